This design comes from an exercise in tuning for small area, a short achievable clock period and few clock cycles on the open sky130 flow, not from production work. Only simulation tests tie the RTL to the original design; equivalence was not proved. Order is by start time. A run may have started before the one above it ended, and the first run may already hold edits. The series may have gaps, and a smaller design here may also do less where the tests do not look.

===== flow/run.sh =====
#!/bin/bash
# synth_recipe.tcl (not shown) runs the flow's synth.tcl, then flattens the netlist and writes it again
# the make line also repeats each setting of config.mk as NAME=value (left out here)
make -C /OpenROAD-flow-scripts/flow DESIGN_CONFIG=/design/flow/config.mk WORK_HOME=/design/flow/orfs CLKGATE_MAP_FILE= SYNTH_SCRIPT=/design/flow/synth_recipe.tcl finish

===== flow/config.mk =====
export PLATFORM = sky130hd
export DESIGN_NAME = associative_memory
export DESIGN_NICKNAME = associative_memory
export VERILOG_FILES = /design/flow/design.v
export SDC_FILE = /design/flow/constraint.sdc
export NUM_CORES = 8
export LEC_CHECK = 0
export CAP_MARGIN = 20
export CORE_MARGIN = 2
export CORE_UTILIZATION = 40
export SLEW_MARGIN = 20
export SYNTH_HIERARCHICAL = 1

===== flow/constraint.sdc =====
create_clock -name core_clock -period 13.5 [get_ports {Clk_CI}]
set_input_delay 2.7000 -clock core_clock [delete_from_list [all_inputs] [get_ports {Clk_CI}]]
set_output_delay 2.7000 -clock core_clock [all_outputs]
set_load 0.01 [all_outputs]

===== flow/design.v =====
module associative_memory
(
	input Clk_CI, Reset_RI,
	input ValidIn_SI, ReadyIn_SI,
	output ReadyOut_SO, ValidOut_SO,
	input [2-1:0] ModeIn_SI,
	input [5-1:0] LabelIn_DI,
	input [0:1000-1] HypervectorIn_DI,
	output [5-1:0] LabelOut_DO,
	output [10-1:0] DistanceOut_DO
);
localparam D = 1000;
localparam NC = 13;
localparam LW = 5;
localparam DW = 10;
localparam KW = DW + 2;          
localparam FD = 6;               
localparam [0:D-1] BIT_SELECT = 1000'b1111101100001010001101000111001110100111111010110010010010010000100111111000111010011100010110101001010100010101001001000100010011000100001011111100010000010011001100010101011010100011010010011010010100001001110101011100111001101111100101000100000100100001000011010000011010000111000011000111101101100010011100111001000111001101001000000100010111000111111010001001011000001101110001001111101010001100010111001111111011111000101100000010000100100001001010111110111001010011000111100101100011010101100110001000001011100110001101101000000111100100111100000001010000110110111011111010001111100101101101110110011010001100011010101001111011011001000011111101011001111001100001101101010100100110100111100111101110101011101101010110100111010110000100000000010010000000000001111011111010000110011110110111011100111100000111000110000100110111000100001111111011110101111100110100110111010111111111010101111001100100101110101111110111110100001000110001110010100010011000000110011110001110101111100111100011011101;
integer j;
genvar i, m;
reg Ready_SP;
reg [2:0] Outst_SP;              
reg [FD-1:0] FifoV_SP;
reg [LW-1:0] FifoL_SP [0:FD-1];
reg [DW-1:0] FifoD_SP [0:FD-1];
wire Accept_S  = ValidIn_SI & Ready_SP;
wire AccPred_S = Accept_S & (ModeIn_SI == 2'b00);
wire Pop_S     = FifoV_SP[0] & ReadyIn_SI;
wire [2:0] OutstN_S = Outst_SP + {2'b0, AccPred_S} - {2'b0, Pop_S};
always @(posedge Clk_CI) begin
	if (Reset_RI) begin
		Outst_SP <= 3'd0;
		Ready_SP <= 1'b1;
	end else begin
		Outst_SP <= OutstN_S;
		Ready_SP <= (OutstN_S < FD);
	end
end
assign ReadyOut_SO = Ready_SP;
reg [0:D-1] Query_DP;
reg [LW-1:0] LabelIn_DP;
reg UpdMode_SP;
reg Shift_SP, Pred_SP;
always @(posedge Clk_CI) begin
	Query_DP   <= HypervectorIn_DI;
	LabelIn_DP <= LabelIn_DI;
	UpdMode_SP <= ModeIn_SI[1];
end
always @(posedge Clk_CI) begin
	if (Reset_RI) begin
		Shift_SP <= 1'b0;
		Pred_SP  <= 1'b0;
	end else begin
		Shift_SP <= Accept_S & ModeIn_SI[0];
		Pred_SP  <= AccPred_S;
	end
end
reg [0:D-1] Mem_DP [0:NC-1];
reg [LW-1:0] Lab_DP [0:NC-1];
reg [NC-1:0] Valid_SP;
reg Rst_SP;
always @(posedge Clk_CI) Rst_SP <= Reset_RI;
wire [0:D-1] Oldest_D = Mem_DP[NC-1];
wire [0:D-1] NewEntry_D = UpdMode_SP ? ((Query_DP & BIT_SELECT) | (Oldest_D & ~BIT_SELECT)) : Query_DP;
wire KeepOld_S = Valid_SP[NC-2] & ~Rst_SP;
always @(posedge Clk_CI) begin
	if (Shift_SP) begin
		Mem_DP[0] <= NewEntry_D;
		for (j = 1; j < NC-1; j = j + 1) Mem_DP[j] <= Mem_DP[j-1];
	end
end
always @(posedge Clk_CI) begin
	if (Shift_SP || Rst_SP)
		Mem_DP[NC-1] <= Mem_DP[NC-2] & {D{KeepOld_S}};
end
always @(posedge Clk_CI) begin
	if (Reset_RI) begin
		for (j = 0; j < NC; j = j + 1) Lab_DP[j] <= {LW{1'b0}};
		Valid_SP <= {NC{1'b0}};
	end else if (Shift_SP) begin
		Lab_DP[0] <= LabelIn_DP;
		for (j = 1; j < NC; j = j + 1) Lab_DP[j] <= Lab_DP[j-1];
		Valid_SP <= {Valid_SP[NC-2:0], 1'b1};
	end
end
localparam UW = 63;
wire [UW-1:0] UPart_D;
reg  [UW-1:0] UPart_DP;
wire [DW-1:0] UCnt_D;
am_pu_a u_ua (.x(NewEntry_D), .m(UPart_D));
am_pu_b u_ub (.m(UPart_DP), .cnt(UCnt_D));
always @(posedge Clk_CI) UPart_DP <= UPart_D;
reg Shift2_SP;
reg Valid12_SP;
reg [DW-1:0] Weight_DP [0:NC-1];
always @(posedge Clk_CI) begin
	Shift2_SP <= Shift_SP & ~Reset_RI;
	Valid12_SP <= Valid_SP[NC-1];
end
always @(posedge Clk_CI) begin
	if (Shift2_SP) begin
		Weight_DP[0] <= UCnt_D;
		for (j = 1; j < NC; j = j + 1) Weight_DP[j] <= Weight_DP[j-1];
	end
end
localparam PW = 63;           
wire [PW-1:0] Part_D [0:NC-1];
reg  [PW-1:0] Part_DP [0:NC-1];
wire [KW-1:0] Key_D [0:NC-1];
generate
	for (i = 0; i < NC; i = i + 1) begin : g_pc
		wire [DW-1:0] w = (i == NC-1) ? (Weight_DP[i] & {DW{Valid12_SP}}) : Weight_DP[i];
		am_pn_a u_a (.e(Mem_DP[i]), .q(Query_DP), .m(Part_D[i]));
		am_pn_b u_b (.m(Part_DP[i]), .pe(w), .cnt(Key_D[i]));
	end
endgenerate
always @(posedge Clk_CI) begin
	for (j = 0; j < NC; j = j + 1) Part_DP[j] <= Part_D[j];
end
reg S1V_SP, S2V_SP;
reg [NC-2:0] S1Valid_SP;
reg [LW-1:0] S1Lab_DP [0:NC-1];
reg [LW-1:0] S2Lab_DP [0:NC-1];
reg [KW-1:0] S2Key_DP [0:NC-1];
reg [DW-1:0] S2Pq_DP;
always @(posedge Clk_CI) begin
	if (Reset_RI) begin
		S1V_SP <= 1'b0;
		S2V_SP <= 1'b0;
	end else begin
		S1V_SP <= Pred_SP;
		S2V_SP <= S1V_SP;
	end
end
always @(posedge Clk_CI) begin
	S1Valid_SP <= Valid_SP[NC-2:0];
	S2Pq_DP <= UCnt_D;
	for (j = 0; j < NC; j = j + 1) begin
		S1Lab_DP[j] <= Lab_DP[j];
		S2Lab_DP[j] <= S1Lab_DP[j];
	end
	for (j = 0; j < NC-1; j = j + 1)
		S2Key_DP[j] <= Key_D[j] | {KW{~S1Valid_SP[j]}};
	S2Key_DP[NC-1] <= Key_D[NC-1];
end
wire [NC-1:0] Win_S;
generate
	for (i = 0; i < NC; i = i + 1) begin : g_win
		wire [NC-1:0] beats;
		for (m = 0; m < NC; m = m + 1) begin : g_b
			if (m == i) assign beats[m] = 1'b1;
			else if (m < i) assign beats[m] = (S2Key_DP[i] <= S2Key_DP[m]);
			else assign beats[m] = (S2Key_DP[i] < S2Key_DP[m]);
		end
		assign Win_S[i] = &beats;
	end
endgenerate
reg [LW-1:0] ResL_D;
reg [KW-1:0] ResK_D;
always @(*) begin
	ResL_D = {LW{1'b0}};
	ResK_D = {KW{1'b0}};
	for (j = 0; j < NC; j = j + 1) begin
		ResL_D = ResL_D | (S2Lab_DP[j] & {LW{Win_S[j]}});
		ResK_D = ResK_D | (S2Key_DP[j] & {KW{Win_S[j]}});
	end
end
localparam [DW-1:0] KOFF = (1 << DW) - ((2 * D) % (1 << DW));
wire [DW-1:0] ResD_D = ResK_D[DW-1:0] + S2Pq_DP + KOFF;
reg [FD-1:0] ShV_S;
reg [FD-1:0] Wr_S;
always @(*) begin
	ShV_S = Pop_S ? {1'b0, FifoV_SP[FD-1:1]} : FifoV_SP;
	for (j = 0; j < FD; j = j + 1)
		Wr_S[j] = S2V_SP & ~ShV_S[j] & ((j == 0) ? 1'b1 : ShV_S[j-1]);
end
always @(posedge Clk_CI) begin
	if (Reset_RI)
		FifoV_SP <= {FD{1'b0}};
	else
		FifoV_SP <= ShV_S | Wr_S;
end
generate
	for (i = 0; i < FD; i = i + 1) begin : g_fifo
		wire [LW-1:0] nl = (i == FD-1) ? {LW{1'b0}} : FifoL_SP[(i == FD-1) ? i : i+1];
		wire [DW-1:0] nd = (i == FD-1) ? {DW{1'b0}} : FifoD_SP[(i == FD-1) ? i : i+1];
		always @(posedge Clk_CI) begin
			if (Wr_S[i]) begin
				FifoL_SP[i] <= ResL_D;
				FifoD_SP[i] <= ResD_D;
			end else if (Pop_S) begin
				FifoL_SP[i] <= nl;
				FifoD_SP[i] <= nd;
			end
		end
	end
endgenerate
assign ValidOut_SO = FifoV_SP[0];
assign LabelOut_DO = FifoL_SP[0];
assign DistanceOut_DO = FifoD_SP[0];
endmodule
module am_pn_a (input [999:0] e, input [999:0] q, output [62:0] m);
  wire [999:0] x = ~(e & q);
  wire s1_1;
  wire c1_1;
  wire s1_2;
  wire c1_2;
  wire s1_3;
  wire c1_3;
  wire s1_4;
  wire c1_4;
  wire s1_5;
  wire c1_5;
  wire s1_6;
  wire c1_6;
  wire s1_7;
  wire c1_7;
  wire s1_8;
  wire c1_8;
  wire s1_9;
  wire c1_9;
  wire s1_10;
  wire c1_10;
  wire s1_11;
  wire c1_11;
  wire s1_12;
  wire c1_12;
  wire s1_13;
  wire c1_13;
  wire s1_14;
  wire c1_14;
  wire s1_15;
  wire c1_15;
  wire s1_16;
  wire c1_16;
  wire s1_17;
  wire c1_17;
  wire s1_18;
  wire c1_18;
  wire s1_19;
  wire c1_19;
  wire s1_20;
  wire c1_20;
  wire s1_21;
  wire c1_21;
  wire s1_22;
  wire c1_22;
  wire s1_23;
  wire c1_23;
  wire s1_24;
  wire c1_24;
  wire s1_25;
  wire c1_25;
  wire s1_26;
  wire c1_26;
  wire s1_27;
  wire c1_27;
  wire s1_28;
  wire c1_28;
  wire s1_29;
  wire c1_29;
  wire s1_30;
  wire c1_30;
  wire s1_31;
  wire c1_31;
  wire s1_32;
  wire c1_32;
  wire s1_33;
  wire c1_33;
  wire s1_34;
  wire c1_34;
  wire s1_35;
  wire c1_35;
  wire s1_36;
  wire c1_36;
  wire s1_37;
  wire c1_37;
  wire s1_38;
  wire c1_38;
  wire s1_39;
  wire c1_39;
  wire s1_40;
  wire c1_40;
  wire s1_41;
  wire c1_41;
  wire s1_42;
  wire c1_42;
  wire s1_43;
  wire c1_43;
  wire s1_44;
  wire c1_44;
  wire s1_45;
  wire c1_45;
  wire s1_46;
  wire c1_46;
  wire s1_47;
  wire c1_47;
  wire s1_48;
  wire c1_48;
  wire s1_49;
  wire c1_49;
  wire s1_50;
  wire c1_50;
  wire s1_51;
  wire c1_51;
  wire s1_52;
  wire c1_52;
  wire s1_53;
  wire c1_53;
  wire s1_54;
  wire c1_54;
  wire s1_55;
  wire c1_55;
  wire s1_56;
  wire c1_56;
  wire s1_57;
  wire c1_57;
  wire s1_58;
  wire c1_58;
  wire s1_59;
  wire c1_59;
  wire s1_60;
  wire c1_60;
  wire s1_61;
  wire c1_61;
  wire s1_62;
  wire c1_62;
  wire s1_63;
  wire c1_63;
  wire s1_64;
  wire c1_64;
  wire s1_65;
  wire c1_65;
  wire s1_66;
  wire c1_66;
  wire s1_67;
  wire c1_67;
  wire s1_68;
  wire c1_68;
  wire s1_69;
  wire c1_69;
  wire s1_70;
  wire c1_70;
  wire s1_71;
  wire c1_71;
  wire s1_72;
  wire c1_72;
  wire s1_73;
  wire c1_73;
  wire s1_74;
  wire c1_74;
  wire s1_75;
  wire c1_75;
  wire s1_76;
  wire c1_76;
  wire s1_77;
  wire c1_77;
  wire s1_78;
  wire c1_78;
  wire s1_79;
  wire c1_79;
  wire s1_80;
  wire c1_80;
  wire s1_81;
  wire c1_81;
  wire s1_82;
  wire c1_82;
  wire s1_83;
  wire c1_83;
  wire s1_84;
  wire c1_84;
  wire s1_85;
  wire c1_85;
  wire s1_86;
  wire c1_86;
  wire s1_87;
  wire c1_87;
  wire s1_88;
  wire c1_88;
  wire s1_89;
  wire c1_89;
  wire s1_90;
  wire c1_90;
  wire s1_91;
  wire c1_91;
  wire s1_92;
  wire c1_92;
  wire s1_93;
  wire c1_93;
  wire s1_94;
  wire c1_94;
  wire s1_95;
  wire c1_95;
  wire s1_96;
  wire c1_96;
  wire s1_97;
  wire c1_97;
  wire s1_98;
  wire c1_98;
  wire s1_99;
  wire c1_99;
  wire s1_100;
  wire c1_100;
  wire s1_101;
  wire c1_101;
  wire s1_102;
  wire c1_102;
  wire s1_103;
  wire c1_103;
  wire s1_104;
  wire c1_104;
  wire s1_105;
  wire c1_105;
  wire s1_106;
  wire c1_106;
  wire s1_107;
  wire c1_107;
  wire s1_108;
  wire c1_108;
  wire s1_109;
  wire c1_109;
  wire s1_110;
  wire c1_110;
  wire s1_111;
  wire c1_111;
  wire s1_112;
  wire c1_112;
  wire s1_113;
  wire c1_113;
  wire s1_114;
  wire c1_114;
  wire s1_115;
  wire c1_115;
  wire s1_116;
  wire c1_116;
  wire s1_117;
  wire c1_117;
  wire s1_118;
  wire c1_118;
  wire s1_119;
  wire c1_119;
  wire s1_120;
  wire c1_120;
  wire s1_121;
  wire c1_121;
  wire s1_122;
  wire c1_122;
  wire s1_123;
  wire c1_123;
  wire s1_124;
  wire c1_124;
  wire s1_125;
  wire c1_125;
  wire s1_126;
  wire c1_126;
  wire s1_127;
  wire c1_127;
  wire s1_128;
  wire c1_128;
  wire s1_129;
  wire c1_129;
  wire s1_130;
  wire c1_130;
  wire s1_131;
  wire c1_131;
  wire s1_132;
  wire c1_132;
  wire s1_133;
  wire c1_133;
  wire s1_134;
  wire c1_134;
  wire s1_135;
  wire c1_135;
  wire s1_136;
  wire c1_136;
  wire s1_137;
  wire c1_137;
  wire s1_138;
  wire c1_138;
  wire s1_139;
  wire c1_139;
  wire s1_140;
  wire c1_140;
  wire s1_141;
  wire c1_141;
  wire s1_142;
  wire c1_142;
  wire s1_143;
  wire c1_143;
  wire s1_144;
  wire c1_144;
  wire s1_145;
  wire c1_145;
  wire s1_146;
  wire c1_146;
  wire s1_147;
  wire c1_147;
  wire s1_148;
  wire c1_148;
  wire s1_149;
  wire c1_149;
  wire s1_150;
  wire c1_150;
  wire s1_151;
  wire c1_151;
  wire s1_152;
  wire c1_152;
  wire s1_153;
  wire c1_153;
  wire s1_154;
  wire c1_154;
  wire s1_155;
  wire c1_155;
  wire s1_156;
  wire c1_156;
  wire s1_157;
  wire c1_157;
  wire s1_158;
  wire c1_158;
  wire s1_159;
  wire c1_159;
  wire s1_160;
  wire c1_160;
  wire s1_161;
  wire c1_161;
  wire s1_162;
  wire c1_162;
  wire s1_163;
  wire c1_163;
  wire s1_164;
  wire c1_164;
  wire s1_165;
  wire c1_165;
  wire s1_166;
  wire c1_166;
  wire s1_167;
  wire c1_167;
  wire s1_168;
  wire c1_168;
  wire s1_169;
  wire c1_169;
  wire s1_170;
  wire c1_170;
  wire s1_171;
  wire c1_171;
  wire s1_172;
  wire c1_172;
  wire s1_173;
  wire c1_173;
  wire s1_174;
  wire c1_174;
  wire s1_175;
  wire c1_175;
  wire s1_176;
  wire c1_176;
  wire s1_177;
  wire c1_177;
  wire s1_178;
  wire c1_178;
  wire s1_179;
  wire c1_179;
  wire s1_180;
  wire c1_180;
  wire s1_181;
  wire c1_181;
  wire s1_182;
  wire c1_182;
  wire s1_183;
  wire c1_183;
  wire s1_184;
  wire c1_184;
  wire s1_185;
  wire c1_185;
  wire s1_186;
  wire c1_186;
  wire s1_187;
  wire c1_187;
  wire s1_188;
  wire c1_188;
  wire s1_189;
  wire c1_189;
  wire s1_190;
  wire c1_190;
  wire s1_191;
  wire c1_191;
  wire s1_192;
  wire c1_192;
  wire s1_193;
  wire c1_193;
  wire s1_194;
  wire c1_194;
  wire s1_195;
  wire c1_195;
  wire s1_196;
  wire c1_196;
  wire s1_197;
  wire c1_197;
  wire s1_198;
  wire c1_198;
  wire s1_199;
  wire c1_199;
  wire s1_200;
  wire c1_200;
  wire s1_201;
  wire c1_201;
  wire s1_202;
  wire c1_202;
  wire s1_203;
  wire c1_203;
  wire s1_204;
  wire c1_204;
  wire s1_205;
  wire c1_205;
  wire s1_206;
  wire c1_206;
  wire s1_207;
  wire c1_207;
  wire s1_208;
  wire c1_208;
  wire s1_209;
  wire c1_209;
  wire s1_210;
  wire c1_210;
  wire s1_211;
  wire c1_211;
  wire s1_212;
  wire c1_212;
  wire s1_213;
  wire c1_213;
  wire s1_214;
  wire c1_214;
  wire s1_215;
  wire c1_215;
  wire s1_216;
  wire c1_216;
  wire s1_217;
  wire c1_217;
  wire s1_218;
  wire c1_218;
  wire s1_219;
  wire c1_219;
  wire s1_220;
  wire c1_220;
  wire s1_221;
  wire c1_221;
  wire s1_222;
  wire c1_222;
  wire s1_223;
  wire c1_223;
  wire s1_224;
  wire c1_224;
  wire s1_225;
  wire c1_225;
  wire s1_226;
  wire c1_226;
  wire s1_227;
  wire c1_227;
  wire s1_228;
  wire c1_228;
  wire s1_229;
  wire c1_229;
  wire s1_230;
  wire c1_230;
  wire s1_231;
  wire c1_231;
  wire s1_232;
  wire c1_232;
  wire s1_233;
  wire c1_233;
  wire s1_234;
  wire c1_234;
  wire s1_235;
  wire c1_235;
  wire s1_236;
  wire c1_236;
  wire s1_237;
  wire c1_237;
  wire s1_238;
  wire c1_238;
  wire s1_239;
  wire c1_239;
  wire s1_240;
  wire c1_240;
  wire s1_241;
  wire c1_241;
  wire s1_242;
  wire c1_242;
  wire s1_243;
  wire c1_243;
  wire s1_244;
  wire c1_244;
  wire s1_245;
  wire c1_245;
  wire s1_246;
  wire c1_246;
  wire s1_247;
  wire c1_247;
  wire s1_248;
  wire c1_248;
  wire s1_249;
  wire c1_249;
  wire s1_250;
  wire c1_250;
  wire s1_251;
  wire c1_251;
  wire s1_252;
  wire c1_252;
  wire s1_253;
  wire c1_253;
  wire s1_254;
  wire c1_254;
  wire s1_255;
  wire c1_255;
  wire s1_256;
  wire c1_256;
  wire s1_257;
  wire c1_257;
  wire s1_258;
  wire c1_258;
  wire s1_259;
  wire c1_259;
  wire s1_260;
  wire c1_260;
  wire s1_261;
  wire c1_261;
  wire s1_262;
  wire c1_262;
  wire s1_263;
  wire c1_263;
  wire s1_264;
  wire c1_264;
  wire s1_265;
  wire c1_265;
  wire s1_266;
  wire c1_266;
  wire s1_267;
  wire c1_267;
  wire s1_268;
  wire c1_268;
  wire s1_269;
  wire c1_269;
  wire s1_270;
  wire c1_270;
  wire s1_271;
  wire c1_271;
  wire s1_272;
  wire c1_272;
  wire s1_273;
  wire c1_273;
  wire s1_274;
  wire c1_274;
  wire s1_275;
  wire c1_275;
  wire s1_276;
  wire c1_276;
  wire s1_277;
  wire c1_277;
  wire s1_278;
  wire c1_278;
  wire s1_279;
  wire c1_279;
  wire s1_280;
  wire c1_280;
  wire s1_281;
  wire c1_281;
  wire s1_282;
  wire c1_282;
  wire s1_283;
  wire c1_283;
  wire s1_284;
  wire c1_284;
  wire s1_285;
  wire c1_285;
  wire s1_286;
  wire c1_286;
  wire s1_287;
  wire c1_287;
  wire s1_288;
  wire c1_288;
  wire s1_289;
  wire c1_289;
  wire s1_290;
  wire c1_290;
  wire s1_291;
  wire c1_291;
  wire s1_292;
  wire c1_292;
  wire s1_293;
  wire c1_293;
  wire s1_294;
  wire c1_294;
  wire s1_295;
  wire c1_295;
  wire s1_296;
  wire c1_296;
  wire s1_297;
  wire c1_297;
  wire s1_298;
  wire c1_298;
  wire s1_299;
  wire c1_299;
  wire s1_300;
  wire c1_300;
  wire s1_301;
  wire c1_301;
  wire s1_302;
  wire c1_302;
  wire s1_303;
  wire c1_303;
  wire s1_304;
  wire c1_304;
  wire s1_305;
  wire c1_305;
  wire s1_306;
  wire c1_306;
  wire s1_307;
  wire c1_307;
  wire s1_308;
  wire c1_308;
  wire s1_309;
  wire c1_309;
  wire s1_310;
  wire c1_310;
  wire s1_311;
  wire c1_311;
  wire s1_312;
  wire c1_312;
  wire s1_313;
  wire c1_313;
  wire s1_314;
  wire c1_314;
  wire s1_315;
  wire c1_315;
  wire s1_316;
  wire c1_316;
  wire s1_317;
  wire c1_317;
  wire s1_318;
  wire c1_318;
  wire s1_319;
  wire c1_319;
  wire s1_320;
  wire c1_320;
  wire s1_321;
  wire c1_321;
  wire s1_322;
  wire c1_322;
  wire s1_323;
  wire c1_323;
  wire s1_324;
  wire c1_324;
  wire s1_325;
  wire c1_325;
  wire s1_326;
  wire c1_326;
  wire s1_327;
  wire c1_327;
  wire s1_328;
  wire c1_328;
  wire s1_329;
  wire c1_329;
  wire s1_330;
  wire c1_330;
  wire s1_331;
  wire c1_331;
  wire s1_332;
  wire c1_332;
  wire s1_333;
  wire c1_333;
  wire s2_334;
  wire c2_334;
  wire s2_335;
  wire c2_335;
  wire s2_336;
  wire c2_336;
  wire s2_337;
  wire c2_337;
  wire s2_338;
  wire c2_338;
  wire s2_339;
  wire c2_339;
  wire s2_340;
  wire c2_340;
  wire s2_341;
  wire c2_341;
  wire s2_342;
  wire c2_342;
  wire s2_343;
  wire c2_343;
  wire s2_344;
  wire c2_344;
  wire s2_345;
  wire c2_345;
  wire s2_346;
  wire c2_346;
  wire s2_347;
  wire c2_347;
  wire s2_348;
  wire c2_348;
  wire s2_349;
  wire c2_349;
  wire s2_350;
  wire c2_350;
  wire s2_351;
  wire c2_351;
  wire s2_352;
  wire c2_352;
  wire s2_353;
  wire c2_353;
  wire s2_354;
  wire c2_354;
  wire s2_355;
  wire c2_355;
  wire s2_356;
  wire c2_356;
  wire s2_357;
  wire c2_357;
  wire s2_358;
  wire c2_358;
  wire s2_359;
  wire c2_359;
  wire s2_360;
  wire c2_360;
  wire s2_361;
  wire c2_361;
  wire s2_362;
  wire c2_362;
  wire s2_363;
  wire c2_363;
  wire s2_364;
  wire c2_364;
  wire s2_365;
  wire c2_365;
  wire s2_366;
  wire c2_366;
  wire s2_367;
  wire c2_367;
  wire s2_368;
  wire c2_368;
  wire s2_369;
  wire c2_369;
  wire s2_370;
  wire c2_370;
  wire s2_371;
  wire c2_371;
  wire s2_372;
  wire c2_372;
  wire s2_373;
  wire c2_373;
  wire s2_374;
  wire c2_374;
  wire s2_375;
  wire c2_375;
  wire s2_376;
  wire c2_376;
  wire s2_377;
  wire c2_377;
  wire s2_378;
  wire c2_378;
  wire s2_379;
  wire c2_379;
  wire s2_380;
  wire c2_380;
  wire s2_381;
  wire c2_381;
  wire s2_382;
  wire c2_382;
  wire s2_383;
  wire c2_383;
  wire s2_384;
  wire c2_384;
  wire s2_385;
  wire c2_385;
  wire s2_386;
  wire c2_386;
  wire s2_387;
  wire c2_387;
  wire s2_388;
  wire c2_388;
  wire s2_389;
  wire c2_389;
  wire s2_390;
  wire c2_390;
  wire s2_391;
  wire c2_391;
  wire s2_392;
  wire c2_392;
  wire s2_393;
  wire c2_393;
  wire s2_394;
  wire c2_394;
  wire s2_395;
  wire c2_395;
  wire s2_396;
  wire c2_396;
  wire s2_397;
  wire c2_397;
  wire s2_398;
  wire c2_398;
  wire s2_399;
  wire c2_399;
  wire s2_400;
  wire c2_400;
  wire s2_401;
  wire c2_401;
  wire s2_402;
  wire c2_402;
  wire s2_403;
  wire c2_403;
  wire s2_404;
  wire c2_404;
  wire s2_405;
  wire c2_405;
  wire s2_406;
  wire c2_406;
  wire s2_407;
  wire c2_407;
  wire s2_408;
  wire c2_408;
  wire s2_409;
  wire c2_409;
  wire s2_410;
  wire c2_410;
  wire s2_411;
  wire c2_411;
  wire s2_412;
  wire c2_412;
  wire s2_413;
  wire c2_413;
  wire s2_414;
  wire c2_414;
  wire s2_415;
  wire c2_415;
  wire s2_416;
  wire c2_416;
  wire s2_417;
  wire c2_417;
  wire s2_418;
  wire c2_418;
  wire s2_419;
  wire c2_419;
  wire s2_420;
  wire c2_420;
  wire s2_421;
  wire c2_421;
  wire s2_422;
  wire c2_422;
  wire s2_423;
  wire c2_423;
  wire s2_424;
  wire c2_424;
  wire s2_425;
  wire c2_425;
  wire s2_426;
  wire c2_426;
  wire s2_427;
  wire c2_427;
  wire s2_428;
  wire c2_428;
  wire s2_429;
  wire c2_429;
  wire s2_430;
  wire c2_430;
  wire s2_431;
  wire c2_431;
  wire s2_432;
  wire c2_432;
  wire s2_433;
  wire c2_433;
  wire s2_434;
  wire c2_434;
  wire s2_435;
  wire c2_435;
  wire s2_436;
  wire c2_436;
  wire s2_437;
  wire c2_437;
  wire s2_438;
  wire c2_438;
  wire s2_439;
  wire c2_439;
  wire s2_440;
  wire c2_440;
  wire s2_441;
  wire c2_441;
  wire s2_442;
  wire c2_442;
  wire s2_443;
  wire c2_443;
  wire s2_444;
  wire c2_444;
  wire s2_445;
  wire c2_445;
  wire s2_446;
  wire c2_446;
  wire s2_447;
  wire c2_447;
  wire s2_448;
  wire c2_448;
  wire s2_449;
  wire c2_449;
  wire s2_450;
  wire c2_450;
  wire s2_451;
  wire c2_451;
  wire s2_452;
  wire c2_452;
  wire s2_453;
  wire c2_453;
  wire s2_454;
  wire c2_454;
  wire s2_455;
  wire c2_455;
  wire s2_456;
  wire c2_456;
  wire s2_457;
  wire c2_457;
  wire s2_458;
  wire c2_458;
  wire s2_459;
  wire c2_459;
  wire s2_460;
  wire c2_460;
  wire s2_461;
  wire c2_461;
  wire s2_462;
  wire c2_462;
  wire s2_463;
  wire c2_463;
  wire s2_464;
  wire c2_464;
  wire s2_465;
  wire c2_465;
  wire s2_466;
  wire c2_466;
  wire s2_467;
  wire c2_467;
  wire s2_468;
  wire c2_468;
  wire s2_469;
  wire c2_469;
  wire s2_470;
  wire c2_470;
  wire s2_471;
  wire c2_471;
  wire s2_472;
  wire c2_472;
  wire s2_473;
  wire c2_473;
  wire s2_474;
  wire c2_474;
  wire s2_475;
  wire c2_475;
  wire s2_476;
  wire c2_476;
  wire s2_477;
  wire c2_477;
  wire s2_478;
  wire c2_478;
  wire s2_479;
  wire c2_479;
  wire s2_480;
  wire c2_480;
  wire s2_481;
  wire c2_481;
  wire s2_482;
  wire c2_482;
  wire s2_483;
  wire c2_483;
  wire s2_484;
  wire c2_484;
  wire s2_485;
  wire c2_485;
  wire s2_486;
  wire c2_486;
  wire s2_487;
  wire c2_487;
  wire s2_488;
  wire c2_488;
  wire s2_489;
  wire c2_489;
  wire s2_490;
  wire c2_490;
  wire s2_491;
  wire c2_491;
  wire s2_492;
  wire c2_492;
  wire s2_493;
  wire c2_493;
  wire s2_494;
  wire c2_494;
  wire s2_495;
  wire c2_495;
  wire s2_496;
  wire c2_496;
  wire s2_497;
  wire c2_497;
  wire s2_498;
  wire c2_498;
  wire s2_499;
  wire c2_499;
  wire s2_500;
  wire c2_500;
  wire s2_501;
  wire c2_501;
  wire s2_502;
  wire c2_502;
  wire s2_503;
  wire c2_503;
  wire s2_504;
  wire c2_504;
  wire s2_505;
  wire c2_505;
  wire s2_506;
  wire c2_506;
  wire s2_507;
  wire c2_507;
  wire s2_508;
  wire c2_508;
  wire s2_509;
  wire c2_509;
  wire s2_510;
  wire c2_510;
  wire s2_511;
  wire c2_511;
  wire s2_512;
  wire c2_512;
  wire s2_513;
  wire c2_513;
  wire s2_514;
  wire c2_514;
  wire s2_515;
  wire c2_515;
  wire s2_516;
  wire c2_516;
  wire s2_517;
  wire c2_517;
  wire s2_518;
  wire c2_518;
  wire s2_519;
  wire c2_519;
  wire s2_520;
  wire c2_520;
  wire s2_521;
  wire c2_521;
  wire s2_522;
  wire c2_522;
  wire s2_523;
  wire c2_523;
  wire s2_524;
  wire c2_524;
  wire s2_525;
  wire c2_525;
  wire s2_526;
  wire c2_526;
  wire s2_527;
  wire c2_527;
  wire s2_528;
  wire c2_528;
  wire s2_529;
  wire c2_529;
  wire s2_530;
  wire c2_530;
  wire s2_531;
  wire c2_531;
  wire s2_532;
  wire c2_532;
  wire s2_533;
  wire c2_533;
  wire s2_534;
  wire c2_534;
  wire s2_535;
  wire c2_535;
  wire s2_536;
  wire c2_536;
  wire s2_537;
  wire c2_537;
  wire s2_538;
  wire c2_538;
  wire s2_539;
  wire c2_539;
  wire s2_540;
  wire c2_540;
  wire s2_541;
  wire c2_541;
  wire s2_542;
  wire c2_542;
  wire s2_543;
  wire c2_543;
  wire s2_544;
  wire c2_544;
  wire s2_545;
  wire c2_545;
  wire s2_546;
  wire c2_546;
  wire s2_547;
  wire c2_547;
  wire s2_548;
  wire c2_548;
  wire s2_549;
  wire c2_549;
  wire s2_550;
  wire c2_550;
  wire s2_551;
  wire c2_551;
  wire s2_552;
  wire c2_552;
  wire s2_553;
  wire c2_553;
  wire s2_554;
  wire c2_554;
  wire s2_555;
  wire c2_555;
  wire s3_556;
  wire c3_556;
  wire s3_557;
  wire c3_557;
  wire s3_558;
  wire c3_558;
  wire s3_559;
  wire c3_559;
  wire s3_560;
  wire c3_560;
  wire s3_561;
  wire c3_561;
  wire s3_562;
  wire c3_562;
  wire s3_563;
  wire c3_563;
  wire s3_564;
  wire c3_564;
  wire s3_565;
  wire c3_565;
  wire s3_566;
  wire c3_566;
  wire s3_567;
  wire c3_567;
  wire s3_568;
  wire c3_568;
  wire s3_569;
  wire c3_569;
  wire s3_570;
  wire c3_570;
  wire s3_571;
  wire c3_571;
  wire s3_572;
  wire c3_572;
  wire s3_573;
  wire c3_573;
  wire s3_574;
  wire c3_574;
  wire s3_575;
  wire c3_575;
  wire s3_576;
  wire c3_576;
  wire s3_577;
  wire c3_577;
  wire s3_578;
  wire c3_578;
  wire s3_579;
  wire c3_579;
  wire s3_580;
  wire c3_580;
  wire s3_581;
  wire c3_581;
  wire s3_582;
  wire c3_582;
  wire s3_583;
  wire c3_583;
  wire s3_584;
  wire c3_584;
  wire s3_585;
  wire c3_585;
  wire s3_586;
  wire c3_586;
  wire s3_587;
  wire c3_587;
  wire s3_588;
  wire c3_588;
  wire s3_589;
  wire c3_589;
  wire s3_590;
  wire c3_590;
  wire s3_591;
  wire c3_591;
  wire s3_592;
  wire c3_592;
  wire s3_593;
  wire c3_593;
  wire s3_594;
  wire c3_594;
  wire s3_595;
  wire c3_595;
  wire s3_596;
  wire c3_596;
  wire s3_597;
  wire c3_597;
  wire s3_598;
  wire c3_598;
  wire s3_599;
  wire c3_599;
  wire s3_600;
  wire c3_600;
  wire s3_601;
  wire c3_601;
  wire s3_602;
  wire c3_602;
  wire s3_603;
  wire c3_603;
  wire s3_604;
  wire c3_604;
  wire s3_605;
  wire c3_605;
  wire s3_606;
  wire c3_606;
  wire s3_607;
  wire c3_607;
  wire s3_608;
  wire c3_608;
  wire s3_609;
  wire c3_609;
  wire s3_610;
  wire c3_610;
  wire s3_611;
  wire c3_611;
  wire s3_612;
  wire c3_612;
  wire s3_613;
  wire c3_613;
  wire s3_614;
  wire c3_614;
  wire s3_615;
  wire c3_615;
  wire s3_616;
  wire c3_616;
  wire s3_617;
  wire c3_617;
  wire s3_618;
  wire c3_618;
  wire s3_619;
  wire c3_619;
  wire s3_620;
  wire c3_620;
  wire s3_621;
  wire c3_621;
  wire s3_622;
  wire c3_622;
  wire s3_623;
  wire c3_623;
  wire s3_624;
  wire c3_624;
  wire s3_625;
  wire c3_625;
  wire s3_626;
  wire c3_626;
  wire s3_627;
  wire c3_627;
  wire s3_628;
  wire c3_628;
  wire s3_629;
  wire c3_629;
  wire s3_630;
  wire c3_630;
  wire s3_631;
  wire c3_631;
  wire s3_632;
  wire c3_632;
  wire s3_633;
  wire c3_633;
  wire s3_634;
  wire c3_634;
  wire s3_635;
  wire c3_635;
  wire s3_636;
  wire c3_636;
  wire s3_637;
  wire c3_637;
  wire s3_638;
  wire c3_638;
  wire s3_639;
  wire c3_639;
  wire s3_640;
  wire c3_640;
  wire s3_641;
  wire c3_641;
  wire s3_642;
  wire c3_642;
  wire s3_643;
  wire c3_643;
  wire s3_644;
  wire c3_644;
  wire s3_645;
  wire c3_645;
  wire s3_646;
  wire c3_646;
  wire s3_647;
  wire c3_647;
  wire s3_648;
  wire c3_648;
  wire s3_649;
  wire c3_649;
  wire s3_650;
  wire c3_650;
  wire s3_651;
  wire c3_651;
  wire s3_652;
  wire c3_652;
  wire s3_653;
  wire c3_653;
  wire s3_654;
  wire c3_654;
  wire s3_655;
  wire c3_655;
  wire s3_656;
  wire c3_656;
  wire s3_657;
  wire c3_657;
  wire s3_658;
  wire c3_658;
  wire s3_659;
  wire c3_659;
  wire s3_660;
  wire c3_660;
  wire s3_661;
  wire c3_661;
  wire s3_662;
  wire c3_662;
  wire s3_663;
  wire c3_663;
  wire s3_664;
  wire c3_664;
  wire s3_665;
  wire c3_665;
  wire s3_666;
  wire c3_666;
  wire s3_667;
  wire c3_667;
  wire s3_668;
  wire c3_668;
  wire s3_669;
  wire c3_669;
  wire s3_670;
  wire c3_670;
  wire s3_671;
  wire c3_671;
  wire s3_672;
  wire c3_672;
  wire s3_673;
  wire c3_673;
  wire s3_674;
  wire c3_674;
  wire s3_675;
  wire c3_675;
  wire s3_676;
  wire c3_676;
  wire s3_677;
  wire c3_677;
  wire s3_678;
  wire c3_678;
  wire s3_679;
  wire c3_679;
  wire s3_680;
  wire c3_680;
  wire s3_681;
  wire c3_681;
  wire s3_682;
  wire c3_682;
  wire s3_683;
  wire c3_683;
  wire s3_684;
  wire c3_684;
  wire s3_685;
  wire c3_685;
  wire s3_686;
  wire c3_686;
  wire s3_687;
  wire c3_687;
  wire s3_688;
  wire c3_688;
  wire s3_689;
  wire c3_689;
  wire s3_690;
  wire c3_690;
  wire s3_691;
  wire c3_691;
  wire s3_692;
  wire c3_692;
  wire s3_693;
  wire c3_693;
  wire s3_694;
  wire c3_694;
  wire s3_695;
  wire c3_695;
  wire s3_696;
  wire c3_696;
  wire s3_697;
  wire c3_697;
  wire s3_698;
  wire c3_698;
  wire s3_699;
  wire c3_699;
  wire s3_700;
  wire c3_700;
  wire s3_701;
  wire c3_701;
  wire s3_702;
  wire c3_702;
  wire s3_703;
  wire c3_703;
  wire s4_704;
  wire c4_704;
  wire s4_705;
  wire c4_705;
  wire s4_706;
  wire c4_706;
  wire s4_707;
  wire c4_707;
  wire s4_708;
  wire c4_708;
  wire s4_709;
  wire c4_709;
  wire s4_710;
  wire c4_710;
  wire s4_711;
  wire c4_711;
  wire s4_712;
  wire c4_712;
  wire s4_713;
  wire c4_713;
  wire s4_714;
  wire c4_714;
  wire s4_715;
  wire c4_715;
  wire s4_716;
  wire c4_716;
  wire s4_717;
  wire c4_717;
  wire s4_718;
  wire c4_718;
  wire s4_719;
  wire c4_719;
  wire s4_720;
  wire c4_720;
  wire s4_721;
  wire c4_721;
  wire s4_722;
  wire c4_722;
  wire s4_723;
  wire c4_723;
  wire s4_724;
  wire c4_724;
  wire s4_725;
  wire c4_725;
  wire s4_726;
  wire c4_726;
  wire s4_727;
  wire c4_727;
  wire s4_728;
  wire c4_728;
  wire s4_729;
  wire c4_729;
  wire s4_730;
  wire c4_730;
  wire s4_731;
  wire c4_731;
  wire s4_732;
  wire c4_732;
  wire s4_733;
  wire c4_733;
  wire s4_734;
  wire c4_734;
  wire s4_735;
  wire c4_735;
  wire s4_736;
  wire c4_736;
  wire s4_737;
  wire c4_737;
  wire s4_738;
  wire c4_738;
  wire s4_739;
  wire c4_739;
  wire s4_740;
  wire c4_740;
  wire s4_741;
  wire c4_741;
  wire s4_742;
  wire c4_742;
  wire s4_743;
  wire c4_743;
  wire s4_744;
  wire c4_744;
  wire s4_745;
  wire c4_745;
  wire s4_746;
  wire c4_746;
  wire s4_747;
  wire c4_747;
  wire s4_748;
  wire c4_748;
  wire s4_749;
  wire c4_749;
  wire s4_750;
  wire c4_750;
  wire s4_751;
  wire c4_751;
  wire s4_752;
  wire c4_752;
  wire s4_753;
  wire c4_753;
  wire s4_754;
  wire c4_754;
  wire s4_755;
  wire c4_755;
  wire s4_756;
  wire c4_756;
  wire s4_757;
  wire c4_757;
  wire s4_758;
  wire c4_758;
  wire s4_759;
  wire c4_759;
  wire s4_760;
  wire c4_760;
  wire s4_761;
  wire c4_761;
  wire s4_762;
  wire c4_762;
  wire s4_763;
  wire c4_763;
  wire s4_764;
  wire c4_764;
  wire s4_765;
  wire c4_765;
  wire s4_766;
  wire c4_766;
  wire s4_767;
  wire c4_767;
  wire s4_768;
  wire c4_768;
  wire s4_769;
  wire c4_769;
  wire s4_770;
  wire c4_770;
  wire s4_771;
  wire c4_771;
  wire s4_772;
  wire c4_772;
  wire s4_773;
  wire c4_773;
  wire s4_774;
  wire c4_774;
  wire s4_775;
  wire c4_775;
  wire s4_776;
  wire c4_776;
  wire s4_777;
  wire c4_777;
  wire s4_778;
  wire c4_778;
  wire s4_779;
  wire c4_779;
  wire s4_780;
  wire c4_780;
  wire s4_781;
  wire c4_781;
  wire s4_782;
  wire c4_782;
  wire s4_783;
  wire c4_783;
  wire s4_784;
  wire c4_784;
  wire s4_785;
  wire c4_785;
  wire s4_786;
  wire c4_786;
  wire s4_787;
  wire c4_787;
  wire s4_788;
  wire c4_788;
  wire s4_789;
  wire c4_789;
  wire s4_790;
  wire c4_790;
  wire s4_791;
  wire c4_791;
  wire s4_792;
  wire c4_792;
  wire s4_793;
  wire c4_793;
  wire s4_794;
  wire c4_794;
  wire s4_795;
  wire c4_795;
  wire s4_796;
  wire c4_796;
  wire s4_797;
  wire c4_797;
  wire s4_798;
  wire c4_798;
  wire s4_799;
  wire c4_799;
  wire s4_800;
  wire c4_800;
  wire s4_801;
  wire c4_801;
  wire s5_802;
  wire c5_802;
  wire s5_803;
  wire c5_803;
  wire s5_804;
  wire c5_804;
  wire s5_805;
  wire c5_805;
  wire s5_806;
  wire c5_806;
  wire s5_807;
  wire c5_807;
  wire s5_808;
  wire c5_808;
  wire s5_809;
  wire c5_809;
  wire s5_810;
  wire c5_810;
  wire s5_811;
  wire c5_811;
  wire s5_812;
  wire c5_812;
  wire s5_813;
  wire c5_813;
  wire s5_814;
  wire c5_814;
  wire s5_815;
  wire c5_815;
  wire s5_816;
  wire c5_816;
  wire s5_817;
  wire c5_817;
  wire s5_818;
  wire c5_818;
  wire s5_819;
  wire c5_819;
  wire s5_820;
  wire c5_820;
  wire s5_821;
  wire c5_821;
  wire s5_822;
  wire c5_822;
  wire s5_823;
  wire c5_823;
  wire s5_824;
  wire c5_824;
  wire s5_825;
  wire c5_825;
  wire s5_826;
  wire c5_826;
  wire s5_827;
  wire c5_827;
  wire s5_828;
  wire c5_828;
  wire s5_829;
  wire c5_829;
  wire s5_830;
  wire c5_830;
  wire s5_831;
  wire c5_831;
  wire s5_832;
  wire c5_832;
  wire s5_833;
  wire c5_833;
  wire s5_834;
  wire c5_834;
  wire s5_835;
  wire c5_835;
  wire s5_836;
  wire c5_836;
  wire s5_837;
  wire c5_837;
  wire s5_838;
  wire c5_838;
  wire s5_839;
  wire c5_839;
  wire s5_840;
  wire c5_840;
  wire s5_841;
  wire c5_841;
  wire s5_842;
  wire c5_842;
  wire s5_843;
  wire c5_843;
  wire s5_844;
  wire c5_844;
  wire s5_845;
  wire c5_845;
  wire s5_846;
  wire c5_846;
  wire s5_847;
  wire c5_847;
  wire s5_848;
  wire c5_848;
  wire s5_849;
  wire c5_849;
  wire s5_850;
  wire c5_850;
  wire s5_851;
  wire c5_851;
  wire s5_852;
  wire c5_852;
  wire s5_853;
  wire c5_853;
  wire s5_854;
  wire c5_854;
  wire s5_855;
  wire c5_855;
  wire s5_856;
  wire c5_856;
  wire s5_857;
  wire c5_857;
  wire s5_858;
  wire c5_858;
  wire s5_859;
  wire c5_859;
  wire s5_860;
  wire c5_860;
  wire s5_861;
  wire c5_861;
  wire s5_862;
  wire c5_862;
  wire s5_863;
  wire c5_863;
  wire s5_864;
  wire c5_864;
  wire c6_866;
  wire c6_867;
  wire s6_868;
  wire c6_868;
  wire s6_869;
  wire c6_869;
  wire s6_870;
  wire c6_870;
  wire s6_871;
  wire c6_871;
  wire s6_872;
  wire c6_872;
  wire s6_873;
  wire c6_873;
  wire s6_874;
  wire c6_874;
  wire s6_875;
  wire c6_875;
  wire s6_876;
  wire c6_876;
  wire s6_877;
  wire c6_877;
  wire s6_878;
  wire c6_878;
  wire s6_879;
  wire c6_879;
  wire s6_880;
  wire c6_880;
  wire s6_881;
  wire c6_881;
  wire s6_882;
  wire c6_882;
  wire s6_883;
  wire c6_883;
  wire s6_884;
  wire c6_884;
  wire s6_885;
  wire c6_885;
  wire s6_886;
  wire c6_886;
  wire s6_887;
  wire c6_887;
  wire s6_888;
  wire c6_888;
  wire s6_889;
  wire c6_889;
  wire s6_890;
  wire c6_890;
  wire s6_891;
  wire c6_891;
  wire s6_892;
  wire c6_892;
  wire s6_893;
  wire c6_893;
  wire s6_894;
  wire c6_894;
  wire s6_895;
  wire c6_895;
  wire s6_896;
  wire c6_896;
  wire s6_897;
  wire c6_897;
  wire s6_898;
  wire c6_898;
  wire s6_899;
  wire c6_899;
  wire s6_900;
  wire c6_900;
  wire s6_901;
  wire c6_901;
  wire c6_902;
  wire s6_903;
  wire c6_903;
  wire s6_904;
  wire c6_904;
  wire s6_905;
  wire c6_905;
  wire s6_906;
  wire c6_906;
  wire s6_907;
  wire c6_907;
  wire s6_908;
  wire c6_908;
  am_fa u1 (.a(x[0]), .b(x[1]), .c(x[2]), .s(s1_1), .co(c1_1));
  am_fa u2 (.a(x[3]), .b(x[4]), .c(x[5]), .s(s1_2), .co(c1_2));
  am_fa u3 (.a(x[6]), .b(x[7]), .c(x[8]), .s(s1_3), .co(c1_3));
  am_fa u4 (.a(x[9]), .b(x[10]), .c(x[11]), .s(s1_4), .co(c1_4));
  am_fa u5 (.a(x[12]), .b(x[13]), .c(x[14]), .s(s1_5), .co(c1_5));
  am_fa u6 (.a(x[15]), .b(x[16]), .c(x[17]), .s(s1_6), .co(c1_6));
  am_fa u7 (.a(x[18]), .b(x[19]), .c(x[20]), .s(s1_7), .co(c1_7));
  am_fa u8 (.a(x[21]), .b(x[22]), .c(x[23]), .s(s1_8), .co(c1_8));
  am_fa u9 (.a(x[24]), .b(x[25]), .c(x[26]), .s(s1_9), .co(c1_9));
  am_fa u10 (.a(x[27]), .b(x[28]), .c(x[29]), .s(s1_10), .co(c1_10));
  am_fa u11 (.a(x[30]), .b(x[31]), .c(x[32]), .s(s1_11), .co(c1_11));
  am_fa u12 (.a(x[33]), .b(x[34]), .c(x[35]), .s(s1_12), .co(c1_12));
  am_fa u13 (.a(x[36]), .b(x[37]), .c(x[38]), .s(s1_13), .co(c1_13));
  am_fa u14 (.a(x[39]), .b(x[40]), .c(x[41]), .s(s1_14), .co(c1_14));
  am_fa u15 (.a(x[42]), .b(x[43]), .c(x[44]), .s(s1_15), .co(c1_15));
  am_fa u16 (.a(x[45]), .b(x[46]), .c(x[47]), .s(s1_16), .co(c1_16));
  am_fa u17 (.a(x[48]), .b(x[49]), .c(x[50]), .s(s1_17), .co(c1_17));
  am_fa u18 (.a(x[51]), .b(x[52]), .c(x[53]), .s(s1_18), .co(c1_18));
  am_fa u19 (.a(x[54]), .b(x[55]), .c(x[56]), .s(s1_19), .co(c1_19));
  am_fa u20 (.a(x[57]), .b(x[58]), .c(x[59]), .s(s1_20), .co(c1_20));
  am_fa u21 (.a(x[60]), .b(x[61]), .c(x[62]), .s(s1_21), .co(c1_21));
  am_fa u22 (.a(x[63]), .b(x[64]), .c(x[65]), .s(s1_22), .co(c1_22));
  am_fa u23 (.a(x[66]), .b(x[67]), .c(x[68]), .s(s1_23), .co(c1_23));
  am_fa u24 (.a(x[69]), .b(x[70]), .c(x[71]), .s(s1_24), .co(c1_24));
  am_fa u25 (.a(x[72]), .b(x[73]), .c(x[74]), .s(s1_25), .co(c1_25));
  am_fa u26 (.a(x[75]), .b(x[76]), .c(x[77]), .s(s1_26), .co(c1_26));
  am_fa u27 (.a(x[78]), .b(x[79]), .c(x[80]), .s(s1_27), .co(c1_27));
  am_fa u28 (.a(x[81]), .b(x[82]), .c(x[83]), .s(s1_28), .co(c1_28));
  am_fa u29 (.a(x[84]), .b(x[85]), .c(x[86]), .s(s1_29), .co(c1_29));
  am_fa u30 (.a(x[87]), .b(x[88]), .c(x[89]), .s(s1_30), .co(c1_30));
  am_fa u31 (.a(x[90]), .b(x[91]), .c(x[92]), .s(s1_31), .co(c1_31));
  am_fa u32 (.a(x[93]), .b(x[94]), .c(x[95]), .s(s1_32), .co(c1_32));
  am_fa u33 (.a(x[96]), .b(x[97]), .c(x[98]), .s(s1_33), .co(c1_33));
  am_fa u34 (.a(x[99]), .b(x[100]), .c(x[101]), .s(s1_34), .co(c1_34));
  am_fa u35 (.a(x[102]), .b(x[103]), .c(x[104]), .s(s1_35), .co(c1_35));
  am_fa u36 (.a(x[105]), .b(x[106]), .c(x[107]), .s(s1_36), .co(c1_36));
  am_fa u37 (.a(x[108]), .b(x[109]), .c(x[110]), .s(s1_37), .co(c1_37));
  am_fa u38 (.a(x[111]), .b(x[112]), .c(x[113]), .s(s1_38), .co(c1_38));
  am_fa u39 (.a(x[114]), .b(x[115]), .c(x[116]), .s(s1_39), .co(c1_39));
  am_fa u40 (.a(x[117]), .b(x[118]), .c(x[119]), .s(s1_40), .co(c1_40));
  am_fa u41 (.a(x[120]), .b(x[121]), .c(x[122]), .s(s1_41), .co(c1_41));
  am_fa u42 (.a(x[123]), .b(x[124]), .c(x[125]), .s(s1_42), .co(c1_42));
  am_fa u43 (.a(x[126]), .b(x[127]), .c(x[128]), .s(s1_43), .co(c1_43));
  am_fa u44 (.a(x[129]), .b(x[130]), .c(x[131]), .s(s1_44), .co(c1_44));
  am_fa u45 (.a(x[132]), .b(x[133]), .c(x[134]), .s(s1_45), .co(c1_45));
  am_fa u46 (.a(x[135]), .b(x[136]), .c(x[137]), .s(s1_46), .co(c1_46));
  am_fa u47 (.a(x[138]), .b(x[139]), .c(x[140]), .s(s1_47), .co(c1_47));
  am_fa u48 (.a(x[141]), .b(x[142]), .c(x[143]), .s(s1_48), .co(c1_48));
  am_fa u49 (.a(x[144]), .b(x[145]), .c(x[146]), .s(s1_49), .co(c1_49));
  am_fa u50 (.a(x[147]), .b(x[148]), .c(x[149]), .s(s1_50), .co(c1_50));
  am_fa u51 (.a(x[150]), .b(x[151]), .c(x[152]), .s(s1_51), .co(c1_51));
  am_fa u52 (.a(x[153]), .b(x[154]), .c(x[155]), .s(s1_52), .co(c1_52));
  am_fa u53 (.a(x[156]), .b(x[157]), .c(x[158]), .s(s1_53), .co(c1_53));
  am_fa u54 (.a(x[159]), .b(x[160]), .c(x[161]), .s(s1_54), .co(c1_54));
  am_fa u55 (.a(x[162]), .b(x[163]), .c(x[164]), .s(s1_55), .co(c1_55));
  am_fa u56 (.a(x[165]), .b(x[166]), .c(x[167]), .s(s1_56), .co(c1_56));
  am_fa u57 (.a(x[168]), .b(x[169]), .c(x[170]), .s(s1_57), .co(c1_57));
  am_fa u58 (.a(x[171]), .b(x[172]), .c(x[173]), .s(s1_58), .co(c1_58));
  am_fa u59 (.a(x[174]), .b(x[175]), .c(x[176]), .s(s1_59), .co(c1_59));
  am_fa u60 (.a(x[177]), .b(x[178]), .c(x[179]), .s(s1_60), .co(c1_60));
  am_fa u61 (.a(x[180]), .b(x[181]), .c(x[182]), .s(s1_61), .co(c1_61));
  am_fa u62 (.a(x[183]), .b(x[184]), .c(x[185]), .s(s1_62), .co(c1_62));
  am_fa u63 (.a(x[186]), .b(x[187]), .c(x[188]), .s(s1_63), .co(c1_63));
  am_fa u64 (.a(x[189]), .b(x[190]), .c(x[191]), .s(s1_64), .co(c1_64));
  am_fa u65 (.a(x[192]), .b(x[193]), .c(x[194]), .s(s1_65), .co(c1_65));
  am_fa u66 (.a(x[195]), .b(x[196]), .c(x[197]), .s(s1_66), .co(c1_66));
  am_fa u67 (.a(x[198]), .b(x[199]), .c(x[200]), .s(s1_67), .co(c1_67));
  am_fa u68 (.a(x[201]), .b(x[202]), .c(x[203]), .s(s1_68), .co(c1_68));
  am_fa u69 (.a(x[204]), .b(x[205]), .c(x[206]), .s(s1_69), .co(c1_69));
  am_fa u70 (.a(x[207]), .b(x[208]), .c(x[209]), .s(s1_70), .co(c1_70));
  am_fa u71 (.a(x[210]), .b(x[211]), .c(x[212]), .s(s1_71), .co(c1_71));
  am_fa u72 (.a(x[213]), .b(x[214]), .c(x[215]), .s(s1_72), .co(c1_72));
  am_fa u73 (.a(x[216]), .b(x[217]), .c(x[218]), .s(s1_73), .co(c1_73));
  am_fa u74 (.a(x[219]), .b(x[220]), .c(x[221]), .s(s1_74), .co(c1_74));
  am_fa u75 (.a(x[222]), .b(x[223]), .c(x[224]), .s(s1_75), .co(c1_75));
  am_fa u76 (.a(x[225]), .b(x[226]), .c(x[227]), .s(s1_76), .co(c1_76));
  am_fa u77 (.a(x[228]), .b(x[229]), .c(x[230]), .s(s1_77), .co(c1_77));
  am_fa u78 (.a(x[231]), .b(x[232]), .c(x[233]), .s(s1_78), .co(c1_78));
  am_fa u79 (.a(x[234]), .b(x[235]), .c(x[236]), .s(s1_79), .co(c1_79));
  am_fa u80 (.a(x[237]), .b(x[238]), .c(x[239]), .s(s1_80), .co(c1_80));
  am_fa u81 (.a(x[240]), .b(x[241]), .c(x[242]), .s(s1_81), .co(c1_81));
  am_fa u82 (.a(x[243]), .b(x[244]), .c(x[245]), .s(s1_82), .co(c1_82));
  am_fa u83 (.a(x[246]), .b(x[247]), .c(x[248]), .s(s1_83), .co(c1_83));
  am_fa u84 (.a(x[249]), .b(x[250]), .c(x[251]), .s(s1_84), .co(c1_84));
  am_fa u85 (.a(x[252]), .b(x[253]), .c(x[254]), .s(s1_85), .co(c1_85));
  am_fa u86 (.a(x[255]), .b(x[256]), .c(x[257]), .s(s1_86), .co(c1_86));
  am_fa u87 (.a(x[258]), .b(x[259]), .c(x[260]), .s(s1_87), .co(c1_87));
  am_fa u88 (.a(x[261]), .b(x[262]), .c(x[263]), .s(s1_88), .co(c1_88));
  am_fa u89 (.a(x[264]), .b(x[265]), .c(x[266]), .s(s1_89), .co(c1_89));
  am_fa u90 (.a(x[267]), .b(x[268]), .c(x[269]), .s(s1_90), .co(c1_90));
  am_fa u91 (.a(x[270]), .b(x[271]), .c(x[272]), .s(s1_91), .co(c1_91));
  am_fa u92 (.a(x[273]), .b(x[274]), .c(x[275]), .s(s1_92), .co(c1_92));
  am_fa u93 (.a(x[276]), .b(x[277]), .c(x[278]), .s(s1_93), .co(c1_93));
  am_fa u94 (.a(x[279]), .b(x[280]), .c(x[281]), .s(s1_94), .co(c1_94));
  am_fa u95 (.a(x[282]), .b(x[283]), .c(x[284]), .s(s1_95), .co(c1_95));
  am_fa u96 (.a(x[285]), .b(x[286]), .c(x[287]), .s(s1_96), .co(c1_96));
  am_fa u97 (.a(x[288]), .b(x[289]), .c(x[290]), .s(s1_97), .co(c1_97));
  am_fa u98 (.a(x[291]), .b(x[292]), .c(x[293]), .s(s1_98), .co(c1_98));
  am_fa u99 (.a(x[294]), .b(x[295]), .c(x[296]), .s(s1_99), .co(c1_99));
  am_fa u100 (.a(x[297]), .b(x[298]), .c(x[299]), .s(s1_100), .co(c1_100));
  am_fa u101 (.a(x[300]), .b(x[301]), .c(x[302]), .s(s1_101), .co(c1_101));
  am_fa u102 (.a(x[303]), .b(x[304]), .c(x[305]), .s(s1_102), .co(c1_102));
  am_fa u103 (.a(x[306]), .b(x[307]), .c(x[308]), .s(s1_103), .co(c1_103));
  am_fa u104 (.a(x[309]), .b(x[310]), .c(x[311]), .s(s1_104), .co(c1_104));
  am_fa u105 (.a(x[312]), .b(x[313]), .c(x[314]), .s(s1_105), .co(c1_105));
  am_fa u106 (.a(x[315]), .b(x[316]), .c(x[317]), .s(s1_106), .co(c1_106));
  am_fa u107 (.a(x[318]), .b(x[319]), .c(x[320]), .s(s1_107), .co(c1_107));
  am_fa u108 (.a(x[321]), .b(x[322]), .c(x[323]), .s(s1_108), .co(c1_108));
  am_fa u109 (.a(x[324]), .b(x[325]), .c(x[326]), .s(s1_109), .co(c1_109));
  am_fa u110 (.a(x[327]), .b(x[328]), .c(x[329]), .s(s1_110), .co(c1_110));
  am_fa u111 (.a(x[330]), .b(x[331]), .c(x[332]), .s(s1_111), .co(c1_111));
  am_fa u112 (.a(x[333]), .b(x[334]), .c(x[335]), .s(s1_112), .co(c1_112));
  am_fa u113 (.a(x[336]), .b(x[337]), .c(x[338]), .s(s1_113), .co(c1_113));
  am_fa u114 (.a(x[339]), .b(x[340]), .c(x[341]), .s(s1_114), .co(c1_114));
  am_fa u115 (.a(x[342]), .b(x[343]), .c(x[344]), .s(s1_115), .co(c1_115));
  am_fa u116 (.a(x[345]), .b(x[346]), .c(x[347]), .s(s1_116), .co(c1_116));
  am_fa u117 (.a(x[348]), .b(x[349]), .c(x[350]), .s(s1_117), .co(c1_117));
  am_fa u118 (.a(x[351]), .b(x[352]), .c(x[353]), .s(s1_118), .co(c1_118));
  am_fa u119 (.a(x[354]), .b(x[355]), .c(x[356]), .s(s1_119), .co(c1_119));
  am_fa u120 (.a(x[357]), .b(x[358]), .c(x[359]), .s(s1_120), .co(c1_120));
  am_fa u121 (.a(x[360]), .b(x[361]), .c(x[362]), .s(s1_121), .co(c1_121));
  am_fa u122 (.a(x[363]), .b(x[364]), .c(x[365]), .s(s1_122), .co(c1_122));
  am_fa u123 (.a(x[366]), .b(x[367]), .c(x[368]), .s(s1_123), .co(c1_123));
  am_fa u124 (.a(x[369]), .b(x[370]), .c(x[371]), .s(s1_124), .co(c1_124));
  am_fa u125 (.a(x[372]), .b(x[373]), .c(x[374]), .s(s1_125), .co(c1_125));
  am_fa u126 (.a(x[375]), .b(x[376]), .c(x[377]), .s(s1_126), .co(c1_126));
  am_fa u127 (.a(x[378]), .b(x[379]), .c(x[380]), .s(s1_127), .co(c1_127));
  am_fa u128 (.a(x[381]), .b(x[382]), .c(x[383]), .s(s1_128), .co(c1_128));
  am_fa u129 (.a(x[384]), .b(x[385]), .c(x[386]), .s(s1_129), .co(c1_129));
  am_fa u130 (.a(x[387]), .b(x[388]), .c(x[389]), .s(s1_130), .co(c1_130));
  am_fa u131 (.a(x[390]), .b(x[391]), .c(x[392]), .s(s1_131), .co(c1_131));
  am_fa u132 (.a(x[393]), .b(x[394]), .c(x[395]), .s(s1_132), .co(c1_132));
  am_fa u133 (.a(x[396]), .b(x[397]), .c(x[398]), .s(s1_133), .co(c1_133));
  am_fa u134 (.a(x[399]), .b(x[400]), .c(x[401]), .s(s1_134), .co(c1_134));
  am_fa u135 (.a(x[402]), .b(x[403]), .c(x[404]), .s(s1_135), .co(c1_135));
  am_fa u136 (.a(x[405]), .b(x[406]), .c(x[407]), .s(s1_136), .co(c1_136));
  am_fa u137 (.a(x[408]), .b(x[409]), .c(x[410]), .s(s1_137), .co(c1_137));
  am_fa u138 (.a(x[411]), .b(x[412]), .c(x[413]), .s(s1_138), .co(c1_138));
  am_fa u139 (.a(x[414]), .b(x[415]), .c(x[416]), .s(s1_139), .co(c1_139));
  am_fa u140 (.a(x[417]), .b(x[418]), .c(x[419]), .s(s1_140), .co(c1_140));
  am_fa u141 (.a(x[420]), .b(x[421]), .c(x[422]), .s(s1_141), .co(c1_141));
  am_fa u142 (.a(x[423]), .b(x[424]), .c(x[425]), .s(s1_142), .co(c1_142));
  am_fa u143 (.a(x[426]), .b(x[427]), .c(x[428]), .s(s1_143), .co(c1_143));
  am_fa u144 (.a(x[429]), .b(x[430]), .c(x[431]), .s(s1_144), .co(c1_144));
  am_fa u145 (.a(x[432]), .b(x[433]), .c(x[434]), .s(s1_145), .co(c1_145));
  am_fa u146 (.a(x[435]), .b(x[436]), .c(x[437]), .s(s1_146), .co(c1_146));
  am_fa u147 (.a(x[438]), .b(x[439]), .c(x[440]), .s(s1_147), .co(c1_147));
  am_fa u148 (.a(x[441]), .b(x[442]), .c(x[443]), .s(s1_148), .co(c1_148));
  am_fa u149 (.a(x[444]), .b(x[445]), .c(x[446]), .s(s1_149), .co(c1_149));
  am_fa u150 (.a(x[447]), .b(x[448]), .c(x[449]), .s(s1_150), .co(c1_150));
  am_fa u151 (.a(x[450]), .b(x[451]), .c(x[452]), .s(s1_151), .co(c1_151));
  am_fa u152 (.a(x[453]), .b(x[454]), .c(x[455]), .s(s1_152), .co(c1_152));
  am_fa u153 (.a(x[456]), .b(x[457]), .c(x[458]), .s(s1_153), .co(c1_153));
  am_fa u154 (.a(x[459]), .b(x[460]), .c(x[461]), .s(s1_154), .co(c1_154));
  am_fa u155 (.a(x[462]), .b(x[463]), .c(x[464]), .s(s1_155), .co(c1_155));
  am_fa u156 (.a(x[465]), .b(x[466]), .c(x[467]), .s(s1_156), .co(c1_156));
  am_fa u157 (.a(x[468]), .b(x[469]), .c(x[470]), .s(s1_157), .co(c1_157));
  am_fa u158 (.a(x[471]), .b(x[472]), .c(x[473]), .s(s1_158), .co(c1_158));
  am_fa u159 (.a(x[474]), .b(x[475]), .c(x[476]), .s(s1_159), .co(c1_159));
  am_fa u160 (.a(x[477]), .b(x[478]), .c(x[479]), .s(s1_160), .co(c1_160));
  am_fa u161 (.a(x[480]), .b(x[481]), .c(x[482]), .s(s1_161), .co(c1_161));
  am_fa u162 (.a(x[483]), .b(x[484]), .c(x[485]), .s(s1_162), .co(c1_162));
  am_fa u163 (.a(x[486]), .b(x[487]), .c(x[488]), .s(s1_163), .co(c1_163));
  am_fa u164 (.a(x[489]), .b(x[490]), .c(x[491]), .s(s1_164), .co(c1_164));
  am_fa u165 (.a(x[492]), .b(x[493]), .c(x[494]), .s(s1_165), .co(c1_165));
  am_fa u166 (.a(x[495]), .b(x[496]), .c(x[497]), .s(s1_166), .co(c1_166));
  am_fa u167 (.a(x[498]), .b(x[499]), .c(x[500]), .s(s1_167), .co(c1_167));
  am_fa u168 (.a(x[501]), .b(x[502]), .c(x[503]), .s(s1_168), .co(c1_168));
  am_fa u169 (.a(x[504]), .b(x[505]), .c(x[506]), .s(s1_169), .co(c1_169));
  am_fa u170 (.a(x[507]), .b(x[508]), .c(x[509]), .s(s1_170), .co(c1_170));
  am_fa u171 (.a(x[510]), .b(x[511]), .c(x[512]), .s(s1_171), .co(c1_171));
  am_fa u172 (.a(x[513]), .b(x[514]), .c(x[515]), .s(s1_172), .co(c1_172));
  am_fa u173 (.a(x[516]), .b(x[517]), .c(x[518]), .s(s1_173), .co(c1_173));
  am_fa u174 (.a(x[519]), .b(x[520]), .c(x[521]), .s(s1_174), .co(c1_174));
  am_fa u175 (.a(x[522]), .b(x[523]), .c(x[524]), .s(s1_175), .co(c1_175));
  am_fa u176 (.a(x[525]), .b(x[526]), .c(x[527]), .s(s1_176), .co(c1_176));
  am_fa u177 (.a(x[528]), .b(x[529]), .c(x[530]), .s(s1_177), .co(c1_177));
  am_fa u178 (.a(x[531]), .b(x[532]), .c(x[533]), .s(s1_178), .co(c1_178));
  am_fa u179 (.a(x[534]), .b(x[535]), .c(x[536]), .s(s1_179), .co(c1_179));
  am_fa u180 (.a(x[537]), .b(x[538]), .c(x[539]), .s(s1_180), .co(c1_180));
  am_fa u181 (.a(x[540]), .b(x[541]), .c(x[542]), .s(s1_181), .co(c1_181));
  am_fa u182 (.a(x[543]), .b(x[544]), .c(x[545]), .s(s1_182), .co(c1_182));
  am_fa u183 (.a(x[546]), .b(x[547]), .c(x[548]), .s(s1_183), .co(c1_183));
  am_fa u184 (.a(x[549]), .b(x[550]), .c(x[551]), .s(s1_184), .co(c1_184));
  am_fa u185 (.a(x[552]), .b(x[553]), .c(x[554]), .s(s1_185), .co(c1_185));
  am_fa u186 (.a(x[555]), .b(x[556]), .c(x[557]), .s(s1_186), .co(c1_186));
  am_fa u187 (.a(x[558]), .b(x[559]), .c(x[560]), .s(s1_187), .co(c1_187));
  am_fa u188 (.a(x[561]), .b(x[562]), .c(x[563]), .s(s1_188), .co(c1_188));
  am_fa u189 (.a(x[564]), .b(x[565]), .c(x[566]), .s(s1_189), .co(c1_189));
  am_fa u190 (.a(x[567]), .b(x[568]), .c(x[569]), .s(s1_190), .co(c1_190));
  am_fa u191 (.a(x[570]), .b(x[571]), .c(x[572]), .s(s1_191), .co(c1_191));
  am_fa u192 (.a(x[573]), .b(x[574]), .c(x[575]), .s(s1_192), .co(c1_192));
  am_fa u193 (.a(x[576]), .b(x[577]), .c(x[578]), .s(s1_193), .co(c1_193));
  am_fa u194 (.a(x[579]), .b(x[580]), .c(x[581]), .s(s1_194), .co(c1_194));
  am_fa u195 (.a(x[582]), .b(x[583]), .c(x[584]), .s(s1_195), .co(c1_195));
  am_fa u196 (.a(x[585]), .b(x[586]), .c(x[587]), .s(s1_196), .co(c1_196));
  am_fa u197 (.a(x[588]), .b(x[589]), .c(x[590]), .s(s1_197), .co(c1_197));
  am_fa u198 (.a(x[591]), .b(x[592]), .c(x[593]), .s(s1_198), .co(c1_198));
  am_fa u199 (.a(x[594]), .b(x[595]), .c(x[596]), .s(s1_199), .co(c1_199));
  am_fa u200 (.a(x[597]), .b(x[598]), .c(x[599]), .s(s1_200), .co(c1_200));
  am_fa u201 (.a(x[600]), .b(x[601]), .c(x[602]), .s(s1_201), .co(c1_201));
  am_fa u202 (.a(x[603]), .b(x[604]), .c(x[605]), .s(s1_202), .co(c1_202));
  am_fa u203 (.a(x[606]), .b(x[607]), .c(x[608]), .s(s1_203), .co(c1_203));
  am_fa u204 (.a(x[609]), .b(x[610]), .c(x[611]), .s(s1_204), .co(c1_204));
  am_fa u205 (.a(x[612]), .b(x[613]), .c(x[614]), .s(s1_205), .co(c1_205));
  am_fa u206 (.a(x[615]), .b(x[616]), .c(x[617]), .s(s1_206), .co(c1_206));
  am_fa u207 (.a(x[618]), .b(x[619]), .c(x[620]), .s(s1_207), .co(c1_207));
  am_fa u208 (.a(x[621]), .b(x[622]), .c(x[623]), .s(s1_208), .co(c1_208));
  am_fa u209 (.a(x[624]), .b(x[625]), .c(x[626]), .s(s1_209), .co(c1_209));
  am_fa u210 (.a(x[627]), .b(x[628]), .c(x[629]), .s(s1_210), .co(c1_210));
  am_fa u211 (.a(x[630]), .b(x[631]), .c(x[632]), .s(s1_211), .co(c1_211));
  am_fa u212 (.a(x[633]), .b(x[634]), .c(x[635]), .s(s1_212), .co(c1_212));
  am_fa u213 (.a(x[636]), .b(x[637]), .c(x[638]), .s(s1_213), .co(c1_213));
  am_fa u214 (.a(x[639]), .b(x[640]), .c(x[641]), .s(s1_214), .co(c1_214));
  am_fa u215 (.a(x[642]), .b(x[643]), .c(x[644]), .s(s1_215), .co(c1_215));
  am_fa u216 (.a(x[645]), .b(x[646]), .c(x[647]), .s(s1_216), .co(c1_216));
  am_fa u217 (.a(x[648]), .b(x[649]), .c(x[650]), .s(s1_217), .co(c1_217));
  am_fa u218 (.a(x[651]), .b(x[652]), .c(x[653]), .s(s1_218), .co(c1_218));
  am_fa u219 (.a(x[654]), .b(x[655]), .c(x[656]), .s(s1_219), .co(c1_219));
  am_fa u220 (.a(x[657]), .b(x[658]), .c(x[659]), .s(s1_220), .co(c1_220));
  am_fa u221 (.a(x[660]), .b(x[661]), .c(x[662]), .s(s1_221), .co(c1_221));
  am_fa u222 (.a(x[663]), .b(x[664]), .c(x[665]), .s(s1_222), .co(c1_222));
  am_fa u223 (.a(x[666]), .b(x[667]), .c(x[668]), .s(s1_223), .co(c1_223));
  am_fa u224 (.a(x[669]), .b(x[670]), .c(x[671]), .s(s1_224), .co(c1_224));
  am_fa u225 (.a(x[672]), .b(x[673]), .c(x[674]), .s(s1_225), .co(c1_225));
  am_fa u226 (.a(x[675]), .b(x[676]), .c(x[677]), .s(s1_226), .co(c1_226));
  am_fa u227 (.a(x[678]), .b(x[679]), .c(x[680]), .s(s1_227), .co(c1_227));
  am_fa u228 (.a(x[681]), .b(x[682]), .c(x[683]), .s(s1_228), .co(c1_228));
  am_fa u229 (.a(x[684]), .b(x[685]), .c(x[686]), .s(s1_229), .co(c1_229));
  am_fa u230 (.a(x[687]), .b(x[688]), .c(x[689]), .s(s1_230), .co(c1_230));
  am_fa u231 (.a(x[690]), .b(x[691]), .c(x[692]), .s(s1_231), .co(c1_231));
  am_fa u232 (.a(x[693]), .b(x[694]), .c(x[695]), .s(s1_232), .co(c1_232));
  am_fa u233 (.a(x[696]), .b(x[697]), .c(x[698]), .s(s1_233), .co(c1_233));
  am_fa u234 (.a(x[699]), .b(x[700]), .c(x[701]), .s(s1_234), .co(c1_234));
  am_fa u235 (.a(x[702]), .b(x[703]), .c(x[704]), .s(s1_235), .co(c1_235));
  am_fa u236 (.a(x[705]), .b(x[706]), .c(x[707]), .s(s1_236), .co(c1_236));
  am_fa u237 (.a(x[708]), .b(x[709]), .c(x[710]), .s(s1_237), .co(c1_237));
  am_fa u238 (.a(x[711]), .b(x[712]), .c(x[713]), .s(s1_238), .co(c1_238));
  am_fa u239 (.a(x[714]), .b(x[715]), .c(x[716]), .s(s1_239), .co(c1_239));
  am_fa u240 (.a(x[717]), .b(x[718]), .c(x[719]), .s(s1_240), .co(c1_240));
  am_fa u241 (.a(x[720]), .b(x[721]), .c(x[722]), .s(s1_241), .co(c1_241));
  am_fa u242 (.a(x[723]), .b(x[724]), .c(x[725]), .s(s1_242), .co(c1_242));
  am_fa u243 (.a(x[726]), .b(x[727]), .c(x[728]), .s(s1_243), .co(c1_243));
  am_fa u244 (.a(x[729]), .b(x[730]), .c(x[731]), .s(s1_244), .co(c1_244));
  am_fa u245 (.a(x[732]), .b(x[733]), .c(x[734]), .s(s1_245), .co(c1_245));
  am_fa u246 (.a(x[735]), .b(x[736]), .c(x[737]), .s(s1_246), .co(c1_246));
  am_fa u247 (.a(x[738]), .b(x[739]), .c(x[740]), .s(s1_247), .co(c1_247));
  am_fa u248 (.a(x[741]), .b(x[742]), .c(x[743]), .s(s1_248), .co(c1_248));
  am_fa u249 (.a(x[744]), .b(x[745]), .c(x[746]), .s(s1_249), .co(c1_249));
  am_fa u250 (.a(x[747]), .b(x[748]), .c(x[749]), .s(s1_250), .co(c1_250));
  am_fa u251 (.a(x[750]), .b(x[751]), .c(x[752]), .s(s1_251), .co(c1_251));
  am_fa u252 (.a(x[753]), .b(x[754]), .c(x[755]), .s(s1_252), .co(c1_252));
  am_fa u253 (.a(x[756]), .b(x[757]), .c(x[758]), .s(s1_253), .co(c1_253));
  am_fa u254 (.a(x[759]), .b(x[760]), .c(x[761]), .s(s1_254), .co(c1_254));
  am_fa u255 (.a(x[762]), .b(x[763]), .c(x[764]), .s(s1_255), .co(c1_255));
  am_fa u256 (.a(x[765]), .b(x[766]), .c(x[767]), .s(s1_256), .co(c1_256));
  am_fa u257 (.a(x[768]), .b(x[769]), .c(x[770]), .s(s1_257), .co(c1_257));
  am_fa u258 (.a(x[771]), .b(x[772]), .c(x[773]), .s(s1_258), .co(c1_258));
  am_fa u259 (.a(x[774]), .b(x[775]), .c(x[776]), .s(s1_259), .co(c1_259));
  am_fa u260 (.a(x[777]), .b(x[778]), .c(x[779]), .s(s1_260), .co(c1_260));
  am_fa u261 (.a(x[780]), .b(x[781]), .c(x[782]), .s(s1_261), .co(c1_261));
  am_fa u262 (.a(x[783]), .b(x[784]), .c(x[785]), .s(s1_262), .co(c1_262));
  am_fa u263 (.a(x[786]), .b(x[787]), .c(x[788]), .s(s1_263), .co(c1_263));
  am_fa u264 (.a(x[789]), .b(x[790]), .c(x[791]), .s(s1_264), .co(c1_264));
  am_fa u265 (.a(x[792]), .b(x[793]), .c(x[794]), .s(s1_265), .co(c1_265));
  am_fa u266 (.a(x[795]), .b(x[796]), .c(x[797]), .s(s1_266), .co(c1_266));
  am_fa u267 (.a(x[798]), .b(x[799]), .c(x[800]), .s(s1_267), .co(c1_267));
  am_fa u268 (.a(x[801]), .b(x[802]), .c(x[803]), .s(s1_268), .co(c1_268));
  am_fa u269 (.a(x[804]), .b(x[805]), .c(x[806]), .s(s1_269), .co(c1_269));
  am_fa u270 (.a(x[807]), .b(x[808]), .c(x[809]), .s(s1_270), .co(c1_270));
  am_fa u271 (.a(x[810]), .b(x[811]), .c(x[812]), .s(s1_271), .co(c1_271));
  am_fa u272 (.a(x[813]), .b(x[814]), .c(x[815]), .s(s1_272), .co(c1_272));
  am_fa u273 (.a(x[816]), .b(x[817]), .c(x[818]), .s(s1_273), .co(c1_273));
  am_fa u274 (.a(x[819]), .b(x[820]), .c(x[821]), .s(s1_274), .co(c1_274));
  am_fa u275 (.a(x[822]), .b(x[823]), .c(x[824]), .s(s1_275), .co(c1_275));
  am_fa u276 (.a(x[825]), .b(x[826]), .c(x[827]), .s(s1_276), .co(c1_276));
  am_fa u277 (.a(x[828]), .b(x[829]), .c(x[830]), .s(s1_277), .co(c1_277));
  am_fa u278 (.a(x[831]), .b(x[832]), .c(x[833]), .s(s1_278), .co(c1_278));
  am_fa u279 (.a(x[834]), .b(x[835]), .c(x[836]), .s(s1_279), .co(c1_279));
  am_fa u280 (.a(x[837]), .b(x[838]), .c(x[839]), .s(s1_280), .co(c1_280));
  am_fa u281 (.a(x[840]), .b(x[841]), .c(x[842]), .s(s1_281), .co(c1_281));
  am_fa u282 (.a(x[843]), .b(x[844]), .c(x[845]), .s(s1_282), .co(c1_282));
  am_fa u283 (.a(x[846]), .b(x[847]), .c(x[848]), .s(s1_283), .co(c1_283));
  am_fa u284 (.a(x[849]), .b(x[850]), .c(x[851]), .s(s1_284), .co(c1_284));
  am_fa u285 (.a(x[852]), .b(x[853]), .c(x[854]), .s(s1_285), .co(c1_285));
  am_fa u286 (.a(x[855]), .b(x[856]), .c(x[857]), .s(s1_286), .co(c1_286));
  am_fa u287 (.a(x[858]), .b(x[859]), .c(x[860]), .s(s1_287), .co(c1_287));
  am_fa u288 (.a(x[861]), .b(x[862]), .c(x[863]), .s(s1_288), .co(c1_288));
  am_fa u289 (.a(x[864]), .b(x[865]), .c(x[866]), .s(s1_289), .co(c1_289));
  am_fa u290 (.a(x[867]), .b(x[868]), .c(x[869]), .s(s1_290), .co(c1_290));
  am_fa u291 (.a(x[870]), .b(x[871]), .c(x[872]), .s(s1_291), .co(c1_291));
  am_fa u292 (.a(x[873]), .b(x[874]), .c(x[875]), .s(s1_292), .co(c1_292));
  am_fa u293 (.a(x[876]), .b(x[877]), .c(x[878]), .s(s1_293), .co(c1_293));
  am_fa u294 (.a(x[879]), .b(x[880]), .c(x[881]), .s(s1_294), .co(c1_294));
  am_fa u295 (.a(x[882]), .b(x[883]), .c(x[884]), .s(s1_295), .co(c1_295));
  am_fa u296 (.a(x[885]), .b(x[886]), .c(x[887]), .s(s1_296), .co(c1_296));
  am_fa u297 (.a(x[888]), .b(x[889]), .c(x[890]), .s(s1_297), .co(c1_297));
  am_fa u298 (.a(x[891]), .b(x[892]), .c(x[893]), .s(s1_298), .co(c1_298));
  am_fa u299 (.a(x[894]), .b(x[895]), .c(x[896]), .s(s1_299), .co(c1_299));
  am_fa u300 (.a(x[897]), .b(x[898]), .c(x[899]), .s(s1_300), .co(c1_300));
  am_fa u301 (.a(x[900]), .b(x[901]), .c(x[902]), .s(s1_301), .co(c1_301));
  am_fa u302 (.a(x[903]), .b(x[904]), .c(x[905]), .s(s1_302), .co(c1_302));
  am_fa u303 (.a(x[906]), .b(x[907]), .c(x[908]), .s(s1_303), .co(c1_303));
  am_fa u304 (.a(x[909]), .b(x[910]), .c(x[911]), .s(s1_304), .co(c1_304));
  am_fa u305 (.a(x[912]), .b(x[913]), .c(x[914]), .s(s1_305), .co(c1_305));
  am_fa u306 (.a(x[915]), .b(x[916]), .c(x[917]), .s(s1_306), .co(c1_306));
  am_fa u307 (.a(x[918]), .b(x[919]), .c(x[920]), .s(s1_307), .co(c1_307));
  am_fa u308 (.a(x[921]), .b(x[922]), .c(x[923]), .s(s1_308), .co(c1_308));
  am_fa u309 (.a(x[924]), .b(x[925]), .c(x[926]), .s(s1_309), .co(c1_309));
  am_fa u310 (.a(x[927]), .b(x[928]), .c(x[929]), .s(s1_310), .co(c1_310));
  am_fa u311 (.a(x[930]), .b(x[931]), .c(x[932]), .s(s1_311), .co(c1_311));
  am_fa u312 (.a(x[933]), .b(x[934]), .c(x[935]), .s(s1_312), .co(c1_312));
  am_fa u313 (.a(x[936]), .b(x[937]), .c(x[938]), .s(s1_313), .co(c1_313));
  am_fa u314 (.a(x[939]), .b(x[940]), .c(x[941]), .s(s1_314), .co(c1_314));
  am_fa u315 (.a(x[942]), .b(x[943]), .c(x[944]), .s(s1_315), .co(c1_315));
  am_fa u316 (.a(x[945]), .b(x[946]), .c(x[947]), .s(s1_316), .co(c1_316));
  am_fa u317 (.a(x[948]), .b(x[949]), .c(x[950]), .s(s1_317), .co(c1_317));
  am_fa u318 (.a(x[951]), .b(x[952]), .c(x[953]), .s(s1_318), .co(c1_318));
  am_fa u319 (.a(x[954]), .b(x[955]), .c(x[956]), .s(s1_319), .co(c1_319));
  am_fa u320 (.a(x[957]), .b(x[958]), .c(x[959]), .s(s1_320), .co(c1_320));
  am_fa u321 (.a(x[960]), .b(x[961]), .c(x[962]), .s(s1_321), .co(c1_321));
  am_fa u322 (.a(x[963]), .b(x[964]), .c(x[965]), .s(s1_322), .co(c1_322));
  am_fa u323 (.a(x[966]), .b(x[967]), .c(x[968]), .s(s1_323), .co(c1_323));
  am_fa u324 (.a(x[969]), .b(x[970]), .c(x[971]), .s(s1_324), .co(c1_324));
  am_fa u325 (.a(x[972]), .b(x[973]), .c(x[974]), .s(s1_325), .co(c1_325));
  am_fa u326 (.a(x[975]), .b(x[976]), .c(x[977]), .s(s1_326), .co(c1_326));
  am_fa u327 (.a(x[978]), .b(x[979]), .c(x[980]), .s(s1_327), .co(c1_327));
  am_fa u328 (.a(x[981]), .b(x[982]), .c(x[983]), .s(s1_328), .co(c1_328));
  am_fa u329 (.a(x[984]), .b(x[985]), .c(x[986]), .s(s1_329), .co(c1_329));
  am_fa u330 (.a(x[987]), .b(x[988]), .c(x[989]), .s(s1_330), .co(c1_330));
  am_fa u331 (.a(x[990]), .b(x[991]), .c(x[992]), .s(s1_331), .co(c1_331));
  am_fa u332 (.a(x[993]), .b(x[994]), .c(x[995]), .s(s1_332), .co(c1_332));
  am_fa u333 (.a(x[996]), .b(x[997]), .c(x[998]), .s(s1_333), .co(c1_333));
  am_fa u334 (.a(s1_1), .b(s1_2), .c(s1_3), .s(s2_334), .co(c2_334));
  am_fa u335 (.a(s1_4), .b(s1_5), .c(s1_6), .s(s2_335), .co(c2_335));
  am_fa u336 (.a(s1_7), .b(s1_8), .c(s1_9), .s(s2_336), .co(c2_336));
  am_fa u337 (.a(s1_10), .b(s1_11), .c(s1_12), .s(s2_337), .co(c2_337));
  am_fa u338 (.a(s1_13), .b(s1_14), .c(s1_15), .s(s2_338), .co(c2_338));
  am_fa u339 (.a(s1_16), .b(s1_17), .c(s1_18), .s(s2_339), .co(c2_339));
  am_fa u340 (.a(s1_19), .b(s1_20), .c(s1_21), .s(s2_340), .co(c2_340));
  am_fa u341 (.a(s1_22), .b(s1_23), .c(s1_24), .s(s2_341), .co(c2_341));
  am_fa u342 (.a(s1_25), .b(s1_26), .c(s1_27), .s(s2_342), .co(c2_342));
  am_fa u343 (.a(s1_28), .b(s1_29), .c(s1_30), .s(s2_343), .co(c2_343));
  am_fa u344 (.a(s1_31), .b(s1_32), .c(s1_33), .s(s2_344), .co(c2_344));
  am_fa u345 (.a(s1_34), .b(s1_35), .c(s1_36), .s(s2_345), .co(c2_345));
  am_fa u346 (.a(s1_37), .b(s1_38), .c(s1_39), .s(s2_346), .co(c2_346));
  am_fa u347 (.a(s1_40), .b(s1_41), .c(s1_42), .s(s2_347), .co(c2_347));
  am_fa u348 (.a(s1_43), .b(s1_44), .c(s1_45), .s(s2_348), .co(c2_348));
  am_fa u349 (.a(s1_46), .b(s1_47), .c(s1_48), .s(s2_349), .co(c2_349));
  am_fa u350 (.a(s1_49), .b(s1_50), .c(s1_51), .s(s2_350), .co(c2_350));
  am_fa u351 (.a(s1_52), .b(s1_53), .c(s1_54), .s(s2_351), .co(c2_351));
  am_fa u352 (.a(s1_55), .b(s1_56), .c(s1_57), .s(s2_352), .co(c2_352));
  am_fa u353 (.a(s1_58), .b(s1_59), .c(s1_60), .s(s2_353), .co(c2_353));
  am_fa u354 (.a(s1_61), .b(s1_62), .c(s1_63), .s(s2_354), .co(c2_354));
  am_fa u355 (.a(s1_64), .b(s1_65), .c(s1_66), .s(s2_355), .co(c2_355));
  am_fa u356 (.a(s1_67), .b(s1_68), .c(s1_69), .s(s2_356), .co(c2_356));
  am_fa u357 (.a(s1_70), .b(s1_71), .c(s1_72), .s(s2_357), .co(c2_357));
  am_fa u358 (.a(s1_73), .b(s1_74), .c(s1_75), .s(s2_358), .co(c2_358));
  am_fa u359 (.a(s1_76), .b(s1_77), .c(s1_78), .s(s2_359), .co(c2_359));
  am_fa u360 (.a(s1_79), .b(s1_80), .c(s1_81), .s(s2_360), .co(c2_360));
  am_fa u361 (.a(s1_82), .b(s1_83), .c(s1_84), .s(s2_361), .co(c2_361));
  am_fa u362 (.a(s1_85), .b(s1_86), .c(s1_87), .s(s2_362), .co(c2_362));
  am_fa u363 (.a(s1_88), .b(s1_89), .c(s1_90), .s(s2_363), .co(c2_363));
  am_fa u364 (.a(s1_91), .b(s1_92), .c(s1_93), .s(s2_364), .co(c2_364));
  am_fa u365 (.a(s1_94), .b(s1_95), .c(s1_96), .s(s2_365), .co(c2_365));
  am_fa u366 (.a(s1_97), .b(s1_98), .c(s1_99), .s(s2_366), .co(c2_366));
  am_fa u367 (.a(s1_100), .b(s1_101), .c(s1_102), .s(s2_367), .co(c2_367));
  am_fa u368 (.a(s1_103), .b(s1_104), .c(s1_105), .s(s2_368), .co(c2_368));
  am_fa u369 (.a(s1_106), .b(s1_107), .c(s1_108), .s(s2_369), .co(c2_369));
  am_fa u370 (.a(s1_109), .b(s1_110), .c(s1_111), .s(s2_370), .co(c2_370));
  am_fa u371 (.a(s1_112), .b(s1_113), .c(s1_114), .s(s2_371), .co(c2_371));
  am_fa u372 (.a(s1_115), .b(s1_116), .c(s1_117), .s(s2_372), .co(c2_372));
  am_fa u373 (.a(s1_118), .b(s1_119), .c(s1_120), .s(s2_373), .co(c2_373));
  am_fa u374 (.a(s1_121), .b(s1_122), .c(s1_123), .s(s2_374), .co(c2_374));
  am_fa u375 (.a(s1_124), .b(s1_125), .c(s1_126), .s(s2_375), .co(c2_375));
  am_fa u376 (.a(s1_127), .b(s1_128), .c(s1_129), .s(s2_376), .co(c2_376));
  am_fa u377 (.a(s1_130), .b(s1_131), .c(s1_132), .s(s2_377), .co(c2_377));
  am_fa u378 (.a(s1_133), .b(s1_134), .c(s1_135), .s(s2_378), .co(c2_378));
  am_fa u379 (.a(s1_136), .b(s1_137), .c(s1_138), .s(s2_379), .co(c2_379));
  am_fa u380 (.a(s1_139), .b(s1_140), .c(s1_141), .s(s2_380), .co(c2_380));
  am_fa u381 (.a(s1_142), .b(s1_143), .c(s1_144), .s(s2_381), .co(c2_381));
  am_fa u382 (.a(s1_145), .b(s1_146), .c(s1_147), .s(s2_382), .co(c2_382));
  am_fa u383 (.a(s1_148), .b(s1_149), .c(s1_150), .s(s2_383), .co(c2_383));
  am_fa u384 (.a(s1_151), .b(s1_152), .c(s1_153), .s(s2_384), .co(c2_384));
  am_fa u385 (.a(s1_154), .b(s1_155), .c(s1_156), .s(s2_385), .co(c2_385));
  am_fa u386 (.a(s1_157), .b(s1_158), .c(s1_159), .s(s2_386), .co(c2_386));
  am_fa u387 (.a(s1_160), .b(s1_161), .c(s1_162), .s(s2_387), .co(c2_387));
  am_fa u388 (.a(s1_163), .b(s1_164), .c(s1_165), .s(s2_388), .co(c2_388));
  am_fa u389 (.a(s1_166), .b(s1_167), .c(s1_168), .s(s2_389), .co(c2_389));
  am_fa u390 (.a(s1_169), .b(s1_170), .c(s1_171), .s(s2_390), .co(c2_390));
  am_fa u391 (.a(s1_172), .b(s1_173), .c(s1_174), .s(s2_391), .co(c2_391));
  am_fa u392 (.a(s1_175), .b(s1_176), .c(s1_177), .s(s2_392), .co(c2_392));
  am_fa u393 (.a(s1_178), .b(s1_179), .c(s1_180), .s(s2_393), .co(c2_393));
  am_fa u394 (.a(s1_181), .b(s1_182), .c(s1_183), .s(s2_394), .co(c2_394));
  am_fa u395 (.a(s1_184), .b(s1_185), .c(s1_186), .s(s2_395), .co(c2_395));
  am_fa u396 (.a(s1_187), .b(s1_188), .c(s1_189), .s(s2_396), .co(c2_396));
  am_fa u397 (.a(s1_190), .b(s1_191), .c(s1_192), .s(s2_397), .co(c2_397));
  am_fa u398 (.a(s1_193), .b(s1_194), .c(s1_195), .s(s2_398), .co(c2_398));
  am_fa u399 (.a(s1_196), .b(s1_197), .c(s1_198), .s(s2_399), .co(c2_399));
  am_fa u400 (.a(s1_199), .b(s1_200), .c(s1_201), .s(s2_400), .co(c2_400));
  am_fa u401 (.a(s1_202), .b(s1_203), .c(s1_204), .s(s2_401), .co(c2_401));
  am_fa u402 (.a(s1_205), .b(s1_206), .c(s1_207), .s(s2_402), .co(c2_402));
  am_fa u403 (.a(s1_208), .b(s1_209), .c(s1_210), .s(s2_403), .co(c2_403));
  am_fa u404 (.a(s1_211), .b(s1_212), .c(s1_213), .s(s2_404), .co(c2_404));
  am_fa u405 (.a(s1_214), .b(s1_215), .c(s1_216), .s(s2_405), .co(c2_405));
  am_fa u406 (.a(s1_217), .b(s1_218), .c(s1_219), .s(s2_406), .co(c2_406));
  am_fa u407 (.a(s1_220), .b(s1_221), .c(s1_222), .s(s2_407), .co(c2_407));
  am_fa u408 (.a(s1_223), .b(s1_224), .c(s1_225), .s(s2_408), .co(c2_408));
  am_fa u409 (.a(s1_226), .b(s1_227), .c(s1_228), .s(s2_409), .co(c2_409));
  am_fa u410 (.a(s1_229), .b(s1_230), .c(s1_231), .s(s2_410), .co(c2_410));
  am_fa u411 (.a(s1_232), .b(s1_233), .c(s1_234), .s(s2_411), .co(c2_411));
  am_fa u412 (.a(s1_235), .b(s1_236), .c(s1_237), .s(s2_412), .co(c2_412));
  am_fa u413 (.a(s1_238), .b(s1_239), .c(s1_240), .s(s2_413), .co(c2_413));
  am_fa u414 (.a(s1_241), .b(s1_242), .c(s1_243), .s(s2_414), .co(c2_414));
  am_fa u415 (.a(s1_244), .b(s1_245), .c(s1_246), .s(s2_415), .co(c2_415));
  am_fa u416 (.a(s1_247), .b(s1_248), .c(s1_249), .s(s2_416), .co(c2_416));
  am_fa u417 (.a(s1_250), .b(s1_251), .c(s1_252), .s(s2_417), .co(c2_417));
  am_fa u418 (.a(s1_253), .b(s1_254), .c(s1_255), .s(s2_418), .co(c2_418));
  am_fa u419 (.a(s1_256), .b(s1_257), .c(s1_258), .s(s2_419), .co(c2_419));
  am_fa u420 (.a(s1_259), .b(s1_260), .c(s1_261), .s(s2_420), .co(c2_420));
  am_fa u421 (.a(s1_262), .b(s1_263), .c(s1_264), .s(s2_421), .co(c2_421));
  am_fa u422 (.a(s1_265), .b(s1_266), .c(s1_267), .s(s2_422), .co(c2_422));
  am_fa u423 (.a(s1_268), .b(s1_269), .c(s1_270), .s(s2_423), .co(c2_423));
  am_fa u424 (.a(s1_271), .b(s1_272), .c(s1_273), .s(s2_424), .co(c2_424));
  am_fa u425 (.a(s1_274), .b(s1_275), .c(s1_276), .s(s2_425), .co(c2_425));
  am_fa u426 (.a(s1_277), .b(s1_278), .c(s1_279), .s(s2_426), .co(c2_426));
  am_fa u427 (.a(s1_280), .b(s1_281), .c(s1_282), .s(s2_427), .co(c2_427));
  am_fa u428 (.a(s1_283), .b(s1_284), .c(s1_285), .s(s2_428), .co(c2_428));
  am_fa u429 (.a(s1_286), .b(s1_287), .c(s1_288), .s(s2_429), .co(c2_429));
  am_fa u430 (.a(s1_289), .b(s1_290), .c(s1_291), .s(s2_430), .co(c2_430));
  am_fa u431 (.a(s1_292), .b(s1_293), .c(s1_294), .s(s2_431), .co(c2_431));
  am_fa u432 (.a(s1_295), .b(s1_296), .c(s1_297), .s(s2_432), .co(c2_432));
  am_fa u433 (.a(s1_298), .b(s1_299), .c(s1_300), .s(s2_433), .co(c2_433));
  am_fa u434 (.a(s1_301), .b(s1_302), .c(s1_303), .s(s2_434), .co(c2_434));
  am_fa u435 (.a(s1_304), .b(s1_305), .c(s1_306), .s(s2_435), .co(c2_435));
  am_fa u436 (.a(s1_307), .b(s1_308), .c(s1_309), .s(s2_436), .co(c2_436));
  am_fa u437 (.a(s1_310), .b(s1_311), .c(s1_312), .s(s2_437), .co(c2_437));
  am_fa u438 (.a(s1_313), .b(s1_314), .c(s1_315), .s(s2_438), .co(c2_438));
  am_fa u439 (.a(s1_316), .b(s1_317), .c(s1_318), .s(s2_439), .co(c2_439));
  am_fa u440 (.a(s1_319), .b(s1_320), .c(s1_321), .s(s2_440), .co(c2_440));
  am_fa u441 (.a(s1_322), .b(s1_323), .c(s1_324), .s(s2_441), .co(c2_441));
  am_fa u442 (.a(s1_325), .b(s1_326), .c(s1_327), .s(s2_442), .co(c2_442));
  am_fa u443 (.a(s1_328), .b(s1_329), .c(s1_330), .s(s2_443), .co(c2_443));
  am_fa u444 (.a(s1_331), .b(s1_332), .c(s1_333), .s(s2_444), .co(c2_444));
  am_fa u445 (.a(c1_1), .b(c1_2), .c(c1_3), .s(s2_445), .co(c2_445));
  am_fa u446 (.a(c1_4), .b(c1_5), .c(c1_6), .s(s2_446), .co(c2_446));
  am_fa u447 (.a(c1_7), .b(c1_8), .c(c1_9), .s(s2_447), .co(c2_447));
  am_fa u448 (.a(c1_10), .b(c1_11), .c(c1_12), .s(s2_448), .co(c2_448));
  am_fa u449 (.a(c1_13), .b(c1_14), .c(c1_15), .s(s2_449), .co(c2_449));
  am_fa u450 (.a(c1_16), .b(c1_17), .c(c1_18), .s(s2_450), .co(c2_450));
  am_fa u451 (.a(c1_19), .b(c1_20), .c(c1_21), .s(s2_451), .co(c2_451));
  am_fa u452 (.a(c1_22), .b(c1_23), .c(c1_24), .s(s2_452), .co(c2_452));
  am_fa u453 (.a(c1_25), .b(c1_26), .c(c1_27), .s(s2_453), .co(c2_453));
  am_fa u454 (.a(c1_28), .b(c1_29), .c(c1_30), .s(s2_454), .co(c2_454));
  am_fa u455 (.a(c1_31), .b(c1_32), .c(c1_33), .s(s2_455), .co(c2_455));
  am_fa u456 (.a(c1_34), .b(c1_35), .c(c1_36), .s(s2_456), .co(c2_456));
  am_fa u457 (.a(c1_37), .b(c1_38), .c(c1_39), .s(s2_457), .co(c2_457));
  am_fa u458 (.a(c1_40), .b(c1_41), .c(c1_42), .s(s2_458), .co(c2_458));
  am_fa u459 (.a(c1_43), .b(c1_44), .c(c1_45), .s(s2_459), .co(c2_459));
  am_fa u460 (.a(c1_46), .b(c1_47), .c(c1_48), .s(s2_460), .co(c2_460));
  am_fa u461 (.a(c1_49), .b(c1_50), .c(c1_51), .s(s2_461), .co(c2_461));
  am_fa u462 (.a(c1_52), .b(c1_53), .c(c1_54), .s(s2_462), .co(c2_462));
  am_fa u463 (.a(c1_55), .b(c1_56), .c(c1_57), .s(s2_463), .co(c2_463));
  am_fa u464 (.a(c1_58), .b(c1_59), .c(c1_60), .s(s2_464), .co(c2_464));
  am_fa u465 (.a(c1_61), .b(c1_62), .c(c1_63), .s(s2_465), .co(c2_465));
  am_fa u466 (.a(c1_64), .b(c1_65), .c(c1_66), .s(s2_466), .co(c2_466));
  am_fa u467 (.a(c1_67), .b(c1_68), .c(c1_69), .s(s2_467), .co(c2_467));
  am_fa u468 (.a(c1_70), .b(c1_71), .c(c1_72), .s(s2_468), .co(c2_468));
  am_fa u469 (.a(c1_73), .b(c1_74), .c(c1_75), .s(s2_469), .co(c2_469));
  am_fa u470 (.a(c1_76), .b(c1_77), .c(c1_78), .s(s2_470), .co(c2_470));
  am_fa u471 (.a(c1_79), .b(c1_80), .c(c1_81), .s(s2_471), .co(c2_471));
  am_fa u472 (.a(c1_82), .b(c1_83), .c(c1_84), .s(s2_472), .co(c2_472));
  am_fa u473 (.a(c1_85), .b(c1_86), .c(c1_87), .s(s2_473), .co(c2_473));
  am_fa u474 (.a(c1_88), .b(c1_89), .c(c1_90), .s(s2_474), .co(c2_474));
  am_fa u475 (.a(c1_91), .b(c1_92), .c(c1_93), .s(s2_475), .co(c2_475));
  am_fa u476 (.a(c1_94), .b(c1_95), .c(c1_96), .s(s2_476), .co(c2_476));
  am_fa u477 (.a(c1_97), .b(c1_98), .c(c1_99), .s(s2_477), .co(c2_477));
  am_fa u478 (.a(c1_100), .b(c1_101), .c(c1_102), .s(s2_478), .co(c2_478));
  am_fa u479 (.a(c1_103), .b(c1_104), .c(c1_105), .s(s2_479), .co(c2_479));
  am_fa u480 (.a(c1_106), .b(c1_107), .c(c1_108), .s(s2_480), .co(c2_480));
  am_fa u481 (.a(c1_109), .b(c1_110), .c(c1_111), .s(s2_481), .co(c2_481));
  am_fa u482 (.a(c1_112), .b(c1_113), .c(c1_114), .s(s2_482), .co(c2_482));
  am_fa u483 (.a(c1_115), .b(c1_116), .c(c1_117), .s(s2_483), .co(c2_483));
  am_fa u484 (.a(c1_118), .b(c1_119), .c(c1_120), .s(s2_484), .co(c2_484));
  am_fa u485 (.a(c1_121), .b(c1_122), .c(c1_123), .s(s2_485), .co(c2_485));
  am_fa u486 (.a(c1_124), .b(c1_125), .c(c1_126), .s(s2_486), .co(c2_486));
  am_fa u487 (.a(c1_127), .b(c1_128), .c(c1_129), .s(s2_487), .co(c2_487));
  am_fa u488 (.a(c1_130), .b(c1_131), .c(c1_132), .s(s2_488), .co(c2_488));
  am_fa u489 (.a(c1_133), .b(c1_134), .c(c1_135), .s(s2_489), .co(c2_489));
  am_fa u490 (.a(c1_136), .b(c1_137), .c(c1_138), .s(s2_490), .co(c2_490));
  am_fa u491 (.a(c1_139), .b(c1_140), .c(c1_141), .s(s2_491), .co(c2_491));
  am_fa u492 (.a(c1_142), .b(c1_143), .c(c1_144), .s(s2_492), .co(c2_492));
  am_fa u493 (.a(c1_145), .b(c1_146), .c(c1_147), .s(s2_493), .co(c2_493));
  am_fa u494 (.a(c1_148), .b(c1_149), .c(c1_150), .s(s2_494), .co(c2_494));
  am_fa u495 (.a(c1_151), .b(c1_152), .c(c1_153), .s(s2_495), .co(c2_495));
  am_fa u496 (.a(c1_154), .b(c1_155), .c(c1_156), .s(s2_496), .co(c2_496));
  am_fa u497 (.a(c1_157), .b(c1_158), .c(c1_159), .s(s2_497), .co(c2_497));
  am_fa u498 (.a(c1_160), .b(c1_161), .c(c1_162), .s(s2_498), .co(c2_498));
  am_fa u499 (.a(c1_163), .b(c1_164), .c(c1_165), .s(s2_499), .co(c2_499));
  am_fa u500 (.a(c1_166), .b(c1_167), .c(c1_168), .s(s2_500), .co(c2_500));
  am_fa u501 (.a(c1_169), .b(c1_170), .c(c1_171), .s(s2_501), .co(c2_501));
  am_fa u502 (.a(c1_172), .b(c1_173), .c(c1_174), .s(s2_502), .co(c2_502));
  am_fa u503 (.a(c1_175), .b(c1_176), .c(c1_177), .s(s2_503), .co(c2_503));
  am_fa u504 (.a(c1_178), .b(c1_179), .c(c1_180), .s(s2_504), .co(c2_504));
  am_fa u505 (.a(c1_181), .b(c1_182), .c(c1_183), .s(s2_505), .co(c2_505));
  am_fa u506 (.a(c1_184), .b(c1_185), .c(c1_186), .s(s2_506), .co(c2_506));
  am_fa u507 (.a(c1_187), .b(c1_188), .c(c1_189), .s(s2_507), .co(c2_507));
  am_fa u508 (.a(c1_190), .b(c1_191), .c(c1_192), .s(s2_508), .co(c2_508));
  am_fa u509 (.a(c1_193), .b(c1_194), .c(c1_195), .s(s2_509), .co(c2_509));
  am_fa u510 (.a(c1_196), .b(c1_197), .c(c1_198), .s(s2_510), .co(c2_510));
  am_fa u511 (.a(c1_199), .b(c1_200), .c(c1_201), .s(s2_511), .co(c2_511));
  am_fa u512 (.a(c1_202), .b(c1_203), .c(c1_204), .s(s2_512), .co(c2_512));
  am_fa u513 (.a(c1_205), .b(c1_206), .c(c1_207), .s(s2_513), .co(c2_513));
  am_fa u514 (.a(c1_208), .b(c1_209), .c(c1_210), .s(s2_514), .co(c2_514));
  am_fa u515 (.a(c1_211), .b(c1_212), .c(c1_213), .s(s2_515), .co(c2_515));
  am_fa u516 (.a(c1_214), .b(c1_215), .c(c1_216), .s(s2_516), .co(c2_516));
  am_fa u517 (.a(c1_217), .b(c1_218), .c(c1_219), .s(s2_517), .co(c2_517));
  am_fa u518 (.a(c1_220), .b(c1_221), .c(c1_222), .s(s2_518), .co(c2_518));
  am_fa u519 (.a(c1_223), .b(c1_224), .c(c1_225), .s(s2_519), .co(c2_519));
  am_fa u520 (.a(c1_226), .b(c1_227), .c(c1_228), .s(s2_520), .co(c2_520));
  am_fa u521 (.a(c1_229), .b(c1_230), .c(c1_231), .s(s2_521), .co(c2_521));
  am_fa u522 (.a(c1_232), .b(c1_233), .c(c1_234), .s(s2_522), .co(c2_522));
  am_fa u523 (.a(c1_235), .b(c1_236), .c(c1_237), .s(s2_523), .co(c2_523));
  am_fa u524 (.a(c1_238), .b(c1_239), .c(c1_240), .s(s2_524), .co(c2_524));
  am_fa u525 (.a(c1_241), .b(c1_242), .c(c1_243), .s(s2_525), .co(c2_525));
  am_fa u526 (.a(c1_244), .b(c1_245), .c(c1_246), .s(s2_526), .co(c2_526));
  am_fa u527 (.a(c1_247), .b(c1_248), .c(c1_249), .s(s2_527), .co(c2_527));
  am_fa u528 (.a(c1_250), .b(c1_251), .c(c1_252), .s(s2_528), .co(c2_528));
  am_fa u529 (.a(c1_253), .b(c1_254), .c(c1_255), .s(s2_529), .co(c2_529));
  am_fa u530 (.a(c1_256), .b(c1_257), .c(c1_258), .s(s2_530), .co(c2_530));
  am_fa u531 (.a(c1_259), .b(c1_260), .c(c1_261), .s(s2_531), .co(c2_531));
  am_fa u532 (.a(c1_262), .b(c1_263), .c(c1_264), .s(s2_532), .co(c2_532));
  am_fa u533 (.a(c1_265), .b(c1_266), .c(c1_267), .s(s2_533), .co(c2_533));
  am_fa u534 (.a(c1_268), .b(c1_269), .c(c1_270), .s(s2_534), .co(c2_534));
  am_fa u535 (.a(c1_271), .b(c1_272), .c(c1_273), .s(s2_535), .co(c2_535));
  am_fa u536 (.a(c1_274), .b(c1_275), .c(c1_276), .s(s2_536), .co(c2_536));
  am_fa u537 (.a(c1_277), .b(c1_278), .c(c1_279), .s(s2_537), .co(c2_537));
  am_fa u538 (.a(c1_280), .b(c1_281), .c(c1_282), .s(s2_538), .co(c2_538));
  am_fa u539 (.a(c1_283), .b(c1_284), .c(c1_285), .s(s2_539), .co(c2_539));
  am_fa u540 (.a(c1_286), .b(c1_287), .c(c1_288), .s(s2_540), .co(c2_540));
  am_fa u541 (.a(c1_289), .b(c1_290), .c(c1_291), .s(s2_541), .co(c2_541));
  am_fa u542 (.a(c1_292), .b(c1_293), .c(c1_294), .s(s2_542), .co(c2_542));
  am_fa u543 (.a(c1_295), .b(c1_296), .c(c1_297), .s(s2_543), .co(c2_543));
  am_fa u544 (.a(c1_298), .b(c1_299), .c(c1_300), .s(s2_544), .co(c2_544));
  am_fa u545 (.a(c1_301), .b(c1_302), .c(c1_303), .s(s2_545), .co(c2_545));
  am_fa u546 (.a(c1_304), .b(c1_305), .c(c1_306), .s(s2_546), .co(c2_546));
  am_fa u547 (.a(c1_307), .b(c1_308), .c(c1_309), .s(s2_547), .co(c2_547));
  am_fa u548 (.a(c1_310), .b(c1_311), .c(c1_312), .s(s2_548), .co(c2_548));
  am_fa u549 (.a(c1_313), .b(c1_314), .c(c1_315), .s(s2_549), .co(c2_549));
  am_fa u550 (.a(c1_316), .b(c1_317), .c(c1_318), .s(s2_550), .co(c2_550));
  am_fa u551 (.a(c1_319), .b(c1_320), .c(c1_321), .s(s2_551), .co(c2_551));
  am_fa u552 (.a(c1_322), .b(c1_323), .c(c1_324), .s(s2_552), .co(c2_552));
  am_fa u553 (.a(c1_325), .b(c1_326), .c(c1_327), .s(s2_553), .co(c2_553));
  am_fa u554 (.a(c1_328), .b(c1_329), .c(c1_330), .s(s2_554), .co(c2_554));
  am_fa u555 (.a(c1_331), .b(c1_332), .c(c1_333), .s(s2_555), .co(c2_555));
  am_fa u556 (.a(s2_334), .b(s2_335), .c(s2_336), .s(s3_556), .co(c3_556));
  am_fa u557 (.a(s2_337), .b(s2_338), .c(s2_339), .s(s3_557), .co(c3_557));
  am_fa u558 (.a(s2_340), .b(s2_341), .c(s2_342), .s(s3_558), .co(c3_558));
  am_fa u559 (.a(s2_343), .b(s2_344), .c(s2_345), .s(s3_559), .co(c3_559));
  am_fa u560 (.a(s2_346), .b(s2_347), .c(s2_348), .s(s3_560), .co(c3_560));
  am_fa u561 (.a(s2_349), .b(s2_350), .c(s2_351), .s(s3_561), .co(c3_561));
  am_fa u562 (.a(s2_352), .b(s2_353), .c(s2_354), .s(s3_562), .co(c3_562));
  am_fa u563 (.a(s2_355), .b(s2_356), .c(s2_357), .s(s3_563), .co(c3_563));
  am_fa u564 (.a(s2_358), .b(s2_359), .c(s2_360), .s(s3_564), .co(c3_564));
  am_fa u565 (.a(s2_361), .b(s2_362), .c(s2_363), .s(s3_565), .co(c3_565));
  am_fa u566 (.a(s2_364), .b(s2_365), .c(s2_366), .s(s3_566), .co(c3_566));
  am_fa u567 (.a(s2_367), .b(s2_368), .c(s2_369), .s(s3_567), .co(c3_567));
  am_fa u568 (.a(s2_370), .b(s2_371), .c(s2_372), .s(s3_568), .co(c3_568));
  am_fa u569 (.a(s2_373), .b(s2_374), .c(s2_375), .s(s3_569), .co(c3_569));
  am_fa u570 (.a(s2_376), .b(s2_377), .c(s2_378), .s(s3_570), .co(c3_570));
  am_fa u571 (.a(s2_379), .b(s2_380), .c(s2_381), .s(s3_571), .co(c3_571));
  am_fa u572 (.a(s2_382), .b(s2_383), .c(s2_384), .s(s3_572), .co(c3_572));
  am_fa u573 (.a(s2_385), .b(s2_386), .c(s2_387), .s(s3_573), .co(c3_573));
  am_fa u574 (.a(s2_388), .b(s2_389), .c(s2_390), .s(s3_574), .co(c3_574));
  am_fa u575 (.a(s2_391), .b(s2_392), .c(s2_393), .s(s3_575), .co(c3_575));
  am_fa u576 (.a(s2_394), .b(s2_395), .c(s2_396), .s(s3_576), .co(c3_576));
  am_fa u577 (.a(s2_397), .b(s2_398), .c(s2_399), .s(s3_577), .co(c3_577));
  am_fa u578 (.a(s2_400), .b(s2_401), .c(s2_402), .s(s3_578), .co(c3_578));
  am_fa u579 (.a(s2_403), .b(s2_404), .c(s2_405), .s(s3_579), .co(c3_579));
  am_fa u580 (.a(s2_406), .b(s2_407), .c(s2_408), .s(s3_580), .co(c3_580));
  am_fa u581 (.a(s2_409), .b(s2_410), .c(s2_411), .s(s3_581), .co(c3_581));
  am_fa u582 (.a(s2_412), .b(s2_413), .c(s2_414), .s(s3_582), .co(c3_582));
  am_fa u583 (.a(s2_415), .b(s2_416), .c(s2_417), .s(s3_583), .co(c3_583));
  am_fa u584 (.a(s2_418), .b(s2_419), .c(s2_420), .s(s3_584), .co(c3_584));
  am_fa u585 (.a(s2_421), .b(s2_422), .c(s2_423), .s(s3_585), .co(c3_585));
  am_fa u586 (.a(s2_424), .b(s2_425), .c(s2_426), .s(s3_586), .co(c3_586));
  am_fa u587 (.a(s2_427), .b(s2_428), .c(s2_429), .s(s3_587), .co(c3_587));
  am_fa u588 (.a(s2_430), .b(s2_431), .c(s2_432), .s(s3_588), .co(c3_588));
  am_fa u589 (.a(s2_433), .b(s2_434), .c(s2_435), .s(s3_589), .co(c3_589));
  am_fa u590 (.a(s2_436), .b(s2_437), .c(s2_438), .s(s3_590), .co(c3_590));
  am_fa u591 (.a(s2_439), .b(s2_440), .c(s2_441), .s(s3_591), .co(c3_591));
  am_fa u592 (.a(s2_442), .b(s2_443), .c(s2_444), .s(s3_592), .co(c3_592));
  am_fa u593 (.a(c2_334), .b(c2_335), .c(c2_336), .s(s3_593), .co(c3_593));
  am_fa u594 (.a(c2_337), .b(c2_338), .c(c2_339), .s(s3_594), .co(c3_594));
  am_fa u595 (.a(c2_340), .b(c2_341), .c(c2_342), .s(s3_595), .co(c3_595));
  am_fa u596 (.a(c2_343), .b(c2_344), .c(c2_345), .s(s3_596), .co(c3_596));
  am_fa u597 (.a(c2_346), .b(c2_347), .c(c2_348), .s(s3_597), .co(c3_597));
  am_fa u598 (.a(c2_349), .b(c2_350), .c(c2_351), .s(s3_598), .co(c3_598));
  am_fa u599 (.a(c2_352), .b(c2_353), .c(c2_354), .s(s3_599), .co(c3_599));
  am_fa u600 (.a(c2_355), .b(c2_356), .c(c2_357), .s(s3_600), .co(c3_600));
  am_fa u601 (.a(c2_358), .b(c2_359), .c(c2_360), .s(s3_601), .co(c3_601));
  am_fa u602 (.a(c2_361), .b(c2_362), .c(c2_363), .s(s3_602), .co(c3_602));
  am_fa u603 (.a(c2_364), .b(c2_365), .c(c2_366), .s(s3_603), .co(c3_603));
  am_fa u604 (.a(c2_367), .b(c2_368), .c(c2_369), .s(s3_604), .co(c3_604));
  am_fa u605 (.a(c2_370), .b(c2_371), .c(c2_372), .s(s3_605), .co(c3_605));
  am_fa u606 (.a(c2_373), .b(c2_374), .c(c2_375), .s(s3_606), .co(c3_606));
  am_fa u607 (.a(c2_376), .b(c2_377), .c(c2_378), .s(s3_607), .co(c3_607));
  am_fa u608 (.a(c2_379), .b(c2_380), .c(c2_381), .s(s3_608), .co(c3_608));
  am_fa u609 (.a(c2_382), .b(c2_383), .c(c2_384), .s(s3_609), .co(c3_609));
  am_fa u610 (.a(c2_385), .b(c2_386), .c(c2_387), .s(s3_610), .co(c3_610));
  am_fa u611 (.a(c2_388), .b(c2_389), .c(c2_390), .s(s3_611), .co(c3_611));
  am_fa u612 (.a(c2_391), .b(c2_392), .c(c2_393), .s(s3_612), .co(c3_612));
  am_fa u613 (.a(c2_394), .b(c2_395), .c(c2_396), .s(s3_613), .co(c3_613));
  am_fa u614 (.a(c2_397), .b(c2_398), .c(c2_399), .s(s3_614), .co(c3_614));
  am_fa u615 (.a(c2_400), .b(c2_401), .c(c2_402), .s(s3_615), .co(c3_615));
  am_fa u616 (.a(c2_403), .b(c2_404), .c(c2_405), .s(s3_616), .co(c3_616));
  am_fa u617 (.a(c2_406), .b(c2_407), .c(c2_408), .s(s3_617), .co(c3_617));
  am_fa u618 (.a(c2_409), .b(c2_410), .c(c2_411), .s(s3_618), .co(c3_618));
  am_fa u619 (.a(c2_412), .b(c2_413), .c(c2_414), .s(s3_619), .co(c3_619));
  am_fa u620 (.a(c2_415), .b(c2_416), .c(c2_417), .s(s3_620), .co(c3_620));
  am_fa u621 (.a(c2_418), .b(c2_419), .c(c2_420), .s(s3_621), .co(c3_621));
  am_fa u622 (.a(c2_421), .b(c2_422), .c(c2_423), .s(s3_622), .co(c3_622));
  am_fa u623 (.a(c2_424), .b(c2_425), .c(c2_426), .s(s3_623), .co(c3_623));
  am_fa u624 (.a(c2_427), .b(c2_428), .c(c2_429), .s(s3_624), .co(c3_624));
  am_fa u625 (.a(c2_430), .b(c2_431), .c(c2_432), .s(s3_625), .co(c3_625));
  am_fa u626 (.a(c2_433), .b(c2_434), .c(c2_435), .s(s3_626), .co(c3_626));
  am_fa u627 (.a(c2_436), .b(c2_437), .c(c2_438), .s(s3_627), .co(c3_627));
  am_fa u628 (.a(c2_439), .b(c2_440), .c(c2_441), .s(s3_628), .co(c3_628));
  am_fa u629 (.a(c2_442), .b(c2_443), .c(c2_444), .s(s3_629), .co(c3_629));
  am_fa u630 (.a(s2_445), .b(s2_446), .c(s2_447), .s(s3_630), .co(c3_630));
  am_fa u631 (.a(s2_448), .b(s2_449), .c(s2_450), .s(s3_631), .co(c3_631));
  am_fa u632 (.a(s2_451), .b(s2_452), .c(s2_453), .s(s3_632), .co(c3_632));
  am_fa u633 (.a(s2_454), .b(s2_455), .c(s2_456), .s(s3_633), .co(c3_633));
  am_fa u634 (.a(s2_457), .b(s2_458), .c(s2_459), .s(s3_634), .co(c3_634));
  am_fa u635 (.a(s2_460), .b(s2_461), .c(s2_462), .s(s3_635), .co(c3_635));
  am_fa u636 (.a(s2_463), .b(s2_464), .c(s2_465), .s(s3_636), .co(c3_636));
  am_fa u637 (.a(s2_466), .b(s2_467), .c(s2_468), .s(s3_637), .co(c3_637));
  am_fa u638 (.a(s2_469), .b(s2_470), .c(s2_471), .s(s3_638), .co(c3_638));
  am_fa u639 (.a(s2_472), .b(s2_473), .c(s2_474), .s(s3_639), .co(c3_639));
  am_fa u640 (.a(s2_475), .b(s2_476), .c(s2_477), .s(s3_640), .co(c3_640));
  am_fa u641 (.a(s2_478), .b(s2_479), .c(s2_480), .s(s3_641), .co(c3_641));
  am_fa u642 (.a(s2_481), .b(s2_482), .c(s2_483), .s(s3_642), .co(c3_642));
  am_fa u643 (.a(s2_484), .b(s2_485), .c(s2_486), .s(s3_643), .co(c3_643));
  am_fa u644 (.a(s2_487), .b(s2_488), .c(s2_489), .s(s3_644), .co(c3_644));
  am_fa u645 (.a(s2_490), .b(s2_491), .c(s2_492), .s(s3_645), .co(c3_645));
  am_fa u646 (.a(s2_493), .b(s2_494), .c(s2_495), .s(s3_646), .co(c3_646));
  am_fa u647 (.a(s2_496), .b(s2_497), .c(s2_498), .s(s3_647), .co(c3_647));
  am_fa u648 (.a(s2_499), .b(s2_500), .c(s2_501), .s(s3_648), .co(c3_648));
  am_fa u649 (.a(s2_502), .b(s2_503), .c(s2_504), .s(s3_649), .co(c3_649));
  am_fa u650 (.a(s2_505), .b(s2_506), .c(s2_507), .s(s3_650), .co(c3_650));
  am_fa u651 (.a(s2_508), .b(s2_509), .c(s2_510), .s(s3_651), .co(c3_651));
  am_fa u652 (.a(s2_511), .b(s2_512), .c(s2_513), .s(s3_652), .co(c3_652));
  am_fa u653 (.a(s2_514), .b(s2_515), .c(s2_516), .s(s3_653), .co(c3_653));
  am_fa u654 (.a(s2_517), .b(s2_518), .c(s2_519), .s(s3_654), .co(c3_654));
  am_fa u655 (.a(s2_520), .b(s2_521), .c(s2_522), .s(s3_655), .co(c3_655));
  am_fa u656 (.a(s2_523), .b(s2_524), .c(s2_525), .s(s3_656), .co(c3_656));
  am_fa u657 (.a(s2_526), .b(s2_527), .c(s2_528), .s(s3_657), .co(c3_657));
  am_fa u658 (.a(s2_529), .b(s2_530), .c(s2_531), .s(s3_658), .co(c3_658));
  am_fa u659 (.a(s2_532), .b(s2_533), .c(s2_534), .s(s3_659), .co(c3_659));
  am_fa u660 (.a(s2_535), .b(s2_536), .c(s2_537), .s(s3_660), .co(c3_660));
  am_fa u661 (.a(s2_538), .b(s2_539), .c(s2_540), .s(s3_661), .co(c3_661));
  am_fa u662 (.a(s2_541), .b(s2_542), .c(s2_543), .s(s3_662), .co(c3_662));
  am_fa u663 (.a(s2_544), .b(s2_545), .c(s2_546), .s(s3_663), .co(c3_663));
  am_fa u664 (.a(s2_547), .b(s2_548), .c(s2_549), .s(s3_664), .co(c3_664));
  am_fa u665 (.a(s2_550), .b(s2_551), .c(s2_552), .s(s3_665), .co(c3_665));
  am_fa u666 (.a(s2_553), .b(s2_554), .c(s2_555), .s(s3_666), .co(c3_666));
  am_fa u667 (.a(c2_445), .b(c2_446), .c(c2_447), .s(s3_667), .co(c3_667));
  am_fa u668 (.a(c2_448), .b(c2_449), .c(c2_450), .s(s3_668), .co(c3_668));
  am_fa u669 (.a(c2_451), .b(c2_452), .c(c2_453), .s(s3_669), .co(c3_669));
  am_fa u670 (.a(c2_454), .b(c2_455), .c(c2_456), .s(s3_670), .co(c3_670));
  am_fa u671 (.a(c2_457), .b(c2_458), .c(c2_459), .s(s3_671), .co(c3_671));
  am_fa u672 (.a(c2_460), .b(c2_461), .c(c2_462), .s(s3_672), .co(c3_672));
  am_fa u673 (.a(c2_463), .b(c2_464), .c(c2_465), .s(s3_673), .co(c3_673));
  am_fa u674 (.a(c2_466), .b(c2_467), .c(c2_468), .s(s3_674), .co(c3_674));
  am_fa u675 (.a(c2_469), .b(c2_470), .c(c2_471), .s(s3_675), .co(c3_675));
  am_fa u676 (.a(c2_472), .b(c2_473), .c(c2_474), .s(s3_676), .co(c3_676));
  am_fa u677 (.a(c2_475), .b(c2_476), .c(c2_477), .s(s3_677), .co(c3_677));
  am_fa u678 (.a(c2_478), .b(c2_479), .c(c2_480), .s(s3_678), .co(c3_678));
  am_fa u679 (.a(c2_481), .b(c2_482), .c(c2_483), .s(s3_679), .co(c3_679));
  am_fa u680 (.a(c2_484), .b(c2_485), .c(c2_486), .s(s3_680), .co(c3_680));
  am_fa u681 (.a(c2_487), .b(c2_488), .c(c2_489), .s(s3_681), .co(c3_681));
  am_fa u682 (.a(c2_490), .b(c2_491), .c(c2_492), .s(s3_682), .co(c3_682));
  am_fa u683 (.a(c2_493), .b(c2_494), .c(c2_495), .s(s3_683), .co(c3_683));
  am_fa u684 (.a(c2_496), .b(c2_497), .c(c2_498), .s(s3_684), .co(c3_684));
  am_fa u685 (.a(c2_499), .b(c2_500), .c(c2_501), .s(s3_685), .co(c3_685));
  am_fa u686 (.a(c2_502), .b(c2_503), .c(c2_504), .s(s3_686), .co(c3_686));
  am_fa u687 (.a(c2_505), .b(c2_506), .c(c2_507), .s(s3_687), .co(c3_687));
  am_fa u688 (.a(c2_508), .b(c2_509), .c(c2_510), .s(s3_688), .co(c3_688));
  am_fa u689 (.a(c2_511), .b(c2_512), .c(c2_513), .s(s3_689), .co(c3_689));
  am_fa u690 (.a(c2_514), .b(c2_515), .c(c2_516), .s(s3_690), .co(c3_690));
  am_fa u691 (.a(c2_517), .b(c2_518), .c(c2_519), .s(s3_691), .co(c3_691));
  am_fa u692 (.a(c2_520), .b(c2_521), .c(c2_522), .s(s3_692), .co(c3_692));
  am_fa u693 (.a(c2_523), .b(c2_524), .c(c2_525), .s(s3_693), .co(c3_693));
  am_fa u694 (.a(c2_526), .b(c2_527), .c(c2_528), .s(s3_694), .co(c3_694));
  am_fa u695 (.a(c2_529), .b(c2_530), .c(c2_531), .s(s3_695), .co(c3_695));
  am_fa u696 (.a(c2_532), .b(c2_533), .c(c2_534), .s(s3_696), .co(c3_696));
  am_fa u697 (.a(c2_535), .b(c2_536), .c(c2_537), .s(s3_697), .co(c3_697));
  am_fa u698 (.a(c2_538), .b(c2_539), .c(c2_540), .s(s3_698), .co(c3_698));
  am_fa u699 (.a(c2_541), .b(c2_542), .c(c2_543), .s(s3_699), .co(c3_699));
  am_fa u700 (.a(c2_544), .b(c2_545), .c(c2_546), .s(s3_700), .co(c3_700));
  am_fa u701 (.a(c2_547), .b(c2_548), .c(c2_549), .s(s3_701), .co(c3_701));
  am_fa u702 (.a(c2_550), .b(c2_551), .c(c2_552), .s(s3_702), .co(c3_702));
  am_fa u703 (.a(c2_553), .b(c2_554), .c(c2_555), .s(s3_703), .co(c3_703));
  am_fa u704 (.a(s3_556), .b(s3_557), .c(s3_558), .s(s4_704), .co(c4_704));
  am_fa u705 (.a(s3_559), .b(s3_560), .c(s3_561), .s(s4_705), .co(c4_705));
  am_fa u706 (.a(s3_562), .b(s3_563), .c(s3_564), .s(s4_706), .co(c4_706));
  am_fa u707 (.a(s3_565), .b(s3_566), .c(s3_567), .s(s4_707), .co(c4_707));
  am_fa u708 (.a(s3_568), .b(s3_569), .c(s3_570), .s(s4_708), .co(c4_708));
  am_fa u709 (.a(s3_571), .b(s3_572), .c(s3_573), .s(s4_709), .co(c4_709));
  am_fa u710 (.a(s3_574), .b(s3_575), .c(s3_576), .s(s4_710), .co(c4_710));
  am_fa u711 (.a(s3_577), .b(s3_578), .c(s3_579), .s(s4_711), .co(c4_711));
  am_fa u712 (.a(s3_580), .b(s3_581), .c(s3_582), .s(s4_712), .co(c4_712));
  am_fa u713 (.a(s3_583), .b(s3_584), .c(s3_585), .s(s4_713), .co(c4_713));
  am_fa u714 (.a(s3_586), .b(s3_587), .c(s3_588), .s(s4_714), .co(c4_714));
  am_fa u715 (.a(s3_589), .b(s3_590), .c(s3_591), .s(s4_715), .co(c4_715));
  am_fa u716 (.a(c3_556), .b(c3_557), .c(c3_558), .s(s4_716), .co(c4_716));
  am_fa u717 (.a(c3_559), .b(c3_560), .c(c3_561), .s(s4_717), .co(c4_717));
  am_fa u718 (.a(c3_562), .b(c3_563), .c(c3_564), .s(s4_718), .co(c4_718));
  am_fa u719 (.a(c3_565), .b(c3_566), .c(c3_567), .s(s4_719), .co(c4_719));
  am_fa u720 (.a(c3_568), .b(c3_569), .c(c3_570), .s(s4_720), .co(c4_720));
  am_fa u721 (.a(c3_571), .b(c3_572), .c(c3_573), .s(s4_721), .co(c4_721));
  am_fa u722 (.a(c3_574), .b(c3_575), .c(c3_576), .s(s4_722), .co(c4_722));
  am_fa u723 (.a(c3_577), .b(c3_578), .c(c3_579), .s(s4_723), .co(c4_723));
  am_fa u724 (.a(c3_580), .b(c3_581), .c(c3_582), .s(s4_724), .co(c4_724));
  am_fa u725 (.a(c3_583), .b(c3_584), .c(c3_585), .s(s4_725), .co(c4_725));
  am_fa u726 (.a(c3_586), .b(c3_587), .c(c3_588), .s(s4_726), .co(c4_726));
  am_fa u727 (.a(c3_589), .b(c3_590), .c(c3_591), .s(s4_727), .co(c4_727));
  am_fa u728 (.a(c3_592), .b(s3_593), .c(s3_594), .s(s4_728), .co(c4_728));
  am_fa u729 (.a(s3_595), .b(s3_596), .c(s3_597), .s(s4_729), .co(c4_729));
  am_fa u730 (.a(s3_598), .b(s3_599), .c(s3_600), .s(s4_730), .co(c4_730));
  am_fa u731 (.a(s3_601), .b(s3_602), .c(s3_603), .s(s4_731), .co(c4_731));
  am_fa u732 (.a(s3_604), .b(s3_605), .c(s3_606), .s(s4_732), .co(c4_732));
  am_fa u733 (.a(s3_607), .b(s3_608), .c(s3_609), .s(s4_733), .co(c4_733));
  am_fa u734 (.a(s3_610), .b(s3_611), .c(s3_612), .s(s4_734), .co(c4_734));
  am_fa u735 (.a(s3_613), .b(s3_614), .c(s3_615), .s(s4_735), .co(c4_735));
  am_fa u736 (.a(s3_616), .b(s3_617), .c(s3_618), .s(s4_736), .co(c4_736));
  am_fa u737 (.a(s3_619), .b(s3_620), .c(s3_621), .s(s4_737), .co(c4_737));
  am_fa u738 (.a(s3_622), .b(s3_623), .c(s3_624), .s(s4_738), .co(c4_738));
  am_fa u739 (.a(s3_625), .b(s3_626), .c(s3_627), .s(s4_739), .co(c4_739));
  am_fa u740 (.a(s3_628), .b(s3_629), .c(s3_630), .s(s4_740), .co(c4_740));
  am_fa u741 (.a(s3_631), .b(s3_632), .c(s3_633), .s(s4_741), .co(c4_741));
  am_fa u742 (.a(s3_634), .b(s3_635), .c(s3_636), .s(s4_742), .co(c4_742));
  am_fa u743 (.a(s3_637), .b(s3_638), .c(s3_639), .s(s4_743), .co(c4_743));
  am_fa u744 (.a(s3_640), .b(s3_641), .c(s3_642), .s(s4_744), .co(c4_744));
  am_fa u745 (.a(s3_643), .b(s3_644), .c(s3_645), .s(s4_745), .co(c4_745));
  am_fa u746 (.a(s3_646), .b(s3_647), .c(s3_648), .s(s4_746), .co(c4_746));
  am_fa u747 (.a(s3_649), .b(s3_650), .c(s3_651), .s(s4_747), .co(c4_747));
  am_fa u748 (.a(s3_652), .b(s3_653), .c(s3_654), .s(s4_748), .co(c4_748));
  am_fa u749 (.a(s3_655), .b(s3_656), .c(s3_657), .s(s4_749), .co(c4_749));
  am_fa u750 (.a(s3_658), .b(s3_659), .c(s3_660), .s(s4_750), .co(c4_750));
  am_fa u751 (.a(s3_661), .b(s3_662), .c(s3_663), .s(s4_751), .co(c4_751));
  am_fa u752 (.a(s3_664), .b(s3_665), .c(s3_666), .s(s4_752), .co(c4_752));
  am_fa u753 (.a(c3_593), .b(c3_594), .c(c3_595), .s(s4_753), .co(c4_753));
  am_fa u754 (.a(c3_596), .b(c3_597), .c(c3_598), .s(s4_754), .co(c4_754));
  am_fa u755 (.a(c3_599), .b(c3_600), .c(c3_601), .s(s4_755), .co(c4_755));
  am_fa u756 (.a(c3_602), .b(c3_603), .c(c3_604), .s(s4_756), .co(c4_756));
  am_fa u757 (.a(c3_605), .b(c3_606), .c(c3_607), .s(s4_757), .co(c4_757));
  am_fa u758 (.a(c3_608), .b(c3_609), .c(c3_610), .s(s4_758), .co(c4_758));
  am_fa u759 (.a(c3_611), .b(c3_612), .c(c3_613), .s(s4_759), .co(c4_759));
  am_fa u760 (.a(c3_614), .b(c3_615), .c(c3_616), .s(s4_760), .co(c4_760));
  am_fa u761 (.a(c3_617), .b(c3_618), .c(c3_619), .s(s4_761), .co(c4_761));
  am_fa u762 (.a(c3_620), .b(c3_621), .c(c3_622), .s(s4_762), .co(c4_762));
  am_fa u763 (.a(c3_623), .b(c3_624), .c(c3_625), .s(s4_763), .co(c4_763));
  am_fa u764 (.a(c3_626), .b(c3_627), .c(c3_628), .s(s4_764), .co(c4_764));
  am_fa u765 (.a(c3_629), .b(c3_630), .c(c3_631), .s(s4_765), .co(c4_765));
  am_fa u766 (.a(c3_632), .b(c3_633), .c(c3_634), .s(s4_766), .co(c4_766));
  am_fa u767 (.a(c3_635), .b(c3_636), .c(c3_637), .s(s4_767), .co(c4_767));
  am_fa u768 (.a(c3_638), .b(c3_639), .c(c3_640), .s(s4_768), .co(c4_768));
  am_fa u769 (.a(c3_641), .b(c3_642), .c(c3_643), .s(s4_769), .co(c4_769));
  am_fa u770 (.a(c3_644), .b(c3_645), .c(c3_646), .s(s4_770), .co(c4_770));
  am_fa u771 (.a(c3_647), .b(c3_648), .c(c3_649), .s(s4_771), .co(c4_771));
  am_fa u772 (.a(c3_650), .b(c3_651), .c(c3_652), .s(s4_772), .co(c4_772));
  am_fa u773 (.a(c3_653), .b(c3_654), .c(c3_655), .s(s4_773), .co(c4_773));
  am_fa u774 (.a(c3_656), .b(c3_657), .c(c3_658), .s(s4_774), .co(c4_774));
  am_fa u775 (.a(c3_659), .b(c3_660), .c(c3_661), .s(s4_775), .co(c4_775));
  am_fa u776 (.a(c3_662), .b(c3_663), .c(c3_664), .s(s4_776), .co(c4_776));
  am_fa u777 (.a(c3_665), .b(c3_666), .c(s3_667), .s(s4_777), .co(c4_777));
  am_fa u778 (.a(s3_668), .b(s3_669), .c(s3_670), .s(s4_778), .co(c4_778));
  am_fa u779 (.a(s3_671), .b(s3_672), .c(s3_673), .s(s4_779), .co(c4_779));
  am_fa u780 (.a(s3_674), .b(s3_675), .c(s3_676), .s(s4_780), .co(c4_780));
  am_fa u781 (.a(s3_677), .b(s3_678), .c(s3_679), .s(s4_781), .co(c4_781));
  am_fa u782 (.a(s3_680), .b(s3_681), .c(s3_682), .s(s4_782), .co(c4_782));
  am_fa u783 (.a(s3_683), .b(s3_684), .c(s3_685), .s(s4_783), .co(c4_783));
  am_fa u784 (.a(s3_686), .b(s3_687), .c(s3_688), .s(s4_784), .co(c4_784));
  am_fa u785 (.a(s3_689), .b(s3_690), .c(s3_691), .s(s4_785), .co(c4_785));
  am_fa u786 (.a(s3_692), .b(s3_693), .c(s3_694), .s(s4_786), .co(c4_786));
  am_fa u787 (.a(s3_695), .b(s3_696), .c(s3_697), .s(s4_787), .co(c4_787));
  am_fa u788 (.a(s3_698), .b(s3_699), .c(s3_700), .s(s4_788), .co(c4_788));
  am_fa u789 (.a(s3_701), .b(s3_702), .c(s3_703), .s(s4_789), .co(c4_789));
  am_fa u790 (.a(c3_667), .b(c3_668), .c(c3_669), .s(s4_790), .co(c4_790));
  am_fa u791 (.a(c3_670), .b(c3_671), .c(c3_672), .s(s4_791), .co(c4_791));
  am_fa u792 (.a(c3_673), .b(c3_674), .c(c3_675), .s(s4_792), .co(c4_792));
  am_fa u793 (.a(c3_676), .b(c3_677), .c(c3_678), .s(s4_793), .co(c4_793));
  am_fa u794 (.a(c3_679), .b(c3_680), .c(c3_681), .s(s4_794), .co(c4_794));
  am_fa u795 (.a(c3_682), .b(c3_683), .c(c3_684), .s(s4_795), .co(c4_795));
  am_fa u796 (.a(c3_685), .b(c3_686), .c(c3_687), .s(s4_796), .co(c4_796));
  am_fa u797 (.a(c3_688), .b(c3_689), .c(c3_690), .s(s4_797), .co(c4_797));
  am_fa u798 (.a(c3_691), .b(c3_692), .c(c3_693), .s(s4_798), .co(c4_798));
  am_fa u799 (.a(c3_694), .b(c3_695), .c(c3_696), .s(s4_799), .co(c4_799));
  am_fa u800 (.a(c3_697), .b(c3_698), .c(c3_699), .s(s4_800), .co(c4_800));
  am_fa u801 (.a(c3_700), .b(c3_701), .c(c3_702), .s(s4_801), .co(c4_801));
  am_fa u802 (.a(s4_704), .b(s4_705), .c(s4_706), .s(s5_802), .co(c5_802));
  am_fa u803 (.a(s4_707), .b(s4_708), .c(s4_709), .s(s5_803), .co(c5_803));
  am_fa u804 (.a(s4_710), .b(s4_711), .c(s4_712), .s(s5_804), .co(c5_804));
  am_fa u805 (.a(s4_713), .b(s4_714), .c(s4_715), .s(s5_805), .co(c5_805));
  am_fa u806 (.a(c4_704), .b(c4_705), .c(c4_706), .s(s5_806), .co(c5_806));
  am_fa u807 (.a(c4_707), .b(c4_708), .c(c4_709), .s(s5_807), .co(c5_807));
  am_fa u808 (.a(c4_710), .b(c4_711), .c(c4_712), .s(s5_808), .co(c5_808));
  am_fa u809 (.a(c4_713), .b(c4_714), .c(c4_715), .s(s5_809), .co(c5_809));
  am_fa u810 (.a(s4_716), .b(s4_717), .c(s4_718), .s(s5_810), .co(c5_810));
  am_fa u811 (.a(s4_719), .b(s4_720), .c(s4_721), .s(s5_811), .co(c5_811));
  am_fa u812 (.a(s4_722), .b(s4_723), .c(s4_724), .s(s5_812), .co(c5_812));
  am_fa u813 (.a(s4_725), .b(s4_726), .c(s4_727), .s(s5_813), .co(c5_813));
  am_fa u814 (.a(s4_728), .b(s4_729), .c(s4_730), .s(s5_814), .co(c5_814));
  am_fa u815 (.a(s4_731), .b(s4_732), .c(s4_733), .s(s5_815), .co(c5_815));
  am_fa u816 (.a(s4_734), .b(s4_735), .c(s4_736), .s(s5_816), .co(c5_816));
  am_fa u817 (.a(s4_737), .b(s4_738), .c(s4_739), .s(s5_817), .co(c5_817));
  am_fa u818 (.a(s4_740), .b(s4_741), .c(s4_742), .s(s5_818), .co(c5_818));
  am_fa u819 (.a(s4_743), .b(s4_744), .c(s4_745), .s(s5_819), .co(c5_819));
  am_fa u820 (.a(s4_746), .b(s4_747), .c(s4_748), .s(s5_820), .co(c5_820));
  am_fa u821 (.a(s4_749), .b(s4_750), .c(s4_751), .s(s5_821), .co(c5_821));
  am_fa u822 (.a(c4_716), .b(c4_717), .c(c4_718), .s(s5_822), .co(c5_822));
  am_fa u823 (.a(c4_719), .b(c4_720), .c(c4_721), .s(s5_823), .co(c5_823));
  am_fa u824 (.a(c4_722), .b(c4_723), .c(c4_724), .s(s5_824), .co(c5_824));
  am_fa u825 (.a(c4_725), .b(c4_726), .c(c4_727), .s(s5_825), .co(c5_825));
  am_fa u826 (.a(c4_728), .b(c4_729), .c(c4_730), .s(s5_826), .co(c5_826));
  am_fa u827 (.a(c4_731), .b(c4_732), .c(c4_733), .s(s5_827), .co(c5_827));
  am_fa u828 (.a(c4_734), .b(c4_735), .c(c4_736), .s(s5_828), .co(c5_828));
  am_fa u829 (.a(c4_737), .b(c4_738), .c(c4_739), .s(s5_829), .co(c5_829));
  am_fa u830 (.a(c4_740), .b(c4_741), .c(c4_742), .s(s5_830), .co(c5_830));
  am_fa u831 (.a(c4_743), .b(c4_744), .c(c4_745), .s(s5_831), .co(c5_831));
  am_fa u832 (.a(c4_746), .b(c4_747), .c(c4_748), .s(s5_832), .co(c5_832));
  am_fa u833 (.a(c4_749), .b(c4_750), .c(c4_751), .s(s5_833), .co(c5_833));
  am_fa u834 (.a(c4_752), .b(s4_753), .c(s4_754), .s(s5_834), .co(c5_834));
  am_fa u835 (.a(s4_755), .b(s4_756), .c(s4_757), .s(s5_835), .co(c5_835));
  am_fa u836 (.a(s4_758), .b(s4_759), .c(s4_760), .s(s5_836), .co(c5_836));
  am_fa u837 (.a(s4_761), .b(s4_762), .c(s4_763), .s(s5_837), .co(c5_837));
  am_fa u838 (.a(s4_764), .b(s4_765), .c(s4_766), .s(s5_838), .co(c5_838));
  am_fa u839 (.a(s4_767), .b(s4_768), .c(s4_769), .s(s5_839), .co(c5_839));
  am_fa u840 (.a(s4_770), .b(s4_771), .c(s4_772), .s(s5_840), .co(c5_840));
  am_fa u841 (.a(s4_773), .b(s4_774), .c(s4_775), .s(s5_841), .co(c5_841));
  am_fa u842 (.a(s4_776), .b(s4_777), .c(s4_778), .s(s5_842), .co(c5_842));
  am_fa u843 (.a(s4_779), .b(s4_780), .c(s4_781), .s(s5_843), .co(c5_843));
  am_fa u844 (.a(s4_782), .b(s4_783), .c(s4_784), .s(s5_844), .co(c5_844));
  am_fa u845 (.a(s4_785), .b(s4_786), .c(s4_787), .s(s5_845), .co(c5_845));
  am_fa u846 (.a(c4_753), .b(c4_754), .c(c4_755), .s(s5_846), .co(c5_846));
  am_fa u847 (.a(c4_756), .b(c4_757), .c(c4_758), .s(s5_847), .co(c5_847));
  am_fa u848 (.a(c4_759), .b(c4_760), .c(c4_761), .s(s5_848), .co(c5_848));
  am_fa u849 (.a(c4_762), .b(c4_763), .c(c4_764), .s(s5_849), .co(c5_849));
  am_fa u850 (.a(c4_765), .b(c4_766), .c(c4_767), .s(s5_850), .co(c5_850));
  am_fa u851 (.a(c4_768), .b(c4_769), .c(c4_770), .s(s5_851), .co(c5_851));
  am_fa u852 (.a(c4_771), .b(c4_772), .c(c4_773), .s(s5_852), .co(c5_852));
  am_fa u853 (.a(c4_774), .b(c4_775), .c(c4_776), .s(s5_853), .co(c5_853));
  am_fa u854 (.a(c4_777), .b(c4_778), .c(c4_779), .s(s5_854), .co(c5_854));
  am_fa u855 (.a(c4_780), .b(c4_781), .c(c4_782), .s(s5_855), .co(c5_855));
  am_fa u856 (.a(c4_783), .b(c4_784), .c(c4_785), .s(s5_856), .co(c5_856));
  am_fa u857 (.a(c4_786), .b(c4_787), .c(c4_788), .s(s5_857), .co(c5_857));
  am_fa u858 (.a(c4_789), .b(s4_790), .c(s4_791), .s(s5_858), .co(c5_858));
  am_fa u859 (.a(s4_792), .b(s4_793), .c(s4_794), .s(s5_859), .co(c5_859));
  am_fa u860 (.a(s4_795), .b(s4_796), .c(s4_797), .s(s5_860), .co(c5_860));
  am_fa u861 (.a(s4_798), .b(s4_799), .c(s4_800), .s(s5_861), .co(c5_861));
  am_fa u862 (.a(c4_790), .b(c4_791), .c(c4_792), .s(s5_862), .co(c5_862));
  am_fa u863 (.a(c4_793), .b(c4_794), .c(c4_795), .s(s5_863), .co(c5_863));
  am_fa u864 (.a(c4_796), .b(c4_797), .c(c4_798), .s(s5_864), .co(c5_864));
  am_fa u865 (.a(c4_799), .b(c4_800), .c(c4_801), .s(m[48]), .co(m[59]));
  am_fa u866 (.a(s5_802), .b(s5_803), .c(s5_804), .s(m[0]), .co(c6_866));
  am_fa u867 (.a(s5_805), .b(s3_592), .c(x[999]), .s(m[1]), .co(c6_867));
  am_fa u868 (.a(c5_802), .b(c5_803), .c(c5_804), .s(s6_868), .co(c6_868));
  am_fa u869 (.a(c5_805), .b(s5_806), .c(s5_807), .s(s6_869), .co(c6_869));
  am_fa u870 (.a(s5_808), .b(s5_809), .c(s5_810), .s(s6_870), .co(c6_870));
  am_fa u871 (.a(s5_811), .b(s5_812), .c(s5_813), .s(s6_871), .co(c6_871));
  am_fa u872 (.a(s5_814), .b(s5_815), .c(s5_816), .s(s6_872), .co(c6_872));
  am_fa u873 (.a(s5_817), .b(s5_818), .c(s5_819), .s(s6_873), .co(c6_873));
  am_fa u874 (.a(s5_820), .b(s5_821), .c(s4_752), .s(s6_874), .co(c6_874));
  am_fa u875 (.a(c5_806), .b(c5_807), .c(c5_808), .s(s6_875), .co(c6_875));
  am_fa u876 (.a(c5_809), .b(c5_810), .c(c5_811), .s(s6_876), .co(c6_876));
  am_fa u877 (.a(c5_812), .b(c5_813), .c(c5_814), .s(s6_877), .co(c6_877));
  am_fa u878 (.a(c5_815), .b(c5_816), .c(c5_817), .s(s6_878), .co(c6_878));
  am_fa u879 (.a(c5_818), .b(c5_819), .c(c5_820), .s(s6_879), .co(c6_879));
  am_fa u880 (.a(c5_821), .b(s5_822), .c(s5_823), .s(s6_880), .co(c6_880));
  am_fa u881 (.a(s5_824), .b(s5_825), .c(s5_826), .s(s6_881), .co(c6_881));
  am_fa u882 (.a(s5_827), .b(s5_828), .c(s5_829), .s(s6_882), .co(c6_882));
  am_fa u883 (.a(s5_830), .b(s5_831), .c(s5_832), .s(s6_883), .co(c6_883));
  am_fa u884 (.a(s5_833), .b(s5_834), .c(s5_835), .s(s6_884), .co(c6_884));
  am_fa u885 (.a(s5_836), .b(s5_837), .c(s5_838), .s(s6_885), .co(c6_885));
  am_fa u886 (.a(s5_839), .b(s5_840), .c(s5_841), .s(s6_886), .co(c6_886));
  am_fa u887 (.a(s5_842), .b(s5_843), .c(s5_844), .s(s6_887), .co(c6_887));
  am_fa u888 (.a(s5_845), .b(s4_788), .c(s4_789), .s(s6_888), .co(c6_888));
  am_fa u889 (.a(c5_822), .b(c5_823), .c(c5_824), .s(s6_889), .co(c6_889));
  am_fa u890 (.a(c5_825), .b(c5_826), .c(c5_827), .s(s6_890), .co(c6_890));
  am_fa u891 (.a(c5_828), .b(c5_829), .c(c5_830), .s(s6_891), .co(c6_891));
  am_fa u892 (.a(c5_831), .b(c5_832), .c(c5_833), .s(s6_892), .co(c6_892));
  am_fa u893 (.a(c5_834), .b(c5_835), .c(c5_836), .s(s6_893), .co(c6_893));
  am_fa u894 (.a(c5_837), .b(c5_838), .c(c5_839), .s(s6_894), .co(c6_894));
  am_fa u895 (.a(c5_840), .b(c5_841), .c(c5_842), .s(s6_895), .co(c6_895));
  am_fa u896 (.a(c5_843), .b(c5_844), .c(c5_845), .s(s6_896), .co(c6_896));
  am_fa u897 (.a(s5_846), .b(s5_847), .c(s5_848), .s(s6_897), .co(c6_897));
  am_fa u898 (.a(s5_849), .b(s5_850), .c(s5_851), .s(s6_898), .co(c6_898));
  am_fa u899 (.a(s5_852), .b(s5_853), .c(s5_854), .s(s6_899), .co(c6_899));
  am_fa u900 (.a(s5_855), .b(s5_856), .c(s5_857), .s(s6_900), .co(c6_900));
  am_fa u901 (.a(s5_858), .b(s5_859), .c(s5_860), .s(s6_901), .co(c6_901));
  am_fa u902 (.a(s5_861), .b(s4_801), .c(c3_703), .s(m[31]), .co(c6_902));
  am_fa u903 (.a(c5_846), .b(c5_847), .c(c5_848), .s(s6_903), .co(c6_903));
  am_fa u904 (.a(c5_849), .b(c5_850), .c(c5_851), .s(s6_904), .co(c6_904));
  am_fa u905 (.a(c5_852), .b(c5_853), .c(c5_854), .s(s6_905), .co(c6_905));
  am_fa u906 (.a(c5_855), .b(c5_856), .c(c5_857), .s(s6_906), .co(c6_906));
  am_fa u907 (.a(c5_858), .b(c5_859), .c(c5_860), .s(s6_907), .co(c6_907));
  am_fa u908 (.a(c5_861), .b(s5_862), .c(s5_863), .s(s6_908), .co(c6_908));
  am_fa u909 (.a(c5_862), .b(c5_863), .c(c5_864), .s(m[58]), .co(m[62]));
  am_fa u910 (.a(c6_866), .b(c6_867), .c(s6_868), .s(m[2]), .co(m[5]));
  am_fa u911 (.a(s6_869), .b(s6_870), .c(s6_871), .s(m[3]), .co(m[6]));
  am_fa u912 (.a(s6_872), .b(s6_873), .c(s6_874), .s(m[4]), .co(m[7]));
  am_fa u913 (.a(c6_868), .b(c6_869), .c(c6_870), .s(m[8]), .co(m[15]));
  am_fa u914 (.a(c6_871), .b(c6_872), .c(c6_873), .s(m[9]), .co(m[16]));
  am_fa u915 (.a(c6_874), .b(s6_875), .c(s6_876), .s(m[10]), .co(m[17]));
  am_fa u916 (.a(s6_877), .b(s6_878), .c(s6_879), .s(m[11]), .co(m[18]));
  am_fa u917 (.a(s6_880), .b(s6_881), .c(s6_882), .s(m[12]), .co(m[19]));
  am_fa u918 (.a(s6_883), .b(s6_884), .c(s6_885), .s(m[13]), .co(m[20]));
  am_fa u919 (.a(s6_886), .b(s6_887), .c(s6_888), .s(m[14]), .co(m[21]));
  am_fa u920 (.a(c6_875), .b(c6_876), .c(c6_877), .s(m[22]), .co(m[32]));
  am_fa u921 (.a(c6_878), .b(c6_879), .c(c6_880), .s(m[23]), .co(m[33]));
  am_fa u922 (.a(c6_881), .b(c6_882), .c(c6_883), .s(m[24]), .co(m[34]));
  am_fa u923 (.a(c6_884), .b(c6_885), .c(c6_886), .s(m[25]), .co(m[35]));
  am_fa u924 (.a(c6_887), .b(c6_888), .c(s6_889), .s(m[26]), .co(m[36]));
  am_fa u925 (.a(s6_890), .b(s6_891), .c(s6_892), .s(m[27]), .co(m[37]));
  am_fa u926 (.a(s6_893), .b(s6_894), .c(s6_895), .s(m[28]), .co(m[38]));
  am_fa u927 (.a(s6_896), .b(s6_897), .c(s6_898), .s(m[29]), .co(m[39]));
  am_fa u928 (.a(s6_899), .b(s6_900), .c(s6_901), .s(m[30]), .co(m[40]));
  am_fa u929 (.a(c6_889), .b(c6_890), .c(c6_891), .s(m[41]), .co(m[49]));
  am_fa u930 (.a(c6_892), .b(c6_893), .c(c6_894), .s(m[42]), .co(m[50]));
  am_fa u931 (.a(c6_895), .b(c6_896), .c(c6_897), .s(m[43]), .co(m[51]));
  am_fa u932 (.a(c6_898), .b(c6_899), .c(c6_900), .s(m[44]), .co(m[52]));
  am_fa u933 (.a(c6_901), .b(c6_902), .c(s6_903), .s(m[45]), .co(m[53]));
  am_fa u934 (.a(s6_904), .b(s6_905), .c(s6_906), .s(m[46]), .co(m[54]));
  am_fa u935 (.a(s6_907), .b(s6_908), .c(s5_864), .s(m[47]), .co(m[55]));
  am_fa u936 (.a(c6_903), .b(c6_904), .c(c6_905), .s(m[56]), .co(m[60]));
  am_fa u937 (.a(c6_906), .b(c6_907), .c(c6_908), .s(m[57]), .co(m[61]));
endmodule
module am_pn_b (input [62:0] m, input [9:0] pe, output [11:0] cnt);
  wire s8_938;
  wire c8_938;
  wire s8_939;
  wire c8_939;
  wire s8_940;
  wire c8_940;
  wire s8_941;
  wire c8_941;
  wire s8_942;
  wire c8_942;
  wire s8_943;
  wire c8_943;
  wire s8_944;
  wire c8_944;
  wire s8_945;
  wire c8_945;
  wire s8_946;
  wire c8_946;
  wire s8_947;
  wire c8_947;
  wire s8_948;
  wire c8_948;
  wire s8_949;
  wire c8_949;
  wire s8_950;
  wire c8_950;
  wire s8_951;
  wire c8_951;
  wire s8_952;
  wire c8_952;
  wire s8_953;
  wire c8_953;
  wire s8_954;
  wire c8_954;
  wire s8_955;
  wire c8_955;
  wire s8_956;
  wire c8_956;
  wire s8_957;
  wire c8_957;
  wire s8_958;
  wire c8_958;
  wire s8_959;
  wire c8_959;
  wire s9_960;
  wire c9_960;
  wire s9_961;
  wire c9_961;
  wire s9_962;
  wire c9_962;
  wire s9_963;
  wire c9_963;
  wire s9_964;
  wire c9_964;
  wire s9_965;
  wire c9_965;
  wire s9_966;
  wire c9_966;
  wire s9_967;
  wire c9_967;
  wire s9_968;
  wire c9_968;
  wire s9_969;
  wire c9_969;
  wire s9_970;
  wire c9_970;
  wire s9_971;
  wire c9_971;
  wire s9_972;
  wire c9_972;
  wire s9_973;
  wire c9_973;
  wire s9_974;
  wire c9_974;
  wire s10_975;
  wire c10_975;
  wire s10_976;
  wire c10_976;
  wire s10_977;
  wire c10_977;
  wire s10_978;
  wire c10_978;
  wire s10_979;
  wire c10_979;
  wire s10_980;
  wire c10_980;
  wire s10_981;
  wire c10_981;
  wire s10_982;
  wire c10_982;
  wire s11_983;
  wire c11_983;
  wire s11_984;
  wire c11_984;
  wire s11_985;
  wire c11_985;
  wire s11_986;
  wire c11_986;
  wire s11_987;
  wire c11_987;
  wire s11_988;
  wire c11_988;
  wire s12_989;
  wire c12_989;
  wire s12_990;
  wire c12_990;
  wire s12_991;
  wire c12_991;
  wire s12_992;
  wire c12_992;
  wire s13_993;
  wire c13_993;
  wire s13_994;
  wire c13_994;
  am_fa u938 (.a(m[0]), .b(m[1]), .c(pe[1]), .s(s8_938), .co(c8_938));
  am_fa u939 (.a(m[2]), .b(m[3]), .c(m[4]), .s(s8_939), .co(c8_939));
  am_fa u940 (.a(m[5]), .b(m[6]), .c(m[7]), .s(s8_940), .co(c8_940));
  am_fa u941 (.a(m[8]), .b(m[9]), .c(m[10]), .s(s8_941), .co(c8_941));
  am_fa u942 (.a(m[11]), .b(m[12]), .c(m[13]), .s(s8_942), .co(c8_942));
  am_fa u943 (.a(m[15]), .b(m[16]), .c(m[17]), .s(s8_943), .co(c8_943));
  am_fa u944 (.a(m[18]), .b(m[19]), .c(m[20]), .s(s8_944), .co(c8_944));
  am_fa u945 (.a(m[21]), .b(m[22]), .c(m[23]), .s(s8_945), .co(c8_945));
  am_fa u946 (.a(m[24]), .b(m[25]), .c(m[26]), .s(s8_946), .co(c8_946));
  am_fa u947 (.a(m[27]), .b(m[28]), .c(m[29]), .s(s8_947), .co(c8_947));
  am_fa u948 (.a(m[30]), .b(m[31]), .c(pe[4]), .s(s8_948), .co(c8_948));
  am_fa u949 (.a(m[32]), .b(m[33]), .c(m[34]), .s(s8_949), .co(c8_949));
  am_fa u950 (.a(m[35]), .b(m[36]), .c(m[37]), .s(s8_950), .co(c8_950));
  am_fa u951 (.a(m[38]), .b(m[39]), .c(m[40]), .s(s8_951), .co(c8_951));
  am_fa u952 (.a(m[41]), .b(m[42]), .c(m[43]), .s(s8_952), .co(c8_952));
  am_fa u953 (.a(m[44]), .b(m[45]), .c(m[46]), .s(s8_953), .co(c8_953));
  am_fa u954 (.a(m[47]), .b(m[48]), .c(pe[5]), .s(s8_954), .co(c8_954));
  am_fa u955 (.a(m[49]), .b(m[50]), .c(m[51]), .s(s8_955), .co(c8_955));
  am_fa u956 (.a(m[52]), .b(m[53]), .c(m[54]), .s(s8_956), .co(c8_956));
  am_fa u957 (.a(m[55]), .b(m[56]), .c(m[57]), .s(s8_957), .co(c8_957));
  am_fa u958 (.a(m[58]), .b(m[59]), .c(pe[6]), .s(s8_958), .co(c8_958));
  am_fa u959 (.a(m[60]), .b(m[61]), .c(m[62]), .s(s8_959), .co(c8_959));
  am_fa u960 (.a(c8_938), .b(s8_939), .c(pe[2]), .s(s9_960), .co(c9_960));
  am_fa u961 (.a(c8_939), .b(s8_940), .c(s8_941), .s(s9_961), .co(c9_961));
  am_fa u962 (.a(s8_942), .b(m[14]), .c(pe[3]), .s(s9_962), .co(c9_962));
  am_fa u963 (.a(c8_940), .b(c8_941), .c(c8_942), .s(s9_963), .co(c9_963));
  am_fa u964 (.a(s8_943), .b(s8_944), .c(s8_945), .s(s9_964), .co(c9_964));
  am_fa u965 (.a(s8_946), .b(s8_947), .c(s8_948), .s(s9_965), .co(c9_965));
  am_fa u966 (.a(c8_943), .b(c8_944), .c(c8_945), .s(s9_966), .co(c9_966));
  am_fa u967 (.a(c8_946), .b(c8_947), .c(c8_948), .s(s9_967), .co(c9_967));
  am_fa u968 (.a(s8_949), .b(s8_950), .c(s8_951), .s(s9_968), .co(c9_968));
  am_fa u969 (.a(s8_952), .b(s8_953), .c(s8_954), .s(s9_969), .co(c9_969));
  am_fa u970 (.a(c8_949), .b(c8_950), .c(c8_951), .s(s9_970), .co(c9_970));
  am_fa u971 (.a(c8_952), .b(c8_953), .c(c8_954), .s(s9_971), .co(c9_971));
  am_fa u972 (.a(s8_955), .b(s8_956), .c(s8_957), .s(s9_972), .co(c9_972));
  am_fa u973 (.a(c8_955), .b(c8_956), .c(c8_957), .s(s9_973), .co(c9_973));
  am_fa u974 (.a(c8_958), .b(s8_959), .c(pe[7]), .s(s9_974), .co(c9_974));
  am_fa u975 (.a(c9_960), .b(s9_961), .c(s9_962), .s(s10_975), .co(c10_975));
  am_fa u976 (.a(c9_961), .b(c9_962), .c(s9_963), .s(s10_976), .co(c10_976));
  am_fa u977 (.a(c9_963), .b(c9_964), .c(c9_965), .s(s10_977), .co(c10_977));
  am_fa u978 (.a(s9_966), .b(s9_967), .c(s9_968), .s(s10_978), .co(c10_978));
  am_fa u979 (.a(c9_966), .b(c9_967), .c(c9_968), .s(s10_979), .co(c10_979));
  am_fa u980 (.a(c9_969), .b(s9_970), .c(s9_971), .s(s10_980), .co(c10_980));
  am_fa u981 (.a(c9_970), .b(c9_971), .c(c9_972), .s(s10_981), .co(c10_981));
  am_fa u982 (.a(c9_973), .b(c9_974), .c(c8_959), .s(s10_982), .co(c10_982));
  am_fa u983 (.a(c10_975), .b(s10_976), .c(s9_964), .s(s11_983), .co(c11_983));
  am_fa u984 (.a(c10_976), .b(s10_977), .c(s10_978), .s(s11_984), .co(c11_984));
  am_fa u985 (.a(c10_977), .b(c10_978), .c(s10_979), .s(s11_985), .co(c11_985));
  am_fa u986 (.a(s10_980), .b(s9_972), .c(s8_958), .s(s11_986), .co(c11_986));
  am_fa u987 (.a(c10_979), .b(c10_980), .c(s10_981), .s(s11_987), .co(c11_987));
  am_fa u988 (.a(c10_981), .b(s10_982), .c(pe[8]), .s(s11_988), .co(c11_988));
  am_fa u989 (.a(c11_983), .b(s11_984), .c(s9_969), .s(s12_989), .co(c12_989));
  am_fa u990 (.a(c11_984), .b(s11_985), .c(s11_986), .s(s12_990), .co(c12_990));
  am_fa u991 (.a(c11_985), .b(c11_986), .c(s11_987), .s(s12_991), .co(c12_991));
  am_fa u992 (.a(c11_988), .b(c10_982), .c(pe[9]), .s(s12_992), .co(c12_992));
  am_fa u993 (.a(c12_990), .b(s12_991), .c(s9_973), .s(s13_993), .co(c13_993));
  am_fa u994 (.a(c12_991), .b(c11_987), .c(s11_988), .s(s13_994), .co(c13_994));
  wire [10:0] ra = {c12_992, c13_994, c13_993, s13_993, c12_989, s12_989, s11_983, s10_975, s9_960, s8_938, pe[0]};
  wire [10:0] rb = {1'b0, s12_992, s13_994, s9_974, s12_990, 1'b0, s9_965, 1'b0, 1'b0, 1'b0, 1'b0};
  wire [11:0] sum = ra + rb;
  assign cnt = sum[11:0];
endmodule
module am_pu_a (input [999:0] x, output [62:0] m);
  wire s1_1;
  wire c1_1;
  wire s1_2;
  wire c1_2;
  wire s1_3;
  wire c1_3;
  wire s1_4;
  wire c1_4;
  wire s1_5;
  wire c1_5;
  wire s1_6;
  wire c1_6;
  wire s1_7;
  wire c1_7;
  wire s1_8;
  wire c1_8;
  wire s1_9;
  wire c1_9;
  wire s1_10;
  wire c1_10;
  wire s1_11;
  wire c1_11;
  wire s1_12;
  wire c1_12;
  wire s1_13;
  wire c1_13;
  wire s1_14;
  wire c1_14;
  wire s1_15;
  wire c1_15;
  wire s1_16;
  wire c1_16;
  wire s1_17;
  wire c1_17;
  wire s1_18;
  wire c1_18;
  wire s1_19;
  wire c1_19;
  wire s1_20;
  wire c1_20;
  wire s1_21;
  wire c1_21;
  wire s1_22;
  wire c1_22;
  wire s1_23;
  wire c1_23;
  wire s1_24;
  wire c1_24;
  wire s1_25;
  wire c1_25;
  wire s1_26;
  wire c1_26;
  wire s1_27;
  wire c1_27;
  wire s1_28;
  wire c1_28;
  wire s1_29;
  wire c1_29;
  wire s1_30;
  wire c1_30;
  wire s1_31;
  wire c1_31;
  wire s1_32;
  wire c1_32;
  wire s1_33;
  wire c1_33;
  wire s1_34;
  wire c1_34;
  wire s1_35;
  wire c1_35;
  wire s1_36;
  wire c1_36;
  wire s1_37;
  wire c1_37;
  wire s1_38;
  wire c1_38;
  wire s1_39;
  wire c1_39;
  wire s1_40;
  wire c1_40;
  wire s1_41;
  wire c1_41;
  wire s1_42;
  wire c1_42;
  wire s1_43;
  wire c1_43;
  wire s1_44;
  wire c1_44;
  wire s1_45;
  wire c1_45;
  wire s1_46;
  wire c1_46;
  wire s1_47;
  wire c1_47;
  wire s1_48;
  wire c1_48;
  wire s1_49;
  wire c1_49;
  wire s1_50;
  wire c1_50;
  wire s1_51;
  wire c1_51;
  wire s1_52;
  wire c1_52;
  wire s1_53;
  wire c1_53;
  wire s1_54;
  wire c1_54;
  wire s1_55;
  wire c1_55;
  wire s1_56;
  wire c1_56;
  wire s1_57;
  wire c1_57;
  wire s1_58;
  wire c1_58;
  wire s1_59;
  wire c1_59;
  wire s1_60;
  wire c1_60;
  wire s1_61;
  wire c1_61;
  wire s1_62;
  wire c1_62;
  wire s1_63;
  wire c1_63;
  wire s1_64;
  wire c1_64;
  wire s1_65;
  wire c1_65;
  wire s1_66;
  wire c1_66;
  wire s1_67;
  wire c1_67;
  wire s1_68;
  wire c1_68;
  wire s1_69;
  wire c1_69;
  wire s1_70;
  wire c1_70;
  wire s1_71;
  wire c1_71;
  wire s1_72;
  wire c1_72;
  wire s1_73;
  wire c1_73;
  wire s1_74;
  wire c1_74;
  wire s1_75;
  wire c1_75;
  wire s1_76;
  wire c1_76;
  wire s1_77;
  wire c1_77;
  wire s1_78;
  wire c1_78;
  wire s1_79;
  wire c1_79;
  wire s1_80;
  wire c1_80;
  wire s1_81;
  wire c1_81;
  wire s1_82;
  wire c1_82;
  wire s1_83;
  wire c1_83;
  wire s1_84;
  wire c1_84;
  wire s1_85;
  wire c1_85;
  wire s1_86;
  wire c1_86;
  wire s1_87;
  wire c1_87;
  wire s1_88;
  wire c1_88;
  wire s1_89;
  wire c1_89;
  wire s1_90;
  wire c1_90;
  wire s1_91;
  wire c1_91;
  wire s1_92;
  wire c1_92;
  wire s1_93;
  wire c1_93;
  wire s1_94;
  wire c1_94;
  wire s1_95;
  wire c1_95;
  wire s1_96;
  wire c1_96;
  wire s1_97;
  wire c1_97;
  wire s1_98;
  wire c1_98;
  wire s1_99;
  wire c1_99;
  wire s1_100;
  wire c1_100;
  wire s1_101;
  wire c1_101;
  wire s1_102;
  wire c1_102;
  wire s1_103;
  wire c1_103;
  wire s1_104;
  wire c1_104;
  wire s1_105;
  wire c1_105;
  wire s1_106;
  wire c1_106;
  wire s1_107;
  wire c1_107;
  wire s1_108;
  wire c1_108;
  wire s1_109;
  wire c1_109;
  wire s1_110;
  wire c1_110;
  wire s1_111;
  wire c1_111;
  wire s1_112;
  wire c1_112;
  wire s1_113;
  wire c1_113;
  wire s1_114;
  wire c1_114;
  wire s1_115;
  wire c1_115;
  wire s1_116;
  wire c1_116;
  wire s1_117;
  wire c1_117;
  wire s1_118;
  wire c1_118;
  wire s1_119;
  wire c1_119;
  wire s1_120;
  wire c1_120;
  wire s1_121;
  wire c1_121;
  wire s1_122;
  wire c1_122;
  wire s1_123;
  wire c1_123;
  wire s1_124;
  wire c1_124;
  wire s1_125;
  wire c1_125;
  wire s1_126;
  wire c1_126;
  wire s1_127;
  wire c1_127;
  wire s1_128;
  wire c1_128;
  wire s1_129;
  wire c1_129;
  wire s1_130;
  wire c1_130;
  wire s1_131;
  wire c1_131;
  wire s1_132;
  wire c1_132;
  wire s1_133;
  wire c1_133;
  wire s1_134;
  wire c1_134;
  wire s1_135;
  wire c1_135;
  wire s1_136;
  wire c1_136;
  wire s1_137;
  wire c1_137;
  wire s1_138;
  wire c1_138;
  wire s1_139;
  wire c1_139;
  wire s1_140;
  wire c1_140;
  wire s1_141;
  wire c1_141;
  wire s1_142;
  wire c1_142;
  wire s1_143;
  wire c1_143;
  wire s1_144;
  wire c1_144;
  wire s1_145;
  wire c1_145;
  wire s1_146;
  wire c1_146;
  wire s1_147;
  wire c1_147;
  wire s1_148;
  wire c1_148;
  wire s1_149;
  wire c1_149;
  wire s1_150;
  wire c1_150;
  wire s1_151;
  wire c1_151;
  wire s1_152;
  wire c1_152;
  wire s1_153;
  wire c1_153;
  wire s1_154;
  wire c1_154;
  wire s1_155;
  wire c1_155;
  wire s1_156;
  wire c1_156;
  wire s1_157;
  wire c1_157;
  wire s1_158;
  wire c1_158;
  wire s1_159;
  wire c1_159;
  wire s1_160;
  wire c1_160;
  wire s1_161;
  wire c1_161;
  wire s1_162;
  wire c1_162;
  wire s1_163;
  wire c1_163;
  wire s1_164;
  wire c1_164;
  wire s1_165;
  wire c1_165;
  wire s1_166;
  wire c1_166;
  wire s1_167;
  wire c1_167;
  wire s1_168;
  wire c1_168;
  wire s1_169;
  wire c1_169;
  wire s1_170;
  wire c1_170;
  wire s1_171;
  wire c1_171;
  wire s1_172;
  wire c1_172;
  wire s1_173;
  wire c1_173;
  wire s1_174;
  wire c1_174;
  wire s1_175;
  wire c1_175;
  wire s1_176;
  wire c1_176;
  wire s1_177;
  wire c1_177;
  wire s1_178;
  wire c1_178;
  wire s1_179;
  wire c1_179;
  wire s1_180;
  wire c1_180;
  wire s1_181;
  wire c1_181;
  wire s1_182;
  wire c1_182;
  wire s1_183;
  wire c1_183;
  wire s1_184;
  wire c1_184;
  wire s1_185;
  wire c1_185;
  wire s1_186;
  wire c1_186;
  wire s1_187;
  wire c1_187;
  wire s1_188;
  wire c1_188;
  wire s1_189;
  wire c1_189;
  wire s1_190;
  wire c1_190;
  wire s1_191;
  wire c1_191;
  wire s1_192;
  wire c1_192;
  wire s1_193;
  wire c1_193;
  wire s1_194;
  wire c1_194;
  wire s1_195;
  wire c1_195;
  wire s1_196;
  wire c1_196;
  wire s1_197;
  wire c1_197;
  wire s1_198;
  wire c1_198;
  wire s1_199;
  wire c1_199;
  wire s1_200;
  wire c1_200;
  wire s1_201;
  wire c1_201;
  wire s1_202;
  wire c1_202;
  wire s1_203;
  wire c1_203;
  wire s1_204;
  wire c1_204;
  wire s1_205;
  wire c1_205;
  wire s1_206;
  wire c1_206;
  wire s1_207;
  wire c1_207;
  wire s1_208;
  wire c1_208;
  wire s1_209;
  wire c1_209;
  wire s1_210;
  wire c1_210;
  wire s1_211;
  wire c1_211;
  wire s1_212;
  wire c1_212;
  wire s1_213;
  wire c1_213;
  wire s1_214;
  wire c1_214;
  wire s1_215;
  wire c1_215;
  wire s1_216;
  wire c1_216;
  wire s1_217;
  wire c1_217;
  wire s1_218;
  wire c1_218;
  wire s1_219;
  wire c1_219;
  wire s1_220;
  wire c1_220;
  wire s1_221;
  wire c1_221;
  wire s1_222;
  wire c1_222;
  wire s1_223;
  wire c1_223;
  wire s1_224;
  wire c1_224;
  wire s1_225;
  wire c1_225;
  wire s1_226;
  wire c1_226;
  wire s1_227;
  wire c1_227;
  wire s1_228;
  wire c1_228;
  wire s1_229;
  wire c1_229;
  wire s1_230;
  wire c1_230;
  wire s1_231;
  wire c1_231;
  wire s1_232;
  wire c1_232;
  wire s1_233;
  wire c1_233;
  wire s1_234;
  wire c1_234;
  wire s1_235;
  wire c1_235;
  wire s1_236;
  wire c1_236;
  wire s1_237;
  wire c1_237;
  wire s1_238;
  wire c1_238;
  wire s1_239;
  wire c1_239;
  wire s1_240;
  wire c1_240;
  wire s1_241;
  wire c1_241;
  wire s1_242;
  wire c1_242;
  wire s1_243;
  wire c1_243;
  wire s1_244;
  wire c1_244;
  wire s1_245;
  wire c1_245;
  wire s1_246;
  wire c1_246;
  wire s1_247;
  wire c1_247;
  wire s1_248;
  wire c1_248;
  wire s1_249;
  wire c1_249;
  wire s1_250;
  wire c1_250;
  wire s1_251;
  wire c1_251;
  wire s1_252;
  wire c1_252;
  wire s1_253;
  wire c1_253;
  wire s1_254;
  wire c1_254;
  wire s1_255;
  wire c1_255;
  wire s1_256;
  wire c1_256;
  wire s1_257;
  wire c1_257;
  wire s1_258;
  wire c1_258;
  wire s1_259;
  wire c1_259;
  wire s1_260;
  wire c1_260;
  wire s1_261;
  wire c1_261;
  wire s1_262;
  wire c1_262;
  wire s1_263;
  wire c1_263;
  wire s1_264;
  wire c1_264;
  wire s1_265;
  wire c1_265;
  wire s1_266;
  wire c1_266;
  wire s1_267;
  wire c1_267;
  wire s1_268;
  wire c1_268;
  wire s1_269;
  wire c1_269;
  wire s1_270;
  wire c1_270;
  wire s1_271;
  wire c1_271;
  wire s1_272;
  wire c1_272;
  wire s1_273;
  wire c1_273;
  wire s1_274;
  wire c1_274;
  wire s1_275;
  wire c1_275;
  wire s1_276;
  wire c1_276;
  wire s1_277;
  wire c1_277;
  wire s1_278;
  wire c1_278;
  wire s1_279;
  wire c1_279;
  wire s1_280;
  wire c1_280;
  wire s1_281;
  wire c1_281;
  wire s1_282;
  wire c1_282;
  wire s1_283;
  wire c1_283;
  wire s1_284;
  wire c1_284;
  wire s1_285;
  wire c1_285;
  wire s1_286;
  wire c1_286;
  wire s1_287;
  wire c1_287;
  wire s1_288;
  wire c1_288;
  wire s1_289;
  wire c1_289;
  wire s1_290;
  wire c1_290;
  wire s1_291;
  wire c1_291;
  wire s1_292;
  wire c1_292;
  wire s1_293;
  wire c1_293;
  wire s1_294;
  wire c1_294;
  wire s1_295;
  wire c1_295;
  wire s1_296;
  wire c1_296;
  wire s1_297;
  wire c1_297;
  wire s1_298;
  wire c1_298;
  wire s1_299;
  wire c1_299;
  wire s1_300;
  wire c1_300;
  wire s1_301;
  wire c1_301;
  wire s1_302;
  wire c1_302;
  wire s1_303;
  wire c1_303;
  wire s1_304;
  wire c1_304;
  wire s1_305;
  wire c1_305;
  wire s1_306;
  wire c1_306;
  wire s1_307;
  wire c1_307;
  wire s1_308;
  wire c1_308;
  wire s1_309;
  wire c1_309;
  wire s1_310;
  wire c1_310;
  wire s1_311;
  wire c1_311;
  wire s1_312;
  wire c1_312;
  wire s1_313;
  wire c1_313;
  wire s1_314;
  wire c1_314;
  wire s1_315;
  wire c1_315;
  wire s1_316;
  wire c1_316;
  wire s1_317;
  wire c1_317;
  wire s1_318;
  wire c1_318;
  wire s1_319;
  wire c1_319;
  wire s1_320;
  wire c1_320;
  wire s1_321;
  wire c1_321;
  wire s1_322;
  wire c1_322;
  wire s1_323;
  wire c1_323;
  wire s1_324;
  wire c1_324;
  wire s1_325;
  wire c1_325;
  wire s1_326;
  wire c1_326;
  wire s1_327;
  wire c1_327;
  wire s1_328;
  wire c1_328;
  wire s1_329;
  wire c1_329;
  wire s1_330;
  wire c1_330;
  wire s1_331;
  wire c1_331;
  wire s1_332;
  wire c1_332;
  wire s1_333;
  wire c1_333;
  wire s2_334;
  wire c2_334;
  wire s2_335;
  wire c2_335;
  wire s2_336;
  wire c2_336;
  wire s2_337;
  wire c2_337;
  wire s2_338;
  wire c2_338;
  wire s2_339;
  wire c2_339;
  wire s2_340;
  wire c2_340;
  wire s2_341;
  wire c2_341;
  wire s2_342;
  wire c2_342;
  wire s2_343;
  wire c2_343;
  wire s2_344;
  wire c2_344;
  wire s2_345;
  wire c2_345;
  wire s2_346;
  wire c2_346;
  wire s2_347;
  wire c2_347;
  wire s2_348;
  wire c2_348;
  wire s2_349;
  wire c2_349;
  wire s2_350;
  wire c2_350;
  wire s2_351;
  wire c2_351;
  wire s2_352;
  wire c2_352;
  wire s2_353;
  wire c2_353;
  wire s2_354;
  wire c2_354;
  wire s2_355;
  wire c2_355;
  wire s2_356;
  wire c2_356;
  wire s2_357;
  wire c2_357;
  wire s2_358;
  wire c2_358;
  wire s2_359;
  wire c2_359;
  wire s2_360;
  wire c2_360;
  wire s2_361;
  wire c2_361;
  wire s2_362;
  wire c2_362;
  wire s2_363;
  wire c2_363;
  wire s2_364;
  wire c2_364;
  wire s2_365;
  wire c2_365;
  wire s2_366;
  wire c2_366;
  wire s2_367;
  wire c2_367;
  wire s2_368;
  wire c2_368;
  wire s2_369;
  wire c2_369;
  wire s2_370;
  wire c2_370;
  wire s2_371;
  wire c2_371;
  wire s2_372;
  wire c2_372;
  wire s2_373;
  wire c2_373;
  wire s2_374;
  wire c2_374;
  wire s2_375;
  wire c2_375;
  wire s2_376;
  wire c2_376;
  wire s2_377;
  wire c2_377;
  wire s2_378;
  wire c2_378;
  wire s2_379;
  wire c2_379;
  wire s2_380;
  wire c2_380;
  wire s2_381;
  wire c2_381;
  wire s2_382;
  wire c2_382;
  wire s2_383;
  wire c2_383;
  wire s2_384;
  wire c2_384;
  wire s2_385;
  wire c2_385;
  wire s2_386;
  wire c2_386;
  wire s2_387;
  wire c2_387;
  wire s2_388;
  wire c2_388;
  wire s2_389;
  wire c2_389;
  wire s2_390;
  wire c2_390;
  wire s2_391;
  wire c2_391;
  wire s2_392;
  wire c2_392;
  wire s2_393;
  wire c2_393;
  wire s2_394;
  wire c2_394;
  wire s2_395;
  wire c2_395;
  wire s2_396;
  wire c2_396;
  wire s2_397;
  wire c2_397;
  wire s2_398;
  wire c2_398;
  wire s2_399;
  wire c2_399;
  wire s2_400;
  wire c2_400;
  wire s2_401;
  wire c2_401;
  wire s2_402;
  wire c2_402;
  wire s2_403;
  wire c2_403;
  wire s2_404;
  wire c2_404;
  wire s2_405;
  wire c2_405;
  wire s2_406;
  wire c2_406;
  wire s2_407;
  wire c2_407;
  wire s2_408;
  wire c2_408;
  wire s2_409;
  wire c2_409;
  wire s2_410;
  wire c2_410;
  wire s2_411;
  wire c2_411;
  wire s2_412;
  wire c2_412;
  wire s2_413;
  wire c2_413;
  wire s2_414;
  wire c2_414;
  wire s2_415;
  wire c2_415;
  wire s2_416;
  wire c2_416;
  wire s2_417;
  wire c2_417;
  wire s2_418;
  wire c2_418;
  wire s2_419;
  wire c2_419;
  wire s2_420;
  wire c2_420;
  wire s2_421;
  wire c2_421;
  wire s2_422;
  wire c2_422;
  wire s2_423;
  wire c2_423;
  wire s2_424;
  wire c2_424;
  wire s2_425;
  wire c2_425;
  wire s2_426;
  wire c2_426;
  wire s2_427;
  wire c2_427;
  wire s2_428;
  wire c2_428;
  wire s2_429;
  wire c2_429;
  wire s2_430;
  wire c2_430;
  wire s2_431;
  wire c2_431;
  wire s2_432;
  wire c2_432;
  wire s2_433;
  wire c2_433;
  wire s2_434;
  wire c2_434;
  wire s2_435;
  wire c2_435;
  wire s2_436;
  wire c2_436;
  wire s2_437;
  wire c2_437;
  wire s2_438;
  wire c2_438;
  wire s2_439;
  wire c2_439;
  wire s2_440;
  wire c2_440;
  wire s2_441;
  wire c2_441;
  wire s2_442;
  wire c2_442;
  wire s2_443;
  wire c2_443;
  wire s2_444;
  wire c2_444;
  wire s2_445;
  wire c2_445;
  wire s2_446;
  wire c2_446;
  wire s2_447;
  wire c2_447;
  wire s2_448;
  wire c2_448;
  wire s2_449;
  wire c2_449;
  wire s2_450;
  wire c2_450;
  wire s2_451;
  wire c2_451;
  wire s2_452;
  wire c2_452;
  wire s2_453;
  wire c2_453;
  wire s2_454;
  wire c2_454;
  wire s2_455;
  wire c2_455;
  wire s2_456;
  wire c2_456;
  wire s2_457;
  wire c2_457;
  wire s2_458;
  wire c2_458;
  wire s2_459;
  wire c2_459;
  wire s2_460;
  wire c2_460;
  wire s2_461;
  wire c2_461;
  wire s2_462;
  wire c2_462;
  wire s2_463;
  wire c2_463;
  wire s2_464;
  wire c2_464;
  wire s2_465;
  wire c2_465;
  wire s2_466;
  wire c2_466;
  wire s2_467;
  wire c2_467;
  wire s2_468;
  wire c2_468;
  wire s2_469;
  wire c2_469;
  wire s2_470;
  wire c2_470;
  wire s2_471;
  wire c2_471;
  wire s2_472;
  wire c2_472;
  wire s2_473;
  wire c2_473;
  wire s2_474;
  wire c2_474;
  wire s2_475;
  wire c2_475;
  wire s2_476;
  wire c2_476;
  wire s2_477;
  wire c2_477;
  wire s2_478;
  wire c2_478;
  wire s2_479;
  wire c2_479;
  wire s2_480;
  wire c2_480;
  wire s2_481;
  wire c2_481;
  wire s2_482;
  wire c2_482;
  wire s2_483;
  wire c2_483;
  wire s2_484;
  wire c2_484;
  wire s2_485;
  wire c2_485;
  wire s2_486;
  wire c2_486;
  wire s2_487;
  wire c2_487;
  wire s2_488;
  wire c2_488;
  wire s2_489;
  wire c2_489;
  wire s2_490;
  wire c2_490;
  wire s2_491;
  wire c2_491;
  wire s2_492;
  wire c2_492;
  wire s2_493;
  wire c2_493;
  wire s2_494;
  wire c2_494;
  wire s2_495;
  wire c2_495;
  wire s2_496;
  wire c2_496;
  wire s2_497;
  wire c2_497;
  wire s2_498;
  wire c2_498;
  wire s2_499;
  wire c2_499;
  wire s2_500;
  wire c2_500;
  wire s2_501;
  wire c2_501;
  wire s2_502;
  wire c2_502;
  wire s2_503;
  wire c2_503;
  wire s2_504;
  wire c2_504;
  wire s2_505;
  wire c2_505;
  wire s2_506;
  wire c2_506;
  wire s2_507;
  wire c2_507;
  wire s2_508;
  wire c2_508;
  wire s2_509;
  wire c2_509;
  wire s2_510;
  wire c2_510;
  wire s2_511;
  wire c2_511;
  wire s2_512;
  wire c2_512;
  wire s2_513;
  wire c2_513;
  wire s2_514;
  wire c2_514;
  wire s2_515;
  wire c2_515;
  wire s2_516;
  wire c2_516;
  wire s2_517;
  wire c2_517;
  wire s2_518;
  wire c2_518;
  wire s2_519;
  wire c2_519;
  wire s2_520;
  wire c2_520;
  wire s2_521;
  wire c2_521;
  wire s2_522;
  wire c2_522;
  wire s2_523;
  wire c2_523;
  wire s2_524;
  wire c2_524;
  wire s2_525;
  wire c2_525;
  wire s2_526;
  wire c2_526;
  wire s2_527;
  wire c2_527;
  wire s2_528;
  wire c2_528;
  wire s2_529;
  wire c2_529;
  wire s2_530;
  wire c2_530;
  wire s2_531;
  wire c2_531;
  wire s2_532;
  wire c2_532;
  wire s2_533;
  wire c2_533;
  wire s2_534;
  wire c2_534;
  wire s2_535;
  wire c2_535;
  wire s2_536;
  wire c2_536;
  wire s2_537;
  wire c2_537;
  wire s2_538;
  wire c2_538;
  wire s2_539;
  wire c2_539;
  wire s2_540;
  wire c2_540;
  wire s2_541;
  wire c2_541;
  wire s2_542;
  wire c2_542;
  wire s2_543;
  wire c2_543;
  wire s2_544;
  wire c2_544;
  wire s2_545;
  wire c2_545;
  wire s2_546;
  wire c2_546;
  wire s2_547;
  wire c2_547;
  wire s2_548;
  wire c2_548;
  wire s2_549;
  wire c2_549;
  wire s2_550;
  wire c2_550;
  wire s2_551;
  wire c2_551;
  wire s2_552;
  wire c2_552;
  wire s2_553;
  wire c2_553;
  wire s2_554;
  wire c2_554;
  wire s2_555;
  wire c2_555;
  wire s3_556;
  wire c3_556;
  wire s3_557;
  wire c3_557;
  wire s3_558;
  wire c3_558;
  wire s3_559;
  wire c3_559;
  wire s3_560;
  wire c3_560;
  wire s3_561;
  wire c3_561;
  wire s3_562;
  wire c3_562;
  wire s3_563;
  wire c3_563;
  wire s3_564;
  wire c3_564;
  wire s3_565;
  wire c3_565;
  wire s3_566;
  wire c3_566;
  wire s3_567;
  wire c3_567;
  wire s3_568;
  wire c3_568;
  wire s3_569;
  wire c3_569;
  wire s3_570;
  wire c3_570;
  wire s3_571;
  wire c3_571;
  wire s3_572;
  wire c3_572;
  wire s3_573;
  wire c3_573;
  wire s3_574;
  wire c3_574;
  wire s3_575;
  wire c3_575;
  wire s3_576;
  wire c3_576;
  wire s3_577;
  wire c3_577;
  wire s3_578;
  wire c3_578;
  wire s3_579;
  wire c3_579;
  wire s3_580;
  wire c3_580;
  wire s3_581;
  wire c3_581;
  wire s3_582;
  wire c3_582;
  wire s3_583;
  wire c3_583;
  wire s3_584;
  wire c3_584;
  wire s3_585;
  wire c3_585;
  wire s3_586;
  wire c3_586;
  wire s3_587;
  wire c3_587;
  wire s3_588;
  wire c3_588;
  wire s3_589;
  wire c3_589;
  wire s3_590;
  wire c3_590;
  wire s3_591;
  wire c3_591;
  wire s3_592;
  wire c3_592;
  wire s3_593;
  wire c3_593;
  wire s3_594;
  wire c3_594;
  wire s3_595;
  wire c3_595;
  wire s3_596;
  wire c3_596;
  wire s3_597;
  wire c3_597;
  wire s3_598;
  wire c3_598;
  wire s3_599;
  wire c3_599;
  wire s3_600;
  wire c3_600;
  wire s3_601;
  wire c3_601;
  wire s3_602;
  wire c3_602;
  wire s3_603;
  wire c3_603;
  wire s3_604;
  wire c3_604;
  wire s3_605;
  wire c3_605;
  wire s3_606;
  wire c3_606;
  wire s3_607;
  wire c3_607;
  wire s3_608;
  wire c3_608;
  wire s3_609;
  wire c3_609;
  wire s3_610;
  wire c3_610;
  wire s3_611;
  wire c3_611;
  wire s3_612;
  wire c3_612;
  wire s3_613;
  wire c3_613;
  wire s3_614;
  wire c3_614;
  wire s3_615;
  wire c3_615;
  wire s3_616;
  wire c3_616;
  wire s3_617;
  wire c3_617;
  wire s3_618;
  wire c3_618;
  wire s3_619;
  wire c3_619;
  wire s3_620;
  wire c3_620;
  wire s3_621;
  wire c3_621;
  wire s3_622;
  wire c3_622;
  wire s3_623;
  wire c3_623;
  wire s3_624;
  wire c3_624;
  wire s3_625;
  wire c3_625;
  wire s3_626;
  wire c3_626;
  wire s3_627;
  wire c3_627;
  wire s3_628;
  wire c3_628;
  wire s3_629;
  wire c3_629;
  wire s3_630;
  wire c3_630;
  wire s3_631;
  wire c3_631;
  wire s3_632;
  wire c3_632;
  wire s3_633;
  wire c3_633;
  wire s3_634;
  wire c3_634;
  wire s3_635;
  wire c3_635;
  wire s3_636;
  wire c3_636;
  wire s3_637;
  wire c3_637;
  wire s3_638;
  wire c3_638;
  wire s3_639;
  wire c3_639;
  wire s3_640;
  wire c3_640;
  wire s3_641;
  wire c3_641;
  wire s3_642;
  wire c3_642;
  wire s3_643;
  wire c3_643;
  wire s3_644;
  wire c3_644;
  wire s3_645;
  wire c3_645;
  wire s3_646;
  wire c3_646;
  wire s3_647;
  wire c3_647;
  wire s3_648;
  wire c3_648;
  wire s3_649;
  wire c3_649;
  wire s3_650;
  wire c3_650;
  wire s3_651;
  wire c3_651;
  wire s3_652;
  wire c3_652;
  wire s3_653;
  wire c3_653;
  wire s3_654;
  wire c3_654;
  wire s3_655;
  wire c3_655;
  wire s3_656;
  wire c3_656;
  wire s3_657;
  wire c3_657;
  wire s3_658;
  wire c3_658;
  wire s3_659;
  wire c3_659;
  wire s3_660;
  wire c3_660;
  wire s3_661;
  wire c3_661;
  wire s3_662;
  wire c3_662;
  wire s3_663;
  wire c3_663;
  wire s3_664;
  wire c3_664;
  wire s3_665;
  wire c3_665;
  wire s3_666;
  wire c3_666;
  wire s3_667;
  wire c3_667;
  wire s3_668;
  wire c3_668;
  wire s3_669;
  wire c3_669;
  wire s3_670;
  wire c3_670;
  wire s3_671;
  wire c3_671;
  wire s3_672;
  wire c3_672;
  wire s3_673;
  wire c3_673;
  wire s3_674;
  wire c3_674;
  wire s3_675;
  wire c3_675;
  wire s3_676;
  wire c3_676;
  wire s3_677;
  wire c3_677;
  wire s3_678;
  wire c3_678;
  wire s3_679;
  wire c3_679;
  wire s3_680;
  wire c3_680;
  wire s3_681;
  wire c3_681;
  wire s3_682;
  wire c3_682;
  wire s3_683;
  wire c3_683;
  wire s3_684;
  wire c3_684;
  wire s3_685;
  wire c3_685;
  wire s3_686;
  wire c3_686;
  wire s3_687;
  wire c3_687;
  wire s3_688;
  wire c3_688;
  wire s3_689;
  wire c3_689;
  wire s3_690;
  wire c3_690;
  wire s3_691;
  wire c3_691;
  wire s3_692;
  wire c3_692;
  wire s3_693;
  wire c3_693;
  wire s3_694;
  wire c3_694;
  wire s3_695;
  wire c3_695;
  wire s3_696;
  wire c3_696;
  wire s3_697;
  wire c3_697;
  wire s3_698;
  wire c3_698;
  wire s3_699;
  wire c3_699;
  wire s3_700;
  wire c3_700;
  wire s3_701;
  wire c3_701;
  wire s3_702;
  wire c3_702;
  wire s3_703;
  wire c3_703;
  wire s4_704;
  wire c4_704;
  wire s4_705;
  wire c4_705;
  wire s4_706;
  wire c4_706;
  wire s4_707;
  wire c4_707;
  wire s4_708;
  wire c4_708;
  wire s4_709;
  wire c4_709;
  wire s4_710;
  wire c4_710;
  wire s4_711;
  wire c4_711;
  wire s4_712;
  wire c4_712;
  wire s4_713;
  wire c4_713;
  wire s4_714;
  wire c4_714;
  wire s4_715;
  wire c4_715;
  wire s4_716;
  wire c4_716;
  wire s4_717;
  wire c4_717;
  wire s4_718;
  wire c4_718;
  wire s4_719;
  wire c4_719;
  wire s4_720;
  wire c4_720;
  wire s4_721;
  wire c4_721;
  wire s4_722;
  wire c4_722;
  wire s4_723;
  wire c4_723;
  wire s4_724;
  wire c4_724;
  wire s4_725;
  wire c4_725;
  wire s4_726;
  wire c4_726;
  wire s4_727;
  wire c4_727;
  wire s4_728;
  wire c4_728;
  wire s4_729;
  wire c4_729;
  wire s4_730;
  wire c4_730;
  wire s4_731;
  wire c4_731;
  wire s4_732;
  wire c4_732;
  wire s4_733;
  wire c4_733;
  wire s4_734;
  wire c4_734;
  wire s4_735;
  wire c4_735;
  wire s4_736;
  wire c4_736;
  wire s4_737;
  wire c4_737;
  wire s4_738;
  wire c4_738;
  wire s4_739;
  wire c4_739;
  wire s4_740;
  wire c4_740;
  wire s4_741;
  wire c4_741;
  wire s4_742;
  wire c4_742;
  wire s4_743;
  wire c4_743;
  wire s4_744;
  wire c4_744;
  wire s4_745;
  wire c4_745;
  wire s4_746;
  wire c4_746;
  wire s4_747;
  wire c4_747;
  wire s4_748;
  wire c4_748;
  wire s4_749;
  wire c4_749;
  wire s4_750;
  wire c4_750;
  wire s4_751;
  wire c4_751;
  wire s4_752;
  wire c4_752;
  wire s4_753;
  wire c4_753;
  wire s4_754;
  wire c4_754;
  wire s4_755;
  wire c4_755;
  wire s4_756;
  wire c4_756;
  wire s4_757;
  wire c4_757;
  wire s4_758;
  wire c4_758;
  wire s4_759;
  wire c4_759;
  wire s4_760;
  wire c4_760;
  wire s4_761;
  wire c4_761;
  wire s4_762;
  wire c4_762;
  wire s4_763;
  wire c4_763;
  wire s4_764;
  wire c4_764;
  wire s4_765;
  wire c4_765;
  wire s4_766;
  wire c4_766;
  wire s4_767;
  wire c4_767;
  wire s4_768;
  wire c4_768;
  wire s4_769;
  wire c4_769;
  wire s4_770;
  wire c4_770;
  wire s4_771;
  wire c4_771;
  wire s4_772;
  wire c4_772;
  wire s4_773;
  wire c4_773;
  wire s4_774;
  wire c4_774;
  wire s4_775;
  wire c4_775;
  wire s4_776;
  wire c4_776;
  wire s4_777;
  wire c4_777;
  wire s4_778;
  wire c4_778;
  wire s4_779;
  wire c4_779;
  wire s4_780;
  wire c4_780;
  wire s4_781;
  wire c4_781;
  wire s4_782;
  wire c4_782;
  wire s4_783;
  wire c4_783;
  wire s4_784;
  wire c4_784;
  wire s4_785;
  wire c4_785;
  wire s4_786;
  wire c4_786;
  wire s4_787;
  wire c4_787;
  wire s4_788;
  wire c4_788;
  wire s4_789;
  wire c4_789;
  wire s4_790;
  wire c4_790;
  wire s4_791;
  wire c4_791;
  wire s4_792;
  wire c4_792;
  wire s4_793;
  wire c4_793;
  wire s4_794;
  wire c4_794;
  wire s4_795;
  wire c4_795;
  wire s4_796;
  wire c4_796;
  wire s4_797;
  wire c4_797;
  wire s4_798;
  wire c4_798;
  wire s4_799;
  wire c4_799;
  wire s4_800;
  wire c4_800;
  wire s4_801;
  wire c4_801;
  wire s5_802;
  wire c5_802;
  wire s5_803;
  wire c5_803;
  wire s5_804;
  wire c5_804;
  wire s5_805;
  wire c5_805;
  wire s5_806;
  wire c5_806;
  wire s5_807;
  wire c5_807;
  wire s5_808;
  wire c5_808;
  wire s5_809;
  wire c5_809;
  wire s5_810;
  wire c5_810;
  wire s5_811;
  wire c5_811;
  wire s5_812;
  wire c5_812;
  wire s5_813;
  wire c5_813;
  wire s5_814;
  wire c5_814;
  wire s5_815;
  wire c5_815;
  wire s5_816;
  wire c5_816;
  wire s5_817;
  wire c5_817;
  wire s5_818;
  wire c5_818;
  wire s5_819;
  wire c5_819;
  wire s5_820;
  wire c5_820;
  wire s5_821;
  wire c5_821;
  wire s5_822;
  wire c5_822;
  wire s5_823;
  wire c5_823;
  wire s5_824;
  wire c5_824;
  wire s5_825;
  wire c5_825;
  wire s5_826;
  wire c5_826;
  wire s5_827;
  wire c5_827;
  wire s5_828;
  wire c5_828;
  wire s5_829;
  wire c5_829;
  wire s5_830;
  wire c5_830;
  wire s5_831;
  wire c5_831;
  wire s5_832;
  wire c5_832;
  wire s5_833;
  wire c5_833;
  wire s5_834;
  wire c5_834;
  wire s5_835;
  wire c5_835;
  wire s5_836;
  wire c5_836;
  wire s5_837;
  wire c5_837;
  wire s5_838;
  wire c5_838;
  wire s5_839;
  wire c5_839;
  wire s5_840;
  wire c5_840;
  wire s5_841;
  wire c5_841;
  wire s5_842;
  wire c5_842;
  wire s5_843;
  wire c5_843;
  wire s5_844;
  wire c5_844;
  wire s5_845;
  wire c5_845;
  wire s5_846;
  wire c5_846;
  wire s5_847;
  wire c5_847;
  wire s5_848;
  wire c5_848;
  wire s5_849;
  wire c5_849;
  wire s5_850;
  wire c5_850;
  wire s5_851;
  wire c5_851;
  wire s5_852;
  wire c5_852;
  wire s5_853;
  wire c5_853;
  wire s5_854;
  wire c5_854;
  wire s5_855;
  wire c5_855;
  wire s5_856;
  wire c5_856;
  wire s5_857;
  wire c5_857;
  wire s5_858;
  wire c5_858;
  wire s5_859;
  wire c5_859;
  wire s5_860;
  wire c5_860;
  wire s5_861;
  wire c5_861;
  wire s5_862;
  wire c5_862;
  wire s5_863;
  wire c5_863;
  wire s5_864;
  wire c5_864;
  wire c6_866;
  wire c6_867;
  wire s6_868;
  wire c6_868;
  wire s6_869;
  wire c6_869;
  wire s6_870;
  wire c6_870;
  wire s6_871;
  wire c6_871;
  wire s6_872;
  wire c6_872;
  wire s6_873;
  wire c6_873;
  wire s6_874;
  wire c6_874;
  wire s6_875;
  wire c6_875;
  wire s6_876;
  wire c6_876;
  wire s6_877;
  wire c6_877;
  wire s6_878;
  wire c6_878;
  wire s6_879;
  wire c6_879;
  wire s6_880;
  wire c6_880;
  wire s6_881;
  wire c6_881;
  wire s6_882;
  wire c6_882;
  wire s6_883;
  wire c6_883;
  wire s6_884;
  wire c6_884;
  wire s6_885;
  wire c6_885;
  wire s6_886;
  wire c6_886;
  wire s6_887;
  wire c6_887;
  wire s6_888;
  wire c6_888;
  wire s6_889;
  wire c6_889;
  wire s6_890;
  wire c6_890;
  wire s6_891;
  wire c6_891;
  wire s6_892;
  wire c6_892;
  wire s6_893;
  wire c6_893;
  wire s6_894;
  wire c6_894;
  wire s6_895;
  wire c6_895;
  wire s6_896;
  wire c6_896;
  wire s6_897;
  wire c6_897;
  wire s6_898;
  wire c6_898;
  wire s6_899;
  wire c6_899;
  wire s6_900;
  wire c6_900;
  wire s6_901;
  wire c6_901;
  wire c6_902;
  wire s6_903;
  wire c6_903;
  wire s6_904;
  wire c6_904;
  wire s6_905;
  wire c6_905;
  wire s6_906;
  wire c6_906;
  wire s6_907;
  wire c6_907;
  wire s6_908;
  wire c6_908;
  am_fa u1 (.a(x[0]), .b(x[1]), .c(x[2]), .s(s1_1), .co(c1_1));
  am_fa u2 (.a(x[3]), .b(x[4]), .c(x[5]), .s(s1_2), .co(c1_2));
  am_fa u3 (.a(x[6]), .b(x[7]), .c(x[8]), .s(s1_3), .co(c1_3));
  am_fa u4 (.a(x[9]), .b(x[10]), .c(x[11]), .s(s1_4), .co(c1_4));
  am_fa u5 (.a(x[12]), .b(x[13]), .c(x[14]), .s(s1_5), .co(c1_5));
  am_fa u6 (.a(x[15]), .b(x[16]), .c(x[17]), .s(s1_6), .co(c1_6));
  am_fa u7 (.a(x[18]), .b(x[19]), .c(x[20]), .s(s1_7), .co(c1_7));
  am_fa u8 (.a(x[21]), .b(x[22]), .c(x[23]), .s(s1_8), .co(c1_8));
  am_fa u9 (.a(x[24]), .b(x[25]), .c(x[26]), .s(s1_9), .co(c1_9));
  am_fa u10 (.a(x[27]), .b(x[28]), .c(x[29]), .s(s1_10), .co(c1_10));
  am_fa u11 (.a(x[30]), .b(x[31]), .c(x[32]), .s(s1_11), .co(c1_11));
  am_fa u12 (.a(x[33]), .b(x[34]), .c(x[35]), .s(s1_12), .co(c1_12));
  am_fa u13 (.a(x[36]), .b(x[37]), .c(x[38]), .s(s1_13), .co(c1_13));
  am_fa u14 (.a(x[39]), .b(x[40]), .c(x[41]), .s(s1_14), .co(c1_14));
  am_fa u15 (.a(x[42]), .b(x[43]), .c(x[44]), .s(s1_15), .co(c1_15));
  am_fa u16 (.a(x[45]), .b(x[46]), .c(x[47]), .s(s1_16), .co(c1_16));
  am_fa u17 (.a(x[48]), .b(x[49]), .c(x[50]), .s(s1_17), .co(c1_17));
  am_fa u18 (.a(x[51]), .b(x[52]), .c(x[53]), .s(s1_18), .co(c1_18));
  am_fa u19 (.a(x[54]), .b(x[55]), .c(x[56]), .s(s1_19), .co(c1_19));
  am_fa u20 (.a(x[57]), .b(x[58]), .c(x[59]), .s(s1_20), .co(c1_20));
  am_fa u21 (.a(x[60]), .b(x[61]), .c(x[62]), .s(s1_21), .co(c1_21));
  am_fa u22 (.a(x[63]), .b(x[64]), .c(x[65]), .s(s1_22), .co(c1_22));
  am_fa u23 (.a(x[66]), .b(x[67]), .c(x[68]), .s(s1_23), .co(c1_23));
  am_fa u24 (.a(x[69]), .b(x[70]), .c(x[71]), .s(s1_24), .co(c1_24));
  am_fa u25 (.a(x[72]), .b(x[73]), .c(x[74]), .s(s1_25), .co(c1_25));
  am_fa u26 (.a(x[75]), .b(x[76]), .c(x[77]), .s(s1_26), .co(c1_26));
  am_fa u27 (.a(x[78]), .b(x[79]), .c(x[80]), .s(s1_27), .co(c1_27));
  am_fa u28 (.a(x[81]), .b(x[82]), .c(x[83]), .s(s1_28), .co(c1_28));
  am_fa u29 (.a(x[84]), .b(x[85]), .c(x[86]), .s(s1_29), .co(c1_29));
  am_fa u30 (.a(x[87]), .b(x[88]), .c(x[89]), .s(s1_30), .co(c1_30));
  am_fa u31 (.a(x[90]), .b(x[91]), .c(x[92]), .s(s1_31), .co(c1_31));
  am_fa u32 (.a(x[93]), .b(x[94]), .c(x[95]), .s(s1_32), .co(c1_32));
  am_fa u33 (.a(x[96]), .b(x[97]), .c(x[98]), .s(s1_33), .co(c1_33));
  am_fa u34 (.a(x[99]), .b(x[100]), .c(x[101]), .s(s1_34), .co(c1_34));
  am_fa u35 (.a(x[102]), .b(x[103]), .c(x[104]), .s(s1_35), .co(c1_35));
  am_fa u36 (.a(x[105]), .b(x[106]), .c(x[107]), .s(s1_36), .co(c1_36));
  am_fa u37 (.a(x[108]), .b(x[109]), .c(x[110]), .s(s1_37), .co(c1_37));
  am_fa u38 (.a(x[111]), .b(x[112]), .c(x[113]), .s(s1_38), .co(c1_38));
  am_fa u39 (.a(x[114]), .b(x[115]), .c(x[116]), .s(s1_39), .co(c1_39));
  am_fa u40 (.a(x[117]), .b(x[118]), .c(x[119]), .s(s1_40), .co(c1_40));
  am_fa u41 (.a(x[120]), .b(x[121]), .c(x[122]), .s(s1_41), .co(c1_41));
  am_fa u42 (.a(x[123]), .b(x[124]), .c(x[125]), .s(s1_42), .co(c1_42));
  am_fa u43 (.a(x[126]), .b(x[127]), .c(x[128]), .s(s1_43), .co(c1_43));
  am_fa u44 (.a(x[129]), .b(x[130]), .c(x[131]), .s(s1_44), .co(c1_44));
  am_fa u45 (.a(x[132]), .b(x[133]), .c(x[134]), .s(s1_45), .co(c1_45));
  am_fa u46 (.a(x[135]), .b(x[136]), .c(x[137]), .s(s1_46), .co(c1_46));
  am_fa u47 (.a(x[138]), .b(x[139]), .c(x[140]), .s(s1_47), .co(c1_47));
  am_fa u48 (.a(x[141]), .b(x[142]), .c(x[143]), .s(s1_48), .co(c1_48));
  am_fa u49 (.a(x[144]), .b(x[145]), .c(x[146]), .s(s1_49), .co(c1_49));
  am_fa u50 (.a(x[147]), .b(x[148]), .c(x[149]), .s(s1_50), .co(c1_50));
  am_fa u51 (.a(x[150]), .b(x[151]), .c(x[152]), .s(s1_51), .co(c1_51));
  am_fa u52 (.a(x[153]), .b(x[154]), .c(x[155]), .s(s1_52), .co(c1_52));
  am_fa u53 (.a(x[156]), .b(x[157]), .c(x[158]), .s(s1_53), .co(c1_53));
  am_fa u54 (.a(x[159]), .b(x[160]), .c(x[161]), .s(s1_54), .co(c1_54));
  am_fa u55 (.a(x[162]), .b(x[163]), .c(x[164]), .s(s1_55), .co(c1_55));
  am_fa u56 (.a(x[165]), .b(x[166]), .c(x[167]), .s(s1_56), .co(c1_56));
  am_fa u57 (.a(x[168]), .b(x[169]), .c(x[170]), .s(s1_57), .co(c1_57));
  am_fa u58 (.a(x[171]), .b(x[172]), .c(x[173]), .s(s1_58), .co(c1_58));
  am_fa u59 (.a(x[174]), .b(x[175]), .c(x[176]), .s(s1_59), .co(c1_59));
  am_fa u60 (.a(x[177]), .b(x[178]), .c(x[179]), .s(s1_60), .co(c1_60));
  am_fa u61 (.a(x[180]), .b(x[181]), .c(x[182]), .s(s1_61), .co(c1_61));
  am_fa u62 (.a(x[183]), .b(x[184]), .c(x[185]), .s(s1_62), .co(c1_62));
  am_fa u63 (.a(x[186]), .b(x[187]), .c(x[188]), .s(s1_63), .co(c1_63));
  am_fa u64 (.a(x[189]), .b(x[190]), .c(x[191]), .s(s1_64), .co(c1_64));
  am_fa u65 (.a(x[192]), .b(x[193]), .c(x[194]), .s(s1_65), .co(c1_65));
  am_fa u66 (.a(x[195]), .b(x[196]), .c(x[197]), .s(s1_66), .co(c1_66));
  am_fa u67 (.a(x[198]), .b(x[199]), .c(x[200]), .s(s1_67), .co(c1_67));
  am_fa u68 (.a(x[201]), .b(x[202]), .c(x[203]), .s(s1_68), .co(c1_68));
  am_fa u69 (.a(x[204]), .b(x[205]), .c(x[206]), .s(s1_69), .co(c1_69));
  am_fa u70 (.a(x[207]), .b(x[208]), .c(x[209]), .s(s1_70), .co(c1_70));
  am_fa u71 (.a(x[210]), .b(x[211]), .c(x[212]), .s(s1_71), .co(c1_71));
  am_fa u72 (.a(x[213]), .b(x[214]), .c(x[215]), .s(s1_72), .co(c1_72));
  am_fa u73 (.a(x[216]), .b(x[217]), .c(x[218]), .s(s1_73), .co(c1_73));
  am_fa u74 (.a(x[219]), .b(x[220]), .c(x[221]), .s(s1_74), .co(c1_74));
  am_fa u75 (.a(x[222]), .b(x[223]), .c(x[224]), .s(s1_75), .co(c1_75));
  am_fa u76 (.a(x[225]), .b(x[226]), .c(x[227]), .s(s1_76), .co(c1_76));
  am_fa u77 (.a(x[228]), .b(x[229]), .c(x[230]), .s(s1_77), .co(c1_77));
  am_fa u78 (.a(x[231]), .b(x[232]), .c(x[233]), .s(s1_78), .co(c1_78));
  am_fa u79 (.a(x[234]), .b(x[235]), .c(x[236]), .s(s1_79), .co(c1_79));
  am_fa u80 (.a(x[237]), .b(x[238]), .c(x[239]), .s(s1_80), .co(c1_80));
  am_fa u81 (.a(x[240]), .b(x[241]), .c(x[242]), .s(s1_81), .co(c1_81));
  am_fa u82 (.a(x[243]), .b(x[244]), .c(x[245]), .s(s1_82), .co(c1_82));
  am_fa u83 (.a(x[246]), .b(x[247]), .c(x[248]), .s(s1_83), .co(c1_83));
  am_fa u84 (.a(x[249]), .b(x[250]), .c(x[251]), .s(s1_84), .co(c1_84));
  am_fa u85 (.a(x[252]), .b(x[253]), .c(x[254]), .s(s1_85), .co(c1_85));
  am_fa u86 (.a(x[255]), .b(x[256]), .c(x[257]), .s(s1_86), .co(c1_86));
  am_fa u87 (.a(x[258]), .b(x[259]), .c(x[260]), .s(s1_87), .co(c1_87));
  am_fa u88 (.a(x[261]), .b(x[262]), .c(x[263]), .s(s1_88), .co(c1_88));
  am_fa u89 (.a(x[264]), .b(x[265]), .c(x[266]), .s(s1_89), .co(c1_89));
  am_fa u90 (.a(x[267]), .b(x[268]), .c(x[269]), .s(s1_90), .co(c1_90));
  am_fa u91 (.a(x[270]), .b(x[271]), .c(x[272]), .s(s1_91), .co(c1_91));
  am_fa u92 (.a(x[273]), .b(x[274]), .c(x[275]), .s(s1_92), .co(c1_92));
  am_fa u93 (.a(x[276]), .b(x[277]), .c(x[278]), .s(s1_93), .co(c1_93));
  am_fa u94 (.a(x[279]), .b(x[280]), .c(x[281]), .s(s1_94), .co(c1_94));
  am_fa u95 (.a(x[282]), .b(x[283]), .c(x[284]), .s(s1_95), .co(c1_95));
  am_fa u96 (.a(x[285]), .b(x[286]), .c(x[287]), .s(s1_96), .co(c1_96));
  am_fa u97 (.a(x[288]), .b(x[289]), .c(x[290]), .s(s1_97), .co(c1_97));
  am_fa u98 (.a(x[291]), .b(x[292]), .c(x[293]), .s(s1_98), .co(c1_98));
  am_fa u99 (.a(x[294]), .b(x[295]), .c(x[296]), .s(s1_99), .co(c1_99));
  am_fa u100 (.a(x[297]), .b(x[298]), .c(x[299]), .s(s1_100), .co(c1_100));
  am_fa u101 (.a(x[300]), .b(x[301]), .c(x[302]), .s(s1_101), .co(c1_101));
  am_fa u102 (.a(x[303]), .b(x[304]), .c(x[305]), .s(s1_102), .co(c1_102));
  am_fa u103 (.a(x[306]), .b(x[307]), .c(x[308]), .s(s1_103), .co(c1_103));
  am_fa u104 (.a(x[309]), .b(x[310]), .c(x[311]), .s(s1_104), .co(c1_104));
  am_fa u105 (.a(x[312]), .b(x[313]), .c(x[314]), .s(s1_105), .co(c1_105));
  am_fa u106 (.a(x[315]), .b(x[316]), .c(x[317]), .s(s1_106), .co(c1_106));
  am_fa u107 (.a(x[318]), .b(x[319]), .c(x[320]), .s(s1_107), .co(c1_107));
  am_fa u108 (.a(x[321]), .b(x[322]), .c(x[323]), .s(s1_108), .co(c1_108));
  am_fa u109 (.a(x[324]), .b(x[325]), .c(x[326]), .s(s1_109), .co(c1_109));
  am_fa u110 (.a(x[327]), .b(x[328]), .c(x[329]), .s(s1_110), .co(c1_110));
  am_fa u111 (.a(x[330]), .b(x[331]), .c(x[332]), .s(s1_111), .co(c1_111));
  am_fa u112 (.a(x[333]), .b(x[334]), .c(x[335]), .s(s1_112), .co(c1_112));
  am_fa u113 (.a(x[336]), .b(x[337]), .c(x[338]), .s(s1_113), .co(c1_113));
  am_fa u114 (.a(x[339]), .b(x[340]), .c(x[341]), .s(s1_114), .co(c1_114));
  am_fa u115 (.a(x[342]), .b(x[343]), .c(x[344]), .s(s1_115), .co(c1_115));
  am_fa u116 (.a(x[345]), .b(x[346]), .c(x[347]), .s(s1_116), .co(c1_116));
  am_fa u117 (.a(x[348]), .b(x[349]), .c(x[350]), .s(s1_117), .co(c1_117));
  am_fa u118 (.a(x[351]), .b(x[352]), .c(x[353]), .s(s1_118), .co(c1_118));
  am_fa u119 (.a(x[354]), .b(x[355]), .c(x[356]), .s(s1_119), .co(c1_119));
  am_fa u120 (.a(x[357]), .b(x[358]), .c(x[359]), .s(s1_120), .co(c1_120));
  am_fa u121 (.a(x[360]), .b(x[361]), .c(x[362]), .s(s1_121), .co(c1_121));
  am_fa u122 (.a(x[363]), .b(x[364]), .c(x[365]), .s(s1_122), .co(c1_122));
  am_fa u123 (.a(x[366]), .b(x[367]), .c(x[368]), .s(s1_123), .co(c1_123));
  am_fa u124 (.a(x[369]), .b(x[370]), .c(x[371]), .s(s1_124), .co(c1_124));
  am_fa u125 (.a(x[372]), .b(x[373]), .c(x[374]), .s(s1_125), .co(c1_125));
  am_fa u126 (.a(x[375]), .b(x[376]), .c(x[377]), .s(s1_126), .co(c1_126));
  am_fa u127 (.a(x[378]), .b(x[379]), .c(x[380]), .s(s1_127), .co(c1_127));
  am_fa u128 (.a(x[381]), .b(x[382]), .c(x[383]), .s(s1_128), .co(c1_128));
  am_fa u129 (.a(x[384]), .b(x[385]), .c(x[386]), .s(s1_129), .co(c1_129));
  am_fa u130 (.a(x[387]), .b(x[388]), .c(x[389]), .s(s1_130), .co(c1_130));
  am_fa u131 (.a(x[390]), .b(x[391]), .c(x[392]), .s(s1_131), .co(c1_131));
  am_fa u132 (.a(x[393]), .b(x[394]), .c(x[395]), .s(s1_132), .co(c1_132));
  am_fa u133 (.a(x[396]), .b(x[397]), .c(x[398]), .s(s1_133), .co(c1_133));
  am_fa u134 (.a(x[399]), .b(x[400]), .c(x[401]), .s(s1_134), .co(c1_134));
  am_fa u135 (.a(x[402]), .b(x[403]), .c(x[404]), .s(s1_135), .co(c1_135));
  am_fa u136 (.a(x[405]), .b(x[406]), .c(x[407]), .s(s1_136), .co(c1_136));
  am_fa u137 (.a(x[408]), .b(x[409]), .c(x[410]), .s(s1_137), .co(c1_137));
  am_fa u138 (.a(x[411]), .b(x[412]), .c(x[413]), .s(s1_138), .co(c1_138));
  am_fa u139 (.a(x[414]), .b(x[415]), .c(x[416]), .s(s1_139), .co(c1_139));
  am_fa u140 (.a(x[417]), .b(x[418]), .c(x[419]), .s(s1_140), .co(c1_140));
  am_fa u141 (.a(x[420]), .b(x[421]), .c(x[422]), .s(s1_141), .co(c1_141));
  am_fa u142 (.a(x[423]), .b(x[424]), .c(x[425]), .s(s1_142), .co(c1_142));
  am_fa u143 (.a(x[426]), .b(x[427]), .c(x[428]), .s(s1_143), .co(c1_143));
  am_fa u144 (.a(x[429]), .b(x[430]), .c(x[431]), .s(s1_144), .co(c1_144));
  am_fa u145 (.a(x[432]), .b(x[433]), .c(x[434]), .s(s1_145), .co(c1_145));
  am_fa u146 (.a(x[435]), .b(x[436]), .c(x[437]), .s(s1_146), .co(c1_146));
  am_fa u147 (.a(x[438]), .b(x[439]), .c(x[440]), .s(s1_147), .co(c1_147));
  am_fa u148 (.a(x[441]), .b(x[442]), .c(x[443]), .s(s1_148), .co(c1_148));
  am_fa u149 (.a(x[444]), .b(x[445]), .c(x[446]), .s(s1_149), .co(c1_149));
  am_fa u150 (.a(x[447]), .b(x[448]), .c(x[449]), .s(s1_150), .co(c1_150));
  am_fa u151 (.a(x[450]), .b(x[451]), .c(x[452]), .s(s1_151), .co(c1_151));
  am_fa u152 (.a(x[453]), .b(x[454]), .c(x[455]), .s(s1_152), .co(c1_152));
  am_fa u153 (.a(x[456]), .b(x[457]), .c(x[458]), .s(s1_153), .co(c1_153));
  am_fa u154 (.a(x[459]), .b(x[460]), .c(x[461]), .s(s1_154), .co(c1_154));
  am_fa u155 (.a(x[462]), .b(x[463]), .c(x[464]), .s(s1_155), .co(c1_155));
  am_fa u156 (.a(x[465]), .b(x[466]), .c(x[467]), .s(s1_156), .co(c1_156));
  am_fa u157 (.a(x[468]), .b(x[469]), .c(x[470]), .s(s1_157), .co(c1_157));
  am_fa u158 (.a(x[471]), .b(x[472]), .c(x[473]), .s(s1_158), .co(c1_158));
  am_fa u159 (.a(x[474]), .b(x[475]), .c(x[476]), .s(s1_159), .co(c1_159));
  am_fa u160 (.a(x[477]), .b(x[478]), .c(x[479]), .s(s1_160), .co(c1_160));
  am_fa u161 (.a(x[480]), .b(x[481]), .c(x[482]), .s(s1_161), .co(c1_161));
  am_fa u162 (.a(x[483]), .b(x[484]), .c(x[485]), .s(s1_162), .co(c1_162));
  am_fa u163 (.a(x[486]), .b(x[487]), .c(x[488]), .s(s1_163), .co(c1_163));
  am_fa u164 (.a(x[489]), .b(x[490]), .c(x[491]), .s(s1_164), .co(c1_164));
  am_fa u165 (.a(x[492]), .b(x[493]), .c(x[494]), .s(s1_165), .co(c1_165));
  am_fa u166 (.a(x[495]), .b(x[496]), .c(x[497]), .s(s1_166), .co(c1_166));
  am_fa u167 (.a(x[498]), .b(x[499]), .c(x[500]), .s(s1_167), .co(c1_167));
  am_fa u168 (.a(x[501]), .b(x[502]), .c(x[503]), .s(s1_168), .co(c1_168));
  am_fa u169 (.a(x[504]), .b(x[505]), .c(x[506]), .s(s1_169), .co(c1_169));
  am_fa u170 (.a(x[507]), .b(x[508]), .c(x[509]), .s(s1_170), .co(c1_170));
  am_fa u171 (.a(x[510]), .b(x[511]), .c(x[512]), .s(s1_171), .co(c1_171));
  am_fa u172 (.a(x[513]), .b(x[514]), .c(x[515]), .s(s1_172), .co(c1_172));
  am_fa u173 (.a(x[516]), .b(x[517]), .c(x[518]), .s(s1_173), .co(c1_173));
  am_fa u174 (.a(x[519]), .b(x[520]), .c(x[521]), .s(s1_174), .co(c1_174));
  am_fa u175 (.a(x[522]), .b(x[523]), .c(x[524]), .s(s1_175), .co(c1_175));
  am_fa u176 (.a(x[525]), .b(x[526]), .c(x[527]), .s(s1_176), .co(c1_176));
  am_fa u177 (.a(x[528]), .b(x[529]), .c(x[530]), .s(s1_177), .co(c1_177));
  am_fa u178 (.a(x[531]), .b(x[532]), .c(x[533]), .s(s1_178), .co(c1_178));
  am_fa u179 (.a(x[534]), .b(x[535]), .c(x[536]), .s(s1_179), .co(c1_179));
  am_fa u180 (.a(x[537]), .b(x[538]), .c(x[539]), .s(s1_180), .co(c1_180));
  am_fa u181 (.a(x[540]), .b(x[541]), .c(x[542]), .s(s1_181), .co(c1_181));
  am_fa u182 (.a(x[543]), .b(x[544]), .c(x[545]), .s(s1_182), .co(c1_182));
  am_fa u183 (.a(x[546]), .b(x[547]), .c(x[548]), .s(s1_183), .co(c1_183));
  am_fa u184 (.a(x[549]), .b(x[550]), .c(x[551]), .s(s1_184), .co(c1_184));
  am_fa u185 (.a(x[552]), .b(x[553]), .c(x[554]), .s(s1_185), .co(c1_185));
  am_fa u186 (.a(x[555]), .b(x[556]), .c(x[557]), .s(s1_186), .co(c1_186));
  am_fa u187 (.a(x[558]), .b(x[559]), .c(x[560]), .s(s1_187), .co(c1_187));
  am_fa u188 (.a(x[561]), .b(x[562]), .c(x[563]), .s(s1_188), .co(c1_188));
  am_fa u189 (.a(x[564]), .b(x[565]), .c(x[566]), .s(s1_189), .co(c1_189));
  am_fa u190 (.a(x[567]), .b(x[568]), .c(x[569]), .s(s1_190), .co(c1_190));
  am_fa u191 (.a(x[570]), .b(x[571]), .c(x[572]), .s(s1_191), .co(c1_191));
  am_fa u192 (.a(x[573]), .b(x[574]), .c(x[575]), .s(s1_192), .co(c1_192));
  am_fa u193 (.a(x[576]), .b(x[577]), .c(x[578]), .s(s1_193), .co(c1_193));
  am_fa u194 (.a(x[579]), .b(x[580]), .c(x[581]), .s(s1_194), .co(c1_194));
  am_fa u195 (.a(x[582]), .b(x[583]), .c(x[584]), .s(s1_195), .co(c1_195));
  am_fa u196 (.a(x[585]), .b(x[586]), .c(x[587]), .s(s1_196), .co(c1_196));
  am_fa u197 (.a(x[588]), .b(x[589]), .c(x[590]), .s(s1_197), .co(c1_197));
  am_fa u198 (.a(x[591]), .b(x[592]), .c(x[593]), .s(s1_198), .co(c1_198));
  am_fa u199 (.a(x[594]), .b(x[595]), .c(x[596]), .s(s1_199), .co(c1_199));
  am_fa u200 (.a(x[597]), .b(x[598]), .c(x[599]), .s(s1_200), .co(c1_200));
  am_fa u201 (.a(x[600]), .b(x[601]), .c(x[602]), .s(s1_201), .co(c1_201));
  am_fa u202 (.a(x[603]), .b(x[604]), .c(x[605]), .s(s1_202), .co(c1_202));
  am_fa u203 (.a(x[606]), .b(x[607]), .c(x[608]), .s(s1_203), .co(c1_203));
  am_fa u204 (.a(x[609]), .b(x[610]), .c(x[611]), .s(s1_204), .co(c1_204));
  am_fa u205 (.a(x[612]), .b(x[613]), .c(x[614]), .s(s1_205), .co(c1_205));
  am_fa u206 (.a(x[615]), .b(x[616]), .c(x[617]), .s(s1_206), .co(c1_206));
  am_fa u207 (.a(x[618]), .b(x[619]), .c(x[620]), .s(s1_207), .co(c1_207));
  am_fa u208 (.a(x[621]), .b(x[622]), .c(x[623]), .s(s1_208), .co(c1_208));
  am_fa u209 (.a(x[624]), .b(x[625]), .c(x[626]), .s(s1_209), .co(c1_209));
  am_fa u210 (.a(x[627]), .b(x[628]), .c(x[629]), .s(s1_210), .co(c1_210));
  am_fa u211 (.a(x[630]), .b(x[631]), .c(x[632]), .s(s1_211), .co(c1_211));
  am_fa u212 (.a(x[633]), .b(x[634]), .c(x[635]), .s(s1_212), .co(c1_212));
  am_fa u213 (.a(x[636]), .b(x[637]), .c(x[638]), .s(s1_213), .co(c1_213));
  am_fa u214 (.a(x[639]), .b(x[640]), .c(x[641]), .s(s1_214), .co(c1_214));
  am_fa u215 (.a(x[642]), .b(x[643]), .c(x[644]), .s(s1_215), .co(c1_215));
  am_fa u216 (.a(x[645]), .b(x[646]), .c(x[647]), .s(s1_216), .co(c1_216));
  am_fa u217 (.a(x[648]), .b(x[649]), .c(x[650]), .s(s1_217), .co(c1_217));
  am_fa u218 (.a(x[651]), .b(x[652]), .c(x[653]), .s(s1_218), .co(c1_218));
  am_fa u219 (.a(x[654]), .b(x[655]), .c(x[656]), .s(s1_219), .co(c1_219));
  am_fa u220 (.a(x[657]), .b(x[658]), .c(x[659]), .s(s1_220), .co(c1_220));
  am_fa u221 (.a(x[660]), .b(x[661]), .c(x[662]), .s(s1_221), .co(c1_221));
  am_fa u222 (.a(x[663]), .b(x[664]), .c(x[665]), .s(s1_222), .co(c1_222));
  am_fa u223 (.a(x[666]), .b(x[667]), .c(x[668]), .s(s1_223), .co(c1_223));
  am_fa u224 (.a(x[669]), .b(x[670]), .c(x[671]), .s(s1_224), .co(c1_224));
  am_fa u225 (.a(x[672]), .b(x[673]), .c(x[674]), .s(s1_225), .co(c1_225));
  am_fa u226 (.a(x[675]), .b(x[676]), .c(x[677]), .s(s1_226), .co(c1_226));
  am_fa u227 (.a(x[678]), .b(x[679]), .c(x[680]), .s(s1_227), .co(c1_227));
  am_fa u228 (.a(x[681]), .b(x[682]), .c(x[683]), .s(s1_228), .co(c1_228));
  am_fa u229 (.a(x[684]), .b(x[685]), .c(x[686]), .s(s1_229), .co(c1_229));
  am_fa u230 (.a(x[687]), .b(x[688]), .c(x[689]), .s(s1_230), .co(c1_230));
  am_fa u231 (.a(x[690]), .b(x[691]), .c(x[692]), .s(s1_231), .co(c1_231));
  am_fa u232 (.a(x[693]), .b(x[694]), .c(x[695]), .s(s1_232), .co(c1_232));
  am_fa u233 (.a(x[696]), .b(x[697]), .c(x[698]), .s(s1_233), .co(c1_233));
  am_fa u234 (.a(x[699]), .b(x[700]), .c(x[701]), .s(s1_234), .co(c1_234));
  am_fa u235 (.a(x[702]), .b(x[703]), .c(x[704]), .s(s1_235), .co(c1_235));
  am_fa u236 (.a(x[705]), .b(x[706]), .c(x[707]), .s(s1_236), .co(c1_236));
  am_fa u237 (.a(x[708]), .b(x[709]), .c(x[710]), .s(s1_237), .co(c1_237));
  am_fa u238 (.a(x[711]), .b(x[712]), .c(x[713]), .s(s1_238), .co(c1_238));
  am_fa u239 (.a(x[714]), .b(x[715]), .c(x[716]), .s(s1_239), .co(c1_239));
  am_fa u240 (.a(x[717]), .b(x[718]), .c(x[719]), .s(s1_240), .co(c1_240));
  am_fa u241 (.a(x[720]), .b(x[721]), .c(x[722]), .s(s1_241), .co(c1_241));
  am_fa u242 (.a(x[723]), .b(x[724]), .c(x[725]), .s(s1_242), .co(c1_242));
  am_fa u243 (.a(x[726]), .b(x[727]), .c(x[728]), .s(s1_243), .co(c1_243));
  am_fa u244 (.a(x[729]), .b(x[730]), .c(x[731]), .s(s1_244), .co(c1_244));
  am_fa u245 (.a(x[732]), .b(x[733]), .c(x[734]), .s(s1_245), .co(c1_245));
  am_fa u246 (.a(x[735]), .b(x[736]), .c(x[737]), .s(s1_246), .co(c1_246));
  am_fa u247 (.a(x[738]), .b(x[739]), .c(x[740]), .s(s1_247), .co(c1_247));
  am_fa u248 (.a(x[741]), .b(x[742]), .c(x[743]), .s(s1_248), .co(c1_248));
  am_fa u249 (.a(x[744]), .b(x[745]), .c(x[746]), .s(s1_249), .co(c1_249));
  am_fa u250 (.a(x[747]), .b(x[748]), .c(x[749]), .s(s1_250), .co(c1_250));
  am_fa u251 (.a(x[750]), .b(x[751]), .c(x[752]), .s(s1_251), .co(c1_251));
  am_fa u252 (.a(x[753]), .b(x[754]), .c(x[755]), .s(s1_252), .co(c1_252));
  am_fa u253 (.a(x[756]), .b(x[757]), .c(x[758]), .s(s1_253), .co(c1_253));
  am_fa u254 (.a(x[759]), .b(x[760]), .c(x[761]), .s(s1_254), .co(c1_254));
  am_fa u255 (.a(x[762]), .b(x[763]), .c(x[764]), .s(s1_255), .co(c1_255));
  am_fa u256 (.a(x[765]), .b(x[766]), .c(x[767]), .s(s1_256), .co(c1_256));
  am_fa u257 (.a(x[768]), .b(x[769]), .c(x[770]), .s(s1_257), .co(c1_257));
  am_fa u258 (.a(x[771]), .b(x[772]), .c(x[773]), .s(s1_258), .co(c1_258));
  am_fa u259 (.a(x[774]), .b(x[775]), .c(x[776]), .s(s1_259), .co(c1_259));
  am_fa u260 (.a(x[777]), .b(x[778]), .c(x[779]), .s(s1_260), .co(c1_260));
  am_fa u261 (.a(x[780]), .b(x[781]), .c(x[782]), .s(s1_261), .co(c1_261));
  am_fa u262 (.a(x[783]), .b(x[784]), .c(x[785]), .s(s1_262), .co(c1_262));
  am_fa u263 (.a(x[786]), .b(x[787]), .c(x[788]), .s(s1_263), .co(c1_263));
  am_fa u264 (.a(x[789]), .b(x[790]), .c(x[791]), .s(s1_264), .co(c1_264));
  am_fa u265 (.a(x[792]), .b(x[793]), .c(x[794]), .s(s1_265), .co(c1_265));
  am_fa u266 (.a(x[795]), .b(x[796]), .c(x[797]), .s(s1_266), .co(c1_266));
  am_fa u267 (.a(x[798]), .b(x[799]), .c(x[800]), .s(s1_267), .co(c1_267));
  am_fa u268 (.a(x[801]), .b(x[802]), .c(x[803]), .s(s1_268), .co(c1_268));
  am_fa u269 (.a(x[804]), .b(x[805]), .c(x[806]), .s(s1_269), .co(c1_269));
  am_fa u270 (.a(x[807]), .b(x[808]), .c(x[809]), .s(s1_270), .co(c1_270));
  am_fa u271 (.a(x[810]), .b(x[811]), .c(x[812]), .s(s1_271), .co(c1_271));
  am_fa u272 (.a(x[813]), .b(x[814]), .c(x[815]), .s(s1_272), .co(c1_272));
  am_fa u273 (.a(x[816]), .b(x[817]), .c(x[818]), .s(s1_273), .co(c1_273));
  am_fa u274 (.a(x[819]), .b(x[820]), .c(x[821]), .s(s1_274), .co(c1_274));
  am_fa u275 (.a(x[822]), .b(x[823]), .c(x[824]), .s(s1_275), .co(c1_275));
  am_fa u276 (.a(x[825]), .b(x[826]), .c(x[827]), .s(s1_276), .co(c1_276));
  am_fa u277 (.a(x[828]), .b(x[829]), .c(x[830]), .s(s1_277), .co(c1_277));
  am_fa u278 (.a(x[831]), .b(x[832]), .c(x[833]), .s(s1_278), .co(c1_278));
  am_fa u279 (.a(x[834]), .b(x[835]), .c(x[836]), .s(s1_279), .co(c1_279));
  am_fa u280 (.a(x[837]), .b(x[838]), .c(x[839]), .s(s1_280), .co(c1_280));
  am_fa u281 (.a(x[840]), .b(x[841]), .c(x[842]), .s(s1_281), .co(c1_281));
  am_fa u282 (.a(x[843]), .b(x[844]), .c(x[845]), .s(s1_282), .co(c1_282));
  am_fa u283 (.a(x[846]), .b(x[847]), .c(x[848]), .s(s1_283), .co(c1_283));
  am_fa u284 (.a(x[849]), .b(x[850]), .c(x[851]), .s(s1_284), .co(c1_284));
  am_fa u285 (.a(x[852]), .b(x[853]), .c(x[854]), .s(s1_285), .co(c1_285));
  am_fa u286 (.a(x[855]), .b(x[856]), .c(x[857]), .s(s1_286), .co(c1_286));
  am_fa u287 (.a(x[858]), .b(x[859]), .c(x[860]), .s(s1_287), .co(c1_287));
  am_fa u288 (.a(x[861]), .b(x[862]), .c(x[863]), .s(s1_288), .co(c1_288));
  am_fa u289 (.a(x[864]), .b(x[865]), .c(x[866]), .s(s1_289), .co(c1_289));
  am_fa u290 (.a(x[867]), .b(x[868]), .c(x[869]), .s(s1_290), .co(c1_290));
  am_fa u291 (.a(x[870]), .b(x[871]), .c(x[872]), .s(s1_291), .co(c1_291));
  am_fa u292 (.a(x[873]), .b(x[874]), .c(x[875]), .s(s1_292), .co(c1_292));
  am_fa u293 (.a(x[876]), .b(x[877]), .c(x[878]), .s(s1_293), .co(c1_293));
  am_fa u294 (.a(x[879]), .b(x[880]), .c(x[881]), .s(s1_294), .co(c1_294));
  am_fa u295 (.a(x[882]), .b(x[883]), .c(x[884]), .s(s1_295), .co(c1_295));
  am_fa u296 (.a(x[885]), .b(x[886]), .c(x[887]), .s(s1_296), .co(c1_296));
  am_fa u297 (.a(x[888]), .b(x[889]), .c(x[890]), .s(s1_297), .co(c1_297));
  am_fa u298 (.a(x[891]), .b(x[892]), .c(x[893]), .s(s1_298), .co(c1_298));
  am_fa u299 (.a(x[894]), .b(x[895]), .c(x[896]), .s(s1_299), .co(c1_299));
  am_fa u300 (.a(x[897]), .b(x[898]), .c(x[899]), .s(s1_300), .co(c1_300));
  am_fa u301 (.a(x[900]), .b(x[901]), .c(x[902]), .s(s1_301), .co(c1_301));
  am_fa u302 (.a(x[903]), .b(x[904]), .c(x[905]), .s(s1_302), .co(c1_302));
  am_fa u303 (.a(x[906]), .b(x[907]), .c(x[908]), .s(s1_303), .co(c1_303));
  am_fa u304 (.a(x[909]), .b(x[910]), .c(x[911]), .s(s1_304), .co(c1_304));
  am_fa u305 (.a(x[912]), .b(x[913]), .c(x[914]), .s(s1_305), .co(c1_305));
  am_fa u306 (.a(x[915]), .b(x[916]), .c(x[917]), .s(s1_306), .co(c1_306));
  am_fa u307 (.a(x[918]), .b(x[919]), .c(x[920]), .s(s1_307), .co(c1_307));
  am_fa u308 (.a(x[921]), .b(x[922]), .c(x[923]), .s(s1_308), .co(c1_308));
  am_fa u309 (.a(x[924]), .b(x[925]), .c(x[926]), .s(s1_309), .co(c1_309));
  am_fa u310 (.a(x[927]), .b(x[928]), .c(x[929]), .s(s1_310), .co(c1_310));
  am_fa u311 (.a(x[930]), .b(x[931]), .c(x[932]), .s(s1_311), .co(c1_311));
  am_fa u312 (.a(x[933]), .b(x[934]), .c(x[935]), .s(s1_312), .co(c1_312));
  am_fa u313 (.a(x[936]), .b(x[937]), .c(x[938]), .s(s1_313), .co(c1_313));
  am_fa u314 (.a(x[939]), .b(x[940]), .c(x[941]), .s(s1_314), .co(c1_314));
  am_fa u315 (.a(x[942]), .b(x[943]), .c(x[944]), .s(s1_315), .co(c1_315));
  am_fa u316 (.a(x[945]), .b(x[946]), .c(x[947]), .s(s1_316), .co(c1_316));
  am_fa u317 (.a(x[948]), .b(x[949]), .c(x[950]), .s(s1_317), .co(c1_317));
  am_fa u318 (.a(x[951]), .b(x[952]), .c(x[953]), .s(s1_318), .co(c1_318));
  am_fa u319 (.a(x[954]), .b(x[955]), .c(x[956]), .s(s1_319), .co(c1_319));
  am_fa u320 (.a(x[957]), .b(x[958]), .c(x[959]), .s(s1_320), .co(c1_320));
  am_fa u321 (.a(x[960]), .b(x[961]), .c(x[962]), .s(s1_321), .co(c1_321));
  am_fa u322 (.a(x[963]), .b(x[964]), .c(x[965]), .s(s1_322), .co(c1_322));
  am_fa u323 (.a(x[966]), .b(x[967]), .c(x[968]), .s(s1_323), .co(c1_323));
  am_fa u324 (.a(x[969]), .b(x[970]), .c(x[971]), .s(s1_324), .co(c1_324));
  am_fa u325 (.a(x[972]), .b(x[973]), .c(x[974]), .s(s1_325), .co(c1_325));
  am_fa u326 (.a(x[975]), .b(x[976]), .c(x[977]), .s(s1_326), .co(c1_326));
  am_fa u327 (.a(x[978]), .b(x[979]), .c(x[980]), .s(s1_327), .co(c1_327));
  am_fa u328 (.a(x[981]), .b(x[982]), .c(x[983]), .s(s1_328), .co(c1_328));
  am_fa u329 (.a(x[984]), .b(x[985]), .c(x[986]), .s(s1_329), .co(c1_329));
  am_fa u330 (.a(x[987]), .b(x[988]), .c(x[989]), .s(s1_330), .co(c1_330));
  am_fa u331 (.a(x[990]), .b(x[991]), .c(x[992]), .s(s1_331), .co(c1_331));
  am_fa u332 (.a(x[993]), .b(x[994]), .c(x[995]), .s(s1_332), .co(c1_332));
  am_fa u333 (.a(x[996]), .b(x[997]), .c(x[998]), .s(s1_333), .co(c1_333));
  am_fa u334 (.a(s1_1), .b(s1_2), .c(s1_3), .s(s2_334), .co(c2_334));
  am_fa u335 (.a(s1_4), .b(s1_5), .c(s1_6), .s(s2_335), .co(c2_335));
  am_fa u336 (.a(s1_7), .b(s1_8), .c(s1_9), .s(s2_336), .co(c2_336));
  am_fa u337 (.a(s1_10), .b(s1_11), .c(s1_12), .s(s2_337), .co(c2_337));
  am_fa u338 (.a(s1_13), .b(s1_14), .c(s1_15), .s(s2_338), .co(c2_338));
  am_fa u339 (.a(s1_16), .b(s1_17), .c(s1_18), .s(s2_339), .co(c2_339));
  am_fa u340 (.a(s1_19), .b(s1_20), .c(s1_21), .s(s2_340), .co(c2_340));
  am_fa u341 (.a(s1_22), .b(s1_23), .c(s1_24), .s(s2_341), .co(c2_341));
  am_fa u342 (.a(s1_25), .b(s1_26), .c(s1_27), .s(s2_342), .co(c2_342));
  am_fa u343 (.a(s1_28), .b(s1_29), .c(s1_30), .s(s2_343), .co(c2_343));
  am_fa u344 (.a(s1_31), .b(s1_32), .c(s1_33), .s(s2_344), .co(c2_344));
  am_fa u345 (.a(s1_34), .b(s1_35), .c(s1_36), .s(s2_345), .co(c2_345));
  am_fa u346 (.a(s1_37), .b(s1_38), .c(s1_39), .s(s2_346), .co(c2_346));
  am_fa u347 (.a(s1_40), .b(s1_41), .c(s1_42), .s(s2_347), .co(c2_347));
  am_fa u348 (.a(s1_43), .b(s1_44), .c(s1_45), .s(s2_348), .co(c2_348));
  am_fa u349 (.a(s1_46), .b(s1_47), .c(s1_48), .s(s2_349), .co(c2_349));
  am_fa u350 (.a(s1_49), .b(s1_50), .c(s1_51), .s(s2_350), .co(c2_350));
  am_fa u351 (.a(s1_52), .b(s1_53), .c(s1_54), .s(s2_351), .co(c2_351));
  am_fa u352 (.a(s1_55), .b(s1_56), .c(s1_57), .s(s2_352), .co(c2_352));
  am_fa u353 (.a(s1_58), .b(s1_59), .c(s1_60), .s(s2_353), .co(c2_353));
  am_fa u354 (.a(s1_61), .b(s1_62), .c(s1_63), .s(s2_354), .co(c2_354));
  am_fa u355 (.a(s1_64), .b(s1_65), .c(s1_66), .s(s2_355), .co(c2_355));
  am_fa u356 (.a(s1_67), .b(s1_68), .c(s1_69), .s(s2_356), .co(c2_356));
  am_fa u357 (.a(s1_70), .b(s1_71), .c(s1_72), .s(s2_357), .co(c2_357));
  am_fa u358 (.a(s1_73), .b(s1_74), .c(s1_75), .s(s2_358), .co(c2_358));
  am_fa u359 (.a(s1_76), .b(s1_77), .c(s1_78), .s(s2_359), .co(c2_359));
  am_fa u360 (.a(s1_79), .b(s1_80), .c(s1_81), .s(s2_360), .co(c2_360));
  am_fa u361 (.a(s1_82), .b(s1_83), .c(s1_84), .s(s2_361), .co(c2_361));
  am_fa u362 (.a(s1_85), .b(s1_86), .c(s1_87), .s(s2_362), .co(c2_362));
  am_fa u363 (.a(s1_88), .b(s1_89), .c(s1_90), .s(s2_363), .co(c2_363));
  am_fa u364 (.a(s1_91), .b(s1_92), .c(s1_93), .s(s2_364), .co(c2_364));
  am_fa u365 (.a(s1_94), .b(s1_95), .c(s1_96), .s(s2_365), .co(c2_365));
  am_fa u366 (.a(s1_97), .b(s1_98), .c(s1_99), .s(s2_366), .co(c2_366));
  am_fa u367 (.a(s1_100), .b(s1_101), .c(s1_102), .s(s2_367), .co(c2_367));
  am_fa u368 (.a(s1_103), .b(s1_104), .c(s1_105), .s(s2_368), .co(c2_368));
  am_fa u369 (.a(s1_106), .b(s1_107), .c(s1_108), .s(s2_369), .co(c2_369));
  am_fa u370 (.a(s1_109), .b(s1_110), .c(s1_111), .s(s2_370), .co(c2_370));
  am_fa u371 (.a(s1_112), .b(s1_113), .c(s1_114), .s(s2_371), .co(c2_371));
  am_fa u372 (.a(s1_115), .b(s1_116), .c(s1_117), .s(s2_372), .co(c2_372));
  am_fa u373 (.a(s1_118), .b(s1_119), .c(s1_120), .s(s2_373), .co(c2_373));
  am_fa u374 (.a(s1_121), .b(s1_122), .c(s1_123), .s(s2_374), .co(c2_374));
  am_fa u375 (.a(s1_124), .b(s1_125), .c(s1_126), .s(s2_375), .co(c2_375));
  am_fa u376 (.a(s1_127), .b(s1_128), .c(s1_129), .s(s2_376), .co(c2_376));
  am_fa u377 (.a(s1_130), .b(s1_131), .c(s1_132), .s(s2_377), .co(c2_377));
  am_fa u378 (.a(s1_133), .b(s1_134), .c(s1_135), .s(s2_378), .co(c2_378));
  am_fa u379 (.a(s1_136), .b(s1_137), .c(s1_138), .s(s2_379), .co(c2_379));
  am_fa u380 (.a(s1_139), .b(s1_140), .c(s1_141), .s(s2_380), .co(c2_380));
  am_fa u381 (.a(s1_142), .b(s1_143), .c(s1_144), .s(s2_381), .co(c2_381));
  am_fa u382 (.a(s1_145), .b(s1_146), .c(s1_147), .s(s2_382), .co(c2_382));
  am_fa u383 (.a(s1_148), .b(s1_149), .c(s1_150), .s(s2_383), .co(c2_383));
  am_fa u384 (.a(s1_151), .b(s1_152), .c(s1_153), .s(s2_384), .co(c2_384));
  am_fa u385 (.a(s1_154), .b(s1_155), .c(s1_156), .s(s2_385), .co(c2_385));
  am_fa u386 (.a(s1_157), .b(s1_158), .c(s1_159), .s(s2_386), .co(c2_386));
  am_fa u387 (.a(s1_160), .b(s1_161), .c(s1_162), .s(s2_387), .co(c2_387));
  am_fa u388 (.a(s1_163), .b(s1_164), .c(s1_165), .s(s2_388), .co(c2_388));
  am_fa u389 (.a(s1_166), .b(s1_167), .c(s1_168), .s(s2_389), .co(c2_389));
  am_fa u390 (.a(s1_169), .b(s1_170), .c(s1_171), .s(s2_390), .co(c2_390));
  am_fa u391 (.a(s1_172), .b(s1_173), .c(s1_174), .s(s2_391), .co(c2_391));
  am_fa u392 (.a(s1_175), .b(s1_176), .c(s1_177), .s(s2_392), .co(c2_392));
  am_fa u393 (.a(s1_178), .b(s1_179), .c(s1_180), .s(s2_393), .co(c2_393));
  am_fa u394 (.a(s1_181), .b(s1_182), .c(s1_183), .s(s2_394), .co(c2_394));
  am_fa u395 (.a(s1_184), .b(s1_185), .c(s1_186), .s(s2_395), .co(c2_395));
  am_fa u396 (.a(s1_187), .b(s1_188), .c(s1_189), .s(s2_396), .co(c2_396));
  am_fa u397 (.a(s1_190), .b(s1_191), .c(s1_192), .s(s2_397), .co(c2_397));
  am_fa u398 (.a(s1_193), .b(s1_194), .c(s1_195), .s(s2_398), .co(c2_398));
  am_fa u399 (.a(s1_196), .b(s1_197), .c(s1_198), .s(s2_399), .co(c2_399));
  am_fa u400 (.a(s1_199), .b(s1_200), .c(s1_201), .s(s2_400), .co(c2_400));
  am_fa u401 (.a(s1_202), .b(s1_203), .c(s1_204), .s(s2_401), .co(c2_401));
  am_fa u402 (.a(s1_205), .b(s1_206), .c(s1_207), .s(s2_402), .co(c2_402));
  am_fa u403 (.a(s1_208), .b(s1_209), .c(s1_210), .s(s2_403), .co(c2_403));
  am_fa u404 (.a(s1_211), .b(s1_212), .c(s1_213), .s(s2_404), .co(c2_404));
  am_fa u405 (.a(s1_214), .b(s1_215), .c(s1_216), .s(s2_405), .co(c2_405));
  am_fa u406 (.a(s1_217), .b(s1_218), .c(s1_219), .s(s2_406), .co(c2_406));
  am_fa u407 (.a(s1_220), .b(s1_221), .c(s1_222), .s(s2_407), .co(c2_407));
  am_fa u408 (.a(s1_223), .b(s1_224), .c(s1_225), .s(s2_408), .co(c2_408));
  am_fa u409 (.a(s1_226), .b(s1_227), .c(s1_228), .s(s2_409), .co(c2_409));
  am_fa u410 (.a(s1_229), .b(s1_230), .c(s1_231), .s(s2_410), .co(c2_410));
  am_fa u411 (.a(s1_232), .b(s1_233), .c(s1_234), .s(s2_411), .co(c2_411));
  am_fa u412 (.a(s1_235), .b(s1_236), .c(s1_237), .s(s2_412), .co(c2_412));
  am_fa u413 (.a(s1_238), .b(s1_239), .c(s1_240), .s(s2_413), .co(c2_413));
  am_fa u414 (.a(s1_241), .b(s1_242), .c(s1_243), .s(s2_414), .co(c2_414));
  am_fa u415 (.a(s1_244), .b(s1_245), .c(s1_246), .s(s2_415), .co(c2_415));
  am_fa u416 (.a(s1_247), .b(s1_248), .c(s1_249), .s(s2_416), .co(c2_416));
  am_fa u417 (.a(s1_250), .b(s1_251), .c(s1_252), .s(s2_417), .co(c2_417));
  am_fa u418 (.a(s1_253), .b(s1_254), .c(s1_255), .s(s2_418), .co(c2_418));
  am_fa u419 (.a(s1_256), .b(s1_257), .c(s1_258), .s(s2_419), .co(c2_419));
  am_fa u420 (.a(s1_259), .b(s1_260), .c(s1_261), .s(s2_420), .co(c2_420));
  am_fa u421 (.a(s1_262), .b(s1_263), .c(s1_264), .s(s2_421), .co(c2_421));
  am_fa u422 (.a(s1_265), .b(s1_266), .c(s1_267), .s(s2_422), .co(c2_422));
  am_fa u423 (.a(s1_268), .b(s1_269), .c(s1_270), .s(s2_423), .co(c2_423));
  am_fa u424 (.a(s1_271), .b(s1_272), .c(s1_273), .s(s2_424), .co(c2_424));
  am_fa u425 (.a(s1_274), .b(s1_275), .c(s1_276), .s(s2_425), .co(c2_425));
  am_fa u426 (.a(s1_277), .b(s1_278), .c(s1_279), .s(s2_426), .co(c2_426));
  am_fa u427 (.a(s1_280), .b(s1_281), .c(s1_282), .s(s2_427), .co(c2_427));
  am_fa u428 (.a(s1_283), .b(s1_284), .c(s1_285), .s(s2_428), .co(c2_428));
  am_fa u429 (.a(s1_286), .b(s1_287), .c(s1_288), .s(s2_429), .co(c2_429));
  am_fa u430 (.a(s1_289), .b(s1_290), .c(s1_291), .s(s2_430), .co(c2_430));
  am_fa u431 (.a(s1_292), .b(s1_293), .c(s1_294), .s(s2_431), .co(c2_431));
  am_fa u432 (.a(s1_295), .b(s1_296), .c(s1_297), .s(s2_432), .co(c2_432));
  am_fa u433 (.a(s1_298), .b(s1_299), .c(s1_300), .s(s2_433), .co(c2_433));
  am_fa u434 (.a(s1_301), .b(s1_302), .c(s1_303), .s(s2_434), .co(c2_434));
  am_fa u435 (.a(s1_304), .b(s1_305), .c(s1_306), .s(s2_435), .co(c2_435));
  am_fa u436 (.a(s1_307), .b(s1_308), .c(s1_309), .s(s2_436), .co(c2_436));
  am_fa u437 (.a(s1_310), .b(s1_311), .c(s1_312), .s(s2_437), .co(c2_437));
  am_fa u438 (.a(s1_313), .b(s1_314), .c(s1_315), .s(s2_438), .co(c2_438));
  am_fa u439 (.a(s1_316), .b(s1_317), .c(s1_318), .s(s2_439), .co(c2_439));
  am_fa u440 (.a(s1_319), .b(s1_320), .c(s1_321), .s(s2_440), .co(c2_440));
  am_fa u441 (.a(s1_322), .b(s1_323), .c(s1_324), .s(s2_441), .co(c2_441));
  am_fa u442 (.a(s1_325), .b(s1_326), .c(s1_327), .s(s2_442), .co(c2_442));
  am_fa u443 (.a(s1_328), .b(s1_329), .c(s1_330), .s(s2_443), .co(c2_443));
  am_fa u444 (.a(s1_331), .b(s1_332), .c(s1_333), .s(s2_444), .co(c2_444));
  am_fa u445 (.a(c1_1), .b(c1_2), .c(c1_3), .s(s2_445), .co(c2_445));
  am_fa u446 (.a(c1_4), .b(c1_5), .c(c1_6), .s(s2_446), .co(c2_446));
  am_fa u447 (.a(c1_7), .b(c1_8), .c(c1_9), .s(s2_447), .co(c2_447));
  am_fa u448 (.a(c1_10), .b(c1_11), .c(c1_12), .s(s2_448), .co(c2_448));
  am_fa u449 (.a(c1_13), .b(c1_14), .c(c1_15), .s(s2_449), .co(c2_449));
  am_fa u450 (.a(c1_16), .b(c1_17), .c(c1_18), .s(s2_450), .co(c2_450));
  am_fa u451 (.a(c1_19), .b(c1_20), .c(c1_21), .s(s2_451), .co(c2_451));
  am_fa u452 (.a(c1_22), .b(c1_23), .c(c1_24), .s(s2_452), .co(c2_452));
  am_fa u453 (.a(c1_25), .b(c1_26), .c(c1_27), .s(s2_453), .co(c2_453));
  am_fa u454 (.a(c1_28), .b(c1_29), .c(c1_30), .s(s2_454), .co(c2_454));
  am_fa u455 (.a(c1_31), .b(c1_32), .c(c1_33), .s(s2_455), .co(c2_455));
  am_fa u456 (.a(c1_34), .b(c1_35), .c(c1_36), .s(s2_456), .co(c2_456));
  am_fa u457 (.a(c1_37), .b(c1_38), .c(c1_39), .s(s2_457), .co(c2_457));
  am_fa u458 (.a(c1_40), .b(c1_41), .c(c1_42), .s(s2_458), .co(c2_458));
  am_fa u459 (.a(c1_43), .b(c1_44), .c(c1_45), .s(s2_459), .co(c2_459));
  am_fa u460 (.a(c1_46), .b(c1_47), .c(c1_48), .s(s2_460), .co(c2_460));
  am_fa u461 (.a(c1_49), .b(c1_50), .c(c1_51), .s(s2_461), .co(c2_461));
  am_fa u462 (.a(c1_52), .b(c1_53), .c(c1_54), .s(s2_462), .co(c2_462));
  am_fa u463 (.a(c1_55), .b(c1_56), .c(c1_57), .s(s2_463), .co(c2_463));
  am_fa u464 (.a(c1_58), .b(c1_59), .c(c1_60), .s(s2_464), .co(c2_464));
  am_fa u465 (.a(c1_61), .b(c1_62), .c(c1_63), .s(s2_465), .co(c2_465));
  am_fa u466 (.a(c1_64), .b(c1_65), .c(c1_66), .s(s2_466), .co(c2_466));
  am_fa u467 (.a(c1_67), .b(c1_68), .c(c1_69), .s(s2_467), .co(c2_467));
  am_fa u468 (.a(c1_70), .b(c1_71), .c(c1_72), .s(s2_468), .co(c2_468));
  am_fa u469 (.a(c1_73), .b(c1_74), .c(c1_75), .s(s2_469), .co(c2_469));
  am_fa u470 (.a(c1_76), .b(c1_77), .c(c1_78), .s(s2_470), .co(c2_470));
  am_fa u471 (.a(c1_79), .b(c1_80), .c(c1_81), .s(s2_471), .co(c2_471));
  am_fa u472 (.a(c1_82), .b(c1_83), .c(c1_84), .s(s2_472), .co(c2_472));
  am_fa u473 (.a(c1_85), .b(c1_86), .c(c1_87), .s(s2_473), .co(c2_473));
  am_fa u474 (.a(c1_88), .b(c1_89), .c(c1_90), .s(s2_474), .co(c2_474));
  am_fa u475 (.a(c1_91), .b(c1_92), .c(c1_93), .s(s2_475), .co(c2_475));
  am_fa u476 (.a(c1_94), .b(c1_95), .c(c1_96), .s(s2_476), .co(c2_476));
  am_fa u477 (.a(c1_97), .b(c1_98), .c(c1_99), .s(s2_477), .co(c2_477));
  am_fa u478 (.a(c1_100), .b(c1_101), .c(c1_102), .s(s2_478), .co(c2_478));
  am_fa u479 (.a(c1_103), .b(c1_104), .c(c1_105), .s(s2_479), .co(c2_479));
  am_fa u480 (.a(c1_106), .b(c1_107), .c(c1_108), .s(s2_480), .co(c2_480));
  am_fa u481 (.a(c1_109), .b(c1_110), .c(c1_111), .s(s2_481), .co(c2_481));
  am_fa u482 (.a(c1_112), .b(c1_113), .c(c1_114), .s(s2_482), .co(c2_482));
  am_fa u483 (.a(c1_115), .b(c1_116), .c(c1_117), .s(s2_483), .co(c2_483));
  am_fa u484 (.a(c1_118), .b(c1_119), .c(c1_120), .s(s2_484), .co(c2_484));
  am_fa u485 (.a(c1_121), .b(c1_122), .c(c1_123), .s(s2_485), .co(c2_485));
  am_fa u486 (.a(c1_124), .b(c1_125), .c(c1_126), .s(s2_486), .co(c2_486));
  am_fa u487 (.a(c1_127), .b(c1_128), .c(c1_129), .s(s2_487), .co(c2_487));
  am_fa u488 (.a(c1_130), .b(c1_131), .c(c1_132), .s(s2_488), .co(c2_488));
  am_fa u489 (.a(c1_133), .b(c1_134), .c(c1_135), .s(s2_489), .co(c2_489));
  am_fa u490 (.a(c1_136), .b(c1_137), .c(c1_138), .s(s2_490), .co(c2_490));
  am_fa u491 (.a(c1_139), .b(c1_140), .c(c1_141), .s(s2_491), .co(c2_491));
  am_fa u492 (.a(c1_142), .b(c1_143), .c(c1_144), .s(s2_492), .co(c2_492));
  am_fa u493 (.a(c1_145), .b(c1_146), .c(c1_147), .s(s2_493), .co(c2_493));
  am_fa u494 (.a(c1_148), .b(c1_149), .c(c1_150), .s(s2_494), .co(c2_494));
  am_fa u495 (.a(c1_151), .b(c1_152), .c(c1_153), .s(s2_495), .co(c2_495));
  am_fa u496 (.a(c1_154), .b(c1_155), .c(c1_156), .s(s2_496), .co(c2_496));
  am_fa u497 (.a(c1_157), .b(c1_158), .c(c1_159), .s(s2_497), .co(c2_497));
  am_fa u498 (.a(c1_160), .b(c1_161), .c(c1_162), .s(s2_498), .co(c2_498));
  am_fa u499 (.a(c1_163), .b(c1_164), .c(c1_165), .s(s2_499), .co(c2_499));
  am_fa u500 (.a(c1_166), .b(c1_167), .c(c1_168), .s(s2_500), .co(c2_500));
  am_fa u501 (.a(c1_169), .b(c1_170), .c(c1_171), .s(s2_501), .co(c2_501));
  am_fa u502 (.a(c1_172), .b(c1_173), .c(c1_174), .s(s2_502), .co(c2_502));
  am_fa u503 (.a(c1_175), .b(c1_176), .c(c1_177), .s(s2_503), .co(c2_503));
  am_fa u504 (.a(c1_178), .b(c1_179), .c(c1_180), .s(s2_504), .co(c2_504));
  am_fa u505 (.a(c1_181), .b(c1_182), .c(c1_183), .s(s2_505), .co(c2_505));
  am_fa u506 (.a(c1_184), .b(c1_185), .c(c1_186), .s(s2_506), .co(c2_506));
  am_fa u507 (.a(c1_187), .b(c1_188), .c(c1_189), .s(s2_507), .co(c2_507));
  am_fa u508 (.a(c1_190), .b(c1_191), .c(c1_192), .s(s2_508), .co(c2_508));
  am_fa u509 (.a(c1_193), .b(c1_194), .c(c1_195), .s(s2_509), .co(c2_509));
  am_fa u510 (.a(c1_196), .b(c1_197), .c(c1_198), .s(s2_510), .co(c2_510));
  am_fa u511 (.a(c1_199), .b(c1_200), .c(c1_201), .s(s2_511), .co(c2_511));
  am_fa u512 (.a(c1_202), .b(c1_203), .c(c1_204), .s(s2_512), .co(c2_512));
  am_fa u513 (.a(c1_205), .b(c1_206), .c(c1_207), .s(s2_513), .co(c2_513));
  am_fa u514 (.a(c1_208), .b(c1_209), .c(c1_210), .s(s2_514), .co(c2_514));
  am_fa u515 (.a(c1_211), .b(c1_212), .c(c1_213), .s(s2_515), .co(c2_515));
  am_fa u516 (.a(c1_214), .b(c1_215), .c(c1_216), .s(s2_516), .co(c2_516));
  am_fa u517 (.a(c1_217), .b(c1_218), .c(c1_219), .s(s2_517), .co(c2_517));
  am_fa u518 (.a(c1_220), .b(c1_221), .c(c1_222), .s(s2_518), .co(c2_518));
  am_fa u519 (.a(c1_223), .b(c1_224), .c(c1_225), .s(s2_519), .co(c2_519));
  am_fa u520 (.a(c1_226), .b(c1_227), .c(c1_228), .s(s2_520), .co(c2_520));
  am_fa u521 (.a(c1_229), .b(c1_230), .c(c1_231), .s(s2_521), .co(c2_521));
  am_fa u522 (.a(c1_232), .b(c1_233), .c(c1_234), .s(s2_522), .co(c2_522));
  am_fa u523 (.a(c1_235), .b(c1_236), .c(c1_237), .s(s2_523), .co(c2_523));
  am_fa u524 (.a(c1_238), .b(c1_239), .c(c1_240), .s(s2_524), .co(c2_524));
  am_fa u525 (.a(c1_241), .b(c1_242), .c(c1_243), .s(s2_525), .co(c2_525));
  am_fa u526 (.a(c1_244), .b(c1_245), .c(c1_246), .s(s2_526), .co(c2_526));
  am_fa u527 (.a(c1_247), .b(c1_248), .c(c1_249), .s(s2_527), .co(c2_527));
  am_fa u528 (.a(c1_250), .b(c1_251), .c(c1_252), .s(s2_528), .co(c2_528));
  am_fa u529 (.a(c1_253), .b(c1_254), .c(c1_255), .s(s2_529), .co(c2_529));
  am_fa u530 (.a(c1_256), .b(c1_257), .c(c1_258), .s(s2_530), .co(c2_530));
  am_fa u531 (.a(c1_259), .b(c1_260), .c(c1_261), .s(s2_531), .co(c2_531));
  am_fa u532 (.a(c1_262), .b(c1_263), .c(c1_264), .s(s2_532), .co(c2_532));
  am_fa u533 (.a(c1_265), .b(c1_266), .c(c1_267), .s(s2_533), .co(c2_533));
  am_fa u534 (.a(c1_268), .b(c1_269), .c(c1_270), .s(s2_534), .co(c2_534));
  am_fa u535 (.a(c1_271), .b(c1_272), .c(c1_273), .s(s2_535), .co(c2_535));
  am_fa u536 (.a(c1_274), .b(c1_275), .c(c1_276), .s(s2_536), .co(c2_536));
  am_fa u537 (.a(c1_277), .b(c1_278), .c(c1_279), .s(s2_537), .co(c2_537));
  am_fa u538 (.a(c1_280), .b(c1_281), .c(c1_282), .s(s2_538), .co(c2_538));
  am_fa u539 (.a(c1_283), .b(c1_284), .c(c1_285), .s(s2_539), .co(c2_539));
  am_fa u540 (.a(c1_286), .b(c1_287), .c(c1_288), .s(s2_540), .co(c2_540));
  am_fa u541 (.a(c1_289), .b(c1_290), .c(c1_291), .s(s2_541), .co(c2_541));
  am_fa u542 (.a(c1_292), .b(c1_293), .c(c1_294), .s(s2_542), .co(c2_542));
  am_fa u543 (.a(c1_295), .b(c1_296), .c(c1_297), .s(s2_543), .co(c2_543));
  am_fa u544 (.a(c1_298), .b(c1_299), .c(c1_300), .s(s2_544), .co(c2_544));
  am_fa u545 (.a(c1_301), .b(c1_302), .c(c1_303), .s(s2_545), .co(c2_545));
  am_fa u546 (.a(c1_304), .b(c1_305), .c(c1_306), .s(s2_546), .co(c2_546));
  am_fa u547 (.a(c1_307), .b(c1_308), .c(c1_309), .s(s2_547), .co(c2_547));
  am_fa u548 (.a(c1_310), .b(c1_311), .c(c1_312), .s(s2_548), .co(c2_548));
  am_fa u549 (.a(c1_313), .b(c1_314), .c(c1_315), .s(s2_549), .co(c2_549));
  am_fa u550 (.a(c1_316), .b(c1_317), .c(c1_318), .s(s2_550), .co(c2_550));
  am_fa u551 (.a(c1_319), .b(c1_320), .c(c1_321), .s(s2_551), .co(c2_551));
  am_fa u552 (.a(c1_322), .b(c1_323), .c(c1_324), .s(s2_552), .co(c2_552));
  am_fa u553 (.a(c1_325), .b(c1_326), .c(c1_327), .s(s2_553), .co(c2_553));
  am_fa u554 (.a(c1_328), .b(c1_329), .c(c1_330), .s(s2_554), .co(c2_554));
  am_fa u555 (.a(c1_331), .b(c1_332), .c(c1_333), .s(s2_555), .co(c2_555));
  am_fa u556 (.a(s2_334), .b(s2_335), .c(s2_336), .s(s3_556), .co(c3_556));
  am_fa u557 (.a(s2_337), .b(s2_338), .c(s2_339), .s(s3_557), .co(c3_557));
  am_fa u558 (.a(s2_340), .b(s2_341), .c(s2_342), .s(s3_558), .co(c3_558));
  am_fa u559 (.a(s2_343), .b(s2_344), .c(s2_345), .s(s3_559), .co(c3_559));
  am_fa u560 (.a(s2_346), .b(s2_347), .c(s2_348), .s(s3_560), .co(c3_560));
  am_fa u561 (.a(s2_349), .b(s2_350), .c(s2_351), .s(s3_561), .co(c3_561));
  am_fa u562 (.a(s2_352), .b(s2_353), .c(s2_354), .s(s3_562), .co(c3_562));
  am_fa u563 (.a(s2_355), .b(s2_356), .c(s2_357), .s(s3_563), .co(c3_563));
  am_fa u564 (.a(s2_358), .b(s2_359), .c(s2_360), .s(s3_564), .co(c3_564));
  am_fa u565 (.a(s2_361), .b(s2_362), .c(s2_363), .s(s3_565), .co(c3_565));
  am_fa u566 (.a(s2_364), .b(s2_365), .c(s2_366), .s(s3_566), .co(c3_566));
  am_fa u567 (.a(s2_367), .b(s2_368), .c(s2_369), .s(s3_567), .co(c3_567));
  am_fa u568 (.a(s2_370), .b(s2_371), .c(s2_372), .s(s3_568), .co(c3_568));
  am_fa u569 (.a(s2_373), .b(s2_374), .c(s2_375), .s(s3_569), .co(c3_569));
  am_fa u570 (.a(s2_376), .b(s2_377), .c(s2_378), .s(s3_570), .co(c3_570));
  am_fa u571 (.a(s2_379), .b(s2_380), .c(s2_381), .s(s3_571), .co(c3_571));
  am_fa u572 (.a(s2_382), .b(s2_383), .c(s2_384), .s(s3_572), .co(c3_572));
  am_fa u573 (.a(s2_385), .b(s2_386), .c(s2_387), .s(s3_573), .co(c3_573));
  am_fa u574 (.a(s2_388), .b(s2_389), .c(s2_390), .s(s3_574), .co(c3_574));
  am_fa u575 (.a(s2_391), .b(s2_392), .c(s2_393), .s(s3_575), .co(c3_575));
  am_fa u576 (.a(s2_394), .b(s2_395), .c(s2_396), .s(s3_576), .co(c3_576));
  am_fa u577 (.a(s2_397), .b(s2_398), .c(s2_399), .s(s3_577), .co(c3_577));
  am_fa u578 (.a(s2_400), .b(s2_401), .c(s2_402), .s(s3_578), .co(c3_578));
  am_fa u579 (.a(s2_403), .b(s2_404), .c(s2_405), .s(s3_579), .co(c3_579));
  am_fa u580 (.a(s2_406), .b(s2_407), .c(s2_408), .s(s3_580), .co(c3_580));
  am_fa u581 (.a(s2_409), .b(s2_410), .c(s2_411), .s(s3_581), .co(c3_581));
  am_fa u582 (.a(s2_412), .b(s2_413), .c(s2_414), .s(s3_582), .co(c3_582));
  am_fa u583 (.a(s2_415), .b(s2_416), .c(s2_417), .s(s3_583), .co(c3_583));
  am_fa u584 (.a(s2_418), .b(s2_419), .c(s2_420), .s(s3_584), .co(c3_584));
  am_fa u585 (.a(s2_421), .b(s2_422), .c(s2_423), .s(s3_585), .co(c3_585));
  am_fa u586 (.a(s2_424), .b(s2_425), .c(s2_426), .s(s3_586), .co(c3_586));
  am_fa u587 (.a(s2_427), .b(s2_428), .c(s2_429), .s(s3_587), .co(c3_587));
  am_fa u588 (.a(s2_430), .b(s2_431), .c(s2_432), .s(s3_588), .co(c3_588));
  am_fa u589 (.a(s2_433), .b(s2_434), .c(s2_435), .s(s3_589), .co(c3_589));
  am_fa u590 (.a(s2_436), .b(s2_437), .c(s2_438), .s(s3_590), .co(c3_590));
  am_fa u591 (.a(s2_439), .b(s2_440), .c(s2_441), .s(s3_591), .co(c3_591));
  am_fa u592 (.a(s2_442), .b(s2_443), .c(s2_444), .s(s3_592), .co(c3_592));
  am_fa u593 (.a(c2_334), .b(c2_335), .c(c2_336), .s(s3_593), .co(c3_593));
  am_fa u594 (.a(c2_337), .b(c2_338), .c(c2_339), .s(s3_594), .co(c3_594));
  am_fa u595 (.a(c2_340), .b(c2_341), .c(c2_342), .s(s3_595), .co(c3_595));
  am_fa u596 (.a(c2_343), .b(c2_344), .c(c2_345), .s(s3_596), .co(c3_596));
  am_fa u597 (.a(c2_346), .b(c2_347), .c(c2_348), .s(s3_597), .co(c3_597));
  am_fa u598 (.a(c2_349), .b(c2_350), .c(c2_351), .s(s3_598), .co(c3_598));
  am_fa u599 (.a(c2_352), .b(c2_353), .c(c2_354), .s(s3_599), .co(c3_599));
  am_fa u600 (.a(c2_355), .b(c2_356), .c(c2_357), .s(s3_600), .co(c3_600));
  am_fa u601 (.a(c2_358), .b(c2_359), .c(c2_360), .s(s3_601), .co(c3_601));
  am_fa u602 (.a(c2_361), .b(c2_362), .c(c2_363), .s(s3_602), .co(c3_602));
  am_fa u603 (.a(c2_364), .b(c2_365), .c(c2_366), .s(s3_603), .co(c3_603));
  am_fa u604 (.a(c2_367), .b(c2_368), .c(c2_369), .s(s3_604), .co(c3_604));
  am_fa u605 (.a(c2_370), .b(c2_371), .c(c2_372), .s(s3_605), .co(c3_605));
  am_fa u606 (.a(c2_373), .b(c2_374), .c(c2_375), .s(s3_606), .co(c3_606));
  am_fa u607 (.a(c2_376), .b(c2_377), .c(c2_378), .s(s3_607), .co(c3_607));
  am_fa u608 (.a(c2_379), .b(c2_380), .c(c2_381), .s(s3_608), .co(c3_608));
  am_fa u609 (.a(c2_382), .b(c2_383), .c(c2_384), .s(s3_609), .co(c3_609));
  am_fa u610 (.a(c2_385), .b(c2_386), .c(c2_387), .s(s3_610), .co(c3_610));
  am_fa u611 (.a(c2_388), .b(c2_389), .c(c2_390), .s(s3_611), .co(c3_611));
  am_fa u612 (.a(c2_391), .b(c2_392), .c(c2_393), .s(s3_612), .co(c3_612));
  am_fa u613 (.a(c2_394), .b(c2_395), .c(c2_396), .s(s3_613), .co(c3_613));
  am_fa u614 (.a(c2_397), .b(c2_398), .c(c2_399), .s(s3_614), .co(c3_614));
  am_fa u615 (.a(c2_400), .b(c2_401), .c(c2_402), .s(s3_615), .co(c3_615));
  am_fa u616 (.a(c2_403), .b(c2_404), .c(c2_405), .s(s3_616), .co(c3_616));
  am_fa u617 (.a(c2_406), .b(c2_407), .c(c2_408), .s(s3_617), .co(c3_617));
  am_fa u618 (.a(c2_409), .b(c2_410), .c(c2_411), .s(s3_618), .co(c3_618));
  am_fa u619 (.a(c2_412), .b(c2_413), .c(c2_414), .s(s3_619), .co(c3_619));
  am_fa u620 (.a(c2_415), .b(c2_416), .c(c2_417), .s(s3_620), .co(c3_620));
  am_fa u621 (.a(c2_418), .b(c2_419), .c(c2_420), .s(s3_621), .co(c3_621));
  am_fa u622 (.a(c2_421), .b(c2_422), .c(c2_423), .s(s3_622), .co(c3_622));
  am_fa u623 (.a(c2_424), .b(c2_425), .c(c2_426), .s(s3_623), .co(c3_623));
  am_fa u624 (.a(c2_427), .b(c2_428), .c(c2_429), .s(s3_624), .co(c3_624));
  am_fa u625 (.a(c2_430), .b(c2_431), .c(c2_432), .s(s3_625), .co(c3_625));
  am_fa u626 (.a(c2_433), .b(c2_434), .c(c2_435), .s(s3_626), .co(c3_626));
  am_fa u627 (.a(c2_436), .b(c2_437), .c(c2_438), .s(s3_627), .co(c3_627));
  am_fa u628 (.a(c2_439), .b(c2_440), .c(c2_441), .s(s3_628), .co(c3_628));
  am_fa u629 (.a(c2_442), .b(c2_443), .c(c2_444), .s(s3_629), .co(c3_629));
  am_fa u630 (.a(s2_445), .b(s2_446), .c(s2_447), .s(s3_630), .co(c3_630));
  am_fa u631 (.a(s2_448), .b(s2_449), .c(s2_450), .s(s3_631), .co(c3_631));
  am_fa u632 (.a(s2_451), .b(s2_452), .c(s2_453), .s(s3_632), .co(c3_632));
  am_fa u633 (.a(s2_454), .b(s2_455), .c(s2_456), .s(s3_633), .co(c3_633));
  am_fa u634 (.a(s2_457), .b(s2_458), .c(s2_459), .s(s3_634), .co(c3_634));
  am_fa u635 (.a(s2_460), .b(s2_461), .c(s2_462), .s(s3_635), .co(c3_635));
  am_fa u636 (.a(s2_463), .b(s2_464), .c(s2_465), .s(s3_636), .co(c3_636));
  am_fa u637 (.a(s2_466), .b(s2_467), .c(s2_468), .s(s3_637), .co(c3_637));
  am_fa u638 (.a(s2_469), .b(s2_470), .c(s2_471), .s(s3_638), .co(c3_638));
  am_fa u639 (.a(s2_472), .b(s2_473), .c(s2_474), .s(s3_639), .co(c3_639));
  am_fa u640 (.a(s2_475), .b(s2_476), .c(s2_477), .s(s3_640), .co(c3_640));
  am_fa u641 (.a(s2_478), .b(s2_479), .c(s2_480), .s(s3_641), .co(c3_641));
  am_fa u642 (.a(s2_481), .b(s2_482), .c(s2_483), .s(s3_642), .co(c3_642));
  am_fa u643 (.a(s2_484), .b(s2_485), .c(s2_486), .s(s3_643), .co(c3_643));
  am_fa u644 (.a(s2_487), .b(s2_488), .c(s2_489), .s(s3_644), .co(c3_644));
  am_fa u645 (.a(s2_490), .b(s2_491), .c(s2_492), .s(s3_645), .co(c3_645));
  am_fa u646 (.a(s2_493), .b(s2_494), .c(s2_495), .s(s3_646), .co(c3_646));
  am_fa u647 (.a(s2_496), .b(s2_497), .c(s2_498), .s(s3_647), .co(c3_647));
  am_fa u648 (.a(s2_499), .b(s2_500), .c(s2_501), .s(s3_648), .co(c3_648));
  am_fa u649 (.a(s2_502), .b(s2_503), .c(s2_504), .s(s3_649), .co(c3_649));
  am_fa u650 (.a(s2_505), .b(s2_506), .c(s2_507), .s(s3_650), .co(c3_650));
  am_fa u651 (.a(s2_508), .b(s2_509), .c(s2_510), .s(s3_651), .co(c3_651));
  am_fa u652 (.a(s2_511), .b(s2_512), .c(s2_513), .s(s3_652), .co(c3_652));
  am_fa u653 (.a(s2_514), .b(s2_515), .c(s2_516), .s(s3_653), .co(c3_653));
  am_fa u654 (.a(s2_517), .b(s2_518), .c(s2_519), .s(s3_654), .co(c3_654));
  am_fa u655 (.a(s2_520), .b(s2_521), .c(s2_522), .s(s3_655), .co(c3_655));
  am_fa u656 (.a(s2_523), .b(s2_524), .c(s2_525), .s(s3_656), .co(c3_656));
  am_fa u657 (.a(s2_526), .b(s2_527), .c(s2_528), .s(s3_657), .co(c3_657));
  am_fa u658 (.a(s2_529), .b(s2_530), .c(s2_531), .s(s3_658), .co(c3_658));
  am_fa u659 (.a(s2_532), .b(s2_533), .c(s2_534), .s(s3_659), .co(c3_659));
  am_fa u660 (.a(s2_535), .b(s2_536), .c(s2_537), .s(s3_660), .co(c3_660));
  am_fa u661 (.a(s2_538), .b(s2_539), .c(s2_540), .s(s3_661), .co(c3_661));
  am_fa u662 (.a(s2_541), .b(s2_542), .c(s2_543), .s(s3_662), .co(c3_662));
  am_fa u663 (.a(s2_544), .b(s2_545), .c(s2_546), .s(s3_663), .co(c3_663));
  am_fa u664 (.a(s2_547), .b(s2_548), .c(s2_549), .s(s3_664), .co(c3_664));
  am_fa u665 (.a(s2_550), .b(s2_551), .c(s2_552), .s(s3_665), .co(c3_665));
  am_fa u666 (.a(s2_553), .b(s2_554), .c(s2_555), .s(s3_666), .co(c3_666));
  am_fa u667 (.a(c2_445), .b(c2_446), .c(c2_447), .s(s3_667), .co(c3_667));
  am_fa u668 (.a(c2_448), .b(c2_449), .c(c2_450), .s(s3_668), .co(c3_668));
  am_fa u669 (.a(c2_451), .b(c2_452), .c(c2_453), .s(s3_669), .co(c3_669));
  am_fa u670 (.a(c2_454), .b(c2_455), .c(c2_456), .s(s3_670), .co(c3_670));
  am_fa u671 (.a(c2_457), .b(c2_458), .c(c2_459), .s(s3_671), .co(c3_671));
  am_fa u672 (.a(c2_460), .b(c2_461), .c(c2_462), .s(s3_672), .co(c3_672));
  am_fa u673 (.a(c2_463), .b(c2_464), .c(c2_465), .s(s3_673), .co(c3_673));
  am_fa u674 (.a(c2_466), .b(c2_467), .c(c2_468), .s(s3_674), .co(c3_674));
  am_fa u675 (.a(c2_469), .b(c2_470), .c(c2_471), .s(s3_675), .co(c3_675));
  am_fa u676 (.a(c2_472), .b(c2_473), .c(c2_474), .s(s3_676), .co(c3_676));
  am_fa u677 (.a(c2_475), .b(c2_476), .c(c2_477), .s(s3_677), .co(c3_677));
  am_fa u678 (.a(c2_478), .b(c2_479), .c(c2_480), .s(s3_678), .co(c3_678));
  am_fa u679 (.a(c2_481), .b(c2_482), .c(c2_483), .s(s3_679), .co(c3_679));
  am_fa u680 (.a(c2_484), .b(c2_485), .c(c2_486), .s(s3_680), .co(c3_680));
  am_fa u681 (.a(c2_487), .b(c2_488), .c(c2_489), .s(s3_681), .co(c3_681));
  am_fa u682 (.a(c2_490), .b(c2_491), .c(c2_492), .s(s3_682), .co(c3_682));
  am_fa u683 (.a(c2_493), .b(c2_494), .c(c2_495), .s(s3_683), .co(c3_683));
  am_fa u684 (.a(c2_496), .b(c2_497), .c(c2_498), .s(s3_684), .co(c3_684));
  am_fa u685 (.a(c2_499), .b(c2_500), .c(c2_501), .s(s3_685), .co(c3_685));
  am_fa u686 (.a(c2_502), .b(c2_503), .c(c2_504), .s(s3_686), .co(c3_686));
  am_fa u687 (.a(c2_505), .b(c2_506), .c(c2_507), .s(s3_687), .co(c3_687));
  am_fa u688 (.a(c2_508), .b(c2_509), .c(c2_510), .s(s3_688), .co(c3_688));
  am_fa u689 (.a(c2_511), .b(c2_512), .c(c2_513), .s(s3_689), .co(c3_689));
  am_fa u690 (.a(c2_514), .b(c2_515), .c(c2_516), .s(s3_690), .co(c3_690));
  am_fa u691 (.a(c2_517), .b(c2_518), .c(c2_519), .s(s3_691), .co(c3_691));
  am_fa u692 (.a(c2_520), .b(c2_521), .c(c2_522), .s(s3_692), .co(c3_692));
  am_fa u693 (.a(c2_523), .b(c2_524), .c(c2_525), .s(s3_693), .co(c3_693));
  am_fa u694 (.a(c2_526), .b(c2_527), .c(c2_528), .s(s3_694), .co(c3_694));
  am_fa u695 (.a(c2_529), .b(c2_530), .c(c2_531), .s(s3_695), .co(c3_695));
  am_fa u696 (.a(c2_532), .b(c2_533), .c(c2_534), .s(s3_696), .co(c3_696));
  am_fa u697 (.a(c2_535), .b(c2_536), .c(c2_537), .s(s3_697), .co(c3_697));
  am_fa u698 (.a(c2_538), .b(c2_539), .c(c2_540), .s(s3_698), .co(c3_698));
  am_fa u699 (.a(c2_541), .b(c2_542), .c(c2_543), .s(s3_699), .co(c3_699));
  am_fa u700 (.a(c2_544), .b(c2_545), .c(c2_546), .s(s3_700), .co(c3_700));
  am_fa u701 (.a(c2_547), .b(c2_548), .c(c2_549), .s(s3_701), .co(c3_701));
  am_fa u702 (.a(c2_550), .b(c2_551), .c(c2_552), .s(s3_702), .co(c3_702));
  am_fa u703 (.a(c2_553), .b(c2_554), .c(c2_555), .s(s3_703), .co(c3_703));
  am_fa u704 (.a(s3_556), .b(s3_557), .c(s3_558), .s(s4_704), .co(c4_704));
  am_fa u705 (.a(s3_559), .b(s3_560), .c(s3_561), .s(s4_705), .co(c4_705));
  am_fa u706 (.a(s3_562), .b(s3_563), .c(s3_564), .s(s4_706), .co(c4_706));
  am_fa u707 (.a(s3_565), .b(s3_566), .c(s3_567), .s(s4_707), .co(c4_707));
  am_fa u708 (.a(s3_568), .b(s3_569), .c(s3_570), .s(s4_708), .co(c4_708));
  am_fa u709 (.a(s3_571), .b(s3_572), .c(s3_573), .s(s4_709), .co(c4_709));
  am_fa u710 (.a(s3_574), .b(s3_575), .c(s3_576), .s(s4_710), .co(c4_710));
  am_fa u711 (.a(s3_577), .b(s3_578), .c(s3_579), .s(s4_711), .co(c4_711));
  am_fa u712 (.a(s3_580), .b(s3_581), .c(s3_582), .s(s4_712), .co(c4_712));
  am_fa u713 (.a(s3_583), .b(s3_584), .c(s3_585), .s(s4_713), .co(c4_713));
  am_fa u714 (.a(s3_586), .b(s3_587), .c(s3_588), .s(s4_714), .co(c4_714));
  am_fa u715 (.a(s3_589), .b(s3_590), .c(s3_591), .s(s4_715), .co(c4_715));
  am_fa u716 (.a(c3_556), .b(c3_557), .c(c3_558), .s(s4_716), .co(c4_716));
  am_fa u717 (.a(c3_559), .b(c3_560), .c(c3_561), .s(s4_717), .co(c4_717));
  am_fa u718 (.a(c3_562), .b(c3_563), .c(c3_564), .s(s4_718), .co(c4_718));
  am_fa u719 (.a(c3_565), .b(c3_566), .c(c3_567), .s(s4_719), .co(c4_719));
  am_fa u720 (.a(c3_568), .b(c3_569), .c(c3_570), .s(s4_720), .co(c4_720));
  am_fa u721 (.a(c3_571), .b(c3_572), .c(c3_573), .s(s4_721), .co(c4_721));
  am_fa u722 (.a(c3_574), .b(c3_575), .c(c3_576), .s(s4_722), .co(c4_722));
  am_fa u723 (.a(c3_577), .b(c3_578), .c(c3_579), .s(s4_723), .co(c4_723));
  am_fa u724 (.a(c3_580), .b(c3_581), .c(c3_582), .s(s4_724), .co(c4_724));
  am_fa u725 (.a(c3_583), .b(c3_584), .c(c3_585), .s(s4_725), .co(c4_725));
  am_fa u726 (.a(c3_586), .b(c3_587), .c(c3_588), .s(s4_726), .co(c4_726));
  am_fa u727 (.a(c3_589), .b(c3_590), .c(c3_591), .s(s4_727), .co(c4_727));
  am_fa u728 (.a(c3_592), .b(s3_593), .c(s3_594), .s(s4_728), .co(c4_728));
  am_fa u729 (.a(s3_595), .b(s3_596), .c(s3_597), .s(s4_729), .co(c4_729));
  am_fa u730 (.a(s3_598), .b(s3_599), .c(s3_600), .s(s4_730), .co(c4_730));
  am_fa u731 (.a(s3_601), .b(s3_602), .c(s3_603), .s(s4_731), .co(c4_731));
  am_fa u732 (.a(s3_604), .b(s3_605), .c(s3_606), .s(s4_732), .co(c4_732));
  am_fa u733 (.a(s3_607), .b(s3_608), .c(s3_609), .s(s4_733), .co(c4_733));
  am_fa u734 (.a(s3_610), .b(s3_611), .c(s3_612), .s(s4_734), .co(c4_734));
  am_fa u735 (.a(s3_613), .b(s3_614), .c(s3_615), .s(s4_735), .co(c4_735));
  am_fa u736 (.a(s3_616), .b(s3_617), .c(s3_618), .s(s4_736), .co(c4_736));
  am_fa u737 (.a(s3_619), .b(s3_620), .c(s3_621), .s(s4_737), .co(c4_737));
  am_fa u738 (.a(s3_622), .b(s3_623), .c(s3_624), .s(s4_738), .co(c4_738));
  am_fa u739 (.a(s3_625), .b(s3_626), .c(s3_627), .s(s4_739), .co(c4_739));
  am_fa u740 (.a(s3_628), .b(s3_629), .c(s3_630), .s(s4_740), .co(c4_740));
  am_fa u741 (.a(s3_631), .b(s3_632), .c(s3_633), .s(s4_741), .co(c4_741));
  am_fa u742 (.a(s3_634), .b(s3_635), .c(s3_636), .s(s4_742), .co(c4_742));
  am_fa u743 (.a(s3_637), .b(s3_638), .c(s3_639), .s(s4_743), .co(c4_743));
  am_fa u744 (.a(s3_640), .b(s3_641), .c(s3_642), .s(s4_744), .co(c4_744));
  am_fa u745 (.a(s3_643), .b(s3_644), .c(s3_645), .s(s4_745), .co(c4_745));
  am_fa u746 (.a(s3_646), .b(s3_647), .c(s3_648), .s(s4_746), .co(c4_746));
  am_fa u747 (.a(s3_649), .b(s3_650), .c(s3_651), .s(s4_747), .co(c4_747));
  am_fa u748 (.a(s3_652), .b(s3_653), .c(s3_654), .s(s4_748), .co(c4_748));
  am_fa u749 (.a(s3_655), .b(s3_656), .c(s3_657), .s(s4_749), .co(c4_749));
  am_fa u750 (.a(s3_658), .b(s3_659), .c(s3_660), .s(s4_750), .co(c4_750));
  am_fa u751 (.a(s3_661), .b(s3_662), .c(s3_663), .s(s4_751), .co(c4_751));
  am_fa u752 (.a(s3_664), .b(s3_665), .c(s3_666), .s(s4_752), .co(c4_752));
  am_fa u753 (.a(c3_593), .b(c3_594), .c(c3_595), .s(s4_753), .co(c4_753));
  am_fa u754 (.a(c3_596), .b(c3_597), .c(c3_598), .s(s4_754), .co(c4_754));
  am_fa u755 (.a(c3_599), .b(c3_600), .c(c3_601), .s(s4_755), .co(c4_755));
  am_fa u756 (.a(c3_602), .b(c3_603), .c(c3_604), .s(s4_756), .co(c4_756));
  am_fa u757 (.a(c3_605), .b(c3_606), .c(c3_607), .s(s4_757), .co(c4_757));
  am_fa u758 (.a(c3_608), .b(c3_609), .c(c3_610), .s(s4_758), .co(c4_758));
  am_fa u759 (.a(c3_611), .b(c3_612), .c(c3_613), .s(s4_759), .co(c4_759));
  am_fa u760 (.a(c3_614), .b(c3_615), .c(c3_616), .s(s4_760), .co(c4_760));
  am_fa u761 (.a(c3_617), .b(c3_618), .c(c3_619), .s(s4_761), .co(c4_761));
  am_fa u762 (.a(c3_620), .b(c3_621), .c(c3_622), .s(s4_762), .co(c4_762));
  am_fa u763 (.a(c3_623), .b(c3_624), .c(c3_625), .s(s4_763), .co(c4_763));
  am_fa u764 (.a(c3_626), .b(c3_627), .c(c3_628), .s(s4_764), .co(c4_764));
  am_fa u765 (.a(c3_629), .b(c3_630), .c(c3_631), .s(s4_765), .co(c4_765));
  am_fa u766 (.a(c3_632), .b(c3_633), .c(c3_634), .s(s4_766), .co(c4_766));
  am_fa u767 (.a(c3_635), .b(c3_636), .c(c3_637), .s(s4_767), .co(c4_767));
  am_fa u768 (.a(c3_638), .b(c3_639), .c(c3_640), .s(s4_768), .co(c4_768));
  am_fa u769 (.a(c3_641), .b(c3_642), .c(c3_643), .s(s4_769), .co(c4_769));
  am_fa u770 (.a(c3_644), .b(c3_645), .c(c3_646), .s(s4_770), .co(c4_770));
  am_fa u771 (.a(c3_647), .b(c3_648), .c(c3_649), .s(s4_771), .co(c4_771));
  am_fa u772 (.a(c3_650), .b(c3_651), .c(c3_652), .s(s4_772), .co(c4_772));
  am_fa u773 (.a(c3_653), .b(c3_654), .c(c3_655), .s(s4_773), .co(c4_773));
  am_fa u774 (.a(c3_656), .b(c3_657), .c(c3_658), .s(s4_774), .co(c4_774));
  am_fa u775 (.a(c3_659), .b(c3_660), .c(c3_661), .s(s4_775), .co(c4_775));
  am_fa u776 (.a(c3_662), .b(c3_663), .c(c3_664), .s(s4_776), .co(c4_776));
  am_fa u777 (.a(c3_665), .b(c3_666), .c(s3_667), .s(s4_777), .co(c4_777));
  am_fa u778 (.a(s3_668), .b(s3_669), .c(s3_670), .s(s4_778), .co(c4_778));
  am_fa u779 (.a(s3_671), .b(s3_672), .c(s3_673), .s(s4_779), .co(c4_779));
  am_fa u780 (.a(s3_674), .b(s3_675), .c(s3_676), .s(s4_780), .co(c4_780));
  am_fa u781 (.a(s3_677), .b(s3_678), .c(s3_679), .s(s4_781), .co(c4_781));
  am_fa u782 (.a(s3_680), .b(s3_681), .c(s3_682), .s(s4_782), .co(c4_782));
  am_fa u783 (.a(s3_683), .b(s3_684), .c(s3_685), .s(s4_783), .co(c4_783));
  am_fa u784 (.a(s3_686), .b(s3_687), .c(s3_688), .s(s4_784), .co(c4_784));
  am_fa u785 (.a(s3_689), .b(s3_690), .c(s3_691), .s(s4_785), .co(c4_785));
  am_fa u786 (.a(s3_692), .b(s3_693), .c(s3_694), .s(s4_786), .co(c4_786));
  am_fa u787 (.a(s3_695), .b(s3_696), .c(s3_697), .s(s4_787), .co(c4_787));
  am_fa u788 (.a(s3_698), .b(s3_699), .c(s3_700), .s(s4_788), .co(c4_788));
  am_fa u789 (.a(s3_701), .b(s3_702), .c(s3_703), .s(s4_789), .co(c4_789));
  am_fa u790 (.a(c3_667), .b(c3_668), .c(c3_669), .s(s4_790), .co(c4_790));
  am_fa u791 (.a(c3_670), .b(c3_671), .c(c3_672), .s(s4_791), .co(c4_791));
  am_fa u792 (.a(c3_673), .b(c3_674), .c(c3_675), .s(s4_792), .co(c4_792));
  am_fa u793 (.a(c3_676), .b(c3_677), .c(c3_678), .s(s4_793), .co(c4_793));
  am_fa u794 (.a(c3_679), .b(c3_680), .c(c3_681), .s(s4_794), .co(c4_794));
  am_fa u795 (.a(c3_682), .b(c3_683), .c(c3_684), .s(s4_795), .co(c4_795));
  am_fa u796 (.a(c3_685), .b(c3_686), .c(c3_687), .s(s4_796), .co(c4_796));
  am_fa u797 (.a(c3_688), .b(c3_689), .c(c3_690), .s(s4_797), .co(c4_797));
  am_fa u798 (.a(c3_691), .b(c3_692), .c(c3_693), .s(s4_798), .co(c4_798));
  am_fa u799 (.a(c3_694), .b(c3_695), .c(c3_696), .s(s4_799), .co(c4_799));
  am_fa u800 (.a(c3_697), .b(c3_698), .c(c3_699), .s(s4_800), .co(c4_800));
  am_fa u801 (.a(c3_700), .b(c3_701), .c(c3_702), .s(s4_801), .co(c4_801));
  am_fa u802 (.a(s4_704), .b(s4_705), .c(s4_706), .s(s5_802), .co(c5_802));
  am_fa u803 (.a(s4_707), .b(s4_708), .c(s4_709), .s(s5_803), .co(c5_803));
  am_fa u804 (.a(s4_710), .b(s4_711), .c(s4_712), .s(s5_804), .co(c5_804));
  am_fa u805 (.a(s4_713), .b(s4_714), .c(s4_715), .s(s5_805), .co(c5_805));
  am_fa u806 (.a(c4_704), .b(c4_705), .c(c4_706), .s(s5_806), .co(c5_806));
  am_fa u807 (.a(c4_707), .b(c4_708), .c(c4_709), .s(s5_807), .co(c5_807));
  am_fa u808 (.a(c4_710), .b(c4_711), .c(c4_712), .s(s5_808), .co(c5_808));
  am_fa u809 (.a(c4_713), .b(c4_714), .c(c4_715), .s(s5_809), .co(c5_809));
  am_fa u810 (.a(s4_716), .b(s4_717), .c(s4_718), .s(s5_810), .co(c5_810));
  am_fa u811 (.a(s4_719), .b(s4_720), .c(s4_721), .s(s5_811), .co(c5_811));
  am_fa u812 (.a(s4_722), .b(s4_723), .c(s4_724), .s(s5_812), .co(c5_812));
  am_fa u813 (.a(s4_725), .b(s4_726), .c(s4_727), .s(s5_813), .co(c5_813));
  am_fa u814 (.a(s4_728), .b(s4_729), .c(s4_730), .s(s5_814), .co(c5_814));
  am_fa u815 (.a(s4_731), .b(s4_732), .c(s4_733), .s(s5_815), .co(c5_815));
  am_fa u816 (.a(s4_734), .b(s4_735), .c(s4_736), .s(s5_816), .co(c5_816));
  am_fa u817 (.a(s4_737), .b(s4_738), .c(s4_739), .s(s5_817), .co(c5_817));
  am_fa u818 (.a(s4_740), .b(s4_741), .c(s4_742), .s(s5_818), .co(c5_818));
  am_fa u819 (.a(s4_743), .b(s4_744), .c(s4_745), .s(s5_819), .co(c5_819));
  am_fa u820 (.a(s4_746), .b(s4_747), .c(s4_748), .s(s5_820), .co(c5_820));
  am_fa u821 (.a(s4_749), .b(s4_750), .c(s4_751), .s(s5_821), .co(c5_821));
  am_fa u822 (.a(c4_716), .b(c4_717), .c(c4_718), .s(s5_822), .co(c5_822));
  am_fa u823 (.a(c4_719), .b(c4_720), .c(c4_721), .s(s5_823), .co(c5_823));
  am_fa u824 (.a(c4_722), .b(c4_723), .c(c4_724), .s(s5_824), .co(c5_824));
  am_fa u825 (.a(c4_725), .b(c4_726), .c(c4_727), .s(s5_825), .co(c5_825));
  am_fa u826 (.a(c4_728), .b(c4_729), .c(c4_730), .s(s5_826), .co(c5_826));
  am_fa u827 (.a(c4_731), .b(c4_732), .c(c4_733), .s(s5_827), .co(c5_827));
  am_fa u828 (.a(c4_734), .b(c4_735), .c(c4_736), .s(s5_828), .co(c5_828));
  am_fa u829 (.a(c4_737), .b(c4_738), .c(c4_739), .s(s5_829), .co(c5_829));
  am_fa u830 (.a(c4_740), .b(c4_741), .c(c4_742), .s(s5_830), .co(c5_830));
  am_fa u831 (.a(c4_743), .b(c4_744), .c(c4_745), .s(s5_831), .co(c5_831));
  am_fa u832 (.a(c4_746), .b(c4_747), .c(c4_748), .s(s5_832), .co(c5_832));
  am_fa u833 (.a(c4_749), .b(c4_750), .c(c4_751), .s(s5_833), .co(c5_833));
  am_fa u834 (.a(c4_752), .b(s4_753), .c(s4_754), .s(s5_834), .co(c5_834));
  am_fa u835 (.a(s4_755), .b(s4_756), .c(s4_757), .s(s5_835), .co(c5_835));
  am_fa u836 (.a(s4_758), .b(s4_759), .c(s4_760), .s(s5_836), .co(c5_836));
  am_fa u837 (.a(s4_761), .b(s4_762), .c(s4_763), .s(s5_837), .co(c5_837));
  am_fa u838 (.a(s4_764), .b(s4_765), .c(s4_766), .s(s5_838), .co(c5_838));
  am_fa u839 (.a(s4_767), .b(s4_768), .c(s4_769), .s(s5_839), .co(c5_839));
  am_fa u840 (.a(s4_770), .b(s4_771), .c(s4_772), .s(s5_840), .co(c5_840));
  am_fa u841 (.a(s4_773), .b(s4_774), .c(s4_775), .s(s5_841), .co(c5_841));
  am_fa u842 (.a(s4_776), .b(s4_777), .c(s4_778), .s(s5_842), .co(c5_842));
  am_fa u843 (.a(s4_779), .b(s4_780), .c(s4_781), .s(s5_843), .co(c5_843));
  am_fa u844 (.a(s4_782), .b(s4_783), .c(s4_784), .s(s5_844), .co(c5_844));
  am_fa u845 (.a(s4_785), .b(s4_786), .c(s4_787), .s(s5_845), .co(c5_845));
  am_fa u846 (.a(c4_753), .b(c4_754), .c(c4_755), .s(s5_846), .co(c5_846));
  am_fa u847 (.a(c4_756), .b(c4_757), .c(c4_758), .s(s5_847), .co(c5_847));
  am_fa u848 (.a(c4_759), .b(c4_760), .c(c4_761), .s(s5_848), .co(c5_848));
  am_fa u849 (.a(c4_762), .b(c4_763), .c(c4_764), .s(s5_849), .co(c5_849));
  am_fa u850 (.a(c4_765), .b(c4_766), .c(c4_767), .s(s5_850), .co(c5_850));
  am_fa u851 (.a(c4_768), .b(c4_769), .c(c4_770), .s(s5_851), .co(c5_851));
  am_fa u852 (.a(c4_771), .b(c4_772), .c(c4_773), .s(s5_852), .co(c5_852));
  am_fa u853 (.a(c4_774), .b(c4_775), .c(c4_776), .s(s5_853), .co(c5_853));
  am_fa u854 (.a(c4_777), .b(c4_778), .c(c4_779), .s(s5_854), .co(c5_854));
  am_fa u855 (.a(c4_780), .b(c4_781), .c(c4_782), .s(s5_855), .co(c5_855));
  am_fa u856 (.a(c4_783), .b(c4_784), .c(c4_785), .s(s5_856), .co(c5_856));
  am_fa u857 (.a(c4_786), .b(c4_787), .c(c4_788), .s(s5_857), .co(c5_857));
  am_fa u858 (.a(c4_789), .b(s4_790), .c(s4_791), .s(s5_858), .co(c5_858));
  am_fa u859 (.a(s4_792), .b(s4_793), .c(s4_794), .s(s5_859), .co(c5_859));
  am_fa u860 (.a(s4_795), .b(s4_796), .c(s4_797), .s(s5_860), .co(c5_860));
  am_fa u861 (.a(s4_798), .b(s4_799), .c(s4_800), .s(s5_861), .co(c5_861));
  am_fa u862 (.a(c4_790), .b(c4_791), .c(c4_792), .s(s5_862), .co(c5_862));
  am_fa u863 (.a(c4_793), .b(c4_794), .c(c4_795), .s(s5_863), .co(c5_863));
  am_fa u864 (.a(c4_796), .b(c4_797), .c(c4_798), .s(s5_864), .co(c5_864));
  am_fa u865 (.a(c4_799), .b(c4_800), .c(c4_801), .s(m[48]), .co(m[59]));
  am_fa u866 (.a(s5_802), .b(s5_803), .c(s5_804), .s(m[0]), .co(c6_866));
  am_fa u867 (.a(s5_805), .b(s3_592), .c(x[999]), .s(m[1]), .co(c6_867));
  am_fa u868 (.a(c5_802), .b(c5_803), .c(c5_804), .s(s6_868), .co(c6_868));
  am_fa u869 (.a(c5_805), .b(s5_806), .c(s5_807), .s(s6_869), .co(c6_869));
  am_fa u870 (.a(s5_808), .b(s5_809), .c(s5_810), .s(s6_870), .co(c6_870));
  am_fa u871 (.a(s5_811), .b(s5_812), .c(s5_813), .s(s6_871), .co(c6_871));
  am_fa u872 (.a(s5_814), .b(s5_815), .c(s5_816), .s(s6_872), .co(c6_872));
  am_fa u873 (.a(s5_817), .b(s5_818), .c(s5_819), .s(s6_873), .co(c6_873));
  am_fa u874 (.a(s5_820), .b(s5_821), .c(s4_752), .s(s6_874), .co(c6_874));
  am_fa u875 (.a(c5_806), .b(c5_807), .c(c5_808), .s(s6_875), .co(c6_875));
  am_fa u876 (.a(c5_809), .b(c5_810), .c(c5_811), .s(s6_876), .co(c6_876));
  am_fa u877 (.a(c5_812), .b(c5_813), .c(c5_814), .s(s6_877), .co(c6_877));
  am_fa u878 (.a(c5_815), .b(c5_816), .c(c5_817), .s(s6_878), .co(c6_878));
  am_fa u879 (.a(c5_818), .b(c5_819), .c(c5_820), .s(s6_879), .co(c6_879));
  am_fa u880 (.a(c5_821), .b(s5_822), .c(s5_823), .s(s6_880), .co(c6_880));
  am_fa u881 (.a(s5_824), .b(s5_825), .c(s5_826), .s(s6_881), .co(c6_881));
  am_fa u882 (.a(s5_827), .b(s5_828), .c(s5_829), .s(s6_882), .co(c6_882));
  am_fa u883 (.a(s5_830), .b(s5_831), .c(s5_832), .s(s6_883), .co(c6_883));
  am_fa u884 (.a(s5_833), .b(s5_834), .c(s5_835), .s(s6_884), .co(c6_884));
  am_fa u885 (.a(s5_836), .b(s5_837), .c(s5_838), .s(s6_885), .co(c6_885));
  am_fa u886 (.a(s5_839), .b(s5_840), .c(s5_841), .s(s6_886), .co(c6_886));
  am_fa u887 (.a(s5_842), .b(s5_843), .c(s5_844), .s(s6_887), .co(c6_887));
  am_fa u888 (.a(s5_845), .b(s4_788), .c(s4_789), .s(s6_888), .co(c6_888));
  am_fa u889 (.a(c5_822), .b(c5_823), .c(c5_824), .s(s6_889), .co(c6_889));
  am_fa u890 (.a(c5_825), .b(c5_826), .c(c5_827), .s(s6_890), .co(c6_890));
  am_fa u891 (.a(c5_828), .b(c5_829), .c(c5_830), .s(s6_891), .co(c6_891));
  am_fa u892 (.a(c5_831), .b(c5_832), .c(c5_833), .s(s6_892), .co(c6_892));
  am_fa u893 (.a(c5_834), .b(c5_835), .c(c5_836), .s(s6_893), .co(c6_893));
  am_fa u894 (.a(c5_837), .b(c5_838), .c(c5_839), .s(s6_894), .co(c6_894));
  am_fa u895 (.a(c5_840), .b(c5_841), .c(c5_842), .s(s6_895), .co(c6_895));
  am_fa u896 (.a(c5_843), .b(c5_844), .c(c5_845), .s(s6_896), .co(c6_896));
  am_fa u897 (.a(s5_846), .b(s5_847), .c(s5_848), .s(s6_897), .co(c6_897));
  am_fa u898 (.a(s5_849), .b(s5_850), .c(s5_851), .s(s6_898), .co(c6_898));
  am_fa u899 (.a(s5_852), .b(s5_853), .c(s5_854), .s(s6_899), .co(c6_899));
  am_fa u900 (.a(s5_855), .b(s5_856), .c(s5_857), .s(s6_900), .co(c6_900));
  am_fa u901 (.a(s5_858), .b(s5_859), .c(s5_860), .s(s6_901), .co(c6_901));
  am_fa u902 (.a(s5_861), .b(s4_801), .c(c3_703), .s(m[31]), .co(c6_902));
  am_fa u903 (.a(c5_846), .b(c5_847), .c(c5_848), .s(s6_903), .co(c6_903));
  am_fa u904 (.a(c5_849), .b(c5_850), .c(c5_851), .s(s6_904), .co(c6_904));
  am_fa u905 (.a(c5_852), .b(c5_853), .c(c5_854), .s(s6_905), .co(c6_905));
  am_fa u906 (.a(c5_855), .b(c5_856), .c(c5_857), .s(s6_906), .co(c6_906));
  am_fa u907 (.a(c5_858), .b(c5_859), .c(c5_860), .s(s6_907), .co(c6_907));
  am_fa u908 (.a(c5_861), .b(s5_862), .c(s5_863), .s(s6_908), .co(c6_908));
  am_fa u909 (.a(c5_862), .b(c5_863), .c(c5_864), .s(m[58]), .co(m[62]));
  am_fa u910 (.a(c6_866), .b(c6_867), .c(s6_868), .s(m[2]), .co(m[5]));
  am_fa u911 (.a(s6_869), .b(s6_870), .c(s6_871), .s(m[3]), .co(m[6]));
  am_fa u912 (.a(s6_872), .b(s6_873), .c(s6_874), .s(m[4]), .co(m[7]));
  am_fa u913 (.a(c6_868), .b(c6_869), .c(c6_870), .s(m[8]), .co(m[15]));
  am_fa u914 (.a(c6_871), .b(c6_872), .c(c6_873), .s(m[9]), .co(m[16]));
  am_fa u915 (.a(c6_874), .b(s6_875), .c(s6_876), .s(m[10]), .co(m[17]));
  am_fa u916 (.a(s6_877), .b(s6_878), .c(s6_879), .s(m[11]), .co(m[18]));
  am_fa u917 (.a(s6_880), .b(s6_881), .c(s6_882), .s(m[12]), .co(m[19]));
  am_fa u918 (.a(s6_883), .b(s6_884), .c(s6_885), .s(m[13]), .co(m[20]));
  am_fa u919 (.a(s6_886), .b(s6_887), .c(s6_888), .s(m[14]), .co(m[21]));
  am_fa u920 (.a(c6_875), .b(c6_876), .c(c6_877), .s(m[22]), .co(m[32]));
  am_fa u921 (.a(c6_878), .b(c6_879), .c(c6_880), .s(m[23]), .co(m[33]));
  am_fa u922 (.a(c6_881), .b(c6_882), .c(c6_883), .s(m[24]), .co(m[34]));
  am_fa u923 (.a(c6_884), .b(c6_885), .c(c6_886), .s(m[25]), .co(m[35]));
  am_fa u924 (.a(c6_887), .b(c6_888), .c(s6_889), .s(m[26]), .co(m[36]));
  am_fa u925 (.a(s6_890), .b(s6_891), .c(s6_892), .s(m[27]), .co(m[37]));
  am_fa u926 (.a(s6_893), .b(s6_894), .c(s6_895), .s(m[28]), .co(m[38]));
  am_fa u927 (.a(s6_896), .b(s6_897), .c(s6_898), .s(m[29]), .co(m[39]));
  am_fa u928 (.a(s6_899), .b(s6_900), .c(s6_901), .s(m[30]), .co(m[40]));
  am_fa u929 (.a(c6_889), .b(c6_890), .c(c6_891), .s(m[41]), .co(m[49]));
  am_fa u930 (.a(c6_892), .b(c6_893), .c(c6_894), .s(m[42]), .co(m[50]));
  am_fa u931 (.a(c6_895), .b(c6_896), .c(c6_897), .s(m[43]), .co(m[51]));
  am_fa u932 (.a(c6_898), .b(c6_899), .c(c6_900), .s(m[44]), .co(m[52]));
  am_fa u933 (.a(c6_901), .b(c6_902), .c(s6_903), .s(m[45]), .co(m[53]));
  am_fa u934 (.a(s6_904), .b(s6_905), .c(s6_906), .s(m[46]), .co(m[54]));
  am_fa u935 (.a(s6_907), .b(s6_908), .c(s5_864), .s(m[47]), .co(m[55]));
  am_fa u936 (.a(c6_903), .b(c6_904), .c(c6_905), .s(m[56]), .co(m[60]));
  am_fa u937 (.a(c6_906), .b(c6_907), .c(c6_908), .s(m[57]), .co(m[61]));
endmodule
module am_pu_b (input [62:0] m, output [9:0] cnt);
  wire s8_938;
  wire c8_938;
  wire s8_939;
  wire c8_939;
  wire s8_940;
  wire c8_940;
  wire s8_941;
  wire c8_941;
  wire s8_942;
  wire c8_942;
  wire s8_943;
  wire c8_943;
  wire s8_944;
  wire c8_944;
  wire s8_945;
  wire c8_945;
  wire s8_946;
  wire c8_946;
  wire s8_947;
  wire c8_947;
  wire s8_948;
  wire c8_948;
  wire s8_949;
  wire c8_949;
  wire s8_950;
  wire c8_950;
  wire s8_951;
  wire c8_951;
  wire s8_952;
  wire c8_952;
  wire s8_953;
  wire c8_953;
  wire s8_954;
  wire c8_954;
  wire s8_955;
  wire c8_955;
  wire s9_956;
  wire c9_956;
  wire s9_957;
  wire c9_957;
  wire s9_958;
  wire c9_958;
  wire s9_959;
  wire c9_959;
  wire s9_960;
  wire c9_960;
  wire s9_961;
  wire c9_961;
  wire s9_962;
  wire c9_962;
  wire s9_963;
  wire c9_963;
  wire s9_964;
  wire c9_964;
  wire s9_965;
  wire c9_965;
  wire s9_966;
  wire c9_966;
  wire s9_967;
  wire c9_967;
  wire s10_968;
  wire c10_968;
  wire s10_969;
  wire c10_969;
  wire s10_970;
  wire c10_970;
  wire s10_971;
  wire c10_971;
  wire s10_972;
  wire c10_972;
  wire s10_973;
  wire c10_973;
  wire s10_974;
  wire c10_974;
  wire s11_975;
  wire c11_975;
  wire s11_976;
  wire c11_976;
  wire s11_977;
  wire c11_977;
  wire s11_978;
  wire c11_978;
  wire s11_979;
  wire c11_979;
  wire s11_980;
  wire c11_980;
  wire s12_981;
  wire c12_981;
  wire s12_982;
  wire c12_982;
  wire s12_983;
  wire c12_983;
  wire s13_984;
  wire c13_984;
  wire s13_985;
  wire c13_985;
  am_fa u938 (.a(m[2]), .b(m[3]), .c(m[4]), .s(s8_938), .co(c8_938));
  am_fa u939 (.a(m[5]), .b(m[6]), .c(m[7]), .s(s8_939), .co(c8_939));
  am_fa u940 (.a(m[8]), .b(m[9]), .c(m[10]), .s(s8_940), .co(c8_940));
  am_fa u941 (.a(m[11]), .b(m[12]), .c(m[13]), .s(s8_941), .co(c8_941));
  am_fa u942 (.a(m[15]), .b(m[16]), .c(m[17]), .s(s8_942), .co(c8_942));
  am_fa u943 (.a(m[18]), .b(m[19]), .c(m[20]), .s(s8_943), .co(c8_943));
  am_fa u944 (.a(m[21]), .b(m[22]), .c(m[23]), .s(s8_944), .co(c8_944));
  am_fa u945 (.a(m[24]), .b(m[25]), .c(m[26]), .s(s8_945), .co(c8_945));
  am_fa u946 (.a(m[27]), .b(m[28]), .c(m[29]), .s(s8_946), .co(c8_946));
  am_fa u947 (.a(m[32]), .b(m[33]), .c(m[34]), .s(s8_947), .co(c8_947));
  am_fa u948 (.a(m[35]), .b(m[36]), .c(m[37]), .s(s8_948), .co(c8_948));
  am_fa u949 (.a(m[38]), .b(m[39]), .c(m[40]), .s(s8_949), .co(c8_949));
  am_fa u950 (.a(m[41]), .b(m[42]), .c(m[43]), .s(s8_950), .co(c8_950));
  am_fa u951 (.a(m[44]), .b(m[45]), .c(m[46]), .s(s8_951), .co(c8_951));
  am_fa u952 (.a(m[49]), .b(m[50]), .c(m[51]), .s(s8_952), .co(c8_952));
  am_fa u953 (.a(m[52]), .b(m[53]), .c(m[54]), .s(s8_953), .co(c8_953));
  am_fa u954 (.a(m[55]), .b(m[56]), .c(m[57]), .s(s8_954), .co(c8_954));
  am_fa u955 (.a(m[60]), .b(m[61]), .c(m[62]), .s(s8_955), .co(c8_955));
  am_fa u956 (.a(c8_938), .b(s8_939), .c(s8_940), .s(s9_956), .co(c9_956));
  am_fa u957 (.a(c8_939), .b(c8_940), .c(c8_941), .s(s9_957), .co(c9_957));
  am_fa u958 (.a(s8_942), .b(s8_943), .c(s8_944), .s(s9_958), .co(c9_958));
  am_fa u959 (.a(s8_945), .b(s8_946), .c(m[30]), .s(s9_959), .co(c9_959));
  am_fa u960 (.a(c8_942), .b(c8_943), .c(c8_944), .s(s9_960), .co(c9_960));
  am_fa u961 (.a(c8_945), .b(c8_946), .c(s8_947), .s(s9_961), .co(c9_961));
  am_fa u962 (.a(s8_948), .b(s8_949), .c(s8_950), .s(s9_962), .co(c9_962));
  am_fa u963 (.a(s8_951), .b(m[47]), .c(m[48]), .s(s9_963), .co(c9_963));
  am_fa u964 (.a(c8_947), .b(c8_948), .c(c8_949), .s(s9_964), .co(c9_964));
  am_fa u965 (.a(c8_950), .b(c8_951), .c(s8_952), .s(s9_965), .co(c9_965));
  am_fa u966 (.a(s8_953), .b(s8_954), .c(m[58]), .s(s9_966), .co(c9_966));
  am_fa u967 (.a(c8_952), .b(c8_953), .c(c8_954), .s(s9_967), .co(c9_967));
  am_fa u968 (.a(s9_956), .b(s8_941), .c(m[14]), .s(s10_968), .co(c10_968));
  am_fa u969 (.a(c9_956), .b(s9_957), .c(s9_958), .s(s10_969), .co(c10_969));
  am_fa u970 (.a(c9_957), .b(c9_958), .c(c9_959), .s(s10_970), .co(c10_970));
  am_fa u971 (.a(s9_960), .b(s9_961), .c(s9_962), .s(s10_971), .co(c10_971));
  am_fa u972 (.a(c9_960), .b(c9_961), .c(c9_962), .s(s10_972), .co(c10_972));
  am_fa u973 (.a(c9_963), .b(s9_964), .c(s9_965), .s(s10_973), .co(c10_973));
  am_fa u974 (.a(c9_964), .b(c9_965), .c(c9_966), .s(s10_974), .co(c10_974));
  am_fa u975 (.a(c10_968), .b(s10_969), .c(s9_959), .s(s11_975), .co(c11_975));
  am_fa u976 (.a(c10_969), .b(s10_970), .c(s10_971), .s(s11_976), .co(c11_976));
  am_fa u977 (.a(c10_970), .b(c10_971), .c(s10_972), .s(s11_977), .co(c11_977));
  am_fa u978 (.a(s10_973), .b(s9_966), .c(m[59]), .s(s11_978), .co(c11_978));
  am_fa u979 (.a(c10_972), .b(c10_973), .c(s10_974), .s(s11_979), .co(c11_979));
  am_fa u980 (.a(c10_974), .b(c9_967), .c(c8_955), .s(s11_980), .co(c11_980));
  am_fa u981 (.a(c11_975), .b(s11_976), .c(s9_963), .s(s12_981), .co(c12_981));
  am_fa u982 (.a(c11_976), .b(s11_977), .c(s11_978), .s(s12_982), .co(c12_982));
  am_fa u983 (.a(c11_977), .b(c11_978), .c(s11_979), .s(s12_983), .co(c12_983));
  am_fa u984 (.a(c12_982), .b(s12_983), .c(s9_967), .s(s13_984), .co(c13_984));
  am_fa u985 (.a(c12_983), .b(c11_979), .c(s11_980), .s(s13_985), .co(c13_985));
  wire [8:0] ra = {c13_985, c13_984, s13_984, c12_981, s12_981, s11_975, s10_968, s8_938, m[0]};
  wire [8:0] rb = {c11_980, s13_985, s8_955, s12_982, 1'b0, m[31], 1'b0, 1'b0, m[1]};
  wire [9:0] sum = ra + rb;
  assign cnt = sum[9:0];
endmodule
module am_fa (input a, b, c, output s, co);
  assign s = a ^ b ^ c;
  assign co = (a & b) | (a & c) | (b & c);
endmodule

==> results.py, run 1 <==
metrics = {
    "cells_and_area": {
        "drive_above_1_share_pct": 9.46,
        "area_delta_synth_final_pct": 14.5,
        "final_cell_mix": "13800 x fa_1, 13300 x nand2_1, 13200 x edfxtp_1, 2205 x dfxtp_1, 1797 x clkbuf_16",
        "layout.nets": 67900,
        "final_common_cell": "fa_1",
        "final_area_mm2": 0.930,
    },
    "global_route": {
        "overflow": 0,
        "grt_max_degree": 203,
        "grt_use_total_pct": 45.6,
        "grt_pass1_vias": 466000,
        "antenna_found_initial": 814,
        "grt_pass1_wl_mm": 5680,
    },
    "clocking": {
        "cts_buffers": 1755,
        "clock-sinks": 15500,
        "cts_tree": "yes",
        "holdBufCountCts": 0,
        "clockRootBuffer": "clkbuf_16",
        "clk_pin_slew_ps": 70,
        "clock_latency_ps": 1710,
        "cts_resized": 0,
        "post_cts_buffers": 0,
        "cts_max_path_buffers": 6,
        "htreeDepth": 7,
    },
    "routing": {
        "drt_iter0_markers": 84600,
        "dr.pass1.iters": 6,
        "postRouteAntennaNets": 6,
        "drt-total-wl_mm": 4680,
        "vias": 481000,
        "vias_per_cell": 5.90,
        "wl_per_cell_um": 57.3,
        "drc": 0,
    },
    "floorplanning": {
        "die_w_mm": 1.43,
        "rows": 523,
        "top_level_ports": 1028,
        "die_height_mm": 1.43,
        "start_util_pct": 40.1,
        "dieArea_mm2": 2.04,
        "core_mm2": 2.03,
    },
    "timing": {
        "period_share_pct": 61.0,
        "rsz0062_at_grt": "false",
        "fin_skew_ps": 222,
        "hold_viol": 0,
        "fin_ws_ps": 5260,
        "finalCriticalPeriod_ps": 8240,
        "setup_viol": 0,
        "relSlewSlack_pct": -2.90,
        "fmax_mhz": 121,
        "tightest_slew_ps": 1540,
        "fin_tns_setup_ps": 0,
        "drv_slew": 19,
    },
    "synthesis": {
        "yosys_warnings": 25,
        "syn_area_mm2": 0.812,
        "synth_nets": 63900,
        "syn_area_per_cell_um2": 16.9,
        "ys_types": 87,
        "postSynth.asyncResetShare_pct": 0,
        "ys_seq_area_share_pct": 54.5,
        "ys.flop_type": "edfxtp_1",
        "syn_inst": 47900,
        "synth_edf_count": 13200,
        "ys_ff_latch": 15500,
    },
    "critical_path": {
        "critPathMaxFanout": 56,
        "path_class": "flop to flop",
        "start_kind": "flop",
        "critPathCaptureType": "flop",
        "cp.required_ps": 15030,
        "arrival_ps": 9770,
    },
    "place": {
        "port_buffers": 1027,
        "dp_hpwl_mm": 4080,
        "placed_cell_area_mm2": 0.868,
        "gp_congestion": 1.16,
        "post-place-ws_ps": 5440,
    },
    "run_status": {
        "violations": "antenna rules, capacitance limit, slew limit",
        "outcome": "finished with violations",
    },
    "min_path": {
        "hold_path.class": "flop to flop",
    },
    "job": {
        "max_cap_viol_count": 2,
    },
}
synthesized netlist by cell type (47+ instances only):
| cell type | n | share of area [%] |
|---|---|---|
| nor2_1 | 161 | 0.074 |
| nand2b_1 | 170 | 0.13 |
| dfxtp_1 | 2291 | 5.6 |
| ha_1 | 1040 | 1.6 |
| mux2_2 | 500 | 0.69 |
| nor2b_1 | 95 | 0.073 |
| o211ai_1 | 81 | 0.075 |
| a31oi_1 | 47 | 0.036 |
| and2_1 | 1020 | 0.79 |
| clkbuf_1 | 215 | 0.099 |
| a21oi_1 | 387 | 0.24 |
| buf_4 | 54 | 0.050 |
| edfxtp_1 | 13200 | 49 |
| a21o_1 | 65 | 0.060 |
| nor3_1 | 51 | 0.031 |
| nand4_1 | 218 | 0.17 |
| o21ai_0 | 164 | 0.10 |
| fa_1 | 13900 | 34 |
| mux2i_1 | 80 | 0.099 |
| nand3_1 | 93 | 0.057 |
| nand2_1 | 13300 | 6.1 |
| inv_1 | 200 | 0.092 |
flip-flops by register name, indices dropped and copies added (netlist names), 3 cells and up:
register,count
Weight_DP,130
Part_DP,819
UPart_DP,63
Mem_DP,13000
FifoL_SP,30
S1Valid_SP,12
S1Lab_DP,65
S2Key_DP,156
S2Lab_DP,65
Lab_DP,65
Outst_SP,3
FifoD_SP,60
Query_DP,1000
FifoV_SP,6
LabelIn_DP,5
S2Pq_DP,10
Valid_SP,13
per-module statistics from Yosys, one instance, submodules excluded, a selection:
| module | cells inside | flip-flops and latches |
|---|---|---|
| am_pn_a | 1000 | 0 |
| am_pu_b | 28 | 0 |
| am_fa | 1 | 0 |
| am_pn_b | 31 | 0 |
| associative_memory | 20600 | 15500 |
critical path: stages (launching register included):
cell,delay [ps]
dfxtp_4,640
buf_12,420
buf_12,340
buf_4,620
mux2_2,430
fa_1,510
fa_1,630
fa_1,710
fa_1,1160
fa_1,780
fa_1,760
fa_1,480
layer usage:
layer	vias to the layer above	track usage (%)	wire [µm]
li1	172000	-	-
met1	266000	57.3	1700000
met2	35600	63.2	1930000
met3	7667	13.6	503000
met4	160	42.1	545000
met5	-	0.150	2740
metrics by stage:
| stage | util, % | cells | hold slack [ps] |
|---|---|---|---|
| 4_1_cts | 45.7 | 80500 | 326 |
| 3_5_place_dp | 42.8 | 77300 | 312 |
| 2_1_floorplan | - | 47900 | 310 |
| 3_3_place_gp | 42.8 | 77300 | 311 |
| 5_1_grt | 45.8 | 81100 | 329 |
| 6_report | 45.9 | 81600 | 320 |
cell type report:
class                    count  area (µm²)
fillers                 176000     1100000
flip-flops and latches   15500      443000
well taps                27000       33800
diodes                    1063        2660
repair buffers            2589       22600
inverters                  201         754
multi-input cells        31900      368000
clock buffers             2278       48300
clock inverters           1006       10700
cell families (layout without fill, tap and decap cells):
group / after synthesis / after routing / share of synthesized area [%]
adder cells (fa/ha/maj): 14900 / 14900 / 35.9
AO/OA/AOI/OAI: 1099 / 1099 / 0.886
XOR/XNOR: 56 / 56 / 0.0604
multiplexers: 580 / 580 / 0.792
other: 0 / 1063 / 0
flip-flops: 15500 / 15500 / 54.5
AND/OR/NAND/NOR: 15200 / 15200 / 7.60
buffers and inverters: 477 / 6074 / 0.245
final timing paths:
path,from,endpoint,slack [ps],cells after the start
setup / recovery,UpdMode_SP$_DFF_P_,UPart_DP[3]$_DFF_P_,5260,11
setup reg to reg,UpdMode_SP$_DFF_P_,UPart_DP[3]$_DFF_P_,5260,11
hold / removal,Mem_DP[10][434]$_DFFE_PP_,Mem_DP[11][434]$_DFFE_PP_,320,0
hold reg to reg,Mem_DP[10][434]$_DFFE_PP_,Mem_DP[11][434]$_DFFE_PP_,320,0
Testbench counts, summed over its fixed seeds: cycles 1,096.
Power of run 1 is left out: the tool's default activity adds up to more than one toggle a clock period on the data nets, which glitch-free logic cannot reach.
==> run 2: too many edits to list; what changed since run 1 <==
flow/design.v: 6033 -> 5918 lines; modules unchanged: 1
  associative_memory: edited, 201 -> 218 lines, not shown
  am_pn_a: edited, 2751 -> 2639 lines, shown in part
  am_pn_b: edited, 177 -> 199 lines, not shown
  am_pn_c: new, 48 lines
  am_pu_a: edited, 2750 -> 2462 lines, not shown
  am_pu_b: edited, 150 -> 327 lines, not shown
  am_pu_c: new, 21 lines
==> module am_pn_a as of run 2, first 124 of 2639 lines <==
module am_pn_a (input [999:0] e, input [999:0] q, output [90:0] m);
  wire [999:0] x = ~(e & q);
  wire s1_1;
  wire c1_1;
  wire s1_2;
  wire c1_2;
  wire s1_3;
  wire c1_3;
  wire s1_4;
  wire c1_4;
  wire s1_5;
  wire c1_5;
  wire s1_6;
  wire c1_6;
  wire s1_7;
  wire c1_7;
  wire s1_8;
  wire c1_8;
  wire s1_9;
  wire c1_9;
  wire s1_10;
  wire c1_10;
  wire s1_11;
  wire c1_11;
  wire s1_12;
  wire c1_12;
  wire s1_13;
  wire c1_13;
  wire s1_14;
  wire c1_14;
  wire s1_15;
  wire c1_15;
  wire s1_16;
  wire c1_16;
  wire s1_17;
  wire c1_17;
  wire s1_18;
  wire c1_18;
  wire s1_19;
  wire c1_19;
  wire s1_20;
  wire c1_20;
  wire s1_21;
  wire c1_21;
  wire s1_22;
  wire c1_22;
  wire s1_23;
  wire c1_23;
  wire s1_24;
  wire c1_24;
  wire s1_25;
  wire c1_25;
  wire s1_26;
  wire c1_26;
  wire s1_27;
  wire c1_27;
  wire s1_28;
  wire c1_28;
  wire s1_29;
  wire c1_29;
  wire s1_30;
  wire c1_30;
  wire s1_31;
  wire c1_31;
  wire s1_32;
  wire c1_32;
  wire s1_33;
  wire c1_33;
  wire s1_34;
  wire c1_34;
  wire s1_35;
  wire c1_35;
  wire s1_36;
  wire c1_36;
  wire s1_37;
  wire c1_37;
  wire s1_38;
  wire c1_38;
  wire s1_39;
  wire c1_39;
  wire s1_40;
  wire c1_40;
  wire s1_41;
  wire c1_41;
  wire s1_42;
  wire c1_42;
  wire s1_43;
  wire c1_43;
  wire s1_44;
  wire c1_44;
  wire s1_45;
  wire c1_45;
  wire s1_46;
  wire c1_46;
  wire s1_47;
  wire c1_47;
  wire s1_48;
  wire c1_48;
  wire s1_49;
  wire c1_49;
  wire s1_50;
  wire c1_50;
  wire s1_51;
  wire c1_51;
  wire s1_52;
  wire c1_52;
  wire s1_53;
  wire c1_53;
  wire s1_54;
  wire c1_54;
  wire s1_55;
  wire c1_55;
  wire s1_56;
  wire c1_56;
  wire s1_57;
  wire c1_57;
  wire s1_58;
  wire c1_58;
  wire s1_59;
  wire c1_59;
  wire s1_60;
  wire c1_60;
  wire s1_61;
  wire c1_61;
==> module am_pn_c as of run 2 <==
module am_pn_c (input [19:0] mi, input [9:0] pe, output [11:0] cnt);
  wire s12_981;
  wire c12_981;
  wire s12_982;
  wire c12_982;
  wire s12_983;
  wire c12_983;
  wire s12_984;
  wire c12_984;
  wire s12_985;
  wire c12_985;
  wire s12_986;
  wire c12_986;
  wire s12_987;
  wire c12_987;
  wire s13_988;
  wire c13_988;
  wire s13_989;
  wire c13_989;
  wire s13_990;
  wire c13_990;
  wire s13_991;
  wire c13_991;
  wire s13_992;
  wire c13_992;
  wire s13_993;
  wire c13_993;
  wire s14_994;
  wire c14_994;
  am_fa u981 (.a(pe[1]), .b(mi[0]), .c(mi[1]), .s(s12_981), .co(c12_981));
  am_fa u982 (.a(pe[4]), .b(mi[5]), .c(mi[4]), .s(s12_982), .co(c12_982));
  am_fa u983 (.a(pe[5]), .b(mi[8]), .c(mi[6]), .s(s12_983), .co(c12_983));
  am_fa u984 (.a(pe[6]), .b(mi[10]), .c(mi[11]), .s(s12_984), .co(c12_984));
  am_fa u985 (.a(pe[7]), .b(mi[12]), .c(mi[14]), .s(s12_985), .co(c12_985));
  am_fa u986 (.a(mi[15]), .b(mi[16]), .c(mi[13]), .s(s12_986), .co(c12_986));
  am_fa u987 (.a(pe[8]), .b(mi[17]), .c(mi[18]), .s(s12_987), .co(c12_987));
  am_fa u988 (.a(pe[2]), .b(c12_981), .c(mi[2]), .s(s13_988), .co(c13_988));
  am_fa u989 (.a(s12_983), .b(c12_982), .c(mi[7]), .s(s13_989), .co(c13_989));
  am_fa u990 (.a(c12_983), .b(s12_984), .c(mi[9]), .s(s13_990), .co(c13_990));
  am_fa u991 (.a(s12_985), .b(c12_984), .c(s12_986), .s(s13_991), .co(c13_991));
  am_fa u992 (.a(c12_985), .b(s12_987), .c(c12_986), .s(s13_992), .co(c13_992));
  am_fa u993 (.a(pe[9]), .b(c12_987), .c(mi[19]), .s(s13_993), .co(c13_993));
  am_fa u994 (.a(pe[3]), .b(c13_988), .c(mi[3]), .s(s14_994), .co(c14_994));
  wire [10:0] ra = {c13_993, s13_993, s13_992, c13_990, c13_989, s13_989, c14_994, s14_994, s13_988, s12_981, pe[0]};
  wire [10:0] rb = {1'b0, c13_992, c13_991, s13_991, s13_990, 1'b0, s12_982, 1'b0, 1'b1, 1'b0, 1'b0};
  wire [11:0] sum = ra + rb;
  assign cnt = sum[11:0];
endmodule
==> module am_pu_c as of run 2 <==
module am_pu_c (input [19:0] mi, output [9:0] cnt);
  wire s12_981;
  wire c12_981;
  wire s12_982;
  wire c12_982;
  wire s12_983;
  wire c12_983;
  wire s13_984;
  wire c13_984;
  wire s13_985;
  wire c13_985;
  am_fa u981 (.a(mi[8]), .b(mi[7]), .c(mi[6]), .s(s12_981), .co(c12_981));
  am_fa u982 (.a(mi[10]), .b(mi[9]), .c(mi[11]), .s(s12_982), .co(c12_982));
  am_fa u983 (.a(mi[12]), .b(mi[15]), .c(mi[13]), .s(s12_983), .co(c12_983));
  am_fa u984 (.a(mi[14]), .b(s12_983), .c(mi[16]), .s(s13_984), .co(c13_984));
  am_fa u985 (.a(mi[17]), .b(mi[18]), .c(c12_983), .s(s13_985), .co(c13_985));
  wire [8:0] ra = {c13_985, c13_984, s13_984, c12_981, s12_981, mi[5], mi[3], mi[2], mi[0]};
  wire [8:0] rb = {mi[19], s13_985, c12_982, s12_982, 1'b1, mi[4], 1'b1, 1'b1, mi[1]};
  wire [9:0] sum = ra + rb;
  assign cnt = sum[9:0];
endmodule
removed: flow/run.sh
==> flow/flow/run.sh (new file) <==
#!/bin/bash
# Layout flow: the standard flow (standard.sh, all steps from synthesis to
# the final layout, with flow/config.mk's settings), changed in two ways:
#  - timing repair aims for 9 ns of setup slack on the 13.5 ns clock, so that
#    the repair steps keep working on paths longer than 4.5 ns;
#  - every port gets a sky130_fd_sc_hd__buf_2 buffer.
# The clock period, the constraints and everything else are the standard flow's.
# make's output goes to run_standard.log; each ORFS step logs under orfs/logs/.
set -euo pipefail
bash standard.sh SETUP_SLACK_MARGIN=9 "BUFFER_PORTS_ARGS=-buffer_cell sky130_fd_sc_hd__buf_2" finish > run_standard.log 2>&1
==> flow/standard.sh (new file) <==
#!/bin/bash
# synth_recipe.tcl (not shown) runs the flow's synth.tcl, then flattens the netlist and writes it again
# the make line also repeats each setting of config.mk as NAME=value (left out here)
make -C /OpenROAD-flow-scripts/flow DESIGN_CONFIG=/design/flow/config.mk WORK_HOME=/design/flow/orfs CLKGATE_MAP_FILE= SYNTH_SCRIPT=/design/flow/synth_recipe.tcl "${@:-finish}"
--- a/flow/config.mk
+++ b/flow/config.mk
@@ -8,5 +8,8 @@
 export CAP_MARGIN = 20
 export CORE_MARGIN = 2
-export CORE_UTILIZATION = 40
+export CORE_UTILIZATION = 55
+export CTS_CLUSTER_DIAMETER = 80
+export CTS_CLUSTER_SIZE = 24
 export SLEW_MARGIN = 20
 export SYNTH_HIERARCHICAL = 1
+export TNS_END_PERCENT = 0
==> results.py, run 2 <==
metrics = {
    "run_status": {
        "outcome": "finished clean",
    },
    "place": {
        "gp_congestion": 1.09,
        "port_buffers": 1027,
        "post-place-ws_ps": 6360,
        "dp_hpwl_mm": 2490,
    },
    "timing": {
        "fmax_mhz": 192,
        "hold_viol": 0,
        "rsz0062_at_grt": "true",
        "drv_slew": 0,
        "relSlewSlack_pct": 8.80,
        "fin_skew_ps": 114,
        "period_share_pct": 38.5,
        "fin_ws_ps": 8300,
        "finalCriticalPeriod_ps": 5200,
        "fin_tns_setup_ps": 0,
        "tightest_slew_ps": 1370,
        "setup_viol": 0,
    },
    "routing": {
        "wl_per_cell_um": 41.0,
        "dr.pass1.iters": 8,
        "drc": 0,
        "vias": 443000,
        "wl_met1_mm": 1080,
        "met2WireLength_mm": 1340,
        "met3_wirelength_mm": 342,
        "drt_iter0_markers": 62200,
        "vias_per_cell": 6.07,
        "drt-total-wl_mm": 2990,
        "postRouteAntennaNets": 0,
        "topRoutingLayerUsed": "met5",
    },
    "critical_path": {
        "path_class": "flop to flop",
        "path_common_cell": "nor2b_1",
        "rr_endpoint": "FifoL_SP[4][3]$_DFFE_PP_",
        "path_delay_family": "compound AO/OA/AOI/OAI gates",
        "rrSetupSlack_ps": 8300,
        "max_stage_delay_ps": 880,
        "arrival_ps": 6180,
        "crit_buf_inv": 2,
        "critPathCaptureType": "flop",
        "rr_worst_depth": 12,
        "start_kind": "flop",
        "slowest_stage": "nor4b_2",
        "critPathMaxFanout": 15,
        "path_cells": "inv_1, ha_1, nor2b_1, o211ai_1, a211oi_1, o31ai_1, nor2b_1, nand4_1, buf_4, o22ai_1, nor4b_2, a31oi_1",
        "crit-reg2reg-launch": "S3Key_DP[1][1]$_DFF_P_",
        "cp.required_ps": 14480,
    },
    "floorplanning": {
        "top_level_ports": 1028,
        "rows": 450,
        "core_mm2": 1.50,
        "die_w_mm": 1.23,
        "start_util_pct": 55.1,
        "dieArea_mm2": 1.51,
        "die_height_mm": 1.23,
    },
    "clocking": {
        "clockRootBuffer": "clkbuf_16",
        "clock_latency_ps": 1350,
        "clock-sinks": 16300,
        "cts_max_path_buffers": 5,
        "cts_buffers": 847,
        "htreeDepth": 6,
        "holdBufCountCts": 0,
        "clk_pin_slew_ps": 90,
        "cts_tree": "yes",
    },
    "synthesis": {
        "ys_types": 83,
        "syn_area_per_cell_um2": 16.8,
        "ys_ff_latch": 16300,
        "yosys.cell_count.top_type": "fa_1",
        "ys.flop_type": "edfxtp_1",
        "synth_nets": 65400,
        "syn_inst": 49300,
        "yosys_warnings": 29,
        "postSynth.asyncResetShare_pct": 0,
        "synth_edf_count": 13200,
        "post-synth-top-area-cell": "edfxtp_1",
        "synth_area_leaders": "edfxtp_1 48%, fa_1 34%, dfxtp_1 7.5%, nand2_1 6.3%, ha_1 1.7%",
        "synth_top_area_share_pct": 48.0,
        "syn_area_mm2": 0.827,
        "ys_seq_area_share_pct": 55.5,
        "synth_common_cells": "13900 x fa_1, 13800 x nand2_1, 13200 x edfxtp_1",
    },
    "cells_and_area": {
        "drive_above_1_share_pct": 7.50,
        "area_delta_synth_final_pct": 8.00,
        "final_common_cell": "nand2_1",
        "largest_reg_flops": 13000,
        "fin_util_pct": 59.5,
        "top_regs": "Mem_DP (13000), Part1_DP (1183), Query_DP (1000)",
        "layout.nets": 67500,
        "final_cell_mix": "13800 x nand2_1, 13700 x fa_1, 13200 x edfxtp_1, 2215 x dfxtp_1, 1140 x ha_1",
        "top_register": "Mem_DP",
    },
    "job": {
        "max_cap_viol_count": 0,
    },
    "global_route": {
        "overflow": 0,
        "antenna_found_initial": 418,
        "grt_pass1_vias": 462000,
        "grt_use_total_pct": 39.9,
        "grt_pass1_wl_mm": 3960,
        "grt_max_degree": 196,
    },
    "min_path": {
        "hold_path.class": "flop to flop",
        "hold_depth": 0,
        "min_to": "S3Lab_DP[4][0]$_DFF_P_",
        "hp-start": "S2Lab_DP[4][0]$_DFF_P_",
    },
}
==> run 2: per-stage QoR <==
stage	hold slack, ps	cells	area (µm²)
after global placement	310	70400	860000
after CTS	292	72000	889000
after floorplan	310	49300	827000
after detailed placement	312	70400	860000
final	293	73000	893000
after global routing	312	72700	893000
==> run 2: area by class of cell <==
type	instances	area (µm²)
Clock buffer	1275	24000
Fill cell	113000	607000
Antenna cell	918	2300
Inverter	725	2740
Timing Repair Buffer	1519	10400
Tap cell	19900	24900
Sequential cell	16300	460000
Multi-Input combinational cell	32100	365000
Clock inverter	306	3590
==> run 2: worst max-delay path by stage <==
stage | from | endpoint | depth (start not counted)
floorplan | Shift_SP$_SDFF_PP0_ | Shift2_SP$_DFF_P_ | 0
global placement | UpdMode_SP$_DFF_P_ | UPart1_DP[0]$_DFF_P_ | 10
detailed placement | UpdMode_SP$_DFF_P_ | UPart1_DP[0]$_DFF_P_ | 10
CTS | FifoL_SP[0][0]$_DFFE_PP_ | LabelOut_DO[0] | 1
global route | S3Key_DP[1][1]$_DFF_P_ | FifoL_SP[1][3]$_DFFE_PP_ | 12
finish | S3Key_DP[1][1]$_DFF_P_ | FifoL_SP[4][3]$_DFFE_PP_ | 12
==> run 2: routing by layer <==
| layer | global-route usage, % | up-vias |
|---|---|---|
| met1 | 52.7 | 241000 |
| met3 | 12.0 | 4789 |
| met5 | 0 | - |
| met2 | 59.4 | 25500 |
| li1 | - | 172000 |
| met4 | 24.0 | 142 |
==> run 2: per-module statistics from Yosys, one instance, submodules excluded, excerpt <==
module,cells inside,copies in the design
am_pn_a,1000,13
am_pn_c,35,13
am_pn_b,2,13
am_pu_c,37,1
am_fa,1,13900
associative_memory,21900,1
==> run 2: cells by family (layout without fill, tap and decap cells) <==
logic type                 after synthesis  count (layout)  share of synthesized area (%)
DFF                                  16300           16300                           55.5
and+or+nand+nor                      14900           14900                           7.03
AOI/OAI and AO/OA                     1784            1784                           1.33
muxes                                   80              80                         0.0968
xor gates and xnor gates               197             197                          0.209
other                                    0             918                              0
adders and majority gates            15100           15100                           35.4
buffers and inverters                  972            3825                          0.467
==> run 2: what timing repair did <==
action / 4_1_cts / 5_1_grt
setup endpoints to repair: 3586 / 4647
pin swaps: 4 / 24
setup buffers: 17 / 29
resized for setup: 690 / 527
cloned: 14 / 9
==> run 2: worst register-to-register path, stage by stage, from the launching register on <==
cell and delay [ps]:
dfxtp_1 580, inv_1 520, ha_1 510, nor2b_1 140, o211ai_1 170, a211oi_1 100
o31ai_1 860, nor2b_1 210, nand4_1 160, buf_4 330, o22ai_1 200, nor4b_2 880
a31oi_1 190
Testbench counts for the RTL of run 2, summed over its fixed seeds: cycles 1,104.
Power of run 2 is not shown: the default activity estimate is doubtful for this run.
==> run 3: changes to the inputs <==
--- a/flow/design.v
+++ b/flow/design.v
@@ -28,5 +28,5 @@
 wire Accept_S  = ValidIn_SI & Ready_SP;
 wire AccPred_S = Accept_S & (ModeIn_SI == 2'b00);
-wire Pop_S     = FifoV_SP[0] & ReadyIn_SI;
+wire Pop_S     = FifoV_SP[0] & ReadyIn_SI;    
 wire [2:0] OutstN_S = Outst_SP + {2'b0, AccPred_S} - {2'b0, Pop_S};
 always @(posedge Clk_CI) begin
@@ -198,4 +198,17 @@
 		FifoV_SP <= ShV_S | Wr_S;
 end
+reg OutV_SP;
+reg [LW-1:0] OutL_DP;
+reg [DW-1:0] OutD_DP;
+wire [LW-1:0] HeadL_D = Pop_S ? (Wr_S[0] ? ResL_D : FifoL_SP[1]) : (Wr_S[0] ? ResL_D : FifoL_SP[0]);
+wire [DW-1:0] HeadD_D = Pop_S ? (Wr_S[0] ? ResD_D : FifoD_SP[1]) : (Wr_S[0] ? ResD_D : FifoD_SP[0]);
+always @(posedge Clk_CI) begin
+	if (Reset_RI)
+		OutV_SP <= 1'b0;
+	else
+		OutV_SP <= ShV_S[0] | Wr_S[0];
+	OutL_DP <= HeadL_D;
+	OutD_DP <= HeadD_D;
+end
 generate
 	for (i = 0; i < FD; i = i + 1) begin : g_fifo
@@ -213,7 +226,7 @@
 	end
 endgenerate
-assign ValidOut_SO = FifoV_SP[0];
-assign LabelOut_DO = FifoL_SP[0];
-assign DistanceOut_DO = FifoD_SP[0];
+assign ValidOut_SO = OutV_SP;
+assign LabelOut_DO = OutL_DP;
+assign DistanceOut_DO = OutD_DP;
 endmodule
 module am_pn_a (input [999:0] e, input [999:0] q, output [90:0] m);
==> results.py, run 3 <==
metrics = {
    "synthesis": {
        "postSynth.asyncResetShare_pct": 0,
        "ys_ff_latch": 16300,
        "synth_edf_count": 13200,
        "synthAdderAreaFrac_pct": 35.4,
        "ys_types": 87,
        "ys.flop_type": "edfxtp_1",
        "syn_area_mm2": 0.828,
        "synth_top_family_by_area": "adder cells",
        "yosys_warnings": 29,
        "syn_area_per_cell_um2": 16.8,
        "synth_area_leaders": "edfxtp_1 48%, fa_1 34%, dfxtp_1 7.5%, nand2_1 6.3%, ha_1 1.7%",
        "synth_top_area_share_pct": 47.9,
        "synth_compound_area_share_pct": 1.27,
        "syn_inst": 49400,
        "ys_seq_area_share_pct": 55.4,
        "synthSimpleGateAreaFrac_pct": 7.08,
        "yosys.cell_count.top_type": "fa_1",
        "synth_xor_area_share_pct": 0.204,
        "synth_common_cells": "13900 x fa_1, 13900 x nand2_1, 13200 x edfxtp_1",
        "synth.area.mux_share_pct": 0.141,
        "post-synth-top-area-cell": "edfxtp_1",
        "synth_nets": 65500,
    },
    "timing": {
        "relSlewSlack_pct": 10.5,
        "drv_slew": 0,
        "fin_tns_setup_ps": 0,
        "fin_skew_ps": 82.9,
        "period_share_pct": 37.2,
        "finalCriticalPeriod_ps": 5020,
        "hold-worst-slack_ps": 302,
        "fmax_mhz": 199,
        "tightest_slew_ps": 1340,
        "rsz0062_at_grt": "true",
        "setup_viol": 0,
        "hold_viol": 0,
    },
    "place": {
        "gp_congestion": 1.09,
        "port_buffers": 1027,
        "dp_hpwl_mm": 2500,
        "placed_cell_area_mm2": 0.861,
    },
    "critical_path": {
        "critPathCaptureType": "flop",
        "path_cells": "inv_1, ha_1, nand4_1, a211o_1, a31oi_1, nor4b_1, nand4b_1, buf_4, o32ai_1, nor4_1, nand3_2, mux2_2",
        "crit_start": "S3Key_DP[5][11]$_DFF_P_",
        "path_class": "flop to flop",
        "critPathMaxFanout": 15,
        "start_kind": "flop",
        "cp.required_ps": 14540,
        "rr_endpoint": "FifoL_SP[1][0]$_DFFE_PP_",
        "rrSetupSlack_ps": 8480,
        "crit_end": "FifoL_SP[1][0]$_DFFE_PP_",
        "crit-reg2reg-launch": "S3Key_DP[5][11]$_DFF_P_",
        "rr_worst_depth": 12,
        "arrival_ps": 6060,
        "slowest_stage": "a31oi_1",
        "max_stage_delay_ps": 690,
    },
    "cells_and_area": {
        "layout.nets": 67700,
        "final_area_mm2": 0.895,
        "top_regs": "Mem_DP (13000), Part1_DP (1183), Query_DP (1000)",
        "top_register": "Mem_DP",
        "area_delta_synth_final_pct": 8.15,
        "drive_above_1_share_pct": 7.94,
        "final_cell_mix": "13900 x nand2_1, 13600 x fa_1, 13200 x edfxtp_1, 2218 x dfxtp_1, 1140 x ha_1",
        "largest_reg_flops": 13000,
        "fin_util_pct": 59.6,
        "final_common_cell": "nand2_1",
    },
    "clocking": {
        "cts_buffers": 854,
        "clk_pin_slew_ps": 100,
        "cts_max_path_buffers": 5,
        "clock-sinks": 16300,
        "htreeDepth": 6,
        "cts_tree": "yes",
        "clock_latency_ps": 1350,
        "clockRootBuffer": "clkbuf_16",
    },
    "min_path": {
        "hold_depth": 0,
        "hold_path.class": "flop to flop",
    },
    "global_route": {
        "grt_pass1_vias": 465000,
        "overflow": 0,
        "grt_max_degree": 212,
        "grt_use_total_pct": 40.6,
        "antenna_found_initial": 424,
        "grt_pass1_wl_mm": 4030,
    },
    "routing": {
        "drt_iter0_markers": 65000,
        "drc": 0,
        "wl_per_cell_um": 41.6,
        "dr.pass1.iters": 9,
        "postRouteAntennaNets": 0,
        "vias": 446000,
        "drt-total-wl_mm": 3040,
        "vias_per_cell": 6.11,
    },
    "floorplanning": {
        "core_mm2": 1.50,
        "die_height_mm": 1.23,
        "rows": 450,
        "top_level_ports": 1028,
        "dieArea_mm2": 1.52,
        "die_w_mm": 1.23,
        "start_util_pct": 55.2,
    },
    "job": {
        "max_cap_viol_count": 0,
    },
    "run_status": {
        "outcome": "finished clean",
    },
}
-- run 3: cell types whose count changed after synthesis, sizes merged, moves of 14 or more --
cell	previous run	this run
dfxtp	3086	3101
a31oi	110	63
nand2b	213	227
mux2	0	30
and3	26	41
nand2	13813	13898
buf	90	76
o21ai	635	657
clkbuf	157	174
nor2	247	212
-- run 3: per-stage QoR --
stage | cells | setup WS [ps]
CTS | 72200 | 8670
global placement | 70500 | 6920
finish | 73000 | 8480
detailed placement | 70500 | 6850
global route | 72800 | 8630
floorplan | 49400 | -81890
-- run 3: per-module statistics from Yosys, one instance, submodules excluded, excerpt --
| module | cells | flops+latches | area, µm² | copies in the design |
|---|---|---|---|---|
| am_pn_a | 1000 | 0 | 3750 | 13 |
| am_fa | 1 | 0 | 20.0 | 13900 |
| am_pu_c | 37 | 0 | 294 | 1 |
| am_pn_b | 2 | 0 | 15.0 | 13 |
| associative_memory | 22000 | 16300 | 497000 | 1 |
| am_pn_c | 35 | 0 | 282 | 13 |
-- run 3: layout make-up --
cell class              instances  area, µm²
repair buffers               1579      11200
fillers                    113000     606000
well taps                   19900      24900
clock buffers                1291      24300
clock inverters               312       3770
multi-input cells           32100     366000
inverters                     721       2740
diodes                        751       1880
flip-flops and latches      16300     461000
-- run 3: per-layer routing --
| layer | global-route usage (%) | share of wire [%] | up-vias |
|---|---|---|---|
| li1 | - | - | 172000 |
| met1 | 53.7 | 36 | 242000 |
| met2 | 59.0 | 44 | 26800 |
| met3 | 13.2 | 12 | 5090 |
| met4 | 25.1 | 8.0 | 178 |
| met5 | 0.340 | 0.081 | - |
-- run 3: timing repair --
item	4_1_cts	5_1_grt
endpoints found under the setup margin	4450	4719
hold buffers	0	0
pin swaps	25	40
buffers inserted	45	27
cloned	19	7
gates resized for setup	1172	319
-- run 3: worst min path at each step --
stage                            startpoint                       to
floorplan            S1Lab_DP[0][0]$_DFF_P_   S2Lab_DP[0][0]$_DFF_P_
CTS                 S1Lab_DP[12][1]$_DFF_P_  S2Lab_DP[12][1]$_DFF_P_
finish              S1Lab_DP[12][1]$_DFF_P_  S2Lab_DP[12][1]$_DFF_P_
global route         S1Lab_DP[2][4]$_DFF_P_   S2Lab_DP[2][4]$_DFF_P_
detailed placement        Shift2_SP$_DFF_P_        Shift3_SP$_DFF_P_
global placement     S1Valid_SP[11]$_DFF_P_   S2Valid_SP[11]$_DFF_P_
-- run 3: kinds of logic after synthesis --
logic type,count (synthesis)
flip-flops,16300
multiplexers,113
AND/OR/NAND/NOR,15000
AO/OA/AOI/OAI,1730
adder cells (fa/ha/maj),15100
XOR/XNOR,193
buffers and inverters,971
-- run 3: worst max-delay path, delay by kind of cell, from the launching register on --
| family | cells | cell delay, ps |
|---|---|---|
| mux | 1 | 440 |
| compound gates | 3 | 1150 |
| simple gates | 5 | 1340 |
| buf+inv | 2 | 730 |
| fa+ha+maj | 1 | 420 |
| flops | 1 | 640 |
Testbench counts for the RTL of run 3, summed over its fixed seeds: cycles 1,104.
Power of run 3 is not shown: the default activity estimate is doubtful for this run.
==> run 4: too many edits to list; what changed since run 3 <==
flow/design.v: 5931 -> 5858 lines; modules unchanged: 1
  associative_memory: edited, 231 -> 282 lines, not shown
  am_pn_a: edited, 2639 -> 2463 lines, not shown
  am_pn_b: edited, 199 -> 303 lines, not shown
  am_pn_c: edited, 48 -> 66 lines
  am_pu_a: edited, 2462 -> 2206 lines, shown in part
  am_pu_b: edited, 327 -> 495 lines, not shown
  am_pu_c: edited, 21 -> 39 lines
==> module am_pn_c as of run 4 <==
module am_pn_c (input [25:0] mi, input [9:0] pe, output [11:0] cnt);
  wire s11_975;
  wire c11_975;
  wire s11_976;
  wire c11_976;
  wire s11_977;
  wire c11_977;
  wire s11_978;
  wire c11_978;
  wire s11_979;
  wire c11_979;
  wire s11_980;
  wire c11_980;
  wire s11_981;
  wire c11_981;
  wire s11_982;
  wire c11_982;
  wire s12_983;
  wire c12_983;
  wire s12_984;
  wire c12_984;
  wire s12_985;
  wire c12_985;
  wire s12_986;
  wire c12_986;
  wire s12_987;
  wire c12_987;
  wire s12_988;
  wire c12_988;
  wire s13_989;
  wire c13_989;
  wire s13_990;
  wire c13_990;
  wire s13_991;
  wire c13_991;
  wire s13_992;
  wire c13_992;
  wire s13_993;
  wire c13_993;
  wire s13_994;
  wire c13_994;
  am_fa u975 (.a(pe[1]), .b(mi[0]), .c(mi[1]), .s(s11_975), .co(c11_975));
  am_fa u976 (.a(pe[4]), .b(mi[6]), .c(mi[7]), .s(s11_976), .co(c11_976));
  am_fa u977 (.a(pe[5]), .b(mi[8]), .c(mi[10]), .s(s11_977), .co(c11_977));
  am_fa u978 (.a(pe[6]), .b(mi[12]), .c(mi[14]), .s(s11_978), .co(c11_978));
  am_fa u979 (.a(mi[15]), .b(mi[13]), .c(mi[17]), .s(s11_979), .co(c11_979));
  am_fa u980 (.a(pe[7]), .b(mi[18]), .c(mi[21]), .s(s11_980), .co(c11_980));
  am_fa u981 (.a(mi[20]), .b(mi[22]), .c(mi[19]), .s(s11_981), .co(c11_981));
  am_fa u982 (.a(pe[8]), .b(mi[24]), .c(mi[23]), .s(s11_982), .co(c11_982));
  am_fa u983 (.a(pe[2]), .b(c11_975), .c(mi[2]), .s(s12_983), .co(c12_983));
  am_fa u984 (.a(s11_976), .b(mi[5]), .c(mi[4]), .s(s12_984), .co(c12_984));
  am_fa u985 (.a(mi[9]), .b(c11_976), .c(mi[11]), .s(s12_985), .co(c12_985));
  am_fa u986 (.a(s11_978), .b(mi[16]), .c(s11_979), .s(s12_986), .co(c12_986));
  am_fa u987 (.a(c11_978), .b(s11_980), .c(c11_979), .s(s12_987), .co(c12_987));
  am_fa u988 (.a(c11_980), .b(s11_982), .c(c11_981), .s(s12_988), .co(c12_988));
  am_fa u989 (.a(pe[3]), .b(c12_983), .c(mi[3]), .s(s13_989), .co(c13_989));
  am_fa u990 (.a(s12_985), .b(s11_977), .c(c12_984), .s(s13_990), .co(c13_990));
  am_fa u991 (.a(c12_985), .b(c11_977), .c(s12_986), .s(s13_991), .co(c13_991));
  am_fa u992 (.a(s12_987), .b(c12_986), .c(s11_981), .s(s13_992), .co(c13_992));
  am_fa u993 (.a(s12_988), .b(c12_987), .c(mi[25]), .s(s13_993), .co(c13_993));
  am_fa u994 (.a(pe[9]), .b(c11_982), .c(c12_988), .s(s13_994), .co(c13_994));
  wire [10:0] ra = {c13_994, c13_993, c13_992, c13_991, c13_990, s13_990, c13_989, s13_989, s12_983, s11_975, pe[0]};
  wire [10:0] rb = {1'b0, s13_994, s13_993, s13_992, s13_991, 1'b0, s12_984, 1'b0, 1'b1, 1'b0, 1'b0};
  wire [11:0] sum = ra + rb;
  assign cnt = sum[11:0];
endmodule
==> module am_pu_a, changes in run 4, first 107 of 492 lines <==
@@ -1,3 +1,3 @@
-module am_pu_a (input [999:0] x, output [134:0] m);
+module am_pu_a (input [999:0] x, output [198:0] m);
   wire s1_1;
   wire c1_1;
@@ -1367,5 +1367,4 @@
   wire c3_684;
   wire s3_685;
-  wire c3_685;
   wire s3_686;
   wire c3_686;
@@ -1404,195 +1403,4 @@
   wire s3_703;
   wire c3_703;
-  wire s4_704;
-  wire c4_704;
-  wire s4_705;
-  wire c4_705;
-  wire s4_706;
-  wire c4_706;
-  wire s4_707;
-  wire c4_707;
-  wire s4_708;
-  wire c4_708;
-  wire s4_709;
-  wire c4_709;
-  wire s4_710;
-  wire c4_710;
-  wire s4_711;
-  wire c4_711;
-  wire s4_712;
-  wire c4_712;
-  wire s4_713;
-  wire c4_713;
-  wire s4_714;
-  wire c4_714;
-  wire s4_715;
-  wire c4_715;
-  wire s4_716;
-  wire c4_716;
-  wire s4_717;
-  wire c4_717;
-  wire s4_718;
-  wire c4_718;
-  wire s4_719;
-  wire c4_719;
-  wire s4_720;
-  wire c4_720;
-  wire s4_721;
-  wire c4_721;
-  wire s4_722;
-  wire c4_722;
-  wire s4_723;
-  wire c4_723;
-  wire s4_724;
-  wire c4_724;
-  wire s4_725;
-  wire s4_726;
-  wire c4_726;
-  wire s4_727;
-  wire c4_727;
-  wire s4_728;
-  wire c4_728;
-  wire s4_729;
-  wire c4_729;
-  wire s4_730;
-  wire c4_730;
-  wire s4_731;
-  wire c4_731;
-  wire s4_732;
-  wire c4_732;
-  wire s4_733;
-  wire c4_733;
-  wire c4_734;
-  wire s4_735;
-  wire c4_735;
-  wire s4_736;
-  wire c4_736;
-  wire s4_737;
-  wire c4_737;
-  wire s4_738;
-  wire c4_738;
-  wire s4_739;
-  wire c4_739;
-  wire s4_740;
-  wire c4_740;
-  wire s4_741;
-  wire c4_741;
-  wire s4_742;
-  wire c4_742;
-  wire s4_743;
-  wire c4_743;
-  wire s4_744;
-  wire c4_744;
-  wire s4_745;
-  wire c4_745;
-  wire s4_746;
-  wire c4_746;
-  wire s4_747;
-  wire c4_747;
-  wire s4_748;
-  wire c4_748;
-  wire s4_749;
-  wire c4_749;
-  wire s4_750;
-  wire c4_750;
-  wire s4_751;
==> module am_pu_c as of run 4 <==
module am_pu_c (input [25:0] mi, output [9:0] cnt);
  wire s11_975;
  wire c11_975;
  wire s11_976;
  wire c11_976;
  wire s11_977;
  wire c11_977;
  wire s11_978;
  wire c11_978;
  wire s11_979;
  wire c11_979;
  wire s11_980;
  wire c11_980;
  wire s12_981;
  wire c12_981;
  wire s12_982;
  wire c12_982;
  wire s12_983;
  wire c12_983;
  wire s13_984;
  wire c13_984;
  wire s13_985;
  wire c13_985;
  am_fa u975 (.a(mi[5]), .b(mi[6]), .c(mi[7]), .s(s11_975), .co(c11_975));
  am_fa u976 (.a(mi[9]), .b(mi[8]), .c(mi[10]), .s(s11_976), .co(c11_976));
  am_fa u977 (.a(mi[12]), .b(mi[14]), .c(mi[16]), .s(s11_977), .co(c11_977));
  am_fa u978 (.a(mi[15]), .b(mi[13]), .c(mi[17]), .s(s11_978), .co(c11_978));
  am_fa u979 (.a(mi[18]), .b(mi[20]), .c(mi[19]), .s(s11_979), .co(c11_979));
  am_fa u980 (.a(mi[24]), .b(mi[25]), .c(mi[23]), .s(s11_980), .co(c11_980));
  am_fa u981 (.a(mi[11]), .b(s11_976), .c(c11_975), .s(s12_981), .co(c12_981));
  am_fa u982 (.a(s11_977), .b(c11_976), .c(s11_978), .s(s12_982), .co(c12_982));
  am_fa u983 (.a(c11_977), .b(mi[21]), .c(c11_978), .s(s12_983), .co(c12_983));
  am_fa u984 (.a(s11_979), .b(s12_983), .c(mi[22]), .s(s13_984), .co(c13_984));
  am_fa u985 (.a(c11_979), .b(s11_980), .c(c12_983), .s(s13_985), .co(c13_985));
  wire [8:0] ra = {c13_985, c13_984, s13_984, c12_981, s12_981, mi[4], mi[3], mi[2], mi[0]};
  wire [8:0] rb = {c11_980, s13_985, c12_982, s12_982, 1'b1, s11_975, 1'b1, 1'b1, mi[1]};
  wire [9:0] sum = ra + rb;
  assign cnt = sum[9:0];
endmodule
--- a/flow/config.mk
+++ b/flow/config.mk
@@ -6,10 +6,10 @@
 export NUM_CORES = 8
 export LEC_CHECK = 0
-export CAP_MARGIN = 20
+export CAP_MARGIN = 40
 export CORE_MARGIN = 2
 export CORE_UTILIZATION = 55
 export CTS_CLUSTER_DIAMETER = 80
 export CTS_CLUSTER_SIZE = 24
-export SLEW_MARGIN = 20
+export SLEW_MARGIN = 40
 export SYNTH_HIERARCHICAL = 1
 export TNS_END_PERCENT = 0
==> results.py, run 4 <==
metrics = {
    "run_status": {
        "outcome": "finished clean",
    },
    "global_route": {
        "grt_max_degree": 184,
        "overflow": 0,
        "grt_pass1_vias": 448000,
        "grt_pass1_wl_mm": 3810,
        "grt_use_total_pct": 38.1,
        "antenna_found_initial": 377,
    },
    "place": {
        "port_buffers": 1027,
        "gp_congestion": 1.13,
        "dp_hpwl_mm": 2390,
    },
    "routing": {
        "wl_per_cell_um": 39.4,
        "vias": 429000,
        "dr.pass1.iters": 10,
        "met3_wirelength_mm": 337,
        "postRouteAntennaNets": 0,
        "drt-total-wl_mm": 2850,
        "wl_met1_mm": 1070,
        "topRoutingLayerUsed": "met5",
        "met2WireLength_mm": 1250,
        "vias_per_cell": 5.92,
        "drc": 0,
        "drt_iter0_markers": 60200,
    },
    "clocking": {
        "cts_tree": "yes",
        "cts_max_path_buffers": 5,
        "clock_latency_ps": 1340,
        "clock-sinks": 17200,
        "holdBufCountCts": 0,
        "clk_pin_slew_ps": 100,
        "htreeDepth": 6,
        "cts_buffers": 879,
        "clockRootBuffer": "clkbuf_16",
    },
    "cells_and_area": {
        "top_regs": "Mem_DP (13000), Part1_DP (1755), Query_DP (1000)",
        "area_delta_synth_final_pct": 7.94,
        "fillerInstances": 113000,
        "top_register": "Mem_DP",
        "largest_reg_flops": 13000,
        "layout.nets": 66100,
        "drive_above_1_share_pct": 6.12,
        "final_cell_mix": "13900 x fa_1, 13700 x nand2_1, 13200 x edfxtp_1, 3700 x dfxtp_1, 1026 x buf_2",
        "final_common_cell": "fa_1",
    },
    "floorplanning": {
        "top_level_ports": 1028,
        "rows": 451,
        "dieArea_mm2": 1.52,
        "start_util_pct": 55.1,
        "core_mm2": 1.51,
        "die_height_mm": 1.23,
        "die_w_mm": 1.23,
    },
    "timing": {
        "fin_tns_setup_ps": 0,
        "relSlewSlack_pct": 14.5,
        "fin_skew_ps": 69.7,
        "setup_viol": 0,
        "finalCriticalPeriod_ps": 4750,
        "drv_slew": 0,
        "fmax_mhz": 210,
        "hold_viol": 0,
        "period_share_pct": 35.2,
        "tightest_slew_ps": 1280,
        "rsz0062_at_grt": "true",
    },
    "synthesis": {
        "syn_inst": 48600,
        "synth_edf_count": 13200,
        "syn_area_per_cell_um2": 17.1,
        "synth_common_cells": "13900 x fa_1, 13700 x nand2_1, 13200 x edfxtp_1",
        "synth_top_area_share_pct": 47.8,
        "ys_seq_area_share_pct": 57.3,
        "syn_area_mm2": 0.831,
        "ys.flop_type": "edfxtp_1",
        "post-synth-top-area-cell": "edfxtp_1",
        "ys_ff_latch": 17200,
        "ys_types": 78,
        "synth_nets": 63900,
        "postSynth.asyncResetShare_pct": 0,
        "synth_area_leaders": "edfxtp_1 48%, fa_1 34%, dfxtp_1 9.5%, nand2_1 6.2%, ha_1 0.69%",
        "yosys_warnings": 35,
        "yosys.cell_count.top_type": "fa_1",
    },
    "critical_path": {
        "path_class": "flop to flop",
        "cp.required_ps": 14720,
        "path_common_cell": "fa_1",
        "critPathMaxFanout": 1,
        "start_kind": "flop",
        "arrival_ps": 5970,
        "critPathCaptureType": "flop",
        "max_stage_delay_ps": 920,
        "slowest_stage": "fa_1",
        "path_cells": "fa_1, fa_1, fa_2, fa_1, fa_1, fa_1",
    },
    "min_path": {
        "hold_path.class": "flop to flop",
    },
    "job": {
        "max_cap_viol_count": 0,
    },
}
[run 4: layout make-up]
cell class / instances / area, µm² / area share [%]
sequential: 17200 / 476000 / 53.1
multi-input combinational: 30400 / 351000 / 39.1
clock buffer: 1371 / 25400 / 2.83
tap: 20200 / 25200 / 2.81
timing repair buffer: 1509 / 10900 / 1.21
clock inverter: 268 / 3030 / 0.338
inverter: 774 / 2910 / 0.324
antenna: 793 / 1980 / 0.221
[run 4: kinds of logic (layout without fill, tap and decap cells)]
logic type,after synthesis,in the layout,share of synthesized area (%)
compound gates,1360,1360,1.07
xor+xnor,198,198,0.209
fa+ha+maj,14400,14400,34.2
buf+inv,1015,3922,0.478
flops,17200,17200,57.3
mux,77,77,0.0928
other cells,0,793,0
simple gates,14400,14400,6.63
[run 4: worst paths after layout]
path,from,endpoint,slack (ps),cells after the start
hold / removal,Shift2_SP$_DFF_P_,Shift3_SP$_DFF_P_,300,0
hold reg to reg,Shift2_SP$_DFF_P_,Shift3_SP$_DFF_P_,300,0
setup reg to reg,UPart1_DP[131]$_DFF_P_,UPart2_DP[3]$_DFF_P_,8750,6
setup / recovery,UPart1_DP[131]$_DFF_P_,UPart2_DP[3]$_DFF_P_,8750,6
[run 4: timing repair]
action,4_1_cts,5_1_grt
setup endpoints to repair,245,174
setup buffers,10,2
pin swaps,1,0
resized for setup,33,22
endpoints found under the hold margin,0,0
cloned,7,1
[run 4: Yosys stat by module (local to each module, per instance), excerpt]
module              flops+latches  cells inside
associative_memory          17200         21100
am_pn_a                         0          1000
am_pn_c                         0            36
am_pu_c                         0            35
am_fa                           0             1
[run 4: worst max-delay path, delay by kind of cell, from the launching register on]
family	cells	cell delay, ps
adder cells (fa/ha/maj)	6	4080
flip-flops	1	530
[run 4: stage by stage]
stage / area (µm²) / util (%) / hold slack (ps) / instances / setup WS (ps)
finish: 897000 / 59.5 / 295 / 72400 / 8750
global route: 896000 / 59.5 / 319 / 72200 / 8810
CTS: 894000 / 59.3 / 297 / 71600 / 8820
detailed placement: 865000 / 57.4 / 312 / 69900 / 7270
global placement: 864000 / 57.3 / 310 / 69900 / 7370
floorplan: 831000 / - / 310 / 48600 / -81890
[run 4: layer usage]
metal,GRT usage [%],up-vias
met4,21.0,136
met5,1.21,-
met1,51.7,233000
met3,12.6,3926
li1,-,167000
met2,54.9,24000
Testbench counts for the RTL of run 4, summed over its fixed seeds: cycles 1,112.
Power of run 4 is not shown: the default activity estimate is doubtful for this run.
==> run 5: changes to the inputs <==
--- a/flow/design.v
+++ b/flow/design.v
@@ -58,7 +58,8 @@
 	end
 end
+localparam NL = NC + 2;
 reg [0:D-1] Mem_DP [0:NC-1];
-reg [LW-1:0] Lab_DP [0:NC-1];
-reg [NC-1:0] Valid_SP;
+reg [LW-1:0] Lab_DP [0:NL-1];
+reg [NC:0] Valid_SP;
 wire UseOld_S = UpdMode_SP & Valid_SP[NC-1];
 wire [0:D-1] NewEntry_D = (Query_DP & (BIT_SELECT | {D{~UpdMode_SP}}))
@@ -72,10 +73,10 @@
 always @(posedge Clk_CI) begin
 	if (Reset_RI) begin
-		for (j = 0; j < NC; j = j + 1) Lab_DP[j] <= {LW{1'b0}};
-		Valid_SP <= {NC{1'b0}};
+		for (j = 0; j < NL; j = j + 1) Lab_DP[j] <= {LW{1'b0}};
+		Valid_SP <= {(NC+1){1'b0}};
 	end else if (Shift_SP) begin
 		Lab_DP[0] <= LabelIn_DP;
-		for (j = 1; j < NC; j = j + 1) Lab_DP[j] <= Lab_DP[j-1];
-		Valid_SP <= {Valid_SP[NC-2:0], 1'b1};
+		for (j = 1; j < NL; j = j + 1) Lab_DP[j] <= Lab_DP[j-1];
+		Valid_SP <= {Valid_SP[NC-1:0], 1'b1};
 	end
 end
@@ -127,8 +128,12 @@
 end
 reg S1V_SP, S2V_SP, S3V_SP;
-reg [NC-1:0] S1Valid_SP, S2Valid_SP;
-reg [LW-1:0] S1Lab_DP [0:NC-1];
-reg [LW-1:0] S2Lab_DP [0:NC-1];
-reg [LW-1:0] S3Lab_DP [0:NC-1];
+wire [NC-1:0] S2Valid_S = Shift2_SP ? Valid_SP[NC:1] : Valid_SP[NC-1:0];
+wire [LW-1:0] S3Lab_D [0:NC-1];
+generate
+	for (i = 0; i < NC; i = i + 1) begin : g_lab
+		assign S3Lab_D[i] = (Shift2_SP & Shift3_SP) ? Lab_DP[i+2] :
+		                    (Shift2_SP | Shift3_SP) ? Lab_DP[i+1] : Lab_DP[i];
+	end
+endgenerate
 reg [KW-1:0] S3Key_DP [0:NC-1];
 reg [DW-1:0] S3Pq_DP;
@@ -145,15 +150,8 @@
 end
 always @(posedge Clk_CI) begin
-	S1Valid_SP <= Valid_SP;
-	S2Valid_SP <= S1Valid_SP;
 	S3Pq_DP <= UCnt_D;
-	for (j = 0; j < NC; j = j + 1) begin
-		S1Lab_DP[j] <= Lab_DP[j];
-		S2Lab_DP[j] <= S1Lab_DP[j];
-		S3Lab_DP[j] <= S2Lab_DP[j];
-	end
 	for (j = 0; j < NC-1; j = j + 1)
-		S3Key_DP[j] <= Key_D[j] | {KW{~S2Valid_SP[j]}};
-	S3Key_DP[NC-1] <= S2Valid_SP[NC-1] ? Key_D[NC-1] : 2 * D + UOFF + KOFF;
+		S3Key_DP[j] <= Key_D[j] | {KW{~S2Valid_S[j]}};
+	S3Key_DP[NC-1] <= S2Valid_S[NC-1] ? Key_D[NC-1] : 2 * D + UOFF + KOFF;
 end
 localparam NG = 4;
@@ -198,5 +196,5 @@
 				k = k | (S3Key_DP[j] & {KW{win[j]}});
 				d = d | (Dist_D[j] & {DW{win[j]}});
-				l = l | (S3Lab_DP[j] & {LW{win[j]}});
+				l = l | (S3Lab_D[j] & {LW{win[j]}});
 			end
 		end
--- a/flow/config.mk
+++ b/flow/config.mk
@@ -13,3 +13,3 @@
 export SLEW_MARGIN = 40
 export SYNTH_HIERARCHICAL = 1
-export TNS_END_PERCENT = 0
+export TNS_END_PERCENT = 100
==> results.py, run 5 <==
metrics = {
    "run_status": {
        "outcome": "finished clean",
    },
    "synthesis": {
        "syn_inst": 48600,
        "ys_seq_area_share_pct": 57.0,
        "synth_nets": 64000,
        "synth_common_cells": "13900 x fa_1, 13700 x nand2_1, 13200 x edfxtp_1",
        "yosys.cell_count.top_type": "fa_1",
        "synth_area_leaders": "edfxtp_1 48%, fa_1 34%, dfxtp_1 9.0%, nand2_1 6.2%, ha_1 0.69%",
        "ys.flop_type": "edfxtp_1",
        "syn_area_mm2": 0.829,
        "synth_edf_count": 13200,
        "post-synth-top-area-cell": "edfxtp_1",
        "postSynth.asyncResetShare_pct": 0,
        "syn_area_per_cell_um2": 17.0,
        "yosys_warnings": 29,
        "synth_top_area_share_pct": 48.0,
        "ys_ff_latch": 17000,
        "ys_types": 92,
    },
    "floorplanning": {
        "die_w_mm": 1.23,
        "die_height_mm": 1.23,
        "rows": 450,
        "dieArea_mm2": 1.52,
        "start_util_pct": 55.2,
        "core_mm2": 1.50,
        "top_level_ports": 1028,
    },
    "cells_and_area": {
        "fin_cells": 71900,
        "fillerInstances": 113000,
        "top_regs": "Mem_DP (13000), Part1_DP (1755), Query_DP (1000)",
        "largest_reg_flops": 13000,
        "final_area_mm2": 0.893,
        "multi_input_area_mm2": 0.353,
        "final_cell_mix": "13800 x fa_1, 13700 x nand2_1, 13200 x edfxtp_1, 3222 x dfxtp_1, 1023 x buf_2",
        "final_common_cell": "fa_1",
        "area_delta_synth_final_pct": 7.82,
        "seq_area_mm2": 0.473,
        "layout.nets": 66000,
        "drive_above_1_share_pct": 6.83,
        "top_register": "Mem_DP",
    },
    "routing": {
        "vias_per_cell": 5.98,
        "wl_met1_mm": 1070,
        "drt_iter0_markers": 59900,
        "wl_per_cell_um": 40.1,
        "postRouteAntennaNets": 0,
        "vias": 430000,
        "met3_wirelength_mm": 346,
        "dr.pass1.iters": 10,
        "drc": 0,
        "drt-total-wl_mm": 2880,
        "met2WireLength_mm": 1260,
        "topRoutingLayerUsed": "met5",
    },
    "timing": {
        "rsz0062_at_grt": "true",
        "relSlewSlack_pct": 32.5,
        "hold_viol": 0,
        "fmax_mhz": 217,
        "fin_tns_setup_ps": 0,
        "tightest_slew_ps": 1010,
        "setup_viol": 0,
        "hold-worst-slack_ps": 412,
        "fin_skew_ps": 86.0,
        "period_share_pct": 34.2,
        "drv_slew": 0,
        "finalCriticalPeriod_ps": 4610,
    },
    "critical_path": {
        "cp.required_ps": 14760,
        "path_cells": "buf_4, buf_16, buf_16, buf_16, o21ai_0, fa_1, fa_1, fa_1, fa_1",
        "arrival_ps": 5870,
        "path_class": "flop to flop",
        "start_kind": "flop",
        "max_stage_delay_ps": 710,
        "slowest_stage": "fa_1",
        "critPathCaptureType": "flop",
        "path_common_cell": "fa_1",
        "critPathMaxFanout": 74,
    },
    "clocking": {
        "cts_tree": "yes",
        "clockRootBuffer": "clkbuf_16",
        "clk_pin_slew_ps": 100,
        "clock-sinks": 17000,
        "htreeDepth": 6,
        "clock_latency_ps": 1430,
        "cts_buffers": 873,
        "holdBufCountCts": 0,
        "cts_max_path_buffers": 5,
    },
    "global_route": {
        "grt_pass1_vias": 452000,
        "grt_pass1_wl_mm": 3850,
        "grt_use_total_pct": 38.5,
        "antenna_found_initial": 340,
        "grt_max_degree": 187,
        "overflow": 0,
    },
    "place": {
        "port_buffers": 1027,
        "placedCellCount": 69600,
        "gp_congestion": 1.11,
        "dp_hpwl_mm": 2410,
        "placed_cell_area_mm2": 0.861,
    },
    "job": {
        "max_cap_viol_count": 0,
    },
    "min_path": {
        "hold_path.class": "flop to flop",
    },
}
[run 5: cell types whose count changed after synthesis, moves of 42 or more]
cell	change
a31oi_1	+123
nand2b_1	-149
nor2_1	+115
or2_2	+149
a222oi_1	-46
dfxtp_1	-210
inv_1	-50
o21ai_0	-42
[run 5: final timing paths]
path | startpoint | end | slack (ps) | cells after the start
worst max-delay path | UpdMode_SP$_DFF_P_ | UPart1_DP[11]$_DFF_P_ | 8890 | 9
worst min-delay path | Mem_DP[4][250]$_DFFE_PP_ | Mem_DP[5][250]$_DFFE_PP_ | 410 | 0
worst max register to register | UpdMode_SP$_DFF_P_ | UPart1_DP[11]$_DFF_P_ | 8890 | 9
worst min register to register | Mem_DP[4][250]$_DFFE_PP_ | Mem_DP[5][250]$_DFFE_PP_ | 410 | 0
[run 5: what timing repair did]
item	CTS	global route
gates resized for setup	127	133
setup buffers	6	5
gates cloned	5	9
setup endpoints to repair	304	461
pin swaps	1	0
[run 5: cells by family after synthesis]
logic type      count (synthesis)  share of synthesized area [%]
flops                       17000                           57.0
mux                           104                          0.126
xor+xnor                      198                          0.209
compound gates               1444                           1.14
simple gates                14500                           6.77
buf+inv                      1000                          0.477
fa+ha+maj                   14400                           34.3
[run 5: per-stage QoR]
step | util [%] | setup WS (ps)
2_1_floorplan | - | -81890
3_3_place_gp | 57.3 | 7450
3_5_place_dp | 57.4 | 7550
4_1_cts | 59.3 | 8960
5_1_grt | 59.5 | 8940
6_report | 59.5 | 8890
[run 5: layer usage]
layer / up-vias / track usage (%)
met5: - / 0.209
met4: 126 / 22.0
met3: 4099 / 13.3
met2: 24200 / 55.5
met1: 234000 / 51.7
li1: 167000 / -
[run 5: layout make-up]
class | instances | share of cell area, %
tap | 19900 | 2.79
clock inverter | 283 | 0.353
clock buffer | 1364 | 2.83
antenna | 674 | 0.189
sequential | 17000 | 52.9
timing repair buffer | 1376 | 1.12
multi-input combinational | 30700 | 39.5
inverter | 725 | 0.305
[run 5: modules after synthesis, one instance, submodules excluded, excerpt]
module / copies in the design / area [µm²] / cells inside / flops+latches
associative_memory: 1 / 497000 / 21200 / 17000
am_pn_a: 13 / 3750 / 1000 / 0
am_pn_c: 13 / 295 / 36 / 0
am_pu_c: 1 / 275 / 35 / 0
am_fa: 13900 / 20.0 / 1 / 0
[run 5: critical path, delay by kind of cell (launching register included)]
family	cells	cell delay [ps]
flops	1	460
compound gates	1	310
fa+ha+maj	4	2280
buf+inv	4	960
Testbench counts for the RTL of run 5, summed over its fixed seeds: cycles 1,112.
Power of run 5 is not shown: the default activity estimate is doubtful for this run.
--- run 6: outline of the changes from run 5 ---
flow/design.v: 5856 -> 5741 lines; modules unchanged: 4
  associative_memory: edited, 280 -> 280 lines
  am_pu_a: edited, 2206 -> 1816 lines, shown in part
  am_pu_b: edited, 495 -> 713 lines, not shown
  am_pu_c: edited, 39 -> 96 lines
==> module associative_memory, changes in run 6 <==
@@ -81,6 +81,6 @@
 	end
 end
-localparam UW1 = 199;
-localparam UW2 = 26;
+localparam UW1 = 297;
+localparam UW2 = 45;
 wire [UW1-1:0] UPart1_D;
 reg  [UW1-1:0] UPart1_DP;
==> module am_pu_a, changes in run 6, first 107 of 702 lines <==
@@ -1,3 +1,3 @@
-module am_pu_a (input [999:0] x, output [198:0] m);
+module am_pu_a (input [999:0] x, output [296:0] m);
   wire s1_1;
   wire c1_1;
@@ -1110,297 +1110,4 @@
   wire s2_555;
   wire c2_555;
-  wire s3_556;
-  wire c3_556;
-  wire s3_557;
-  wire c3_557;
-  wire s3_558;
-  wire c3_558;
-  wire s3_559;
-  wire c3_559;
-  wire s3_560;
-  wire c3_560;
-  wire s3_561;
-  wire c3_561;
-  wire s3_562;
-  wire c3_562;
-  wire s3_563;
-  wire c3_563;
-  wire s3_564;
-  wire c3_564;
-  wire c3_565;
-  wire s3_566;
-  wire c3_566;
-  wire s3_567;
-  wire c3_567;
-  wire s3_568;
-  wire c3_568;
-  wire s3_569;
-  wire c3_569;
-  wire s3_570;
-  wire c3_570;
-  wire s3_571;
-  wire c3_571;
-  wire s3_572;
-  wire c3_572;
-  wire s3_573;
-  wire c3_573;
-  wire s3_574;
-  wire c3_574;
-  wire s3_575;
-  wire c3_575;
-  wire s3_576;
-  wire c3_576;
-  wire s3_577;
-  wire c3_577;
-  wire s3_578;
-  wire c3_578;
-  wire s3_579;
-  wire c3_579;
-  wire s3_580;
-  wire c3_580;
-  wire s3_581;
-  wire c3_581;
-  wire s3_582;
-  wire c3_582;
-  wire c3_583;
-  wire s3_584;
-  wire c3_584;
-  wire s3_585;
-  wire c3_585;
-  wire s3_586;
-  wire c3_586;
-  wire s3_587;
-  wire c3_587;
-  wire s3_588;
-  wire c3_588;
-  wire s3_589;
-  wire c3_589;
-  wire s3_590;
-  wire c3_590;
-  wire s3_591;
-  wire c3_591;
-  wire s3_592;
-  wire c3_592;
-  wire s3_593;
-  wire c3_593;
-  wire s3_594;
-  wire c3_594;
-  wire s3_595;
-  wire c3_595;
-  wire s3_596;
-  wire c3_596;
-  wire s3_597;
-  wire c3_597;
-  wire s3_598;
-  wire c3_598;
-  wire s3_599;
-  wire c3_599;
-  wire s3_600;
-  wire c3_600;
-  wire s3_601;
-  wire c3_601;
-  wire s3_602;
-  wire c3_602;
-  wire s3_603;
-  wire c3_603;
-  wire s3_604;
-  wire c3_604;
-  wire s3_605;
-  wire c3_605;
-  wire s3_606;
==> module am_pu_c as of run 6 <==
module am_pu_c (input [44:0] mi, output [9:0] cnt);
  wire s9_956;
  wire c9_956;
  wire s9_957;
  wire c9_957;
  wire s9_958;
  wire c9_958;
  wire s9_959;
  wire c9_959;
  wire s9_960;
  wire c9_960;
  wire s9_961;
  wire c9_961;
  wire s9_962;
  wire c9_962;
  wire s9_963;
  wire c9_963;
  wire s9_964;
  wire c9_964;
  wire s9_965;
  wire c9_965;
  wire s9_966;
  wire c9_966;
  wire s9_967;
  wire c9_967;
  wire s10_968;
  wire c10_968;
  wire s10_969;
  wire c10_969;
  wire s10_970;
  wire c10_970;
  wire s10_971;
  wire c10_971;
  wire s10_972;
  wire c10_972;
  wire s10_973;
  wire c10_973;
  wire s10_974;
  wire c10_974;
  wire s11_975;
  wire c11_975;
  wire s11_976;
  wire c11_976;
  wire s11_977;
  wire c11_977;
  wire s11_978;
  wire c11_978;
  wire s11_979;
  wire c11_979;
  wire s11_980;
  wire c11_980;
  wire s12_981;
  wire c12_981;
  wire s12_982;
  wire c12_982;
  wire s12_983;
  wire c12_983;
  wire s13_984;
  wire c13_984;
  wire s13_985;
  wire c13_985;
  am_fa u956 (.a(mi[4]), .b(mi[3]), .c(mi[6]), .s(s9_956), .co(c9_956));
  am_fa u957 (.a(mi[11]), .b(mi[8]), .c(mi[16]), .s(s9_957), .co(c9_957));
  am_fa u958 (.a(mi[12]), .b(mi[9]), .c(mi[14]), .s(s9_958), .co(c9_958));
  am_fa u959 (.a(mi[17]), .b(mi[10]), .c(mi[15]), .s(s9_959), .co(c9_959));
  am_fa u960 (.a(mi[18]), .b(mi[23]), .c(mi[28]), .s(s9_960), .co(c9_960));
  am_fa u961 (.a(mi[24]), .b(mi[19]), .c(mi[25]), .s(s9_961), .co(c9_961));
  am_fa u962 (.a(mi[20]), .b(mi[21]), .c(mi[26]), .s(s9_962), .co(c9_962));
  am_fa u963 (.a(mi[29]), .b(mi[22]), .c(mi[27]), .s(s9_963), .co(c9_963));
  am_fa u964 (.a(mi[30]), .b(mi[35]), .c(mi[38]), .s(s9_964), .co(c9_964));
  am_fa u965 (.a(mi[31]), .b(mi[32]), .c(mi[33]), .s(s9_965), .co(c9_965));
  am_fa u966 (.a(mi[39]), .b(mi[37]), .c(mi[34]), .s(s9_966), .co(c9_966));
  am_fa u967 (.a(mi[40]), .b(mi[43]), .c(mi[42]), .s(s9_967), .co(c9_967));
  am_fa u968 (.a(s9_956), .b(mi[5]), .c(mi[7]), .s(s10_968), .co(c10_968));
  am_fa u969 (.a(s9_957), .b(c9_956), .c(s9_959), .s(s10_969), .co(c10_969));
  am_fa u970 (.a(s9_960), .b(c9_957), .c(s9_961), .s(s10_970), .co(c10_970));
  am_fa u971 (.a(s9_962), .b(c9_959), .c(s9_963), .s(s10_971), .co(c10_971));
  am_fa u972 (.a(c9_960), .b(s9_964), .c(s9_965), .s(s10_972), .co(c10_972));
  am_fa u973 (.a(mi[36]), .b(c9_962), .c(c9_963), .s(s10_973), .co(c10_973));
  am_fa u974 (.a(c9_964), .b(c9_965), .c(c9_966), .s(s10_974), .co(c10_974));
  am_fa u975 (.a(s10_969), .b(s9_958), .c(mi[13]), .s(s11_975), .co(c11_975));
  am_fa u976 (.a(s10_970), .b(c10_969), .c(s10_971), .s(s11_976), .co(c11_976));
  am_fa u977 (.a(c10_970), .b(s10_972), .c(c9_961), .s(s11_977), .co(c11_977));
  am_fa u978 (.a(s10_973), .b(c10_971), .c(s9_966), .s(s11_978), .co(c11_978));
  am_fa u979 (.a(c10_972), .b(s10_974), .c(c10_973), .s(s11_979), .co(c11_979));
  am_fa u980 (.a(mi[44]), .b(c9_967), .c(c10_974), .s(s11_980), .co(c11_980));
  am_fa u981 (.a(c9_958), .b(s11_976), .c(c11_975), .s(s12_981), .co(c12_981));
  am_fa u982 (.a(s11_977), .b(c11_976), .c(s11_978), .s(s12_982), .co(c12_982));
  am_fa u983 (.a(c11_977), .b(s9_967), .c(c11_978), .s(s12_983), .co(c12_983));
  am_fa u984 (.a(s11_979), .b(s12_983), .c(mi[41]), .s(s13_984), .co(c13_984));
  am_fa u985 (.a(c11_979), .b(s11_980), .c(c12_983), .s(s13_985), .co(c13_985));
  wire [8:0] ra = {c13_985, c13_984, s13_984, c12_981, s12_981, c10_968, s10_968, mi[2], mi[0]};
  wire [8:0] rb = {c11_980, s13_985, c12_982, s12_982, 1'b1, s11_975, 1'b1, 1'b1, mi[1]};
  wire [9:0] sum = ra + rb;
  assign cnt = sum[9:0];
endmodule
==> results.py, run 6 <==
metrics = {
    "run_status": {
        "outcome": "finished clean",
    },
    "routing": {
        "dr.pass1.iters": 9,
        "drt-total-wl_mm": 2840,
        "met3_wirelength_mm": 337,
        "met2WireLength_mm": 1240,
        "vias": 429000,
        "drt_iter0_markers": 60400,
        "topRoutingLayerUsed": "met5",
        "wl_met1_mm": 1060,
        "vias_per_cell": 5.92,
        "wl_per_cell_um": 39.2,
        "drc": 0,
        "postRouteAntennaNets": 0,
    },
    "min_path": {
        "min_to": "Mem_DP[3][629]$_DFFE_PP_",
        "hp-start": "Mem_DP[2][629]$_DFFE_PP_",
        "hold_path.class": "flop to flop",
        "hold_depth": 0,
    },
    "place": {
        "gp_congestion": 1.10,
        "port_buffers": 1027,
        "dp_hpwl_mm": 2390,
    },
    "synthesis": {
        "syn_area_mm2": 0.831,
        "ys_types": 92,
        "yosys_warnings": 29,
        "synth_area_leaders": "edfxtp_1 48%, fa_1 34%, dfxtp_1 9.2%, nand2_1 6.2%, ha_1 0.69%",
        "syn_inst": 48700,
        "synth_nets": 64100,
        "ys.flop_type": "edfxtp_1",
        "synth_common_cells": "13900 x fa_1, 13700 x nand2_1, 13200 x edfxtp_1",
        "post-synth-top-area-cell": "edfxtp_1",
        "ys_ff_latch": 17100,
        "syn_area_per_cell_um2": 17.0,
        "postSynth.asyncResetShare_pct": 0,
        "synth_edf_count": 13200,
        "yosys.cell_count.top_type": "fa_1",
        "synth_top_area_share_pct": 47.8,
        "ys_seq_area_share_pct": 57.1,
    },
    "floorplanning": {
        "rows": 451,
        "die_height_mm": 1.23,
        "die_w_mm": 1.23,
        "dieArea_mm2": 1.52,
        "core_mm2": 1.51,
        "start_util_pct": 55.1,
        "top_level_ports": 1028,
    },
    "critical_path": {
        "max_stage_delay_ps": 1010,
        "path_delay_family": "adder cells",
        "critPathMaxFanout": 15,
        "path_common_cell": "fa_1",
        "path_cells": "nand2_1, fa_1, fa_1, fa_1, fa_1, fa_1",
        "cp.required_ps": 14660,
        "slowest_stage": "fa_1",
        "path_class": "flop to flop",
        "rr_endpoint": "Part1_DP[5][22]$_DFF_P_",
        "start_kind": "flop",
        "rrSetupSlack_ps": 8920,
        "crit_buf_inv": 0,
        "arrival_ps": 5740,
        "critPathCaptureType": "flop",
        "rr_worst_depth": 6,
        "crit-reg2reg-launch": "Query_DP[232]$_DFF_P_",
    },
    "cells_and_area": {
        "layout.nets": 66100,
        "final_common_cell": "fa_1",
        "largest_reg_flops": 13000,
        "area_delta_synth_final_pct": 7.84,
        "drive_above_1_share_pct": 6.70,
        "final_cell_mix": "13900 x fa_1, 13700 x nand2_1, 13200 x edfxtp_1, 3408 x dfxtp_1, 1016 x buf_2",
        "top_regs": "Mem_DP (13000), Part1_DP (1755), Query_DP (1000)",
        "fillerInstances": 113000,
        "top_register": "Mem_DP",
    },
    "timing": {
        "relSlewSlack_pct": 28.9,
        "drv_slew": 0,
        "setup_viol": 0,
        "hold_viol": 0,
        "fin_skew_ps": 78.9,
        "finalCriticalPeriod_ps": 4580,
        "fin_tns_setup_ps": 0,
        "tightest_slew_ps": 1060,
        "period_share_pct": 34.0,
        "rsz0062_at_grt": "true",
        "fmax_mhz": 218,
    },
    "job": {
        "max_cap_viol_count": 0,
    },
    "clocking": {
        "clock_latency_ps": 1350,
        "clockRootBuffer": "clkbuf_16",
        "clk_pin_slew_ps": 100,
        "htreeDepth": 6,
        "cts_max_path_buffers": 5,
        "holdBufCountCts": 0,
        "clock-sinks": 17100,
        "cts_tree": "yes",
        "cts_buffers": 878,
    },
    "global_route": {
        "antenna_found_initial": 381,
        "grt_pass1_vias": 450000,
        "grt_pass1_wl_mm": 3800,
        "overflow": 0,
        "grt_use_total_pct": 37.9,
        "grt_max_degree": 179,
    },
}
## run 6: cell count changes after synthesis, sizes merged
cell,previous run,this run
dfxtp,3721,3838
buf,88,89
## run 6: cells by family (layout without fill, tap and decap cells)
kind of cell | after synthesis | after routing | synth area share, %
flip-flops | 17100 | 17100 | 57.1
AND/OR/NAND/NOR | 14500 | 14500 | 6.75
adder cells (fa/ha/maj) | 14400 | 14400 | 34.2
AO/OA/AOI/OAI | 1444 | 1444 | 1.14
buffers and inverters | 1001 | 3775 | 0.477
XOR/XNOR | 198 | 198 | 0.209
multiplexers | 104 | 104 | 0.125
other | 0 | 818 | 0
## run 6: area by class of cell
cell class / count / area [µm²] / share of cell area [%]
flip-flops and latches: 17100 / 475000 / 53.0
multi-input cells: 30700 / 353000 / 39.4
clock buffers: 1365 / 25600 / 2.85
well taps: 20200 / 25200 / 2.81
repair buffers: 1391 / 9700 / 1.08
clock inverters: 294 / 3020 / 0.337
inverters: 725 / 2720 / 0.304
diodes: 818 / 2050 / 0.228
## run 6: modules after synthesis, one instance, submodules excluded, a selection
module,cell area (µm²),times used,flops+latches
am_fa,20.0,13900,0
am_pu_a,7.51,1,0
am_pn_a,3750,13,0
am_pn_c,295,13,0
am_pu_c,275,1,0
associative_memory,500000,1,17100
## run 6: worst register-to-register path: cells and delay by family, from the launching register on
family | cells | cell delay [ps]
adders and majority gates | 5 | 3280
DFF | 1 | 910
and+or+nand+nor | 1 | 220
## run 6: through the flow
stage / hold WS, ps / instance area [µm²] / utilization (%) / worst slack (ps) / cells
4_1_cts: 423 / 893000 / 59.2 / 8920 / 71600
3_5_place_dp: 428 / 864000 / 57.3 / 7590 / 70000
3_3_place_gp: 422 / 863000 / 57.3 / 7670 / 70000
6_report: 407 / 896000 / 59.5 / 8920 / 72500
5_1_grt: 431 / 896000 / 59.4 / 8980 / 72300
2_1_floorplan: 329 / 831000 / - / -81890 / 48700
## run 6: per-layer routing
metal / global-route usage (%) / vias up
li1: - / 168000
met4: 21.3 / 152
met1: 51.4 / 234000
met5: 0.946 / -
met3: 12.6 / 3825
met2: 54.7 / 23400
## run 6: repair_timing
| action | 4_1_cts | 5_1_grt |
|---|---|---|
| gates cloned | 1 | 0 |
| setup endpoints to repair | 226 | 66 |
| buffers inserted | 4 | 4 |
| gates resized for setup | 116 | 109 |
| pin swaps | 1 | 1 |
## run 6: worst max-delay path by stage
| stage | start | end | slack (ps) | depth (start not counted) |
|---|---|---|---|---|
| CTS | OutD_DP[6]$_DFF_P_ | DistanceOut_DO[6] | 8920 | 1 |
| finish | Query_DP[232]$_DFF_P_ | Part1_DP[5][22]$_DFF_P_ | 8920 | 6 |
| floorplan | Shift_SP$_SDFF_PP0_ | Shift2_SP$_DFF_P_ | -81890 | 0 |
| global route | OutD_DP[5]$_DFF_P_ | DistanceOut_DO[5] | 8980 | 1 |
| global placement | UpdMode_SP$_DFF_P_ | UPart1_DP[7]$_DFF_P_ | 7670 | 9 |
| detailed placement | UpdMode_SP$_DFF_P_ | UPart1_DP[6]$_DFF_P_ | 7590 | 9 |
Testbench counts for the RTL of run 6, summed over its fixed seeds: cycles 1,112.
Power of run 6 is not shown: the default activity estimate is doubtful for this run.
==> run 7: too many edits to list; what changed since run 6 <==
flow/design.v: 5741 -> 5795 lines; modules unchanged: 4
  associative_memory: edited, 280 -> 280 lines
  am_pn_a: edited, 2463 -> 2639 lines, shown in part
  am_pn_b: edited, 303 -> 199 lines, not shown
  am_pn_c: edited, 66 -> 48 lines
==> module associative_memory, changes in run 7 <==
@@ -107,6 +107,6 @@
 	end
 end
-localparam PW1 = 135;         
-localparam PW2 = 26;         
+localparam PW1 = 91;         
+localparam PW2 = 20;         
 wire [PW1-1:0] Part1_D [0:NC-1];
 reg  [PW1-1:0] Part1_DP [0:NC-1];
==> module am_pn_a, changes in run 7, first 102 of 390 lines <==
@@ -1,3 +1,3 @@
-module am_pn_a (input [999:0] e, input [999:0] q, output [134:0] m);
+module am_pn_a (input [999:0] e, input [999:0] q, output [90:0] m);
   wire [999:0] x = ~(e & q);
   wire s1_1;
@@ -1129,4 +1129,5 @@
   wire s3_564;
   wire c3_564;
+  wire s3_565;
   wire c3_565;
   wire s3_566;
@@ -1164,4 +1165,5 @@
   wire s3_582;
   wire c3_582;
+  wire s3_583;
   wire c3_583;
   wire s3_584;
@@ -1448,4 +1450,5 @@
   wire c4_724;
   wire s4_725;
+  wire c4_725;
   wire s4_726;
   wire c4_726;
@@ -1464,4 +1467,5 @@
   wire s4_733;
   wire c4_733;
+  wire s4_734;
   wire c4_734;
   wire s4_735;
@@ -1520,4 +1524,5 @@
   wire c4_761;
   wire s4_762;
+  wire c4_762;
   wire s4_763;
   wire c4_763;
@@ -1554,4 +1559,6 @@
   wire s4_779;
   wire c4_779;
+  wire s4_780;
+  wire c4_780;
   wire s4_781;
   wire c4_781;
@@ -1596,4 +1603,129 @@
   wire s4_801;
   wire c4_801;
+  wire s5_802;
+  wire c5_802;
+  wire s5_803;
+  wire c5_803;
+  wire s5_804;
+  wire c5_804;
+  wire s5_805;
+  wire c5_805;
+  wire s5_806;
+  wire c5_806;
+  wire s5_807;
+  wire c5_807;
+  wire s5_808;
+  wire c5_808;
+  wire s5_809;
+  wire c5_809;
+  wire s5_810;
+  wire c5_810;
+  wire s5_811;
+  wire c5_811;
+  wire s5_812;
+  wire c5_812;
+  wire s5_813;
+  wire c5_813;
+  wire s5_814;
+  wire c5_814;
+  wire s5_815;
+  wire c5_815;
+  wire s5_816;
+  wire c5_816;
+  wire s5_817;
+  wire c5_817;
+  wire s5_818;
+  wire c5_818;
+  wire s5_819;
+  wire c5_819;
+  wire s5_820;
+  wire c5_820;
+  wire s5_821;
+  wire c5_821;
+  wire s5_822;
+  wire c5_822;
+  wire s5_823;
+  wire c5_823;
+  wire s5_824;
+  wire c5_824;
+  wire s5_825;
+  wire c5_825;
+  wire s5_826;
+  wire c5_826;
+  wire s5_827;
+  wire c5_827;
+  wire s5_828;
+  wire c5_828;
+  wire s5_829;
+  wire c5_829;
+  wire s5_830;
==> module am_pn_c as of run 7 <==
module am_pn_c (input [19:0] mi, input [9:0] pe, output [11:0] cnt);
  wire s12_981;
  wire c12_981;
  wire s12_982;
  wire c12_982;
  wire s12_983;
  wire c12_983;
  wire s12_984;
  wire c12_984;
  wire s12_985;
  wire c12_985;
  wire s12_986;
  wire c12_986;
  wire s12_987;
  wire c12_987;
  wire s13_988;
  wire c13_988;
  wire s13_989;
  wire c13_989;
  wire s13_990;
  wire c13_990;
  wire s13_991;
  wire c13_991;
  wire s13_992;
  wire c13_992;
  wire s13_993;
  wire c13_993;
  wire s14_994;
  wire c14_994;
  am_fa u981 (.a(pe[1]), .b(mi[0]), .c(mi[1]), .s(s12_981), .co(c12_981));
  am_fa u982 (.a(pe[4]), .b(mi[5]), .c(mi[4]), .s(s12_982), .co(c12_982));
  am_fa u983 (.a(pe[5]), .b(mi[8]), .c(mi[6]), .s(s12_983), .co(c12_983));
  am_fa u984 (.a(pe[6]), .b(mi[10]), .c(mi[11]), .s(s12_984), .co(c12_984));
  am_fa u985 (.a(pe[7]), .b(mi[12]), .c(mi[14]), .s(s12_985), .co(c12_985));
  am_fa u986 (.a(mi[15]), .b(mi[16]), .c(mi[13]), .s(s12_986), .co(c12_986));
  am_fa u987 (.a(pe[8]), .b(mi[17]), .c(mi[18]), .s(s12_987), .co(c12_987));
  am_fa u988 (.a(pe[2]), .b(c12_981), .c(mi[2]), .s(s13_988), .co(c13_988));
  am_fa u989 (.a(s12_983), .b(c12_982), .c(mi[7]), .s(s13_989), .co(c13_989));
  am_fa u990 (.a(c12_983), .b(s12_984), .c(mi[9]), .s(s13_990), .co(c13_990));
  am_fa u991 (.a(s12_985), .b(c12_984), .c(s12_986), .s(s13_991), .co(c13_991));
  am_fa u992 (.a(c12_985), .b(s12_987), .c(c12_986), .s(s13_992), .co(c13_992));
  am_fa u993 (.a(pe[9]), .b(c12_987), .c(mi[19]), .s(s13_993), .co(c13_993));
  am_fa u994 (.a(pe[3]), .b(c13_988), .c(mi[3]), .s(s14_994), .co(c14_994));
  wire [10:0] ra = {c13_993, s13_993, s13_992, c13_990, c13_989, s13_989, c14_994, s14_994, s13_988, s12_981, pe[0]};
  wire [10:0] rb = {1'b0, c13_992, c13_991, s13_991, s13_990, 1'b0, s12_982, 1'b0, 1'b1, 1'b0, 1'b0};
  wire [11:0] sum = ra + rb;
  assign cnt = sum[11:0];
endmodule
==> flow/flow/run.sh (replaced) <==
#!/bin/bash
# Layout flow: the standard flow (standard.sh, all steps from synthesis to
# the final layout, with flow/config.mk's settings), changed in two ways:
#  - timing repair aims for 9.5 ns of setup slack on the 13.5 ns clock, so that
#    the repair steps keep working on paths longer than 4 ns;
#  - every port gets a sky130_fd_sc_hd__buf_2 buffer.
# The clock period, the constraints and everything else are the standard flow's.
# make's output goes to run_standard.log; each ORFS step logs under orfs/logs/.
set -euo pipefail
bash standard.sh SETUP_SLACK_MARGIN=9.5 "BUFFER_PORTS_ARGS=-buffer_cell sky130_fd_sc_hd__buf_2" finish > run_standard.log 2>&1
==> results.py, run 7 <==
metrics = {
    "run_status": {
        "outcome": "finished clean",
    },
    "global_route": {
        "grt_use_total_pct": 39.6,
        "grt_max_degree": 181,
        "antenna_found_initial": 391,
        "grt_pass1_wl_mm": 3890,
        "overflow": 0,
        "grt_pass1_vias": 457000,
    },
    "timing": {
        "tightest_slew_ps": 1040,
        "drv_slew": 0,
        "finalCriticalPeriod_ps": 4710,
        "period_share_pct": 34.9,
        "setup_viol": 0,
        "fmax_mhz": 212,
        "fin_skew_ps": 69.0,
        "hold-worst-slack_ps": 325,
        "hold_viol": 0,
        "rsz0062_at_grt": "true",
        "relSlewSlack_pct": 30.3,
        "fin_tns_setup_ps": 0,
    },
    "min_path": {
        "hold_path.class": "flop to flop",
    },
    "synthesis": {
        "synth_area_leaders": "edfxtp_1 49%, fa_1 34%, dfxtp_1 7.8%, nand2_1 6.3%, ha_1 0.70%",
        "synth_top_area_share_pct": 48.6,
        "synth_nets": 63500,
        "postSynth.asyncResetShare_pct": 0,
        "syn_area_mm2": 0.818,
        "synth_xor_area_share_pct": 0.212,
        "synth_top_family_by_area": "adder cells",
        "ys_types": 92,
        "syn_inst": 48100,
        "ys.flop_type": "edfxtp_1",
        "syn_area_per_cell_um2": 17.0,
        "yosys_warnings": 29,
        "post-synth-top-area-cell": "edfxtp_1",
        "synthSimpleGateAreaFrac_pct": 6.85,
        "synth_compound_area_share_pct": 1.15,
        "ys_seq_area_share_pct": 56.4,
        "ys_ff_latch": 16400,
        "synth_common_cells": "13900 x fa_1, 13700 x nand2_1, 13200 x edfxtp_1",
        "synthAdderAreaFrac_pct": 34.8,
        "synth.area.mux_share_pct": 0.127,
        "yosys.cell_count.top_type": "fa_1",
        "synth_edf_count": 13200,
    },
    "routing": {
        "drt_iter0_markers": 63100,
        "wl_per_cell_um": 40.3,
        "vias": 442000,
        "drt-total-wl_mm": 2970,
        "dr.pass1.iters": 8,
        "drc": 0,
        "postRouteAntennaNets": 0,
        "vias_per_cell": 6.00,
    },
    "clocking": {
        "clk_pin_slew_ps": 100,
        "clock-sinks": 16400,
        "holdBufCountCts": 0,
        "htreeDepth": 6,
        "cts_buffers": 857,
        "clockRootBuffer": "clkbuf_16",
        "clock_latency_ps": 1330,
        "cts_max_path_buffers": 5,
        "cts_tree": "yes",
    },
    "cells_and_area": {
        "area_delta_synth_final_pct": 13.7,
        "fin_util_pct": 62.6,
        "final_cell_mix": "13200 x edfxtp_1, 13100 x nand2_1, 8987 x fa_1, 4934 x fa_2, 2178 x dfxtp_1",
        "top_regs": "Mem_DP (13000), Part1_DP (1183), Query_DP (1000)",
        "layout.nets": 67900,
        "largest_reg_flops": 13000,
        "drive_above_1_share_pct": 22.3,
        "top_register": "Mem_DP",
        "fin_cells": 73700,
        "final_common_cell": "edfxtp_1",
    },
    "critical_path": {
        "start_kind": "flop",
        "cp.required_ps": 14710,
        "critPathCaptureType": "flop",
        "critPathMaxFanout": 8,
        "arrival_ps": 5920,
        "path_class": "flop to flop",
    },
    "place": {
        "port_buffers": 1027,
        "placedCellCount": 69000,
        "dp_hpwl_mm": 2380,
        "gp_congestion": 1.09,
    },
    "floorplanning": {
        "top_level_ports": 1028,
        "rows": 448,
        "core_mm2": 1.49,
        "start_util_pct": 55.1,
        "die_height_mm": 1.22,
        "die_w_mm": 1.22,
        "dieArea_mm2": 1.50,
    },
    "job": {
        "max_cap_viol_count": 0,
    },
}
[run 7: cell types whose count changed in the layout (fill, tap and decap cells not counted), moves of 379 or more]
cell	previous run	this run
fa_2	64	4934
dfxtp_1	3408	2178
buf_4	200	1374
fa_1	13857	8987
buf_6	68	447
buf_12	58	701
dfxtp_4	7	947
nand2_1	13667	13143
[run 7: cell families (layout without fill, tap and decap cells)]
group                    count (synthesis)  in the layout
other                                    0            684
AND/OR/NAND/NOR                      14500          14500
XOR/XNOR                               198            198
adder cells (fa/ha/maj)              14400          14400
buffers and inverters                 1027           6174
AO/OA/AOI/OAI                         1444           1444
flip-flops                           16400          16400
multiplexers                           104            104
[run 7: worst max-delay path, cell delays in order, from the launching register on]
cell and delay, ps:
dfxtp_4 450, buf_6 120, buf_6 80, buf_6 100
nand2_4 50, fa_2 590, fa_2 450, fa_2 690
fa_2 600, fa_2 910, fa_2 530
[run 7: final timing paths]
| path | endpoint | slack, ps | depth (start not counted) | startpoint |
|---|---|---|---|---|
| setup reg to reg | Part1_DP[2][0]$_DFF_P_ | 8790 | 10 | Query_DP[937]$_DFF_P_ |
| hold reg to reg | Part2_DP[6][0]$_DFF_P_ | 320 | 0 | Part1_DP[6][0]$_DFF_P_ |
| setup / recovery | Part1_DP[2][0]$_DFF_P_ | 8790 | 10 | Query_DP[937]$_DFF_P_ |
| hold / removal | Part2_DP[6][0]$_DFF_P_ | 320 | 0 | Part1_DP[6][0]$_DFF_P_ |
[run 7: Yosys stat by module (local to each module, per instance), excerpt]
module              cells  flops+latches  copies in the design  area (µm²)
associative_memory  20700          16400                     1      487000
am_pn_a              1000              0                    13        3750
am_pn_c                36              0                    13         295
am_pu_c                35              0                     1         275
am_fa                   1              0                 13900        20.0
am_pu_a                 1              0                     1        7.51
[run 7: repair_timing]
| item | in CTS | in global routing |
|---|---|---|
| pin swaps | 2350 | 2040 |
| gates cloned | 40 | 13 |
| setup endpoints to repair | 5092 | 2518 |
| setup buffers | 1701 | 697 |
| gates resized for setup | 6783 | 2004 |
[run 7: routing by layer]
layer	vias up	GRT usage, %	share of wire [%]
met5	-	0	0.057
met4	140	22.7	7.6
met3	4536	12.1	12
met2	26300	57.7	44
met1	240000	53.8	36
li1	171000	-	-
[run 7: stage by stage]
stage	cell area, µm²	setup WS [ps]
after floorplan	818000	-81890
after global placement	850000	7490
after detailed placement	851000	7900
after CTS	915000	8810
after global routing	930000	8810
final	930000	8790
[run 7: final cells by class]
class	count	area, µm²
Fill cell	107000	555000
Sequential cell	16400	465000
Multi-Input combinational cell	30700	368000
Timing Repair Buffer	3844	40400
Tap cell	19800	24800
Clock buffer	1311	24500
Clock inverter	294	3170
Inverter	725	2720
Antenna cell	684	1710
Testbench counts for the RTL of run 7, summed over its fixed seeds: cycles 1,112.
Power of run 7 is not shown: the default activity estimate is doubtful for this run.
==> run 8: too many edits to list; what changed since run 7 <==
flow/design.v: 5795 -> 5741 lines; modules unchanged: 4
  associative_memory: edited, 280 -> 280 lines
  am_pn_a: edited, 2639 -> 2463 lines, shown in part
  am_pn_b: edited, 199 -> 303 lines, not shown
  am_pn_c: edited, 48 -> 66 lines
==> module associative_memory, changes in run 8 <==
@@ -107,6 +107,6 @@
 	end
 end
-localparam PW1 = 91;         
-localparam PW2 = 20;         
+localparam PW1 = 135;         
+localparam PW2 = 26;         
 wire [PW1-1:0] Part1_D [0:NC-1];
 reg  [PW1-1:0] Part1_DP [0:NC-1];
@@ -164,5 +164,5 @@
 endgenerate
 reg S4V_SP;
-reg [KW-1:0] GKey_DP [0:NG-1];
+reg [NG-1:0] GInv_DP;           
 reg [DW-1:0] GDist_DP [0:NG-1];
 reg [LW-1:0] GLab_DP [0:NG-1];
@@ -200,5 +200,5 @@
 		end
 		always @(posedge Clk_CI) begin
-			GKey_DP[g] <= k;
+			GInv_DP[g] <= &k;
 			GDist_DP[g] <= d;
 			GLab_DP[g] <= l;
@@ -218,6 +218,6 @@
 		for (m = 0; m < NG; m = m + 1) begin : g_b
 			if (m == i) assign beats[m] = 1'b1;
-			else if (m < i) assign beats[m] = (GKey_DP[i] <= GKey_DP[m]);
-			else assign beats[m] = (GKey_DP[i] < GKey_DP[m]);
+			else if (m < i) assign beats[m] = ({GInv_DP[i], GDist_DP[i]} <= {GInv_DP[m], GDist_DP[m]});
+			else assign beats[m] = ({GInv_DP[i], GDist_DP[i]} < {GInv_DP[m], GDist_DP[m]});
 		end
 		assign Win_S[i] = &beats;
==> module am_pn_a, changes in run 8, first 102 of 390 lines <==
@@ -1,3 +1,3 @@
-module am_pn_a (input [999:0] e, input [999:0] q, output [90:0] m);
+module am_pn_a (input [999:0] e, input [999:0] q, output [134:0] m);
   wire [999:0] x = ~(e & q);
   wire s1_1;
@@ -1129,5 +1129,4 @@
   wire s3_564;
   wire c3_564;
-  wire s3_565;
   wire c3_565;
   wire s3_566;
@@ -1165,5 +1164,4 @@
   wire s3_582;
   wire c3_582;
-  wire s3_583;
   wire c3_583;
   wire s3_584;
@@ -1450,5 +1448,4 @@
   wire c4_724;
   wire s4_725;
-  wire c4_725;
   wire s4_726;
   wire c4_726;
@@ -1467,5 +1464,4 @@
   wire s4_733;
   wire c4_733;
-  wire s4_734;
   wire c4_734;
   wire s4_735;
@@ -1524,5 +1520,4 @@
   wire c4_761;
   wire s4_762;
-  wire c4_762;
   wire s4_763;
   wire c4_763;
@@ -1559,6 +1554,4 @@
   wire s4_779;
   wire c4_779;
-  wire s4_780;
-  wire c4_780;
   wire s4_781;
   wire c4_781;
@@ -1603,129 +1596,4 @@
   wire s4_801;
   wire c4_801;
-  wire s5_802;
-  wire c5_802;
-  wire s5_803;
-  wire c5_803;
-  wire s5_804;
-  wire c5_804;
-  wire s5_805;
-  wire c5_805;
-  wire s5_806;
-  wire c5_806;
-  wire s5_807;
-  wire c5_807;
-  wire s5_808;
-  wire c5_808;
-  wire s5_809;
-  wire c5_809;
-  wire s5_810;
-  wire c5_810;
-  wire s5_811;
-  wire c5_811;
-  wire s5_812;
-  wire c5_812;
-  wire s5_813;
-  wire c5_813;
-  wire s5_814;
-  wire c5_814;
-  wire s5_815;
-  wire c5_815;
-  wire s5_816;
-  wire c5_816;
-  wire s5_817;
-  wire c5_817;
-  wire s5_818;
-  wire c5_818;
-  wire s5_819;
-  wire c5_819;
-  wire s5_820;
-  wire c5_820;
-  wire s5_821;
-  wire c5_821;
-  wire s5_822;
-  wire c5_822;
-  wire s5_823;
-  wire c5_823;
-  wire s5_824;
-  wire c5_824;
-  wire s5_825;
-  wire c5_825;
-  wire s5_826;
-  wire c5_826;
-  wire s5_827;
-  wire c5_827;
-  wire s5_828;
-  wire c5_828;
-  wire s5_829;
-  wire c5_829;
-  wire s5_830;
==> module am_pn_c as of run 8 <==
module am_pn_c (input [25:0] mi, input [9:0] pe, output [11:0] cnt);
  wire s11_975;
  wire c11_975;
  wire s11_976;
  wire c11_976;
  wire s11_977;
  wire c11_977;
  wire s11_978;
  wire c11_978;
  wire s11_979;
  wire c11_979;
  wire s11_980;
  wire c11_980;
  wire s11_981;
  wire c11_981;
  wire s11_982;
  wire c11_982;
  wire s12_983;
  wire c12_983;
  wire s12_984;
  wire c12_984;
  wire s12_985;
  wire c12_985;
  wire s12_986;
  wire c12_986;
  wire s12_987;
  wire c12_987;
  wire s12_988;
  wire c12_988;
  wire s13_989;
  wire c13_989;
  wire s13_990;
  wire c13_990;
  wire s13_991;
  wire c13_991;
  wire s13_992;
  wire c13_992;
  wire s13_993;
  wire c13_993;
  wire s13_994;
  wire c13_994;
  am_fa u975 (.a(pe[1]), .b(mi[0]), .c(mi[1]), .s(s11_975), .co(c11_975));
  am_fa u976 (.a(pe[4]), .b(mi[6]), .c(mi[7]), .s(s11_976), .co(c11_976));
  am_fa u977 (.a(pe[5]), .b(mi[8]), .c(mi[10]), .s(s11_977), .co(c11_977));
  am_fa u978 (.a(pe[6]), .b(mi[12]), .c(mi[14]), .s(s11_978), .co(c11_978));
  am_fa u979 (.a(mi[15]), .b(mi[13]), .c(mi[17]), .s(s11_979), .co(c11_979));
  am_fa u980 (.a(pe[7]), .b(mi[18]), .c(mi[21]), .s(s11_980), .co(c11_980));
  am_fa u981 (.a(mi[20]), .b(mi[22]), .c(mi[19]), .s(s11_981), .co(c11_981));
  am_fa u982 (.a(pe[8]), .b(mi[24]), .c(mi[23]), .s(s11_982), .co(c11_982));
  am_fa u983 (.a(pe[2]), .b(c11_975), .c(mi[2]), .s(s12_983), .co(c12_983));
  am_fa u984 (.a(s11_976), .b(mi[5]), .c(mi[4]), .s(s12_984), .co(c12_984));
  am_fa u985 (.a(mi[9]), .b(c11_976), .c(mi[11]), .s(s12_985), .co(c12_985));
  am_fa u986 (.a(s11_978), .b(mi[16]), .c(s11_979), .s(s12_986), .co(c12_986));
  am_fa u987 (.a(c11_978), .b(s11_980), .c(c11_979), .s(s12_987), .co(c12_987));
  am_fa u988 (.a(c11_980), .b(s11_982), .c(c11_981), .s(s12_988), .co(c12_988));
  am_fa u989 (.a(pe[3]), .b(c12_983), .c(mi[3]), .s(s13_989), .co(c13_989));
  am_fa u990 (.a(s12_985), .b(s11_977), .c(c12_984), .s(s13_990), .co(c13_990));
  am_fa u991 (.a(c12_985), .b(c11_977), .c(s12_986), .s(s13_991), .co(c13_991));
  am_fa u992 (.a(s12_987), .b(c12_986), .c(s11_981), .s(s13_992), .co(c13_992));
  am_fa u993 (.a(s12_988), .b(c12_987), .c(mi[25]), .s(s13_993), .co(c13_993));
  am_fa u994 (.a(pe[9]), .b(c11_982), .c(c12_988), .s(s13_994), .co(c13_994));
  wire [10:0] ra = {c13_994, c13_993, c13_992, c13_991, c13_990, s13_990, c13_989, s13_989, s12_983, s11_975, pe[0]};
  wire [10:0] rb = {1'b0, s13_994, s13_993, s13_992, s13_991, 1'b0, s12_984, 1'b0, 1'b1, 1'b0, 1'b0};
  wire [11:0] sum = ra + rb;
  assign cnt = sum[11:0];
endmodule
==> flow/flow/run.sh (replaced) <==
#!/bin/bash
# Layout flow: the standard flow (standard.sh, all steps from synthesis to
# the final layout, with flow/config.mk's settings), changed in two ways:
#  - timing repair aims for 9 ns of setup slack on the 13.5 ns clock, so that
#    the repair steps keep working on paths longer than 4.5 ns;
#  - every port gets a sky130_fd_sc_hd__buf_2 buffer.
# The clock period, the constraints and everything else are the standard flow's.
# make's output goes to run_standard.log; each ORFS step logs under orfs/logs/.
set -euo pipefail
bash standard.sh SETUP_SLACK_MARGIN=9 "BUFFER_PORTS_ARGS=-buffer_cell sky130_fd_sc_hd__buf_2" finish > run_standard.log 2>&1
==> results.py, run 8 <==
metrics = {
    "cells_and_area": {
        "layout.nets": 66000,
        "largest_reg_flops": 13000,
        "top_regs": "Mem_DP (13000), Part1_DP (1755), Query_DP (1000)",
        "area_delta_synth_final_pct": 7.71,
        "final_cell_mix": "13900 x fa_1, 13700 x nand2_1, 13200 x edfxtp_1, 3430 x dfxtp_1, 1024 x buf_2",
        "final_common_cell": "fa_1",
        "drive_above_1_share_pct": 6.42,
        "top_register": "Mem_DP",
    },
    "synthesis": {
        "post-synth-top-area-cell": "edfxtp_1",
        "postSynth.asyncResetShare_pct": 0,
        "syn_area_mm2": 0.829,
        "ys_ff_latch": 17000,
        "syn_area_per_cell_um2": 17.0,
        "ys_seq_area_share_pct": 57.1,
        "ys_types": 78,
        "synth_top_area_share_pct": 47.9,
        "synth_nets": 64000,
        "synth_common_cells": "13900 x fa_1, 13700 x nand2_1, 13200 x edfxtp_1",
        "syn_inst": 48600,
        "yosys_warnings": 27,
        "ys.flop_type": "edfxtp_1",
        "synth_area_leaders": "edfxtp_1 48%, fa_1 34%, dfxtp_1 9.2%, nand2_1 6.2%, ha_1 0.68%",
        "yosys.cell_count.top_type": "fa_1",
        "synth_edf_count": 13200,
    },
    "floorplanning": {
        "start_util_pct": 55.1,
        "core_mm2": 1.51,
        "die_height_mm": 1.23,
        "top_level_ports": 1028,
        "rows": 451,
        "die_w_mm": 1.23,
        "dieArea_mm2": 1.52,
    },
    "clocking": {
        "clockRootBuffer": "clkbuf_16",
        "holdBufCountCts": 0,
        "cts_buffers": 868,
        "clock-sinks": 17000,
        "cts_tree": "yes",
        "htreeDepth": 6,
        "clock_latency_ps": 1350,
        "clk_pin_slew_ps": 90,
        "cts_max_path_buffers": 5,
    },
    "routing": {
        "met2WireLength_mm": 1250,
        "topRoutingLayerUsed": "met5",
        "postRouteAntennaNets": 0,
        "drt_iter0_markers": 58800,
        "vias_per_cell": 5.94,
        "wl_per_cell_um": 39.3,
        "met3_wirelength_mm": 334,
        "wl_met1_mm": 1050,
        "drt-total-wl_mm": 2830,
        "drc": 0,
        "vias": 428000,
        "dr.pass1.iters": 9,
    },
    "critical_path": {
        "start_kind": "flop",
        "cp.required_ps": 14600,
        "rr_worst_depth": 6,
        "path_class": "flop to flop",
        "critPathMaxFanout": 15,
        "arrival_ps": 5660,
        "critPathCaptureType": "flop",
    },
    "global_route": {
        "grt_max_degree": 183,
        "overflow": 0,
        "grt_pass1_vias": 449000,
        "grt_use_total_pct": 37.9,
        "grt_pass1_wl_mm": 3780,
        "antenna_found_initial": 385,
    },
    "timing": {
        "fin_tns_setup_ps": 0,
        "rsz0062_at_grt": "true",
        "finalCriticalPeriod_ps": 4560,
        "setup_viol": 0,
        "tightest_slew_ps": 1070,
        "period_share_pct": 33.8,
        "relSlewSlack_pct": 28.7,
        "drv_slew": 0,
        "fmax_mhz": 219,
        "fin_skew_ps": 89.7,
        "hold_viol": 0,
    },
    "min_path": {
        "hold_path.class": "flop to flop",
        "hold_depth": 0,
    },
    "job": {
        "max_cap_viol_count": 0,
    },
    "place": {
        "dp_hpwl_mm": 2380,
        "gp_congestion": 1.11,
        "port_buffers": 1027,
    },
    "run_status": {
        "outcome": "finished clean",
    },
}
## run 8: cell count changes after synthesis, moves of 27 or more
cell	previous run	this run
a21o_1	57	84
a21oi_1	213	288
a221o_1	46	13
a221oi_1	1	28
a22oi_1	4	37
a31oi_1	129	21
buf_4	58	28
dfxtp_1	3188	3794
inv_1	724	771
nor2_1	340	247
nor3_1	56	26
o21ai_1	38	73
o21bai_1	6	53
o221ai_1	38	4
## run 8: path summary, 6_finish.rpt
check	to	slack [ps]	from
setup / recovery	Part1_DP[11][113]$_DFF_P_	8940	Query_DP[913]$_DFF_P_
hold / removal	Mem_DP[1][967]$_DFFE_PP_	410	Mem_DP[0][967]$_DFFE_PP_
setup reg to reg	Part1_DP[11][113]$_DFF_P_	8940	Query_DP[913]$_DFF_P_
hold reg to reg	Mem_DP[1][967]$_DFFE_PP_	410	Mem_DP[0][967]$_DFFE_PP_
## run 8: per-layer routing
layer	up-vias	global-route usage, %
met1	233000	51.1
met2	23400	55.0
met4	162	20.7
met5	-	0.153
met3	3920	12.7
li1	167000	-
## run 8: final cells by class
type / count / area (µm²)
Fill cell: 113000 / 612000
Multi-Input combinational cell: 30600 / 352000
Clock inverter: 265 / 2880
Tap cell: 19900 / 24900
Inverter: 771 / 2890
Sequential cell: 17000 / 474000
Timing Repair Buffer: 1369 / 9400
Antenna cell: 734 / 1840
Clock buffer: 1372 / 25300
## run 8: timing repair
action	4_1_cts	5_1_grt
gates resized for setup	66	107
pin swaps	1	0
endpoints found under the setup margin	323	78
gates cloned	1	0
setup buffers	12	0
## run 8: modules after synthesis (local to each module, per instance), a selection
module / copies in the design / cells inside / area [µm²] / flops+latches
am_pn_c: 13 / 36 / 295 / 0
am_pu_a: 1 / 1 / 7.51 / 0
am_fa: 13900 / 1 / 20.0 / 0
am_pu_c: 1 / 35 / 275 / 0
associative_memory: 1 / 21200 / 498000 / 17000
am_pn_a: 13 / 1000 / 3750 / 0
## run 8: logic make-up (layout without fill, tap and decap cells)
logic type	Yosys count	in the layout	share of synthesized area [%]
adders and majority gates	14400	14400	34.3
muxes	103	103	0.124
DFF	17000	17000	57.1
other	0	734	0
AOI/OAI and AO/OA	1489	1489	1.13
xor gates and xnor gates	193	193	0.204
buffers and inverters	1038	3777	0.486
and+or+nand+nor	14400	14400	6.68
## run 8: through the flow
stage | setup WS (ps) | area (µm²) | hold WS, ps | util (%) | cells
6_report | 8940 | 893000 | 412 | 59.3 | 72000
5_1_grt | 8960 | 893000 | 431 | 59.3 | 71900
4_1_cts | 8910 | 890000 | 418 | 59.1 | 71300
3_5_place_dp | 7600 | 862000 | 430 | 57.3 | 69600
3_3_place_gp | 7560 | 861000 | 428 | 57.2 | 69600
2_1_floorplan | -81890 | 829000 | 329 | - | 48600
## run 8: worst max-delay path, cell delays in order, from the launching register on
cell     delay, ps
dfxtp_1        850
nand2_1        160
fa_1           440
fa_1           510
fa_1           550
fa_1           840
fa_1           950
Testbench counts for the RTL of run 8, summed over its fixed seeds: cycles 1,112.
Power of run 8 is not shown: the default activity estimate is doubtful for this run.
==> run 9: changes to the inputs <==
--- a/flow/config.mk
+++ b/flow/config.mk
@@ -8,7 +8,8 @@
 export CAP_MARGIN = 40
 export CORE_MARGIN = 2
-export CORE_UTILIZATION = 55
+export CORE_UTILIZATION = 65
 export CTS_CLUSTER_DIAMETER = 80
 export CTS_CLUSTER_SIZE = 24
+export PLACE_DENSITY = 0.7
 export SLEW_MARGIN = 40
 export SYNTH_HIERARCHICAL = 1
==> results.py, run 9 <==
metrics = {
    "run_status": {
        "outcome": "finished clean",
    },
    "clocking": {
        "cts_tree": "yes",
        "cts_buffers": 844,
        "clk_pin_slew_ps": 100,
        "clock-sinks": 17000,
        "clock_latency_ps": 1310,
        "holdBufCountCts": 0,
        "clockRootBuffer": "clkbuf_16",
        "cts_max_path_buffers": 5,
        "htreeDepth": 6,
    },
    "synthesis": {
        "ys.flop_type": "edfxtp_1",
        "yosys.cell_count.top_type": "fa_1",
        "synth_top_area_share_pct": 47.9,
        "synth_common_cells": "13900 x fa_1, 13700 x nand2_1, 13200 x edfxtp_1",
        "post-synth-top-area-cell": "edfxtp_1",
        "synth_edf_count": 13200,
        "synth_nets": 64000,
        "ys_types": 78,
        "postSynth.asyncResetShare_pct": 0,
        "syn_inst": 48600,
        "ys_ff_latch": 17000,
        "synth_area_leaders": "edfxtp_1 48%, fa_1 34%, dfxtp_1 9.2%, nand2_1 6.2%, ha_1 0.68%",
        "syn_area_per_cell_um2": 17.0,
        "syn_area_mm2": 0.829,
        "yosys_warnings": 27,
        "ys_seq_area_share_pct": 57.1,
    },
    "timing": {
        "period_share_pct": 33.8,
        "fin_tns_setup_ps": 0,
        "finalCriticalPeriod_ps": 4570,
        "tightest_slew_ps": 1230,
        "fmax_mhz": 219,
        "fin_skew_ps": 88.2,
        "rsz0062_at_grt": "false",
        "drv_slew": 0,
        "hold_viol": 0,
        "relSlewSlack_pct": 18.2,
        "setup_viol": 0,
    },
    "global_route": {
        "busiest_layer": "met2",
        "overflow": 0,
        "antenna_found_initial": 348,
        "use_met3_pct": 16.8,
        "use_met2_pct": 59.5,
        "grt_use_total_pct": 42.9,
        "grt_pass1_vias": 453000,
        "grt_max_degree": 186,
        "met1_usage_pct": 57.5,
        "grt_pass1_wl_mm": 3650,
    },
    "routing": {
        "drt_iter0_markers": 66600,
        "drt-total-wl_mm": 2700,
        "drc": 0,
        "wl_per_cell_um": 39.2,
        "dr.pass1.iters": 9,
        "vias_per_cell": 6.30,
        "vias": 434000,
        "postRouteAntennaNets": 0,
    },
    "critical_path": {
        "cp.required_ps": 14600,
        "critPathCaptureType": "flop",
        "start_kind": "flop",
        "rr_worst_depth": 6,
        "rrSetupSlack_ps": 8930,
        "rr_endpoint": "Part1_DP[11][0]$_DFF_P_",
        "arrival_ps": 5670,
        "crit-reg2reg-launch": "Query_DP[837]$_DFF_P_",
        "path_class": "flop to flop",
        "critPathMaxFanout": 14,
    },
    "floorplanning": {
        "die_height_mm": 1.13,
        "die_w_mm": 1.13,
        "top_level_ports": 1028,
        "start_util_pct": 65.2,
        "rows": 414,
        "core_mm2": 1.27,
        "dieArea_mm2": 1.28,
    },
    "cells_and_area": {
        "drive_above_1_share_pct": 5.95,
        "largest_reg_flops": 13000,
        "top_register": "Mem_DP",
        "area_delta_synth_final_pct": 7.03,
        "final_cell_mix": "13900 x fa_1, 13700 x nand2_1, 13200 x edfxtp_1, 3463 x dfxtp_1, 1025 x buf_2",
        "final_common_cell": "fa_1",
        "top_regs": "Mem_DP (13000), Part1_DP (1755), Query_DP (1000)",
        "layout.nets": 65900,
        "fin_util_pct": 69.8,
    },
    "place": {
        "dp_hpwl_mm": 2260,
        "port_buffers": 1027,
        "gp_congestion": 1.13,
    },
    "min_path": {
        "hold_path.class": "flop to flop",
        "hp-start": "Mem_DP[3][730]$_DFFE_PP_",
        "min_to": "Mem_DP[4][730]$_DFFE_PP_",
        "hold_depth": 0,
    },
    "job": {
        "max_cap_viol_count": 0,
    },
}
[run 9: cell families (layout without fill, tap and decap cells)]
logic type / Yosys count / count (layout) / share of synthesized area, %
xor+xnor: 193 / 193 / 0.204
other cells: 0 / 791 / 0
simple gates: 14400 / 14400 / 6.68
flops: 17000 / 17000 / 57.1
mux: 103 / 103 / 0.124
buf+inv: 1038 / 3675 / 0.486
fa+ha+maj: 14400 / 14400 / 34.3
compound gates: 1489 / 1489 / 1.13
[run 9: area by class of cell]
cell class              count  area (µm²)
diodes                    791        1980
clock buffers            1391       24100
clock inverters           201        2440
fillers                 81300      384000
inverters                 771        2890
multi-input cells       30600      352000
flip-flops and latches  17000      474000
well taps               16800       21100
repair buffers           1312        9240
[run 9: worst max path at each step]
stage                                      from  cells after the start                       to  slack (ps)
after CTS                    UpdMode_SP$_DFF_P_                      9    UPart1_DP[33]$_DFF_P_        8950
final                     Query_DP[837]$_DFF_P_                      6  Part1_DP[11][0]$_DFF_P_        8930
after detailed placement     UpdMode_SP$_DFF_P_                      9    UPart1_DP[33]$_DFF_P_        8250
after global placement       UpdMode_SP$_DFF_P_                      9    UPart1_DP[33]$_DFF_P_        8030
after global routing      Query_DP[715]$_DFF_P_                      6  Part1_DP[0][31]$_DFF_P_        8980
after floorplan             Shift_SP$_SDFF_PP0_                      0        Shift2_SP$_DFF_P_      -81890
[run 9: what timing repair did]
item / 4_1_cts / 5_1_grt
buffers inserted: 4 / 1
cloned: 1 / 3
endpoints found under the setup margin: 174 / 510
gates resized for setup: 40 / 146
pin swaps: 1 / 0
[run 9: per-layer routing]
layer / part of all wire (%) / wire (µm)
met1: 34 / 927000
met2: 43 / 1160000
met3: 14 / 391000
met4: 8.3 / 225000
met5: 0.055 / 1500
[run 9: critical path, cell delays in order, from the launching register on]
cell and delay [ps]:
dfxtp_1 840, nand2_1 200, fa_1 550, fa_1 520
fa_1 690, fa_1 1000, fa_1 590
[run 9: through the flow]
stage	worst slack, ps	instance area [µm²]	instances	hold slack [ps]
final	8930	888000	68900	419
after global routing	8980	887000	68700	421
after CTS	8950	884000	68100	393
after detailed placement	8250	858000	66500	432
after global placement	8030	857000	66500	423
after floorplan	-81890	829000	48600	329
[run 9: Yosys stat by module, one instance, submodules excluded, excerpt]
module | area [µm²] | cells | copies in the design | flip-flops and latches
am_pn_a | 3750 | 1000 | 13 | 0
am_pn_c | 295 | 36 | 13 | 0
am_pu_c | 275 | 35 | 1 | 0
am_fa | 20.0 | 1 | 13900 | 0
associative_memory | 498000 | 21200 | 1 | 17000
am_pu_a | 7.51 | 1 | 1 | 0
Power of run 9 is not shown: the default activity estimate is doubtful for this run.
==> run 10: changes to the inputs <==
--- a/flow/design.v
+++ b/flow/design.v
@@ -30,14 +30,17 @@
 wire Pop_S     = FifoV_SP[0] & ReadyIn_SI;    
 wire [2:0] OutstN_S = Outst_SP + {2'b0, AccPred_S} - {2'b0, Pop_S};
+reg ReadyOut_SP;
 always @(posedge Clk_CI) begin
 	if (Reset_RI) begin
 		Outst_SP <= 3'd0;
 		Ready_SP <= 1'b1;
+		ReadyOut_SP <= 1'b1;
 	end else begin
 		Outst_SP <= OutstN_S;
 		Ready_SP <= (OutstN_S < FD);
+		ReadyOut_SP <= ~&OutstN_S;
 	end
 end
-assign ReadyOut_SO = Ready_SP;
+assign ReadyOut_SO = ReadyOut_SP;
 reg [0:D-1] Query_DP;
 reg [LW-1:0] LabelIn_DP;
@@ -256,5 +259,5 @@
 		OutV_SP <= 1'b0;
 	else
-		OutV_SP <= ShV_S[0] | Wr_S[0];
+		OutV_SP <= ShV_S[0] | (|Wr_S);
 	OutL_DP <= HeadL_D;
 	OutD_DP <= HeadD_D;
==> flow/flow/run.sh (replaced) <==
#!/bin/bash
# Layout flow: the standard flow (standard.sh, all steps from synthesis to
# the final layout, with flow/config.mk's settings), changed in two ways:
#  - timing repair aims for 9.25 ns of setup slack on the 13.5 ns clock, so that
#    the repair steps keep working on paths longer than 4.25 ns;
#  - every port gets a sky130_fd_sc_hd__buf_2 buffer.
# The clock period, the constraints and everything else are the standard flow's.
# make's output goes to run_standard.log; each ORFS step logs under orfs/logs/.
set -euo pipefail
bash standard.sh SETUP_SLACK_MARGIN=9.25 "BUFFER_PORTS_ARGS=-buffer_cell sky130_fd_sc_hd__buf_2" finish > run_standard.log 2>&1
--- a/flow/config.mk
+++ b/flow/config.mk
@@ -8,8 +8,7 @@
 export CAP_MARGIN = 40
 export CORE_MARGIN = 2
-export CORE_UTILIZATION = 65
+export CORE_UTILIZATION = 55
 export CTS_CLUSTER_DIAMETER = 80
 export CTS_CLUSTER_SIZE = 24
-export PLACE_DENSITY = 0.7
 export SLEW_MARGIN = 40
 export SYNTH_HIERARCHICAL = 1
==> results.py, run 10 <==
metrics = {
    "synthesis": {
        "yosys_warnings": 27,
        "syn_inst": 48700,
        "synth_common_cells": "13900 x fa_1, 13700 x nand2_1, 13200 x edfxtp_1",
        "ys.flop_type": "edfxtp_1",
        "ys_types": 93,
        "synth_edf_count": 13200,
        "synth_top_area_share_pct": 47.9,
        "synth_nets": 64100,
        "ys_ff_latch": 17000,
        "synth_area_leaders": "edfxtp_1 48%, fa_1 34%, dfxtp_1 9.2%, nand2_1 6.2%, ha_1 0.68%",
        "ys_seq_area_share_pct": 57.1,
        "syn_area_per_cell_um2": 17.0,
        "yosys.cell_count.top_type": "fa_1",
        "syn_area_mm2": 0.830,
        "post-synth-top-area-cell": "edfxtp_1",
        "postSynth.asyncResetShare_pct": 0,
    },
    "clocking": {
        "clock_latency_ps": 1360,
        "cts_tree": "yes",
        "clock-sinks": 17000,
        "holdBufCountCts": 0,
        "clockRootBuffer": "clkbuf_16",
        "cts_buffers": 869,
        "htreeDepth": 6,
        "clk_pin_slew_ps": 100,
        "cts_max_path_buffers": 5,
    },
    "critical_path": {
        "path_delay_family": "flip-flops",
        "critPathCaptureType": "primary output",
        "rrSetupSlack_ps": 9090,
        "max_stage_delay_ps": 340,
        "path_cells": "buf_6",
        "start_kind": "flop",
        "slowest_stage": "dfxtp_2",
        "crit-reg2reg-launch": "Part1_DP[8][28]$_DFF_P_",
        "crit_buf_inv": 1,
        "path_class": "flop to primary output",
        "rr_worst_depth": 5,
        "critPathMaxFanout": 1,
        "rr_endpoint": "Part2_DP[8][3]$_DFF_P_",
        "cp.required_ps": 10800,
        "arrival_ps": 1730,
    },
    "global_route": {
        "grt_use_total_pct": 37.9,
        "overflow": 0,
        "grt_pass1_wl_mm": 3790,
        "grt_pass1_vias": 450000,
        "antenna_found_initial": 381,
        "grt_max_degree": 183,
    },
    "routing": {
        "vias_per_cell": 5.93,
        "wl_per_cell_um": 39.3,
        "vias": 428000,
        "drt_iter0_markers": 57300,
        "drc": 0,
        "dr.pass1.iters": 9,
        "drt-total-wl_mm": 2840,
        "postRouteAntennaNets": 0,
    },
    "cells_and_area": {
        "largest_reg_flops": 13000,
        "final_area_mm2": 0.895,
        "area_delta_synth_final_pct": 7.84,
        "top_regs": "Mem_DP (13000), Part1_DP (1755), Query_DP (1000)",
        "layout.nets": 66000,
        "top_register": "Mem_DP",
        "seq_area_mm2": 0.474,
        "multi_input_area_mm2": 0.353,
        "final_common_cell": "fa_1",
        "drive_above_1_share_pct": 7.26,
        "fin_util_pct": 59.4,
        "fillerInstances": 113000,
        "final_cell_mix": "13800 x fa_1, 13700 x nand2_1, 13200 x edfxtp_1, 3055 x dfxtp_1, 1021 x buf_2",
    },
    "floorplanning": {
        "die_w_mm": 1.23,
        "top_level_ports": 1028,
        "dieArea_mm2": 1.52,
        "die_height_mm": 1.23,
        "core_mm2": 1.51,
        "rows": 451,
        "start_util_pct": 55.1,
    },
    "timing": {
        "setup_viol": 0,
        "fmax_mhz": 226,
        "period_share_pct": 32.8,
        "fin_tns_setup_ps": 0,
        "relSlewSlack_pct": 32.8,
        "rsz0062_at_grt": "true",
        "hold_viol": 0,
        "drv_slew": 0,
        "fin_skew_ps": 92.9,
        "tightest_slew_ps": 1000,
        "finalCriticalPeriod_ps": 4430,
    },
    "min_path": {
        "min_to": "Mem_DP[3][164]$_DFFE_PP_",
        "hold_depth": 0,
        "hp-start": "Mem_DP[2][164]$_DFFE_PP_",
        "hold_path.class": "flop to flop",
    },
    "place": {
        "dp_hpwl_mm": 2380,
        "gp_congestion": 1.11,
        "placed_cell_area_mm2": 0.862,
        "port_buffers": 1027,
    },
    "job": {
        "max_cap_viol_count": 0,
    },
    "run_status": {
        "outcome": "finished clean",
    },
}
[run 10: cell count changes in the layout (fill, tap and decap cells not counted), sizes merged, moves of 19 or more]
cell	delta
diode	+58
a221oi	-27
buf	+64
nor2	-19
a22o	-21
nand4	+60
nand3	+22
a21o	-26
o22ai	+34
clkbuf	-37
nor3	+28
or3	+25
[run 10: logic make-up (layout without fill, tap and decap cells)]
group	Yosys count	count (layout)	share of synthesized area, %
fa+ha+maj	14400	14400	34.3
flops	17000	17000	57.1
other cells	0	849	0
mux	109	109	0.132
compound gates	1454	1454	1.10
xor+xnor	193	193	0.204
simple gates	14500	14500	6.76
buf+inv	995	3735	0.465
[run 10: what timing repair did]
action,CTS,global route
buffers inserted,4,0
cloned,3,5
setup endpoints to repair,959,764
gates resized for setup,444,237
pin swaps,1,0
hold endpoints to repair,0,0
[run 10: area by class of cell]
class / count / share of cell area [%]
Sequential cell: 17000 / 53.0
Multi-Input combinational cell: 30700 / 39.4
Clock buffer: 1353 / 2.80
Tap cell: 19900 / 2.79
Timing Repair Buffer: 1377 / 1.09
Clock inverter: 275 / 0.327
Inverter: 730 / 0.306
Antenna cell: 849 / 0.237
[run 10: routing by layer]
| layer | vias up | part of all wire, % | wire length [µm] | global-route usage (%) |
|---|---|---|---|---|
| li1 | 168000 | - | - | - |
| met1 | 233000 | 37 | 1050000 | 50.8 |
| met2 | 23300 | 44 | 1250000 | 54.7 |
| met3 | 3986 | 12 | 336000 | 13.1 |
| met4 | 138 | 7.0 | 200000 | 21.4 |
| met5 | - | 0.079 | 2240 | 0.531 |
[run 10: worst max path at each step]
| stage | start | endpoint | slack, ps | cells past startpoint |
|---|---|---|---|---|
| 2_1_floorplan | Shift_SP$_SDFF_PP0_ | Shift2_SP$_DFF_P_ | -81890 | 0 |
| 3_3_place_gp | ReadyIn_SI | FifoD_SP[5][4]$_DFFE_PP_ | 7990 | 7 |
| 3_5_place_dp | ReadyIn_SI | FifoD_SP[3][5]$_DFFE_PP_ | 8030 | 8 |
| 4_1_cts | ReadyOut_SP$_SDFF_PP1_ | ReadyOut_SO | 8940 | 1 |
| 5_1_grt | ReadyOut_SP$_SDFF_PP1_ | ReadyOut_SO | 8990 | 1 |
| 6_report | ReadyOut_SP$_SDFF_PP1_ | ReadyOut_SO | 9070 | 1 |
[run 10: modules after synthesis, one instance, submodules excluded, excerpt]
module | cells | area, µm² | flops+latches | times used
am_fa | 1 | 20.0 | 0 | 13900
am_pn_a | 1000 | 3750 | 0 | 13
am_pu_a | 1 | 7.51 | 0 | 1
associative_memory | 21300 | 498000 | 17000 | 1
am_pu_c | 35 | 275 | 0 | 1
am_pn_c | 36 | 295 | 0 | 13
[run 10: stage by stage]
stage          setup WS, ps  hold WS, ps  std cells
6_report               9070          397      72200
5_1_grt                8990          423      72000
4_1_cts                8940          412      71300
3_5_place_dp           8030          426      69700
3_3_place_gp           7990          428      69700
2_1_floorplan        -81890          329      48700
Testbench counts for the RTL of run 10, summed over its fixed seeds: cycles 1,112.
Power of run 10 is not shown: the default activity estimate is doubtful for this run.
==> run 11: changes to the inputs <==
--- a/flow/design.v
+++ b/flow/design.v
@@ -176,4 +176,8 @@
 		localparam integer HI = GSTART[5*(g+1) +: 5];
 		wire [NC-1:0] win;
+		wire [HI-LO-1:0] inv;
+		for (i = LO; i < HI; i = i + 1) begin : g_inv
+			assign inv[i-LO] = &S3Key_DP[i];
+		end
 		for (i = 0; i < NC; i = i + 1) begin : g_w
 			if (i < LO || i >= HI) begin : g_out
@@ -203,5 +207,5 @@
 		end
 		always @(posedge Clk_CI) begin
-			GInv_DP[g] <= &k;
+			GInv_DP[g] <= &inv;
 			GDist_DP[g] <= d;
 			GLab_DP[g] <= l;
==> flow/flow/run.sh (replaced) <==
#!/bin/bash
# Layout flow: the standard flow (standard.sh, all steps from synthesis to
# the final layout, with flow/config.mk's settings), changed in two ways:
#  - timing repair aims for 9.4 ns of setup slack on the 13.5 ns clock, so that
#    the repair steps keep working on paths longer than 4.1 ns;
#  - every port gets a sky130_fd_sc_hd__buf_2 buffer.
# The clock period, the constraints and everything else are the standard flow's.
# make's output goes to run_standard.log; each ORFS step logs under orfs/logs/.
set -euo pipefail
bash standard.sh SETUP_SLACK_MARGIN=9.4 "BUFFER_PORTS_ARGS=-buffer_cell sky130_fd_sc_hd__buf_2" finish > run_standard.log 2>&1
==> results.py, run 11 <==
metrics = {
    "run_status": {
        "outcome": "finished clean",
    },
    "synthesis": {
        "syn_area_mm2": 0.829,
        "yosys_warnings": 27,
        "syn_area_per_cell_um2": 17.1,
        "post-synth-top-area-cell": "edfxtp_1",
        "ys_seq_area_share_pct": 57.1,
        "ys_types": 83,
        "ys.flop_type": "edfxtp_1",
        "yosys.cell_count.top_type": "fa_1",
        "synth_common_cells": "13900 x fa_1, 13700 x nand2_1, 13200 x edfxtp_1",
        "synth_top_area_share_pct": 48.0,
        "postSynth.asyncResetShare_pct": 0,
        "synth_edf_count": 13200,
        "synth_area_leaders": "edfxtp_1 48%, fa_1 34%, dfxtp_1 9.2%, nand2_1 6.2%, ha_1 0.68%",
        "ys_ff_latch": 17000,
        "synth_nets": 63900,
        "syn_inst": 48600,
    },
    "timing": {
        "hold_viol": 0,
        "finalCriticalPeriod_ps": 4450,
        "period_share_pct": 32.9,
        "fin_skew_ps": 78.4,
        "tightest_slew_ps": 1180,
        "fin_tns_setup_ps": 0,
        "rsz0062_at_grt": "true",
        "relSlewSlack_pct": 20.9,
        "setup_viol": 0,
        "fmax_mhz": 225,
        "drv_slew": 0,
    },
    "floorplanning": {
        "core_mm2": 1.51,
        "dieArea_mm2": 1.52,
        "start_util_pct": 55.1,
        "die_height_mm": 1.23,
        "rows": 451,
        "die_w_mm": 1.23,
        "top_level_ports": 1028,
    },
    "global_route": {
        "grt_use_total_pct": 38.1,
        "grt_pass1_wl_mm": 3810,
        "antenna_found_initial": 375,
        "overflow": 0,
        "grt_pass1_vias": 449000,
        "grt_max_degree": 170,
    },
    "cells_and_area": {
        "area_delta_synth_final_pct": 8.01,
        "largest_reg_flops": 13000,
        "layout.nets": 65900,
        "fillerInstances": 113000,
        "seq_area_mm2": 0.475,
        "final_cell_mix": "13700 x nand2_1, 13700 x fa_1, 13200 x edfxtp_1, 2860 x dfxtp_1, 1017 x buf_2",
        "multi_input_area_mm2": 0.352,
        "drive_above_1_share_pct": 7.97,
        "top_regs": "Mem_DP (13000), Part1_DP (1755), Query_DP (1000)",
        "top_register": "Mem_DP",
        "final_common_cell": "nand2_1",
    },
    "critical_path": {
        "start_kind": "flop",
        "crit-reg2reg-launch": "Part1_DP[9][89]$_DFF_P_",
        "critPathCaptureType": "primary output",
        "path_class": "flop to primary output",
        "slowest_stage": "dfxtp_2",
        "arrival_ps": 1750,
        "max_stage_delay_ps": 340,
        "cp.required_ps": 10800,
        "rrSetupSlack_ps": 9220,
        "rr_endpoint": "Part2_DP[9][5]$_DFF_P_",
        "rr_worst_depth": 5,
        "critPathMaxFanout": 1,
        "path_delay_family": "flip-flops",
        "path_cells": "buf_6",
        "crit_buf_inv": 1,
    },
    "clocking": {
        "holdBufCountCts": 0,
        "clock-sinks": 17000,
        "clk_pin_slew_ps": 100,
        "clockRootBuffer": "clkbuf_16",
        "cts_tree": "yes",
        "cts_max_path_buffers": 5,
        "clock_latency_ps": 1350,
        "cts_buffers": 872,
        "htreeDepth": 6,
    },
    "min_path": {
        "min_to": "Mem_DP[6][594]$_DFFE_PP_",
        "hold_depth": 0,
        "hp-start": "Mem_DP[5][594]$_DFFE_PP_",
        "hold_path.class": "flop to flop",
    },
    "place": {
        "dp_hpwl_mm": 2390,
        "gp_congestion": 1.13,
        "port_buffers": 1027,
    },
    "routing": {
        "drc": 0,
        "drt-total-wl_mm": 2850,
        "vias": 428000,
        "drt_iter0_markers": 58700,
        "wl_per_cell_um": 39.5,
        "postRouteAntennaNets": 0,
        "vias_per_cell": 5.94,
        "dr.pass1.iters": 9,
    },
    "job": {
        "max_cap_viol_count": 0,
    },
}
run 11: cell count changes in the layout (fill, tap and decap cells not counted), sizes merged, moves of 15 or more:
cell	before	now
o21bai	35	5
a21o	58	77
clkbuf	1360	1397
nor2	229	295
a21oi	284	242
buf	1369	1351
nand2	13690	13707
o22ai	54	37
o21a	11	28
inv	876	854
nand4	114	93
a22oi	31	5
xnor2	84	69
nand3	88	49
run 11: Yosys stat by module (local to each module, per instance), excerpt:
module	cells inside	area, µm²
am_pn_c	36	295
am_pu_a	1	7.51
am_pu_c	35	275
associative_memory	21100	498000
am_fa	1	20.0
am_pn_a	1000	3750
run 11: timing repair:
action	4_1_cts	5_1_grt
pin swaps	6	13
hold endpoints to repair	0	0
endpoints found under the setup margin	1244	284
gates cloned	1	1
buffers inserted	7	0
resized for setup	923	241
run 11: worst reg2reg max path, delay by kind of cell (launching register included):
family / cells / cell delay [ps]
fa+ha+maj: 5 / 3810
flops: 1 / 340
run 11: worst max path at each step:
stage | from | endpoint | cells past startpoint
CTS | OutV_SP$_SDFF_PP0_ | ValidOut_SO | 1
floorplan | Shift_SP$_SDFF_PP0_ | Shift2_SP$_DFF_P_ | 0
detailed placement | UpdMode_SP$_DFF_P_ | UPart1_DP[2]$_DFF_P_ | 9
global placement | UpdMode_SP$_DFF_P_ | UPart1_DP[2]$_DFF_P_ | 9
finish | OutD_DP[2]$_DFF_P_ | DistanceOut_DO[2] | 1
global route | OutL_DP[4]$_DFF_P_ | LabelOut_DO[4] | 1
run 11: layer usage:
metal	up-vias	global-route usage, %	wire length [µm]
met1	234000	51.9	1070000
met3	3759	12.5	333000
met5	-	0.974	2000
met4	132	20.9	199000
li1	167000	-	-
met2	23300	54.9	1240000
run 11: layout make-up:
| class | count | share of cell area [%] |
|---|---|---|
| inverters | 712 | 0.299 |
| diodes | 848 | 0.237 |
| clock inverters | 268 | 0.337 |
| repair buffers | 1363 | 1.08 |
| multi-input cells | 30600 | 39.4 |
| well taps | 19900 | 2.79 |
| flip-flops and latches | 17000 | 53.0 |
| clock buffers | 1385 | 2.85 |
run 11: kinds of logic after synthesis:
| family | count (synthesis) | share of synthesized area [%] |
|---|---|---|
| muxes | 101 | 0.122 |
| xor gates and xnor gates | 191 | 0.202 |
| buffers and inverters | 961 | 0.451 |
| and+or+nand+nor | 14500 | 6.74 |
| adders and majority gates | 14400 | 34.3 |
| AOI/OAI and AO/OA | 1385 | 1.07 |
| DFF | 17000 | 57.1 |
run 11: per-stage QoR:
| stage | hold slack [ps] | utilization, % | cells | cell area [µm²] | worst slack [ps] |
|---|---|---|---|---|---|
| floorplan | 329 | - | 48600 | 829000 | -81890 |
| global placement | 420 | 57.1 | 69500 | 860000 | 7560 |
| detailed placement | 420 | 57.2 | 69600 | 862000 | 7480 |
| CTS | 420 | 59.2 | 71200 | 892000 | 8960 |
| global route | 441 | 59.4 | 71800 | 895000 | 9000 |
| finish | 410 | 59.5 | 72100 | 895000 | 9050 |
Testbench counts for the RTL of run 11, summed over its fixed seeds: cycles 1,112.
Power of run 11 is not shown: the default activity estimate is doubtful for this run.
==> run 12: changes to the inputs <==
==> flow/flow/run.sh (replaced) <==
#!/bin/bash
# Layout flow: the standard flow (standard.sh, all steps from synthesis to
# the final layout, with flow/config.mk's settings), changed in two ways:
#  - timing repair aims for 9.25 ns of setup slack on the 13.5 ns clock, so that
#    the repair steps keep working on paths longer than 4.25 ns;
#  - every port gets a sky130_fd_sc_hd__buf_2 buffer.
# The clock period, the constraints and everything else are the standard flow's.
# make's output goes to run_standard.log; each ORFS step logs under orfs/logs/.
set -euo pipefail
bash standard.sh SETUP_SLACK_MARGIN=9.25 "BUFFER_PORTS_ARGS=-buffer_cell sky130_fd_sc_hd__buf_2" finish > run_standard.log 2>&1
==> results.py, run 12 <==
metrics = {
    "timing": {
        "drv_slew": 0,
        "period_share_pct": 32.9,
        "setup_viol": 0,
        "fin_skew_ps": 77.7,
        "fmax_mhz": 225,
        "hold_viol": 0,
        "finalCriticalPeriod_ps": 4440,
        "rsz0062_at_grt": "true",
        "relSlewSlack_pct": 28.6,
        "tightest_slew_ps": 1070,
        "fin_tns_setup_ps": 0,
    },
    "synthesis": {
        "post-synth-top-area-cell": "edfxtp_1",
        "postSynth.asyncResetShare_pct": 0,
        "ys_types": 83,
        "synth_edf_count": 13200,
        "ys.flop_type": "edfxtp_1",
        "syn_area_per_cell_um2": 17.1,
        "synth_nets": 63900,
        "ys_ff_latch": 17000,
        "syn_inst": 48600,
        "yosys.cell_count.top_type": "fa_1",
        "synth_common_cells": "13900 x fa_1, 13700 x nand2_1, 13200 x edfxtp_1",
        "synth_top_area_share_pct": 48.0,
        "synth_area_leaders": "edfxtp_1 48%, fa_1 34%, dfxtp_1 9.2%, nand2_1 6.2%, ha_1 0.68%",
        "ys_seq_area_share_pct": 57.1,
        "yosys_warnings": 27,
        "syn_area_mm2": 0.829,
    },
    "floorplanning": {
        "core_mm2": 1.51,
        "dieArea_mm2": 1.52,
        "die_height_mm": 1.23,
        "rows": 451,
        "top_level_ports": 1028,
        "die_w_mm": 1.23,
        "start_util_pct": 55.1,
    },
    "cells_and_area": {
        "top_regs": "Mem_DP (13000), Part1_DP (1755), Query_DP (1000)",
        "final_cell_mix": "13800 x fa_1, 13700 x nand2_1, 13200 x edfxtp_1, 2963 x dfxtp_1, 1017 x buf_2",
        "layout.nets": 65900,
        "fin_util_pct": 59.4,
        "drive_above_1_share_pct": 7.50,
        "final_common_cell": "fa_1",
        "largest_reg_flops": 13000,
        "top_register": "Mem_DP",
        "area_delta_synth_final_pct": 7.89,
        "fin_cells": 72000,
    },
    "clocking": {
        "clockRootBuffer": "clkbuf_16",
        "htreeDepth": 6,
        "clock-sinks": 17000,
        "holdBufCountCts": 0,
        "clock_latency_ps": 1350,
        "cts_tree": "yes",
        "cts_buffers": 872,
        "cts_max_path_buffers": 5,
        "clk_pin_slew_ps": 100,
    },
    "routing": {
        "drc": 0,
        "drt_iter0_markers": 58700,
        "vias_per_cell": 5.95,
        "wl_per_cell_um": 39.5,
        "dr.pass1.iters": 10,
        "drt-total-wl_mm": 2850,
        "postRouteAntennaNets": 0,
        "vias": 428000,
    },
    "global_route": {
        "grt_use_total_pct": 38.1,
        "use_met3_pct": 12.3,
        "overflow": 0,
        "grt_pass1_wl_mm": 3810,
        "grt_pass1_vias": 449000,
        "busiest_layer": "met2",
        "met1_usage_pct": 52.0,
        "use_met2_pct": 54.9,
        "antenna_found_initial": 387,
        "grt_max_degree": 170,
    },
    "critical_path": {
        "path_class": "flop to primary output",
        "critPathCaptureType": "primary output",
        "slowest_stage": "dfxtp_2",
        "arrival_ps": 1740,
        "path_cells": "buf_6",
        "max_stage_delay_ps": 340,
        "cp.required_ps": 10800,
        "path_delay_family": "flip-flops",
        "critPathMaxFanout": 1,
        "crit_buf_inv": 1,
        "start_kind": "flop",
    },
    "min_path": {
        "hold_path.class": "flop to flop",
    },
    "place": {
        "gp_congestion": 1.13,
        "dp_hpwl_mm": 2390,
        "port_buffers": 1027,
        "placedCellCount": 69600,
    },
    "job": {
        "max_cap_viol_count": 0,
    },
    "run_status": {
        "outcome": "finished clean",
    },
}
-- run 12: cells by family after synthesis --
family	share of synthesized area, %
AOI/OAI and AO/OA	1.07
xor gates and xnor gates	0.202
adders and majority gates	34.3
buffers and inverters	0.451
DFF	57.1
muxes	0.122
and+or+nand+nor	6.74
-- run 12: path summary, 6_finish.rpt --
check,startpoint,to,slack [ps],cells after the start
setup / recovery,OutD_DP[2]$_DFF_P_,DistanceOut_DO[2],9060,1
hold / removal,Mem_DP[5][594]$_DFFE_PP_,Mem_DP[6][594]$_DFFE_PP_,420,0
setup reg to reg,UPart1_DP[33]$_DFF_P_,UPart2_DP[2]$_DFF_P_,9120,5
hold reg to reg,Mem_DP[5][594]$_DFFE_PP_,Mem_DP[6][594]$_DFFE_PP_,420,0
-- run 12: layer usage --
layer | vias up | routed length [µm]
met5 | - | 2680
met4 | 150 | 197000
met3 | 3747 | 335000
met2 | 23500 | 1250000
met1 | 234000 | 1070000
li1 | 167000 | -
-- run 12: final cells by class --
cell class / instances / area (µm²)
well taps: 19900 / 24900
flip-flops and latches: 17000 / 474000
clock buffers: 1385 / 25500
fillers: 113000 / 611000
inverters: 712 / 2670
repair buffers: 1361 / 9540
clock inverters: 268 / 3010
diodes: 769 / 1920
multi-input cells: 30600 / 352000
-- run 12: per-stage QoR --
step,hold slack [ps],area (µm²),worst slack [ps]
after global routing,441,894000,9000
after detailed placement,420,862000,7480
after global placement,420,860000,7560
after floorplan,329,829000,-81890
final,418,894000,9060
after CTS,420,891000,8960
-- run 12: modules after synthesis, one instance, submodules excluded, a selection --
module | times used | cell area [µm²] | flops+latches | cells inside
associative_memory | 1 | 498000 | 17000 | 21100
am_pn_a | 13 | 3750 | 0 | 1000
am_pu_a | 1 | 7.51 | 0 | 1
am_pn_c | 13 | 295 | 0 | 36
am_pu_c | 1 | 275 | 0 | 35
am_fa | 13900 | 20.0 | 0 | 1
-- run 12: what timing repair did --
item / CTS / global route
pin swaps: 1 / 1
setup endpoints to repair: 870 / 309
gates cloned: 1 / 1
buffers inserted: 7 / 0
gates resized for setup: 603 / 185
Power of run 12 is not shown: the default activity estimate is doubtful for this run.
==> run 13: changes to the inputs <==
==> flow/flow/run.sh (replaced) <==
#!/bin/bash
# Layout flow: the standard flow (standard.sh, all steps from synthesis to
# the final layout, with flow/config.mk's settings), changed in two ways:
#  - timing repair aims for 9.4 ns of setup slack on the 13.5 ns clock, so that
#    the repair steps keep working on paths longer than 4.1 ns;
#  - every port gets a sky130_fd_sc_hd__buf_2 buffer.
# The clock period, the constraints and everything else are the standard flow's.
# make's output goes to run_standard.log; each ORFS step logs under orfs/logs/.
set -euo pipefail
bash standard.sh SETUP_SLACK_MARGIN=9.4 "BUFFER_PORTS_ARGS=-buffer_cell sky130_fd_sc_hd__buf_2" finish > run_standard.log 2>&1
--- a/flow/config.mk
+++ b/flow/config.mk
@@ -6,10 +6,10 @@
 export NUM_CORES = 8
 export LEC_CHECK = 0
-export CAP_MARGIN = 40
+export CAP_MARGIN = 20
 export CORE_MARGIN = 2
 export CORE_UTILIZATION = 55
 export CTS_CLUSTER_DIAMETER = 80
 export CTS_CLUSTER_SIZE = 24
-export SLEW_MARGIN = 40
+export SLEW_MARGIN = 20
 export SYNTH_HIERARCHICAL = 1
 export TNS_END_PERCENT = 100
==> results.py, run 13 <==
metrics = {
    "synthesis": {
        "syn_area_per_cell_um2": 17.1,
        "post-synth-top-area-cell": "edfxtp_1",
        "ys.flop_type": "edfxtp_1",
        "synth_area_leaders": "edfxtp_1 48%, fa_1 34%, dfxtp_1 9.2%, nand2_1 6.2%, ha_1 0.68%",
        "synth_nets": 63900,
        "postSynth.asyncResetShare_pct": 0,
        "ys_seq_area_share_pct": 57.1,
        "yosys_warnings": 27,
        "syn_inst": 48600,
        "ys_ff_latch": 17000,
        "ys_types": 83,
        "synth_top_area_share_pct": 48.0,
        "synth_edf_count": 13200,
        "yosys.cell_count.top_type": "fa_1",
        "syn_area_mm2": 0.829,
        "synth_common_cells": "13900 x fa_1, 13700 x nand2_1, 13200 x edfxtp_1",
    },
    "floorplanning": {
        "rows": 451,
        "core_mm2": 1.51,
        "die_w_mm": 1.23,
        "dieArea_mm2": 1.52,
        "die_height_mm": 1.23,
        "top_level_ports": 1028,
        "start_util_pct": 55.1,
    },
    "place": {
        "placed_cell_area_mm2": 0.860,
        "dp_hpwl_mm": 2390,
        "port_buffers": 1027,
        "gp_congestion": 1.13,
        "post-place-ws_ps": 7490,
    },
    "cells_and_area": {
        "area_delta_synth_final_pct": 7.81,
        "layout.nets": 65900,
        "final_common_cell": "nand2_1",
        "top_register": "Mem_DP",
        "final_cell_mix": "13700 x nand2_1, 13700 x fa_1, 13200 x edfxtp_1, 2870 x dfxtp_1, 1019 x buf_2",
        "final_area_mm2": 0.894,
        "largest_reg_flops": 13000,
        "drive_above_1_share_pct": 7.82,
        "top_regs": "Mem_DP (13000), Part1_DP (1755), Query_DP (1000)",
    },
    "routing": {
        "drc": 0,
        "dr.pass1.iters": 8,
        "drt-total-wl_mm": 2850,
        "vias": 429000,
        "drt_iter0_markers": 58400,
        "postRouteAntennaNets": 0,
        "vias_per_cell": 5.96,
        "wl_per_cell_um": 39.5,
    },
    "critical_path": {
        "max_stage_delay_ps": 340,
        "crit_buf_inv": 1,
        "arrival_ps": 1730,
        "path_delay_family": "flip-flops",
        "cp.required_ps": 10800,
        "crit_start": "OutD_DP[2]$_DFF_P_",
        "critPathCaptureType": "primary output",
        "path_class": "flop to primary output",
        "crit-reg2reg-launch": "UPart1_DP[293]$_DFF_P_",
        "path_cells": "buf_6",
        "slowest_stage": "dfxtp_2",
        "start_kind": "flop",
        "critPathMaxFanout": 1,
    },
    "timing": {
        "drv_slew": 0,
        "fin_ws_ps": 9070,
        "tightest_slew_ps": 1300,
        "setup_viol": 0,
        "fin_skew_ps": 83.3,
        "hold_viol": 0,
        "fmax_mhz": 226,
        "finalCriticalPeriod_ps": 4430,
        "rsz0062_at_grt": "true",
        "hold-worst-slack_ps": 399,
        "fin_tns_setup_ps": 0,
        "period_share_pct": 32.8,
        "relSlewSlack_pct": 13.1,
    },
    "min_path": {
        "hp-start": "Mem_DP[11][219]$_DFFE_PP_",
        "hold_path.class": "flop to flop",
    },
    "clocking": {
        "clockRootBuffer": "clkbuf_16",
        "cts_max_path_buffers": 5,
        "holdBufCountCts": 0,
        "clk_pin_slew_ps": 110,
        "clock-sinks": 17000,
        "clock_latency_ps": 1330,
        "htreeDepth": 6,
        "cts_buffers": 870,
        "cts_tree": "yes",
    },
    "job": {
        "max_cap_viol_count": 0,
    },
    "global_route": {
        "grt_pass1_wl_mm": 3810,
        "grt_use_total_pct": 38.1,
        "overflow": 0,
        "antenna_found_initial": 384,
        "grt_pass1_vias": 449000,
        "grt_max_degree": 213,
    },
    "run_status": {
        "outcome": "finished clean",
    },
}
run 13: what timing repair did:
action,CTS,global route
setup endpoints to repair,2277,2326
pin swaps,6,16
hold endpoints to repair,0,0
resized for setup,1090,304
cloned,2,2
buffers inserted,9,4
run 13: per-layer routing:
| layer | GRT usage (%) | part of all wire (%) | vias up |
|---|---|---|---|
| met5 | 0.237 | 0.057 | - |
| met4 | 20.6 | 6.9 | 154 |
| met3 | 12.4 | 12 | 3697 |
| met2 | 55.0 | 44 | 23500 |
| met1 | 52.0 | 37 | 234000 |
| li1 | - | - | 167000 |
run 13: through the flow:
| step | util (%) | cells |
|---|---|---|
| floorplan | - | 48600 |
| global placement | 57.1 | 69500 |
| detailed placement | 57.2 | 69500 |
| CTS | 59.1 | 71200 |
| global route | 59.3 | 71800 |
| finish | 59.4 | 72000 |
run 13: logic make-up after synthesis:
kind of cell	Yosys count	share of synthesized area (%)
AO/OA/AOI/OAI	1385	1.07
XOR/XNOR	191	0.202
adder cells (fa/ha/maj)	14400	34.3
buffers and inverters	961	0.451
flip-flops	17000	57.1
multiplexers	101	0.122
AND/OR/NAND/NOR	14500	6.74
run 13: final cells by class:
cell class	count	area [µm²]
Antenna cell	818	2050
Sequential cell	17000	475000
Multi-Input combinational cell	30600	352000
Timing Repair Buffer	1323	8620
Clock inverter	287	3130
Inverter	712	2670
Tap cell	19900	24900
Clock buffer	1349	24800
Fill cell	113000	612000
run 13: modules after synthesis, one instance, submodules excluded, a selection:
| module | copies in the design | area, µm² |
|---|---|---|
| am_pu_c | 1 | 275 |
| am_pn_c | 13 | 295 |
| am_pu_a | 1 | 7.51 |
| associative_memory | 1 | 498000 |
| am_fa | 13900 | 20.0 |
| am_pn_a | 13 | 3750 |
run 13: path summary, 6_finish.rpt:
path | to | slack [ps] | cells past startpoint
setup / recovery | DistanceOut_DO[2] | 9070 | 1
hold / removal | Mem_DP[12][219]$_DFFE_PP_ | 400 | 0
setup reg to reg | UPart2_DP[42]$_DFF_P_ | 9210 | 5
hold reg to reg | Mem_DP[12][219]$_DFFE_PP_ | 400 | 0
Power of run 13 is not shown: the default activity estimate is doubtful for this run.
==> run 14: changes to the inputs <==
--- a/flow/config.mk
+++ b/flow/config.mk
@@ -6,10 +6,10 @@
 export NUM_CORES = 8
 export LEC_CHECK = 0
-export CAP_MARGIN = 20
+export CAP_MARGIN = 40
 export CORE_MARGIN = 2
 export CORE_UTILIZATION = 55
 export CTS_CLUSTER_DIAMETER = 80
 export CTS_CLUSTER_SIZE = 24
-export SLEW_MARGIN = 20
+export SLEW_MARGIN = 40
 export SYNTH_HIERARCHICAL = 1
-export TNS_END_PERCENT = 100
+export TNS_END_PERCENT = 30
==> results.py, run 14 <==
metrics = {
    "critical_path": {
        "critPathCaptureType": "primary output",
        "max_stage_delay_ps": 340,
        "crit_buf_inv": 1,
        "slowest_stage": "dfxtp_2",
        "path_delay_family": "flip-flops",
        "critPathMaxFanout": 1,
        "path_cells": "buf_6",
        "start_kind": "flop",
        "path_class": "flop to primary output",
        "cp.required_ps": 10800,
        "arrival_ps": 1740,
    },
    "timing": {
        "fin_skew_ps": 76.6,
        "period_share_pct": 32.9,
        "hold-worst-slack_ps": 423,
        "tightest_slew_ps": 1120,
        "fmax_mhz": 225,
        "relSlewSlack_pct": 25.4,
        "drv_slew": 0,
        "fin_ws_ps": 9060,
        "rsz0062_at_grt": "true",
        "hold_viol": 0,
        "finalCriticalPeriod_ps": 4440,
        "fin_tns_setup_ps": 0,
        "setup_viol": 0,
    },
    "floorplanning": {
        "die_height_mm": 1.23,
        "die_w_mm": 1.23,
        "rows": 451,
        "start_util_pct": 55.1,
        "top_level_ports": 1028,
        "core_mm2": 1.51,
        "dieArea_mm2": 1.52,
    },
    "routing": {
        "postRouteAntennaNets": 0,
        "vias": 429000,
        "drt_iter0_markers": 58500,
        "dr.pass1.iters": 10,
        "vias_per_cell": 5.95,
        "drc": 0,
        "wl_per_cell_um": 39.5,
        "drt-total-wl_mm": 2850,
    },
    "job": {
        "max_cap_viol_count": 0,
    },
    "cells_and_area": {
        "top_regs": "Mem_DP (13000), Part1_DP (1755), Query_DP (1000)",
        "multi_input_area_mm2": 0.352,
        "final_common_cell": "fa_1",
        "drive_above_1_share_pct": 7.79,
        "final_cell_mix": "13700 x fa_1, 13700 x nand2_1, 13200 x edfxtp_1, 2876 x dfxtp_1, 1017 x buf_2",
        "fin_util_pct": 59.4,
        "fillerInstances": 113000,
        "seq_area_mm2": 0.475,
        "layout.nets": 65900,
        "largest_reg_flops": 13000,
        "area_delta_synth_final_pct": 7.96,
        "top_register": "Mem_DP",
    },
    "global_route": {
        "grt_pass1_wl_mm": 3810,
        "antenna_found_initial": 384,
        "grt_pass1_vias": 449000,
        "overflow": 0,
        "grt_use_total_pct": 38.1,
        "grt_max_degree": 170,
    },
    "synthesis": {
        "syn_area_per_cell_um2": 17.1,
        "ys_types": 83,
        "syn_inst": 48600,
        "synth_common_cells": "13900 x fa_1, 13700 x nand2_1, 13200 x edfxtp_1",
        "yosys.cell_count.top_type": "fa_1",
        "post-synth-top-area-cell": "edfxtp_1",
        "synth_area_leaders": "edfxtp_1 48%, fa_1 34%, dfxtp_1 9.2%, nand2_1 6.2%, ha_1 0.68%",
        "syn_area_mm2": 0.829,
        "yosys_warnings": 27,
        "ys.flop_type": "edfxtp_1",
        "ys_seq_area_share_pct": 57.1,
        "postSynth.asyncResetShare_pct": 0,
        "synth_edf_count": 13200,
        "synth_nets": 63900,
        "synth_top_area_share_pct": 48.0,
        "ys_ff_latch": 17000,
    },
    "clocking": {
        "cts_max_path_buffers": 5,
        "clockRootBuffer": "clkbuf_16",
        "clk_pin_slew_ps": 100,
        "cts_buffers": 872,
        "cts_tree": "yes",
        "htreeDepth": 6,
        "clock_latency_ps": 1350,
        "holdBufCountCts": 0,
        "clock-sinks": 17000,
    },
    "min_path": {
        "hold_path.class": "flop to flop",
    },
    "place": {
        "post-place-ws_ps": 7480,
        "gp_congestion": 1.13,
        "port_buffers": 1027,
        "dp_hpwl_mm": 2390,
    },
    "run_status": {
        "outcome": "finished clean",
    },
}
[run 14: cell counts after synthesis]
No cell type changed its count.
[run 14: path summary, 6_finish.rpt]
check / slack (ps) / depth (start not counted) / from / endpoint
worst max-delay path: 9060 / 1 / OutD_DP[2]$_DFF_P_ / DistanceOut_DO[2]
worst min-delay path: 420 / 0 / Mem_DP[5][594]$_DFFE_PP_ / Mem_DP[6][594]$_DFFE_PP_
worst min register to register: 420 / 0 / Mem_DP[5][594]$_DFFE_PP_ / Mem_DP[6][594]$_DFFE_PP_
worst max register to register: 9120 / 5 / UPart1_DP[285]$_DFF_P_ / UPart2_DP[32]$_DFF_P_
[run 14: logic make-up after synthesis]
logic type                 synth area share, %
AOI/OAI and AO/OA                         1.07
xor gates and xnor gates                 0.202
adders and majority gates                 34.3
buffers and inverters                    0.451
DFF                                       57.1
muxes                                    0.122
and+or+nand+nor                           6.74
[run 14: per-module statistics from Yosys (local to each module, per instance), a selection]
module,flip-flops and latches,copies in the design
am_pu_c,0,1
am_fa,0,13900
am_pn_a,0,13
associative_memory,17000,1
am_pn_c,0,13
am_pu_a,0,1
[run 14: area by class of cell]
cell class | instances | area share [%]
Inverter | 712 | 0.299
Multi-Input combinational cell | 30600 | 39.4
Timing Repair Buffer | 1362 | 1.07
Clock buffer | 1385 | 2.85
Tap cell | 19900 | 2.79
Clock inverter | 268 | 0.337
Sequential cell | 17000 | 53.1
Antenna cell | 831 | 0.232
[run 14: timing repair]
item                        CTS  global route
setup endpoints to repair  1244           595
cloned                        1             1
gates resized for setup     662           315
buffers inserted              7             0
pin swaps                     5             3
[run 14: through the flow]
step	instances	area [µm²]
after floorplan	48600	829000
after global placement	69500	860000
after global routing	71900	894000
after CTS	71200	891000
after detailed placement	69600	862000
final	72100	895000
[run 14: layer usage]
metal | vias to the layer above | track usage [%] | part of all wire (%)
li1 | 167000 | - | -
met1 | 234000 | 52.1 | 38
met2 | 23500 | 55.0 | 44
met3 | 3757 | 12.1 | 12
met4 | 158 | 20.6 | 6.9
met5 | - | 1.25 | 0.13
[run 14: worst register-to-register path: cells and delay by family, from the launching register on]
family	cells	cell delay (ps)
flip-flops	1	450
adder cells (fa/ha/maj)	5	3580
Power of run 14 is not shown: the default activity estimate is doubtful for this run.
==> run 15: changes to the inputs <==
==> flow/flow/run.sh (replaced) <==
#!/bin/bash
# Layout flow: the standard flow (standard.sh, all steps from synthesis to
# the final layout, with flow/config.mk's settings), changed in two ways:
#  - timing repair aims for 9.4 ns of setup slack on the 13.5 ns clock, so that
#    the repair steps keep working on paths longer than 4.1 ns;
#  - every port gets a sky130_fd_sc_hd__buf_1 buffer.
# The clock period, the constraints and everything else are the standard flow's.
# make's output goes to run_standard.log; each ORFS step logs under orfs/logs/.
set -euo pipefail
bash standard.sh SETUP_SLACK_MARGIN=9.4 "BUFFER_PORTS_ARGS=-buffer_cell sky130_fd_sc_hd__buf_1" finish > run_standard.log 2>&1
--- a/flow/config.mk
+++ b/flow/config.mk
@@ -6,10 +6,10 @@
 export NUM_CORES = 8
 export LEC_CHECK = 0
-export CAP_MARGIN = 40
+export CAP_MARGIN = 20
 export CORE_MARGIN = 2
 export CORE_UTILIZATION = 55
 export CTS_CLUSTER_DIAMETER = 80
 export CTS_CLUSTER_SIZE = 24
-export SLEW_MARGIN = 40
+export SLEW_MARGIN = 20
 export SYNTH_HIERARCHICAL = 1
-export TNS_END_PERCENT = 30
+export TNS_END_PERCENT = 100
==> results.py, run 15 <==
metrics = {
    "critical_path": {
        "path_cells": "buf_6",
        "rr_worst_depth": 5,
        "cp.required_ps": 10800,
        "start_kind": "flop",
        "crit_buf_inv": 1,
        "crit-reg2reg-launch": "Part1_DP[8][71]$_DFF_P_",
        "crit_start": "ReadyOut_SP$_SDFF_PP1_",
        "critPathMaxFanout": 1,
        "path_delay_family": "flip-flops",
        "max_stage_delay_ps": 380,
        "critPathCaptureType": "primary output",
        "arrival_ps": 1750,
        "path_class": "flop to primary output",
        "slowest_stage": "dfxtp_2",
        "cp.depth": 1,
    },
    "floorplanning": {
        "core_mm2": 1.51,
        "dieArea_mm2": 1.52,
        "start_util_pct": 55.1,
        "die_height_mm": 1.23,
        "rows": 451,
        "die_w_mm": 1.23,
        "top_level_ports": 1028,
    },
    "timing": {
        "relSlewSlack_pct": 3.54,
        "period_share_pct": 32.9,
        "fin_tns_setup_ps": 0,
        "rsz0062_at_grt": "true",
        "tightest_slew_ps": 1450,
        "drv_slew": 0,
        "fin_skew_ps": 74.9,
        "fmax_mhz": 225,
        "hold_viol": 0,
        "finalCriticalPeriod_ps": 4450,
        "setup_viol": 0,
    },
    "min_path": {
        "hold_depth": 0,
        "hold_path.class": "flop to flop",
        "hp-start": "Mem_DP[0][681]$_DFFE_PP_",
    },
    "cells_and_area": {
        "layout.nets": 65900,
        "top_register": "Mem_DP",
        "top_regs": "Mem_DP (13000), Part1_DP (1755), Query_DP (1000)",
        "final_cell_mix": "13700 x nand2_1, 13700 x fa_1, 13200 x edfxtp_1, 2854 x dfxtp_1, 1009 x buf_1",
        "drive_above_1_share_pct": 5.92,
        "fillerInstances": 114000,
        "largest_reg_flops": 13000,
        "area_delta_synth_final_pct": 7.76,
        "final_common_cell": "nand2_1",
    },
    "routing": {
        "drt_iter0_markers": 58600,
        "vias": 426000,
        "wl_per_cell_um": 39.3,
        "dr.pass1.iters": 9,
        "vias_per_cell": 5.91,
        "postRouteAntennaNets": 1,
        "drc": 0,
        "drt-total-wl_mm": 2830,
    },
    "synthesis": {
        "postSynth.asyncResetShare_pct": 0,
        "yosys.cell_count.top_type": "fa_1",
        "ys_seq_area_share_pct": 57.1,
        "synth_edf_count": 13200,
        "ys_ff_latch": 17000,
        "synth_top_area_share_pct": 48.0,
        "ys.flop_type": "edfxtp_1",
        "ys_types": 83,
        "syn_inst": 48600,
        "synth_nets": 63900,
        "synth_common_cells": "13900 x fa_1, 13700 x nand2_1, 13200 x edfxtp_1",
        "yosys_warnings": 27,
        "post-synth-top-area-cell": "edfxtp_1",
        "syn_area_mm2": 0.829,
        "syn_area_per_cell_um2": 17.1,
        "synth_area_leaders": "edfxtp_1 48%, fa_1 34%, dfxtp_1 9.2%, nand2_1 6.2%, ha_1 0.68%",
    },
    "clocking": {
        "clock-sinks": 17000,
        "clk_pin_slew_ps": 100,
        "cts_tree": "yes",
        "clockRootBuffer": "clkbuf_16",
        "holdBufCountCts": 0,
        "cts_max_path_buffers": 5,
        "cts_buffers": 876,
        "clock_latency_ps": 1330,
        "htreeDepth": 6,
    },
    "global_route": {
        "antenna_found_initial": 344,
        "overflow": 0,
        "grt_max_degree": 213,
        "grt_pass1_vias": 448000,
        "grt_pass1_wl_mm": 3780,
        "grt_use_total_pct": 37.8,
    },
    "place": {
        "dp_hpwl_mm": 2370,
        "port_buffers": 1027,
        "gp_congestion": 1.13,
    },
    "run_status": {
        "violations": "antenna rules",
        "outcome": "finished with violations",
    },
    "job": {
        "max_cap_viol_count": 0,
    },
}
==> run 15: cell families (layout without fill, tap and decap cells) <==
| group | after synthesis | in the layout | synth area share (%) |
|---|---|---|---|
| XOR/XNOR | 191 | 191 | 0.202 |
| multiplexers | 101 | 101 | 0.122 |
| AND/OR/NAND/NOR | 14500 | 14500 | 6.74 |
| flip-flops | 17000 | 17000 | 57.1 |
| other | 0 | 940 | 0 |
| buffers and inverters | 961 | 3656 | 0.451 |
| adder cells (fa/ha/maj) | 14400 | 14400 | 34.3 |
| AO/OA/AOI/OAI | 1385 | 1387 | 1.07 |
==> run 15: timing repair <==
| action | in CTS | in global routing |
|---|---|---|
| endpoints found under the setup margin | 6003 | 2604 |
| pin swaps | 6 | 17 |
| gates resized for setup | 1128 | 318 |
| gates cloned | 4 | 7 |
| buffers inserted | 16 | 12 |
==> run 15: metal layers <==
metal  track usage, %  part of all wire (%)
met1             50.9                    37
met2             55.4                    44
met3             12.7                    12
met4             20.2                   6.8
met5            0.147                 0.054
==> run 15: per-module statistics from Yosys, one instance, submodules excluded, a selection <==
module | cells | area (µm²) | copies in the design | flops+latches
am_pn_a | 1000 | 3750 | 13 | 0
associative_memory | 21100 | 498000 | 1 | 17000
am_pu_a | 1 | 7.51 | 1 | 0
am_fa | 1 | 20.0 | 13900 | 0
am_pn_c | 36 | 295 | 13 | 0
am_pu_c | 35 | 275 | 1 | 0
==> run 15: metrics by stage <==
step | setup slack, ps | hold slack (ps) | utilization (%) | cell area [µm²] | cells
final | 9050 | 425 | 59.3 | 893000 | 72100
after global routing | 8960 | 426 | 59.3 | 893000 | 71900
after CTS | 8920 | 420 | 59.1 | 890000 | 71200
after detailed placement | 7630 | 425 | 57.1 | 859000 | 69500
after global placement | 7660 | 423 | 57.0 | 859000 | 69500
after floorplan | -81890 | 329 | - | 829000 | 48600
==> run 15: worst reg2reg max path: cells and delay by family (launching register included) <==
family / cells / cell delay [ps]
flip-flops: 1 / 350
adder cells (fa/ha/maj): 5 / 3810
==> run 15: worst paths after layout <==
path | end | slack [ps]
max reg2reg | Part2_DP[8][5]$_DFF_P_ | 9210
max | ReadyOut_SO | 9050
min reg2reg | Mem_DP[1][681]$_DFFE_PP_ | 430
min | Mem_DP[1][681]$_DFFE_PP_ | 430
==> run 15: final cells by class <==
cell class,instances,area (µm²),area share [%]
inverter,712,2670,0.299
sequential,17000,475000,53.2
antenna,940,2350,0.263
clock buffer,1357,25300,2.83
multi-input combinational,30600,352000,39.5
tap,19900,24900,2.79
timing repair buffer,1299,7380,0.827
clock inverter,288,3110,0.348
Power of run 15 is not shown: the default activity estimate is doubtful for this run.
==> run 16: changes to the inputs <==
==> flow/flow/run.sh (replaced) <==
#!/bin/bash
# Layout flow: the standard flow (standard.sh, all steps from synthesis to
# the final layout, with flow/config.mk's settings), changed in two ways:
#  - timing repair aims for 9.4 ns of setup slack on the 13.5 ns clock, so that
#    the repair steps keep working on paths longer than 4.1 ns;
#  - every port gets a sky130_fd_sc_hd__buf_2 buffer.
# The clock period, the constraints and everything else are the standard flow's.
# make's output goes to run_standard.log; each ORFS step logs under orfs/logs/.
set -euo pipefail
bash standard.sh SETUP_SLACK_MARGIN=9.4 "BUFFER_PORTS_ARGS=-buffer_cell sky130_fd_sc_hd__buf_2" finish > run_standard.log 2>&1
--- a/flow/config.mk
+++ b/flow/config.mk
@@ -8,5 +8,5 @@
 export CAP_MARGIN = 20
 export CORE_MARGIN = 2
-export CORE_UTILIZATION = 55
+export CORE_UTILIZATION = 60
 export CTS_CLUSTER_DIAMETER = 80
 export CTS_CLUSTER_SIZE = 24
==> results.py, run 16 <==
metrics = {
    "run_status": {
        "outcome": "finished clean",
    },
    "timing": {
        "finalCriticalPeriod_ps": 4440,
        "fmax_mhz": 225,
        "relSlewSlack_pct": 14.3,
        "tightest_slew_ps": 1280,
        "rsz0062_at_grt": "true",
        "period_share_pct": 32.9,
        "setup_viol": 0,
        "hold_viol": 0,
        "fin_tns_setup_ps": 0,
        "fin_skew_ps": 92.8,
        "drv_slew": 0,
    },
    "global_route": {
        "antenna_found_initial": 337,
        "grt_max_degree": 228,
        "grt_pass1_wl_mm": 3700,
        "grt_pass1_vias": 449000,
        "overflow": 0,
        "grt_use_total_pct": 40.4,
    },
    "clocking": {
        "cts_max_path_buffers": 5,
        "clockRootBuffer": "clkbuf_16",
        "cts_tree": "yes",
        "htreeDepth": 6,
        "clock_latency_ps": 1350,
        "cts_buffers": 858,
        "clk_pin_slew_ps": 100,
        "clock-sinks": 17000,
        "holdBufCountCts": 0,
    },
    "min_path": {
        "hp-start": "Mem_DP[4][802]$_DFFE_PP_",
        "hold_path.class": "flop to flop",
    },
    "synthesis": {
        "synth_common_cells": "13900 x fa_1, 13700 x nand2_1, 13200 x edfxtp_1",
        "syn_area_per_cell_um2": 17.1,
        "yosys.cell_count.top_type": "fa_1",
        "ys.flop_type": "edfxtp_1",
        "ys_ff_latch": 17000,
        "ys_seq_area_share_pct": 57.1,
        "syn_inst": 48600,
        "syn_area_mm2": 0.829,
        "postSynth.asyncResetShare_pct": 0,
        "synth_top_area_share_pct": 48.0,
        "synth_edf_count": 13200,
        "synth_nets": 63900,
        "post-synth-top-area-cell": "edfxtp_1",
        "ys_types": 83,
        "synth_area_leaders": "edfxtp_1 48%, fa_1 34%, dfxtp_1 9.2%, nand2_1 6.2%, ha_1 0.68%",
        "yosys_warnings": 27,
    },
    "critical_path": {
        "crit_start": "OutD_DP[5]$_DFF_P_",
        "arrival_ps": 1740,
        "crit_buf_inv": 1,
        "path_delay_family": "flip-flops",
        "critPathCaptureType": "primary output",
        "cp.required_ps": 10800,
        "slowest_stage": "dfxtp_2",
        "critPathMaxFanout": 1,
        "start_kind": "flop",
        "path_cells": "buf_6",
        "crit-reg2reg-launch": "UPart1_DP[212]$_DFF_P_",
        "max_stage_delay_ps": 330,
        "path_class": "flop to primary output",
    },
    "job": {
        "max_cap_viol_count": 0,
    },
    "floorplanning": {
        "dieArea_mm2": 1.39,
        "top_level_ports": 1028,
        "rows": 431,
        "die_height_mm": 1.18,
        "start_util_pct": 60.2,
        "die_w_mm": 1.18,
        "core_mm2": 1.38,
    },
    "cells_and_area": {
        "final_area_mm2": 0.891,
        "final_cell_mix": "13800 x fa_1, 13700 x nand2_1, 13200 x edfxtp_1, 2945 x dfxtp_1, 1019 x buf_2",
        "layout.nets": 66000,
        "largest_reg_flops": 13000,
        "fin_util_pct": 64.7,
        "drive_above_1_share_pct": 7.55,
        "top_register": "Mem_DP",
        "area_delta_synth_final_pct": 7.55,
        "top_regs": "Mem_DP (13000), Part1_DP (1755), Query_DP (1000)",
        "final_common_cell": "fa_1",
    },
    "place": {
        "placed_cell_area_mm2": 0.859,
        "gp_congestion": 1.11,
        "dp_hpwl_mm": 2300,
        "port_buffers": 1027,
    },
    "routing": {
        "drt_iter0_markers": 61400,
        "drt-total-wl_mm": 2760,
        "vias": 430000,
        "postRouteAntennaNets": 0,
        "vias_per_cell": 6.11,
        "wl_per_cell_um": 39.2,
        "drc": 0,
        "dr.pass1.iters": 9,
    },
}
[run 16: cell counts after synthesis]
Identical to the previous run, type by type.
[run 16: layout make-up]
type                    instances  area (µm²)
fillers                     96300      486000
flip-flops and latches      17000      475000
multi-input cells           30600      352000
clock buffers                1373       24800
well taps                   18400       23000
repair buffers               1402        9690
clock inverters               241        2840
inverters                     712        2670
diodes                        628        1570
[run 16: layer usage]
metal | vias to the layer above | share of wire (%) | track usage, %
met5 | - | 0.064 | 0.411
met4 | 114 | 7.5 | 23.8
met3 | 4262 | 13 | 15.1
met2 | 26100 | 43 | 57.2
met1 | 232000 | 36 | 54.4
li1 | 167000 | - | -
[run 16: cell families after synthesis]
family	share of synthesized area, %
buffers and inverters	0.451
adders and majority gates	34.3
xor gates and xnor gates	0.202
DFF	57.1
muxes	0.122
and+or+nand+nor	6.74
AOI/OAI and AO/OA	1.07
[run 16: per-stage QoR]
step,instances,hold slack (ps),setup slack (ps)
2_1_floorplan,48600,329,-81890
5_1_grt,70200,422,8980
3_3_place_gp,68100,419,8160
6_report,70400,412,9060
3_5_place_dp,68100,424,8030
4_1_cts,69700,402,8960
[run 16: worst paths after layout]
kind,to,slack (ps),cells past startpoint
hold reg to reg,Mem_DP[5][802]$_DFFE_PP_,410,0
setup reg to reg,UPart2_DP[15]$_DFF_P_,9200,5
setup / recovery,DistanceOut_DO[5],9060,1
hold / removal,Mem_DP[5][802]$_DFFE_PP_,410,0
[run 16: repair_timing]
item	in CTS	in global routing
resized for setup	924	270
endpoints found under the setup margin	4896	2689
pin swaps	11	20
cloned	8	9
setup buffers	15	15
[run 16: per-module statistics from Yosys (local to each module, per instance), excerpt]
module,copies in the design,cells,cell area [µm²]
am_pn_a,13,1000,3750
am_fa,13900,1,20.0
am_pu_c,1,35,275
am_pn_c,13,36,295
associative_memory,1,21100,498000
am_pu_a,1,1,7.51
Power of run 16 is not shown: the default activity estimate is doubtful for this run.
==> run 17: changes to the inputs <==
--- a/flow/config.mk
+++ b/flow/config.mk
@@ -6,10 +6,10 @@
 export NUM_CORES = 8
 export LEC_CHECK = 0
-export CAP_MARGIN = 20
+export CAP_MARGIN = 10
 export CORE_MARGIN = 2
-export CORE_UTILIZATION = 60
+export CORE_UTILIZATION = 55
 export CTS_CLUSTER_DIAMETER = 80
 export CTS_CLUSTER_SIZE = 24
-export SLEW_MARGIN = 20
+export SLEW_MARGIN = 10
 export SYNTH_HIERARCHICAL = 1
 export TNS_END_PERCENT = 100
==> results.py, run 17 <==
metrics = {
    "clocking": {
        "cts_buffers": 874,
        "clock_latency_ps": 1330,
        "cts_max_path_buffers": 5,
        "holdBufCountCts": 0,
        "clk_pin_slew_ps": 90,
        "cts_tree": "yes",
        "clock-sinks": 17000,
        "clockRootBuffer": "clkbuf_16",
        "htreeDepth": 6,
    },
    "cells_and_area": {
        "area_delta_synth_final_pct": 7.84,
        "drive_above_1_share_pct": 7.80,
        "final_common_cell": "nand2_1",
        "final_cell_mix": "13700 x nand2_1, 13700 x fa_1, 13200 x edfxtp_1, 2870 x dfxtp_1, 1020 x buf_2",
        "fillerInstances": 113000,
        "top_regs": "Mem_DP (13000), Part1_DP (1755), Query_DP (1000)",
        "largest_reg_flops": 13000,
        "top_register": "Mem_DP",
        "layout.nets": 65900,
    },
    "critical_path": {
        "path_delay_family": "flip-flops",
        "crit_buf_inv": 1,
        "rrSetupSlack_ps": 9220,
        "start_kind": "flop",
        "path_class": "flop to primary output",
        "critPathMaxFanout": 1,
        "critPathCaptureType": "primary output",
        "path_cells": "buf_2",
        "cp.required_ps": 10800,
        "arrival_ps": 1730,
        "slowest_stage": "dfxtp_1",
        "max_stage_delay_ps": 330,
    },
    "routing": {
        "drt-total-wl_mm": 2840,
        "wl_per_cell_um": 39.5,
        "dr.pass1.iters": 9,
        "vias": 428000,
        "drt_iter0_markers": 58400,
        "postRouteAntennaNets": 0,
        "drc": 0,
        "vias_per_cell": 5.94,
    },
    "synthesis": {
        "synthAdderAreaFrac_pct": 34.3,
        "yosys.cell_count.top_type": "fa_1",
        "synth_top_family_by_area": "adder cells",
        "ys_seq_area_share_pct": 57.1,
        "synth_edf_count": 13200,
        "synthSimpleGateAreaFrac_pct": 6.74,
        "synth_common_cells": "13900 x fa_1, 13700 x nand2_1, 13200 x edfxtp_1",
        "ys_types": 83,
        "synth_compound_area_share_pct": 1.07,
        "synth.area.mux_share_pct": 0.122,
        "synth_area_leaders": "edfxtp_1 48%, fa_1 34%, dfxtp_1 9.2%, nand2_1 6.2%, ha_1 0.68%",
        "synth_nets": 63900,
        "synth_xor_area_share_pct": 0.202,
        "postSynth.asyncResetShare_pct": 0,
        "ys_ff_latch": 17000,
        "syn_area_per_cell_um2": 17.1,
        "post-synth-top-area-cell": "edfxtp_1",
        "synth_top_area_share_pct": 48.0,
        "syn_area_mm2": 0.829,
        "ys.flop_type": "edfxtp_1",
        "yosys_warnings": 27,
        "syn_inst": 48600,
    },
    "place": {
        "dp_hpwl_mm": 2380,
        "port_buffers": 1027,
        "gp_congestion": 1.13,
    },
    "global_route": {
        "overflow": 0,
        "antenna_found_initial": 376,
        "grt_max_degree": 213,
        "grt_pass1_wl_mm": 3800,
        "grt_pass1_vias": 449000,
        "grt_use_total_pct": 38.0,
    },
    "floorplanning": {
        "dieArea_mm2": 1.52,
        "top_level_ports": 1028,
        "die_height_mm": 1.23,
        "core_mm2": 1.51,
        "rows": 451,
        "start_util_pct": 55.1,
        "die_w_mm": 1.23,
    },
    "min_path": {
        "hold_path.class": "flop to flop",
    },
    "timing": {
        "fin_skew_ps": 69.4,
        "setup_viol": 0,
        "relSlewSlack_pct": 10.1,
        "fin_tns_setup_ps": 0,
        "finalCriticalPeriod_ps": 4430,
        "hold_viol": 0,
        "drv_slew": 0,
        "tightest_slew_ps": 1350,
        "fmax_mhz": 226,
        "rsz0062_at_grt": "true",
        "period_share_pct": 32.8,
    },
    "job": {
        "max_cap_viol_count": 0,
    },
    "run_status": {
        "outcome": "finished clean",
    },
}
-- run 17: cell counts after synthesis --
No cell type changed its count.
-- run 17: final timing paths --
path	from	to	cells past startpoint
setup / recovery	OutL_DP[2]$_DFF_P_	LabelOut_DO[2]	1
hold reg to reg	Mem_DP[9][618]$_DFFE_PP_	Mem_DP[10][618]$_DFFE_PP_	0
hold / removal	Mem_DP[9][618]$_DFFE_PP_	Mem_DP[10][618]$_DFFE_PP_	0
setup reg to reg	Part1_DP[9][69]$_DFF_P_	Part2_DP[9][5]$_DFF_P_	5
-- run 17: area by class of cell --
cell class	instances	area (µm²)	share of cell area, %
clock buffers	1359	25300	2.83
inverters	712	2670	0.299
multi-input cells	30600	352000	39.4
well taps	19900	24900	2.79
diodes	803	2010	0.225
flip-flops and latches	17000	475000	53.1
clock inverters	296	3310	0.370
repair buffers	1315	8370	0.936
-- run 17: routing by layer --
metal / track usage [%] / vias up / share of wire (%)
met1: 51.9 / 234000 / 37
li1: - / 167000 / -
met2: 54.6 / 23300 / 44
met3: 12.3 / 3876 / 12
met4: 21.4 / 160 / 7.1
met5: 1.07 / - / 0.079
-- run 17: Yosys stat by module (local to each module, per instance), excerpt --
module / flip-flops and latches / area, µm² / cells inside
am_fa: 0 / 20.0 / 1
am_pn_a: 0 / 3750 / 1000
am_pn_c: 0 / 295 / 36
am_pu_a: 0 / 7.51 / 1
am_pu_c: 0 / 275 / 35
associative_memory: 17000 / 498000 / 21100
-- run 17: metrics by stage --
stage / std cells / util [%] / area, µm² / hold slack [ps] / worst slack, ps
final: 72000 / 59.4 / 894000 / 415 / 9070
after detailed placement: 69500 / 57.2 / 860000 / 426 / 7480
after global placement: 69500 / 57.1 / 860000 / 420 / 7560
after floorplan: 48600 / - / 829000 / 329 / -81890
after CTS: 71200 / 59.2 / 891000 / 410 / 8950
after global routing: 71800 / 59.3 / 893000 / 425 / 8980
-- run 17: kinds of logic after synthesis --
| family | count (synthesis) |
|---|---|
| AO/OA/AOI/OAI | 1385 |
| AND/OR/NAND/NOR | 14500 |
| adder cells (fa/ha/maj) | 14400 |
| multiplexers | 101 |
| XOR/XNOR | 191 |
| buffers and inverters | 961 |
| flip-flops | 17000 |
-- run 17: what timing repair did --
| action | 4_1_cts | 5_1_grt |
|---|---|---|
| pin swaps | 5 | 15 |
| cloned | 2 | 2 |
| gates resized for setup | 1087 | 254 |
| setup endpoints to repair | 2251 | 2388 |
| setup buffers | 9 | 4 |
Power of run 17 is not shown: the default activity estimate is doubtful for this run.
==> run 18: changes to the inputs <==
--- a/flow/config.mk
+++ b/flow/config.mk
@@ -6,10 +6,11 @@
 export NUM_CORES = 8
 export LEC_CHECK = 0
-export CAP_MARGIN = 10
+export CAP_MARGIN = 20
 export CORE_MARGIN = 2
 export CORE_UTILIZATION = 55
 export CTS_CLUSTER_DIAMETER = 80
 export CTS_CLUSTER_SIZE = 24
-export SLEW_MARGIN = 10
+export PLACE_DENSITY = 0.66
+export SLEW_MARGIN = 20
 export SYNTH_HIERARCHICAL = 1
 export TNS_END_PERCENT = 100
==> results.py, run 18 <==
metrics = {
    "place": {
        "port_buffers": 1027,
        "dp_hpwl_mm": 2320,
        "gp_congestion": 1.12,
        "placed_cell_area_mm2": 0.860,
    },
    "global_route": {
        "grt_pass1_vias": 449000,
        "busiest_layer": "met2",
        "grt_max_degree": 230,
        "use_met2_pct": 53.2,
        "use_met3_pct": 12.7,
        "overflow": 0,
        "grt_use_total_pct": 37.2,
        "antenna_found_initial": 385,
        "grt_pass1_wl_mm": 3730,
        "met1_usage_pct": 49.5,
    },
    "critical_path": {
        "critPathCaptureType": "primary output",
        "crit_buf_inv": 1,
        "path_cells": "buf_6",
        "max_stage_delay_ps": 340,
        "arrival_ps": 1730,
        "critPathMaxFanout": 1,
        "start_kind": "flop",
        "path_delay_family": "flip-flops",
        "path_class": "flop to primary output",
        "slowest_stage": "dfxtp_2",
        "cp.required_ps": 10800,
    },
    "synthesis": {
        "synth_xor_area_share_pct": 0.202,
        "postSynth.asyncResetShare_pct": 0,
        "ys.flop_type": "edfxtp_1",
        "synthSimpleGateAreaFrac_pct": 6.74,
        "synth_edf_count": 13200,
        "ys_types": 83,
        "ys_ff_latch": 17000,
        "synth_area_leaders": "edfxtp_1 48%, fa_1 34%, dfxtp_1 9.2%, nand2_1 6.2%, ha_1 0.68%",
        "syn_inst": 48600,
        "synthAdderAreaFrac_pct": 34.3,
        "synth.area.mux_share_pct": 0.122,
        "yosys_warnings": 27,
        "synth_compound_area_share_pct": 1.07,
        "syn_area_per_cell_um2": 17.1,
        "ys_seq_area_share_pct": 57.1,
        "synth_top_family_by_area": "adder cells",
        "yosys.cell_count.top_type": "fa_1",
        "post-synth-top-area-cell": "edfxtp_1",
        "syn_area_mm2": 0.829,
        "synth_common_cells": "13900 x fa_1, 13700 x nand2_1, 13200 x edfxtp_1",
        "synth_top_area_share_pct": 48.0,
        "synth_nets": 63900,
    },
    "clocking": {
        "cts_buffers": 859,
        "cts_max_path_buffers": 5,
        "clock-sinks": 17000,
        "htreeDepth": 6,
        "cts_tree": "yes",
        "clock_latency_ps": 1350,
        "clk_pin_slew_ps": 100,
        "clockRootBuffer": "clkbuf_16",
    },
    "timing": {
        "drv_slew": 0,
        "setup_viol": 0,
        "hold_viol": 0,
        "relSlewSlack_pct": 17.2,
        "fmax_mhz": 226,
        "rsz0062_at_grt": "true",
        "tightest_slew_ps": 1240,
        "fin_skew_ps": 127,
        "fin_tns_setup_ps": 0,
        "period_share_pct": 32.8,
        "finalCriticalPeriod_ps": 4430,
    },
    "min_path": {
        "hold_path.class": "flop to flop",
    },
    "routing": {
        "wl_per_cell_um": 38.7,
        "vias": 429000,
        "drc": 0,
        "vias_per_cell": 5.96,
        "drt_iter0_markers": 62500,
        "drt-total-wl_mm": 2790,
        "dr.pass1.iters": 12,
        "postRouteAntennaNets": 0,
    },
    "floorplanning": {
        "dieArea_mm2": 1.52,
        "start_util_pct": 55.1,
        "core_mm2": 1.51,
        "die_w_mm": 1.23,
        "die_height_mm": 1.23,
        "rows": 451,
        "top_level_ports": 1028,
    },
    "cells_and_area": {
        "layout.nets": 65800,
        "largest_reg_flops": 13000,
        "fillerInstances": 112000,
        "drive_above_1_share_pct": 7.61,
        "final_cell_mix": "13700 x fa_1, 13700 x nand2_1, 13200 x edfxtp_1, 2863 x dfxtp_1, 1021 x buf_2",
        "area_delta_synth_final_pct": 7.76,
        "final_common_cell": "fa_1",
        "final_area_mm2": 0.893,
        "top_regs": "Mem_DP (13000), Part1_DP (1755), Query_DP (1000)",
        "top_register": "Mem_DP",
    },
    "run_status": {
        "outcome": "finished clean",
    },
    "job": {
        "max_cap_viol_count": 0,
    },
}
-- run 18: cell count changes in the layout (fill, tap and decap cells not counted), moves of 9 or more --
cell and change:
diode_2 +47, dfxtp_2 +35, buf_4 -33, clkbuf_16 -33, clkbuf_1 +31, dfxtp_4 -28, fa_1 +20, fa_2 -20
buf_16 +19, buf_6 -19, clkinv_2 -15, inv_8 -14, clkinv_4 +11, clkbuf_8 +9
-- run 18: final timing paths --
path / startpoint / to / slack [ps] / cells past startpoint
worst max-delay path: OutL_DP[0]$_DFF_P_ / LabelOut_DO[0] / 9070 / 1
worst min-delay path: Mem_DP[8][220]$_DFFE_PP_ / Mem_DP[9][220]$_DFFE_PP_ / 380 / 0
worst min register to register: Mem_DP[8][220]$_DFFE_PP_ / Mem_DP[9][220]$_DFFE_PP_ / 380 / 0
worst max register to register: Part1_DP[10][28]$_DFF_P_ / Part2_DP[10][3]$_DFF_P_ / 9220 / 5
-- run 18: per-stage QoR --
step	worst slack (ps)	hold slack, ps	util (%)	cells
CTS	8960	378	59.1	71100
global placement	7610	428	57.1	69500
floorplan	-81890	329	-	48600
finish	9070	382	59.3	72000
detailed placement	8050	426	57.1	69500
global route	8980	393	59.3	71900
-- run 18: cell families (layout without fill, tap and decap cells) --
group	Yosys count	count (layout)
flip-flops	17000	17000
AO/OA/AOI/OAI	1385	1385
XOR/XNOR	191	191
AND/OR/NAND/NOR	14500	14500
adder cells (fa/ha/maj)	14400	14400
multiplexers	101	101
buffers and inverters	961	3628
other	0	850
-- run 18: modules after synthesis, one instance, submodules excluded, a selection --
module / area, µm² / times used / cells
associative_memory: 498000 / 1 / 21100
am_pn_a: 3750 / 13 / 1000
am_pn_c: 295 / 13 / 36
am_pu_c: 275 / 1 / 35
am_fa: 20.0 / 13900 / 1
am_pu_a: 7.51 / 1 / 1
-- run 18: area by class of cell --
type	count	area, µm²	area share (%)
flip-flops and latches	17000	475000	53.2
multi-input cells	30600	352000	39.4
well taps	19900	24900	2.79
clock buffers	1360	24600	2.75
repair buffers	1292	8670	0.971
clock inverters	264	3050	0.341
inverters	712	2670	0.299
diodes	850	2130	0.238
-- run 18: layer usage --
metal | share of wire (%) | vias up | wire (µm)
li1 | - | 167000 | -
met3 | 12 | 4335 | 347000
met4 | 7.8 | 124 | 217000
met2 | 43 | 25100 | 1210000
met1 | 36 | 233000 | 1010000
met5 | 0.14 | - | 3850
-- run 18: repair_timing --
action	4_1_cts	5_1_grt
hold buffers	0	0
gates resized for setup	962	306
endpoints found under the setup margin	1677	1526
pin swaps	3	16
setup buffers	5	14
endpoints found under the hold margin	0	0
cloned	6	8
Power of run 18 is not shown: the default activity estimate is doubtful for this run.

separate check: timing with driven ports:
The flow's constraints put no driver on any port. The routed layouts listed below were extracted and timed again, unchanged, in two steps.
Step 1, drivers: a clkbuf_16 drives Clk_CI and a buf_2 each remaining input, both assumed.
Step 2 also shifts input and output timing later by t, the mid clock arrival at the registers, as if the neighbouring blocks saw the same clock.
a / b / c = ideal / step 1 / step 2; a / b = the first two.
run | shift t [ns] | setup slack, ns | clock arrival spread, ns | worst data-port slew with drivers (ns)
run 1 | 1.852 | 5.259 / 5.259 / 5.259 | 0.226 / 0.226 | 0.27
run 2 | 1.475 | 8.302 / 8.302 / 7.757 | 0.129 / 0.128 | 0.30
run 3 | 1.520 | 8.482 / 8.482 / 7.520 | 0.098 / 0.098 | 0.18
run 4 | 1.507 | 8.749 / 8.723 / 8.394 | 0.072 / 0.072 | 0.16
run 5 | 1.536 | 8.887 / 8.846 / 8.051 | 0.089 / 0.089 | 0.14
run 6 | 1.514 | 8.915 / 8.826 / 8.290 | 0.095 / 0.095 | 0.13
run 7 | 1.490 | 8.791 / 8.676 / 8.281 | 0.080 / 0.079 | 0.13
run 8 | 1.511 | 8.941 / 8.819 / 8.426 | 0.093 / 0.094 | 0.16
run 9 | 1.459 | 8.930 / 8.870 / 8.450 | 0.102 / 0.102 | 0.14
run 10 | 1.508 | 9.072 / 8.874 / 8.096 | 0.100 / 0.100 | 0.17
run 11 | 1.502 | 9.053 / 8.861 / 8.461 | 0.083 / 0.083 | 0.14
run 12 | 1.498 | 9.057 / 8.866 / 8.442 | 0.077 / 0.078 | 0.13
run 13 | 1.484 | 9.068 / 8.875 / 8.354 | 0.090 / 0.089 | 0.14
run 14 | 1.500 | 9.059 / 8.868 / 8.450 | 0.078 / 0.077 | 0.13
run 15 | 1.486 | 9.054 / 8.859 / 8.076 | 0.077 / 0.077 | 0.15
run 16 | 1.503 | 9.055 / 8.857 / 8.253 | 0.098 / 0.098 | 0.18
run 17 | 1.494 | 9.066 / 8.874 / 8.362 | 0.081 / 0.080 | 0.13
run 18 | 1.505 | 9.072 / 8.863 / 8.265 | 0.156 / 0.156 | 0.19
For run 15, which loses most, drivers alone change the setup slack by -0.195 ns; drivers and shift together by -0.978 ns.
